From an optimization exercise on the open Yosys and OpenROAD flow, aimed at small area, a short achievable clock period and few clock cycles; shortcuts taken in it are not production practice. RTL that was checked went through simulation tests only; none was proved equivalent to the original. Runs are listed by start time; runs that overlapped did not see each other's results, and the first one shown may already differ from the original design. Not every run is shown, and edits may drop behaviour that the tests do not exercise. The RTL of runs 2 to 4, 11, 16 and 22 to 25 was laid out without a check of its function.

==> design/flow/design.v <==
module counter(
	clk,
	rst,
	count,
	clear,
	keep
);
	input               clk;
	input               rst;
	input               keep;
	input               clear;
	output reg        [2:0]   count;
	reg        [2:0]   count_in;
	always@(posedge clk or posedge rst)
	begin
		if(rst)
		begin
			count<=3'd0;
		end
		else
		begin
			count<=count_in;
		end
	end
	always@(*)
	begin
		if(clear)
		begin
			count_in=3'd0;
		end
		else if(keep)
		begin
			count_in=count;
		end
		else
		begin
			count_in=count+3'd1;
		end
	end
endmodule
module cross_calculator(
						x0,
						y0,
						x1,
						y1,
						result
);
input signed  [10:0] x0;
input signed  [10:0] y0;
input signed  [10:0] x1;
input signed  [10:0] y1;
output signed [22:0] result;
wire   signed [21:0] Minute; 
wire   signed [21:0] Minus;
assign Minute=$signed(x0)*$signed(y1);
assign Minus =$signed(y0)*$signed(x1);
assign result=$signed(Minute)-$signed(Minus);
endmodule
module store_reg(
		clk,
		rst,
		write_enable,
		address,
		data_inx,
		data_iny,
		data_outx,
		data_outy
);
input	      clk;
input	      rst;
input	      write_enable;
input 	[2:0] address;
input 	[9:0] data_inx;
input 	[9:0] data_iny;
output  [9:0] data_outx;
output  [9:0] data_outy;
reg [9:0] ANS_REG [5:0][1:0];
integer i;
integer j;
always@(posedge clk or posedge rst)
begin
	if(rst)
	begin
		for(i=0;i<6;i=i+1)
		begin
			for(j=0;j<2;j=j+1)
			begin
				ANS_REG[i][j]<=10'd0;
			end
		end
	end
	else
	begin
		if(write_enable)
		begin
			ANS_REG[address][0]<=data_inx;
			ANS_REG[address][1]<=data_iny;
		end
		else
		begin
			for(i=0;i<6;i=i+1)
			begin
				for(j=0;j<2;j=j+1)
				begin
					ANS_REG[i][j]<=ANS_REG[i][j];
				end
			end
		end
	end
end
assign data_outx=ANS_REG[address][0];
assign data_outy=ANS_REG[address][1];
endmodule
module store_reg2(
		clk,
		rst,
		write_enable,
		address0,
		address1,
		data_inx,
		data_iny,
		data_outx0,
		data_outy0,
		data_outx1,
		data_outy1
);
input	      clk;
input	      rst;
input	      write_enable;
input 	[2:0] address0;
input 	[2:0] address1;
input 	[10:0] data_inx;
input 	[10:0] data_iny;
output  [10:0] data_outx0;
output  [10:0] data_outy0;
output  [10:0] data_outx1;
output  [10:0] data_outy1;
reg [10:0] ANS_REG [5:0][1:0];
integer i;
integer j;
always@(posedge clk or posedge rst)
begin
	if(rst)
	begin
		for(i=0;i<6;i=i+1)
		begin
			for(j=0;j<2;j=j+1)
			begin
				ANS_REG[i][j]<=11'd0;
			end
		end
	end
	else
	begin
		if(write_enable)
		begin
			ANS_REG[address0][0]<=data_inx;
			ANS_REG[address0][1]<=data_iny;
		end
		else
		begin
			for(i=0;i<6;i=i+1)
			begin
				for(j=0;j<2;j=j+1)
				begin
					ANS_REG[i][j]<=ANS_REG[i][j];
				end
			end
		end
	end
end
assign data_outx0=ANS_REG[address0][0];
assign data_outy0=ANS_REG[address0][1];
assign data_outx1=ANS_REG[address1][0];
assign data_outy1=ANS_REG[address1][1];
endmodule
module PSE ( clk,
			reset,
			Xin,
			Yin,
			point_num,
			valid,
			Xout,
			Yout);
input        clk;
input        reset;
input [9:0]  Xin;
input [9:0]  Yin;
input [2:0]  point_num;
output reg		 valid;
output reg [9:0] Xout;
output reg [9:0] Yout;
localparam   IDLE       = 3'b000;
localparam   STORE_P    = 3'b001;
localparam   VECTOR_GEN = 3'b010;
localparam   CROSS_CAL  = 3'b011;
localparam   DONE       = 3'b100;
localparam   STORE_ANS  = 3'b101;
integer i;
integer j;
reg         [ 2:0] CS;
reg         [ 2:0] NS;
wire        [ 2:0] point_in_count;
reg                point_in_clear;
reg                point_in_keep;
wire        [2:0]  ier_count;
reg                ier_clear;
reg                ier_keep;
wire        [2:0]  cand_count;
reg                cand_clear;
reg                cand_keep;
reg  signed [10:0] cross_x0;
reg  signed [10:0] cross_y0;
reg  signed [10:0] cross_x1;
reg  signed [10:0] cross_y1;
wire signed [22:0] cross_result1;
reg        ans_write;
reg  [2:0] ans_addr;
reg  [9:0] ans_inx;
reg  [9:0] ans_iny;
wire [9:0] ans_outx;
wire [9:0] ans_outy;
reg        store_write;
reg  [2:0] store_addr;
reg  [9:0] store_inx;
reg  [9:0] store_iny;
wire [9:0] store_outx;
wire [9:0] store_outy;
reg         vector_write;
reg  [ 2:0] vector_addr0;
reg  [ 2:0] vector_addr1;
reg  signed [10:0] vector_inx;
reg  signed [10:0] vector_iny;
wire signed [10:0] vector_outx0;
wire signed [10:0] vector_outy0;
wire signed [10:0] vector_outx1;
wire signed [10:0] vector_outy1;
always@(posedge clk or posedge reset)
begin
	if(reset)
	begin
		CS<=IDLE;
	end
	else
	begin
		CS<=NS;
	end
end
assign keep=1'b0;
store_reg ANS(
		.clk(clk),
		.rst(reset),
		.write_enable(ans_write),
		.address(ans_addr),
		.data_inx(ans_inx),
		.data_iny(ans_iny),
		.data_outx(ans_outx),
		.data_outy(ans_outy)
);
store_reg STORE(
		.clk(clk),
		.rst(reset),
		.write_enable(store_write),
		.address(store_addr),
		.data_inx(store_inx),
		.data_iny(store_iny),
		.data_outx(store_outx),
		.data_outy(store_outy)
);
store_reg2 VECTOR(
		.clk(clk),
		.rst(reset),
		.write_enable(vector_write),
		.address0(vector_addr0),
		.address1(vector_addr1),
		.data_inx(vector_inx),
		.data_iny(vector_iny),
		.data_outx0(vector_outx0),
		.data_outy0(vector_outy0),
		.data_outx1(vector_outx1),
		.data_outy1(vector_outy1)
);
counter point_in_counter(
	.clk(clk),
	.rst(reset),
	.count(point_in_count),
	.clear(point_in_clear),
	.keep(point_in_keep)
);
counter cross_cand_counter(
	.clk(clk),
	.rst(reset),
	.count(cand_count),
	.clear(cand_clear),
	.keep(cand_keep)
);
counter cross_ier_counter(
	.clk(clk),
	.rst(reset),
	.count(ier_count),
	.clear(ier_clear),
	.keep(ier_keep)
);
cross_calculator R0(
						.x0(cross_x0),
						.y0(cross_y0),
						.x1(cross_x1),
						.y1(cross_y1),
						.result(cross_result1)
);
always@(*)
begin
	cross_x0=vector_outx0;
	cross_y0=vector_outy0;
	cross_x1=vector_outx1;
	cross_y1=vector_outy1;
	case(CS)
		IDLE:
		begin
			NS=reset?IDLE:STORE_P;
			point_in_clear=reset?1'b1:1'b0;
			ans_write     =reset?1'b0:1'b1;
			ans_addr      =3'd0;
			ans_inx       =Xin;
			ans_iny       =Yin;
			point_in_keep =1'b0;
			cand_keep     =1'b0;
			cand_clear    =1'b1;
			ier_keep      =1'b0;
			ier_clear     =1'b1;
			valid         =1'b0;
			Xout          =10'd0;
			Yout          =10'd0;
			store_write   =1'b1;
			store_addr    =3'd0;
			store_inx     =Xin;
			store_iny     =Yin;
			vector_write  =1'b0;
			vector_addr0  =3'd0;
			vector_addr1  =3'd0;
			vector_inx    =11'd0;
			vector_iny    =11'd0;
		end
		STORE_P:
		begin
			if($unsigned(point_in_count)<($unsigned(point_num)))
			begin
				NS=STORE_P;
				store_write=1'b1;
				store_addr=point_in_count;
				store_inx  =Xin;
				store_iny  =Yin;
				vector_write=1'b0;
				vector_addr0=3'd0;
				vector_addr1=3'd0;
				vector_inx  =11'd0;
				vector_iny  =11'd0;
				point_in_clear=1'b0;
				point_in_keep =1'b0;
			end
			else
			begin
				NS=VECTOR_GEN;
				point_in_clear=1'b1;
				point_in_keep =1'b0;
				store_write=1'b0;
				store_addr =3'd0;
				store_inx  =10'd0;
				store_iny  =10'd0;
				vector_write=1'b0;
				vector_addr0=3'd0;
				vector_addr1=3'd0;
				vector_inx  =11'd0;
				vector_iny  =11'd0;
			end
			cand_keep =1'b0;
			cand_clear=1'b1;
			ier_keep  =1'b0;
			ier_clear =1'b1;
			valid=1'b0;
			Xout=10'd0;
			Yout=10'd0;
			ans_write=1'b0;
			ans_addr    =3'd0;
			ans_inx     =10'd0;
			ans_iny     =10'd0;
		end
		VECTOR_GEN:
		begin
			store_write=1'b0;
			store_addr =point_in_count+3'd1;
			store_inx  =10'd0;
			store_iny  =10'd0;
			vector_write=1'b1;
			vector_addr0 =point_in_count;
			vector_addr1 =3'd0;
			vector_inx  =$signed({1'b0,store_outx})-$signed({1'b0,ans_outx});
			vector_iny  =$signed({1'b0,store_outy})-$signed({1'b0,ans_outy});
			NS=(point_in_count==(point_num-3'd2))?CROSS_CAL:VECTOR_GEN;
			point_in_clear=(point_in_count==(point_num-3'd2))?1'b1:1'b0;
			point_in_keep =1'b0;
			cand_keep =1'b0;
			cand_clear=1'b1;
			ier_keep  =1'b0;
			ier_clear =1'b1;
			valid=1'b0;
			Xout=10'd0;
			Yout=10'd0;
			ans_write=1'b0;
			ans_addr    =3'd0;
			ans_inx     =10'd0;
			ans_iny     =10'd0;
		end
		CROSS_CAL:
		begin
			ans_write=1'b0;
			ans_addr    =3'd0;
			ans_inx     =10'd0;
			ans_iny     =10'd0;
			valid=1'b0;
			point_in_clear=1'b0;
			point_in_keep=($signed(cross_result1)>$signed(23'd0))?1'b0:1'b1;
			ier_keep=1'b0;
			ier_clear=1'b0;
			cand_keep=1'b1;
			cand_clear=1'b0;
			NS=($unsigned(ier_count[2:0])==($unsigned(point_num)-3'd2) )?STORE_ANS:CROSS_CAL;
			Xout=10'd0;
			Yout=10'd0;
			store_write=1'b0;
			store_addr =3'd0;
			store_inx  =10'd0;
			store_iny  =10'd0;
			vector_write=1'b0;
			vector_addr0=cand_count;
			vector_addr1=ier_count;
			vector_inx  =11'd0;
			vector_iny  =11'd0;
		end
		STORE_ANS:
		begin
			ans_write=1'b1;
			ans_addr    =point_in_count[2:0]+3'd1;
			ans_inx     =store_outx;
			ans_iny     =store_outy;
			store_write=1'b0;
			store_addr =cand_count+16'd1;
			store_inx  =10'd0;
			store_iny  =10'd0;
			vector_write=1'b0;
			vector_addr0=3'd0;
			vector_addr1=3'd0;
			vector_inx  =11'd0;
			vector_iny  =11'd0;
			NS=($unsigned(cand_count[2:0])==($unsigned(point_num)-3'd2) )?DONE:CROSS_CAL;
			point_in_clear=1'b1;
			point_in_keep=1'b0;
			cand_keep =1'b0;
			cand_clear=1'b0;
			ier_keep  =1'b0;
			ier_clear =1'b1;
			valid=1'b0;
			Xout=10'd0;
			Yout=10'd0;
		end
		DONE:
		begin
			valid=1'b1;
			point_in_clear=($unsigned(point_in_count)==($unsigned(point_num)-3'd1))?1'b1:1'b0;
			ans_write=1'b0;
			ans_addr    =point_in_count;
			ans_inx     =10'd0;
			ans_iny     =10'd0;
			store_write=1'b0;
			store_addr =3'd0;
			store_inx  =10'd0;
			store_iny  =10'd0;
			vector_write=1'b0;
			vector_addr0=3'd0;
			vector_addr1=3'd0;
			vector_inx  =11'd0;
			vector_iny  =11'd0;
			point_in_keep=1'b0;
			cand_keep =1'b0;
			cand_clear=1'b1;
			ier_keep  =1'b0;
			ier_clear =1'b1;
			Xout=ans_outx;
			Yout=ans_outy;
			NS=($unsigned(point_in_count)==($unsigned(point_num)-3'd1))?IDLE:DONE;
		end
		default:
		begin
			NS=IDLE;
			point_in_clear=1'b1;
			point_in_keep =1'b0;
			cand_keep =1'b0;
			cand_clear=1'b1;
			ier_keep  =1'b0;
			ier_clear =1'b1;
			Xout=10'd0;
			Yout=10'd0;
			valid=1'b0;
			ans_write=1'b0;
			ans_addr    =3'd0;
			ans_inx     =10'd0;
			ans_iny     =10'd0;
			store_write=1'b0;
			store_addr =3'd0;
			store_inx  =10'd0;
			store_iny  =10'd0;
			vector_write=1'b0;
			vector_addr0=3'd0;
			vector_addr1=3'd0;
			vector_inx  =11'd0;
			vector_iny  =11'd0;
		end
	endcase
end
endmodule
==> design/flow/run.sh <==
#!/bin/bash
# synth_recipe.tcl (not shown) runs the flow's synth.tcl, then flattens the netlist and writes it again
# the make line also repeats each setting of config.mk as NAME=value (left out here)
make -C /OpenROAD-flow-scripts/flow DESIGN_CONFIG=/design/flow/config.mk WORK_HOME=/design/flow/orfs CLKGATE_MAP_FILE= SYNTH_SCRIPT=/design/flow/synth_recipe.tcl finish
==> design/flow/config.mk <==
export PLATFORM = sky130hd
export DESIGN_NAME = PSE
export DESIGN_NICKNAME = PSE
export VERILOG_FILES = /design/flow/design.v
export SDC_FILE = /design/flow/constraint.sdc
export NUM_CORES = 4
export LEC_CHECK = 0
export CAP_MARGIN = 20
export CORE_MARGIN = 2
export CORE_UTILIZATION = 40
export SLEW_MARGIN = 20
==> design/flow/constraint.sdc <==
create_clock -name core_clock -period 11.0 [get_ports {clk}]
set_input_delay 2.2000 -clock core_clock [delete_from_list [all_inputs] [get_ports {clk}]]
set_output_delay 2.2000 -clock core_clock [all_outputs]
set_load 0.01 [all_outputs]
==> impl_metrics.csv, run 1 <==
group,metric,value,unit
global_route,grt_pass1_vias,23400,
clock_tree,clock_latency,0.60,ns
logic_synthesis,synth_top_area_share,32.0,%
worst_setup_path,critPathMostFrequentCell,"fa_1",
timing,rsz0062_at_grt,"false",
clock_tree,post-cts-setup-buffers,0,
clock_tree,clockBufferDepth,3,
clock_tree,htreeDepth,2,
worst_hold_path,hold_start,"ANS.ANS_REG[8][7]$_DFFE_PP0P_",
global_route,grtUsageMet3,3.85,%
final_layout,finalCoreUtilization,44.4,%
worst_setup_path,critPathMaxFanout,18,
timing,fin_crit_sh,93.0,%
final_layout,drive_gt1_share,13.3,%
worst_setup_path,startpoint,"CS[0]$_DFF_PP0_",
die,dieHeight,278,µm
worst_setup_path,arrival,10.72,ns
worst_hold_path,hold_depth,2,
worst_hold_path,min_path_type,"reg2reg",
route,drc_errors,0,
clock_tree,cts_tree,"done",
clock_tree,root_buffer,"clkbuf_16",
route,num_vias,22800,
timing,period_minus_slack,10.23,ns
place,hpwl,63700,µm
clock_tree,hold_buffers,0,
worst_setup_path,cp-end-kind,"flop",
logic_synthesis,syn_area,0.0300,mm²
logic_synthesis,synthTopCellsByArea,"dfrtp_1 (32%), fa_1 (19%), mux2_2 (8.2%)",
worst_setup_path,crit_type,"reg2reg",
clock_tree,cts.sinks,384,
logic_synthesis,ys_types,86,
worst_setup_path,r2r_slack,0.77,ns
global_route,use_met1,30.7,%
route,viasPerCell,5.52,
global_route,grt-busiest-layer,"met2",
timing,hold_slack,0.477,ns
route,wl_per_cell,21.3,µm
die,core,0.0743,mm²
logic_synthesis,synth_nets,3553,
route,first_pass_iters,8,
die,die_w,278,µm
global_route,grt_pass1_wl,139000,µm
worst_setup_path,timing.rr.start,"CS[0]$_DFF_PP0_",
global_route,antenna_found_initial,6,
global_route,overflow,0,
timing,finalSetupTns,0,ns
route,first_iter_violations,1910,
clock_tree,path_clk_slew,0.06,ns
logic_synthesis,ys_seq_area_share,32.0,%
flow_run,drv_cap,0,
logic_synthesis,syn_inst,3140,
place,io_buffers,45,
logic_synthesis,synth-main-ff-cell,"dfrtp_1",
place,place.gp.congestion,0.889,
timing,hold_violations,0,
logic_synthesis,postSynthAreaPerCell,9.55,µm²
worst_setup_path,slowest_stage,"fa_1",
worst_setup_path,reg2reg_depth,31,
timing,drv_slew,0,
die,dieArea,0.0772,mm²
die,num_io_pins,46,
final_layout,multiInputGateArea,0.0184,mm²
die,initial_utilization,40.4,%
route,drt.antenna.violating_nets,0,
place,place_inst,4060,
worst_setup_path,start_kind,"flop",
logic_synthesis,netlist.top_cell.by_area,"dfrtp_1",
worst_hold_path,holdPathEnd,"ANS.ANS_REG[8][7]$_DFFE_PP0P_",
global_route,grt_use_total,23.2,%
final_layout,layout.area.seq,0.00961,mm²
clock_tree,cts_resized,0,
logic_synthesis,ys_seq_elements,384,
final_layout,final_cells,4133,
logic_synthesis,synthArstFlopShare,100,%
worst_setup_path,cp.required,11.48,ns
timing,tightest_slew,1.11,ns
final_layout,nets,3548,
global_route,gr-usage-met2,38.6,%
worst_setup_path,slowest_delay,0.75,ns
route,wirelength,87900,µm
timing,setup_violations,0,
logic_synthesis,yosys_warnings,7,
timing,finClkSkew,0.0380,ns
logic_synthesis,synth_edf_count,0,
run_status,status,"finished clean",
timing,slew_headroom,25.5,%
timing,fmax,0.0977,GHz
clock_tree,cts-buffers-inserted,42,
die,std_cell_rows,100,
global_route,grt_max_degree,176,
final_layout,fillers,7257,
final_layout,syn_to_final_growth,10.0,%
worst_setup_path,r2r_end,"point_in_counter.count[2]$_DFFE_PP0P_",
==> worst max-delay path: cells and delay by family, from the launching register on <==
family          cells  cell delay, ns
compound gates      8            1.70
flops               1            0.70
fa+ha+maj           8            4.14
buf+inv             5            0.26
mux                 1            0.41
simple gates        9            2.88
==> layer usage <==
layer  vias to the layer above  part of all wire [%]
met3                       173                   6.5
met2                       770                    48
li1                      10400                     -
met1                     11400                    42
met5                         -                 0.085
met4                        12                   3.2
==> registers in the layout, indices dropped and copies added (netlist names) <==
name,count
cross_ier_counter.count,3
CS,3
cross_cand_counter.count,3
ANS.ANS_REG,120
point_in_counter.count,3
STORE.ANS_REG,120
VECTOR.ANS_REG,132
==> synthesized netlist by cell type, types with 6 or more instances <==
cell type  instances
a211oi_1          10
a21o_1            17
a21oi_1           85
a221oi_1          11
a222oi_1          11
a22o_1            24
a22oi_1           49
a311oi_1           6
a31oi_1           56
and2_1             8
and3_1            13
and4_1             7
buf_2             46
buf_4             10
clkbuf_1         105
dfrtp_1          384
fa_1             278
ha_1             110
inv_1            366
mux2_2           218
mux2i_1           82
nand2_1          476
nand2b_1          35
nand3_1           55
nand4_1            8
nor2_1           235
nor2b_1           22
nor3_1            18
o21ai_0          193
o21ai_1            6
o22a_1             6
o22ai_1           15
o31ai_1            9
or2_2             24
or3_1              6
xnor2_1           31
xor2_1            13
==> stage by stage <==
| step | setup slack, ns | cell area [µm²] |
|---|---|---|
| after floorplan | 1.65 | 30000 |
| final | 0.767 | 33000 |
| after CTS | 0.538 | 33000 |
| after detailed placement | 0.561 | 31600 |
| after global routing | 0.140 | 33000 |
| after global placement | 0.675 | 31600 |
==> layout make-up <==
cell class,count,area share (%)
Inverter,366,4.18
Clock inverter,12,0.478
Multi-Input combinational cell,2224,55.7
Clock buffer,60,3.73
Tap cell,969,3.67
Timing Repair Buffer,117,3.08
Sequential cell,384,29.1
Antenna cell,1,0.00758
==> cells by family after synthesis <==
group	share of synthesized area, %
and+or+nand+nor	13.7
DFF	32.0
buffers and inverters	7.00
muxes	10.9
xor gates and xnor gates	1.28
AOI/OAI and AO/OA	11.9
adders and majority gates	23.1
==> cell usage in the layout, fill, tap and decap left out, types with 45 or more instances in the layout <==
cell type	instances
ha_1	110
nand2_1	475
fa_1	278
a21oi_1	83
dfrtp_1	384
mux2_2	218
a31oi_1	56
clkdlybuf4s50_1	45
o21ai_0	192
nand3_1	55
nor2_1	234
buf_4	70
a22oi_1	48
mux2i_1	82
inv_1	365
==> worst max-delay path by stage <==
| stage | endpoint | slack, ns | depth (start not counted) |
|---|---|---|---|
| floorplan | ANS.ANS_REG[3][0]$_DFFE_PP0P_ | 1.65 | 5 |
| global placement | point_in_counter.count[2]$_DFFE_PP0P_ | 0.68 | 29 |
| detailed placement | point_in_counter.count[2]$_DFFE_PP0P_ | 0.56 | 29 |
| CTS | point_in_counter.count[2]$_DFFE_PP0P_ | 0.54 | 29 |
| global route | point_in_counter.count[2]$_DFFE_PP0P_ | 0.14 | 31 |
| finish | point_in_counter.count[2]$_DFFE_PP0P_ | 0.77 | 31 |
Testbench counts, summed over its fixed seeds: cycles 72,583.
Power of run 1 is not shown: default switching activity piles up to over one toggle a cycle in this logic, so the estimate is an artifact.
==> run 2: changes to the inputs <==
==> design/flow/design.v (replaced) <==
module cross_calculator(
						x0,
						y0,
						x1,
						y1,
						pos
);
input signed  [10:0] x0;
input signed  [10:0] y0;
input signed  [10:0] x1;
input signed  [10:0] y1;
output               pos;
wire signed [21:0] p = x0 * y1 - y0 * x1;
assign pos = ~p[21];
endmodule
module PSE ( clk,
			reset,
			Xin,
			Yin,
			point_num,
			valid,
			Xout,
			Yout);
input        clk;
input        reset;
input [9:0]  Xin;
input [9:0]  Yin;
input [2:0]  point_num;
output       valid;
output [9:0] Xout;
output [9:0] Yout;
reg  [3:0] cyc;
reg  [2:0] n;
reg  [9:0] p0x, p0y;
reg  signed [10:0] sx1, sy1, sx2, sy2, sx3, sy3, sx4, sy4, sx5, sy5;
reg  [1:0] r1, r2, r3;
reg        b5first;
reg  [1:0] ia;
reg        ib;
reg        ibdone;
reg        vld;
reg  [9:0] ovx, ovy;
wire n6 = (n == 3'd6);
wire n5 = (n == 3'd5);
wire big = n[2] & (n[1] | n[0]);           
wire [3:0] start = big ? {1'b0, n} + 4'd1 : {1'b0, n};
wire merge = (cyc >= start) && (cyc <= start + {1'b0, n} - 4'd2);
wire last  = (cyc == start + {1'b0, n} - 4'd1);
wire [1:0] sizeA = big ? 2'd3 : n[1:0] - 2'd2;   
wire aLeft = ia < sizeA;
wire hA1 = (r1 == ia);
wire hA2 = ~hA1 & (r2 == ia);
wire hA3 = ~hA1 & ~hA2;
wire sel5 = ib ^ b5first;
reg  [3:0] xs;   
reg  [3:0] ys;   
always @(*) begin
	xs = 4'b0000;
	ys = 4'b0000;
	if (merge) begin
		xs = {1'b0, hA3, hA2, hA1};
		if (n6)      ys = sel5 ? 4'b1000 : 4'b0100;
		else if (n5) ys = 4'b0100;
		else if (n[0]) ys = 4'b0001;             
		else         ys = 4'b0010;               
	end else begin
		case (cyc)
			4'd3: begin xs = 4'b0001; ys = 4'b0001; end
			4'd4: begin xs = 4'b0001; ys = 4'b0010; end
			4'd5: begin xs = 4'b0010; ys = 4'b0010; end
			default: begin xs = 4'b1000; ys = 4'b1000; end
		endcase
	end
end
wire signed [10:0] ax = ({11{xs[0]}} & sx1) | ({11{xs[1]}} & sx2) | ({11{xs[2]}} & sx3) | ({11{xs[3]}} & sx4);
wire signed [10:0] ay = ({11{xs[0]}} & sy1) | ({11{xs[1]}} & sy2) | ({11{xs[2]}} & sy3) | ({11{xs[3]}} & sy4);
wire signed [10:0] bx = ({11{ys[0]}} & sx2) | ({11{ys[1]}} & sx3) | ({11{ys[2]}} & sx4) | ({11{ys[3]}} & sx5);
wire signed [10:0] by = ({11{ys[0]}} & sy2) | ({11{ys[1]}} & sy3) | ({11{ys[2]}} & sy4) | ({11{ys[3]}} & sy5);
wire c;   
cross_calculator CC(.x0(ax), .y0(ay), .x1(bx), .y1(by), .pos(c));
wire takeB = ~ibdone & (~aLeft | c);
always @(posedge clk or posedge reset) begin
	if (reset) begin
		cyc <= 4'd0;
		vld <= 1'b0;
	end else begin
		cyc <= last ? 4'd0 : cyc + 4'd1;
		vld <= (cyc != 4'd0) & (merge | (cyc == start - 4'd1));
	end
end
always @(posedge clk) begin
	if (cyc == 4'd0) begin
		p0x <= Xin;
		p0y <= Yin;
		n   <= point_num;
	end
	if (cyc == 4'd1) begin sx1 <= {1'b0, Xin} - {1'b0, p0x}; sy1 <= {1'b0, Yin} - {1'b0, p0y}; end
	if (cyc == 4'd2) begin sx2 <= {1'b0, Xin} - {1'b0, p0x}; sy2 <= {1'b0, Yin} - {1'b0, p0y}; end
	if (cyc == 4'd3) begin sx3 <= {1'b0, Xin} - {1'b0, p0x}; sy3 <= {1'b0, Yin} - {1'b0, p0y}; end
	if (cyc == 4'd4) begin sx4 <= {1'b0, Xin} - {1'b0, p0x}; sy4 <= {1'b0, Yin} - {1'b0, p0y}; end
	if (cyc == 4'd5) begin sx5 <= {1'b0, Xin} - {1'b0, p0x}; sy5 <= {1'b0, Yin} - {1'b0, p0y}; end
	if (cyc == 4'd0) begin
		r1 <= 2'd0; r2 <= 2'd0; r3 <= 2'd0;
		ia <= 2'd0; ib <= 1'b0; ibdone <= 1'b0;
	end else if (merge) begin
		if (takeB) begin
			if (n6 && !ib) ib <= 1'b1;
			else ibdone <= 1'b1;
		end else
			ia <= ia + 2'd1;
	end else begin
		if (cyc == 4'd3) begin r1 <= r1 + c; r2 <= r2 + !c; end
		if (cyc == 4'd4) begin r1 <= r1 + c; r3 <= r3 + !c; end
		if (cyc == 4'd5) begin r2 <= r2 + c; r3 <= r3 + !c; end
		if (cyc == 4'd6) b5first <= c;
	end
	if (merge) begin
		ovx <= takeB ? bx[9:0] : ax[9:0];
		ovy <= takeB ? by[9:0] : ay[9:0];
	end else begin
		ovx <= 10'd0;
		ovy <= 10'd0;
	end
end
assign valid = vld;
assign Xout = ovx + p0x;
assign Yout = ovy + p0y;
endmodule
==> impl_metrics.csv, run 2 <==
group,metric,value,unit
worst_setup_path,critPathMaxFanout,16,
worst_hold_path,hold_start,"r1[0]$_SDFFE_PN0P_",
global_route,grt_pass1_wl,73200,µm
logic_synthesis,postSynthAreaPerCell,10.6,µm²
logic_synthesis,synthArstFlopShare,2.99,%
route,drc_errors,0,
logic_synthesis,syn_area,0.0179,mm²
clock_tree,cts_tree,"done",
die,dieHeight,215,µm
logic_synthesis,syn_inst,1686,
worst_setup_path,r2r_end,"ovy[2]$_SDFF_PP0_",
route,first_iter_violations,798,
timing,setup_violations,0,
timing,tightest_slew,1.07,ns
worst_setup_path,r2r_slack,0.44,ns
clock_tree,root_buffer,"clkbuf_16",
die,dieArea,0.0464,mm²
worst_setup_path,critPathMostFrequentCell,"fa_1",
clock_tree,htreeDepth,4,
global_route,grt_max_degree,33,
route,viasPerCell,5.12,
worst_setup_path,crit_type,"reg2reg",
worst_hold_path,hold_depth,2,
logic_synthesis,ys_types,67,
final_layout,final_cells,2421,
clock_tree,cts.sinks,167,
route,first_pass_iters,6,
logic_synthesis,synth-main-ff-cell,"edfxtp_1",
clock_tree,cts-buffers-inserted,17,
die,std_cell_rows,77,
worst_setup_path,start_kind,"flop",
final_layout,layout_common_cells,"inv_1 (368), fa_1 (268), nor2_1 (166), ha_1 (140), edfxtp_1 (134)",
final_layout,syn_to_final_growth,15.0,%
logic_synthesis,synthXorXnorAreaFrac,3.87,%
logic_synthesis,synthSimpleGateAreaFrac,9.23,%
flow_run,drv_cap,0,
logic_synthesis,synth_top_family_by_area,"adder cells",
timing,fmax,0.0947,GHz
worst_setup_path,arrival,10.91,ns
timing,hold_slack,0.516,ns
timing,period_minus_slack,10.56,ns
logic_synthesis,yosys-top-cells-count,"inv_1 (369), fa_1 (269), nor2_1 (167)",
final_layout,drive_gt1_share,11.9,%
place,place_inst,2366,
place,placed_area,0.0196,mm²
logic_synthesis,synth_nets,2121,
final_layout,fillers,4123,
worst_hold_path,min_path_type,"reg2reg",
logic_synthesis,synthTopCellsByArea,"fa_1 (30%), edfxtp_1 (22%), ha_1 (9.9%)",
place,io_buffers,45,
place,place.gp.congestion,0.933,
worst_setup_path,timing.rr.start,"n[1]$_DFFE_PN_",
worst_setup_path,reg2reg_depth,47,
worst_setup_path,critPathTopFamily,"adder cells",
global_route,grt_pass1_vias,13200,
logic_synthesis,synth_edf_count,134,
logic_synthesis,synth_fa_ha_area_share,40.0,%
worst_setup_path,path_buf_inv,13,
die,num_io_pins,46,
die,core,0.0442,mm²
final_layout,finalCoreUtilization,46.5,%
timing,finClkSkew,0.0105,ns
worst_hold_path,holdPathEnd,"r1[0]$_SDFFE_PN0P_",
place,hpwl,38300,µm
worst_setup_path,cp-end-kind,"flop",
worst_setup_path,slowest_delay,0.54,ns
logic_synthesis,yosysMostFrequentCell,"inv_1",
route,wirelength,46500,µm
clock_tree,clock_latency,0.44,ns
route,wl_per_cell,19.2,µm
global_route,antenna_found_initial,0,
timing,hold_violations,0,
logic_synthesis,netlist.top_cell.by_area,"fa_1",
route,num_vias,12400,
global_route,grt_use_total,20.6,%
clock_tree,clockBufferDepth,2,
worst_setup_path,cp.required,11.35,ns
final_layout,final_area,0.0206,mm²
logic_synthesis,yosys_warnings,1,
logic_synthesis,ys_seq_area_share,26.3,%
run_status,status,"finished clean",
logic_synthesis,synth_mux_area_share,0.483,%
timing,slew_headroom,28.6,%
final_layout,final_common_cell,"inv_1",
route,drt.antenna.violating_nets,0,
logic_synthesis,synth_top_area_share,30.1,%
logic_synthesis,synth_compound_area_share,11.1,%
worst_setup_path,startpoint,"n[1]$_DFFE_PN_",
final_layout,nets,2251,
final_layout,antenna_cells,0,
worst_setup_path,slowest_stage,"fa_1",
die,initial_utilization,40.4,%
global_route,overflow,0,
clock_tree,path_clk_slew,0.06,ns
timing,drv_slew,0,
timing,fin_crit_sh,96.0,%
die,die_w,215,µm
logic_synthesis,ys_seq_elements,167,
-- run 2: cell count changes after synthesis, sizes merged, moves of 56 or more --
cell,delta
nand2,-358
dfrtp,-379
nor2,-67
edfxtp,+134
clkbuf,-66
mux2i,-76
o21ai,-183
mux2,-216
a31oi,-56
-- run 2: worst max-delay path by stage --
stage	slack [ns]	cells after the start	end
after floorplan	0.55	43	ovx[0]$_SDFF_PP0_
after global placement	-0.12	44	r2[0]$_SDFFE_PN0P_
after detailed placement	-0.30	44	r2[0]$_SDFFE_PN0P_
after CTS	0.04	45	r2[0]$_SDFFE_PN0P_
after global routing	-0.07	49	ovy[0]$_SDFF_PP0_
final	0.44	47	ovy[2]$_SDFF_PP0_
-- run 2: worst register-to-register path, delay by kind of cell (launching register included) --
family | cells | cell delay (ns)
DFF | 1 | 0.43
adders and majority gates | 11 | 4.40
xor gates and xnor gates | 3 | 0.51
and+or+nand+nor | 9 | 1.38
AOI/OAI and AO/OA | 9 | 1.74
buffers and inverters | 13 | 1.51
muxes | 2 | 0.52
-- run 2: through the flow --
stage | setup slack (ns) | TNS, ns
floorplan | 0.549 | 0
CTS | 0.0446 | 0
detailed placement | -0.302 | -3.67
global placement | -0.117 | -0.345
finish | 0.440 | 0
global route | -0.0666 | -0.379
-- run 2: logic make-up (layout without fill, tap and decap cells) --
logic type	Yosys count	in the layout
buffers and inverters	416	559
adder cells (fa/ha/maj)	410	410
AND/OR/NAND/NOR	372	372
AO/OA/AOI/OAI	234	234
flip-flops	167	167
XOR/XNOR	79	79
multiplexers	8	8
-- run 2: final cells by class --
| type | instances | area (µm²) | share of cell area (%) |
|---|---|---|---|
| Clock buffer | 20 | 458 | 2.23 |
| Tap cell | 592 | 741 | 3.60 |
| Sequential cell | 167 | 4710 | 22.9 |
| Clock inverter | 12 | 154 | 0.748 |
| Timing Repair Buffer | 158 | 1400 | 6.80 |
| Inverter | 369 | 1390 | 6.73 |
| Multi-Input combinational cell | 1103 | 11700 | 57.0 |
-- run 2: routing by layer --
layer	track usage, %	wire [µm]	up-vias
li1	-	-	5723
met1	27.8	20800	6303
met2	35.2	22500	309
met3	2.42	2210	59
met4	5.86	1040	0
met5	0	0	-
-- run 2: repair_timing --
action | in CTS | in global routing
setup endpoints to repair | 27 | 29
pin swaps | 0 | 11
cloned | 0 | 2
resized for setup | 4 | 35
hold buffers | 0 | 0
buffers inserted | 0 | 21
Power of run 2 is left out for the same reason.
==> run 3: changes to the inputs <==
==> design/flow/design.v (replaced) <==
module cross_calculator(x0, y0, x1, y1, pos);
input  [10:0] x0;
input  [10:0] y0;
input  [10:0] x1;
input  [10:0] y1;
output        pos;
wire pp1 = x0[0] & y1[0];
wire pp2 = x0[0] & y1[1];
wire pp3 = x0[0] & y1[2];
wire pp4 = x0[0] & y1[3];
wire pp5 = x0[0] & y1[4];
wire pp6 = x0[0] & y1[5];
wire pp7 = x0[0] & y1[6];
wire pp8 = x0[0] & y1[7];
wire pp9 = x0[0] & y1[8];
wire pp10 = x0[0] & y1[9];
wire pp11 = ~(x0[0] & y1[10]);
wire pp12 = x0[1] & y1[0];
wire pp13 = x0[1] & y1[1];
wire pp14 = x0[1] & y1[2];
wire pp15 = x0[1] & y1[3];
wire pp16 = x0[1] & y1[4];
wire pp17 = x0[1] & y1[5];
wire pp18 = x0[1] & y1[6];
wire pp19 = x0[1] & y1[7];
wire pp20 = x0[1] & y1[8];
wire pp21 = x0[1] & y1[9];
wire pp22 = ~(x0[1] & y1[10]);
wire pp23 = x0[2] & y1[0];
wire pp24 = x0[2] & y1[1];
wire pp25 = x0[2] & y1[2];
wire pp26 = x0[2] & y1[3];
wire pp27 = x0[2] & y1[4];
wire pp28 = x0[2] & y1[5];
wire pp29 = x0[2] & y1[6];
wire pp30 = x0[2] & y1[7];
wire pp31 = x0[2] & y1[8];
wire pp32 = x0[2] & y1[9];
wire pp33 = ~(x0[2] & y1[10]);
wire pp34 = x0[3] & y1[0];
wire pp35 = x0[3] & y1[1];
wire pp36 = x0[3] & y1[2];
wire pp37 = x0[3] & y1[3];
wire pp38 = x0[3] & y1[4];
wire pp39 = x0[3] & y1[5];
wire pp40 = x0[3] & y1[6];
wire pp41 = x0[3] & y1[7];
wire pp42 = x0[3] & y1[8];
wire pp43 = x0[3] & y1[9];
wire pp44 = ~(x0[3] & y1[10]);
wire pp45 = x0[4] & y1[0];
wire pp46 = x0[4] & y1[1];
wire pp47 = x0[4] & y1[2];
wire pp48 = x0[4] & y1[3];
wire pp49 = x0[4] & y1[4];
wire pp50 = x0[4] & y1[5];
wire pp51 = x0[4] & y1[6];
wire pp52 = x0[4] & y1[7];
wire pp53 = x0[4] & y1[8];
wire pp54 = x0[4] & y1[9];
wire pp55 = ~(x0[4] & y1[10]);
wire pp56 = x0[5] & y1[0];
wire pp57 = x0[5] & y1[1];
wire pp58 = x0[5] & y1[2];
wire pp59 = x0[5] & y1[3];
wire pp60 = x0[5] & y1[4];
wire pp61 = x0[5] & y1[5];
wire pp62 = x0[5] & y1[6];
wire pp63 = x0[5] & y1[7];
wire pp64 = x0[5] & y1[8];
wire pp65 = x0[5] & y1[9];
wire pp66 = ~(x0[5] & y1[10]);
wire pp67 = x0[6] & y1[0];
wire pp68 = x0[6] & y1[1];
wire pp69 = x0[6] & y1[2];
wire pp70 = x0[6] & y1[3];
wire pp71 = x0[6] & y1[4];
wire pp72 = x0[6] & y1[5];
wire pp73 = x0[6] & y1[6];
wire pp74 = x0[6] & y1[7];
wire pp75 = x0[6] & y1[8];
wire pp76 = x0[6] & y1[9];
wire pp77 = ~(x0[6] & y1[10]);
wire pp78 = x0[7] & y1[0];
wire pp79 = x0[7] & y1[1];
wire pp80 = x0[7] & y1[2];
wire pp81 = x0[7] & y1[3];
wire pp82 = x0[7] & y1[4];
wire pp83 = x0[7] & y1[5];
wire pp84 = x0[7] & y1[6];
wire pp85 = x0[7] & y1[7];
wire pp86 = x0[7] & y1[8];
wire pp87 = x0[7] & y1[9];
wire pp88 = ~(x0[7] & y1[10]);
wire pp89 = x0[8] & y1[0];
wire pp90 = x0[8] & y1[1];
wire pp91 = x0[8] & y1[2];
wire pp92 = x0[8] & y1[3];
wire pp93 = x0[8] & y1[4];
wire pp94 = x0[8] & y1[5];
wire pp95 = x0[8] & y1[6];
wire pp96 = x0[8] & y1[7];
wire pp97 = x0[8] & y1[8];
wire pp98 = x0[8] & y1[9];
wire pp99 = ~(x0[8] & y1[10]);
wire pp100 = x0[9] & y1[0];
wire pp101 = x0[9] & y1[1];
wire pp102 = x0[9] & y1[2];
wire pp103 = x0[9] & y1[3];
wire pp104 = x0[9] & y1[4];
wire pp105 = x0[9] & y1[5];
wire pp106 = x0[9] & y1[6];
wire pp107 = x0[9] & y1[7];
wire pp108 = x0[9] & y1[8];
wire pp109 = x0[9] & y1[9];
wire pp110 = ~(x0[9] & y1[10]);
wire pp111 = ~(x0[10] & y1[0]);
wire pp112 = ~(x0[10] & y1[1]);
wire pp113 = ~(x0[10] & y1[2]);
wire pp114 = ~(x0[10] & y1[3]);
wire pp115 = ~(x0[10] & y1[4]);
wire pp116 = ~(x0[10] & y1[5]);
wire pp117 = ~(x0[10] & y1[6]);
wire pp118 = ~(x0[10] & y1[7]);
wire pp119 = ~(x0[10] & y1[8]);
wire pp120 = ~(x0[10] & y1[9]);
wire pp121 = x0[10] & y1[10];
wire pp122 = ~(y0[0] & x1[0]);
wire pp123 = ~(y0[0] & x1[1]);
wire pp124 = ~(y0[0] & x1[2]);
wire pp125 = ~(y0[0] & x1[3]);
wire pp126 = ~(y0[0] & x1[4]);
wire pp127 = ~(y0[0] & x1[5]);
wire pp128 = ~(y0[0] & x1[6]);
wire pp129 = ~(y0[0] & x1[7]);
wire pp130 = ~(y0[0] & x1[8]);
wire pp131 = ~(y0[0] & x1[9]);
wire pp132 = y0[0] & x1[10];
wire pp133 = ~(y0[1] & x1[0]);
wire pp134 = ~(y0[1] & x1[1]);
wire pp135 = ~(y0[1] & x1[2]);
wire pp136 = ~(y0[1] & x1[3]);
wire pp137 = ~(y0[1] & x1[4]);
wire pp138 = ~(y0[1] & x1[5]);
wire pp139 = ~(y0[1] & x1[6]);
wire pp140 = ~(y0[1] & x1[7]);
wire pp141 = ~(y0[1] & x1[8]);
wire pp142 = ~(y0[1] & x1[9]);
wire pp143 = y0[1] & x1[10];
wire pp144 = ~(y0[2] & x1[0]);
wire pp145 = ~(y0[2] & x1[1]);
wire pp146 = ~(y0[2] & x1[2]);
wire pp147 = ~(y0[2] & x1[3]);
wire pp148 = ~(y0[2] & x1[4]);
wire pp149 = ~(y0[2] & x1[5]);
wire pp150 = ~(y0[2] & x1[6]);
wire pp151 = ~(y0[2] & x1[7]);
wire pp152 = ~(y0[2] & x1[8]);
wire pp153 = ~(y0[2] & x1[9]);
wire pp154 = y0[2] & x1[10];
wire pp155 = ~(y0[3] & x1[0]);
wire pp156 = ~(y0[3] & x1[1]);
wire pp157 = ~(y0[3] & x1[2]);
wire pp158 = ~(y0[3] & x1[3]);
wire pp159 = ~(y0[3] & x1[4]);
wire pp160 = ~(y0[3] & x1[5]);
wire pp161 = ~(y0[3] & x1[6]);
wire pp162 = ~(y0[3] & x1[7]);
wire pp163 = ~(y0[3] & x1[8]);
wire pp164 = ~(y0[3] & x1[9]);
wire pp165 = y0[3] & x1[10];
wire pp166 = ~(y0[4] & x1[0]);
wire pp167 = ~(y0[4] & x1[1]);
wire pp168 = ~(y0[4] & x1[2]);
wire pp169 = ~(y0[4] & x1[3]);
wire pp170 = ~(y0[4] & x1[4]);
wire pp171 = ~(y0[4] & x1[5]);
wire pp172 = ~(y0[4] & x1[6]);
wire pp173 = ~(y0[4] & x1[7]);
wire pp174 = ~(y0[4] & x1[8]);
wire pp175 = ~(y0[4] & x1[9]);
wire pp176 = y0[4] & x1[10];
wire pp177 = ~(y0[5] & x1[0]);
wire pp178 = ~(y0[5] & x1[1]);
wire pp179 = ~(y0[5] & x1[2]);
wire pp180 = ~(y0[5] & x1[3]);
wire pp181 = ~(y0[5] & x1[4]);
wire pp182 = ~(y0[5] & x1[5]);
wire pp183 = ~(y0[5] & x1[6]);
wire pp184 = ~(y0[5] & x1[7]);
wire pp185 = ~(y0[5] & x1[8]);
wire pp186 = ~(y0[5] & x1[9]);
wire pp187 = y0[5] & x1[10];
wire pp188 = ~(y0[6] & x1[0]);
wire pp189 = ~(y0[6] & x1[1]);
wire pp190 = ~(y0[6] & x1[2]);
wire pp191 = ~(y0[6] & x1[3]);
wire pp192 = ~(y0[6] & x1[4]);
wire pp193 = ~(y0[6] & x1[5]);
wire pp194 = ~(y0[6] & x1[6]);
wire pp195 = ~(y0[6] & x1[7]);
wire pp196 = ~(y0[6] & x1[8]);
wire pp197 = ~(y0[6] & x1[9]);
wire pp198 = y0[6] & x1[10];
wire pp199 = ~(y0[7] & x1[0]);
wire pp200 = ~(y0[7] & x1[1]);
wire pp201 = ~(y0[7] & x1[2]);
wire pp202 = ~(y0[7] & x1[3]);
wire pp203 = ~(y0[7] & x1[4]);
wire pp204 = ~(y0[7] & x1[5]);
wire pp205 = ~(y0[7] & x1[6]);
wire pp206 = ~(y0[7] & x1[7]);
wire pp207 = ~(y0[7] & x1[8]);
wire pp208 = ~(y0[7] & x1[9]);
wire pp209 = y0[7] & x1[10];
wire pp210 = ~(y0[8] & x1[0]);
wire pp211 = ~(y0[8] & x1[1]);
wire pp212 = ~(y0[8] & x1[2]);
wire pp213 = ~(y0[8] & x1[3]);
wire pp214 = ~(y0[8] & x1[4]);
wire pp215 = ~(y0[8] & x1[5]);
wire pp216 = ~(y0[8] & x1[6]);
wire pp217 = ~(y0[8] & x1[7]);
wire pp218 = ~(y0[8] & x1[8]);
wire pp219 = ~(y0[8] & x1[9]);
wire pp220 = y0[8] & x1[10];
wire pp221 = ~(y0[9] & x1[0]);
wire pp222 = ~(y0[9] & x1[1]);
wire pp223 = ~(y0[9] & x1[2]);
wire pp224 = ~(y0[9] & x1[3]);
wire pp225 = ~(y0[9] & x1[4]);
wire pp226 = ~(y0[9] & x1[5]);
wire pp227 = ~(y0[9] & x1[6]);
wire pp228 = ~(y0[9] & x1[7]);
wire pp229 = ~(y0[9] & x1[8]);
wire pp230 = ~(y0[9] & x1[9]);
wire pp231 = y0[9] & x1[10];
wire pp232 = y0[10] & x1[0];
wire pp233 = y0[10] & x1[1];
wire pp234 = y0[10] & x1[2];
wire pp235 = y0[10] & x1[3];
wire pp236 = y0[10] & x1[4];
wire pp237 = y0[10] & x1[5];
wire pp238 = y0[10] & x1[6];
wire pp239 = y0[10] & x1[7];
wire pp240 = y0[10] & x1[8];
wire pp241 = y0[10] & x1[9];
wire pp242 = ~(y0[10] & x1[10]);
wire s243, c244;
assign s243 = pp10 ^ pp20 ^ pp30;
assign c244 = (pp10 & pp20) | (pp10 & pp30) | (pp20 & pp30);
wire s245, c246;
assign s245 = pp11 ^ pp21 ^ pp31;
assign c246 = (pp11 & pp21) | (pp11 & pp31) | (pp21 & pp31);
wire s247, c248;
assign s247 = pp41 ^ pp51 ^ pp61;
assign c248 = (pp41 & pp51) | (pp41 & pp61) | (pp51 & pp61);
wire s249, c250;
assign s249 = pp71 ^ pp81;
assign c250 = pp71 & pp81;
wire s251, c252;
assign s251 = pp22 ^ pp32 ^ pp42;
assign c252 = (pp22 & pp32) | (pp22 & pp42) | (pp32 & pp42);
wire s253, c254;
assign s253 = pp52 ^ pp62 ^ pp72;
assign c254 = (pp52 & pp62) | (pp52 & pp72) | (pp62 & pp72);
wire s255, c256;
assign s255 = pp82 ^ pp92;
assign c256 = pp82 & pp92;
wire s257, c258;
assign s257 = pp33 ^ pp43 ^ pp53;
assign c258 = (pp33 & pp43) | (pp33 & pp53) | (pp43 & pp53);
wire s259, c260;
assign s259 = pp7 ^ pp17 ^ pp27;
assign c260 = (pp7 & pp17) | (pp7 & pp27) | (pp17 & pp27);
wire s261, c262;
assign s261 = pp8 ^ pp18 ^ pp28;
assign c262 = (pp8 & pp18) | (pp8 & pp28) | (pp18 & pp28);
wire s263, c264;
assign s263 = pp38 ^ pp48 ^ pp58;
assign c264 = (pp38 & pp48) | (pp38 & pp58) | (pp48 & pp58);
wire s265, c266;
assign s265 = pp68 ^ pp78;
assign c266 = pp68 & pp78;
wire s267, c268;
assign s267 = pp9 ^ pp19 ^ pp29;
assign c268 = (pp9 & pp19) | (pp9 & pp29) | (pp19 & pp29);
wire s269, c270;
assign s269 = pp39 ^ pp49 ^ pp59;
assign c270 = (pp39 & pp49) | (pp39 & pp59) | (pp49 & pp59);
wire s271, c272;
assign s271 = pp69 ^ pp79 ^ pp89;
assign c272 = (pp69 & pp79) | (pp69 & pp89) | (pp79 & pp89);
wire s273, c274;
assign s273 = pp130 ^ pp140 ^ pp150;
assign c274 = (pp130 & pp140) | (pp130 & pp150) | (pp140 & pp150);
wire s275, c276;
assign s275 = pp160 ^ pp170;
assign c276 = pp160 & pp170;
wire s277, c278;
assign s277 = pp40 ^ pp50 ^ pp60;
assign c278 = (pp40 & pp50) | (pp40 & pp60) | (pp50 & pp60);
wire s279, c280;
assign s279 = pp70 ^ pp80 ^ pp90;
assign c280 = (pp70 & pp80) | (pp70 & pp90) | (pp80 & pp90);
wire s281, c282;
assign s281 = pp100 ^ pp131 ^ pp141;
assign c282 = (pp100 & pp131) | (pp100 & pp141) | (pp131 & pp141);
wire s283, c284;
assign s283 = pp151 ^ pp161 ^ pp171;
assign c284 = (pp151 & pp161) | (pp151 & pp171) | (pp161 & pp171);
wire s285, c286;
assign s285 = pp181 ^ pp191 ^ pp201;
assign c286 = (pp181 & pp191) | (pp181 & pp201) | (pp191 & pp201);
wire s287, c288;
assign s287 = pp211 ^ pp221;
assign c288 = pp211 & pp221;
wire s289, c290;
assign s289 = pp91 ^ pp101 ^ pp111;
assign c290 = (pp91 & pp101) | (pp91 & pp111) | (pp101 & pp111);
wire s291, c292;
assign s291 = pp132 ^ pp142 ^ pp152;
assign c292 = (pp132 & pp142) | (pp132 & pp152) | (pp142 & pp152);
wire s293, c294;
assign s293 = pp162 ^ pp172 ^ pp182;
assign c294 = (pp162 & pp172) | (pp162 & pp182) | (pp172 & pp182);
wire s295, c296;
assign s295 = pp192 ^ pp202 ^ pp212;
assign c296 = (pp192 & pp202) | (pp192 & pp212) | (pp202 & pp212);
wire s297, c298;
assign s297 = pp222 ^ pp232 ^ c244;
assign c298 = (pp222 & pp232) | (pp222 & c244) | (pp232 & c244);
wire s299, c300;
assign s299 = s245 ^ s247 ^ s249;
assign c300 = (s245 & s247) | (s245 & s249) | (s247 & s249);
wire s301, c302;
assign s301 = pp102 ^ pp112 ^ pp143;
assign c302 = (pp102 & pp112) | (pp102 & pp143) | (pp112 & pp143);
wire s303, c304;
assign s303 = pp153 ^ pp163 ^ pp173;
assign c304 = (pp153 & pp163) | (pp153 & pp173) | (pp163 & pp173);
wire s305, c306;
assign s305 = pp183 ^ pp193 ^ pp203;
assign c306 = (pp183 & pp193) | (pp183 & pp203) | (pp193 & pp203);
wire s307, c308;
assign s307 = pp213 ^ pp223 ^ pp233;
assign c308 = (pp213 & pp223) | (pp213 & pp233) | (pp223 & pp233);
wire s309, c310;
assign s309 = c246 ^ c248 ^ c250;
assign c310 = (c246 & c248) | (c246 & c250) | (c248 & c250);
wire s311, c312;
assign s311 = s251 ^ s253 ^ s255;
assign c312 = (s251 & s253) | (s251 & s255) | (s253 & s255);
wire s313, c314;
assign s313 = pp63 ^ pp73 ^ pp83;
assign c314 = (pp63 & pp73) | (pp63 & pp83) | (pp73 & pp83);
wire s315, c316;
assign s315 = pp93 ^ pp103 ^ pp113;
assign c316 = (pp93 & pp103) | (pp93 & pp113) | (pp103 & pp113);
wire s317, c318;
assign s317 = pp154 ^ pp164 ^ pp174;
assign c318 = (pp154 & pp164) | (pp154 & pp174) | (pp164 & pp174);
wire s319, c320;
assign s319 = pp184 ^ pp194 ^ pp204;
assign c320 = (pp184 & pp194) | (pp184 & pp204) | (pp194 & pp204);
wire s321, c322;
assign s321 = pp214 ^ pp224 ^ pp234;
assign c322 = (pp214 & pp224) | (pp214 & pp234) | (pp224 & pp234);
wire s323, c324;
assign s323 = c252 ^ c254 ^ c256;
assign c324 = (c252 & c254) | (c252 & c256) | (c254 & c256);
wire s325, c326;
assign s325 = pp44 ^ pp54 ^ pp64;
assign c326 = (pp44 & pp54) | (pp44 & pp64) | (pp54 & pp64);
wire s327, c328;
assign s327 = pp74 ^ pp84 ^ pp94;
assign c328 = (pp74 & pp84) | (pp74 & pp94) | (pp84 & pp94);
wire s329, c330;
assign s329 = pp104 ^ pp114 ^ pp165;
assign c330 = (pp104 & pp114) | (pp104 & pp165) | (pp114 & pp165);
wire s331, c332;
assign s331 = pp175 ^ pp185 ^ pp195;
assign c332 = (pp175 & pp185) | (pp175 & pp195) | (pp185 & pp195);
wire s333, c334;
assign s333 = pp205 ^ pp215 ^ pp225;
assign c334 = (pp205 & pp215) | (pp205 & pp225) | (pp215 & pp225);
wire s335, c336;
assign s335 = pp55 ^ pp65 ^ pp75;
assign c336 = (pp55 & pp65) | (pp55 & pp75) | (pp65 & pp75);
wire s337, c338;
assign s337 = pp85 ^ pp95 ^ pp105;
assign c338 = (pp85 & pp95) | (pp85 & pp105) | (pp95 & pp105);
wire s339, c340;
assign s339 = pp115 ^ pp176 ^ pp186;
assign c340 = (pp115 & pp176) | (pp115 & pp186) | (pp176 & pp186);
wire s341, c342;
assign s341 = pp66 ^ pp76 ^ pp86;
assign c342 = (pp66 & pp76) | (pp66 & pp86) | (pp76 & pp86);
wire s343, c344;
assign s343 = pp5 ^ pp15 ^ pp25;
assign c344 = (pp5 & pp15) | (pp5 & pp25) | (pp15 & pp25);
wire s345, c346;
assign s345 = pp6 ^ pp16 ^ pp26;
assign c346 = (pp6 & pp16) | (pp6 & pp26) | (pp16 & pp26);
wire s347, c348;
assign s347 = pp36 ^ pp46 ^ pp56;
assign c348 = (pp36 & pp46) | (pp36 & pp56) | (pp46 & pp56);
wire s349, c350;
assign s349 = pp127 ^ pp137;
assign c350 = pp127 & pp137;
wire s351, c352;
assign s351 = pp37 ^ pp47 ^ pp57;
assign c352 = (pp37 & pp47) | (pp37 & pp57) | (pp47 & pp57);
wire s353, c354;
assign s353 = pp67 ^ pp128 ^ pp138;
assign c354 = (pp67 & pp128) | (pp67 & pp138) | (pp128 & pp138);
wire s355, c356;
assign s355 = pp148 ^ pp158 ^ pp168;
assign c356 = (pp148 & pp158) | (pp148 & pp168) | (pp158 & pp168);
wire s357, c358;
assign s357 = pp178 ^ pp188;
assign c358 = pp178 & pp188;
wire s359, c360;
assign s359 = pp129 ^ pp139 ^ pp149;
assign c360 = (pp129 & pp139) | (pp129 & pp149) | (pp139 & pp149);
wire s361, c362;
assign s361 = pp159 ^ pp169 ^ pp179;
assign c362 = (pp159 & pp169) | (pp159 & pp179) | (pp169 & pp179);
wire s363, c364;
assign s363 = pp189 ^ pp199 ^ c260;
assign c364 = (pp189 & pp199) | (pp189 & c260) | (pp199 & c260);
wire s365, c366;
assign s365 = s261 ^ s263 ^ s265;
assign c366 = (s261 & s263) | (s261 & s265) | (s263 & s265);
wire s367, c368;
assign s367 = pp180 ^ pp190 ^ pp200;
assign c368 = (pp180 & pp190) | (pp180 & pp200) | (pp190 & pp200);
wire s369, c370;
assign s369 = pp210 ^ c262 ^ c264;
assign c370 = (pp210 & c262) | (pp210 & c264) | (c262 & c264);
wire s371, c372;
assign s371 = c266 ^ s267 ^ s269;
assign c372 = (c266 & s267) | (c266 & s269) | (s267 & s269);
wire s373, c374;
assign s373 = s271 ^ s273 ^ s275;
assign c374 = (s271 & s273) | (s271 & s275) | (s273 & s275);
wire s375, c376;
assign s375 = s243 ^ c268 ^ c270;
assign c376 = (s243 & c268) | (s243 & c270) | (c268 & c270);
wire s377, c378;
assign s377 = c272 ^ c274 ^ c276;
assign c378 = (c272 & c274) | (c272 & c276) | (c274 & c276);
wire s379, c380;
assign s379 = s277 ^ s279 ^ s281;
assign c380 = (s277 & s279) | (s277 & s281) | (s279 & s281);
wire s381, c382;
assign s381 = s283 ^ s285 ^ s287;
assign c382 = (s283 & s285) | (s283 & s287) | (s285 & s287);
wire s383, c384;
assign s383 = c278 ^ c280 ^ c282;
assign c384 = (c278 & c280) | (c278 & c282) | (c280 & c282);
wire s385, c386;
assign s385 = c284 ^ c286 ^ c288;
assign c386 = (c284 & c286) | (c284 & c288) | (c286 & c288);
wire s387, c388;
assign s387 = s289 ^ s291 ^ s293;
assign c388 = (s289 & s291) | (s289 & s293) | (s291 & s293);
wire s389, c390;
assign s389 = s295 ^ s297 ^ s299;
assign c390 = (s295 & s297) | (s295 & s299) | (s297 & s299);
wire s391, c392;
assign s391 = c290 ^ c292 ^ c294;
assign c392 = (c290 & c292) | (c290 & c294) | (c292 & c294);
wire s393, c394;
assign s393 = c296 ^ c298 ^ c300;
assign c394 = (c296 & c298) | (c296 & c300) | (c298 & c300);
wire s395, c396;
assign s395 = s301 ^ s303 ^ s305;
assign c396 = (s301 & s303) | (s301 & s305) | (s303 & s305);
wire s397, c398;
assign s397 = s307 ^ s309 ^ s311;
assign c398 = (s307 & s309) | (s307 & s311) | (s309 & s311);
wire s399, c400;
assign s399 = s257 ^ c302 ^ c304;
assign c400 = (s257 & c302) | (s257 & c304) | (c302 & c304);
wire s401, c402;
assign s401 = c306 ^ c308 ^ c310;
assign c402 = (c306 & c308) | (c306 & c310) | (c308 & c310);
wire s403, c404;
assign s403 = c312 ^ s313 ^ s315;
assign c404 = (c312 & s313) | (c312 & s315) | (s313 & s315);
wire s405, c406;
assign s405 = s317 ^ s319 ^ s321;
assign c406 = (s317 & s319) | (s317 & s321) | (s319 & s321);
wire s407, c408;
assign s407 = pp235 ^ c258 ^ c314;
assign c408 = (pp235 & c258) | (pp235 & c314) | (c258 & c314);
wire s409, c410;
assign s409 = c316 ^ c318 ^ c320;
assign c410 = (c316 & c318) | (c316 & c320) | (c318 & c320);
wire s411, c412;
assign s411 = c322 ^ c324 ^ s325;
assign c412 = (c322 & c324) | (c322 & s325) | (c324 & s325);
wire s413, c414;
assign s413 = s327 ^ s329 ^ s331;
assign c414 = (s327 & s329) | (s327 & s331) | (s329 & s331);
wire s415, c416;
assign s415 = pp196 ^ pp206 ^ pp216;
assign c416 = (pp196 & pp206) | (pp196 & pp216) | (pp206 & pp216);
wire s417, c418;
assign s417 = pp226 ^ pp236 ^ c326;
assign c418 = (pp226 & pp236) | (pp226 & c326) | (pp236 & c326);
wire s419, c420;
assign s419 = c328 ^ c330 ^ c332;
assign c420 = (c328 & c330) | (c328 & c332) | (c330 & c332);
wire s421, c422;
assign s421 = c334 ^ s335 ^ s337;
assign c422 = (c334 & s335) | (c334 & s337) | (s335 & s337);
wire s423, c424;
assign s423 = pp96 ^ pp106 ^ pp116;
assign c424 = (pp96 & pp106) | (pp96 & pp116) | (pp106 & pp116);
wire s425, c426;
assign s425 = pp187 ^ pp197 ^ pp207;
assign c426 = (pp187 & pp197) | (pp187 & pp207) | (pp197 & pp207);
wire s427, c428;
assign s427 = pp217 ^ pp227 ^ pp237;
assign c428 = (pp217 & pp227) | (pp217 & pp237) | (pp227 & pp237);
wire s429, c430;
assign s429 = c336 ^ c338 ^ c340;
assign c430 = (c336 & c338) | (c336 & c340) | (c338 & c340);
wire s431, c432;
assign s431 = pp77 ^ pp87 ^ pp97;
assign c432 = (pp77 & pp87) | (pp77 & pp97) | (pp87 & pp97);
wire s433, c434;
assign s433 = pp107 ^ pp117 ^ pp198;
assign c434 = (pp107 & pp117) | (pp107 & pp198) | (pp117 & pp198);
wire s435, c436;
assign s435 = pp208 ^ pp218 ^ pp228;
assign c436 = (pp208 & pp218) | (pp208 & pp228) | (pp218 & pp228);
wire s437, c438;
assign s437 = pp88 ^ pp98 ^ pp108;
assign c438 = (pp88 & pp98) | (pp88 & pp108) | (pp98 & pp108);
wire s439, c440;
assign s439 = pp3 ^ pp13;
assign c440 = pp3 & pp13;
wire s441, c442;
assign s441 = pp4 ^ pp14 ^ pp24;
assign c442 = (pp4 & pp14) | (pp4 & pp24) | (pp14 & pp24);
wire s443, c444;
assign s443 = pp34 ^ pp125 ^ pp135;
assign c444 = (pp34 & pp125) | (pp34 & pp135) | (pp125 & pp135);
wire s445, c446;
assign s445 = pp35 ^ pp45 ^ pp126;
assign c446 = (pp35 & pp45) | (pp35 & pp126) | (pp45 & pp126);
wire s447, c448;
assign s447 = pp136 ^ pp146 ^ pp156;
assign c448 = (pp136 & pp146) | (pp136 & pp156) | (pp146 & pp156);
wire s449, c450;
assign s449 = pp166 ^ s343;
assign c450 = pp166 & s343;
wire s451, c452;
assign s451 = pp147 ^ pp157 ^ pp167;
assign c452 = (pp147 & pp157) | (pp147 & pp167) | (pp157 & pp167);
wire s453, c454;
assign s453 = pp177 ^ c344 ^ s345;
assign c454 = (pp177 & c344) | (pp177 & s345) | (c344 & s345);
wire s455 = ~(s347 ^ s349);
wire c456 = s347 | s349;
wire s457, c458;
assign s457 = s259 ^ c346 ^ c348;
assign c458 = (s259 & c346) | (s259 & c348) | (c346 & c348);
wire s459, c460;
assign s459 = c350 ^ s351 ^ s353;
assign c460 = (c350 & s351) | (c350 & s353) | (s351 & s353);
wire s461 = ~(s355 ^ s357);
wire c462 = s355 | s357;
wire s463, c464;
assign s463 = c352 ^ c354 ^ c356;
assign c464 = (c352 & c354) | (c352 & c356) | (c354 & c356);
wire s465, c466;
assign s465 = c358 ^ s359 ^ s361;
assign c466 = (c358 & s359) | (c358 & s361) | (s359 & s361);
wire s467 = ~(s363 ^ s365);
wire c468 = s363 | s365;
wire s469, c470;
assign s469 = c360 ^ c362 ^ c364;
assign c470 = (c360 & c362) | (c360 & c364) | (c362 & c364);
wire s471, c472;
assign s471 = c366 ^ s367 ^ s369;
assign c472 = (c366 & s367) | (c366 & s369) | (s367 & s369);
wire s473 = ~(s371 ^ s373);
wire c474 = s371 | s373;
wire s475, c476;
assign s475 = c368 ^ c370 ^ c372;
assign c476 = (c368 & c370) | (c368 & c372) | (c370 & c372);
wire s477, c478;
assign s477 = c374 ^ s375 ^ s377;
assign c478 = (c374 & s375) | (c374 & s377) | (s375 & s377);
wire s479 = ~(s379 ^ s381);
wire c480 = s379 | s381;
wire s481, c482;
assign s481 = c376 ^ c378 ^ c380;
assign c482 = (c376 & c378) | (c376 & c380) | (c378 & c380);
wire s483, c484;
assign s483 = c382 ^ s383 ^ s385;
assign c484 = (c382 & s383) | (c382 & s385) | (s383 & s385);
wire s485 = ~(s387 ^ s389);
wire c486 = s387 | s389;
wire s487, c488;
assign s487 = c384 ^ c386 ^ c388;
assign c488 = (c384 & c386) | (c384 & c388) | (c386 & c388);
wire s489, c490;
assign s489 = c390 ^ s391 ^ s393;
assign c490 = (c390 & s391) | (c390 & s393) | (s391 & s393);
wire s491 = ~(s395 ^ s397);
wire c492 = s395 | s397;
wire s493, c494;
assign s493 = s323 ^ c392 ^ c394;
assign c494 = (s323 & c392) | (s323 & c394) | (c392 & c394);
wire s495, c496;
assign s495 = c396 ^ c398 ^ s399;
assign c496 = (c396 & c398) | (c396 & s399) | (c398 & s399);
wire s497, c498;
assign s497 = s401 ^ s403 ^ s405;
assign c498 = (s401 & s403) | (s401 & s405) | (s403 & s405);
wire s499, c500;
assign s499 = s333 ^ c400 ^ c402;
assign c500 = (s333 & c400) | (s333 & c402) | (c400 & c402);
wire s501, c502;
assign s501 = c404 ^ c406 ^ s407;
assign c502 = (c404 & c406) | (c404 & s407) | (c406 & s407);
wire s503, c504;
assign s503 = s409 ^ s411 ^ s413;
assign c504 = (s409 & s411) | (s409 & s413) | (s411 & s413);
wire s505, c506;
assign s505 = s339 ^ c408 ^ c410;
assign c506 = (s339 & c408) | (s339 & c410) | (c408 & c410);
wire s507, c508;
assign s507 = c412 ^ c414 ^ s415;
assign c508 = (c412 & c414) | (c412 & s415) | (c414 & s415);
wire s509, c510;
assign s509 = s417 ^ s419 ^ s421;
assign c510 = (s417 & s419) | (s417 & s421) | (s419 & s421);
wire s511, c512;
assign s511 = s341 ^ c416 ^ c418;
assign c512 = (s341 & c416) | (s341 & c418) | (c416 & c418);
wire s513, c514;
assign s513 = c420 ^ c422 ^ s423;
assign c514 = (c420 & c422) | (c420 & s423) | (c422 & s423);
wire s515, c516;
assign s515 = s425 ^ s427 ^ s429;
assign c516 = (s425 & s427) | (s425 & s429) | (s427 & s429);
wire s517, c518;
assign s517 = pp238 ^ c342 ^ c424;
assign c518 = (pp238 & c342) | (pp238 & c424) | (c342 & c424);
wire s519, c520;
assign s519 = c426 ^ c428 ^ c430;
assign c520 = (c426 & c428) | (c426 & c430) | (c428 & c430);
wire s521, c522;
assign s521 = s431 ^ s433 ^ s435;
assign c522 = (s431 & s433) | (s431 & s435) | (s433 & s435);
wire s523, c524;
assign s523 = pp118 ^ pp209 ^ pp219;
assign c524 = (pp118 & pp209) | (pp118 & pp219) | (pp209 & pp219);
wire s525, c526;
assign s525 = pp229 ^ pp239 ^ c432;
assign c526 = (pp229 & pp239) | (pp229 & c432) | (pp239 & c432);
wire s527, c528;
assign s527 = c434 ^ c436 ^ s437;
assign c528 = (c434 & c436) | (c434 & s437) | (c436 & s437);
wire s529, c530;
assign s529 = pp99 ^ pp109 ^ pp119;
assign c530 = (pp99 & pp109) | (pp99 & pp119) | (pp109 & pp119);
wire s531, c532;
assign s531 = pp220 ^ pp230 ^ pp240;
assign c532 = (pp220 & pp230) | (pp220 & pp240) | (pp230 & pp240);
wire s533, c534;
assign s533 = pp2 ^ pp12;
assign c534 = pp2 & pp12;
wire s535, c536;
assign s535 = pp23 ^ pp124 ^ pp134;
assign c536 = (pp23 & pp124) | (pp23 & pp134) | (pp124 & pp134);
wire s537, c538;
assign s537 = pp144 ^ s439;
assign c538 = pp144 & s439;
wire s539, c540;
assign s539 = pp145 ^ pp155 ^ c440;
assign c540 = (pp145 & pp155) | (pp145 & c440) | (pp155 & c440);
wire s541 = ~(s441 ^ s443);
wire c542 = s441 | s443;
wire s543, c544;
assign s543 = c442 ^ c444 ^ s445;
assign c544 = (c442 & c444) | (c442 & s445) | (c444 & s445);
wire s545 = ~(s447 ^ s449);
wire c546 = s447 | s449;
wire s547, c548;
assign s547 = c446 ^ c448 ^ c450;
assign c548 = (c446 & c448) | (c446 & c450) | (c448 & c450);
wire s549, c550;
assign s549 = s451 ^ s453 ^ s455;
assign c550 = (s451 & s453) | (s451 & s455) | (s453 & s455);
wire s551, c552;
assign s551 = c452 ^ c454 ^ c456;
assign c552 = (c452 & c454) | (c452 & c456) | (c454 & c456);
wire s553, c554;
assign s553 = s457 ^ s459 ^ s461;
assign c554 = (s457 & s459) | (s457 & s461) | (s459 & s461);
wire s555, c556;
assign s555 = c458 ^ c460 ^ c462;
assign c556 = (c458 & c460) | (c458 & c462) | (c460 & c462);
wire s557, c558;
assign s557 = s463 ^ s465 ^ s467;
assign c558 = (s463 & s465) | (s463 & s467) | (s465 & s467);
wire s559, c560;
assign s559 = c464 ^ c466 ^ c468;
assign c560 = (c464 & c466) | (c464 & c468) | (c466 & c468);
wire s561, c562;
assign s561 = s469 ^ s471 ^ s473;
assign c562 = (s469 & s471) | (s469 & s473) | (s471 & s473);
wire s563, c564;
assign s563 = c470 ^ c472 ^ c474;
assign c564 = (c470 & c472) | (c470 & c474) | (c472 & c474);
wire s565, c566;
assign s565 = s475 ^ s477 ^ s479;
assign c566 = (s475 & s477) | (s475 & s479) | (s477 & s479);
wire s567, c568;
assign s567 = c476 ^ c478 ^ c480;
assign c568 = (c476 & c478) | (c476 & c480) | (c478 & c480);
wire s569, c570;
assign s569 = s481 ^ s483 ^ s485;
assign c570 = (s481 & s483) | (s481 & s485) | (s483 & s485);
wire s571, c572;
assign s571 = c482 ^ c484 ^ c486;
assign c572 = (c482 & c484) | (c482 & c486) | (c484 & c486);
wire s573, c574;
assign s573 = s487 ^ s489 ^ s491;
assign c574 = (s487 & s489) | (s487 & s491) | (s489 & s491);
wire s575, c576;
assign s575 = c488 ^ c490 ^ c492;
assign c576 = (c488 & c490) | (c488 & c492) | (c490 & c492);
wire s577, c578;
assign s577 = s493 ^ s495 ^ s497;
assign c578 = (s493 & s495) | (s493 & s497) | (s495 & s497);
wire s579, c580;
assign s579 = c494 ^ c496 ^ c498;
assign c580 = (c494 & c496) | (c494 & c498) | (c496 & c498);
wire s581, c582;
assign s581 = s499 ^ s501 ^ s503;
assign c582 = (s499 & s501) | (s499 & s503) | (s501 & s503);
wire s583, c584;
assign s583 = c500 ^ c502 ^ c504;
assign c584 = (c500 & c502) | (c500 & c504) | (c502 & c504);
wire s585, c586;
assign s585 = s505 ^ s507 ^ s509;
assign c586 = (s505 & s507) | (s505 & s509) | (s507 & s509);
wire s587, c588;
assign s587 = c506 ^ c508 ^ c510;
assign c588 = (c506 & c508) | (c506 & c510) | (c508 & c510);
wire s589, c590;
assign s589 = s511 ^ s513 ^ s515;
assign c590 = (s511 & s513) | (s511 & s515) | (s513 & s515);
wire s591, c592;
assign s591 = c512 ^ c514 ^ c516;
assign c592 = (c512 & c514) | (c512 & c516) | (c514 & c516);
wire s593, c594;
assign s593 = s517 ^ s519 ^ s521;
assign c594 = (s517 & s519) | (s517 & s521) | (s519 & s521);
wire s595, c596;
assign s595 = c518 ^ c520 ^ c522;
assign c596 = (c518 & c520) | (c518 & c522) | (c520 & c522);
wire s597, c598;
assign s597 = s523 ^ s525 ^ s527;
assign c598 = (s523 & s525) | (s523 & s527) | (s525 & s527);
wire s599, c600;
assign s599 = c438 ^ c524 ^ c526;
assign c600 = (c438 & c524) | (c438 & c526) | (c524 & c526);
wire s601, c602;
assign s601 = c528 ^ s529 ^ s531;
assign c602 = (c528 & s529) | (c528 & s531) | (s529 & s531);
wire s603, c604;
assign s603 = pp110 ^ pp120 ^ pp231;
assign c604 = (pp110 & pp120) | (pp110 & pp231) | (pp120 & pp231);
wire s605, c606;
assign s605 = pp241 ^ c530 ^ c532;
assign c606 = (pp241 & c530) | (pp241 & c532) | (c530 & c532);
wire s607, c608;
assign s607 = pp123 ^ pp133;
assign c608 = pp123 & pp133;
wire s609, c610;
assign s609 = c534 ^ s535 ^ s537;
assign c610 = (c534 & s535) | (c534 & s537) | (s535 & s537);
wire s611, c612;
assign s611 = c536 ^ c538 ^ s539;
assign c612 = (c536 & c538) | (c536 & s539) | (c538 & s539);
wire s613, c614;
assign s613 = c540 ^ c542 ^ s543;
assign c614 = (c540 & c542) | (c540 & s543) | (c542 & s543);
wire s615, c616;
assign s615 = c544 ^ c546 ^ s547;
assign c616 = (c544 & c546) | (c544 & s547) | (c546 & s547);
wire s617, c618;
assign s617 = c548 ^ c550 ^ s551;
assign c618 = (c548 & c550) | (c548 & s551) | (c550 & s551);
wire s619, c620;
assign s619 = c552 ^ c554 ^ s555;
assign c620 = (c552 & c554) | (c552 & s555) | (c554 & s555);
wire s621, c622;
assign s621 = c556 ^ c558 ^ s559;
assign c622 = (c556 & c558) | (c556 & s559) | (c558 & s559);
wire s623, c624;
assign s623 = c560 ^ c562 ^ s563;
assign c624 = (c560 & c562) | (c560 & s563) | (c562 & s563);
wire s625, c626;
assign s625 = c564 ^ c566 ^ s567;
assign c626 = (c564 & c566) | (c564 & s567) | (c566 & s567);
wire s627, c628;
assign s627 = c568 ^ c570 ^ s571;
assign c628 = (c568 & c570) | (c568 & s571) | (c570 & s571);
wire s629, c630;
assign s629 = c572 ^ c574 ^ s575;
assign c630 = (c572 & c574) | (c572 & s575) | (c574 & s575);
wire s631, c632;
assign s631 = c576 ^ c578 ^ s579;
assign c632 = (c576 & c578) | (c576 & s579) | (c578 & s579);
wire s633, c634;
assign s633 = c580 ^ c582 ^ s583;
assign c634 = (c580 & c582) | (c580 & s583) | (c582 & s583);
wire s635, c636;
assign s635 = c584 ^ c586 ^ s587;
assign c636 = (c584 & c586) | (c584 & s587) | (c586 & s587);
wire s637, c638;
assign s637 = c588 ^ c590 ^ s591;
assign c638 = (c588 & c590) | (c588 & s591) | (c590 & s591);
wire s639, c640;
assign s639 = c592 ^ c594 ^ s595;
assign c640 = (c592 & c594) | (c592 & s595) | (c594 & s595);
wire s641, c642;
assign s641 = c596 ^ c598 ^ s599;
assign c642 = (c596 & c598) | (c596 & s599) | (c598 & s599);
wire s643, c644;
assign s643 = c600 ^ c602 ^ s603;
assign c644 = (c600 & c602) | (c600 & s603) | (c602 & s603);
wire s645, c646;
assign s645 = pp121 ^ pp242 ^ c604;
assign c646 = (pp121 & pp242) | (pp121 & c604) | (pp242 & c604);
wire s647, c648;
assign s647 = pp1 ^ pp122;
assign c648 = pp1 & pp122;
wire s649 = ~(s533 ^ s607);
wire c650 = s533 | s607;
wire s651 = ~(c608 ^ s609);
wire c652 = c608 | s609;
wire s653, c654;
assign s653 = s541 ^ c610 ^ s611;
assign c654 = (s541 & c610) | (s541 & s611) | (c610 & s611);
wire s655, c656;
assign s655 = s545 ^ c612 ^ s613;
assign c656 = (s545 & c612) | (s545 & s613) | (c612 & s613);
wire s657, c658;
assign s657 = s549 ^ c614 ^ s615;
assign c658 = (s549 & c614) | (s549 & s615) | (c614 & s615);
wire s659, c660;
assign s659 = s553 ^ c616 ^ s617;
assign c660 = (s553 & c616) | (s553 & s617) | (c616 & s617);
wire s661, c662;
assign s661 = s557 ^ c618 ^ s619;
assign c662 = (s557 & c618) | (s557 & s619) | (c618 & s619);
wire s663, c664;
assign s663 = s561 ^ c620 ^ s621;
assign c664 = (s561 & c620) | (s561 & s621) | (c620 & s621);
wire s665, c666;
assign s665 = s565 ^ c622 ^ s623;
assign c666 = (s565 & c622) | (s565 & s623) | (c622 & s623);
wire s667, c668;
assign s667 = s569 ^ c624 ^ s625;
assign c668 = (s569 & c624) | (s569 & s625) | (c624 & s625);
wire s669, c670;
assign s669 = s573 ^ c626 ^ s627;
assign c670 = (s573 & c626) | (s573 & s627) | (c626 & s627);
wire s671, c672;
assign s671 = s577 ^ c628 ^ s629;
assign c672 = (s577 & c628) | (s577 & s629) | (c628 & s629);
wire s673, c674;
assign s673 = s581 ^ c630 ^ s631;
assign c674 = (s581 & c630) | (s581 & s631) | (c630 & s631);
wire s675, c676;
assign s675 = s585 ^ c632 ^ s633;
assign c676 = (s585 & c632) | (s585 & s633) | (c632 & s633);
wire s677, c678;
assign s677 = s589 ^ c634 ^ s635;
assign c678 = (s589 & c634) | (s589 & s635) | (c634 & s635);
wire s679, c680;
assign s679 = s593 ^ c636 ^ s637;
assign c680 = (s593 & c636) | (s593 & s637) | (c636 & s637);
wire s681, c682;
assign s681 = s597 ^ c638 ^ s639;
assign c682 = (s597 & c638) | (s597 & s639) | (c638 & s639);
wire s683, c684;
assign s683 = s601 ^ c640 ^ s641;
assign c684 = (s601 & c640) | (s601 & s641) | (c640 & s641);
wire s685, c686;
assign s685 = s605 ^ c642 ^ s643;
assign c686 = (s605 & c642) | (s605 & s643) | (c642 & s643);
wire s687, c688;
assign s687 = c606 ^ c644 ^ s645;
assign c688 = (c606 & c644) | (c606 & s645) | (c644 & s645);
wire [21:0] ra = {c646, c686, c684, c682, c680, c678, c676, c674, c672, c670, c668, c666, c664, c662, c660, c658, c656, c654, c652, c650, c648, s647};
wire [21:0] rb = {c688, s687, s685, s683, s681, s679, s677, s675, s673, s671, s669, s667, s665, s663, s661, s659, s657, s655, s653, s651, s649, 1'b1};
wire [21:0] sum = ra + rb;
assign pos = ~sum[21];
endmodule
module PSE ( clk,
			reset,
			Xin,
			Yin,
			point_num,
			valid,
			Xout,
			Yout);
input        clk;
input        reset;
input [9:0]  Xin;
input [9:0]  Yin;
input [2:0]  point_num;
output       valid;
output [9:0] Xout;
output [9:0] Yout;
reg  [3:0] cyc;
reg  [2:0] n;
reg  [9:0] p0x, p0y;
reg  [10:0] sx1, sy1, sx2, sy2, sx3, sy3, sx4, sy4, sx5, sy5;
reg  [3:0] xs;          
reg  [3:0] ys;          
reg  [4:0] osel;        
reg        vld;
reg        c12, c13, c23, b5first;
reg        mg;          
reg  [1:0] ia;          
reg        ib;          
reg        aLeft, bLeft;
wire c;   
wire [10:0] ax = ({11{xs[0]}} & sx1) | ({11{xs[1]}} & sx2) | ({11{xs[2]}} & sx3) | ({11{xs[3]}} & sx4);
wire [10:0] ay = ({11{xs[0]}} & sy1) | ({11{xs[1]}} & sy2) | ({11{xs[2]}} & sy3) | ({11{xs[3]}} & sy4);
wire [10:0] bx = ({11{ys[0]}} & sx2) | ({11{ys[1]}} & sx3) | ({11{ys[2]}} & sx4) | ({11{ys[3]}} & sx5);
wire [10:0] by = ({11{ys[0]}} & sy2) | ({11{ys[1]}} & sy3) | ({11{ys[2]}} & sy4) | ({11{ys[3]}} & sy5);
cross_calculator CC(.x0(ax), .y0(ay), .x1(bx), .y1(by), .pos(c));
wire big = n[2] & (n[1] | n[0]);           
wire [3:0] start = big ? {1'b0, n} + 4'd1 : {1'b0, n};    
wire [3:0] stop  = start + {1'b0, n} - 4'd1;              
wire pre  = (cyc == start - 4'd1);         
function [3:0] headA;    
	input [1:0] k;
	input x12, x13, x23;
	input [2:0] nn;
	reg [1:0] r1, r2, r3;
	begin
		if (nn == 3'd3) begin
			r1 = 2'd0; r2 = 2'd3; r3 = 2'd3;
		end else if (nn == 3'd4) begin
			r1 = {1'b0, x12}; r2 = {1'b0, ~x12}; r3 = 2'd3;
		end else begin
			r1 = {1'b0, x12} + {1'b0, x13};
			r2 = {1'b0, ~x12} + {1'b0, x23};
			r3 = {1'b0, ~x13} + {1'b0, ~x23};
		end
		headA = {1'b0, r3 == k, r2 == k, r1 == k};
	end
endfunction
function [3:0] headB;
	input       k;
	input       b5;
	input [2:0] nn;
	begin
		case (nn)
			3'd3: headB = 4'b0001;
			3'd4: headB = 4'b0010;
			3'd5: headB = 4'b0100;
			default: headB = (k ^ b5) ? 4'b1000 : 4'b0100;
		endcase
	end
endfunction
wire [4:0] xslot = {1'b0, xs};
wire [4:0] yslot = {ys, 1'b0};
reg [3:0] xs_n [0:1];
reg [3:0] ys_n [0:1];
reg [4:0] osel_n [0:1];
reg       vld_n [0:1];
reg       mg_n [0:1];
reg [1:0] ia_n [0:1];
reg       ib_n [0:1];
reg       aL_n [0:1];
reg       bL_n [0:1];
reg       c12_n [0:1], c13_n [0:1], c23_n [0:1], b5_n [0:1];
reg [1:0] sizeA;
reg       takeB;
integer v;
always @(*) begin
	sizeA = big ? 2'd3 : (n == 3'd4 ? 2'd2 : 2'd1);
	for (v = 0; v < 2; v = v + 1) begin
		c12_n[v] = (cyc == 4'd3) ? v[0] : c12;
		c13_n[v] = (cyc == 4'd4) ? v[0] : c13;
		c23_n[v] = (cyc == 4'd5) ? v[0] : c23;
		b5_n[v]  = (cyc == 4'd6) ? v[0] : b5first;
		xs_n[v] = 4'b0000;
		ys_n[v] = 4'b0000;
		osel_n[v] = 5'b00000;
		vld_n[v] = 1'b0;
		mg_n[v] = 1'b0;
		ia_n[v] = 2'd0;
		ib_n[v] = 1'b0;
		aL_n[v] = 1'b1;
		bL_n[v] = 1'b1;
		takeB = bLeft & (~aLeft | v[0]);
		if (mg) begin
			vld_n[v] = 1'b1;
			osel_n[v] = takeB ? yslot : xslot;
			ia_n[v] = takeB ? ia : ia + 2'd1;
			ib_n[v] = takeB ? 1'b1 : ib;
			aL_n[v] = takeB ? aLeft : (ia + 2'd1 < sizeA);
			bL_n[v] = takeB ? (n == 3'd6 && !ib) : bLeft;
			mg_n[v] = (cyc != stop - 4'd1);
			xs_n[v] = headA(ia_n[v], c12, c13, c23, n);
			ys_n[v] = headB(ib_n[v], b5first, n);
		end else if (pre) begin
			vld_n[v] = 1'b1;
			mg_n[v] = 1'b1;
			xs_n[v] = headA(2'd0, c12_n[v], c13_n[v], c23_n[v], n);
			ys_n[v] = headB(1'b0, b5_n[v], n);
		end else begin
			case (cyc)
				4'd2: begin xs_n[v] = 4'b0001; ys_n[v] = 4'b0001; end   
				4'd3: begin xs_n[v] = 4'b0001; ys_n[v] = 4'b0010; end   
				4'd4: begin xs_n[v] = 4'b0010; ys_n[v] = 4'b0010; end   
				4'd5: begin xs_n[v] = 4'b1000; ys_n[v] = 4'b1000; end   
				default: ;
			endcase
		end
	end
end
always @(posedge clk or posedge reset) begin
	if (reset) begin
		cyc <= 4'd0;
		vld <= 1'b0;
		mg  <= 1'b0;
	end else begin
		cyc <= (cyc == stop) ? 4'd0 : cyc + 4'd1;
		vld <= (cyc != 4'd0) & (c ? vld_n[1] : vld_n[0]);
		mg  <= (cyc != 4'd0) & (c ? mg_n[1] : mg_n[0]);
	end
end
always @(posedge clk) begin
	if (cyc == 4'd0) begin
		p0x <= Xin;
		p0y <= Yin;
		n   <= point_num;
	end
	if (cyc == 4'd1) begin sx1 <= {1'b0, Xin} - {1'b0, p0x}; sy1 <= {1'b0, Yin} - {1'b0, p0y}; end
	if (cyc == 4'd2) begin sx2 <= {1'b0, Xin} - {1'b0, p0x}; sy2 <= {1'b0, Yin} - {1'b0, p0y}; end
	if (cyc == 4'd3) begin sx3 <= {1'b0, Xin} - {1'b0, p0x}; sy3 <= {1'b0, Yin} - {1'b0, p0y}; end
	if (cyc == 4'd4) begin sx4 <= {1'b0, Xin} - {1'b0, p0x}; sy4 <= {1'b0, Yin} - {1'b0, p0y}; end
	if (cyc == 4'd5) begin sx5 <= {1'b0, Xin} - {1'b0, p0x}; sy5 <= {1'b0, Yin} - {1'b0, p0y}; end
	xs    <= c ? xs_n[1] : xs_n[0];
	ys    <= c ? ys_n[1] : ys_n[0];
	osel  <= c ? osel_n[1] : osel_n[0];
	ia    <= c ? ia_n[1] : ia_n[0];
	ib    <= c ? ib_n[1] : ib_n[0];
	aLeft <= c ? aL_n[1] : aL_n[0];
	bLeft <= c ? bL_n[1] : bL_n[0];
	c12 <= c12_n[c];
	c13 <= c13_n[c];
	c23 <= c23_n[c];
	b5first <= b5_n[c];
end
wire [9:0] ovx = ({10{osel[0]}} & sx1[9:0]) | ({10{osel[1]}} & sx2[9:0]) | ({10{osel[2]}} & sx3[9:0])
               | ({10{osel[3]}} & sx4[9:0]) | ({10{osel[4]}} & sx5[9:0]);
wire [9:0] ovy = ({10{osel[0]}} & sy1[9:0]) | ({10{osel[1]}} & sy2[9:0]) | ({10{osel[2]}} & sy3[9:0])
               | ({10{osel[3]}} & sy4[9:0]) | ({10{osel[4]}} & sy5[9:0]);
assign valid = vld;
assign Xout = ovx + p0x;
assign Yout = ovy + p0y;
endmodule
--- a/design/flow/config.mk
+++ b/design/flow/config.mk
@@ -6,6 +6,8 @@
 export NUM_CORES = 4
 export LEC_CHECK = 0
+export ABC_CLOCK_PERIOD_IN_PS = 5500
 export CAP_MARGIN = 20
 export CORE_MARGIN = 2
 export CORE_UTILIZATION = 40
+export SETUP_SLACK_MARGIN = 4.5
 export SLEW_MARGIN = 20
==> impl_metrics.csv, run 3 <==
group,metric,value,unit
timing,setup_ws,4.54,ns
timing,finalSetupTns,0,ns
final_layout,final_common_cell,"inv_1",
logic_synthesis,synthTopCellsByArea,"edfxtp_1 (26%), fa_1 (26%), ha_1 (8.4%)",
global_route,grt_use_total,20.9,%
worst_setup_path,arrival,6.77,ns
clock_tree,path_clk_slew,0.06,ns
place,hpwl,33300,µm
clock_tree,htreeDepth,4,
logic_synthesis,synth_top_area_share,26.1,%
worst_setup_path,timing.rr.start,"ys[1]$_DFF_P_",
timing,hold_slack,0.537,ns
die,num_io_pins,46,
flow_run,drv_cap,0,
final_layout,multiInputGateArea,0.0103,mm²
die,initial_utilization,40.4,%
timing,drv_slew,0,
timing,slew_headroom,21.0,%
die,dieHeight,204,µm
logic_synthesis,netlist.top_cell.by_area,"edfxtp_1",
route,first_iter_violations,938,
worst_setup_path,crit_type,"reg2reg",
run_status,status,"finished clean",
logic_synthesis,synth_compound_area_share,11.4,%
timing,period_minus_slack,6.46,ns
worst_hold_path,min_path_type,"reg2reg",
worst_setup_path,r2r_end,"ys[2]$_DFF_P_",
logic_synthesis,synth_nets,1957,
worst_setup_path,r2r_slack,4.54,ns
place,place.gp.congestion,0.944,
logic_synthesis,synth_edf_count,139,
die,dieArea,0.0415,mm²
timing,rsz0062_at_grt,"true",
clock_tree,cts_tree,"done",
logic_synthesis,synthArstFlopShare,3.73,%
logic_synthesis,ys_seq_area_share,29.1,%
timing,fmax,0.155,GHz
logic_synthesis,synthSimpleGateAreaFrac,12.6,%
global_route,grt_pass1_wl,67000,µm
route,first_pass_iters,5,
route,wl_per_cell,19.3,µm
global_route,grt_max_degree,26,
die,die_w,204,µm
global_route,overflow,0,
timing,hold_violations,0,
route,viasPerCell,5.31,
worst_setup_path,cp-end-kind,"flop",
logic_synthesis,synth_top_family_by_area,"adder cells",
logic_synthesis,synth-main-ff-cell,"edfxtp_1",
final_layout,layout.area.seq,0.00466,mm²
timing,finClkSkew,0.0103,ns
die,core,0.0395,mm²
logic_synthesis,synthXorXnorAreaFrac,3.18,%
logic_synthesis,postSynthAreaPerCell,9.85,µm²
global_route,antenna_found_initial,0,
global_route,grt_pass1_vias,12000,
route,num_vias,11900,
timing,fin_crit_sh,58.7,%
worst_setup_path,slowest_delay,0.59,ns
logic_synthesis,synth_fa_ha_area_share,34.0,%
route,drc_errors,0,
worst_setup_path,slowest_stage,"fa_2",
logic_synthesis,yosys-top-cells-count,"inv_1 (311), nand2_1 (213), fa_1 (204)",
logic_synthesis,yosys_warnings,14,
final_layout,nets,2034,
logic_synthesis,yosysMostFrequentCell,"inv_1",
worst_hold_path,hold_start,"ib$_DFF_P_",
worst_hold_path,holdPathEnd,"ib$_DFF_P_",
final_layout,drive_gt1_share,13.5,%
worst_setup_path,cp.required,11.31,ns
logic_synthesis,ys_seq_elements,161,
logic_synthesis,ys_types,60,
clock_tree,cts.sinks,161,
route,drt.antenna.violating_nets,0,
final_layout,layout_common_cells,"inv_1 (301), fa_1 (192), nand2_1 (190), edfxtp_1 (139)",
clock_tree,root_buffer,"clkbuf_16",
logic_synthesis,syn_area,0.0160,mm²
final_layout,fillers,3640,
timing,setup_violations,0,
clock_tree,clock_latency,0.44,ns
logic_synthesis,synth_mux_area_share,0.917,%
worst_setup_path,reg2reg_depth,24,
worst_setup_path,critPathMostFrequentCell,"fa_1",
worst_setup_path,critPathMaxFanout,11,
clock_tree,clockBufferDepth,2,
final_layout,syn_to_final_growth,16.2,%
worst_setup_path,cp_cell_sequence,"clkbuf_16 > a22oi_1 > nand2_1 > and2_1 > fa_1 > fa_1 > fa_2 > inv_1 > fa_2 > fa_1 > inv_1 > fa_1 > inv_1 > ha_1 > and4_1 > nand3_2 > o21a_1 > nand2_2 > nor2_4 > xor2_4 > buf_12 > buf_6 > a311oi_2 > a22oi_2",
route,wirelength,43200,µm
final_layout,antenna_cells,0,
logic_synthesis,syn_inst,1621,
worst_setup_path,start_kind,"flop",
die,std_cell_rows,73,
clock_tree,cts-buffers-inserted,17,
timing,tightest_slew,1.18,ns
final_layout,final_cells,2236,
place,post-place-ws,3.01,ns
place,io_buffers,45,
clock_tree,hold_buffers,0,
worst_hold_path,hold_depth,2,
place,place_inst,2150,
-- run 3: worst max-delay path, delay by kind of cell, from the launching register on --
kind | cells | cell delay [ns]
flops | 1 | 0.39
xor+xnor | 1 | 0.10
buf+inv | 6 | 0.65
compound gates | 4 | 0.73
fa+ha+maj | 7 | 3.12
simple gates | 6 | 1.33
-- run 3: through the flow --
| step | area, µm² | utilization (%) |
|---|---|---|
| after floorplan | 16000 | - |
| after global placement | 17000 | 43.0 |
| after detailed placement | 17000 | 43.0 |
| after CTS | 18000 | 45.4 |
| after global routing | 18600 | 46.9 |
| final | 18600 | 46.9 |
-- run 3: area by class of cell --
| type | count | share of cell area (%) |
|---|---|---|
| clock buffers | 18 | 2.31 |
| clock inverters | 14 | 0.930 |
| inverters | 313 | 6.33 |
| multi-input cells | 1085 | 55.6 |
| flip-flops and latches | 161 | 25.1 |
| well taps | 525 | 3.54 |
| repair buffers | 120 | 6.14 |
-- run 3: kinds of logic after synthesis --
logic type               Yosys count
multiplexers                      14
flip-flops                       161
XOR/XNOR                          58
buffers and inverters            375
adder cells (fa/ha/maj)          311
AND/OR/NAND/NOR                  445
AO/OA/AOI/OAI                    257
-- run 3: worst max path at each step --
stage	from	endpoint	slack, ns	cells after the start
after global placement	xs[0]$_DFF_P_	ys[2]$_DFF_P_	3.31	22
after floorplan	ys[0]$_DFF_P_	ys[3]$_DFF_P_	4.52	25
after CTS	sx2[3]$_DFFE_PN_	osel[1]$_DFF_P_	4.51	25
final	ys[1]$_DFF_P_	ys[2]$_DFF_P_	4.54	24
after global routing	xs[2]$_DFF_P_	ys[2]$_DFF_P_	4.33	24
after detailed placement	xs[1]$_DFF_P_	ys[2]$_DFF_P_	3.01	22
-- run 3: per-layer routing --
| metal | global-route usage, % | wire [µm] | part of all wire (%) | up-vias |
|---|---|---|---|---|
| met2 | 34.4 | 20400 | 47 | 465 |
| met1 | 29.2 | 19000 | 44 | 5898 |
| met3 | 2.18 | 2850 | 6.6 | 53 |
| li1 | - | - | - | 5461 |
| met4 | 6.13 | 950 | 2.2 | 0 |
| met5 | 0 | 0 | 0 | - |
-- run 3: timing repair --
action / in CTS / in global routing
pin swaps: 9 / 44
gates resized for setup: 66 / 85
cloned: 0 / 2
buffers inserted: 19 / 33
setup endpoints to repair: 20 / 20
Power of run 3 is left out for the same reason.
==> run 4: changes to the inputs <==
--- a/design/flow/config.mk
+++ b/design/flow/config.mk
@@ -6,8 +6,6 @@
 export NUM_CORES = 4
 export LEC_CHECK = 0
-export ABC_CLOCK_PERIOD_IN_PS = 5500
 export CAP_MARGIN = 20
 export CORE_MARGIN = 2
 export CORE_UTILIZATION = 40
-export SETUP_SLACK_MARGIN = 4.5
 export SLEW_MARGIN = 20
==> impl_metrics.csv, run 4 <==
group,metric,value,unit
run_status,status,"finished clean",
die,std_cell_rows,73,
clock_tree,clock_latency,0.44,ns
timing,hold_violations,0,
timing,setup_violations,0,
final_layout,drive_gt1_share,4.41,%
global_route,overflow,0,
logic_synthesis,postSynthAreaPerCell,9.85,µm²
worst_setup_path,reg2reg_depth,23,
logic_synthesis,syn_area,0.0160,mm²
worst_setup_path,crit_type,"reg2reg",
final_layout,fillers,3792,
logic_synthesis,yosysMostFrequentCell,"inv_1",
timing,finalSetupTns,0,ns
clock_tree,htreeDepth,4,
route,first_iter_violations,1063,
timing,rsz0062_at_grt,"false",
final_layout,nets,1979,
worst_setup_path,r2r_slack,3.19,ns
clock_tree,path_clk_slew,0.07,ns
worst_setup_path,cp-end-kind,"flop",
final_layout,syn_to_final_growth,9.97,%
global_route,grt_pass1_vias,12000,
die,initial_utilization,40.4,%
final_layout,final_cells,2182,
timing,fin_crit_sh,71.0,%
die,dieHeight,204,µm
worst_setup_path,startpoint,"xs[0]$_DFF_P_",
route,first_pass_iters,5,
worst_setup_path,slowest_stage,"dfxtp_1",
logic_synthesis,synth-main-ff-cell,"edfxtp_1",
clock_tree,cts-buffers-inserted,17,
logic_synthesis,synthArstFlopShare,3.73,%
logic_synthesis,ys_seq_area_share,29.1,%
final_layout,final_common_cell,"inv_1",
die,core,0.0395,mm²
die,num_io_pins,46,
timing,finClkSkew,0.00545,ns
clock_tree,cts_resized,0,
worst_setup_path,cp.required,11.36,ns
logic_synthesis,netlist.top_cell.by_area,"edfxtp_1",
worst_setup_path,cp.depth,23,
worst_setup_path,path_buf_inv,4,
clock_tree,clockBufferDepth,2,
flow_run,drv_cap,0,
global_route,grt_pass1_wl,66300,µm
place,hpwl,33500,µm
global_route,grt_max_degree,26,
timing,hold_slack,0.522,ns
logic_synthesis,synth_top_area_share,26.1,%
worst_setup_path,cp_cell_sequence,"a22oi_1 > and2_0 > nor2_1 > fa_1 > inv_1 > fa_1 > fa_1 > fa_1 > inv_1 > fa_1 > fa_1 > inv_1 > fa_1 > inv_1 > ha_1 > and4_1 > nand3_1 > o21a_1 > nand2_1 > nor2_1 > xor2_1 > mux2_2 > a22oi_1",
logic_synthesis,syn_inst,1621,
clock_tree,post-cts-setup-buffers,0,
worst_setup_path,r2r_end,"ys[2]$_DFF_P_",
timing,tightest_slew,1.02,ns
clock_tree,cts.sinks,161,
timing,slew_headroom,32.1,%
route,wirelength,41400,µm
logic_synthesis,yosys_warnings,14,
place,io_buffers,45,
final_layout,layout_common_cells,"inv_1 (310), nand2_1 (213), fa_1 (204), edfxtp_1 (139), nor2_1 (109)",
global_route,grt_use_total,20.7,%
clock_tree,hold_buffers,0,
logic_synthesis,synth_nets,1957,
route,viasPerCell,5.31,
worst_setup_path,critPathTopFamily,"adder cells",
worst_hold_path,min_path_type,"reg2reg",
worst_setup_path,crit_end,"ys[2]$_DFF_P_",
route,num_vias,11600,
timing,period_minus_slack,7.81,ns
logic_synthesis,synth_edf_count,139,
place,place.gp.congestion,0.919,
clock_tree,cts_tree,"done",
die,dieArea,0.0415,mm²
worst_setup_path,arrival,8.17,ns
timing,fmax,0.128,GHz
route,wl_per_cell,19.0,µm
logic_synthesis,yosys-top-cells-count,"inv_1 (311), nand2_1 (213), fa_1 (204)",
place,place_inst,2149,
timing,drv_slew,0,
worst_setup_path,start_kind,"flop",
worst_setup_path,critPathMostFrequentCell,"fa_1",
logic_synthesis,ys_seq_elements,161,
logic_synthesis,ys_types,60,
route,drc_errors,0,
die,die_w,204,µm
worst_setup_path,slowest_delay,0.91,ns
clock_tree,root_buffer,"clkbuf_16",
worst_setup_path,critPathMaxFanout,23,
global_route,antenna_found_initial,1,
route,drt.antenna.violating_nets,0,
worst_setup_path,timing.rr.start,"xs[0]$_DFF_P_",
logic_synthesis,synthTopCellsByArea,"edfxtp_1 (26%), fa_1 (26%), ha_1 (8.4%)",
-- run 4: layout make-up --
cell class | instances | area, µm² | share of cell area, %
repair buffers | 65 | 601 | 3.42
multi-input cells | 1085 | 9910 | 56.4
well taps | 525 | 657 | 3.74
inverters | 313 | 1170 | 6.69
clock inverters | 14 | 143 | 0.812
clock buffers | 18 | 429 | 2.44
diodes | 1 | 2.50 | 0.0142
flip-flops and latches | 161 | 4640 | 26.4
-- run 4: worst register-to-register path, cell delays in order, from the launching register on --
cell and delay (ns):
dfxtp_1 0.91, a22oi_1 0.27, and2_0 0.36, nor2_1 0.21, fa_1 0.43, inv_1 0.09, fa_1 0.44, fa_1 0.43
fa_1 0.52, inv_1 0.05, fa_1 0.41, fa_1 0.51, inv_1 0.05, fa_1 0.48, inv_1 0.05, ha_1 0.28
and4_1 0.18, nand3_1 0.13, o21a_1 0.17, nand2_1 0.06, nor2_1 0.26, xor2_1 0.83, mux2_2 0.42, a22oi_1 0.19
-- run 4: worst min path at each step --
stage                     from  cells after the start  slack [ns]         end
global placement    ib$_DFF_P_                      2        0.50  ib$_DFF_P_
detailed placement  ib$_DFF_P_                      2        0.51  ib$_DFF_P_
CTS                 ib$_DFF_P_                      2        0.52  ib$_DFF_P_
finish              ib$_DFF_P_                      2        0.52  ib$_DFF_P_
global route        ib$_DFF_P_                      2        0.55  ib$_DFF_P_
floorplan           ib$_DFF_P_                      2        0.49  ib$_DFF_P_
-- run 4: metrics by stage --
stage	area, µm²	setup WS [ns]	util (%)
2_1_floorplan	16000	4.20	-
3_3_place_gp	17000	3.36	43.0
3_5_place_dp	17000	3.23	43.0
4_1_cts	17600	3.23	44.4
5_1_grt	17600	2.82	44.4
6_report	17600	3.19	44.4
-- run 4: logic make-up (layout without fill, tap and decap cells) --
family | count (synthesis) | after routing | synth area share (%)
simple gates | 445 | 445 | 12.6
buf+inv | 375 | 410 | 8.89
fa+ha+maj | 311 | 311 | 34.0
compound gates | 257 | 257 | 11.4
flops | 161 | 161 | 29.1
xor+xnor | 58 | 58 | 3.18
mux | 14 | 14 | 0.917
other cells | 0 | 1 | 0
-- run 4: routing by layer --
metal,vias up,GRT usage (%),share of wire [%],routed length (µm)
met1,5688,29.1,45,18400
li1,5369,-,-,-
met4,0,7.01,2.2,903
met3,46,3.60,7.9,3280
met5,-,0,0,0
met2,485,32.6,45,18800
Power of run 4 is left out for the same reason.
==> run 5: changes to the inputs <==
==> design/flow/design.v (replaced) <==
module cross_calculator(x0, y0, x1, y1, pos);
input  [10:0] x0;
input  [10:0] y0;
input  [10:0] x1;
input  [10:0] y1;
output        pos;
wire pp1 = x0[0] & y1[0];
wire pp2 = x0[0] & y1[1];
wire pp3 = x0[0] & y1[2];
wire pp4 = x0[0] & y1[3];
wire pp5 = x0[0] & y1[4];
wire pp6 = x0[0] & y1[5];
wire pp7 = x0[0] & y1[6];
wire pp8 = x0[0] & y1[7];
wire pp9 = x0[0] & y1[8];
wire pp10 = x0[0] & y1[9];
wire pp11 = ~(x0[0] & y1[10]);
wire pp12 = x0[1] & y1[0];
wire pp13 = x0[1] & y1[1];
wire pp14 = x0[1] & y1[2];
wire pp15 = x0[1] & y1[3];
wire pp16 = x0[1] & y1[4];
wire pp17 = x0[1] & y1[5];
wire pp18 = x0[1] & y1[6];
wire pp19 = x0[1] & y1[7];
wire pp20 = x0[1] & y1[8];
wire pp21 = x0[1] & y1[9];
wire pp22 = ~(x0[1] & y1[10]);
wire pp23 = x0[2] & y1[0];
wire pp24 = x0[2] & y1[1];
wire pp25 = x0[2] & y1[2];
wire pp26 = x0[2] & y1[3];
wire pp27 = x0[2] & y1[4];
wire pp28 = x0[2] & y1[5];
wire pp29 = x0[2] & y1[6];
wire pp30 = x0[2] & y1[7];
wire pp31 = x0[2] & y1[8];
wire pp32 = x0[2] & y1[9];
wire pp33 = ~(x0[2] & y1[10]);
wire pp34 = x0[3] & y1[0];
wire pp35 = x0[3] & y1[1];
wire pp36 = x0[3] & y1[2];
wire pp37 = x0[3] & y1[3];
wire pp38 = x0[3] & y1[4];
wire pp39 = x0[3] & y1[5];
wire pp40 = x0[3] & y1[6];
wire pp41 = x0[3] & y1[7];
wire pp42 = x0[3] & y1[8];
wire pp43 = x0[3] & y1[9];
wire pp44 = ~(x0[3] & y1[10]);
wire pp45 = x0[4] & y1[0];
wire pp46 = x0[4] & y1[1];
wire pp47 = x0[4] & y1[2];
wire pp48 = x0[4] & y1[3];
wire pp49 = x0[4] & y1[4];
wire pp50 = x0[4] & y1[5];
wire pp51 = x0[4] & y1[6];
wire pp52 = x0[4] & y1[7];
wire pp53 = x0[4] & y1[8];
wire pp54 = x0[4] & y1[9];
wire pp55 = ~(x0[4] & y1[10]);
wire pp56 = x0[5] & y1[0];
wire pp57 = x0[5] & y1[1];
wire pp58 = x0[5] & y1[2];
wire pp59 = x0[5] & y1[3];
wire pp60 = x0[5] & y1[4];
wire pp61 = x0[5] & y1[5];
wire pp62 = x0[5] & y1[6];
wire pp63 = x0[5] & y1[7];
wire pp64 = x0[5] & y1[8];
wire pp65 = x0[5] & y1[9];
wire pp66 = ~(x0[5] & y1[10]);
wire pp67 = x0[6] & y1[0];
wire pp68 = x0[6] & y1[1];
wire pp69 = x0[6] & y1[2];
wire pp70 = x0[6] & y1[3];
wire pp71 = x0[6] & y1[4];
wire pp72 = x0[6] & y1[5];
wire pp73 = x0[6] & y1[6];
wire pp74 = x0[6] & y1[7];
wire pp75 = x0[6] & y1[8];
wire pp76 = x0[6] & y1[9];
wire pp77 = ~(x0[6] & y1[10]);
wire pp78 = x0[7] & y1[0];
wire pp79 = x0[7] & y1[1];
wire pp80 = x0[7] & y1[2];
wire pp81 = x0[7] & y1[3];
wire pp82 = x0[7] & y1[4];
wire pp83 = x0[7] & y1[5];
wire pp84 = x0[7] & y1[6];
wire pp85 = x0[7] & y1[7];
wire pp86 = x0[7] & y1[8];
wire pp87 = x0[7] & y1[9];
wire pp88 = ~(x0[7] & y1[10]);
wire pp89 = x0[8] & y1[0];
wire pp90 = x0[8] & y1[1];
wire pp91 = x0[8] & y1[2];
wire pp92 = x0[8] & y1[3];
wire pp93 = x0[8] & y1[4];
wire pp94 = x0[8] & y1[5];
wire pp95 = x0[8] & y1[6];
wire pp96 = x0[8] & y1[7];
wire pp97 = x0[8] & y1[8];
wire pp98 = x0[8] & y1[9];
wire pp99 = ~(x0[8] & y1[10]);
wire pp100 = x0[9] & y1[0];
wire pp101 = x0[9] & y1[1];
wire pp102 = x0[9] & y1[2];
wire pp103 = x0[9] & y1[3];
wire pp104 = x0[9] & y1[4];
wire pp105 = x0[9] & y1[5];
wire pp106 = x0[9] & y1[6];
wire pp107 = x0[9] & y1[7];
wire pp108 = x0[9] & y1[8];
wire pp109 = x0[9] & y1[9];
wire pp110 = ~(x0[9] & y1[10]);
wire pp111 = ~(x0[10] & y1[0]);
wire pp112 = ~(x0[10] & y1[1]);
wire pp113 = ~(x0[10] & y1[2]);
wire pp114 = ~(x0[10] & y1[3]);
wire pp115 = ~(x0[10] & y1[4]);
wire pp116 = ~(x0[10] & y1[5]);
wire pp117 = ~(x0[10] & y1[6]);
wire pp118 = ~(x0[10] & y1[7]);
wire pp119 = ~(x0[10] & y1[8]);
wire pp120 = ~(x0[10] & y1[9]);
wire pp121 = x0[10] & y1[10];
wire pp122 = ~(y0[0] & x1[0]);
wire pp123 = ~(y0[0] & x1[1]);
wire pp124 = ~(y0[0] & x1[2]);
wire pp125 = ~(y0[0] & x1[3]);
wire pp126 = ~(y0[0] & x1[4]);
wire pp127 = ~(y0[0] & x1[5]);
wire pp128 = ~(y0[0] & x1[6]);
wire pp129 = ~(y0[0] & x1[7]);
wire pp130 = ~(y0[0] & x1[8]);
wire pp131 = ~(y0[0] & x1[9]);
wire pp132 = y0[0] & x1[10];
wire pp133 = ~(y0[1] & x1[0]);
wire pp134 = ~(y0[1] & x1[1]);
wire pp135 = ~(y0[1] & x1[2]);
wire pp136 = ~(y0[1] & x1[3]);
wire pp137 = ~(y0[1] & x1[4]);
wire pp138 = ~(y0[1] & x1[5]);
wire pp139 = ~(y0[1] & x1[6]);
wire pp140 = ~(y0[1] & x1[7]);
wire pp141 = ~(y0[1] & x1[8]);
wire pp142 = ~(y0[1] & x1[9]);
wire pp143 = y0[1] & x1[10];
wire pp144 = ~(y0[2] & x1[0]);
wire pp145 = ~(y0[2] & x1[1]);
wire pp146 = ~(y0[2] & x1[2]);
wire pp147 = ~(y0[2] & x1[3]);
wire pp148 = ~(y0[2] & x1[4]);
wire pp149 = ~(y0[2] & x1[5]);
wire pp150 = ~(y0[2] & x1[6]);
wire pp151 = ~(y0[2] & x1[7]);
wire pp152 = ~(y0[2] & x1[8]);
wire pp153 = ~(y0[2] & x1[9]);
wire pp154 = y0[2] & x1[10];
wire pp155 = ~(y0[3] & x1[0]);
wire pp156 = ~(y0[3] & x1[1]);
wire pp157 = ~(y0[3] & x1[2]);
wire pp158 = ~(y0[3] & x1[3]);
wire pp159 = ~(y0[3] & x1[4]);
wire pp160 = ~(y0[3] & x1[5]);
wire pp161 = ~(y0[3] & x1[6]);
wire pp162 = ~(y0[3] & x1[7]);
wire pp163 = ~(y0[3] & x1[8]);
wire pp164 = ~(y0[3] & x1[9]);
wire pp165 = y0[3] & x1[10];
wire pp166 = ~(y0[4] & x1[0]);
wire pp167 = ~(y0[4] & x1[1]);
wire pp168 = ~(y0[4] & x1[2]);
wire pp169 = ~(y0[4] & x1[3]);
wire pp170 = ~(y0[4] & x1[4]);
wire pp171 = ~(y0[4] & x1[5]);
wire pp172 = ~(y0[4] & x1[6]);
wire pp173 = ~(y0[4] & x1[7]);
wire pp174 = ~(y0[4] & x1[8]);
wire pp175 = ~(y0[4] & x1[9]);
wire pp176 = y0[4] & x1[10];
wire pp177 = ~(y0[5] & x1[0]);
wire pp178 = ~(y0[5] & x1[1]);
wire pp179 = ~(y0[5] & x1[2]);
wire pp180 = ~(y0[5] & x1[3]);
wire pp181 = ~(y0[5] & x1[4]);
wire pp182 = ~(y0[5] & x1[5]);
wire pp183 = ~(y0[5] & x1[6]);
wire pp184 = ~(y0[5] & x1[7]);
wire pp185 = ~(y0[5] & x1[8]);
wire pp186 = ~(y0[5] & x1[9]);
wire pp187 = y0[5] & x1[10];
wire pp188 = ~(y0[6] & x1[0]);
wire pp189 = ~(y0[6] & x1[1]);
wire pp190 = ~(y0[6] & x1[2]);
wire pp191 = ~(y0[6] & x1[3]);
wire pp192 = ~(y0[6] & x1[4]);
wire pp193 = ~(y0[6] & x1[5]);
wire pp194 = ~(y0[6] & x1[6]);
wire pp195 = ~(y0[6] & x1[7]);
wire pp196 = ~(y0[6] & x1[8]);
wire pp197 = ~(y0[6] & x1[9]);
wire pp198 = y0[6] & x1[10];
wire pp199 = ~(y0[7] & x1[0]);
wire pp200 = ~(y0[7] & x1[1]);
wire pp201 = ~(y0[7] & x1[2]);
wire pp202 = ~(y0[7] & x1[3]);
wire pp203 = ~(y0[7] & x1[4]);
wire pp204 = ~(y0[7] & x1[5]);
wire pp205 = ~(y0[7] & x1[6]);
wire pp206 = ~(y0[7] & x1[7]);
wire pp207 = ~(y0[7] & x1[8]);
wire pp208 = ~(y0[7] & x1[9]);
wire pp209 = y0[7] & x1[10];
wire pp210 = ~(y0[8] & x1[0]);
wire pp211 = ~(y0[8] & x1[1]);
wire pp212 = ~(y0[8] & x1[2]);
wire pp213 = ~(y0[8] & x1[3]);
wire pp214 = ~(y0[8] & x1[4]);
wire pp215 = ~(y0[8] & x1[5]);
wire pp216 = ~(y0[8] & x1[6]);
wire pp217 = ~(y0[8] & x1[7]);
wire pp218 = ~(y0[8] & x1[8]);
wire pp219 = ~(y0[8] & x1[9]);
wire pp220 = y0[8] & x1[10];
wire pp221 = ~(y0[9] & x1[0]);
wire pp222 = ~(y0[9] & x1[1]);
wire pp223 = ~(y0[9] & x1[2]);
wire pp224 = ~(y0[9] & x1[3]);
wire pp225 = ~(y0[9] & x1[4]);
wire pp226 = ~(y0[9] & x1[5]);
wire pp227 = ~(y0[9] & x1[6]);
wire pp228 = ~(y0[9] & x1[7]);
wire pp229 = ~(y0[9] & x1[8]);
wire pp230 = ~(y0[9] & x1[9]);
wire pp231 = y0[9] & x1[10];
wire pp232 = y0[10] & x1[0];
wire pp233 = y0[10] & x1[1];
wire pp234 = y0[10] & x1[2];
wire pp235 = y0[10] & x1[3];
wire pp236 = y0[10] & x1[4];
wire pp237 = y0[10] & x1[5];
wire pp238 = y0[10] & x1[6];
wire pp239 = y0[10] & x1[7];
wire pp240 = y0[10] & x1[8];
wire pp241 = y0[10] & x1[9];
wire pp242 = ~(y0[10] & x1[10]);
wire s243, c244;
assign {c244, s243} = pp10 + pp20 + pp30;
wire s245, c246;
assign {c246, s245} = pp11 + pp21 + pp31;
wire s247, c248;
assign {c248, s247} = pp41 + pp51 + pp61;
wire s249, c250;
assign {c250, s249} = pp71 + pp81;
wire s251, c252;
assign {c252, s251} = pp22 + pp32 + pp42;
wire s253, c254;
assign {c254, s253} = pp52 + pp62 + pp72;
wire s255, c256;
assign {c256, s255} = pp82 + pp92;
wire s257, c258;
assign {c258, s257} = pp33 + pp43 + pp53;
wire s259, c260;
assign {c260, s259} = pp7 + pp17 + pp27;
wire s261, c262;
assign {c262, s261} = pp8 + pp18 + pp28;
wire s263, c264;
assign {c264, s263} = pp38 + pp48 + pp58;
wire s265, c266;
assign {c266, s265} = pp68 + pp78;
wire s267, c268;
assign {c268, s267} = pp9 + pp19 + pp29;
wire s269, c270;
assign {c270, s269} = pp39 + pp49 + pp59;
wire s271, c272;
assign {c272, s271} = pp69 + pp79 + pp89;
wire s273, c274;
assign {c274, s273} = pp130 + pp140 + pp150;
wire s275, c276;
assign {c276, s275} = pp160 + pp170;
wire s277, c278;
assign {c278, s277} = pp40 + pp50 + pp60;
wire s279, c280;
assign {c280, s279} = pp70 + pp80 + pp90;
wire s281, c282;
assign {c282, s281} = pp100 + pp131 + pp141;
wire s283, c284;
assign {c284, s283} = pp151 + pp161 + pp171;
wire s285, c286;
assign {c286, s285} = pp181 + pp191 + pp201;
wire s287, c288;
assign {c288, s287} = pp211 + pp221;
wire s289, c290;
assign {c290, s289} = pp91 + pp101 + pp111;
wire s291, c292;
assign {c292, s291} = pp132 + pp142 + pp152;
wire s293, c294;
assign {c294, s293} = pp162 + pp172 + pp182;
wire s295, c296;
assign {c296, s295} = pp192 + pp202 + pp212;
wire s297, c298;
assign {c298, s297} = pp222 + pp232 + c244;
wire s299, c300;
assign {c300, s299} = s245 + s247 + s249;
wire s301, c302;
assign {c302, s301} = pp102 + pp112 + pp143;
wire s303, c304;
assign {c304, s303} = pp153 + pp163 + pp173;
wire s305, c306;
assign {c306, s305} = pp183 + pp193 + pp203;
wire s307, c308;
assign {c308, s307} = pp213 + pp223 + pp233;
wire s309, c310;
assign {c310, s309} = c246 + c248 + c250;
wire s311, c312;
assign {c312, s311} = s251 + s253 + s255;
wire s313, c314;
assign {c314, s313} = pp63 + pp73 + pp83;
wire s315, c316;
assign {c316, s315} = pp93 + pp103 + pp113;
wire s317, c318;
assign {c318, s317} = pp154 + pp164 + pp174;
wire s319, c320;
assign {c320, s319} = pp184 + pp194 + pp204;
wire s321, c322;
assign {c322, s321} = pp214 + pp224 + pp234;
wire s323, c324;
assign {c324, s323} = c252 + c254 + c256;
wire s325, c326;
assign {c326, s325} = pp44 + pp54 + pp64;
wire s327, c328;
assign {c328, s327} = pp74 + pp84 + pp94;
wire s329, c330;
assign {c330, s329} = pp104 + pp114 + pp165;
wire s331, c332;
assign {c332, s331} = pp175 + pp185 + pp195;
wire s333, c334;
assign {c334, s333} = pp205 + pp215 + pp225;
wire s335, c336;
assign {c336, s335} = pp55 + pp65 + pp75;
wire s337, c338;
assign {c338, s337} = pp85 + pp95 + pp105;
wire s339, c340;
assign {c340, s339} = pp115 + pp176 + pp186;
wire s341, c342;
assign {c342, s341} = pp66 + pp76 + pp86;
wire s343, c344;
assign {c344, s343} = pp5 + pp15 + pp25;
wire s345, c346;
assign {c346, s345} = pp6 + pp16 + pp26;
wire s347, c348;
assign {c348, s347} = pp36 + pp46 + pp56;
wire s349, c350;
assign {c350, s349} = pp127 + pp137;
wire s351, c352;
assign {c352, s351} = pp37 + pp47 + pp57;
wire s353, c354;
assign {c354, s353} = pp67 + pp128 + pp138;
wire s355, c356;
assign {c356, s355} = pp148 + pp158 + pp168;
wire s357, c358;
assign {c358, s357} = pp178 + pp188;
wire s359, c360;
assign {c360, s359} = pp129 + pp139 + pp149;
wire s361, c362;
assign {c362, s361} = pp159 + pp169 + pp179;
wire s363, c364;
assign {c364, s363} = pp189 + pp199 + c260;
wire s365, c366;
assign {c366, s365} = s261 + s263 + s265;
wire s367, c368;
assign {c368, s367} = pp180 + pp190 + pp200;
wire s369, c370;
assign {c370, s369} = pp210 + c262 + c264;
wire s371, c372;
assign {c372, s371} = c266 + s267 + s269;
wire s373, c374;
assign {c374, s373} = s271 + s273 + s275;
wire s375, c376;
assign {c376, s375} = s243 + c268 + c270;
wire s377, c378;
assign {c378, s377} = c272 + c274 + c276;
wire s379, c380;
assign {c380, s379} = s277 + s279 + s281;
wire s381, c382;
assign {c382, s381} = s283 + s285 + s287;
wire s383, c384;
assign {c384, s383} = c278 + c280 + c282;
wire s385, c386;
assign {c386, s385} = c284 + c286 + c288;
wire s387, c388;
assign {c388, s387} = s289 + s291 + s293;
wire s389, c390;
assign {c390, s389} = s295 + s297 + s299;
wire s391, c392;
assign {c392, s391} = c290 + c292 + c294;
wire s393, c394;
assign {c394, s393} = c296 + c298 + c300;
wire s395, c396;
assign {c396, s395} = s301 + s303 + s305;
wire s397, c398;
assign {c398, s397} = s307 + s309 + s311;
wire s399, c400;
assign {c400, s399} = s257 + c302 + c304;
wire s401, c402;
assign {c402, s401} = c306 + c308 + c310;
wire s403, c404;
assign {c404, s403} = c312 + s313 + s315;
wire s405, c406;
assign {c406, s405} = s317 + s319 + s321;
wire s407, c408;
assign {c408, s407} = pp235 + c258 + c314;
wire s409, c410;
assign {c410, s409} = c316 + c318 + c320;
wire s411, c412;
assign {c412, s411} = c322 + c324 + s325;
wire s413, c414;
assign {c414, s413} = s327 + s329 + s331;
wire s415, c416;
assign {c416, s415} = pp196 + pp206 + pp216;
wire s417, c418;
assign {c418, s417} = pp226 + pp236 + c326;
wire s419, c420;
assign {c420, s419} = c328 + c330 + c332;
wire s421, c422;
assign {c422, s421} = c334 + s335 + s337;
wire s423, c424;
assign {c424, s423} = pp96 + pp106 + pp116;
wire s425, c426;
assign {c426, s425} = pp187 + pp197 + pp207;
wire s427, c428;
assign {c428, s427} = pp217 + pp227 + pp237;
wire s429, c430;
assign {c430, s429} = c336 + c338 + c340;
wire s431, c432;
assign {c432, s431} = pp77 + pp87 + pp97;
wire s433, c434;
assign {c434, s433} = pp107 + pp117 + pp198;
wire s435, c436;
assign {c436, s435} = pp208 + pp218 + pp228;
wire s437, c438;
assign {c438, s437} = pp88 + pp98 + pp108;
wire s439, c440;
assign {c440, s439} = pp3 + pp13;
wire s441, c442;
assign {c442, s441} = pp4 + pp14 + pp24;
wire s443, c444;
assign {c444, s443} = pp34 + pp125 + pp135;
wire s445, c446;
assign {c446, s445} = pp35 + pp45 + pp126;
wire s447, c448;
assign {c448, s447} = pp136 + pp146 + pp156;
wire s449, c450;
assign {c450, s449} = pp166 + s343;
wire s451, c452;
assign {c452, s451} = pp147 + pp157 + pp167;
wire s453, c454;
assign {c454, s453} = pp177 + c344 + s345;
wire s455 = ~(s347 ^ s349);
wire c456 = s347 | s349;
wire s457, c458;
assign {c458, s457} = s259 + c346 + c348;
wire s459, c460;
assign {c460, s459} = c350 + s351 + s353;
wire s461 = ~(s355 ^ s357);
wire c462 = s355 | s357;
wire s463, c464;
assign {c464, s463} = c352 + c354 + c356;
wire s465, c466;
assign {c466, s465} = c358 + s359 + s361;
wire s467 = ~(s363 ^ s365);
wire c468 = s363 | s365;
wire s469, c470;
assign {c470, s469} = c360 + c362 + c364;
wire s471, c472;
assign {c472, s471} = c366 + s367 + s369;
wire s473 = ~(s371 ^ s373);
wire c474 = s371 | s373;
wire s475, c476;
assign {c476, s475} = c368 + c370 + c372;
wire s477, c478;
assign {c478, s477} = c374 + s375 + s377;
wire s479 = ~(s379 ^ s381);
wire c480 = s379 | s381;
wire s481, c482;
assign {c482, s481} = c376 + c378 + c380;
wire s483, c484;
assign {c484, s483} = c382 + s383 + s385;
wire s485 = ~(s387 ^ s389);
wire c486 = s387 | s389;
wire s487, c488;
assign {c488, s487} = c384 + c386 + c388;
wire s489, c490;
assign {c490, s489} = c390 + s391 + s393;
wire s491 = ~(s395 ^ s397);
wire c492 = s395 | s397;
wire s493, c494;
assign {c494, s493} = s323 + c392 + c394;
wire s495, c496;
assign {c496, s495} = c396 + c398 + s399;
wire s497, c498;
assign {c498, s497} = s401 + s403 + s405;
wire s499, c500;
assign {c500, s499} = s333 + c400 + c402;
wire s501, c502;
assign {c502, s501} = c404 + c406 + s407;
wire s503, c504;
assign {c504, s503} = s409 + s411 + s413;
wire s505, c506;
assign {c506, s505} = s339 + c408 + c410;
wire s507, c508;
assign {c508, s507} = c412 + c414 + s415;
wire s509, c510;
assign {c510, s509} = s417 + s419 + s421;
wire s511, c512;
assign {c512, s511} = s341 + c416 + c418;
wire s513, c514;
assign {c514, s513} = c420 + c422 + s423;
wire s515, c516;
assign {c516, s515} = s425 + s427 + s429;
wire s517, c518;
assign {c518, s517} = pp238 + c342 + c424;
wire s519, c520;
assign {c520, s519} = c426 + c428 + c430;
wire s521, c522;
assign {c522, s521} = s431 + s433 + s435;
wire s523, c524;
assign {c524, s523} = pp118 + pp209 + pp219;
wire s525, c526;
assign {c526, s525} = pp229 + pp239 + c432;
wire s527, c528;
assign {c528, s527} = c434 + c436 + s437;
wire s529, c530;
assign {c530, s529} = pp99 + pp109 + pp119;
wire s531, c532;
assign {c532, s531} = pp220 + pp230 + pp240;
wire s533, c534;
assign {c534, s533} = pp2 + pp12;
wire s535, c536;
assign {c536, s535} = pp23 + pp124 + pp134;
wire s537, c538;
assign {c538, s537} = pp144 + s439;
wire s539, c540;
assign {c540, s539} = pp145 + pp155 + c440;
wire s541 = ~(s441 ^ s443);
wire c542 = s441 | s443;
wire s543, c544;
assign {c544, s543} = c442 + c444 + s445;
wire s545 = ~(s447 ^ s449);
wire c546 = s447 | s449;
wire s547, c548;
assign {c548, s547} = c446 + c448 + c450;
wire s549, c550;
assign {c550, s549} = s451 + s453 + s455;
wire s551, c552;
assign {c552, s551} = c452 + c454 + c456;
wire s553, c554;
assign {c554, s553} = s457 + s459 + s461;
wire s555, c556;
assign {c556, s555} = c458 + c460 + c462;
wire s557, c558;
assign {c558, s557} = s463 + s465 + s467;
wire s559, c560;
assign {c560, s559} = c464 + c466 + c468;
wire s561, c562;
assign {c562, s561} = s469 + s471 + s473;
wire s563, c564;
assign {c564, s563} = c470 + c472 + c474;
wire s565, c566;
assign {c566, s565} = s475 + s477 + s479;
wire s567, c568;
assign {c568, s567} = c476 + c478 + c480;
wire s569, c570;
assign {c570, s569} = s481 + s483 + s485;
wire s571, c572;
assign {c572, s571} = c482 + c484 + c486;
wire s573, c574;
assign {c574, s573} = s487 + s489 + s491;
wire s575, c576;
assign {c576, s575} = c488 + c490 + c492;
wire s577, c578;
assign {c578, s577} = s493 + s495 + s497;
wire s579, c580;
assign {c580, s579} = c494 + c496 + c498;
wire s581, c582;
assign {c582, s581} = s499 + s501 + s503;
wire s583, c584;
assign {c584, s583} = c500 + c502 + c504;
wire s585, c586;
assign {c586, s585} = s505 + s507 + s509;
wire s587, c588;
assign {c588, s587} = c506 + c508 + c510;
wire s589, c590;
assign {c590, s589} = s511 + s513 + s515;
wire s591, c592;
assign {c592, s591} = c512 + c514 + c516;
wire s593, c594;
assign {c594, s593} = s517 + s519 + s521;
wire s595, c596;
assign {c596, s595} = c518 + c520 + c522;
wire s597, c598;
assign {c598, s597} = s523 + s525 + s527;
wire s599, c600;
assign {c600, s599} = c438 + c524 + c526;
wire s601, c602;
assign {c602, s601} = c528 + s529 + s531;
wire s603, c604;
assign {c604, s603} = pp110 + pp120 + pp231;
wire s605, c606;
assign {c606, s605} = pp241 + c530 + c532;
wire s607, c608;
assign {c608, s607} = pp123 + pp133;
wire s609, c610;
assign {c610, s609} = c534 + s535 + s537;
wire s611, c612;
assign {c612, s611} = c536 + c538 + s539;
wire s613, c614;
assign {c614, s613} = c540 + c542 + s543;
wire s615, c616;
assign {c616, s615} = c544 + c546 + s547;
wire s617, c618;
assign {c618, s617} = c548 + c550 + s551;
wire s619, c620;
assign {c620, s619} = c552 + c554 + s555;
wire s621, c622;
assign {c622, s621} = c556 + c558 + s559;
wire s623, c624;
assign {c624, s623} = c560 + c562 + s563;
wire s625, c626;
assign {c626, s625} = c564 + c566 + s567;
wire s627, c628;
assign {c628, s627} = c568 + c570 + s571;
wire s629, c630;
assign {c630, s629} = c572 + c574 + s575;
wire s631, c632;
assign {c632, s631} = c576 + c578 + s579;
wire s633, c634;
assign {c634, s633} = c580 + c582 + s583;
wire s635, c636;
assign {c636, s635} = c584 + c586 + s587;
wire s637, c638;
assign {c638, s637} = c588 + c590 + s591;
wire s639, c640;
assign {c640, s639} = c592 + c594 + s595;
wire s641, c642;
assign {c642, s641} = c596 + c598 + s599;
wire s643, c644;
assign {c644, s643} = c600 + c602 + s603;
wire s645, c646;
assign {c646, s645} = pp121 + pp242 + c604;
wire s647, c648;
assign {c648, s647} = pp1 + pp122;
wire s649 = ~(s533 ^ s607);
wire c650 = s533 | s607;
wire s651 = ~(c608 ^ s609);
wire c652 = c608 | s609;
wire s653, c654;
assign {c654, s653} = s541 + c610 + s611;
wire s655, c656;
assign {c656, s655} = s545 + c612 + s613;
wire s657, c658;
assign {c658, s657} = s549 + c614 + s615;
wire s659, c660;
assign {c660, s659} = s553 + c616 + s617;
wire s661, c662;
assign {c662, s661} = s557 + c618 + s619;
wire s663, c664;
assign {c664, s663} = s561 + c620 + s621;
wire s665, c666;
assign {c666, s665} = s565 + c622 + s623;
wire s667, c668;
assign {c668, s667} = s569 + c624 + s625;
wire s669, c670;
assign {c670, s669} = s573 + c626 + s627;
wire s671, c672;
assign {c672, s671} = s577 + c628 + s629;
wire s673, c674;
assign {c674, s673} = s581 + c630 + s631;
wire s675, c676;
assign {c676, s675} = s585 + c632 + s633;
wire s677, c678;
assign {c678, s677} = s589 + c634 + s635;
wire s679, c680;
assign {c680, s679} = s593 + c636 + s637;
wire s681, c682;
assign {c682, s681} = s597 + c638 + s639;
wire s683, c684;
assign {c684, s683} = s601 + c640 + s641;
wire s685, c686;
assign {c686, s685} = s605 + c642 + s643;
wire s687, c688;
assign {c688, s687} = c606 + c644 + s645;
wire [21:0] ra = {c646, c686, c684, c682, c680, c678, c676, c674, c672, c670, c668, c666, c664, c662, c660, c658, c656, c654, c652, c650, c648, s647};
wire [21:0] rb = {c688, s687, s685, s683, s681, s679, s677, s675, s673, s671, s669, s667, s665, s663, s661, s659, s657, s655, s653, s651, s649, 1'b1};
wire [21:0] sum = ra + rb;
assign pos = ~sum[21];
endmodule
module PSE ( clk,
			reset,
			Xin,
			Yin,
			point_num,
			valid,
			Xout,
			Yout);
input        clk;
input        reset;
input [9:0]  Xin;
input [9:0]  Yin;
input [2:0]  point_num;
output       valid;
output [9:0] Xout;
output [9:0] Yout;
reg  [3:0] cyc;
reg  [2:0] n;
reg  [9:0] p0x, p0y;
reg  [10:0] sx1, sy1, sx2, sy2, sx3, sy3, sx4, sy4, sx5, sy5;
reg  [3:0] xs;          
reg  [3:0] ys;          
reg  [4:0] osel;        
reg        vld;
reg        c12, c13, c23, b5first;
reg        mg;          
reg  [1:0] ia;          
reg        ib;          
reg        aLeft, bLeft;
wire c;   
wire [10:0] ax = ({11{xs[0]}} & sx1) | ({11{xs[1]}} & sx2) | ({11{xs[2]}} & sx3) | ({11{xs[3]}} & sx4);
wire [10:0] ay = ({11{xs[0]}} & sy1) | ({11{xs[1]}} & sy2) | ({11{xs[2]}} & sy3) | ({11{xs[3]}} & sy4);
wire [10:0] bx = ({11{ys[0]}} & sx2) | ({11{ys[1]}} & sx3) | ({11{ys[2]}} & sx4) | ({11{ys[3]}} & sx5);
wire [10:0] by = ({11{ys[0]}} & sy2) | ({11{ys[1]}} & sy3) | ({11{ys[2]}} & sy4) | ({11{ys[3]}} & sy5);
cross_calculator CC(.x0(ax), .y0(ay), .x1(bx), .y1(by), .pos(c));
wire big = n[2] & (n[1] | n[0]);           
wire [3:0] start = big ? {1'b0, n} + 4'd1 : {1'b0, n};    
wire [3:0] stop  = start + {1'b0, n} - 4'd1;              
wire pre  = (cyc == start - 4'd1);         
function [3:0] headA;    
	input [1:0] k;
	input x12, x13, x23;
	input [2:0] nn;
	reg [1:0] r1, r2, r3;
	begin
		if (nn == 3'd3) begin
			r1 = 2'd0; r2 = 2'd3; r3 = 2'd3;
		end else if (nn == 3'd4) begin
			r1 = {1'b0, x12}; r2 = {1'b0, ~x12}; r3 = 2'd3;
		end else begin
			r1 = {1'b0, x12} + {1'b0, x13};
			r2 = {1'b0, ~x12} + {1'b0, x23};
			r3 = {1'b0, ~x13} + {1'b0, ~x23};
		end
		headA = {1'b0, r3 == k, r2 == k, r1 == k};
	end
endfunction
function [3:0] headB;
	input       k;
	input       b5;
	input [2:0] nn;
	begin
		case (nn)
			3'd3: headB = 4'b0001;
			3'd4: headB = 4'b0010;
			3'd5: headB = 4'b0100;
			default: headB = (k ^ b5) ? 4'b1000 : 4'b0100;
		endcase
	end
endfunction
wire [4:0] xslot = {1'b0, xs};
wire [4:0] yslot = {ys, 1'b0};
reg [3:0] xs_n [0:1];
reg [3:0] ys_n [0:1];
reg [4:0] osel_n [0:1];
reg       vld_n [0:1];
reg       mg_n [0:1];
reg [1:0] ia_n [0:1];
reg       ib_n [0:1];
reg       aL_n [0:1];
reg       bL_n [0:1];
reg       c12_n [0:1], c13_n [0:1], c23_n [0:1], b5_n [0:1];
reg [1:0] sizeA;
reg       takeB;
integer v;
always @(*) begin
	sizeA = big ? 2'd3 : (n == 3'd4 ? 2'd2 : 2'd1);
	for (v = 0; v < 2; v = v + 1) begin
		c12_n[v] = (cyc == 4'd3) ? v[0] : c12;
		c13_n[v] = (cyc == 4'd4) ? v[0] : c13;
		c23_n[v] = (cyc == 4'd5) ? v[0] : c23;
		b5_n[v]  = (cyc == 4'd6) ? v[0] : b5first;
		xs_n[v] = 4'b0000;
		ys_n[v] = 4'b0000;
		osel_n[v] = 5'b00000;
		vld_n[v] = 1'b0;
		mg_n[v] = 1'b0;
		ia_n[v] = 2'd0;
		ib_n[v] = 1'b0;
		aL_n[v] = 1'b1;
		bL_n[v] = 1'b1;
		takeB = bLeft & (~aLeft | v[0]);
		if (mg) begin
			vld_n[v] = 1'b1;
			osel_n[v] = takeB ? yslot : xslot;
			ia_n[v] = takeB ? ia : ia + 2'd1;
			ib_n[v] = takeB ? 1'b1 : ib;
			aL_n[v] = takeB ? aLeft : (ia + 2'd1 < sizeA);
			bL_n[v] = takeB ? (n == 3'd6 && !ib) : bLeft;
			mg_n[v] = (cyc != stop - 4'd1);
			xs_n[v] = headA(ia_n[v], c12, c13, c23, n);
			ys_n[v] = headB(ib_n[v], b5first, n);
		end else if (pre) begin
			vld_n[v] = 1'b1;
			mg_n[v] = 1'b1;
			xs_n[v] = headA(2'd0, c12_n[v], c13_n[v], c23_n[v], n);
			ys_n[v] = headB(1'b0, b5_n[v], n);
		end else begin
			case (cyc)
				4'd2: begin xs_n[v] = 4'b0001; ys_n[v] = 4'b0001; end   
				4'd3: begin xs_n[v] = 4'b0001; ys_n[v] = 4'b0010; end   
				4'd4: begin xs_n[v] = 4'b0010; ys_n[v] = 4'b0010; end   
				4'd5: begin xs_n[v] = 4'b1000; ys_n[v] = 4'b1000; end   
				default: ;
			endcase
		end
	end
end
always @(posedge clk or posedge reset) begin
	if (reset) begin
		cyc <= 4'd0;
		vld <= 1'b0;
		mg  <= 1'b0;
	end else begin
		cyc <= (cyc == stop) ? 4'd0 : cyc + 4'd1;
		vld <= (cyc != 4'd0) & (c ? vld_n[1] : vld_n[0]);
		mg  <= (cyc != 4'd0) & (c ? mg_n[1] : mg_n[0]);
	end
end
always @(posedge clk) begin
	if (cyc == 4'd0) begin
		p0x <= Xin;
		p0y <= Yin;
		n   <= point_num;
	end
	if (cyc == 4'd1) begin sx1 <= {1'b0, Xin} - {1'b0, p0x}; sy1 <= {1'b0, Yin} - {1'b0, p0y}; end
	if (cyc == 4'd2) begin sx2 <= {1'b0, Xin} - {1'b0, p0x}; sy2 <= {1'b0, Yin} - {1'b0, p0y}; end
	if (cyc == 4'd3) begin sx3 <= {1'b0, Xin} - {1'b0, p0x}; sy3 <= {1'b0, Yin} - {1'b0, p0y}; end
	if (cyc == 4'd4) begin sx4 <= {1'b0, Xin} - {1'b0, p0x}; sy4 <= {1'b0, Yin} - {1'b0, p0y}; end
	if (cyc == 4'd5) begin sx5 <= {1'b0, Xin} - {1'b0, p0x}; sy5 <= {1'b0, Yin} - {1'b0, p0y}; end
	xs    <= c ? xs_n[1] : xs_n[0];
	ys    <= c ? ys_n[1] : ys_n[0];
	osel  <= c ? osel_n[1] : osel_n[0];
	ia    <= c ? ia_n[1] : ia_n[0];
	ib    <= c ? ib_n[1] : ib_n[0];
	aLeft <= c ? aL_n[1] : aL_n[0];
	bLeft <= c ? bL_n[1] : bL_n[0];
	c12 <= c12_n[c];
	c13 <= c13_n[c];
	c23 <= c23_n[c];
	b5first <= b5_n[c];
end
wire [9:0] ovx = ({10{osel[0]}} & sx1[9:0]) | ({10{osel[1]}} & sx2[9:0]) | ({10{osel[2]}} & sx3[9:0])
               | ({10{osel[3]}} & sx4[9:0]) | ({10{osel[4]}} & sx5[9:0]);
wire [9:0] ovy = ({10{osel[0]}} & sy1[9:0]) | ({10{osel[1]}} & sy2[9:0]) | ({10{osel[2]}} & sy3[9:0])
               | ({10{osel[3]}} & sy4[9:0]) | ({10{osel[4]}} & sy5[9:0]);
assign valid = vld;
assign Xout = ovx + p0x;
assign Yout = ovy + p0y;
endmodule
--- a/design/flow/config.mk
+++ b/design/flow/config.mk
@@ -6,6 +6,8 @@
 export NUM_CORES = 4
 export LEC_CHECK = 0
+export ABC_CLOCK_PERIOD_IN_PS = 5500
 export CAP_MARGIN = 20
 export CORE_MARGIN = 2
 export CORE_UTILIZATION = 40
+export SETUP_SLACK_MARGIN = 4.5
 export SLEW_MARGIN = 20
==> impl_metrics.csv, run 5 <==
group,metric,value,unit
logic_synthesis,yosys_warnings,14,
timing,drv_slew,0,
clock_tree,root_buffer,"clkbuf_16",
place,place.gp.congestion,0.910,
route,drc_errors,0,
place,io_buffers,45,
worst_hold_path,hold_start,"ib$_DFF_P_",
final_layout,finalCoreUtilization,47.7,%
logic_synthesis,yosysMostFrequentCell,"fa_1",
route,first_pass_iters,8,
logic_synthesis,ys_seq_area_share,29.6,%
clock_tree,cts-buffers-inserted,17,
route,viasPerCell,5.53,
worst_setup_path,critPathMaxFanout,8,
global_route,grt_max_degree,29,
final_layout,nets,1948,
timing,rsz0062_at_grt,"true",
clock_tree,cts.sinks,161,
timing,finClkSkew,0.0111,ns
die,initial_utilization,40.5,%
timing,hold_violations,0,
worst_setup_path,cp.required,11.17,ns
timing,fin_crit_sh,60.2,%
logic_synthesis,ys_seq_elements,161,
die,dieHeight,202,µm
flow_run,drv_cap,0,
global_route,overflow,0,
logic_synthesis,synth-main-ff-cell,"edfxtp_1",
die,dieArea,0.0409,mm²
worst_setup_path,crit_end,"aLeft$_SDFFCE_PN1P_",
worst_setup_path,startpoint,"ys[0]$_DFF_P_",
die,core,0.0387,mm²
clock_tree,clockBufferDepth,2,
place,place_inst,2048,
clock_tree,clock_latency,0.42,ns
clock_tree,path_clk_slew,0.07,ns
logic_synthesis,syn_inst,1517,
worst_setup_path,start_kind,"flop",
timing,setup_violations,0,
route,wl_per_cell,21.3,µm
timing,setup_ws,4.38,ns
worst_setup_path,reg2reg_depth,26,
route,drt.antenna.violating_nets,0,
global_route,grt_use_total,22.9,%
global_route,grt_pass1_wl,71400,µm
clock_tree,hold_buffers,0,
timing,fmax,0.151,GHz
place,hpwl,32900,µm
logic_synthesis,synth_top_area_share,26.6,%
clock_tree,htreeDepth,4,
timing,finalSetupTns,0,ns
logic_synthesis,ys_types,79,
die,std_cell_rows,72,
logic_synthesis,syn_area,0.0157,mm²
die,num_io_pins,46,
global_route,grt_pass1_vias,12500,
route,first_iter_violations,1033,
global_route,antenna_found_initial,0,
final_layout,final_common_cell,"inv_1",
timing,period_minus_slack,6.62,ns
logic_synthesis,postSynthAreaPerCell,10.4,µm²
timing,tightest_slew,1.00,ns
run_status,status,"finished clean",
final_layout,antenna_cells,0,
route,wirelength,45600,µm
worst_setup_path,r2r_end,"aLeft$_SDFFCE_PN1P_",
logic_synthesis,netlist.top_cell.by_area,"edfxtp_1",
die,die_w,202,µm
worst_setup_path,r2r_slack,4.38,ns
clock_tree,cts_tree,"done",
final_layout,final_cells,2144,
worst_setup_path,crit_type,"reg2reg",
final_layout,layout_common_cells,"inv_1 (191), fa_1 (177), nor2_1 (168), nand2_1 (144), edfxtp_1 (139)",
logic_synthesis,synth_edf_count,139,
worst_setup_path,arrival,6.79,ns
place,post-place-ws,3.44,ns
final_layout,drive_gt1_share,16.1,%
final_layout,fillers,3614,
worst_hold_path,min_path_type,"reg2reg",
timing,slew_headroom,33.2,%
route,num_vias,11800,
logic_synthesis,synthTopCellsByArea,"edfxtp_1 (27%), fa_1 (26%), ha_1 (8.4%)",
logic_synthesis,synth_nets,1852,
logic_synthesis,synthArstFlopShare,3.73,%
worst_setup_path,cp-end-kind,"flop",
final_layout,syn_to_final_growth,17.8,%
logic_synthesis,yosys-top-cells-count,"fa_1 (204), inv_1 (200), nor2_1 (174)",
worst_setup_path,timing.rr.start,"ys[0]$_DFF_P_",
-- run 5: kinds of logic after synthesis --
kind of cell               synth area share, %
muxes                                    0.741
buffers and inverters                     6.55
DFF                                       29.6
adders and majority gates                 34.4
xor gates and xnor gates                  3.07
and+or+nand+nor                           13.1
AOI/OAI and AO/OA                         12.5
-- run 5: worst max-delay path: stages (launching register included) --
cell      delay (ns)
dfxtp_4         0.38
buf_12          0.15
a22o_1          0.21
a221oi_2        0.21
buf_4           0.22
buf_6           0.11
nor2_2          0.03
fa_1            0.49
inv_1           0.05
fa_2            0.53
inv_2           0.04
fa_2            0.52
inv_2           0.04
ha_4            0.14
fa_2            0.53
fa_1            0.40
fa_1            0.51
inv_2           0.06
ha_4            0.26
nand4_1         0.19
nor3_2          0.18
o211a_1         0.24
nor4_4          0.06
buf_6           0.15
o221ai_4        0.31
and2_4          0.28
nand2_2         0.06
-- run 5: repair_timing --
action	4_1_cts	5_1_grt
endpoints found under the setup margin	20	22
resized for setup	114	29
pin swaps	55	19
gates cloned	3	0
setup buffers	55	6
-- run 5: final cells by class --
class,instances,area [µm²],area share (%)
clock buffers,18,439,2.37
clock inverters,14,131,0.710
inverters,200,751,4.06
multi-input cells,1095,10500,56.9
flip-flops and latches,161,4660,25.2
well taps,518,648,3.50
repair buffers,138,1330,7.19
-- run 5: how the worst min path moves through the flow --
| stage | cells past startpoint | slack, ns | to |
|---|---|---|---|
| CTS | 1 | 0.61 | ib$_DFF_P_ |
| detailed placement | 1 | 0.60 | ib$_DFF_P_ |
| finish | 1 | 0.61 | ib$_DFF_P_ |
| global route | 1 | 0.64 | ib$_DFF_P_ |
| global placement | 1 | 0.60 | ib$_DFF_P_ |
| floorplan | 1 | 0.55 | ib$_DFF_P_ |
-- run 5: layer usage --
layer	part of all wire, %	routed length (µm)	track usage [%]	vias to the layer above
li1	-	-	-	5349
met1	41	18700	30.2	5928
met2	49	22300	39.0	504
met3	7.3	3310	3.24	68
met4	2.7	1240	7.46	0
met5	0	0	0	-
-- run 5: metrics by stage --
step / hold WS, ns / cell area [µm²]
6_report: 0.610 / 18500
5_1_grt: 0.638 / 18500
4_1_cts: 0.614 / 18300
3_5_place_dp: 0.605 / 16800
3_3_place_gp: 0.601 / 16800
2_1_floorplan: 0.550 / 15700
Testbench counts for the RTL of run 5, summed over its fixed seeds: cycles 22,671.
Power of run 5 is left out for the same reason.
==> run 6: changes to the inputs <==
--- a/design/flow/config.mk
+++ b/design/flow/config.mk
@@ -6,8 +6,8 @@
 export NUM_CORES = 4
 export LEC_CHECK = 0
-export ABC_CLOCK_PERIOD_IN_PS = 5500
+export ABC_CLOCK_PERIOD_IN_PS = 5000
 export CAP_MARGIN = 20
 export CORE_MARGIN = 2
 export CORE_UTILIZATION = 40
-export SETUP_SLACK_MARGIN = 4.5
+export SETUP_SLACK_MARGIN = 5
 export SLEW_MARGIN = 20
==> impl_metrics.csv, run 6 <==
group,metric,value,unit
timing,tightest_slew,0.887,ns
final_layout,syn_to_final_growth,17.4,%
route,viasPerCell,5.61,
clock_tree,clockBufferDepth,2,
place,place.gp.congestion,0.938,
final_layout,final_cells,2130,
flow_run,drv_cap,0,
timing,hold_violations,0,
logic_synthesis,synth-main-ff-cell,"edfxtp_1",
route,wirelength,45500,µm
logic_synthesis,yosysMostFrequentCell,"fa_1",
timing,finClkSkew,0.0105,ns
global_route,grt_pass1_vias,12500,
timing,drv_slew,0,
die,initial_utilization,40.5,%
worst_setup_path,crit_type,"reg2reg",
route,drt.antenna.violating_nets,0,
worst_setup_path,cp-end-kind,"flop",
timing,fmax,0.152,GHz
worst_setup_path,timing.rr.start,"xs[1]$_DFF_P_",
global_route,grt_pass1_wl,71000,µm
worst_setup_path,start_kind,"flop",
clock_tree,cts-buffers-inserted,17,
clock_tree,path_clk_slew,0.06,ns
final_layout,layout_common_cells,"inv_1 (192), fa_1 (185), nor2_1 (169), nand2_1 (144), edfxtp_1 (139)",
logic_synthesis,syn_area,0.0157,mm²
logic_synthesis,yosys_warnings,14,
route,first_pass_iters,9,
final_layout,drive_gt1_share,15.1,%
global_route,overflow,0,
logic_synthesis,postSynthAreaPerCell,10.4,µm²
clock_tree,root_buffer,"clkbuf_16",
final_layout,nets,1934,
die,std_cell_rows,72,
logic_synthesis,synthArstFlopShare,3.73,%
final_layout,final_common_cell,"inv_1",
logic_synthesis,synthTopCellsByArea,"edfxtp_1 (27%), fa_1 (26%), ha_1 (8.4%)",
route,first_iter_violations,1207,
place,hpwl,33300,µm
die,die_w,202,µm
global_route,grt_max_degree,26,
worst_setup_path,reg2reg_depth,20,
worst_setup_path,arrival,6.94,ns
logic_synthesis,ys_seq_area_share,29.6,%
clock_tree,htreeDepth,4,
die,num_io_pins,46,
logic_synthesis,yosys-top-cells-count,"fa_1 (204), inv_1 (200), nor2_1 (174)",
route,num_vias,11900,
worst_hold_path,holdPathEnd,"ib$_DFF_P_",
logic_synthesis,ys_seq_elements,161,
die,core,0.0387,mm²
worst_setup_path,r2r_slack,4.41,ns
clock_tree,cts.sinks,161,
timing,fin_crit_sh,59.9,%
logic_synthesis,syn_inst,1517,
logic_synthesis,synth_edf_count,139,
timing,rsz0062_at_grt,"true",
clock_tree,hold_buffers,0,
place,io_buffers,45,
die,dieHeight,202,µm
route,wl_per_cell,21.4,µm
timing,setup_violations,0,
worst_hold_path,min_path_type,"reg2reg",
timing,finalSetupTns,0,ns
global_route,antenna_found_initial,0,
worst_setup_path,r2r_end,"ys[3]$_DFF_P_",
worst_hold_path,hold_depth,1,
run_status,status,"finished clean",
place,place_inst,2052,
logic_synthesis,synth_nets,1852,
final_layout,antenna_cells,0,
clock_tree,clock_latency,0.44,ns
logic_synthesis,synth_top_area_share,26.6,%
worst_setup_path,cp.required,11.36,ns
worst_setup_path,critPathMaxFanout,23,
timing,slew_headroom,40.1,%
global_route,grt_use_total,22.8,%
route,drc_errors,0,
logic_synthesis,ys_types,79,
clock_tree,cts_tree,"done",
logic_synthesis,netlist.top_cell.by_area,"edfxtp_1",
worst_hold_path,hold_start,"ib$_DFF_P_",
timing,period_minus_slack,6.59,ns
die,dieArea,0.0409,mm²
==> run 6: stage by stage <==
stage / area [µm²] / utilization (%) / worst slack (ns) / hold slack, ns
6_report: 18400 / 47.6 / 4.41 / 0.618
5_1_grt: 18400 / 47.6 / 4.27 / 0.636
4_1_cts: 18200 / 47.0 / 4.51 / 0.599
3_3_place_gp: 16900 / 43.7 / 3.90 / 0.604
3_5_place_dp: 16900 / 43.7 / 3.86 / 0.602
2_1_floorplan: 15900 / - / 4.73 / 0.550
==> run 6: logic make-up (layout without fill, tap and decap cells) <==
family | after synthesis | count (layout) | share of synthesized area (%)
AO/OA/AOI/OAI | 262 | 263 | 12.5
XOR/XNOR | 55 | 55 | 3.07
adder cells (fa/ha/maj) | 310 | 310 | 34.4
buffers and inverters | 262 | 356 | 6.55
flip-flops | 161 | 161 | 29.6
multiplexers | 11 | 11 | 0.741
AND/OR/NAND/NOR | 456 | 456 | 13.1
==> run 6: worst max path at each step <==
stage	start	endpoint	depth (start not counted)
detailed placement	xs[1]$_DFF_P_	bLeft$_DFFE_PP_	21
global placement	xs[1]$_DFF_P_	bLeft$_DFFE_PP_	21
finish	xs[1]$_DFF_P_	ys[3]$_DFF_P_	20
CTS	ys[1]$_DFF_P_	aLeft$_SDFFCE_PN1P_	25
floorplan	ys[0]$_DFF_P_	bLeft$_DFFE_PP_	23
global route	ys[1]$_DFF_P_	aLeft$_SDFFCE_PN1P_	25
==> run 6: layout make-up <==
type                       count  area, µm²
timing repair buffer         124       1270
sequential                   161       4650
inverter                     200        751
multi-input combinational   1095      10600
clock inverter                14        105
fill                        3630      20300
clock buffer                  18        429
tap                          518        648
==> run 6: layer usage <==
layer / share of wire (%) / GRT usage [%] / vias up
li1: - / - / 5327
met1: 43 / 30.6 / 5960
met2: 46 / 36.0 / 560
met3: 8.2 / 4.87 / 102
met4: 3.4 / 8.94 / 0
met5: 0 / 0 / -
==> run 6: worst max-delay path, stage by stage, from the launching register on <==
cell and delay (ns):
dfxtp_1 0.32, buf_12 0.16, a22oi_1 0.52, nand2_2 0.31, nand2_1 0.17, fa_1 0.45
fa_1 0.51, fa_1 0.47, fa_1 0.46, fa_1 0.51, inv_1 0.05, fa_1 0.58
ha_4 0.21, a21o_1 0.18, o2111ai_2 0.19, nand3_2 0.16, nor4_4 0.31, buf_6 0.17
o22ai_4 0.12, or4b_1 0.54, o221ai_1 0.08
==> run 6: timing repair <==
item / in CTS / in global routing
buffers inserted: 32 / 10
resized for setup: 95 / 38
pin swaps: 32 / 17
endpoints found under the setup margin: 22 / 28
cloned: 3 / 1
Power of run 6 is left out for the same reason.
==> run 7: changes to the inputs <==
--- a/design/flow/config.mk
+++ b/design/flow/config.mk
@@ -6,8 +6,8 @@
 export NUM_CORES = 4
 export LEC_CHECK = 0
-export ABC_CLOCK_PERIOD_IN_PS = 5000
+export ABC_CLOCK_PERIOD_IN_PS = 4000
 export CAP_MARGIN = 20
 export CORE_MARGIN = 2
 export CORE_UTILIZATION = 40
-export SETUP_SLACK_MARGIN = 5
+export SETUP_SLACK_MARGIN = 4.5
 export SLEW_MARGIN = 20
==> impl_metrics.csv, run 7 <==
group,metric,value,unit
final_layout,final_common_cell,"inv_1",
route,drt.antenna.violating_nets,0,
worst_hold_path,hold_depth,1,
die,num_io_pins,46,
timing,hold_violations,0,
global_route,overflow,0,
die,core,0.0387,mm²
global_route,gr-usage-met2,39.0,%
logic_synthesis,synth_top_area_share,26.6,%
final_layout,layout_common_cells,"inv_1 (191), fa_1 (177), nor2_1 (168), nand2_1 (144), edfxtp_1 (139)",
final_layout,drive_gt1_share,16.1,%
timing,slew_headroom,33.2,%
die,dieHeight,202,µm
logic_synthesis,netlist.top_cell.by_area,"edfxtp_1",
global_route,grtUsageMet3,3.24,%
final_layout,syn_to_final_growth,17.8,%
die,initial_utilization,40.5,%
timing,finClkSkew,0.0111,ns
worst_hold_path,holdPathEnd,"ib$_DFF_P_",
logic_synthesis,yosys_warnings,14,
logic_synthesis,ys_seq_area_share,29.6,%
global_route,grt_max_degree,29,
worst_setup_path,timing.rr.start,"ys[0]$_DFF_P_",
global_route,grt_pass1_vias,12500,
logic_synthesis,synthTopCellsByArea,"edfxtp_1 (27%), fa_1 (26%), ha_1 (8.4%)",
run_status,status,"finished clean",
logic_synthesis,postSynthAreaPerCell,10.4,µm²
worst_setup_path,cp.required,11.17,ns
flow_run,drv_cap,0,
worst_setup_path,r2r_end,"aLeft$_SDFFCE_PN1P_",
logic_synthesis,synth_nets,1852,
final_layout,final_cells,2144,
timing,drv_slew,0,
route,wirelength,45600,µm
clock_tree,cts-buffers-inserted,17,
worst_setup_path,arrival,6.79,ns
clock_tree,root_buffer,"clkbuf_16",
route,wl_per_cell,21.3,µm
route,drc_errors,0,
worst_setup_path,cp-end-kind,"flop",
timing,setup_violations,0,
global_route,grt_use_total,22.9,%
worst_hold_path,min_path_type,"reg2reg",
timing,finalSetupTns,0,ns
global_route,use_met1,30.2,%
clock_tree,cts_tree,"done",
clock_tree,path_clk_slew,0.07,ns
worst_hold_path,hold_start,"ib$_DFF_P_",
route,first_iter_violations,1033,
clock_tree,clockBufferDepth,2,
worst_setup_path,slowest_stage,"fa_2",
clock_tree,clock_latency,0.42,ns
place,place.gp.congestion,0.910,
logic_synthesis,ys_seq_elements,161,
logic_synthesis,syn_area,0.0157,mm²
final_layout,antenna_cells,0,
final_layout,nets,1948,
logic_synthesis,yosysMostFrequentCell,"fa_1",
die,die_w,202,µm
worst_setup_path,start_kind,"flop",
logic_synthesis,synth_edf_count,139,
logic_synthesis,ys_types,79,
timing,rsz0062_at_grt,"true",
timing,fmax,0.151,GHz
logic_synthesis,syn_inst,1517,
worst_setup_path,slowest_delay,0.53,ns
worst_setup_path,reg2reg_depth,26,
worst_setup_path,crit_type,"reg2reg",
timing,period_minus_slack,6.62,ns
global_route,grt-busiest-layer,"met2",
timing,tightest_slew,1.00,ns
place,place_inst,2048,
logic_synthesis,yosys-top-cells-count,"fa_1 (204), inv_1 (200), nor2_1 (174)",
place,hpwl,32900,µm
worst_setup_path,critPathMaxFanout,8,
place,io_buffers,45,
clock_tree,cts.sinks,161,
timing,hold_slack,0.610,ns
clock_tree,htreeDepth,4,
global_route,antenna_found_initial,0,
global_route,grt_pass1_wl,71400,µm
die,std_cell_rows,72,
logic_synthesis,synth-main-ff-cell,"edfxtp_1",
timing,fin_crit_sh,60.2,%
route,viasPerCell,5.53,
logic_synthesis,synthArstFlopShare,3.73,%
worst_setup_path,r2r_slack,4.38,ns
route,num_vias,11800,
die,dieArea,0.0409,mm²
route,first_pass_iters,8,
run 7: logic make-up after synthesis:
group	count (synthesis)	share of synthesized area (%)
XOR/XNOR	55	3.07
adder cells (fa/ha/maj)	310	34.4
flip-flops	161	29.6
AO/OA/AOI/OAI	262	12.5
buffers and inverters	262	6.55
multiplexers	11	0.741
AND/OR/NAND/NOR	456	13.1
run 7: critical path: cells and delay by family, from the launching register on:
kind,cells,cell delay [ns]
buffers and inverters,8,0.82
DFF,1,0.38
adders and majority gates,8,3.38
AOI/OAI and AO/OA,4,0.97
and+or+nand+nor,6,0.80
run 7: per-stage QoR:
step	cell area [µm²]	worst slack [ns]	util, %
after floorplan	15700	4.52	-
after global placement	16800	3.50	43.4
after detailed placement	16800	3.44	43.4
after CTS	18300	4.42	47.3
after global routing	18500	4.19	47.7
final	18500	4.38	47.7
run 7: worst max-delay path by stage:
stage                                endpoint  cells after the start             start  slack [ns]
after floorplan               bLeft$_DFFE_PP_                     23  sy2[9]$_DFFE_PP_        4.52
after global placement        bLeft$_DFFE_PP_                     20     ys[0]$_DFF_P_        3.50
after detailed placement      bLeft$_DFFE_PP_                     19     xs[2]$_DFF_P_        3.44
after CTS                 aLeft$_SDFFCE_PN1P_                     25     ys[0]$_DFF_P_        4.42
after global routing            ys[2]$_DFF_P_                     26     ys[0]$_DFF_P_        4.19
final                     aLeft$_SDFFCE_PN1P_                     26     ys[0]$_DFF_P_        4.38
run 7: timing repair:
action / in CTS / in global routing
setup buffers: 55 / 6
gates resized for setup: 114 / 29
hold buffers: 0 / 0
pin swaps: 55 / 19
cloned: 3 / 0
setup endpoints to repair: 20 / 22
run 7: layout make-up:
class	count	area [µm²]
fill	3614	20200
multi-input combinational	1095	10500
sequential	161	4660
timing repair buffer	138	1330
inverter	200	751
tap	518	648
clock buffer	18	439
clock inverter	14	131
run 7: per-layer routing:
layer	vias to the layer above	wire length (µm)
met5	-	0
met4	0	1240
met3	68	3310
met2	504	22300
met1	5928	18700
li1	5349	-
Power of run 7 is left out for the same reason.
==> run 8: changes to the inputs <==
--- a/design/flow/config.mk
+++ b/design/flow/config.mk
@@ -6,8 +6,8 @@
 export NUM_CORES = 4
 export LEC_CHECK = 0
-export ABC_CLOCK_PERIOD_IN_PS = 4000
+export ABC_CLOCK_PERIOD_IN_PS = 5500
 export CAP_MARGIN = 20
 export CORE_MARGIN = 2
-export CORE_UTILIZATION = 40
+export CORE_UTILIZATION = 55
 export SETUP_SLACK_MARGIN = 4.5
 export SLEW_MARGIN = 20
==> impl_metrics.csv, run 8 <==
group,metric,value,unit
logic_synthesis,ys_seq_area_share,29.6,%
worst_setup_path,start_kind,"flop",
worst_setup_path,crit_type,"reg2reg",
worst_hold_path,min_path_type,"reg2reg",
logic_synthesis,ys_types,79,
flow_run,drv_cap,0,
logic_synthesis,synthTopCellsByArea,"edfxtp_1 (27%), fa_1 (26%), ha_1 (8.4%)",
run_status,status,"finished clean",
final_layout,antenna_cells,0,
logic_synthesis,yosysMostFrequentCell,"fa_1",
final_layout,final_common_cell,"inv_1",
worst_setup_path,critPathMaxFanout,11,
global_route,grt_pass1_wl,71400,µm
clock_tree,hold_buffers,0,
worst_setup_path,startpoint,"ys[0]$_DFF_P_",
timing,drv_slew,0,
route,first_pass_iters,7,
worst_setup_path,arrival,6.95,ns
timing,fin_crit_sh,60.5,%
logic_synthesis,synth_top_area_share,26.6,%
logic_synthesis,synth_edf_count,139,
logic_synthesis,yosys_warnings,14,
logic_synthesis,syn_area,0.0157,mm²
clock_tree,cts.sinks,161,
timing,fmax,0.150,GHz
logic_synthesis,postSynthAreaPerCell,10.4,µm²
route,first_iter_violations,1189,
timing,tightest_slew,1.03,ns
worst_setup_path,critPathTopFamily,"adder cells",
final_layout,syn_to_final_growth,16.8,%
clock_tree,clock_latency,0.43,ns
route,wl_per_cell,22.9,µm
final_layout,layout_common_cells,"inv_1 (192), fa_1 (181), nor2_1 (171), nand2_1 (144), edfxtp_1 (139)",
logic_synthesis,yosys-top-cells-count,"fa_1 (204), inv_1 (200), nor2_1 (174)",
clock_tree,path_clk_slew,0.07,ns
final_layout,finalCoreUtilization,65.6,%
final_layout,fillers,2264,
global_route,grt_pass1_vias,12400,
clock_tree,cts-buffers-inserted,17,
global_route,overflow,0,
final_layout,drive_gt1_share,15.8,%
clock_tree,root_buffer,"clkbuf_16",
logic_synthesis,synthArstFlopShare,3.73,%
global_route,antenna_found_initial,0,
clock_tree,cts_tree,"done",
die,core,0.0279,mm²
global_route,grt_use_total,31.2,%
logic_synthesis,synth-main-ff-cell,"edfxtp_1",
timing,finalSetupTns,0,ns
route,wirelength,45800,µm
final_layout,layout.area.seq,0.00467,mm²
die,dieHeight,173,µm
die,dieArea,0.0299,mm²
timing,hold_violations,0,
timing,period_minus_slack,6.66,ns
timing,finClkSkew,0.0107,ns
clock_tree,htreeDepth,4,
route,viasPerCell,5.97,
route,drt.antenna.violating_nets,0,
die,std_cell_rows,61,
timing,slew_headroom,31.0,%
logic_synthesis,ys_seq_elements,161,
place,place.gp.congestion,0.976,
global_route,grt_max_degree,29,
die,initial_utilization,56.2,%
worst_setup_path,slowest_stage,"fa_1",
logic_synthesis,syn_inst,1517,
final_layout,nets,1945,
final_layout,multiInputGateArea,0.0105,mm²
place,hpwl,33400,µm
worst_setup_path,path_buf_inv,9,
route,num_vias,12000,
route,drc_errors,0,
worst_setup_path,timing.rr.start,"ys[0]$_DFF_P_",
worst_setup_path,slowest_delay,0.56,ns
logic_synthesis,netlist.top_cell.by_area,"edfxtp_1",
worst_setup_path,cp-end-kind,"flop",
die,die_w,173,µm
die,num_io_pins,46,
worst_setup_path,cp.required,11.29,ns
timing,rsz0062_at_grt,"true",
place,io_buffers,45,
worst_hold_path,hold_start,"ib$_DFF_P_",
clock_tree,clockBufferDepth,2,
logic_synthesis,synth_nets,1852,
timing,setup_violations,0,
[run 8: cell counts after synthesis]
Identical to the previous run, type by type.
[run 8: stage by stage]
stage / cell area, µm² / instances / hold slack [ns] / worst slack, ns
final: 18300 / 2001 / 0.609 / 4.34
after global routing: 18300 / 2001 / 0.610 / 4.13
after detailed placement: 16600 / 1911 / 0.601 / 3.28
after floorplan: 15700 / 1517 / 0.550 / 4.52
after CTS: 17900 / 1977 / 0.608 / 4.44
after global placement: 16600 / 1910 / 0.596 / 3.36
[run 8: logic make-up after synthesis]
| group | Yosys count | synth area share, % |
|---|---|---|
| flip-flops | 161 | 29.6 |
| multiplexers | 11 | 0.741 |
| XOR/XNOR | 55 | 3.07 |
| AO/OA/AOI/OAI | 262 | 12.5 |
| adder cells (fa/ha/maj) | 310 | 34.4 |
| AND/OR/NAND/NOR | 456 | 13.1 |
| buffers and inverters | 262 | 6.55 |
[run 8: metal layers]
layer	up-vias	part of all wire [%]	global-route usage, %
met3	111	8.1	6.00
met2	528	48	52.2
li1	5348	-	-
met4	0	4.2	11.6
met1	5965	40	40.5
met5	-	0	0
[run 8: final timing paths]
check / to / slack [ns] / cells after the start
setup / recovery: xs[2]$_DFF_P_ / 4.34 / 26
hold / removal: ib$_DFF_P_ / 0.61 / 1
setup reg to reg: xs[2]$_DFF_P_ / 4.34 / 26
hold reg to reg: ib$_DFF_P_ / 0.61 / 1
max in group asynchronous: mg$_DFF_PP0_ / 8.84 / 2
min in group asynchronous: cyc[2]$_DFF_PP0_ / 1.98 / 2
[run 8: timing repair]
action                                  4_1_cts  5_1_grt
setup buffers                                32       22
pin swaps                                    45       23
endpoints found under the setup margin       20       21
cloned                                        2        2
resized for setup                            90       52
[run 8: area by class of cell]
type	instances	area share (%)
inverter	200	4.09
multi-input combinational	1095	57.5
clock buffer	17	2.32
tap	378	2.58
clock inverter	15	0.948
timing repair buffer	135	7.10
sequential	161	25.5
Power of run 8 is left out for the same reason.
==> run 9: changes to the inputs <==
==> design/flow/config.mk (replaced) <==
export PLATFORM = sky130hd
export DESIGN_NAME = PSE
export DESIGN_NICKNAME = PSE
export VERILOG_FILES = /design/flow/design.v
export SDC_FILE = /design/flow/constraint.sdc
export NUM_CORES = 4
export LEC_CHECK = 0
export CAP_MARGIN = 20
export CORE_MARGIN = 2
export CORE_UTILIZATION = 40
export SETUP_SLACK_MARGIN = 4.0
export SLEW_MARGIN = 20
==> impl_metrics.csv, run 9 <==
group,metric,value,unit
die,core,0.0387,mm²
logic_synthesis,synth_edf_count,139,
worst_setup_path,cp-end-kind,"flop",
route,viasPerCell,5.56,
final_layout,syn_to_final_growth,13.2,%
run_status,status,"finished clean",
route,wl_per_cell,20.8,µm
die,std_cell_rows,72,
logic_synthesis,syn_area,0.0157,mm²
die,dieHeight,202,µm
final_layout,nets,1906,
route,first_pass_iters,6,
timing,rsz0062_at_grt,"false",
global_route,grt_max_degree,29,
logic_synthesis,ys_seq_elements,161,
global_route,grt_pass1_vias,12400,
clock_tree,root_buffer,"clkbuf_16",
die,initial_utilization,40.5,%
logic_synthesis,synthTopCellsByArea,"edfxtp_1 (27%), fa_1 (26%), ha_1 (8.4%)",
place,place.gp.congestion,0.901,
global_route,grt_pass1_wl,68900,µm
timing,setup_ws,4.20,ns
timing,drv_slew,0,
final_layout,final_common_cell,"fa_1",
logic_synthesis,postSynthAreaPerCell,10.4,µm²
worst_hold_path,min_path_type,"reg2reg",
clock_tree,cts_tree,"done",
global_route,overflow,0,
route,drt.antenna.violating_nets,0,
clock_tree,clockBufferDepth,2,
timing,setup_violations,0,
flow_run,drv_cap,0,
die,die_w,202,µm
global_route,antenna_found_initial,0,
timing,hold_violations,0,
timing,fin_crit_sh,61.9,%
timing,fmax,0.147,GHz
place,io_buffers,45,
clock_tree,cts-buffers-inserted,17,
final_layout,drive_gt1_share,9.47,%
timing,finClkSkew,0.0124,ns
timing,slew_headroom,34.3,%
clock_tree,hold_buffers,0,
logic_synthesis,synth-main-ff-cell,"edfxtp_1",
timing,tightest_slew,0.984,ns
route,wirelength,43800,µm
route,first_iter_violations,1127,
worst_setup_path,critPathMaxFanout,5,
clock_tree,clock_latency,0.44,ns
final_layout,antenna_cells,0,
timing,period_minus_slack,6.80,ns
logic_synthesis,synth_nets,1852,
logic_synthesis,ys_seq_area_share,29.6,%
clock_tree,path_clk_slew,0.06,ns
logic_synthesis,ys_types,79,
place,hpwl,32600,µm
timing,finalSetupTns,0,ns
final_layout,fillers,3688,
logic_synthesis,yosys-top-cells-count,"fa_1 (204), inv_1 (200), nor2_1 (174)",
logic_synthesis,netlist.top_cell.by_area,"edfxtp_1",
global_route,grt_use_total,22.0,%
place,place_inst,2052,
logic_synthesis,synth_top_area_share,26.6,%
worst_setup_path,cp.required,11.18,ns
final_layout,final_cells,2102,
logic_synthesis,syn_inst,1517,
worst_setup_path,crit_type,"reg2reg",
place,post-place-ws,3.30,ns
logic_synthesis,yosysMostFrequentCell,"fa_1",
final_layout,layout_common_cells,"fa_1 (200), inv_1 (199), nor2_1 (174), nand2_1 (150), edfxtp_1 (139)",
worst_setup_path,start_kind,"flop",
die,num_io_pins,46,
clock_tree,htreeDepth,4,
logic_synthesis,yosys_warnings,14,
worst_setup_path,arrival,6.99,ns
die,dieArea,0.0409,mm²
clock_tree,cts.sinks,161,
route,num_vias,11700,
logic_synthesis,synthArstFlopShare,3.73,%
route,drc_errors,0,
[run 9: worst max-delay path: stages, from the launching register on]
cell and delay, ns:
edfxtp_1 0.51, a22oi_1 0.44, and2_1 0.44, nor2_1 0.12, fa_1 0.52, inv_1 0.07
fa_1 0.42, fa_1 0.44, fa_1 0.47, fa_1 0.51, fa_1 0.55, inv_1 0.04
ha_1 0.30, a211oi_1 0.21, o21bai_1 0.12, a21o_1 0.24, nor4_4 0.30, buf_6 0.19
o22ai_4 0.13, buf_6 0.16, or3_1 0.34
[run 9: kinds of logic (layout without fill, tap and decap cells)]
group,after synthesis,after routing,synth area share [%]
fa+ha+maj,310,310,34.4
compound gates,262,263,12.5
buf+inv,262,328,6.55
simple gates,456,456,13.1
xor+xnor,55,55,3.07
mux,11,11,0.741
flops,161,161,29.6
[run 9: repair_timing]
item                                    in CTS  in global routing
endpoints found under the setup margin      20                 15
buffers inserted                             9                  7
resized for setup                           20                 37
cloned                                       1                  1
pin swaps                                    2                 16
[run 9: stage by stage]
step	cell area [µm²]	hold WS, ns	util (%)
2_1_floorplan	15700	0.550	-
5_1_grt	17800	0.613	45.9
3_3_place_gp	16800	0.606	43.4
4_1_cts	17600	0.619	45.3
3_5_place_dp	16800	0.614	43.4
6_report	17800	0.596	45.9
[run 9: worst paths after layout]
| path | startpoint | depth (start not counted) | slack [ns] | endpoint |
|---|---|---|---|---|
| setup / recovery | sy4[2]$_DFFE_PP_ | 20 | 4.20 | bLeft$_DFFE_PP_ |
| hold / removal | ys[1]$_DFF_P_ | 2 | 0.60 | osel[2]$_DFF_P_ |
| setup reg to reg | sy4[2]$_DFFE_PP_ | 20 | 4.20 | bLeft$_DFFE_PP_ |
| hold reg to reg | ys[1]$_DFF_P_ | 2 | 0.60 | osel[2]$_DFF_P_ |
| max in group asynchronous | reset | 2 | 8.85 | cyc[2]$_DFF_PP0_ |
| min in group asynchronous | reset | 2 | 1.96 | cyc[3]$_DFF_PP0_ |
[run 9: layout make-up]
type	count	area (µm²)	share of cell area (%)
Multi-Input combinational cell	1095	10200	57.6
Sequential cell	161	4660	26.2
Timing Repair Buffer	96	887	4.99
Inverter	200	751	4.22
Tap cell	518	648	3.64
Clock buffer	17	425	2.39
Clock inverter	15	171	0.964
[run 9: per-layer routing]
metal / share of wire [%] / track usage, %
met5: 0 / 0
met4: 2.4 / 6.67
met3: 8.6 / 3.82
met2: 48 / 37.0
met1: 41 / 29.1
Power of run 9 is left out for the same reason.
==> run 10: changes to the inputs <==
--- a/design/flow/config.mk
+++ b/design/flow/config.mk
@@ -9,4 +9,4 @@
 export CORE_MARGIN = 2
 export CORE_UTILIZATION = 40
-export SETUP_SLACK_MARGIN = 4.0
+export SETUP_SLACK_MARGIN = 3.5
 export SLEW_MARGIN = 20
==> impl_metrics.csv, run 10 <==
group,metric,value,unit
timing,fmax,0.136,GHz
timing,slew_headroom,34.2,%
logic_synthesis,synth_top_area_share,26.6,%
logic_synthesis,syn_inst,1517,
worst_setup_path,path_buf_inv,3,
run_status,status,"finished clean",
timing,period_minus_slack,7.33,ns
logic_synthesis,synthSimpleGateAreaFrac,13.1,%
global_route,grt_max_degree,29,
worst_hold_path,hold_start,"ib$_DFF_P_",
logic_synthesis,syn_area,0.0157,mm²
route,num_vias,11600,
worst_setup_path,startpoint,"ys[1]$_DFF_P_",
logic_synthesis,postSynthAreaPerCell,10.4,µm²
global_route,grt_pass1_vias,12200,
route,drc_errors,0,
worst_setup_path,cp-end-kind,"flop",
die,die_w,202,µm
worst_setup_path,arrival,7.47,ns
route,viasPerCell,5.54,
logic_synthesis,yosysMostFrequentCell,"fa_1",
logic_synthesis,synthTopCellsByArea,"edfxtp_1 (27%), fa_1 (26%), ha_1 (8.4%)",
logic_synthesis,ys_seq_area_share,29.6,%
die,dieHeight,202,µm
die,num_io_pins,46,
timing,drv_slew,0,
place,place.gp.congestion,0.901,
worst_hold_path,min_path_type,"reg2reg",
timing,hold_violations,0,
clock_tree,cts_tree,"done",
logic_synthesis,yosys_warnings,14,
die,initial_utilization,40.5,%
worst_setup_path,cp.required,11.14,ns
final_layout,final_area,0.0174,mm²
route,wirelength,42800,µm
logic_synthesis,synthXorXnorAreaFrac,3.07,%
flow_run,drv_cap,0,
worst_setup_path,crit_type,"reg2reg",
route,drt.antenna.violating_nets,0,
logic_synthesis,netlist.top_cell.by_area,"edfxtp_1",
clock_tree,cts.sinks,161,
logic_synthesis,synth_mux_area_share,0.741,%
worst_setup_path,critPathMaxFanout,15,
place,placed_area,0.0168,mm²
logic_synthesis,synthArstFlopShare,3.73,%
timing,setup_violations,0,
die,core,0.0387,mm²
timing,fin_crit_sh,66.7,%
final_layout,layout_common_cells,"fa_1 (204), inv_1 (200), nor2_1 (174), nand2_1 (155), edfxtp_1 (139)",
route,first_iter_violations,982,
logic_synthesis,synth_fa_ha_area_share,34.4,%
global_route,grt_use_total,21.6,%
clock_tree,clock_latency,0.43,ns
die,std_cell_rows,72,
clock_tree,htreeDepth,4,
clock_tree,clockBufferDepth,2,
final_layout,antenna_cells,0,
logic_synthesis,ys_seq_elements,161,
logic_synthesis,synth_top_family_by_area,"adder cells",
worst_setup_path,timing.rr.start,"ys[1]$_DFF_P_",
logic_synthesis,synth_nets,1852,
timing,finalSetupTns,0,ns
timing,finClkSkew,0.0129,ns
die,dieArea,0.0409,mm²
final_layout,nets,1890,
place,io_buffers,45,
route,first_pass_iters,9,
worst_setup_path,start_kind,"flop",
worst_setup_path,slowest_delay,0.65,ns
worst_setup_path,slowest_stage,"o22ai_2",
final_layout,drive_gt1_share,6.82,%
route,wl_per_cell,20.5,µm
clock_tree,cts-buffers-inserted,17,
clock_tree,path_clk_slew,0.06,ns
final_layout,final_common_cell,"fa_1",
logic_synthesis,synth-main-ff-cell,"edfxtp_1",
worst_setup_path,cp_cell_sequence,"buf_4 > a22o_1 > a221oi_1 > inv_1 > nand2_1 > fa_1 > fa_1 > fa_1 > fa_1 > fa_1 > inv_1 > fa_1 > ha_1 > o21ai_0 > o21bai_1 > a21o_1 > a211o_1 > o22ai_2 > nor2b_1 > o31ai_1",
worst_setup_path,critPathMostFrequentCell,"fa_1",
final_layout,fillers,3711,
final_layout,syn_to_final_growth,11.1,%
timing,rsz0062_at_grt,"true",
timing,tightest_slew,0.986,ns
place,hpwl,32600,µm
global_route,grt_pass1_wl,67900,µm
global_route,antenna_found_initial,1,
logic_synthesis,synth_edf_count,139,
global_route,overflow,0,
clock_tree,root_buffer,"clkbuf_16",
worst_setup_path,critPathTopFamily,"adder cells",
logic_synthesis,ys_types,79,
logic_synthesis,synth_compound_area_share,12.5,%
logic_synthesis,yosys-top-cells-count,"fa_1 (204), inv_1 (200), nor2_1 (174)",
-- run 10: area by class of cell --
type                            instances  area [µm²]  area share, %
Clock inverter                         15         171          0.983
Clock buffer                           17         425           2.44
Tap cell                              518         648           3.72
Inverter                              200         751           4.30
Sequential cell                       161        4650           26.7
Timing Repair Buffer                   81         731           4.19
Multi-Input combinational cell       1094       10100           57.7
-- run 10: cell families (layout without fill, tap and decap cells) --
logic type,after synthesis,after routing
flops,161,161
mux,11,11
buf+inv,262,313
fa+ha+maj,310,310
compound gates,262,262
xor+xnor,55,55
simple gates,456,456
-- run 10: metrics by stage --
stage / utilization [%] / setup WS (ns) / std cells / hold slack [ns]
floorplan: - / 4.15 / 1517 / 0.550
global placement: 43.4 / 3.32 / 2051 / 0.606
detailed placement: 43.4 / 3.30 / 2052 / 0.614
CTS: 44.9 / 3.72 / 2084 / 0.620
global route: 45.0 / 3.42 / 2086 / 0.655
finish: 45.0 / 3.67 / 2086 / 0.630
-- run 10: layer usage --
| metal | track usage, % | part of all wire [%] | vias to the layer above |
|---|---|---|---|
| li1 | - | - | 5219 |
| met1 | 28.3 | 42 | 5797 |
| met2 | 36.8 | 49 | 478 |
| met3 | 3.85 | 7.3 | 64 |
| met4 | 6.28 | 2.3 | 0 |
| met5 | 0 | 0 | - |
-- run 10: path summary, 6_finish.rpt --
check / end / slack [ns] / depth (start not counted)
max reg2reg: bLeft$_DFFE_PP_ / 3.67 / 20
max in group asynchronous: cyc[2]$_DFF_PP0_ / 8.85 / 2
min in group asynchronous: cyc[3]$_DFF_PP0_ / 1.97 / 2
min: ib$_DFF_P_ / 0.63 / 1
min reg2reg: ib$_DFF_P_ / 0.63 / 1
max: bLeft$_DFFE_PP_ / 3.67 / 20
-- run 10: timing repair --
| item | 4_1_cts | 5_1_grt |
|---|---|---|
| resized for setup | 4 | 2 |
| setup buffers | 0 | 2 |
| hold buffers | 0 | 0 |
| setup endpoints to repair | 15 | 5 |
Power of run 10 is left out for the same reason.
==> run 11: changes to the inputs <==
==> design/flow/design.v (replaced) <==
module cross_calculator(x0, y0, x1, y1, pos);
input  [10:0] x0;
input  [10:0] y0;
input  [10:0] x1;
input  [10:0] y1;
output        pos;
wire one1 = y1[0] ^ 1'b0;
wire two2 = (y1[1] & ~y1[0] & ~1'b0) | (~y1[1] & y1[0] & 1'b0);
wire neg3 = y1[1];
wire pp4 = ((one1 & x0[0]) | (two2 & 1'b0)) ^ neg3;
wire pp5 = ((one1 & x0[1]) | (two2 & x0[0])) ^ neg3;
wire pp6 = ((one1 & x0[2]) | (two2 & x0[1])) ^ neg3;
wire pp7 = ((one1 & x0[3]) | (two2 & x0[2])) ^ neg3;
wire pp8 = ((one1 & x0[4]) | (two2 & x0[3])) ^ neg3;
wire pp9 = ((one1 & x0[5]) | (two2 & x0[4])) ^ neg3;
wire pp10 = ((one1 & x0[6]) | (two2 & x0[5])) ^ neg3;
wire pp11 = ((one1 & x0[7]) | (two2 & x0[6])) ^ neg3;
wire pp12 = ((one1 & x0[8]) | (two2 & x0[7])) ^ neg3;
wire pp13 = ((one1 & x0[9]) | (two2 & x0[8])) ^ neg3;
wire pp14 = ((one1 & x0[10]) | (two2 & x0[9])) ^ neg3;
wire pp15 = ~(((one1 & x0[10]) | (two2 & x0[10])) ^ neg3);
wire one16 = y1[2] ^ y1[1];
wire two17 = (y1[3] & ~y1[2] & ~y1[1]) | (~y1[3] & y1[2] & y1[1]);
wire neg18 = y1[3];
wire pp19 = ((one16 & x0[0]) | (two17 & 1'b0)) ^ neg18;
wire pp20 = ((one16 & x0[1]) | (two17 & x0[0])) ^ neg18;
wire pp21 = ((one16 & x0[2]) | (two17 & x0[1])) ^ neg18;
wire pp22 = ((one16 & x0[3]) | (two17 & x0[2])) ^ neg18;
wire pp23 = ((one16 & x0[4]) | (two17 & x0[3])) ^ neg18;
wire pp24 = ((one16 & x0[5]) | (two17 & x0[4])) ^ neg18;
wire pp25 = ((one16 & x0[6]) | (two17 & x0[5])) ^ neg18;
wire pp26 = ((one16 & x0[7]) | (two17 & x0[6])) ^ neg18;
wire pp27 = ((one16 & x0[8]) | (two17 & x0[7])) ^ neg18;
wire pp28 = ((one16 & x0[9]) | (two17 & x0[8])) ^ neg18;
wire pp29 = ((one16 & x0[10]) | (two17 & x0[9])) ^ neg18;
wire pp30 = ~(((one16 & x0[10]) | (two17 & x0[10])) ^ neg18);
wire one31 = y1[4] ^ y1[3];
wire two32 = (y1[5] & ~y1[4] & ~y1[3]) | (~y1[5] & y1[4] & y1[3]);
wire neg33 = y1[5];
wire pp34 = ((one31 & x0[0]) | (two32 & 1'b0)) ^ neg33;
wire pp35 = ((one31 & x0[1]) | (two32 & x0[0])) ^ neg33;
wire pp36 = ((one31 & x0[2]) | (two32 & x0[1])) ^ neg33;
wire pp37 = ((one31 & x0[3]) | (two32 & x0[2])) ^ neg33;
wire pp38 = ((one31 & x0[4]) | (two32 & x0[3])) ^ neg33;
wire pp39 = ((one31 & x0[5]) | (two32 & x0[4])) ^ neg33;
wire pp40 = ((one31 & x0[6]) | (two32 & x0[5])) ^ neg33;
wire pp41 = ((one31 & x0[7]) | (two32 & x0[6])) ^ neg33;
wire pp42 = ((one31 & x0[8]) | (two32 & x0[7])) ^ neg33;
wire pp43 = ((one31 & x0[9]) | (two32 & x0[8])) ^ neg33;
wire pp44 = ((one31 & x0[10]) | (two32 & x0[9])) ^ neg33;
wire pp45 = ~(((one31 & x0[10]) | (two32 & x0[10])) ^ neg33);
wire one46 = y1[6] ^ y1[5];
wire two47 = (y1[7] & ~y1[6] & ~y1[5]) | (~y1[7] & y1[6] & y1[5]);
wire neg48 = y1[7];
wire pp49 = ((one46 & x0[0]) | (two47 & 1'b0)) ^ neg48;
wire pp50 = ((one46 & x0[1]) | (two47 & x0[0])) ^ neg48;
wire pp51 = ((one46 & x0[2]) | (two47 & x0[1])) ^ neg48;
wire pp52 = ((one46 & x0[3]) | (two47 & x0[2])) ^ neg48;
wire pp53 = ((one46 & x0[4]) | (two47 & x0[3])) ^ neg48;
wire pp54 = ((one46 & x0[5]) | (two47 & x0[4])) ^ neg48;
wire pp55 = ((one46 & x0[6]) | (two47 & x0[5])) ^ neg48;
wire pp56 = ((one46 & x0[7]) | (two47 & x0[6])) ^ neg48;
wire pp57 = ((one46 & x0[8]) | (two47 & x0[7])) ^ neg48;
wire pp58 = ((one46 & x0[9]) | (two47 & x0[8])) ^ neg48;
wire pp59 = ((one46 & x0[10]) | (two47 & x0[9])) ^ neg48;
wire pp60 = ~(((one46 & x0[10]) | (two47 & x0[10])) ^ neg48);
wire one61 = y1[8] ^ y1[7];
wire two62 = (y1[9] & ~y1[8] & ~y1[7]) | (~y1[9] & y1[8] & y1[7]);
wire neg63 = y1[9];
wire pp64 = ((one61 & x0[0]) | (two62 & 1'b0)) ^ neg63;
wire pp65 = ((one61 & x0[1]) | (two62 & x0[0])) ^ neg63;
wire pp66 = ((one61 & x0[2]) | (two62 & x0[1])) ^ neg63;
wire pp67 = ((one61 & x0[3]) | (two62 & x0[2])) ^ neg63;
wire pp68 = ((one61 & x0[4]) | (two62 & x0[3])) ^ neg63;
wire pp69 = ((one61 & x0[5]) | (two62 & x0[4])) ^ neg63;
wire pp70 = ((one61 & x0[6]) | (two62 & x0[5])) ^ neg63;
wire pp71 = ((one61 & x0[7]) | (two62 & x0[6])) ^ neg63;
wire pp72 = ((one61 & x0[8]) | (two62 & x0[7])) ^ neg63;
wire pp73 = ((one61 & x0[9]) | (two62 & x0[8])) ^ neg63;
wire pp74 = ((one61 & x0[10]) | (two62 & x0[9])) ^ neg63;
wire pp75 = ~(((one61 & x0[10]) | (two62 & x0[10])) ^ neg63);
wire one76 = y1[10] ^ y1[9];
wire two77 = (y1[10] & ~y1[10] & ~y1[9]) | (~y1[10] & y1[10] & y1[9]);
wire neg78 = y1[10];
wire pp79 = ((one76 & x0[0]) | (two77 & 1'b0)) ^ neg78;
wire pp80 = ((one76 & x0[1]) | (two77 & x0[0])) ^ neg78;
wire pp81 = ((one76 & x0[2]) | (two77 & x0[1])) ^ neg78;
wire pp82 = ((one76 & x0[3]) | (two77 & x0[2])) ^ neg78;
wire pp83 = ((one76 & x0[4]) | (two77 & x0[3])) ^ neg78;
wire pp84 = ((one76 & x0[5]) | (two77 & x0[4])) ^ neg78;
wire pp85 = ((one76 & x0[6]) | (two77 & x0[5])) ^ neg78;
wire pp86 = ((one76 & x0[7]) | (two77 & x0[6])) ^ neg78;
wire pp87 = ((one76 & x0[8]) | (two77 & x0[7])) ^ neg78;
wire pp88 = ((one76 & x0[9]) | (two77 & x0[8])) ^ neg78;
wire pp89 = ((one76 & x0[10]) | (two77 & x0[9])) ^ neg78;
wire pp90 = ~(((one76 & x0[10]) | (two77 & x0[10])) ^ neg78);
wire one91 = x1[0] ^ 1'b0;
wire two92 = (x1[1] & ~x1[0] & ~1'b0) | (~x1[1] & x1[0] & 1'b0);
wire neg93 = ~x1[1];
wire pp94 = ((one91 & y0[0]) | (two92 & 1'b0)) ^ neg93;
wire pp95 = ((one91 & y0[1]) | (two92 & y0[0])) ^ neg93;
wire pp96 = ((one91 & y0[2]) | (two92 & y0[1])) ^ neg93;
wire pp97 = ((one91 & y0[3]) | (two92 & y0[2])) ^ neg93;
wire pp98 = ((one91 & y0[4]) | (two92 & y0[3])) ^ neg93;
wire pp99 = ((one91 & y0[5]) | (two92 & y0[4])) ^ neg93;
wire pp100 = ((one91 & y0[6]) | (two92 & y0[5])) ^ neg93;
wire pp101 = ((one91 & y0[7]) | (two92 & y0[6])) ^ neg93;
wire pp102 = ((one91 & y0[8]) | (two92 & y0[7])) ^ neg93;
wire pp103 = ((one91 & y0[9]) | (two92 & y0[8])) ^ neg93;
wire pp104 = ((one91 & y0[10]) | (two92 & y0[9])) ^ neg93;
wire pp105 = ~(((one91 & y0[10]) | (two92 & y0[10])) ^ neg93);
wire one106 = x1[2] ^ x1[1];
wire two107 = (x1[3] & ~x1[2] & ~x1[1]) | (~x1[3] & x1[2] & x1[1]);
wire neg108 = ~x1[3];
wire pp109 = ((one106 & y0[0]) | (two107 & 1'b0)) ^ neg108;
wire pp110 = ((one106 & y0[1]) | (two107 & y0[0])) ^ neg108;
wire pp111 = ((one106 & y0[2]) | (two107 & y0[1])) ^ neg108;
wire pp112 = ((one106 & y0[3]) | (two107 & y0[2])) ^ neg108;
wire pp113 = ((one106 & y0[4]) | (two107 & y0[3])) ^ neg108;
wire pp114 = ((one106 & y0[5]) | (two107 & y0[4])) ^ neg108;
wire pp115 = ((one106 & y0[6]) | (two107 & y0[5])) ^ neg108;
wire pp116 = ((one106 & y0[7]) | (two107 & y0[6])) ^ neg108;
wire pp117 = ((one106 & y0[8]) | (two107 & y0[7])) ^ neg108;
wire pp118 = ((one106 & y0[9]) | (two107 & y0[8])) ^ neg108;
wire pp119 = ((one106 & y0[10]) | (two107 & y0[9])) ^ neg108;
wire pp120 = ~(((one106 & y0[10]) | (two107 & y0[10])) ^ neg108);
wire one121 = x1[4] ^ x1[3];
wire two122 = (x1[5] & ~x1[4] & ~x1[3]) | (~x1[5] & x1[4] & x1[3]);
wire neg123 = ~x1[5];
wire pp124 = ((one121 & y0[0]) | (two122 & 1'b0)) ^ neg123;
wire pp125 = ((one121 & y0[1]) | (two122 & y0[0])) ^ neg123;
wire pp126 = ((one121 & y0[2]) | (two122 & y0[1])) ^ neg123;
wire pp127 = ((one121 & y0[3]) | (two122 & y0[2])) ^ neg123;
wire pp128 = ((one121 & y0[4]) | (two122 & y0[3])) ^ neg123;
wire pp129 = ((one121 & y0[5]) | (two122 & y0[4])) ^ neg123;
wire pp130 = ((one121 & y0[6]) | (two122 & y0[5])) ^ neg123;
wire pp131 = ((one121 & y0[7]) | (two122 & y0[6])) ^ neg123;
wire pp132 = ((one121 & y0[8]) | (two122 & y0[7])) ^ neg123;
wire pp133 = ((one121 & y0[9]) | (two122 & y0[8])) ^ neg123;
wire pp134 = ((one121 & y0[10]) | (two122 & y0[9])) ^ neg123;
wire pp135 = ~(((one121 & y0[10]) | (two122 & y0[10])) ^ neg123);
wire one136 = x1[6] ^ x1[5];
wire two137 = (x1[7] & ~x1[6] & ~x1[5]) | (~x1[7] & x1[6] & x1[5]);
wire neg138 = ~x1[7];
wire pp139 = ((one136 & y0[0]) | (two137 & 1'b0)) ^ neg138;
wire pp140 = ((one136 & y0[1]) | (two137 & y0[0])) ^ neg138;
wire pp141 = ((one136 & y0[2]) | (two137 & y0[1])) ^ neg138;
wire pp142 = ((one136 & y0[3]) | (two137 & y0[2])) ^ neg138;
wire pp143 = ((one136 & y0[4]) | (two137 & y0[3])) ^ neg138;
wire pp144 = ((one136 & y0[5]) | (two137 & y0[4])) ^ neg138;
wire pp145 = ((one136 & y0[6]) | (two137 & y0[5])) ^ neg138;
wire pp146 = ((one136 & y0[7]) | (two137 & y0[6])) ^ neg138;
wire pp147 = ((one136 & y0[8]) | (two137 & y0[7])) ^ neg138;
wire pp148 = ((one136 & y0[9]) | (two137 & y0[8])) ^ neg138;
wire pp149 = ((one136 & y0[10]) | (two137 & y0[9])) ^ neg138;
wire pp150 = ~(((one136 & y0[10]) | (two137 & y0[10])) ^ neg138);
wire one151 = x1[8] ^ x1[7];
wire two152 = (x1[9] & ~x1[8] & ~x1[7]) | (~x1[9] & x1[8] & x1[7]);
wire neg153 = ~x1[9];
wire pp154 = ((one151 & y0[0]) | (two152 & 1'b0)) ^ neg153;
wire pp155 = ((one151 & y0[1]) | (two152 & y0[0])) ^ neg153;
wire pp156 = ((one151 & y0[2]) | (two152 & y0[1])) ^ neg153;
wire pp157 = ((one151 & y0[3]) | (two152 & y0[2])) ^ neg153;
wire pp158 = ((one151 & y0[4]) | (two152 & y0[3])) ^ neg153;
wire pp159 = ((one151 & y0[5]) | (two152 & y0[4])) ^ neg153;
wire pp160 = ((one151 & y0[6]) | (two152 & y0[5])) ^ neg153;
wire pp161 = ((one151 & y0[7]) | (two152 & y0[6])) ^ neg153;
wire pp162 = ((one151 & y0[8]) | (two152 & y0[7])) ^ neg153;
wire pp163 = ((one151 & y0[9]) | (two152 & y0[8])) ^ neg153;
wire pp164 = ((one151 & y0[10]) | (two152 & y0[9])) ^ neg153;
wire pp165 = ~(((one151 & y0[10]) | (two152 & y0[10])) ^ neg153);
wire one166 = x1[10] ^ x1[9];
wire two167 = (x1[10] & ~x1[10] & ~x1[9]) | (~x1[10] & x1[10] & x1[9]);
wire neg168 = ~x1[10];
wire pp169 = ((one166 & y0[0]) | (two167 & 1'b0)) ^ neg168;
wire pp170 = ((one166 & y0[1]) | (two167 & y0[0])) ^ neg168;
wire pp171 = ((one166 & y0[2]) | (two167 & y0[1])) ^ neg168;
wire pp172 = ((one166 & y0[3]) | (two167 & y0[2])) ^ neg168;
wire pp173 = ((one166 & y0[4]) | (two167 & y0[3])) ^ neg168;
wire pp174 = ((one166 & y0[5]) | (two167 & y0[4])) ^ neg168;
wire pp175 = ((one166 & y0[6]) | (two167 & y0[5])) ^ neg168;
wire pp176 = ((one166 & y0[7]) | (two167 & y0[6])) ^ neg168;
wire pp177 = ((one166 & y0[8]) | (two167 & y0[7])) ^ neg168;
wire pp178 = ((one166 & y0[9]) | (two167 & y0[8])) ^ neg168;
wire pp179 = ((one166 & y0[10]) | (two167 & y0[9])) ^ neg168;
wire pp180 = ~(((one166 & y0[10]) | (two167 & y0[10])) ^ neg168);
wire s181, c182;
assign {c182, s181} = pp14 + pp27;
wire s183, c184;
assign {c184, s183} = pp10 + pp23;
wire s185, c186;
assign {c186, s185} = pp12 + pp25 + pp38;
wire s187, c188;
assign {c188, s187} = pp51 + pp64;
wire s189, c190;
assign {c190, s189} = pp13 + pp26 + pp39;
wire s191, c192;
assign {c192, s191} = pp52 + pp65;
wire s193, c194;
assign {c194, s193} = pp40 + pp53 + pp66;
wire s195, c196;
assign {c196, s195} = pp79 + neg78 + pp104;
wire s197, c198;
assign {c198, s197} = pp117 + pp130 + pp143;
wire s199, c200;
assign {c200, s199} = pp15 + pp28 + pp41;
wire s201, c202;
assign {c202, s201} = pp54 + pp67 + pp80;
wire s203, c204;
assign {c204, s203} = pp105 + pp118 + pp131;
wire s205, c206;
assign {c206, s205} = pp144 + pp157;
wire s207, c208;
assign {c208, s207} = pp29 + pp42 + pp55;
wire s209, c210;
assign {c210, s209} = pp68 + pp81 + pp119;
wire s211, c212;
assign {c212, s211} = pp132 + pp145 + pp158;
wire s213, c214;
assign {c214, s213} = pp30 + pp43 + pp56;
wire s215, c216;
assign {c216, s215} = pp69 + pp82 + pp120;
wire s217, c218;
assign {c218, s217} = pp133 + pp146;
wire s219, c220;
assign {c220, s219} = pp44 + pp57 + pp70;
wire s221, c222;
assign {c222, s221} = pp45 + pp58;
wire s223, c224;
assign {c224, s223} = pp8 + pp21 + pp34;
wire s225, c226;
assign {c226, s225} = pp9 + pp22;
wire s227, c228;
assign {c228, s227} = pp36 + pp49 + neg48;
wire s229, c230;
assign {c230, s229} = pp100 + pp113 + pp126;
wire s231, c232;
assign {c232, s231} = pp11 + pp24 + pp37;
wire s233, c234;
assign {c234, s233} = pp50 + pp101 + pp114;
wire s235, c236;
assign {c236, s235} = pp127 + pp140;
wire s237, c238;
assign {c238, s237} = neg63 + pp102 + pp115;
wire s239, c240;
assign {c240, s239} = pp128 + pp141 + pp154;
wire s241, c242;
assign {c242, s241} = neg153 + s185 + s187;
wire s243, c244;
assign {c244, s243} = pp103 + pp116 + pp129;
wire s245, c246;
assign {c246, s245} = pp142 + pp155 + c186;
wire s247, c248;
assign {c248, s247} = c188 + s189 + s191;
wire s249, c250;
assign {c250, s249} = pp156 + pp169 + neg168;
wire s251, c252;
assign {c252, s251} = s181 + c190 + c192;
wire s253, c254;
assign {c254, s253} = s193 + s195 + s197;
wire s255, c256;
assign {c256, s255} = pp170 + c182 + c194;
wire s257, c258;
assign {c258, s257} = c196 + c198 + s199;
wire s259, c260;
assign {c260, s259} = s201 + s203 + s205;
wire s261, c262;
assign {c262, s261} = pp171 + c200 + c202;
wire s263, c264;
assign {c264, s263} = c204 + c206 + s207;
wire s265 = ~(s209 ^ s211);
wire c266 = s209 | s211;
wire s267, c268;
assign {c268, s267} = pp159 + pp172 + c208;
wire s269, c270;
assign {c270, s269} = c210 + c212 + s213;
wire s271 = ~(s215 ^ s217);
wire c272 = s215 | s217;
wire s273, c274;
assign {c274, s273} = pp83 + pp134 + pp147;
wire s275, c276;
assign {c276, s275} = pp160 + pp173 + c214;
wire s277, c278;
assign {c278, s277} = c216 + c218 + s219;
wire s279, c280;
assign {c280, s279} = pp71 + pp84 + pp135;
wire s281, c282;
assign {c282, s281} = pp148 + pp161 + pp174;
wire s283 = ~(c220 ^ s221);
wire c284 = c220 | s221;
wire s285, c286;
assign {c286, s285} = pp59 + pp72 + pp85;
wire s287, c288;
assign {c288, s287} = pp149 + pp162 + pp175;
wire s289, c290;
assign {c290, s289} = pp60 + pp73 + pp86;
wire s291, c292;
assign {c292, s291} = pp150 + pp163;
wire s293, c294;
assign {c294, s293} = pp6 + pp19 + neg18;
wire s295, c296;
assign {c296, s295} = pp7 + pp20;
wire s297, c298;
assign {c298, s297} = neg33 + pp98 + pp111;
wire s299, c300;
assign {c300, s299} = pp124 + neg123;
wire s301, c302;
assign {c302, s301} = pp35 + pp99 + pp112;
wire s303, c304;
assign {c304, s303} = pp125 + c224 + s225;
wire s305, c306;
assign {c306, s305} = pp139 + neg138 + s183;
wire s307, c308;
assign {c308, s307} = c226 + s227 + s229;
wire s309, c310;
assign {c310, s309} = c184 + c228 + c230;
wire s311, c312;
assign {c312, s311} = s231 + s233 + s235;
wire s313, c314;
assign {c314, s313} = c232 + c234 + c236;
wire s315, c316;
assign {c316, s315} = s237 + s239 + s241;
wire s317, c318;
assign {c318, s317} = c238 + c240 + c242;
wire s319, c320;
assign {c320, s319} = s243 + s245 + s247;
wire s321, c322;
assign {c322, s321} = c244 + c246 + c248;
wire s323, c324;
assign {c324, s323} = s249 + s251 + s253;
wire s325, c326;
assign {c326, s325} = c250 + c252 + c254;
wire s327, c328;
assign {c328, s327} = s255 + s257 + s259;
wire s329, c330;
assign {c330, s329} = c256 + c258 + c260;
wire s331, c332;
assign {c332, s331} = s261 + s263 + s265;
wire s333, c334;
assign {c334, s333} = c262 + c264 + c266;
wire s335, c336;
assign {c336, s335} = s267 + s269 + s271;
wire s337, c338;
assign {c338, s337} = c268 + c270 + c272;
wire s339, c340;
assign {c340, s339} = s273 + s275 + s277;
wire s341, c342;
assign {c342, s341} = c274 + c276 + c278;
wire s343, c344;
assign {c344, s343} = s279 + s281 + s283;
wire s345, c346;
assign {c346, s345} = c222 + c280 + c282;
wire s347, c348;
assign {c348, s347} = c284 + s285 + s287;
wire s349, c350;
assign {c350, s349} = pp176 + c286 + c288;
wire s351 = ~(s289 ^ s291);
wire c352 = s289 | s291;
wire s353, c354;
assign {c354, s353} = pp74 + pp87 + pp164;
wire s355, c356;
assign {c356, s355} = pp177 + c290 + c292;
wire s357, c358;
assign {c358, s357} = pp75 + pp88 + pp165;
wire s359 = ~pp178;
wire c360 = pp178;
wire s361, c362;
assign {c362, s361} = pp4 + neg3;
wire s363, c364;
assign {c364, s363} = pp96 + pp109;
wire s365, c366;
assign {c366, s365} = pp97 + pp110 + c294;
wire s367, c368;
assign {c368, s367} = s223 + c296 + s297;
wire s369, c370;
assign {c370, s369} = c298 + c300 + s301;
wire s371, c372;
assign {c372, s371} = c302 + c304 + s305;
wire s373, c374;
assign {c374, s373} = c306 + c308 + s309;
wire s375, c376;
assign {c376, s375} = c310 + c312 + s313;
wire s377, c378;
assign {c378, s377} = c314 + c316 + s317;
wire s379, c380;
assign {c380, s379} = c318 + c320 + s321;
wire s381, c382;
assign {c382, s381} = c322 + c324 + s325;
wire s383, c384;
assign {c384, s383} = c326 + c328 + s329;
wire s385, c386;
assign {c386, s385} = c330 + c332 + s333;
wire s387, c388;
assign {c388, s387} = c334 + c336 + s337;
wire s389, c390;
assign {c390, s389} = c338 + c340 + s341;
wire s391, c392;
assign {c392, s391} = c342 + c344 + s345;
wire s393, c394;
assign {c394, s393} = c346 + c348 + s349;
wire s395, c396;
assign {c396, s395} = c350 + c352 + s353;
wire s397, c398;
assign {c398, s397} = c354 + c356 + s357;
wire s399, c400;
assign {c400, s399} = pp89 + pp179 + c358;
wire s401, c402;
assign {c402, s401} = pp90 + pp180;
wire s403, c404;
assign {c404, s403} = pp94 + neg93;
wire s405, c406;
assign {c406, s405} = pp5 + pp95 + c362;
wire s407, c408;
assign {c408, s407} = neg108 + s293 + s363;
wire s409, c410;
assign {c410, s409} = s295 + c364 + s365;
wire s411, c412;
assign {c412, s411} = s299 + c366 + s367;
wire s413, c414;
assign {c414, s413} = s303 + c368 + s369;
wire s415, c416;
assign {c416, s415} = s307 + c370 + s371;
wire s417, c418;
assign {c418, s417} = s311 + c372 + s373;
wire s419, c420;
assign {c420, s419} = s315 + c374 + s375;
wire s421, c422;
assign {c422, s421} = s319 + c376 + s377;
wire s423, c424;
assign {c424, s423} = s323 + c378 + s379;
wire s425, c426;
assign {c426, s425} = s327 + c380 + s381;
wire s427, c428;
assign {c428, s427} = s331 + c382 + s383;
wire s429, c430;
assign {c430, s429} = s335 + c384 + s385;
wire s431, c432;
assign {c432, s431} = s339 + c386 + s387;
wire s433, c434;
assign {c434, s433} = s343 + c388 + s389;
wire s435, c436;
assign {c436, s435} = s347 + c390 + s391;
wire s437, c438;
assign {c438, s437} = s351 + c392 + s393;
wire s439, c440;
assign {c440, s439} = s355 + c394 + s395;
wire s441, c442;
assign {c442, s441} = s359 + c396 + s397;
wire s443, c444;
assign {c444, s443} = c360 + c398 + s399;
wire s445 = ~(c400 ^ s401);
wire c446 = c400 | s401;
wire [21:0] ra = {c444, c442, c440, c438, c436, c434, c432, c430, c428, c426, c424, c422, c420, c418, c416, c414, c412, c410, c408, c406, c404, s361};
wire [21:0] rb = {s445, s443, s441, s439, s437, s435, s433, s431, s429, s427, s425, s423, s421, s419, s417, s415, s413, s411, s409, s407, s405, s403};
wire [21:0] sum = ra + rb;
assign pos = ~sum[21];
endmodule
module PSE ( clk,
			reset,
			Xin,
			Yin,
			point_num,
			valid,
			Xout,
			Yout);
input        clk;
input        reset;
input [9:0]  Xin;
input [9:0]  Yin;
input [2:0]  point_num;
output       valid;
output [9:0] Xout;
output [9:0] Yout;
reg  [3:0] cyc;
reg  [2:0] n;
reg  [9:0] p0x, p0y;
reg  [10:0] sx1, sy1, sx2, sy2, sx3, sy3, sx4, sy4, sx5, sy5;
reg  [3:0] xs;          
reg  [3:0] ys;          
reg  [4:0] osel;        
reg        vld;
reg        c12, c13, c23, b5first;
reg        mg;          
reg  [1:0] ia;          
reg        ib;          
reg        aLeft, bLeft;
wire c;   
wire [10:0] ax = ({11{xs[0]}} & sx1) | ({11{xs[1]}} & sx2) | ({11{xs[2]}} & sx3) | ({11{xs[3]}} & sx4);
wire [10:0] ay = ({11{xs[0]}} & sy1) | ({11{xs[1]}} & sy2) | ({11{xs[2]}} & sy3) | ({11{xs[3]}} & sy4);
wire [10:0] bx = ({11{ys[0]}} & sx2) | ({11{ys[1]}} & sx3) | ({11{ys[2]}} & sx4) | ({11{ys[3]}} & sx5);
wire [10:0] by = ({11{ys[0]}} & sy2) | ({11{ys[1]}} & sy3) | ({11{ys[2]}} & sy4) | ({11{ys[3]}} & sy5);
cross_calculator CC(.x0(ax), .y0(ay), .x1(bx), .y1(by), .pos(c));
wire big = n[2] & (n[1] | n[0]);           
wire [3:0] start = big ? {1'b0, n} + 4'd1 : {1'b0, n};    
wire [3:0] stop  = start + {1'b0, n} - 4'd1;              
wire pre  = (cyc == start - 4'd1);         
function [3:0] headA;    
	input [1:0] k;
	input x12, x13, x23;
	input [2:0] nn;
	reg [1:0] r1, r2, r3;
	begin
		if (nn == 3'd3) begin
			r1 = 2'd0; r2 = 2'd3; r3 = 2'd3;
		end else if (nn == 3'd4) begin
			r1 = {1'b0, x12}; r2 = {1'b0, ~x12}; r3 = 2'd3;
		end else begin
			r1 = {1'b0, x12} + {1'b0, x13};
			r2 = {1'b0, ~x12} + {1'b0, x23};
			r3 = {1'b0, ~x13} + {1'b0, ~x23};
		end
		headA = {1'b0, r3 == k, r2 == k, r1 == k};
	end
endfunction
function [3:0] headB;
	input       k;
	input       b5;
	input [2:0] nn;
	begin
		case (nn)
			3'd3: headB = 4'b0001;
			3'd4: headB = 4'b0010;
			3'd5: headB = 4'b0100;
			default: headB = (k ^ b5) ? 4'b1000 : 4'b0100;
		endcase
	end
endfunction
wire [4:0] xslot = {1'b0, xs};
wire [4:0] yslot = {ys, 1'b0};
reg [3:0] xs_n [0:1];
reg [3:0] ys_n [0:1];
reg [4:0] osel_n [0:1];
reg       vld_n [0:1];
reg       mg_n [0:1];
reg [1:0] ia_n [0:1];
reg       ib_n [0:1];
reg       aL_n [0:1];
reg       bL_n [0:1];
reg       c12_n [0:1], c13_n [0:1], c23_n [0:1], b5_n [0:1];
reg [1:0] sizeA;
reg       takeB;
integer v;
always @(*) begin
	sizeA = big ? 2'd3 : (n == 3'd4 ? 2'd2 : 2'd1);
	for (v = 0; v < 2; v = v + 1) begin
		c12_n[v] = (cyc == 4'd3) ? v[0] : c12;
		c13_n[v] = (cyc == 4'd4) ? v[0] : c13;
		c23_n[v] = (cyc == 4'd5) ? v[0] : c23;
		b5_n[v]  = (cyc == 4'd6) ? v[0] : b5first;
		xs_n[v] = 4'b0000;
		ys_n[v] = 4'b0000;
		osel_n[v] = 5'b00000;
		vld_n[v] = 1'b0;
		mg_n[v] = 1'b0;
		ia_n[v] = 2'd0;
		ib_n[v] = 1'b0;
		aL_n[v] = 1'b1;
		bL_n[v] = 1'b1;
		takeB = bLeft & (~aLeft | v[0]);
		if (mg) begin
			vld_n[v] = 1'b1;
			osel_n[v] = takeB ? yslot : xslot;
			ia_n[v] = takeB ? ia : ia + 2'd1;
			ib_n[v] = takeB ? 1'b1 : ib;
			aL_n[v] = takeB ? aLeft : (ia + 2'd1 < sizeA);
			bL_n[v] = takeB ? (n == 3'd6 && !ib) : bLeft;
			mg_n[v] = (cyc != stop - 4'd1);
			xs_n[v] = headA(ia_n[v], c12, c13, c23, n);
			ys_n[v] = headB(ib_n[v], b5first, n);
		end else if (pre) begin
			vld_n[v] = 1'b1;
			mg_n[v] = 1'b1;
			xs_n[v] = headA(2'd0, c12_n[v], c13_n[v], c23_n[v], n);
			ys_n[v] = headB(1'b0, b5_n[v], n);
		end else begin
			case (cyc)
				4'd2: begin xs_n[v] = 4'b0001; ys_n[v] = 4'b0001; end   
				4'd3: begin xs_n[v] = 4'b0001; ys_n[v] = 4'b0010; end   
				4'd4: begin xs_n[v] = 4'b0010; ys_n[v] = 4'b0010; end   
				4'd5: begin xs_n[v] = 4'b1000; ys_n[v] = 4'b1000; end   
				default: ;
			endcase
		end
	end
end
always @(posedge clk or posedge reset) begin
	if (reset) begin
		cyc <= 4'd0;
		vld <= 1'b0;
		mg  <= 1'b0;
	end else begin
		cyc <= (cyc == stop) ? 4'd0 : cyc + 4'd1;
		vld <= (cyc != 4'd0) & (c ? vld_n[1] : vld_n[0]);
		mg  <= (cyc != 4'd0) & (c ? mg_n[1] : mg_n[0]);
	end
end
always @(posedge clk) begin
	if (cyc == 4'd0) begin
		p0x <= Xin;
		p0y <= Yin;
		n   <= point_num;
	end
	if (cyc == 4'd1) begin sx1 <= {1'b0, Xin} - {1'b0, p0x}; sy1 <= {1'b0, Yin} - {1'b0, p0y}; end
	if (cyc == 4'd2) begin sx2 <= {1'b0, Xin} - {1'b0, p0x}; sy2 <= {1'b0, Yin} - {1'b0, p0y}; end
	if (cyc == 4'd3) begin sx3 <= {1'b0, Xin} - {1'b0, p0x}; sy3 <= {1'b0, Yin} - {1'b0, p0y}; end
	if (cyc == 4'd4) begin sx4 <= {1'b0, Xin} - {1'b0, p0x}; sy4 <= {1'b0, Yin} - {1'b0, p0y}; end
	if (cyc == 4'd5) begin sx5 <= {1'b0, Xin} - {1'b0, p0x}; sy5 <= {1'b0, Yin} - {1'b0, p0y}; end
	xs    <= c ? xs_n[1] : xs_n[0];
	ys    <= c ? ys_n[1] : ys_n[0];
	osel  <= c ? osel_n[1] : osel_n[0];
	ia    <= c ? ia_n[1] : ia_n[0];
	ib    <= c ? ib_n[1] : ib_n[0];
	aLeft <= c ? aL_n[1] : aL_n[0];
	bLeft <= c ? bL_n[1] : bL_n[0];
	c12 <= c12_n[c];
	c13 <= c13_n[c];
	c23 <= c23_n[c];
	b5first <= b5_n[c];
end
wire [9:0] ovx = ({10{osel[0]}} & sx1[9:0]) | ({10{osel[1]}} & sx2[9:0]) | ({10{osel[2]}} & sx3[9:0])
               | ({10{osel[3]}} & sx4[9:0]) | ({10{osel[4]}} & sx5[9:0]);
wire [9:0] ovy = ({10{osel[0]}} & sy1[9:0]) | ({10{osel[1]}} & sy2[9:0]) | ({10{osel[2]}} & sy3[9:0])
               | ({10{osel[3]}} & sy4[9:0]) | ({10{osel[4]}} & sy5[9:0]);
assign valid = vld;
assign Xout = ovx + p0x;
assign Yout = ovy + p0y;
endmodule
--- a/design/flow/config.mk
+++ b/design/flow/config.mk
@@ -9,4 +9,4 @@
 export CORE_MARGIN = 2
 export CORE_UTILIZATION = 40
-export SETUP_SLACK_MARGIN = 3.5
+export SETUP_SLACK_MARGIN = 4.0
 export SLEW_MARGIN = 20
==> impl_metrics.csv, run 11 <==
group,metric,value,unit
worst_setup_path,arrival,7.13,ns
worst_setup_path,r2r_end,"xs[2]$_DFF_P_",
logic_synthesis,netlist.top_cell.by_area,"edfxtp_1",
logic_synthesis,synth-main-ff-cell,"edfxtp_1",
logic_synthesis,synthTopCellsByArea,"edfxtp_1 (26%), fa_1 (14%), ha_1 (7.8%)",
worst_setup_path,start_kind,"flop",
final_layout,antenna_cells,0,
route,first_iter_violations,1836,
route,wl_per_cell,22.9,µm
timing,hold_violations,0,
global_route,grt_pass1_vias,13800,
global_route,grtUsageMet3,4.88,%
clock_tree,path_clk_slew,0.07,ns
clock_tree,clock_latency,0.45,ns
final_layout,syn_to_final_growth,11.0,%
run_status,status,"finished clean",
route,wirelength,53400,µm
logic_synthesis,synthArstFlopShare,3.73,%
worst_setup_path,critPathMaxFanout,37,
logic_synthesis,syn_area,0.0162,mm²
timing,fmax,0.148,GHz
timing,slew_headroom,33.8,%
global_route,grt_use_total,25.6,%
logic_synthesis,ys_seq_elements,161,
die,num_io_pins,46,
timing,setup_violations,0,
clock_tree,cts_tree,"done",
place,io_buffers,45,
timing,finalSetupTns,0,ns
logic_synthesis,postSynthAreaPerCell,8.84,µm²
global_route,grt_max_degree,40,
logic_synthesis,yosys_warnings,14,
global_route,grt-busiest-layer,"met2",
flow_run,drv_cap,0,
clock_tree,cts.sinks,161,
worst_hold_path,hold_depth,2,
worst_setup_path,reg2reg_depth,23,
die,std_cell_rows,73,
worst_setup_path,crit_type,"reg2reg",
logic_synthesis,synth_edf_count,139,
clock_tree,cts-buffers-inserted,17,
worst_hold_path,holdPathEnd,"ib$_DFF_P_",
timing,fin_crit_sh,61.5,%
route,drt.antenna.violating_nets,0,
clock_tree,root_buffer,"clkbuf_16",
route,first_pass_iters,6,
global_route,gr-usage-met2,40.6,%
place,place.gp.congestion,0.995,
die,dieHeight,205,µm
route,viasPerCell,6.19,
global_route,grt_pass1_wl,82100,µm
logic_synthesis,ys_types,70,
timing,rsz0062_at_grt,"false",
timing,period_minus_slack,6.77,ns
die,dieArea,0.0422,mm²
worst_setup_path,timing.rr.start,"ys[1]$_DFF_P_",
route,num_vias,14500,
final_layout,drive_gt1_share,8.01,%
timing,tightest_slew,0.992,ns
route,drc_errors,0,
timing,finClkSkew,0.0110,ns
worst_setup_path,cp.required,11.36,ns
die,core,0.0399,mm²
clock_tree,htreeDepth,4,
worst_setup_path,cp-end-kind,"flop",
clock_tree,clockBufferDepth,2,
timing,drv_slew,0,
logic_synthesis,synth_nets,2074,
global_route,antenna_found_initial,0,
clock_tree,hold_buffers,0,
final_layout,nets,2036,
place,hpwl,39100,µm
global_route,use_met1,35.5,%
die,die_w,205,µm
logic_synthesis,yosysMostFrequentCell,"a21oi_1",
die,initial_utilization,40.6,%
final_layout,layout_common_cells,"a21oi_1 (173), nand2_1 (153), inv_1 (150), o21ai_0 (144), edfxtp_1 (139)",
logic_synthesis,syn_inst,1835,
logic_synthesis,synth_top_area_share,25.7,%
logic_synthesis,ys_seq_area_share,28.6,%
global_route,overflow,0,
final_layout,final_common_cell,"a21oi_1",
worst_setup_path,r2r_slack,4.23,ns
worst_hold_path,min_path_type,"reg2reg",
logic_synthesis,yosys-top-cells-count,"a21oi_1 (175), nand2_1 (168), inv_1 (151)",
worst_hold_path,hold_start,"ib$_DFF_P_",
-- run 11: cell type report --
class | instances | area [µm²]
fillers | 3861 | 21900
multi-input cells | 1374 | 10700
flip-flops and latches | 161 | 4650
repair buffers | 87 | 826
well taps | 525 | 657
inverters | 156 | 598
clock buffers | 17 | 425
clock inverters | 15 | 151
-- run 11: per-layer routing --
metal	part of all wire [%]	vias up	wire, µm
li1	-	6637	-
met1	42	7009	22500
met2	46	724	24400
met3	9.6	94	5130
met4	2.7	0	1430
met5	0	-	0
-- run 11: worst max-delay path by stage --
stage | start | end | slack (ns)
2_1_floorplan | sy3[1]$_DFFE_PP_ | bLeft$_DFFE_PP_ | 4.38
3_3_place_gp | ys[1]$_DFF_P_ | xs[2]$_DFF_P_ | 3.21
3_5_place_dp | ys[1]$_DFF_P_ | xs[2]$_DFF_P_ | 3.06
4_1_cts | ys[3]$_DFF_P_ | xs[2]$_DFF_P_ | 4.00
5_1_grt | ys[1]$_DFF_P_ | xs[2]$_DFF_P_ | 3.97
6_report | ys[1]$_DFF_P_ | xs[2]$_DFF_P_ | 4.23
-- run 11: worst max-delay path: stages (launching register included) --
cell and delay, ns:
dfxtp_1 0.30, buf_4 0.23, a22oi_1 0.37, nand2_1 0.11
buf_6 0.22, xnor2_2 0.28, nand2_2 0.18, o22ai_1 0.20
a21oi_1 0.09, fa_1 0.58, fa_1 0.45, fa_1 0.51
fa_1 0.54, inv_1 0.05, fa_1 0.48, ha_1 0.32
a21o_1 0.17, a21oi_2 0.18, o211a_1 0.19, o311ai_2 0.19
a21boi_4 0.29, xnor2_4 0.21, mux2_2 0.39, o32ai_2 0.11
-- run 11: what timing repair did --
item | 4_1_cts | 5_1_grt
gates resized for setup | 24 | 63
setup buffers | 2 | 10
endpoints found under the setup margin | 20 | 19
endpoints found under the hold margin | 0 | 0
cloned | 0 | 1
pin swaps | 1 | 4
-- run 11: metrics by stage --
stage	util [%]	worst slack (ns)	instance area, µm²	std cells	hold WS (ns)
6_report	45.1	4.23	18000	2335	0.517
5_1_grt	45.1	3.97	18000	2335	0.563
4_1_cts	44.3	4.00	17700	2324	0.523
3_5_place_dp	42.6	3.06	17000	2290	0.512
3_3_place_gp	42.6	3.21	17000	2290	0.497
2_1_floorplan	-	4.38	16200	1835	0.469
-- run 11: cells by family after synthesis --
family	after synthesis	synth area share, %
AOI/OAI and AO/OA	666	26.5
buffers and inverters	300	7.00
and+or+nand+nor	407	11.2
DFF	161	28.6
xor gates and xnor gates	77	4.21
adders and majority gates	214	21.7
muxes	10	0.633
Power of run 11 is left out for the same reason.
==> run 12: changes to the inputs <==
==> design/flow/design.v: back to that of run 5 <==
--- a/design/flow/config.mk
+++ b/design/flow/config.mk
@@ -9,4 +9,4 @@
 export CORE_MARGIN = 2
 export CORE_UTILIZATION = 40
-export SETUP_SLACK_MARGIN = 4.0
+export SETUP_SLACK_MARGIN = 5
 export SLEW_MARGIN = 20
==> impl_metrics.csv, run 12 <==
group,metric,value,unit
global_route,grt_pass1_wl,71000,µm
worst_setup_path,crit_type,"reg2reg",
route,viasPerCell,5.61,
timing,tightest_slew,0.887,ns
final_layout,final_common_cell,"inv_1",
clock_tree,root_buffer,"clkbuf_16",
place,io_buffers,45,
die,initial_utilization,40.5,%
logic_synthesis,synth_nets,1852,
global_route,grt_pass1_vias,12500,
worst_setup_path,timing.rr.start,"xs[1]$_DFF_P_",
final_layout,syn_to_final_growth,17.4,%
clock_tree,cts.sinks,161,
logic_synthesis,syn_area,0.0157,mm²
logic_synthesis,synthArstFlopShare,3.73,%
place,hpwl,33300,µm
worst_setup_path,critPathMostFrequentCell,"fa_1",
worst_setup_path,start_kind,"flop",
die,dieArea,0.0409,mm²
logic_synthesis,ys_seq_elements,161,
global_route,antenna_found_initial,0,
logic_synthesis,netlist.top_cell.by_area,"edfxtp_1",
final_layout,nets,1934,
logic_synthesis,synth_top_area_share,26.6,%
route,num_vias,11900,
global_route,grt_use_total,22.8,%
logic_synthesis,postSynthAreaPerCell,10.4,µm²
worst_setup_path,cp.required,11.36,ns
clock_tree,cts-buffers-inserted,17,
global_route,overflow,0,
timing,fmax,0.152,GHz
logic_synthesis,yosys_warnings,14,
worst_setup_path,arrival,6.94,ns
die,die_w,202,µm
logic_synthesis,synth-main-ff-cell,"edfxtp_1",
place,place.gp.congestion,0.938,
route,wl_per_cell,21.4,µm
route,wirelength,45500,µm
timing,finClkSkew,0.0105,ns
worst_setup_path,slowest_delay,0.58,ns
worst_hold_path,min_path_type,"reg2reg",
timing,slew_headroom,40.1,%
route,first_iter_violations,1207,
clock_tree,htreeDepth,4,
global_route,grt_max_degree,26,
run_status,status,"finished clean",
final_layout,layout_common_cells,"inv_1 (192), fa_1 (185), nor2_1 (169), nand2_1 (144), edfxtp_1 (139)",
worst_setup_path,critPathMaxFanout,23,
final_layout,antenna_cells,0,
timing,rsz0062_at_grt,"true",
timing,hold_violations,0,
worst_setup_path,startpoint,"xs[1]$_DFF_P_",
final_layout,drive_gt1_share,15.1,%
logic_synthesis,ys_seq_area_share,29.6,%
logic_synthesis,ys_types,79,
die,core,0.0387,mm²
logic_synthesis,yosys-top-cells-count,"fa_1 (204), inv_1 (200), nor2_1 (174)",
die,num_io_pins,46,
worst_setup_path,slowest_stage,"fa_1",
clock_tree,clock_latency,0.44,ns
route,drt.antenna.violating_nets,0,
timing,period_minus_slack,6.59,ns
timing,finalSetupTns,0,ns
route,drc_errors,0,
timing,hold_slack,0.618,ns
logic_synthesis,syn_inst,1517,
worst_setup_path,r2r_slack,4.41,ns
timing,fin_crit_sh,59.9,%
clock_tree,path_clk_slew,0.06,ns
worst_setup_path,critPathTopFamily,"adder cells",
clock_tree,cts_tree,"done",
clock_tree,hold_buffers,0,
worst_setup_path,path_buf_inv,3,
logic_synthesis,synthTopCellsByArea,"edfxtp_1 (27%), fa_1 (26%), ha_1 (8.4%)",
clock_tree,clockBufferDepth,2,
logic_synthesis,yosysMostFrequentCell,"fa_1",
logic_synthesis,synth_edf_count,139,
worst_hold_path,hold_start,"ib$_DFF_P_",
die,dieHeight,202,µm
route,first_pass_iters,9,
worst_setup_path,cp-end-kind,"flop",
worst_setup_path,cp_cell_sequence,"buf_12 > a22oi_1 > nand2_2 > nand2_1 > fa_1 > fa_1 > fa_1 > fa_1 > fa_1 > inv_1 > fa_1 > ha_4 > a21o_1 > o2111ai_2 > nand3_2 > nor4_4 > buf_6 > o22ai_4 > or4b_1 > o221ai_1",
timing,setup_violations,0,
die,std_cell_rows,72,
flow_run,drv_cap,0,
timing,drv_slew,0,
[run 12: cell types whose count changed after synthesis, moves of 18 or more]
cell	change
a22oi_1	-37
and2_1	-18
o221ai_1	-38
a21oi_1	-134
nand3_1	-27
fa_1	+91
o21ai_0	-122
inv_1	+49
clkbuf_1	-80
nor2_1	+76
o22ai_1	-74
[run 12: final timing paths]
| kind | depth (start not counted) | to |
|---|---|---|
| max | 20 | ys[3]$_DFF_P_ |
| min | 1 | ib$_DFF_P_ |
| max reg2reg | 20 | ys[3]$_DFF_P_ |
| min reg2reg | 1 | ib$_DFF_P_ |
| max in group asynchronous | 2 | cyc[1]$_DFF_PP0_ |
| min in group asynchronous | 2 | mg$_DFF_PP0_ |
[run 12: layout make-up]
class,instances,area [µm²]
sequential,161,4650
tap,518,648
fill,3630,20300
inverter,200,751
multi-input combinational,1095,10600
timing repair buffer,124,1270
clock buffer,18,429
clock inverter,14,105
[run 12: logic make-up after synthesis]
group	synth area share [%]
AO/OA/AOI/OAI	12.5
XOR/XNOR	3.07
adder cells (fa/ha/maj)	34.4
buffers and inverters	6.55
flip-flops	29.6
multiplexers	0.741
AND/OR/NAND/NOR	13.1
[run 12: per-layer routing]
layer  GRT usage (%)  vias to the layer above  share of wire, %
li1                -                     5327                 -
met1            30.6                     5960                43
met2            36.0                      560                46
met3            4.87                      102               8.2
met4            8.94                        0               3.4
met5               0                        -                 0
[run 12: what timing repair did]
action                                  CTS  global route
cloned                                    3             1
gates resized for setup                  95            38
buffers inserted                         32            10
endpoints found under the setup margin   22            28
pin swaps                                32            17
[run 12: metrics by stage]
step	worst slack, ns	cell area, µm²	std cells	utilization (%)
2_1_floorplan	4.73	15900	1517	-
3_3_place_gp	3.90	16900	2052	43.7
3_5_place_dp	3.86	16900	2052	43.7
4_1_cts	4.51	18200	2119	47.0
5_1_grt	4.27	18400	2130	47.6
6_report	4.41	18400	2130	47.6
Testbench counts for the RTL of run 12, summed over its fixed seeds: cycles 22,671.
Power of run 12 is left out for the same reason.
==> run 13: changes to the inputs <==
--- a/design/flow/design.v
+++ b/design/flow/design.v
@@ -725,6 +725,5 @@
 reg        mg;          
 reg  [1:0] ia;          
-reg        ib;          
-reg        aLeft, bLeft;
+reg  [1:0] ib;          
 wire c;   
 wire [10:0] ax = ({11{xs[0]}} & sx1) | ({11{xs[1]}} & sx2) | ({11{xs[2]}} & sx3) | ({11{xs[3]}} & sx4);
@@ -776,13 +775,16 @@
 reg       mg_n [0:1];
 reg [1:0] ia_n [0:1];
-reg       ib_n [0:1];
-reg       aL_n [0:1];
-reg       bL_n [0:1];
+reg [1:0] ib_n [0:1];
 reg       c12_n [0:1], c13_n [0:1], c23_n [0:1], b5_n [0:1];
 reg [1:0] sizeA;
+reg [1:0] sizeB;
+reg       aLeft, bLeft;
 reg       takeB;
 integer v;
 always @(*) begin
 	sizeA = big ? 2'd3 : (n == 3'd4 ? 2'd2 : 2'd1);
+	sizeB = (n == 3'd6) ? 2'd2 : 2'd1;
+	aLeft = (ia < sizeA);
+	bLeft = (ib < sizeB);
 	for (v = 0; v < 2; v = v + 1) begin
 		c12_n[v] = (cyc == 4'd3) ? v[0] : c12;
@@ -796,7 +798,5 @@
 		mg_n[v] = 1'b0;
 		ia_n[v] = 2'd0;
-		ib_n[v] = 1'b0;
-		aL_n[v] = 1'b1;
-		bL_n[v] = 1'b1;
+		ib_n[v] = 2'd0;
 		takeB = bLeft & (~aLeft | v[0]);
 		if (mg) begin
@@ -804,10 +804,8 @@
 			osel_n[v] = takeB ? yslot : xslot;
 			ia_n[v] = takeB ? ia : ia + 2'd1;
-			ib_n[v] = takeB ? 1'b1 : ib;
-			aL_n[v] = takeB ? aLeft : (ia + 2'd1 < sizeA);
-			bL_n[v] = takeB ? (n == 3'd6 && !ib) : bLeft;
+			ib_n[v] = takeB ? ib + 2'd1 : ib;
 			mg_n[v] = (cyc != stop - 4'd1);
 			xs_n[v] = headA(ia_n[v], c12, c13, c23, n);
-			ys_n[v] = headB(ib_n[v], b5first, n);
+			ys_n[v] = headB(ib_n[v][0], b5first, n);
 		end else if (pre) begin
 			vld_n[v] = 1'b1;
@@ -853,6 +851,4 @@
 	ia    <= c ? ia_n[1] : ia_n[0];
 	ib    <= c ? ib_n[1] : ib_n[0];
-	aLeft <= c ? aL_n[1] : aL_n[0];
-	bLeft <= c ? bL_n[1] : bL_n[0];
 	c12 <= c12_n[c];
 	c13 <= c13_n[c];
--- a/design/flow/config.mk
+++ b/design/flow/config.mk
@@ -9,4 +9,5 @@
 export CORE_MARGIN = 2
 export CORE_UTILIZATION = 40
-export SETUP_SLACK_MARGIN = 5
+export CTS_BUF_LIST = sky130_fd_sc_hd__clkbuf_4 sky130_fd_sc_hd__clkbuf_8
+export SETUP_SLACK_MARGIN = 4.0
 export SLEW_MARGIN = 20
==> impl_metrics.csv, run 13 <==
group,metric,value,unit
worst_setup_path,cp_cell_sequence,"buf_8 > a22o_1 > a221oi_2 > buf_4 > inv_1 > nand2_1 > fa_1 > fa_1 > fa_1 > fa_1 > fa_1 > fa_1 > inv_1 > fa_1 > ha_1 > and4_2 > nand4_1 > a2111o_1 > nand4_1 > xnor2_4 > buf_6 > mux2i_1 > o32ai_1",
clock_tree,htreeDepth,4,
route,num_vias,11700,
timing,finalSetupTns,0,ns
die,core,0.0386,mm²
clock_tree,cts_tree,"done",
logic_synthesis,ys_types,68,
logic_synthesis,synth_nets,1851,
worst_setup_path,critPathMostFrequentCell,"fa_1",
logic_synthesis,synth_mux_area_share,0.712,%
die,die_w,202,µm
route,wirelength,43400,µm
final_layout,syn_to_final_growth,12.8,%
place,placed_area,0.0168,mm²
logic_synthesis,netlist.top_cell.by_area,"edfxtp_1",
timing,finClkSkew,0.0139,ns
logic_synthesis,yosysMostFrequentCell,"fa_1",
final_layout,drive_gt1_share,10.1,%
route,drc_errors,0,
flow_run,drv_cap,0,
worst_setup_path,start_kind,"flop",
worst_setup_path,timing.rr.start,"xs[0]$_DFF_P_",
worst_setup_path,slowest_stage,"fa_1",
die,std_cell_rows,72,
route,drt.antenna.violating_nets,0,
clock_tree,path_clk_slew,0.09,ns
logic_synthesis,postSynthAreaPerCell,10.3,µm²
place,hpwl,33000,µm
die,dieArea,0.0407,mm²
route,viasPerCell,5.55,
global_route,grt_max_degree,28,
timing,tightest_slew,0.858,ns
timing,setup_violations,0,
die,dieHeight,202,µm
worst_setup_path,r2r_slack,4.18,ns
timing,period_minus_slack,6.82,ns
die,initial_utilization,40.5,%
worst_setup_path,cp.required,11.36,ns
logic_synthesis,synth_edf_count,138,
logic_synthesis,synthArstFlopShare,3.75,%
final_layout,antenna_cells,0,
final_layout,final_area,0.0177,mm²
clock_tree,cts-buffers-inserted,17,
logic_synthesis,synthTopCellsByArea,"edfxtp_1 (26%), fa_1 (26%), ha_1 (8.6%)",
timing,rsz0062_at_grt,"false",
clock_tree,cts.sinks,160,
worst_hold_path,holdPathEnd,"ib[0]$_DFF_P_",
global_route,grt_use_total,21.4,%
logic_synthesis,syn_inst,1515,
route,first_iter_violations,1083,
global_route,grt_pass1_vias,11900,
logic_synthesis,ys_seq_elements,160,
worst_setup_path,crit_type,"reg2reg",
timing,fmax,0.147,GHz
timing,slew_headroom,42.1,%
global_route,overflow,0,
worst_setup_path,critPathMaxFanout,15,
logic_synthesis,syn_area,0.0156,mm²
logic_synthesis,yosys-top-cells-count,"fa_1 (204), inv_1 (200), nor2_1 (172)",
logic_synthesis,synth_top_area_share,26.5,%
die,num_io_pins,46,
clock_tree,clockBufferDepth,2,
logic_synthesis,synthSimpleGateAreaFrac,12.8,%
logic_synthesis,synth-main-ff-cell,"edfxtp_1",
worst_hold_path,hold_start,"ib[0]$_DFF_P_",
logic_synthesis,synth_compound_area_share,12.6,%
logic_synthesis,synth_fa_ha_area_share,34.7,%
final_layout,layout_common_cells,"fa_1 (203), inv_1 (199), nor2_1 (172), nand2_1 (141), edfxtp_1 (138)",
worst_setup_path,reg2reg_depth,23,
timing,drv_slew,0,
route,wl_per_cell,20.6,µm
logic_synthesis,yosys_warnings,12,
worst_setup_path,slowest_delay,0.56,ns
logic_synthesis,synthXorXnorAreaFrac,3.36,%
timing,hold_violations,0,
place,place.gp.congestion,0.913,
worst_setup_path,arrival,7.18,ns
logic_synthesis,ys_seq_area_share,29.5,%
worst_hold_path,hold_depth,2,
worst_hold_path,min_path_type,"reg2reg",
clock_tree,root_buffer,"clkbuf_8",
global_route,antenna_found_initial,0,
worst_setup_path,r2r_end,"xs[2]$_DFF_P_",
final_layout,fillers,3594,
run_status,status,"finished clean",
timing,fin_crit_sh,62.0,%
final_layout,nets,1913,
route,first_pass_iters,7,
logic_synthesis,synth_top_family_by_area,"adder cells",
clock_tree,clock_latency,0.49,ns
place,io_buffers,45,
worst_setup_path,cp-end-kind,"flop",
final_layout,final_common_cell,"fa_1",
global_route,grt_pass1_wl,66800,µm
-- run 13: changes by cell type in the layout (fill, tap and decap cells not counted), sizes merged, moves of 4 or more --
cell / before / now
clkdlybuf4s50: 40 / 45
dlymetal6s2s: 5 / 0
or2: 14 / 21
buf: 76 / 59
o221ai: 4 / 0
xnor2: 38 / 44
nand2: 155 / 146
-- run 13: final cells by class --
| class | count | area [µm²] | area share [%] |
|---|---|---|---|
| Inverter | 200 | 751 | 4.25 |
| Timing Repair Buffer | 106 | 1000 | 5.68 |
| Clock buffer | 17 | 234 | 1.33 |
| Tap cell | 518 | 648 | 3.67 |
| Clock inverter | 15 | 188 | 1.06 |
| Sequential cell | 160 | 4630 | 26.2 |
| Multi-Input combinational cell | 1092 | 10200 | 57.8 |
-- run 13: logic make-up after synthesis --
logic type | after synthesis
flops | 160
fa+ha+maj | 311
buf+inv | 263
mux | 11
compound gates | 269
xor+xnor | 60
simple gates | 441
-- run 13: layer usage --
metal  GRT usage, %  vias to the layer above  part of all wire, %
met4           6.72                        0                  2.6
met2           35.6                      483                   48
met3           2.40                       71                  6.3
li1               -                     5282                    -
met1           29.4                     5853                   44
met5              0                        -                    0
-- run 13: metrics by stage --
step           util, %  worst slack, ns  hold slack (ns)  instances
2_1_floorplan        -             4.06            0.550       1515
3_3_place_gp      43.4             3.20            0.609       2051
3_5_place_dp      43.4             3.07            0.615       2052
4_1_cts           45.0             4.08            0.599       2092
5_1_grt           45.7             3.97            0.662       2108
6_report          45.7             4.18            0.623       2108
-- run 13: how the worst max path moves through the flow --
stage | start | endpoint | slack, ns | cells after the start
3_3_place_gp | ys[1]$_DFF_P_ | ib[1]$_DFFE_PP_ | 3.20 | 19
5_1_grt | sy2[9]$_DFFE_PP_ | xs[2]$_DFF_P_ | 3.97 | 24
2_1_floorplan | ys[1]$_DFF_P_ | ib[1]$_DFFE_PP_ | 4.06 | 22
4_1_cts | xs[0]$_DFF_P_ | xs[0]$_DFF_P_ | 4.08 | 25
6_report | xs[0]$_DFF_P_ | xs[2]$_DFF_P_ | 4.18 | 23
3_5_place_dp | ys[2]$_DFF_P_ | ib[1]$_DFFE_PP_ | 3.07 | 20
-- run 13: critical path, delay by kind of cell (launching register included) --
kind | cells | cell delay, ns
AOI/OAI and AO/OA | 4 | 0.91
xor gates and xnor gates | 1 | 0.23
adders and majority gates | 8 | 3.58
buffers and inverters | 5 | 0.66
DFF | 1 | 0.38
muxes | 1 | 0.19
and+or+nand+nor | 4 | 0.72
-- run 13: timing repair --
item                                   CTS  global route
pin swaps                                4            18
hold buffers                             0             0
endpoints found under the hold margin    0             0
gates resized for setup                 26            30
gates cloned                             0             2
setup endpoints to repair               19            11
buffers inserted                         8            13
Testbench counts for the RTL of run 13, summed over its fixed seeds: cycles 22,671.
Power of run 13 is left out for the same reason.
==> run 14: changes to the inputs <==
--- a/design/flow/config.mk
+++ b/design/flow/config.mk
@@ -9,5 +9,4 @@
 export CORE_MARGIN = 2
 export CORE_UTILIZATION = 40
-export CTS_BUF_LIST = sky130_fd_sc_hd__clkbuf_4 sky130_fd_sc_hd__clkbuf_8
 export SETUP_SLACK_MARGIN = 4.0
 export SLEW_MARGIN = 20
==> impl_metrics.csv, run 14 <==
group,metric,value,unit
run_status,status,"finished clean",
logic_synthesis,syn_inst,1515,
clock_tree,root_buffer,"clkbuf_16",
logic_synthesis,yosys_warnings,12,
worst_hold_path,min_path_type,"reg2reg",
logic_synthesis,synthTopCellsByArea,"edfxtp_1 (26%), fa_1 (26%), ha_1 (8.6%)",
global_route,overflow,0,
route,wl_per_cell,20.5,µm
die,num_io_pins,46,
timing,finalSetupTns,0,ns
worst_setup_path,critPathMostFrequentCell,"fa_1",
timing,drv_slew,0,
final_layout,finalCoreUtilization,46.0,%
global_route,grt_pass1_vias,11900,
logic_synthesis,yosysMostFrequentCell,"fa_1",
final_layout,nets,1910,
logic_synthesis,synth_top_area_share,26.5,%
worst_setup_path,slowest_delay,0.54,ns
worst_setup_path,critPathTopFamily,"adder cells",
clock_tree,cts_tree,"done",
route,wirelength,43200,µm
timing,fin_crit_sh,61.6,%
logic_synthesis,syn_area,0.0156,mm²
timing,tightest_slew,0.860,ns
place,place.gp.congestion,0.913,
final_layout,antenna_cells,0,
logic_synthesis,synth_edf_count,138,
logic_synthesis,synth_nets,1851,
die,dieHeight,202,µm
global_route,antenna_found_initial,0,
die,dieArea,0.0407,mm²
logic_synthesis,ys_seq_elements,160,
logic_synthesis,yosys-top-cells-count,"fa_1 (204), inv_1 (200), nor2_1 (172)",
timing,period_minus_slack,6.78,ns
clock_tree,path_clk_slew,0.07,ns
clock_tree,cts.sinks,160,
final_layout,syn_to_final_growth,13.6,%
logic_synthesis,ys_types,68,
flow_run,drv_cap,0,
die,core,0.0386,mm²
final_layout,drive_gt1_share,9.64,%
clock_tree,cts-buffers-inserted,17,
logic_synthesis,ys_seq_area_share,29.5,%
place,hpwl,33000,µm
worst_setup_path,crit_type,"reg2reg",
final_layout,final_common_cell,"fa_1",
route,drc_errors,0,
timing,slew_headroom,42.0,%
logic_synthesis,synth-main-ff-cell,"edfxtp_1",
timing,hold_violations,0,
worst_setup_path,cp.required,11.31,ns
global_route,grt_max_degree,28,
route,first_pass_iters,6,
route,viasPerCell,5.54,
clock_tree,htreeDepth,4,
timing,finClkSkew,0.00856,ns
logic_synthesis,synthArstFlopShare,3.75,%
timing,rsz0062_at_grt,"false",
die,die_w,202,µm
final_layout,layout_common_cells,"fa_1 (203), inv_1 (199), nor2_1 (172), nand2_1 (142), edfxtp_1 (138)",
worst_setup_path,start_kind,"flop",
die,initial_utilization,40.5,%
worst_setup_path,slowest_stage,"fa_1",
timing,fmax,0.148,GHz
timing,setup_violations,0,
worst_setup_path,critPathMaxFanout,8,
clock_tree,clock_latency,0.44,ns
worst_setup_path,path_buf_inv,7,
logic_synthesis,netlist.top_cell.by_area,"edfxtp_1",
clock_tree,clockBufferDepth,2,
route,drt.antenna.violating_nets,0,
worst_setup_path,arrival,7.09,ns
worst_setup_path,r2r_slack,4.22,ns
route,first_iter_violations,1206,
global_route,grt_use_total,21.5,%
route,num_vias,11700,
worst_setup_path,cp-end-kind,"flop",
logic_synthesis,postSynthAreaPerCell,10.3,µm²
die,std_cell_rows,72,
global_route,grt_pass1_wl,66800,µm
place,io_buffers,45,
run 14: cell counts after synthesis:
No cell type changed its count.
run 14: what timing repair did:
item | 4_1_cts | 5_1_grt
setup endpoints to repair | 19 | 15
endpoints found under the hold margin | 0 | 0
resized for setup | 22 | 24
hold buffers | 0 | 0
pin swaps | 3 | 10
gates cloned | 1 | 1
setup buffers | 5 | 13
run 14: worst paths after layout:
kind	startpoint	end	depth (start not counted)
max	sy2[9]$_DFFE_PP_	osel[2]$_DFF_P_	25
min in group asynchronous	reset	mg$_DFF_PP0_	2
max reg2reg	sy2[9]$_DFFE_PP_	osel[2]$_DFF_P_	25
min reg2reg	xs[0]$_DFF_P_	osel[0]$_DFF_P_	1
min	xs[0]$_DFF_P_	osel[0]$_DFF_P_	1
max in group asynchronous	reset	cyc[0]$_DFF_PP0_	2
run 14: per-layer routing:
metal / track usage [%] / vias up / share of wire (%)
met3: 3.18 / 57 / 6.9
li1: - / 5285 / -
met1: 29.2 / 5849 / 43
met4: 7.17 / 0 / 2.6
met2: 35.3 / 475 / 47
met5: 0 / - / 0
run 14: cells by family after synthesis:
kind of cell | share of synthesized area [%]
flip-flops | 29.5
AND/OR/NAND/NOR | 12.8
multiplexers | 0.712
XOR/XNOR | 3.36
AO/OA/AOI/OAI | 12.6
adder cells (fa/ha/maj) | 34.7
buffers and inverters | 6.39
run 14: final cells by class:
class,count,area [µm²]
timing repair buffer,102,935
clock buffer,17,425
sequential,160,4630
inverter,200,751
multi-input combinational,1093,10200
tap,518,648
fill,3566,20900
clock inverter,15,188
run 14: worst reg2reg max path, stage by stage (launching register included):
cell      delay [ns]
edfxtp_1        0.43
a22o_1          0.29
a221oi_4        0.24
buf_6           0.17
nor2_1          0.06
fa_1            0.50
inv_1           0.06
fa_1            0.51
inv_1           0.06
fa_1            0.42
inv_1           0.09
fa_1            0.43
fa_2            0.36
fa_1            0.50
fa_1            0.54
inv_1           0.04
ha_1            0.30
and4_1          0.21
nand4_1         0.13
a2111o_1        0.36
buf_4           0.15
and4_4          0.18
nor3_4          0.15
buf_12          0.17
mux2i_2         0.24
nor2_1          0.06
run 14: stage by stage:
step	instance area [µm²]	hold WS, ns	setup slack (ns)	std cells
2_1_floorplan	15600	0.550	4.06	1515
3_3_place_gp	16800	0.609	3.20	2051
3_5_place_dp	16800	0.615	3.07	2052
4_1_cts	17500	0.594	4.00	2090
5_1_grt	17800	0.560	3.96	2105
6_report	17800	0.554	4.22	2105
Power of run 14 is left out for the same reason.
==> run 15: changes to the inputs <==
--- a/design/flow/config.mk
+++ b/design/flow/config.mk
@@ -6,7 +6,7 @@
 export NUM_CORES = 4
 export LEC_CHECK = 0
-export CAP_MARGIN = 20
+export CAP_MARGIN = 0
 export CORE_MARGIN = 2
 export CORE_UTILIZATION = 40
 export SETUP_SLACK_MARGIN = 4.0
-export SLEW_MARGIN = 20
+export SLEW_MARGIN = 0
==> impl_metrics.csv, run 15 <==
group,metric,value,unit
run_status,status,"finished clean",
logic_synthesis,yosys-top-cells-count,"fa_1 (204), inv_1 (200), nor2_1 (172)",
global_route,grt_max_degree,28,
logic_synthesis,synth_mux_area_share,0.712,%
route,first_iter_violations,1107,
clock_tree,root_buffer,"clkbuf_16",
global_route,use_met1,29.0,%
worst_setup_path,crit_type,"reg2reg",
die,std_cell_rows,72,
timing,rsz0062_at_grt,"false",
logic_synthesis,yosysMostFrequentCell,"fa_1",
worst_setup_path,start_kind,"flop",
worst_setup_path,slowest_delay,0.54,ns
clock_tree,path_clk_slew,0.07,ns
worst_setup_path,crit_end,"ys[3]$_DFF_P_",
clock_tree,cts.sinks,160,
place,post-place-ws,3.09,ns
final_layout,antenna_cells,0,
clock_tree,clockBufferDepth,2,
clock_tree,htreeDepth,4,
logic_synthesis,netlist.top_cell.by_area,"edfxtp_1",
logic_synthesis,synth-main-ff-cell,"edfxtp_1",
timing,period_minus_slack,6.79,ns
die,dieArea,0.0407,mm²
worst_hold_path,min_path_type,"reg2reg",
logic_synthesis,synth_top_area_share,26.5,%
logic_synthesis,ys_types,68,
worst_setup_path,startpoint,"sy2[9]$_DFFE_PP_",
global_route,gr-usage-met2,35.6,%
place,hpwl,32900,µm
logic_synthesis,synth_nets,1851,
logic_synthesis,synth_fa_ha_area_share,34.7,%
logic_synthesis,yosys_warnings,12,
worst_setup_path,cp-end-kind,"flop",
logic_synthesis,synthSimpleGateAreaFrac,12.8,%
logic_synthesis,synthXorXnorAreaFrac,3.36,%
global_route,grt_pass1_vias,11900,
timing,drv_slew,0,
logic_synthesis,synthTopCellsByArea,"edfxtp_1 (26%), fa_1 (26%), ha_1 (8.6%)",
die,dieHeight,202,µm
die,num_io_pins,46,
logic_synthesis,postSynthAreaPerCell,10.3,µm²
worst_setup_path,cp.required,11.31,ns
die,core,0.0386,mm²
route,num_vias,11700,
timing,fmax,0.147,GHz
final_layout,drive_gt1_share,9.29,%
route,wl_per_cell,20.5,µm
flow_run,drv_cap,0,
worst_setup_path,cp_cell_sequence,"a22o_1 > a221oi_4 > buf_6 > buf_4 > nor2_1 > fa_1 > fa_1 > inv_1 > fa_1 > fa_1 > fa_1 > fa_1 > fa_1 > inv_1 > ha_1 > and4_1 > nand4_1 > a2111o_1 > nand4_1 > buf_12 > xnor2_4 > buf_4 > mux2i_1 > o22ai_1",
final_layout,final_common_cell,"fa_1",
timing,slew_headroom,26.7,%
worst_setup_path,r2r_end,"ys[3]$_DFF_P_",
timing,fin_crit_sh,61.7,%
timing,finClkSkew,0.00909,ns
final_layout,syn_to_final_growth,13.1,%
logic_synthesis,synthArstFlopShare,3.75,%
worst_setup_path,critPathMaxFanout,6,
logic_synthesis,syn_inst,1515,
logic_synthesis,syn_area,0.0156,mm²
route,wirelength,43100,µm
worst_setup_path,arrival,7.10,ns
clock_tree,cts_tree,"done",
worst_setup_path,timing.rr.start,"sy2[9]$_DFFE_PP_",
global_route,antenna_found_initial,0,
route,viasPerCell,5.59,
global_route,grtUsageMet3,2.87,%
clock_tree,cts-buffers-inserted,17,
route,drt.antenna.violating_nets,0,
route,drc_errors,0,
timing,hold_violations,0,
worst_setup_path,critPathMostFrequentCell,"fa_1",
global_route,grt_pass1_wl,66900,µm
logic_synthesis,ys_seq_area_share,29.5,%
logic_synthesis,ys_seq_elements,160,
place,place.gp.congestion,0.913,
final_layout,layout_common_cells,"fa_1 (204), inv_1 (200), nor2_1 (172), nand2_1 (142), edfxtp_1 (138)",
timing,setup_violations,0,
route,first_pass_iters,7,
final_layout,nets,1905,
global_route,grt_use_total,21.5,%
logic_synthesis,synth_edf_count,138,
worst_setup_path,r2r_slack,4.21,ns
global_route,grt-busiest-layer,"met2",
die,initial_utilization,40.5,%
clock_tree,clock_latency,0.45,ns
place,io_buffers,45,
die,die_w,202,µm
timing,tightest_slew,1.10,ns
worst_setup_path,reg2reg_depth,24,
worst_setup_path,slowest_stage,"fa_1",
logic_synthesis,synth_top_family_by_area,"adder cells",
final_layout,fillers,3593,
timing,setup_ws,4.21,ns
timing,finalSetupTns,0,ns
global_route,overflow,0,
logic_synthesis,synth_compound_area_share,12.6,%
run 15: through the flow:
stage	instances	instance area, µm²	hold slack (ns)	utilization [%]
after CTS	2089	17500	0.598	45.3
after global placement	2051	16800	0.609	43.4
after global routing	2100	17700	0.603	45.8
after floorplan	1515	15600	0.550	-
final	2100	17700	0.597	45.8
after detailed placement	2051	16800	0.623	43.4
run 15: worst min path at each step:
stage                           startpoint  depth (start not counted)  slack (ns)                to
after detailed placement     ib[0]$_DFF_P_                          2        0.62     ib[0]$_DFF_P_
after global placement       ib[0]$_DFF_P_                          2        0.61     ib[0]$_DFF_P_
final                        xs[0]$_DFF_P_                          1        0.60   osel[0]$_DFF_P_
after floorplan           cyc[0]$_DFF_PP0_                          1        0.55  cyc[0]$_DFF_PP0_
after CTS                    xs[0]$_DFF_P_                          1        0.60   osel[0]$_DFF_P_
after global routing         xs[0]$_DFF_P_                          1        0.60   osel[0]$_DFF_P_
run 15: kinds of logic after synthesis:
family          Yosys count
simple gates            441
fa+ha+maj               311
compound gates          269
buf+inv                 263
flops                   160
xor+xnor                 60
mux                      11
run 15: cell type report:
| cell class | instances | area (µm²) | share of cell area (%) |
|---|---|---|---|
| clock inverters | 15 | 173 | 0.976 |
| inverters | 200 | 751 | 4.24 |
| clock buffers | 17 | 425 | 2.40 |
| well taps | 518 | 648 | 3.66 |
| repair buffers | 97 | 885 | 5.00 |
| flip-flops and latches | 160 | 4630 | 26.2 |
| multi-input cells | 1093 | 10200 | 57.6 |
run 15: worst max-delay path, delay by kind of cell, from the launching register on:
| kind | cells | cell delay, ns |
|---|---|---|
| xor+xnor | 1 | 0.16 |
| simple gates | 4 | 0.58 |
| buf+inv | 6 | 0.73 |
| flops | 1 | 0.43 |
| compound gates | 4 | 0.98 |
| fa+ha+maj | 8 | 3.60 |
| mux | 1 | 0.17 |
run 15: timing repair:
| item | 4_1_cts | 5_1_grt |
|---|---|---|
| pin swaps | 3 | 6 |
| setup endpoints to repair | 19 | 15 |
| gates cloned | 1 | 1 |
| hold buffers | 0 | 0 |
| buffers inserted | 5 | 10 |
| gates resized for setup | 20 | 23 |
run 15: routing by layer:
layer / vias to the layer above / share of wire (%)
met4: 0 / 3.1
met3: 91 / 6.6
met5: - / 0
li1: 5277 / -
met2: 500 / 47
met1: 5873 / 43
Power of run 15 is left out for the same reason.
==> run 16: changes to the inputs <==
--- a/design/flow/design.v
+++ b/design/flow/design.v
@@ -727,4 +727,5 @@
 reg  [1:0] ib;          
 wire c;   
+wire [10:0] ux, uy;
 wire [10:0] ax = ({11{xs[0]}} & sx1) | ({11{xs[1]}} & sx2) | ({11{xs[2]}} & sx3) | ({11{xs[3]}} & sx4);
 wire [10:0] ay = ({11{xs[0]}} & sy1) | ({11{xs[1]}} & sy2) | ({11{xs[2]}} & sy3) | ({11{xs[3]}} & sy4);
@@ -841,9 +842,9 @@
 		n   <= point_num;
 	end
-	if (cyc == 4'd1) begin sx1 <= {1'b0, Xin} - {1'b0, p0x}; sy1 <= {1'b0, Yin} - {1'b0, p0y}; end
-	if (cyc == 4'd2) begin sx2 <= {1'b0, Xin} - {1'b0, p0x}; sy2 <= {1'b0, Yin} - {1'b0, p0y}; end
-	if (cyc == 4'd3) begin sx3 <= {1'b0, Xin} - {1'b0, p0x}; sy3 <= {1'b0, Yin} - {1'b0, p0y}; end
-	if (cyc == 4'd4) begin sx4 <= {1'b0, Xin} - {1'b0, p0x}; sy4 <= {1'b0, Yin} - {1'b0, p0y}; end
-	if (cyc == 4'd5) begin sx5 <= {1'b0, Xin} - {1'b0, p0x}; sy5 <= {1'b0, Yin} - {1'b0, p0y}; end
+	if (cyc == 4'd1) begin sx1 <= ux; sy1 <= uy; end
+	if (cyc == 4'd2) begin sx2 <= ux; sy2 <= uy; end
+	if (cyc == 4'd3) begin sx3 <= ux; sy3 <= uy; end
+	if (cyc == 4'd4) begin sx4 <= ux; sy4 <= uy; end
+	if (cyc == 4'd5) begin sx5 <= ux; sy5 <= uy; end
 	xs    <= c ? xs_n[1] : xs_n[0];
 	ys    <= c ? ys_n[1] : ys_n[0];
@@ -860,6 +861,8 @@
 wire [9:0] ovy = ({10{osel[0]}} & sy1[9:0]) | ({10{osel[1]}} & sy2[9:0]) | ({10{osel[2]}} & sy3[9:0])
                | ({10{osel[3]}} & sy4[9:0]) | ({10{osel[4]}} & sy5[9:0]);
+assign ux = (vld ? {1'b0, ovx} : {1'b0, Xin}) + ({1'b0, p0x} ^ {11{~vld}}) + {10'd0, ~vld};
+assign uy = (vld ? {1'b0, ovy} : {1'b0, Yin}) + ({1'b0, p0y} ^ {11{~vld}}) + {10'd0, ~vld};
 assign valid = vld;
-assign Xout = ovx + p0x;
-assign Yout = ovy + p0y;
+assign Xout = ux[9:0];
+assign Yout = uy[9:0];
 endmodule
--- a/design/flow/config.mk
+++ b/design/flow/config.mk
@@ -6,7 +6,7 @@
 export NUM_CORES = 4
 export LEC_CHECK = 0
-export CAP_MARGIN = 0
+export CAP_MARGIN = 20
 export CORE_MARGIN = 2
 export CORE_UTILIZATION = 40
 export SETUP_SLACK_MARGIN = 4.0
-export SLEW_MARGIN = 0
+export SLEW_MARGIN = 20
==> impl_metrics.csv, run 16 <==
group,metric,value,unit
logic_synthesis,synth_nets,1815,
logic_synthesis,yosysMostFrequentCell,"fa_1",
logic_synthesis,syn_inst,1502,
final_layout,syn_to_final_growth,13.5,%
timing,fin_crit_sh,64.7,%
worst_hold_path,hold_start,"xs[3]$_DFF_P_",
logic_synthesis,synth_edf_count,138,
timing,hold_violations,0,
worst_setup_path,cp_cell_sequence,"clkdlybuf4s50_1 > nor3_2 > nor2_1 > fa_1 > a21o_1 > a21oi_2 > o21bai_1 > a21oi_2 > o21a_1 > xnor2_2 > dlygate4sd2_1",
timing,rsz0062_at_grt,"true",
global_route,grt_max_degree,62,
timing,setup_ws,3.88,ns
final_layout,fillers,3601,
timing,hold_slack,0.535,ns
final_layout,nets,1852,
route,viasPerCell,5.68,
worst_setup_path,start_kind,"input pin",
global_route,grt_use_total,22.1,%
route,num_vias,11700,
logic_synthesis,synthArstFlopShare,3.75,%
place,place.gp.congestion,0.942,
clock_tree,cts-buffers-inserted,17,
route,first_iter_violations,1277,
worst_setup_path,arrival,4.92,ns
worst_setup_path,slowest_delay,0.46,ns
worst_setup_path,path_buf_inv,2,
route,drc_errors,0,
route,wl_per_cell,21.5,µm
final_layout,final_common_cell,"fa_1",
route,first_pass_iters,8,
logic_synthesis,synthTopCellsByArea,"edfxtp_1 (27%), fa_1 (26%), ha_1 (7.0%)",
place,hpwl,32900,µm
logic_synthesis,ys_seq_elements,160,
worst_setup_path,critPathTopFamily,"compound AO/OA/AOI/OAI gates",
logic_synthesis,syn_area,0.0154,mm²
final_layout,antenna_cells,0,
clock_tree,clockBufferDepth,2,
clock_tree,root_buffer,"clkbuf_16",
logic_synthesis,postSynthAreaPerCell,10.3,µm²
worst_setup_path,slowest_stage,"clkdlybuf4s50_1",
timing,slew_headroom,45.1,%
timing,finClkSkew,0.00959,ns
worst_hold_path,min_path_type,"reg2reg",
logic_synthesis,ys_types,66,
worst_setup_path,cp-end-kind,"primary output",
timing,setup_violations,0,
die,dieArea,0.0402,mm²
final_layout,final_area,0.0175,mm²
timing,drv_slew,0,
die,initial_utilization,40.8,%
place,post-place-ws,3.37,ns
final_layout,layout_common_cells,"fa_1 (198), nor2_1 (195), inv_1 (172), edfxtp_1 (138), nand2_1 (121)",
logic_synthesis,yosys-top-cells-count,"fa_1 (202), nor2_1 (195), inv_1 (172)",
logic_synthesis,ys_seq_area_share,29.9,%
die,std_cell_rows,71,
place,io_buffers,45,
logic_synthesis,synth_top_area_share,26.8,%
global_route,grt_pass1_wl,68400,µm
die,core,0.0378,mm²
worst_setup_path,critPathMostFrequentCell,"a21oi_2",
logic_synthesis,netlist.top_cell.by_area,"edfxtp_1",
timing,fmax,0.141,GHz
die,num_io_pins,46,
global_route,overflow,0,
route,wirelength,44300,µm
timing,tightest_slew,0.823,ns
clock_tree,hold_buffers,0,
timing,finalSetupTns,0,ns
clock_tree,clock_latency,0.43,ns
die,die_w,200,µm
final_layout,drive_gt1_share,12.0,%
worst_setup_path,startpoint,"Xin[0]",
logic_synthesis,synth-main-ff-cell,"edfxtp_1",
die,dieHeight,200,µm
worst_setup_path,timing.rr.start,"xs[1]$_DFF_P_",
worst_setup_path,cp.required,8.80,ns
clock_tree,cts_tree,"done",
logic_synthesis,yosys_warnings,12,
place,placed_area,0.0164,mm²
clock_tree,path_clk_slew,0.07,ns
global_route,grt_pass1_vias,12100,
global_route,antenna_found_initial,0,
run_status,status,"finished clean",
flow_run,drv_cap,0,
clock_tree,htreeDepth,4,
final_layout,layout.area.seq,0.00463,mm²
route,drt.antenna.violating_nets,0,
timing,period_minus_slack,7.12,ns
clock_tree,cts.sinks,160,
worst_setup_path,crit_type,"in2out",
final_layout,multiInputGateArea,0.0101,mm²
worst_setup_path,critPathMaxFanout,6,
[run 16: cell count changes in the layout (fill, tap and decap cells not counted), sizes merged, moves of 15 or more]
cell / change
nor2: +23
a21o: -15
inv: -29
ha: -21
a31oi: +21
nand2: -17
[run 16: logic make-up after synthesis]
family	Yosys count	share of synthesized area, %
AND/OR/NAND/NOR	456	13.3
XOR/XNOR	59	3.35
AO/OA/AOI/OAI	269	12.7
flip-flops	160	29.9
buffers and inverters	260	6.84
multiplexers	10	0.753
adder cells (fa/ha/maj)	288	33.2
[run 16: final timing paths]
check,endpoint,slack (ns),cells past startpoint
max,Xout[8],3.88,11
min,osel[3]$_DFF_P_,0.53,2
max reg2reg,ys[3]$_DFF_P_,4.19,24
min reg2reg,osel[3]$_DFF_P_,0.53,2
max in group asynchronous,vld$_DFF_PP0_,8.82,2
min in group asynchronous,mg$_DFF_PP0_,1.98,2
[run 16: tightest hold or removal path, delay by kind of cell, from the launching register on]
family	cells	cell delay, ns
AO/OA/AOI/OAI	2	0.17
flip-flops	1	0.32
[run 16: stage by stage]
step	utilization, %	std cells
global placement	43.4	2010
CTS	45.6	2055
detailed placement	43.4	2010
floorplan	-	1502
global route	46.3	2063
finish	46.3	2063
[run 16: area by class of cell]
class / instances / share of cell area, %
clock buffers: 17 / 2.43
repair buffers: 106 / 5.44
clock inverters: 15 / 0.714
multi-input cells: 1082 / 57.7
flip-flops and latches: 160 / 26.4
inverters: 172 / 3.68
well taps: 511 / 3.65
[run 16: layer usage]
layer	part of all wire, %	vias to the layer above	global-route usage [%]
li1	-	5206	-
met1	42	5911	30.0
met2	47	518	36.1
met3	7.7	85	3.34
met4	3.2	0	7.67
met5	0	-	0
[run 16: timing repair]
item / 4_1_cts / 5_1_grt
gates resized for setup: 41 / 59
pin swaps: 7 / 16
buffers inserted: 13 / 7
cloned: 0 / 1
setup endpoints to repair: 33 / 31
Power of run 16 is left out for the same reason.
==> run 17: changes to the inputs <==
--- a/design/flow/design.v
+++ b/design/flow/design.v
@@ -727,5 +727,4 @@
 reg  [1:0] ib;          
 wire c;   
-wire [10:0] ux, uy;
 wire [10:0] ax = ({11{xs[0]}} & sx1) | ({11{xs[1]}} & sx2) | ({11{xs[2]}} & sx3) | ({11{xs[3]}} & sx4);
 wire [10:0] ay = ({11{xs[0]}} & sy1) | ({11{xs[1]}} & sy2) | ({11{xs[2]}} & sy3) | ({11{xs[3]}} & sy4);
@@ -842,9 +841,9 @@
 		n   <= point_num;
 	end
-	if (cyc == 4'd1) begin sx1 <= ux; sy1 <= uy; end
-	if (cyc == 4'd2) begin sx2 <= ux; sy2 <= uy; end
-	if (cyc == 4'd3) begin sx3 <= ux; sy3 <= uy; end
-	if (cyc == 4'd4) begin sx4 <= ux; sy4 <= uy; end
-	if (cyc == 4'd5) begin sx5 <= ux; sy5 <= uy; end
+	if (cyc == 4'd1) begin sx1 <= {1'b0, Xin} - {1'b0, p0x}; sy1 <= {1'b0, Yin} - {1'b0, p0y}; end
+	if (cyc == 4'd2) begin sx2 <= {1'b0, Xin} - {1'b0, p0x}; sy2 <= {1'b0, Yin} - {1'b0, p0y}; end
+	if (cyc == 4'd3) begin sx3 <= {1'b0, Xin} - {1'b0, p0x}; sy3 <= {1'b0, Yin} - {1'b0, p0y}; end
+	if (cyc == 4'd4) begin sx4 <= {1'b0, Xin} - {1'b0, p0x}; sy4 <= {1'b0, Yin} - {1'b0, p0y}; end
+	if (cyc == 4'd5) begin sx5 <= {1'b0, Xin} - {1'b0, p0x}; sy5 <= {1'b0, Yin} - {1'b0, p0y}; end
 	xs    <= c ? xs_n[1] : xs_n[0];
 	ys    <= c ? ys_n[1] : ys_n[0];
@@ -861,8 +860,6 @@
 wire [9:0] ovy = ({10{osel[0]}} & sy1[9:0]) | ({10{osel[1]}} & sy2[9:0]) | ({10{osel[2]}} & sy3[9:0])
                | ({10{osel[3]}} & sy4[9:0]) | ({10{osel[4]}} & sy5[9:0]);
-assign ux = (vld ? {1'b0, ovx} : {1'b0, Xin}) + ({1'b0, p0x} ^ {11{~vld}}) + {10'd0, ~vld};
-assign uy = (vld ? {1'b0, ovy} : {1'b0, Yin}) + ({1'b0, p0y} ^ {11{~vld}}) + {10'd0, ~vld};
 assign valid = vld;
-assign Xout = ux[9:0];
-assign Yout = uy[9:0];
+assign Xout = ovx + p0x;
+assign Yout = ovy + p0y;
 endmodule
--- a/design/flow/config.mk
+++ b/design/flow/config.mk
@@ -9,4 +9,4 @@
 export CORE_MARGIN = 2
 export CORE_UTILIZATION = 40
-export SETUP_SLACK_MARGIN = 4.0
+export SETUP_SLACK_MARGIN = 4.5
 export SLEW_MARGIN = 20
==> impl_metrics.csv, run 17 <==
group,metric,value,unit
timing,finClkSkew,0.00785,ns
worst_setup_path,reg2reg_depth,23,
flow_run,drv_cap,0,
die,core,0.0386,mm²
global_route,overflow,0,
die,std_cell_rows,72,
logic_synthesis,syn_area,0.0156,mm²
logic_synthesis,synth_edf_count,138,
die,dieHeight,202,µm
route,first_pass_iters,9,
final_layout,multiInputGateArea,0.0103,mm²
worst_hold_path,hold_start,"cyc[0]$_DFF_PP0_",
worst_setup_path,arrival,6.93,ns
clock_tree,root_buffer,"clkbuf_16",
clock_tree,htreeDepth,4,
worst_setup_path,r2r_slack,4.39,ns
die,dieArea,0.0407,mm²
route,num_vias,11700,
worst_setup_path,critPathMostFrequentCell,"fa_1",
place,hpwl,32800,µm
place,place.gp.congestion,0.874,
logic_synthesis,ys_seq_area_share,29.5,%
route,drc_errors,0,
route,viasPerCell,5.53,
final_layout,drive_gt1_share,13.1,%
timing,slew_headroom,33.6,%
logic_synthesis,yosysMostFrequentCell,"fa_1",
logic_synthesis,ys_types,68,
clock_tree,clockBufferDepth,2,
timing,fin_crit_sh,60.1,%
run_status,status,"finished clean",
clock_tree,path_clk_slew,0.07,ns
die,initial_utilization,40.5,%
global_route,grt_use_total,22.5,%
final_layout,antenna_cells,0,
global_route,grt_pass1_wl,70200,µm
place,post-place-ws,3.59,ns
logic_synthesis,synth_nets,1851,
worst_setup_path,critPathMaxFanout,8,
logic_synthesis,yosys-top-cells-count,"fa_1 (204), inv_1 (200), nor2_1 (172)",
final_layout,syn_to_final_growth,15.8,%
place,io_buffers,45,
logic_synthesis,postSynthAreaPerCell,10.3,µm²
logic_synthesis,synth-main-ff-cell,"edfxtp_1",
logic_synthesis,synth_top_area_share,26.5,%
final_layout,nets,1924,
global_route,grt_max_degree,28,
worst_setup_path,slowest_delay,0.59,ns
clock_tree,cts_tree,"done",
route,drt.antenna.violating_nets,0,
timing,rsz0062_at_grt,"true",
timing,finalSetupTns,0,ns
logic_synthesis,syn_inst,1515,
die,num_io_pins,46,
logic_synthesis,netlist.top_cell.by_area,"edfxtp_1",
global_route,antenna_found_initial,0,
timing,drv_slew,0,
worst_hold_path,holdPathEnd,"cyc[0]$_DFF_PP0_",
logic_synthesis,synthTopCellsByArea,"edfxtp_1 (26%), fa_1 (26%), ha_1 (8.6%)",
timing,setup_ws,4.39,ns
timing,tightest_slew,0.982,ns
timing,setup_violations,0,
worst_hold_path,min_path_type,"reg2reg",
final_layout,final_area,0.0181,mm²
die,die_w,202,µm
final_layout,final_common_cell,"fa_1",
global_route,grt_pass1_vias,12200,
worst_setup_path,crit_type,"reg2reg",
logic_synthesis,yosys_warnings,12,
final_layout,layout.area.seq,0.00463,mm²
clock_tree,cts.sinks,160,
worst_setup_path,r2r_end,"ia[1]$_DFF_P_",
worst_setup_path,cp_cell_sequence,"buf_12 > buf_12 > a22o_1 > a221oi_1 > buf_4 > nor2_1 > fa_1 > fa_1 > fa_2 > fa_1 > fa_1 > inv_2 > fa_1 > ha_1 > and4_4 > nand4_1 > a2111o_1 > buf_4 > o211ai_1 > nor3_4 > buf_12 > o211ai_1 > o31ai_1",
timing,period_minus_slack,6.61,ns
timing,hold_violations,0,
timing,fmax,0.151,GHz
worst_setup_path,slowest_stage,"fa_1",
clock_tree,clock_latency,0.44,ns
clock_tree,cts-buffers-inserted,17,
route,first_iter_violations,1078,
worst_setup_path,timing.rr.start,"ys[0]$_DFF_P_",
logic_synthesis,ys_seq_elements,160,
place,placed_area,0.0168,mm²
worst_setup_path,start_kind,"flop",
worst_setup_path,cp-end-kind,"flop",
logic_synthesis,synthArstFlopShare,3.75,%
final_layout,layout_common_cells,"fa_1 (191), inv_1 (187), nor2_1 (169), edfxtp_1 (138), nand2_1 (136)",
final_layout,fillers,3542,
worst_setup_path,cp.required,11.32,ns
route,wirelength,44600,µm
route,wl_per_cell,21.1,µm
worst_hold_path,hold_depth,1,
run 17: cell types whose count changed in the layout (fill, tap and decap cells not counted), sizes merged, moves of 10 or more:
cell,before,now
inv,179,205
nor2,195,172
a31oi,23,2
ha,86,107
nand2,129,146
a21o,6,21
buf,60,70
run 17: per-stage QoR:
| stage | utilization [%] | hold WS [ns] | std cells |
|---|---|---|---|
| 2_1_floorplan | - | 0.550 | 1515 |
| 6_report | 46.9 | 0.625 | 2119 |
| 3_3_place_gp | 43.5 | 0.614 | 2050 |
| 3_5_place_dp | 43.5 | 0.616 | 2050 |
| 5_1_grt | 46.9 | 0.669 | 2119 |
| 4_1_cts | 46.7 | 0.628 | 2114 |
run 17: layout make-up:
cell class / instances / share of cell area [%]
Multi-Input combinational cell: 1092 / 56.9
Clock inverter: 14 / 0.980
Timing Repair Buffer: 117 / 6.46
Inverter: 200 / 4.14
Clock buffer: 18 / 2.37
Tap cell: 518 / 3.58
Sequential cell: 160 / 25.6
run 17: critical path, delay by kind of cell (launching register included):
kind | cells | cell delay [ns]
adder cells (fa/ha/maj) | 7 | 3.30
AO/OA/AOI/OAI | 6 | 1.38
buffers and inverters | 6 | 0.90
AND/OR/NAND/NOR | 4 | 0.52
flip-flops | 1 | 0.37
run 17: cell families (layout without fill, tap and decap cells):
group	count (synthesis)	after routing	synth area share [%]
simple gates	441	441	12.8
fa+ha+maj	311	311	34.7
compound gates	269	269	12.6
buf+inv	263	349	6.39
flops	160	160	29.5
xor+xnor	60	60	3.36
mux	11	11	0.712
run 17: per-layer routing:
layer  global-route usage (%)  vias up  wire length, µm
li1                         -     5301                -
met1                     30.8     5853            19500
met2                     36.5      502            20700
met3                     3.79       70             3240
met4                     7.17        0             1200
met5                        0        -                0
run 17: worst max-delay path by stage:
stage | end | slack (ns) | start | cells after the start
6_report | ia[1]$_DFF_P_ | 4.39 | ys[0]$_DFF_P_ | 23
5_1_grt | ia[1]$_DFF_P_ | 4.18 | sy3[8]$_DFFE_PP_ | 24
4_1_cts | xs[2]$_DFF_P_ | 4.38 | sy3[8]$_DFFE_PP_ | 23
3_5_place_dp | osel[1]$_DFF_P_ | 3.59 | ys[0]$_DFF_P_ | 22
3_3_place_gp | osel[3]$_DFF_P_ | 3.70 | ys[2]$_DFF_P_ | 22
2_1_floorplan | ib[1]$_DFFE_PP_ | 4.59 | ys[1]$_DFF_P_ | 24
run 17: timing repair:
action / in CTS / in global routing
cloned: 2 / 0
hold buffers: 0 / 0
setup buffers: 30 / 5
endpoints found under the setup margin: 19 / 20
pin swaps: 40 / 13
gates resized for setup: 82 / 18
hold endpoints to repair: 0 / 0
Testbench counts for the RTL of run 17, summed over its fixed seeds: cycles 22,671.
Power of run 17 is left out for the same reason.
==> run 18: changes to the inputs <==
--- a/design/flow/config.mk
+++ b/design/flow/config.mk
@@ -6,7 +6,8 @@
 export NUM_CORES = 4
 export LEC_CHECK = 0
+export ABC_AREA = 1
 export CAP_MARGIN = 20
 export CORE_MARGIN = 2
 export CORE_UTILIZATION = 40
-export SETUP_SLACK_MARGIN = 4.5
+export SETUP_SLACK_MARGIN = 4.0
 export SLEW_MARGIN = 20
==> impl_metrics.csv, run 18 <==
group,metric,value,unit
place,hpwl,37900,µm
timing,setup_violations,0,
final_layout,syn_to_final_growth,11.6,%
worst_hold_path,holdPathEnd,"osel[0]$_DFF_P_",
flow_run,drv_cap,0,
timing,rsz0062_at_grt,"false",
logic_synthesis,syn_inst,1864,
clock_tree,path_clk_slew,0.06,ns
logic_synthesis,synth_nets,2200,
worst_setup_path,arrival,6.81,ns
timing,fin_crit_sh,60.5,%
place,post-place-ws,3.74,ns
global_route,overflow,0,
route,drc_errors,0,
worst_setup_path,cp-end-kind,"flop",
logic_synthesis,postSynthAreaPerCell,8.78,µm²
logic_synthesis,yosys_warnings,12,
timing,finalSetupTns,0,ns
clock_tree,hold_buffers,0,
logic_synthesis,synth_edf_count,138,
logic_synthesis,yosysMostFrequentCell,"inv_1",
die,dieArea,0.0426,mm²
route,num_vias,13200,
worst_setup_path,slowest_stage,"fa_1",
final_layout,final_common_cell,"inv_1",
route,drt.antenna.violating_nets,0,
clock_tree,cts-buffers-inserted,17,
clock_tree,clockBufferDepth,2,
logic_synthesis,syn_area,0.0164,mm²
logic_synthesis,yosys-top-cells-count,"inv_1 (362), nand2_1 (328), nor2_1 (253)",
worst_setup_path,critPathMaxFanout,14,
logic_synthesis,synth-main-ff-cell,"edfxtp_1",
worst_setup_path,timing.rr.start,"xs[0]$_DFF_P_",
clock_tree,cts_tree,"done",
final_layout,final_cells,2476,
route,wirelength,48200,µm
worst_setup_path,r2r_slack,4.34,ns
die,num_io_pins,46,
worst_hold_path,min_path_type,"reg2reg",
global_route,grt_pass1_wl,73900,µm
worst_setup_path,critPathMostFrequentCell,"fa_1",
timing,finClkSkew,0.00971,ns
worst_setup_path,path_buf_inv,4,
place,io_buffers,45,
die,std_cell_rows,74,
worst_setup_path,critPathTopFamily,"adder cells",
worst_setup_path,cp.required,11.15,ns
timing,slew_headroom,30.4,%
final_layout,layout_common_cells,"inv_1 (354), nand2_1 (326), nor2_1 (238), fa_1 (204), edfxtp_1 (138)",
global_route,grt_max_degree,26,
die,core,0.0406,mm²
timing,fmax,0.150,GHz
place,place_inst,2422,
worst_hold_path,hold_depth,2,
logic_synthesis,synthArstFlopShare,3.75,%
final_layout,antenna_cells,0,
worst_setup_path,reg2reg_depth,25,
route,viasPerCell,5.35,
final_layout,nets,2267,
global_route,antenna_found_initial,0,
logic_synthesis,netlist.top_cell.by_area,"edfxtp_1",
global_route,grt_use_total,22.9,%
timing,hold_violations,0,
clock_tree,clock_latency,0.44,ns
logic_synthesis,ys_seq_elements,160,
worst_hold_path,hold_start,"xs[0]$_DFF_P_",
die,initial_utilization,40.3,%
logic_synthesis,synth_top_area_share,25.3,%
logic_synthesis,ys_seq_area_share,28.2,%
place,place.gp.congestion,0.919,
clock_tree,htreeDepth,4,
worst_setup_path,start_kind,"flop",
die,dieHeight,206,µm
final_layout,drive_gt1_share,6.84,%
global_route,grt_pass1_vias,13200,
die,die_w,206,µm
worst_setup_path,r2r_end,"ib[1]$_DFFE_PP_",
worst_setup_path,crit_type,"reg2reg",
route,wl_per_cell,19.5,µm
clock_tree,root_buffer,"clkbuf_16",
run_status,status,"finished clean",
timing,tightest_slew,1.04,ns
clock_tree,cts.sinks,160,
timing,period_minus_slack,6.66,ns
route,first_pass_iters,5,
logic_synthesis,synthTopCellsByArea,"edfxtp_1 (25%), fa_1 (25%), inv_1 (8.3%)",
route,first_iter_violations,1351,
timing,setup_ws,4.34,ns
logic_synthesis,ys_types,41,
worst_setup_path,slowest_delay,0.54,ns
timing,drv_slew,0,
==> run 18: cell types whose count changed in the layout (fill, tap and decap cells not counted), moves of 25 or more <==
| cell | change |
|---|---|
| inv_1 | +167 |
| o22ai_1 | +64 |
| nand3_1 | +64 |
| nor2_1 | +69 |
| o21ai_0 | +26 |
| xnor2_1 | -25 |
| nand2_1 | +190 |
| a22oi_1 | -56 |
==> run 18: worst max-delay path by stage <==
stage | start | to | slack (ns) | cells past startpoint
floorplan | ys[2]$_DFF_P_ | ib[1]$_DFFE_PP_ | 4.83 | 27
global placement | ys[0]$_DFF_P_ | ib[1]$_DFFE_PP_ | 3.88 | 24
detailed placement | xs[0]$_DFF_P_ | ib[1]$_DFFE_PP_ | 3.74 | 24
CTS | xs[0]$_DFF_P_ | ib[1]$_DFFE_PP_ | 4.11 | 25
global route | xs[0]$_DFF_P_ | ib[1]$_DFFE_PP_ | 4.01 | 28
finish | xs[0]$_DFF_P_ | ib[1]$_DFFE_PP_ | 4.34 | 25
==> run 18: layout make-up <==
type	count	area, µm²
inverters	368	1400
repair buffers	76	691
repair inverters	8	40.0
well taps	532	666
clock buffers	17	425
flip-flops and latches	160	4630
clock inverters	15	171
fillers	4034	22400
multi-input cells	1300	10200
==> run 18: cell families (layout without fill, tap and decap cells) <==
kind of cell | Yosys count | count (layout) | share of synthesized area, %
and+or+nand+nor | 701 | 702 | 17.7
buffers and inverters | 405 | 484 | 9.59
adders and majority gates | 311 | 311 | 33.1
AOI/OAI and AO/OA | 238 | 238 | 8.82
DFF | 160 | 160 | 28.2
xor gates and xnor gates | 49 | 49 | 2.62
==> run 18: worst min-delay path, delay by kind of cell, from the launching register on <==
kind	cells	cell delay (ns)
AO/OA/AOI/OAI	1	0.08
flip-flops	1	0.38
AND/OR/NAND/NOR	1	0.10
==> run 18: per-stage QoR <==
stage               hold WS (ns)  cell area (µm²)  util (%)
detailed placement         0.545            17400      42.9
floorplan                  0.498            16400         -
finish                     0.605            18300      44.9
global placement           0.539            17400      42.9
global route               0.639            18300      44.9
CTS                        0.641            18100      44.5
==> run 18: layer usage <==
metal / share of wire, % / up-vias / GRT usage (%)
li1: - / 6084 / -
met1: 44 / 6495 / 32.5
met2: 47 / 580 / 37.3
met3: 6.8 / 81 / 3.15
met4: 2.0 / 0 / 5.41
met5: 0 / - / 0
==> run 18: repair_timing <==
action	CTS	global route
resized for setup	10	22
endpoints found under the setup margin	8	15
buffers inserted	0	12
pin swaps	0	1
gates cloned	1	8
Power of run 18 is left out for the same reason.
==> run 19: changes to the inputs <==
==> design/flow/flow/run.sh (new file) <==
#!/bin/bash
# Standard layout, with plain buffers on the ports instead of delay buffers.
cp standard.sh standard_copy.log 2>/dev/null
export BUFFER_PORTS_ARGS="-buffer_cell sky130_fd_sc_hd__buf_2"
bash standard.sh > standard.log 2>&1
==> design/flow/standard.sh (new file) <==
#!/bin/bash
# synth_recipe.tcl (not shown) runs the flow's synth.tcl, then flattens the netlist and writes it again
# the make line also repeats each setting of config.mk as NAME=value (left out here)
make -C /OpenROAD-flow-scripts/flow DESIGN_CONFIG=/design/flow/config.mk WORK_HOME=/design/flow/orfs CLKGATE_MAP_FILE= SYNTH_SCRIPT=/design/flow/synth_recipe.tcl "${@:-finish}"
--- a/design/flow/config.mk
+++ b/design/flow/config.mk
@@ -6,5 +6,4 @@
 export NUM_CORES = 4
 export LEC_CHECK = 0
-export ABC_AREA = 1
 export CAP_MARGIN = 20
 export CORE_MARGIN = 2
removed: design/flow/run.sh
==> impl_metrics.csv, run 19 <==
group,metric,value,unit
worst_hold_path,min_path_type,"reg2reg",
final_layout,drive_gt1_share,11.8,%
logic_synthesis,syn_inst,1515,
logic_synthesis,netlist.top_cell.by_area,"edfxtp_1",
timing,finClkSkew,0.00956,ns
final_layout,antenna_cells,0,
worst_hold_path,hold_start,"cyc[0]$_DFF_PP0_",
logic_synthesis,synth_compound_area_share,12.6,%
logic_synthesis,syn_area,0.0156,mm²
clock_tree,hold_buffers,0,
route,num_vias,11600,
worst_setup_path,startpoint,"ys[1]$_DFF_P_",
worst_setup_path,timing.rr.start,"ys[1]$_DFF_P_",
worst_setup_path,arrival,7.01,ns
route,viasPerCell,5.52,
route,wl_per_cell,20.5,µm
global_route,grt_use_total,21.7,%
timing,drv_slew,0,
clock_tree,cts.sinks,160,
logic_synthesis,postSynthAreaPerCell,10.3,µm²
die,core,0.0386,mm²
logic_synthesis,yosys-top-cells-count,"fa_1 (204), inv_1 (200), nor2_1 (172)",
worst_setup_path,path_buf_inv,6,
worst_setup_path,critPathMostFrequentCell,"fa_1",
worst_setup_path,crit_type,"reg2reg",
worst_setup_path,r2r_slack,4.29,ns
timing,tightest_slew,0.969,ns
worst_setup_path,cp-end-kind,"flop",
place,place.gp.congestion,0.917,
timing,finalSetupTns,0,ns
worst_setup_path,cp.required,11.30,ns
worst_setup_path,critPathMaxFanout,23,
route,first_iter_violations,953,
final_layout,nets,1901,
logic_synthesis,yosysMostFrequentCell,"fa_1",
clock_tree,cts-buffers-inserted,17,
place,hpwl,33000,µm
logic_synthesis,synthSimpleGateAreaFrac,12.8,%
worst_setup_path,cp_cell_sequence,"a22o_1 > a221oi_2 > buf_4 > nor2_1 > fa_1 > inv_1 > fa_1 > inv_1 > fa_1 > inv_1 > fa_1 > fa_2 > fa_1 > fa_1 > inv_1 > ha_1 > and4_1 > nand4_1 > a2111o_1 > nand4_1 > xnor2_4 > buf_4 > mux2i_1 > o22ai_1",
die,dieHeight,202,µm
final_layout,final_common_cell,"fa_1",
worst_setup_path,start_kind,"flop",
die,num_io_pins,46,
logic_synthesis,synth_mux_area_share,0.712,%
timing,rsz0062_at_grt,"true",
timing,setup_violations,0,
global_route,grt_pass1_wl,67800,µm
timing,slew_headroom,34.5,%
logic_synthesis,synth_top_area_share,26.5,%
timing,hold_violations,0,
clock_tree,cts_tree,"done",
clock_tree,clockBufferDepth,2,
final_layout,layout_common_cells,"fa_1 (203), inv_1 (199), nor2_1 (172), nand2_1 (141), edfxtp_1 (138)",
final_layout,fillers,3633,
global_route,antenna_found_initial,0,
route,wirelength,42900,µm
logic_synthesis,synthArstFlopShare,3.75,%
run_status,status,"finished clean",
logic_synthesis,synth_fa_ha_area_share,34.7,%
clock_tree,path_clk_slew,0.06,ns
route,drc_errors,0,
global_route,overflow,0,
die,std_cell_rows,72,
timing,period_minus_slack,6.71,ns
clock_tree,htreeDepth,4,
logic_synthesis,synth_top_family_by_area,"adder cells",
place,io_buffers,45,
worst_setup_path,critPathTopFamily,"adder cells",
route,drt.antenna.violating_nets,0,
timing,fin_crit_sh,61.0,%
route,first_pass_iters,8,
logic_synthesis,synthXorXnorAreaFrac,3.36,%
logic_synthesis,synth_edf_count,138,
logic_synthesis,ys_seq_area_share,29.5,%
logic_synthesis,synth-main-ff-cell,"edfxtp_1",
logic_synthesis,synthTopCellsByArea,"edfxtp_1 (26%), fa_1 (26%), ha_1 (8.6%)",
worst_setup_path,slowest_delay,0.55,ns
clock_tree,root_buffer,"clkbuf_16",
timing,fmax,0.149,GHz
global_route,grt_max_degree,28,
die,dieArea,0.0407,mm²
die,initial_utilization,40.5,%
logic_synthesis,ys_seq_elements,160,
logic_synthesis,ys_types,68,
clock_tree,clock_latency,0.43,ns
die,die_w,202,µm
final_layout,syn_to_final_growth,11.1,%
worst_setup_path,slowest_stage,"fa_1",
logic_synthesis,yosys_warnings,12,
flow_run,drv_cap,0,
logic_synthesis,synth_nets,1851,
global_route,grt_pass1_vias,12000,
run 19: cell types whose count changed in the layout (fill, tap and decap cells not counted), sizes merged, moves of 45 or more:
cell / previous run / this run
a22oi: 0 / 65
buf: 31 / 94
clkdlybuf4s50: 45 / 0
inv: 370 / 203
nand2: 346 / 146
nand3: 73 / 9
nor2: 257 / 172
o22ai: 68 / 4
run 19: metrics by stage:
stage	std cells	setup slack [ns]	instance area, µm²	utilization [%]	hold slack [ns]
final	2096	4.29	17400	45.0	0.622
after global routing	2096	3.99	17400	45.0	0.665
after CTS	2095	4.01	17300	44.8	0.621
after detailed placement	2052	3.48	16600	42.9	0.613
after global placement	2051	3.19	16600	42.9	0.606
after floorplan	1515	4.06	15600	-	0.550
run 19: routing by layer:
layer	track usage, %	share of wire [%]	wire length, µm	vias to the layer above
met5	0	0	0	-
li1	-	-	-	5259
met4	8.40	3.0	1300	0
met3	4.29	7.3	3140	69
met1	29.3	43	18500	5769
met2	34.6	47	20000	474
run 19: worst paths after layout:
kind                            depth (start not counted)               end
worst max-delay path                                   24     ys[3]$_DFF_P_
worst min-delay path                                    1  cyc[0]$_DFF_PP0_
worst max register to register                         24     ys[3]$_DFF_P_
worst min register to register                          1  cyc[0]$_DFF_PP0_
max in group asynchronous                               2  cyc[1]$_DFF_PP0_
min in group asynchronous                               2     vld$_DFF_PP0_
run 19: cells by family after synthesis:
family,after synthesis
AND/OR/NAND/NOR,441
flip-flops,160
XOR/XNOR,60
buffers and inverters,263
adder cells (fa/ha/maj),311
multiplexers,11
AO/OA/AOI/OAI,269
run 19: final cells by class:
type / count / area [µm²] / share of cell area, %
flip-flops and latches: 160 / 4630 / 26.6
well taps: 518 / 648 / 3.73
clock buffers: 19 / 433 / 2.49
repair buffers: 94 / 618 / 3.55
multi-input cells: 1092 / 10200 / 58.5
inverters: 200 / 751 / 4.32
clock inverters: 13 / 138 / 0.791
run 19: repair_timing:
| action | 4_1_cts | 5_1_grt |
|---|---|---|
| buffers inserted | 11 | 1 |
| setup endpoints to repair | 19 | 18 |
| pin swaps | 3 | 6 |
| gates resized for setup | 24 | 18 |
run 19: worst reg2reg max path, delay by kind of cell, from the launching register on:
family,cells,cell delay [ns]
adder cells (fa/ha/maj),8,3.62
AO/OA/AOI/OAI,4,0.91
AND/OR/NAND/NOR,4,0.65
buffers and inverters,6,0.59
flip-flops,1,0.44
XOR/XNOR,1,0.20
multiplexers,1,0.18
Power of run 19 is left out for the same reason.
==> run 20: changes to the inputs <==
==> design/flow/run.sh (new file) <==
#!/bin/bash
# synth_recipe.tcl (not shown) runs the flow's synth.tcl, then flattens the netlist and writes it again
# the make line also repeats each setting of config.mk as NAME=value (left out here)
make -C /OpenROAD-flow-scripts/flow DESIGN_CONFIG=/design/flow/config.mk WORK_HOME=/design/flow/orfs CLKGATE_MAP_FILE= SYNTH_SCRIPT=/design/flow/synth_recipe.tcl finish
--- a/design/flow/config.mk
+++ b/design/flow/config.mk
@@ -9,4 +9,7 @@
 export CORE_MARGIN = 2
 export CORE_UTILIZATION = 40
-export SETUP_SLACK_MARGIN = 4.0
+export CTS_BUF_LIST = sky130_fd_sc_hd__clkbuf_8
+export CTS_CLUSTER_DIAMETER = 100
+export CTS_CLUSTER_SIZE = 40
+export SETUP_SLACK_MARGIN = 4.5
 export SLEW_MARGIN = 20
removed: design/flow/flow/run.sh
removed: design/flow/standard.sh
==> impl_metrics.csv, run 20 <==
group,metric,value,unit
run_status,status,"finished clean",
global_route,grt_pass1_vias,12200,
logic_synthesis,synth-main-ff-cell,"edfxtp_1",
clock_tree,hold_buffers,0,
final_layout,fillers,3570,
place,post-place-ws,3.59,ns
timing,tightest_slew,0.848,ns
logic_synthesis,synth_nets,1851,
worst_setup_path,crit_type,"reg2reg",
timing,rsz0062_at_grt,"true",
place,place.gp.congestion,0.874,
die,die_w,202,µm
timing,hold_violations,0,
logic_synthesis,synth_top_area_share,26.5,%
final_layout,layout.area.seq,0.00463,mm²
die,initial_utilization,40.5,%
worst_setup_path,start_kind,"flop",
die,num_io_pins,46,
logic_synthesis,syn_area,0.0156,mm²
timing,fin_crit_sh,60.2,%
logic_synthesis,synth_edf_count,138,
clock_tree,root_buffer,"clkbuf_8",
route,first_iter_violations,1123,
final_layout,finalCoreUtilization,47.0,%
clock_tree,htreeDepth,4,
clock_tree,cts-buffers-inserted,17,
die,dieHeight,202,µm
route,wl_per_cell,20.9,µm
logic_synthesis,synthArstFlopShare,3.75,%
worst_setup_path,arrival,6.98,ns
logic_synthesis,syn_inst,1515,
logic_synthesis,postSynthAreaPerCell,10.3,µm²
global_route,grt_max_degree,28,
timing,hold_slack,0.627,ns
timing,finalSetupTns,0,ns
route,first_pass_iters,6,
logic_synthesis,ys_types,68,
place,io_buffers,45,
timing,fmax,0.151,GHz
logic_synthesis,yosys_warnings,12,
global_route,overflow,0,
global_route,grt_use_total,22.4,%
die,core,0.0386,mm²
timing,finClkSkew,0.0134,ns
final_layout,drive_gt1_share,15.1,%
timing,drv_slew,0,
route,drt.antenna.violating_nets,0,
clock_tree,clockBufferDepth,2,
worst_hold_path,min_path_type,"reg2reg",
global_route,antenna_found_initial,1,
logic_synthesis,ys_seq_elements,160,
final_layout,layout_common_cells,"inv_1 (188), fa_1 (183), nor2_1 (169), nand2_1 (138), edfxtp_1 (138)",
logic_synthesis,ys_seq_area_share,29.5,%
worst_setup_path,cp-end-kind,"flop",
clock_tree,cts_tree,"done",
timing,period_minus_slack,6.62,ns
final_layout,multiInputGateArea,0.0104,mm²
global_route,grt_pass1_wl,70000,µm
flow_run,drv_cap,0,
route,wirelength,44800,µm
final_layout,nets,1948,
place,hpwl,32800,µm
clock_tree,path_clk_slew,0.09,ns
logic_synthesis,yosys-top-cells-count,"fa_1 (204), inv_1 (200), nor2_1 (172)",
logic_synthesis,synthTopCellsByArea,"edfxtp_1 (26%), fa_1 (26%), ha_1 (8.6%)",
timing,slew_headroom,42.7,%
route,drc_errors,0,
logic_synthesis,netlist.top_cell.by_area,"edfxtp_1",
final_layout,final_common_cell,"inv_1",
die,dieArea,0.0407,mm²
worst_setup_path,cp.required,11.36,ns
timing,setup_ws,4.38,ns
worst_setup_path,critPathMaxFanout,23,
clock_tree,cts.sinks,160,
timing,setup_violations,0,
route,num_vias,11800,
logic_synthesis,yosysMostFrequentCell,"fa_1",
clock_tree,clock_latency,0.47,ns
route,viasPerCell,5.51,
die,std_cell_rows,72,
final_layout,syn_to_final_growth,16.0,%
run 20: cell counts after synthesis:
Identical to the previous run, type by type.
run 20: what timing repair did:
action / in CTS / in global routing
gates cloned: 1 / 0
gates resized for setup: 80 / 33
pin swaps: 59 / 13
endpoints found under the setup margin: 19 / 21
setup buffers: 50 / 10
run 20: logic make-up (layout without fill, tap and decap cells):
group           Yosys count  count (layout)  share of synthesized area [%]
mux                      11              11                          0.712
flops                   160             160                           29.5
other cells               0               1                              0
compound gates          269             269                           12.6
simple gates            441             441                           12.8
buf+inv                 263             373                           6.39
fa+ha+maj               311             311                           34.7
xor+xnor                 60              60                           3.36
run 20: metrics by stage:
step,cell area (µm²),instances
detailed placement,16800,2050
global placement,16800,2050
floorplan,15700,1515
global route,18200,2143
finish,18200,2144
CTS,17900,2133
run 20: per-layer routing:
layer / up-vias / routed length [µm] / track usage, %
li1: 5350 / - / -
met1: 5859 / 19300 / 31.1
met2: 543 / 20800 / 35.6
met3: 71 / 3360 / 3.66
met4: 0 / 1340 / 7.85
met5: - / 0 / 0
run 20: final timing paths:
| path | slack, ns | end | depth (start not counted) | startpoint |
|---|---|---|---|---|
| max | 4.38 | ia[1]$_DFF_P_ | 26 | xs[0]$_DFF_P_ |
| min in group asynchronous | 1.94 | vld$_DFF_PP0_ | 2 | reset |
| min | 0.63 | cyc[0]$_DFF_PP0_ | 1 | cyc[0]$_DFF_PP0_ |
| max reg2reg | 4.38 | ia[1]$_DFF_P_ | 26 | xs[0]$_DFF_P_ |
| max in group asynchronous | 8.86 | cyc[3]$_DFF_PP0_ | 2 | reset |
| min reg2reg | 0.63 | cyc[0]$_DFF_PP0_ | 1 | cyc[0]$_DFF_PP0_ |
run 20: worst max-delay path, stage by stage (launching register included):
cell and delay, ns:
dfxtp_1 0.32, buf_6 0.17, a22o_1 0.25, a221oi_4 0.23
buf_12 0.16, inv_4 0.03, nand2_2 0.06, fa_1 0.44
fa_2 0.56, inv_2 0.04, fa_2 0.32, inv_2 0.06
fa_2 0.46, fa_2 0.41, fa_1 0.55, inv_2 0.04
fa_1 0.44, ha_1 0.30, and4_4 0.20, nand4_1 0.14
a2111o_1 0.36, buf_4 0.15, o211ai_1 0.28, nor3_4 0.09
buf_12 0.16, o211ai_1 0.15, o31ai_1 0.09
run 20: final cells by class:
cell class,count,share of cell area [%]
well taps,518,3.57
clock buffers,17,1.29
flip-flops and latches,160,25.5
repair buffers,141,7.38
diodes,1,0.0138
clock inverters,15,0.999
inverters,200,4.15
multi-input cells,1092,57.1
Power of run 20 is left out for the same reason.
==> run 21: changes to the inputs <==
==> design/flow/flow/run.sh (new file) <==
#!/bin/bash
# The standard layout (standard.sh), with plain buffers on the ports
# instead of delay buffers. Each tool's output goes to standard.log here and
# to the ORFS logs under orfs/logs/.
export BUFFER_PORTS_ARGS="-buffer_cell sky130_fd_sc_hd__buf_1"
bash standard.sh > standard.log 2>&1
==> design/flow/standard.sh (new file) <==
#!/bin/bash
# synth_recipe.tcl (not shown) runs the flow's synth.tcl, then flattens the netlist and writes it again
# the make line also repeats each setting of config.mk as NAME=value (left out here)
make -C /OpenROAD-flow-scripts/flow DESIGN_CONFIG=/design/flow/config.mk WORK_HOME=/design/flow/orfs CLKGATE_MAP_FILE= SYNTH_SCRIPT=/design/flow/synth_recipe.tcl "${@:-finish}"
--- a/design/flow/config.mk
+++ b/design/flow/config.mk
@@ -9,7 +9,4 @@
 export CORE_MARGIN = 2
 export CORE_UTILIZATION = 40
-export CTS_BUF_LIST = sky130_fd_sc_hd__clkbuf_8
-export CTS_CLUSTER_DIAMETER = 100
-export CTS_CLUSTER_SIZE = 40
 export SETUP_SLACK_MARGIN = 4.5
 export SLEW_MARGIN = 20
removed: design/flow/run.sh
==> impl_metrics.csv, run 21 <==
group,metric,value,unit
final_layout,layout_common_cells,"inv_1 (193), fa_1 (182), nor2_1 (169), edfxtp_1 (138), nand2_1 (136)",
logic_synthesis,synthArstFlopShare,3.75,%
clock_tree,cts-buffers-inserted,17,
timing,finClkSkew,0.0116,ns
timing,fmax,0.152,GHz
clock_tree,path_clk_slew,0.07,ns
final_layout,final_cells,2143,
die,num_io_pins,46,
timing,drv_slew,0,
timing,fin_crit_sh,59.9,%
worst_setup_path,startpoint,"xs[1]$_DFF_P_",
place,place_inst,2049,
run_status,status,"finished clean",
die,std_cell_rows,72,
route,first_pass_iters,6,
route,viasPerCell,5.56,
logic_synthesis,ys_types,68,
clock_tree,clock_latency,0.44,ns
logic_synthesis,ys_seq_area_share,29.5,%
die,dieHeight,202,µm
route,wirelength,45100,µm
timing,setup_violations,0,
logic_synthesis,yosys_warnings,12,
global_route,grt_use_total,22.6,%
logic_synthesis,synth_edf_count,138,
clock_tree,clockBufferDepth,2,
logic_synthesis,yosys-top-cells-count,"fa_1 (204), inv_1 (200), nor2_1 (172)",
die,die_w,202,µm
logic_synthesis,syn_area,0.0156,mm²
timing,hold_violations,0,
die,core,0.0386,mm²
clock_tree,root_buffer,"clkbuf_16",
logic_synthesis,synthTopCellsByArea,"edfxtp_1 (26%), fa_1 (26%), ha_1 (8.6%)",
place,place.gp.congestion,0.922,
final_layout,nets,1948,
route,wl_per_cell,21.0,µm
logic_synthesis,synth-main-ff-cell,"edfxtp_1",
route,drc_errors,0,
final_layout,syn_to_final_growth,16.4,%
worst_setup_path,timing.rr.start,"xs[1]$_DFF_P_",
final_layout,antenna_cells,0,
timing,period_minus_slack,6.59,ns
worst_setup_path,cp-end-kind,"flop",
logic_synthesis,syn_inst,1515,
route,num_vias,11900,
worst_setup_path,start_kind,"flop",
logic_synthesis,postSynthAreaPerCell,10.3,µm²
final_layout,drive_gt1_share,15.3,%
worst_setup_path,cp.required,11.30,ns
place,hpwl,33200,µm
global_route,grt_pass1_wl,70800,µm
logic_synthesis,ys_seq_elements,160,
logic_synthesis,netlist.top_cell.by_area,"edfxtp_1",
timing,hold_slack,0.613,ns
clock_tree,cts_tree,"done",
clock_tree,cts.sinks,160,
die,dieArea,0.0407,mm²
worst_setup_path,crit_end,"xs[2]$_DFF_P_",
route,first_iter_violations,1413,
global_route,grt_pass1_vias,12500,
worst_setup_path,r2r_slack,4.41,ns
die,initial_utilization,40.5,%
place,io_buffers,45,
route,drt.antenna.violating_nets,0,
clock_tree,hold_buffers,0,
worst_hold_path,min_path_type,"reg2reg",
worst_setup_path,reg2reg_depth,24,
timing,rsz0062_at_grt,"true",
logic_synthesis,synth_nets,1851,
timing,tightest_slew,1.00,ns
timing,finalSetupTns,0,ns
final_layout,final_common_cell,"inv_1",
global_route,grt_max_degree,28,
logic_synthesis,yosysMostFrequentCell,"fa_1",
global_route,antenna_found_initial,0,
flow_run,drv_cap,0,
worst_setup_path,arrival,6.90,ns
worst_setup_path,crit_type,"reg2reg",
timing,slew_headroom,33.2,%
worst_setup_path,r2r_end,"xs[2]$_DFF_P_",
clock_tree,htreeDepth,4,
logic_synthesis,synth_top_area_share,26.5,%
worst_setup_path,critPathMaxFanout,6,
global_route,overflow,0,
## run 21: cell counts after synthesis
No cell type changed its count.
## run 21: cell type report
| cell class | count | area [µm²] |
|---|---|---|
| Fill cell | 3562 | 20400 |
| Multi-Input combinational cell | 1092 | 10500 |
| Sequential cell | 160 | 4640 |
| Timing Repair Buffer | 141 | 1120 |
| Inverter | 200 | 751 |
| Tap cell | 518 | 648 |
| Clock buffer | 19 | 433 |
| Clock inverter | 13 | 135 |
## run 21: per-layer routing
| layer | GRT usage, % | share of wire [%] | vias to the layer above |
|---|---|---|---|
| met4 | 8.74 | 3.0 | 0 |
| li1 | - | - | 5347 |
| met3 | 3.74 | 7.9 | 74 |
| met1 | 30.8 | 42 | 5943 |
| met2 | 36.1 | 47 | 546 |
| met5 | 0 | 0 | - |
## run 21: worst max-delay path: stages (launching register included)
cell and delay [ns]:
dfxtp_4 0.37, buf_12 0.13, buf_16 0.13, a22oi_2 0.20, and2_4 0.24, nor2_2 0.06
fa_1 0.53, inv_1 0.06, fa_2 0.36, fa_1 0.51, fa_2 0.41, fa_1 0.49
fa_1 0.55, inv_1 0.05, fa_1 0.43, ha_1 0.30, and4_4 0.20, nand4_1 0.11
a2111o_1 0.34, nand4_1 0.25, xnor2_4 0.16, buf_12 0.16, buf_6 0.10, mux2i_2 0.21
o32ai_2 0.09
## run 21: timing repair
item | in CTS | in global routing
setup endpoints to repair | 19 | 19
gates cloned | 2 | 0
pin swaps | 35 | 44
resized for setup | 73 | 51
setup buffers | 43 | 17
## run 21: worst min-delay path by stage
stage / to / cells after the start / start
after floorplan: cyc[0]$_DFF_PP0_ / 1 / cyc[0]$_DFF_PP0_
after global placement: ib[0]$_DFF_P_ / 2 / ib[0]$_DFF_P_
after detailed placement: ib[0]$_DFF_P_ / 2 / ib[0]$_DFF_P_
after CTS: ib[0]$_DFF_P_ / 2 / ib[0]$_DFF_P_
after global routing: osel[0]$_DFF_P_ / 1 / xs[0]$_DFF_P_
final: ib[0]$_DFF_P_ / 2 / ib[0]$_DFF_P_
## run 21: kinds of logic (layout without fill, tap and decap cells)
kind of cell | count (synthesis) | in the layout | synth area share, %
adders and majority gates | 311 | 311 | 34.7
buffers and inverters | 263 | 373 | 6.39
and+or+nand+nor | 441 | 441 | 12.8
DFF | 160 | 160 | 29.5
muxes | 11 | 11 | 0.712
AOI/OAI and AO/OA | 269 | 269 | 12.6
xor gates and xnor gates | 60 | 60 | 3.36
## run 21: metrics by stage
stage | utilization, % | instance area (µm²) | setup WS [ns]
6_report | 47.1 | 18200 | 4.41
5_1_grt | 47.1 | 18200 | 4.19
4_1_cts | 46.1 | 17800 | 4.31
3_5_place_dp | 42.9 | 16600 | 3.50
3_3_place_gp | 42.8 | 16500 | 3.28
2_1_floorplan | - | 15700 | 4.59
Power of run 21 is left out for the same reason.
==> run 22: changes to the inputs <==
--- a/design/flow/design.v
+++ b/design/flow/design.v
@@ -718,12 +718,17 @@
 reg  [9:0] p0x, p0y;
 reg  [10:0] sx1, sy1, sx2, sy2, sx3, sy3, sx4, sy4, sx5, sy5;
-reg  [3:0] xs;          
-reg  [3:0] ys;          
+reg        cr;          
+reg  [3:0] xs0, xs1;    
+reg  [3:0] ys0, ys1;    
+wire [3:0] xs = cr ? xs1 : xs0;
+wire [3:0] ys = cr ? ys1 : ys0;
 reg  [4:0] osel;        
 reg        vld;
 reg        c12, c13, c23, b5first;
 reg        mg;          
-reg  [1:0] ia;          
-reg  [1:0] ib;          
+reg  [1:0] ia0, ia1;    
+reg  [1:0] ib0, ib1;    
+wire [1:0] ia = cr ? ia1 : ia0;
+wire [1:0] ib = cr ? ib1 : ib0;
 wire c;   
 wire [10:0] ax = ({11{xs[0]}} & sx1) | ({11{xs[1]}} & sx2) | ({11{xs[2]}} & sx3) | ({11{xs[3]}} & sx4);
@@ -846,9 +851,14 @@
 	if (cyc == 4'd4) begin sx4 <= {1'b0, Xin} - {1'b0, p0x}; sy4 <= {1'b0, Yin} - {1'b0, p0y}; end
 	if (cyc == 4'd5) begin sx5 <= {1'b0, Xin} - {1'b0, p0x}; sy5 <= {1'b0, Yin} - {1'b0, p0y}; end
-	xs    <= c ? xs_n[1] : xs_n[0];
-	ys    <= c ? ys_n[1] : ys_n[0];
+	cr    <= c;
+	xs0   <= xs_n[0];
+	xs1   <= xs_n[1];
+	ys0   <= ys_n[0];
+	ys1   <= ys_n[1];
 	osel  <= c ? osel_n[1] : osel_n[0];
-	ia    <= c ? ia_n[1] : ia_n[0];
-	ib    <= c ? ib_n[1] : ib_n[0];
+	ia0   <= ia_n[0];
+	ia1   <= ia_n[1];
+	ib0   <= ib_n[0];
+	ib1   <= ib_n[1];
 	c12 <= c12_n[c];
 	c13 <= c13_n[c];
==> design/flow/flow/run.sh (replaced) <==
#!/bin/bash
# The standard layout (standard.sh), with plain buffers on the ports
# instead of delay buffers. Each tool's output goes to standard.log here and
# to the ORFS logs under orfs/logs/.
export BUFFER_PORTS_ARGS="-buffer_cell sky130_fd_sc_hd__buf_2"
bash standard.sh > standard.log 2>&1
==> impl_metrics.csv, run 22 <==
group,metric,value,unit
run_status,status,"finished clean",
route,first_pass_iters,6,
timing,setup_ws,4.21,ns
global_route,grt_max_degree,29,
clock_tree,cts_tree,"done",
logic_synthesis,synth_nets,1949,
logic_synthesis,synthTopCellsByArea,"edfxtp_1 (25%), fa_1 (25%), ha_1 (8.1%)",
place,io_buffers,45,
clock_tree,cts-buffers-inserted,17,
timing,hold_slack,0.584,ns
logic_synthesis,synth_compound_area_share,11.7,%
route,num_vias,13100,
logic_synthesis,yosys_warnings,12,
worst_setup_path,r2r_end,"osel[0]$_DFF_P_",
timing,finClkSkew,0.00826,ns
logic_synthesis,synth_edf_count,137,
flow_run,drv_cap,0,
route,viasPerCell,5.78,
timing,slew_headroom,28.7,%
die,dieHeight,206,µm
route,wirelength,50300,µm
die,std_cell_rows,74,
worst_setup_path,crit_type,"reg2reg",
worst_setup_path,timing.rr.start,"cr$_DFF_P_",
timing,drv_slew,0,
logic_synthesis,synth_fa_ha_area_share,33.1,%
route,drc_errors,0,
timing,fmax,0.147,GHz
final_layout,drive_gt1_share,17.3,%
die,dieArea,0.0424,mm²
final_layout,final_common_cell,"nand2_1",
die,num_io_pins,46,
route,wl_per_cell,22.2,µm
timing,period_minus_slack,6.79,ns
logic_synthesis,netlist.top_cell.by_area,"edfxtp_1",
logic_synthesis,syn_area,0.0163,mm²
route,drt.antenna.violating_nets,0,
die,initial_utilization,40.3,%
worst_setup_path,cp.required,11.36,ns
logic_synthesis,synthSimpleGateAreaFrac,15.3,%
worst_setup_path,cp-end-kind,"flop",
die,core,0.0406,mm²
worst_hold_path,min_path_type,"reg2reg",
timing,tightest_slew,1.07,ns
worst_hold_path,holdPathEnd,"cyc[0]$_DFF_PP0_",
global_route,grt_pass1_wl,77200,µm
timing,hold_violations,0,
route,first_iter_violations,1331,
route,wl_met2,24300,µm
clock_tree,clock_latency,0.44,ns
global_route,overflow,0,
worst_setup_path,start_kind,"flop",
worst_setup_path,arrival,7.15,ns
worst_setup_path,critPathMaxFanout,7,
worst_hold_path,hold_depth,1,
logic_synthesis,ys_seq_elements,170,
worst_setup_path,reg2reg_depth,25,
clock_tree,cts.sinks,170,
global_route,grt_use_total,24.4,%
clock_tree,htreeDepth,4,
place,hpwl,35900,µm
logic_synthesis,postSynthAreaPerCell,10.1,µm²
logic_synthesis,synth_top_area_share,25.2,%
logic_synthesis,yosysMostFrequentCell,"nand2_1",
place,place.gp.congestion,0.931,
route,top_layer,"met4",
clock_tree,hold_buffers,0,
route,m1WireLength,19800,µm
logic_synthesis,synth_top_family_by_area,"adder cells",
final_layout,syn_to_final_growth,15.1,%
logic_synthesis,syn_inst,1614,
worst_hold_path,hold_start,"cyc[0]$_DFF_PP0_",
place,post-place-ws,2.85,ns
timing,fin_crit_sh,61.7,%
final_layout,nets,2055,
clock_tree,clockBufferDepth,2,
route,wl_met3,3730,µm
logic_synthesis,synth-main-ff-cell,"edfxtp_1",
timing,setup_violations,0,
die,die_w,206,µm
timing,finalSetupTns,0,ns
logic_synthesis,synthArstFlopShare,3.53,%
logic_synthesis,yosys-top-cells-count,"nand2_1 (214), fa_1 (204), inv_1 (200)",
clock_tree,path_clk_slew,0.07,ns
worst_setup_path,r2r_slack,4.21,ns
clock_tree,root_buffer,"clkbuf_16",
logic_synthesis,ys_seq_area_share,29.4,%
global_route,antenna_found_initial,0,
global_route,grt_pass1_vias,13300,
final_layout,antenna_cells,0,
timing,rsz0062_at_grt,"true",
logic_synthesis,ys_types,74,
logic_synthesis,synth_mux_area_share,0.996,%
logic_synthesis,synthXorXnorAreaFrac,2.95,%
final_layout,layout_common_cells,"nand2_1 (209), inv_1 (191), fa_1 (179), nor2_1 (173), edfxtp_1 (137)",
## run 22: cell types whose count changed after synthesis, moves of 11 or more
cell | before | now
dfxtp_1 | 16 | 27
a22oi_1 | 65 | 28
nand2_1 | 146 | 214
clkbuf_1 | 55 | 39
buf_2 | 4 | 22
and4_1 | 1 | 15
nand4_1 | 3 | 22
a221o_1 | 0 | 15
a21o_1 | 21 | 7
## run 22: how the worst max path moves through the flow
stage	from	endpoint	slack (ns)	cells past startpoint
2_1_floorplan	cr$_DFF_P_	osel[4]$_DFF_P_	4.56	23
3_3_place_gp	cr$_DFF_P_	osel[4]$_DFF_P_	2.95	19
3_5_place_dp	cr$_DFF_P_	osel[4]$_DFF_P_	2.85	18
4_1_cts	cr$_DFF_P_	flop	4.28	23
5_1_grt	cr$_DFF_P_	osel[2]$_DFF_P_	4.04	24
6_report	cr$_DFF_P_	osel[0]$_DFF_P_	4.21	25
## run 22: cell type report
cell class                 instances  area (µm²)
fill                            3856       21800
sequential                       170        4810
tap                              532         666
clock inverter                    13         106
multi-input combinational       1182       10900
timing repair buffer             148        1060
clock buffer                      19         454
inverter                         201         754
## run 22: what timing repair did
action | CTS | global route
setup buffers | 71 | 6
pin swaps | 61 | 3
setup endpoints to repair | 10 | 10
cloned | 6 | 0
gates resized for setup | 91 | 11
## run 22: worst max-delay path: stages (launching register included)
cell and delay (ns):
dfxtp_4 0.37, buf_6 0.11, mux2_8 0.41, a221oi_4 0.44, buf_6 0.17, a31oi_4 0.03
fa_2 0.56, inv_2 0.04, fa_2 0.52, inv_2 0.04, fa_2 0.32, inv_2 0.07
fa_2 0.42, fa_2 0.36, fa_1 0.48, fa_2 0.55, inv_2 0.04, ha_4 0.22
a21oi_1 0.19, o21ai_2 0.12, a221oi_2 0.27, buf_4 0.18, nand3b_1 0.20, xnor2_2 0.21
buf_4 0.18, a211oi_2 0.17
## run 22: stage by stage
| stage | instance area (µm²) | instances | utilization (%) |
|---|---|---|---|
| final | 18800 | 2265 | 46.3 |
| after global routing | 18800 | 2265 | 46.3 |
| after CTS | 18700 | 2259 | 46.1 |
| after detailed placement | 17200 | 2150 | 42.4 |
| after global placement | 17200 | 2150 | 42.4 |
| after floorplan | 16400 | 1614 | - |
## run 22: cells by family after synthesis
kind of cell	Yosys count
adder cells (fa/ha/maj)	310
AND/OR/NAND/NOR	547
flip-flops	170
XOR/XNOR	55
AO/OA/AOI/OAI	252
buffers and inverters	268
multiplexers	12
## run 22: per-layer routing
layer | track usage [%] | up-vias
met5 | 0 | -
met4 | 11.7 | 0
met3 | 3.26 | 143
met2 | 41.4 | 613
met1 | 30.7 | 6567
li1 | - | 5767
Power of run 22 is left out for the same reason.
==> run 23: changes to the inputs <==
==> design/flow/run.sh (new file) <==
#!/bin/bash
# synth_recipe.tcl (not shown) runs the flow's synth.tcl, then flattens the netlist and writes it again
# the make line also repeats each setting of config.mk as NAME=value (left out here)
make -C /OpenROAD-flow-scripts/flow DESIGN_CONFIG=/design/flow/config.mk WORK_HOME=/design/flow/orfs CLKGATE_MAP_FILE= SYNTH_SCRIPT=/design/flow/synth_recipe.tcl finish
removed: design/flow/flow/run.sh
removed: design/flow/standard.sh
==> impl_metrics.csv, run 23 <==
group,metric,value,unit
clock_tree,clock_latency,0.44,ns
global_route,grt-busiest-layer,"met2",
place,place_inst,2151,
global_route,grt_pass1_vias,13400,
route,viasPerCell,5.73,
final_layout,final_cells,2276,
timing,slew_headroom,29.5,%
logic_synthesis,yosys-top-cells-count,"nand2_1 (214), fa_1 (204), inv_1 (200)",
worst_setup_path,critPathTopFamily,"adder cells",
final_layout,syn_to_final_growth,18.5,%
logic_synthesis,netlist.top_cell.by_area,"edfxtp_1",
logic_synthesis,postSynthAreaPerCell,10.1,µm²
global_route,overflow,0,
global_route,grt_pass1_wl,77600,µm
global_route,antenna_found_initial,0,
worst_setup_path,critPathMostFrequentCell,"fa_2",
route,wirelength,50000,µm
place,hpwl,35200,µm
logic_synthesis,synth_top_area_share,25.2,%
timing,drv_slew,0,
logic_synthesis,yosysMostFrequentCell,"nand2_1",
die,num_io_pins,46,
worst_setup_path,cp.required,11.19,ns
logic_synthesis,ys_types,74,
worst_setup_path,slowest_stage,"fa_2",
timing,fin_crit_sh,60.3,%
worst_setup_path,arrival,6.82,ns
final_layout,antenna_cells,0,
worst_setup_path,cp.depth,22,
die,core,0.0406,mm²
final_layout,final_common_cell,"nand2_1",
worst_setup_path,path_buf_inv,6,
worst_setup_path,startpoint,"cr$_DFF_P_",
final_layout,drive_gt1_share,16.5,%
timing,tightest_slew,1.06,ns
clock_tree,htreeDepth,4,
timing,finalSetupTns,0,ns
worst_setup_path,timing.rr.start,"cr$_DFF_P_",
timing,rsz0062_at_grt,"true",
worst_setup_path,critPathMaxFanout,6,
timing,finClkSkew,0.0144,ns
clock_tree,cts.sinks,170,
logic_synthesis,synth_nets,1949,
worst_setup_path,cp-end-kind,"flop",
clock_tree,cts-buffers-inserted,17,
logic_synthesis,syn_area,0.0163,mm²
route,drt.antenna.violating_nets,0,
run_status,status,"finished clean",
worst_setup_path,cp_cell_sequence,"buf_6 > mux2_8 > a221oi_4 > buf_4 > buf_4 > nor2_1 > fa_2 > fa_2 > inv_2 > fa_2 > fa_2 > fa_2 > fa_2 > fa_1 > inv_2 > ha_4 > nand2_4 > nor4_4 > o211a_4 > nand3b_1 > xnor2_2 > buf_4",
place,io_buffers,45,
logic_synthesis,synthArstFlopShare,3.53,%
logic_synthesis,ys_seq_elements,170,
logic_synthesis,synthTopCellsByArea,"edfxtp_1 (25%), fa_1 (25%), ha_1 (8.1%)",
die,std_cell_rows,74,
clock_tree,path_clk_slew,0.07,ns
die,initial_utilization,40.3,%
global_route,grt_max_degree,29,
worst_setup_path,reg2reg_depth,22,
global_route,grtUsageMet3,3.80,%
worst_setup_path,start_kind,"flop",
worst_hold_path,min_path_type,"reg2reg",
clock_tree,clockBufferDepth,2,
final_layout,fillers,3783,
worst_hold_path,hold_start,"cyc[0]$_DFF_PP0_",
timing,fmax,0.151,GHz
timing,setup_violations,0,
clock_tree,hold_buffers,0,
final_layout,nets,2066,
clock_tree,cts_tree,"done",
global_route,use_met1,30.8,%
place,place.gp.congestion,0.935,
logic_synthesis,synth_edf_count,137,
die,die_w,206,µm
route,first_iter_violations,1382,
logic_synthesis,ys_seq_area_share,29.4,%
final_layout,layout_common_cells,"nand2_1 (207), inv_1 (189), nor2_1 (174), fa_1 (169), edfxtp_1 (137)",
clock_tree,root_buffer,"clkbuf_16",
worst_setup_path,crit_type,"reg2reg",
die,dieArea,0.0424,mm²
logic_synthesis,synth-main-ff-cell,"edfxtp_1",
global_route,gr-usage-met2,40.9,%
timing,hold_violations,0,
flow_run,drv_cap,0,
timing,period_minus_slack,6.63,ns
logic_synthesis,yosys_warnings,12,
logic_synthesis,syn_inst,1614,
route,first_pass_iters,8,
worst_hold_path,hold_depth,1,
global_route,grt_use_total,24.4,%
die,dieHeight,206,µm
route,wl_per_cell,21.9,µm
route,drc_errors,0,
route,num_vias,13000,
worst_setup_path,slowest_delay,0.56,ns
-- run 23: cell counts after synthesis --
No cell type changed its count.
-- run 23: metrics by stage --
step                      util (%)  instance area [µm²]  worst slack (ns)  hold slack (ns)
after detailed placement      43.0                17400              3.10            0.590
after global routing          47.7                19300              4.19            0.639
after floorplan                  -                16400              4.56            0.515
after global placement        43.0                17400              3.17            0.574
after CTS                     47.5                19300              4.39            0.600
final                         47.7                19300              4.37            0.592
-- run 23: worst reg2reg max path, delay by kind of cell, from the launching register on --
kind | cells | cell delay (ns)
adder cells (fa/ha/maj) | 8 | 3.36
AND/OR/NAND/NOR | 4 | 0.74
buffers and inverters | 6 | 0.70
AO/OA/AOI/OAI | 2 | 0.68
flip-flops | 1 | 0.41
multiplexers | 1 | 0.39
XOR/XNOR | 1 | 0.13
-- run 23: cell families after synthesis --
| group | share of synthesized area, % |
|---|---|
| mux | 0.996 |
| buf+inv | 6.42 |
| simple gates | 15.3 |
| xor+xnor | 2.95 |
| flops | 29.4 |
| fa+ha+maj | 33.1 |
| compound gates | 11.7 |
-- run 23: final timing paths --
check / end / slack, ns
worst max-delay path: flop / 4.37
worst min-delay path: cyc[0]$_DFF_PP0_ / 0.59
worst max register to register: flop / 4.37
worst min register to register: cyc[0]$_DFF_PP0_ / 0.59
max in group asynchronous: mg$_DFF_PP0_ / 8.86
min in group asynchronous: cyc[2]$_DFF_PP0_ / 1.97
-- run 23: timing repair --
action	in CTS	in global routing
setup endpoints to repair	10	11
pin swaps	62	12
endpoints found under the hold margin	0	0
cloned	11	0
resized for setup	124	12
buffers inserted	78	4
-- run 23: final cells by class --
| class | count | area [µm²] | area share [%] |
|---|---|---|---|
| flip-flops and latches | 170 | 4810 | 24.9 |
| repair buffers | 155 | 1410 | 7.28 |
| multi-input cells | 1186 | 11100 | 57.5 |
| clock buffers | 21 | 504 | 2.61 |
| clock inverters | 11 | 80.1 | 0.414 |
| inverters | 201 | 754 | 3.90 |
| well taps | 532 | 666 | 3.44 |
-- run 23: routing by layer --
metal | part of all wire [%] | routed length, µm | vias to the layer above
met1 | 39 | 19600 | 6493
met4 | 5.2 | 2580 | 0
li1 | - | - | 5793
met5 | 0 | 0 | -
met3 | 7.4 | 3670 | 158
met2 | 48 | 24100 | 601
Power of run 23 is left out for the same reason.
==> run 24: changes to the inputs <==
--- a/design/flow/design.v
+++ b/design/flow/design.v
@@ -719,11 +719,13 @@
 reg  [10:0] sx1, sy1, sx2, sy2, sx3, sy3, sx4, sy4, sx5, sy5;
 reg        cr;          
+assign cr_ = cr;
 reg  [3:0] xs0, xs1;    
 reg  [3:0] ys0, ys1;    
 wire [3:0] xs = cr ? xs1 : xs0;
 wire [3:0] ys = cr ? ys1 : ys0;
-reg  [4:0] osel;        
+reg  [4:0] osel0, osel1;  
+wire [4:0] osel = cr ? osel1 : osel0;
 reg        vld;
-reg        c12, c13, c23, b5first;
+reg        c12r, c13r, c23r, b5r;    
 reg        mg;          
 reg  [1:0] ia0, ia1;    
@@ -732,4 +734,9 @@
 wire [1:0] ib = cr ? ib1 : ib0;
 wire c;   
+wire cr_;
+wire c12     = (cyc == 4'd4) ? cr_ : c12r;
+wire c13     = (cyc == 4'd5) ? cr_ : c13r;
+wire c23     = (cyc == 4'd6) ? cr_ : c23r;
+wire b5first = (cyc == 4'd7) ? cr_ : b5r;
 wire [10:0] ax = ({11{xs[0]}} & sx1) | ({11{xs[1]}} & sx2) | ({11{xs[2]}} & sx3) | ({11{xs[3]}} & sx4);
 wire [10:0] ay = ({11{xs[0]}} & sy1) | ({11{xs[1]}} & sy2) | ({11{xs[2]}} & sy3) | ({11{xs[3]}} & sy4);
@@ -856,13 +863,14 @@
 	ys0   <= ys_n[0];
 	ys1   <= ys_n[1];
-	osel  <= c ? osel_n[1] : osel_n[0];
+	osel0 <= osel_n[0];
+	osel1 <= osel_n[1];
 	ia0   <= ia_n[0];
 	ia1   <= ia_n[1];
 	ib0   <= ib_n[0];
 	ib1   <= ib_n[1];
-	c12 <= c12_n[c];
-	c13 <= c13_n[c];
-	c23 <= c23_n[c];
-	b5first <= b5_n[c];
+	c12r <= c12;
+	c13r <= c13;
+	c23r <= c23;
+	b5r  <= b5first;
 end
 wire [9:0] ovx = ({10{osel[0]}} & sx1[9:0]) | ({10{osel[1]}} & sx2[9:0]) | ({10{osel[2]}} & sx3[9:0])
==> design/flow/flow/run.sh (new file) <==
#!/bin/bash
# The standard layout (standard.sh), with plain buffers on the ports
# instead of delay buffers. Each tool's output goes to standard.log here and
# to the ORFS logs under orfs/logs/.
export BUFFER_PORTS_ARGS="-buffer_cell sky130_fd_sc_hd__buf_2"
bash standard.sh > standard.log 2>&1
==> design/flow/standard.sh (new file) <==
#!/bin/bash
# synth_recipe.tcl (not shown) runs the flow's synth.tcl, then flattens the netlist and writes it again
# the make line also repeats each setting of config.mk as NAME=value (left out here)
make -C /OpenROAD-flow-scripts/flow DESIGN_CONFIG=/design/flow/config.mk WORK_HOME=/design/flow/orfs CLKGATE_MAP_FILE= SYNTH_SCRIPT=/design/flow/synth_recipe.tcl "${@:-finish}"
--- a/design/flow/config.mk
+++ b/design/flow/config.mk
@@ -9,4 +9,4 @@
 export CORE_MARGIN = 2
 export CORE_UTILIZATION = 40
-export SETUP_SLACK_MARGIN = 4.5
+export SETUP_SLACK_MARGIN = 4.0
 export SLEW_MARGIN = 20
removed: design/flow/run.sh
==> impl_metrics.csv, run 24 <==
group,metric,value,unit
logic_synthesis,netlist.top_cell.by_area,"fa_1",
die,std_cell_rows,74,
logic_synthesis,synthArstFlopShare,3.43,%
die,dieHeight,208,µm
logic_synthesis,synthXorXnorAreaFrac,3.01,%
final_layout,final_common_cell,"nand2_1",
route,first_pass_iters,6,
logic_synthesis,ys_types,82,
timing,setup_ws,4.30,ns
timing,hold_violations,0,
worst_setup_path,cp.required,11.36,ns
clock_tree,path_clk_slew,0.07,ns
logic_synthesis,synth_edf_count,133,
global_route,grt_use_total,20.5,%
logic_synthesis,synth_nets,1956,
global_route,overflow,0,
global_route,grt_pass1_vias,12600,
final_layout,layout_common_cells,"nand2_1 (220), fa_1 (204), inv_1 (196), nor2_1 (189), edfxtp_1 (133)",
clock_tree,root_buffer,"clkbuf_16",
final_layout,nets,1992,
timing,drv_slew,0,
logic_synthesis,ys_seq_area_share,29.4,%
clock_tree,clock_latency,0.44,ns
worst_setup_path,cp-end-kind,"flop",
timing,fin_crit_sh,60.9,%
logic_synthesis,yosys_warnings,12,
logic_synthesis,synth_top_family_by_area,"adder cells",
logic_synthesis,synth-main-ff-cell,"edfxtp_1",
place,hpwl,34100,µm
clock_tree,clockBufferDepth,2,
die,initial_utilization,40.6,%
clock_tree,hold_buffers,0,
logic_synthesis,synthTopCellsByArea,"fa_1 (25%), edfxtp_1 (24%), ha_1 (8.0%)",
timing,rsz0062_at_grt,"false",
final_layout,drive_gt1_share,10.5,%
place,place.gp.congestion,0.938,
global_route,grt_pass1_wl,69200,µm
place,io_buffers,45,
die,num_io_pins,46,
timing,tightest_slew,0.818,ns
worst_setup_path,start_kind,"flop",
die,core,0.0408,mm²
final_layout,antenna_cells,0,
logic_synthesis,ys_seq_elements,175,
logic_synthesis,synth_compound_area_share,11.5,%
route,wirelength,44400,µm
worst_setup_path,crit_type,"reg2reg",
run_status,status,"finished clean",
timing,finClkSkew,0.00831,ns
worst_setup_path,critPathMaxFanout,34,
timing,finalSetupTns,0,ns
global_route,grt_max_degree,36,
route,num_vias,12200,
logic_synthesis,synth_top_area_share,24.6,%
flow_run,drv_cap,0,
logic_synthesis,yosysMostFrequentCell,"nand2_1",
worst_hold_path,min_path_type,"reg2reg",
clock_tree,htreeDepth,4,
timing,setup_violations,0,
timing,slew_headroom,45.5,%
timing,period_minus_slack,6.70,ns
route,first_iter_violations,1004,
die,die_w,208,µm
worst_setup_path,arrival,7.06,ns
timing,fmax,0.149,GHz
global_route,antenna_found_initial,1,
timing,hold_slack,0.576,ns
final_layout,final_area,0.0181,mm²
route,drt.antenna.violating_nets,0,
clock_tree,cts_tree,"done",
logic_synthesis,synth_mux_area_share,1.95,%
die,dieArea,0.0431,mm²
logic_synthesis,syn_area,0.0166,mm²
route,viasPerCell,5.53,
logic_synthesis,postSynthAreaPerCell,10.2,µm²
route,wl_per_cell,20.2,µm
worst_setup_path,reg2reg_depth,21,
logic_synthesis,syn_inst,1621,
worst_hold_path,hold_depth,2,
logic_synthesis,synthSimpleGateAreaFrac,15.1,%
clock_tree,cts-buffers-inserted,17,
logic_synthesis,synth_fa_ha_area_share,32.6,%
place,placed_area,0.0173,mm²
logic_synthesis,yosys-top-cells-count,"nand2_1 (222), fa_1 (204), inv_1 (196)",
route,drc_errors,0,
final_layout,syn_to_final_growth,9.15,%
place,post-place-ws,3.12,ns
clock_tree,cts.sinks,175,
[run 24: final cells by class]
type / count / area (µm²)
Clock inverter: 14 / 95.1
Multi-Input combinational cell: 1183 / 10800
Tap cell: 532 / 666
Sequential cell: 175 / 4870
Inverter: 202 / 759
Fill cell: 3811 / 22700
Timing Repair Buffer: 78 / 510
Clock buffer: 18 / 429
[run 24: path summary, 6_finish.rpt]
path,endpoint,slack (ns),start
worst max-delay path,cr$_DFF_P_,4.30,cr$_DFF_P_
worst min-delay path,c13r$_DFF_P_,0.58,c13r$_DFF_P_
worst max register to register,cr$_DFF_P_,4.30,cr$_DFF_P_
worst min register to register,c13r$_DFF_P_,0.58,c13r$_DFF_P_
max in group asynchronous,cyc[3]$_DFF_PP0_,9.14,reset
min in group asynchronous,cyc[0]$_DFF_PP0_,1.66,reset
[run 24: through the flow]
stage | utilization [%] | std cells
after floorplan | - | 1621
after global placement | 42.4 | 2155
after detailed placement | 42.4 | 2155
after CTS | 43.8 | 2187
after global routing | 44.3 | 2202
final | 44.3 | 2202
[run 24: routing by layer]
metal,part of all wire (%),vias to the layer above,GRT usage [%]
met3,6.2,65,3.25
met2,48,425,34.1
met5,0.029,-,0
met4,2.2,2,7.02
li1,-,5602,-
met1,44,6093,27.4
[run 24: worst max-delay path: stages (launching register included)]
cell	delay, ns
dfxtp_4	0.39
buf_12	0.17
mux2_8	0.49
a221o_2	0.49
inv_1	0.13
nor2_1	0.07
fa_1	0.49
fa_1	0.43
inv_1	0.08
fa_1	0.44
fa_1	0.48
fa_1	0.49
fa_1	0.52
fa_1	0.54
inv_1	0.04
ha_1	0.31
nand4_1	0.13
nor2_1	0.07
a211oi_2	0.23
a211oi_2	0.14
a2111oi_4	0.31
xnor2_1	0.16
[run 24: repair_timing]
item                       in CTS  in global routing
pin swaps                       1                  6
resized for setup              10                 23
setup endpoints to repair       1                  1
gates cloned                    0                  2
setup buffers                   0                 13
[run 24: logic make-up after synthesis]
kind of cell / Yosys count
mux: 27
compound gates: 231
simple gates: 557
buf+inv: 264
flops: 175
fa+ha+maj: 310
xor+xnor: 57
Power of run 24 is left out for the same reason.
==> run 25: changes to the inputs <==
--- a/design/flow/config.mk
+++ b/design/flow/config.mk
@@ -9,4 +9,4 @@
 export CORE_MARGIN = 2
 export CORE_UTILIZATION = 40
-export SETUP_SLACK_MARGIN = 4.0
+export SETUP_SLACK_MARGIN = 4.5
 export SLEW_MARGIN = 20
==> impl_metrics.csv, run 25 <==
group,metric,value,unit
worst_setup_path,cp-end-kind,"flop",
global_route,antenna_found_initial,0,
timing,rsz0062_at_grt,"true",
worst_setup_path,start_kind,"flop",
global_route,overflow,0,
worst_setup_path,path_buf_inv,5,
global_route,grt_use_total,21.9,%
route,first_iter_violations,1034,
flow_run,drv_cap,0,
timing,hold_violations,0,
timing,setup_ws,4.59,ns
die,dieArea,0.0431,mm²
global_route,grt_pass1_wl,73100,µm
worst_setup_path,reg2reg_depth,23,
global_route,grt_max_degree,26,
route,wirelength,46600,µm
logic_synthesis,yosysMostFrequentCell,"nand2_1",
clock_tree,cts_tree,"done",
route,wl_per_cell,20.8,µm
clock_tree,cts-buffers-inserted,17,
logic_synthesis,yosys_warnings,12,
worst_setup_path,slowest_stage,"fa_2",
place,place.gp.congestion,0.943,
die,num_io_pins,46,
die,std_cell_rows,74,
logic_synthesis,synth_edf_count,133,
final_layout,layout.area.seq,0.00487,mm²
logic_synthesis,syn_inst,1621,
final_layout,final_cells,2238,
final_layout,drive_gt1_share,13.7,%
worst_setup_path,critPathTopFamily,"adder cells",
worst_setup_path,r2r_slack,4.59,ns
place,place_inst,2153,
worst_setup_path,critPathMaxFanout,12,
timing,slew_headroom,52.5,%
logic_synthesis,yosys-top-cells-count,"nand2_1 (222), fa_1 (204), inv_1 (196)",
final_layout,fillers,3779,
worst_setup_path,cp.required,11.36,ns
clock_tree,clock_latency,0.43,ns
logic_synthesis,postSynthAreaPerCell,10.2,µm²
die,die_w,208,µm
worst_hold_path,hold_start,"c13r$_DFF_P_",
timing,finalSetupTns,0,ns
logic_synthesis,synth-main-ff-cell,"edfxtp_1",
final_layout,antenna_cells,0,
logic_synthesis,synthArstFlopShare,3.43,%
logic_synthesis,syn_area,0.0166,mm²
die,core,0.0408,mm²
worst_setup_path,crit_type,"reg2reg",
worst_hold_path,holdPathEnd,"c13r$_DFF_P_",
route,first_pass_iters,7,
timing,period_minus_slack,6.41,ns
route,drt.antenna.violating_nets,0,
route,num_vias,12400,
final_layout,final_common_cell,"nand2_1",
timing,fin_crit_sh,58.3,%
worst_setup_path,slowest_delay,0.55,ns
clock_tree,root_buffer,"clkbuf_16",
place,hpwl,34400,µm
global_route,grt_pass1_vias,13000,
clock_tree,cts.sinks,175,
clock_tree,clockBufferDepth,2,
logic_synthesis,netlist.top_cell.by_area,"fa_1",
final_layout,finalCoreUtilization,45.8,%
logic_synthesis,synthTopCellsByArea,"fa_1 (25%), edfxtp_1 (24%), ha_1 (8.0%)",
worst_setup_path,critPathMostFrequentCell,"fa_1",
final_layout,layout_common_cells,"nand2_1 (220), fa_1 (196), inv_1 (194), nor2_1 (187), edfxtp_1 (133)",
worst_hold_path,min_path_type,"reg2reg",
timing,setup_violations,0,
clock_tree,htreeDepth,4,
route,drc_errors,0,
worst_setup_path,arrival,6.77,ns
timing,tightest_slew,0.706,ns
timing,drv_slew,0,
route,viasPerCell,5.55,
final_layout,multiInputGateArea,0.0110,mm²
final_layout,nets,2028,
worst_setup_path,timing.rr.start,"cr$_DFF_P_",
worst_setup_path,r2r_end,"cr$_DFF_P_",
timing,finClkSkew,0.00635,ns
logic_synthesis,ys_types,82,
place,io_buffers,45,
die,dieHeight,208,µm
clock_tree,path_clk_slew,0.07,ns
logic_synthesis,ys_seq_area_share,29.4,%
run_status,status,"finished clean",
timing,fmax,0.156,GHz
logic_synthesis,synth_top_area_share,24.6,%
final_layout,syn_to_final_growth,12.8,%
place,post-place-ws,3.36,ns
logic_synthesis,ys_seq_elements,175,
logic_synthesis,synth_nets,1956,
worst_setup_path,cp_cell_sequence,"buf_12 > mux2_4 > nand2_1 > and4_2 > nor2_1 > fa_1 > inv_1 > fa_2 > inv_2 > fa_2 > inv_1 > ha_2 > fa_1 > fa_1 > inv_1 > fa_1 > ha_4 > a21oi_2 > nand2_1 > a211oi_2 > a211oi_2 > a2111oi_4 > xnor2_1",
die,initial_utilization,40.6,%
worst_hold_path,hold_depth,2,
## run 25: logic make-up (layout without fill, tap and decap cells)
group	after synthesis	after routing	synth area share (%)
simple gates	557	557	15.1
fa+ha+maj	310	310	32.6
flops	175	175	29.4
mux	27	34	1.95
xor+xnor	57	57	3.01
buf+inv	264	342	6.44
compound gates	231	231	11.5
## run 25: timing repair
| action | CTS | global route |
|---|---|---|
| cloned | 9 | 1 |
| setup buffers | 24 | 19 |
| hold buffers | 0 | 0 |
| resized for setup | 43 | 21 |
| setup endpoints to repair | 1 | 5 |
| hold endpoints to repair | 0 | 0 |
| pin swaps | 14 | 23 |
## run 25: how the worst max path moves through the flow
stage | from | to | slack, ns | cells after the start
final | cr$_DFF_P_ | cr$_DFF_P_ | 4.59 | 23
after CTS | cr$_DFF_P_ | cr$_DFF_P_ | 4.51 | 22
after global routing | cr$_DFF_P_ | cr$_DFF_P_ | 4.42 | 22
after global placement | cr$_DFF_P_ | cr$_DFF_P_ | 3.41 | 22
after floorplan | cr$_DFF_P_ | cr$_DFF_P_ | 4.52 | 23
after detailed placement | cr$_DFF_P_ | cr$_DFF_P_ | 3.36 | 21
## run 25: cell type report
cell class                 count  share of cell area [%]
tap                          532                    3.56
clock inverter                15                   0.904
multi-input combinational   1189                    58.9
timing repair buffer         108                    4.25
inverter                     202                    4.06
clock buffer                  17                    2.28
sequential                   175                    26.1
## run 25: metrics by stage
stage	hold WS [ns]	cell area, µm²
final	0.555	18700
after detailed placement	0.543	17300
after CTS	0.560	18400
after floorplan	0.487	16600
after global placement	0.542	17300
after global routing	0.589	18700
## run 25: worst reg2reg max path, cell delays in order (launching register included)
cell,delay (ns)
dfxtp_4,0.38
buf_12,0.15
mux2_4,0.40
nand2_1,0.12
and4_2,0.34
nor2_1,0.09
fa_1,0.48
inv_1,0.06
fa_2,0.54
inv_2,0.05
fa_2,0.55
inv_1,0.04
ha_2,0.17
fa_1,0.50
fa_1,0.54
inv_1,0.05
fa_1,0.51
ha_4,0.21
a21oi_2,0.11
nand2_1,0.07
a211oi_2,0.29
a211oi_2,0.14
a2111oi_4,0.39
xnor2_1,0.16
## run 25: layer usage
metal,global-route usage [%],vias to the layer above,part of all wire (%)
met3,3.03,75,6.9
met5,0,-,0
li1,-,5687,-
met1,29.6,6174,43
met2,36.4,484,48
met4,6.80,0,2.4
Power of run 25 is left out for the same reason.
==> run 26: changes to the inputs <==
--- a/design/flow/design.v
+++ b/design/flow/design.v
@@ -718,25 +718,13 @@
 reg  [9:0] p0x, p0y;
 reg  [10:0] sx1, sy1, sx2, sy2, sx3, sy3, sx4, sy4, sx5, sy5;
-reg        cr;          
-assign cr_ = cr;
-reg  [3:0] xs0, xs1;    
-reg  [3:0] ys0, ys1;    
-wire [3:0] xs = cr ? xs1 : xs0;
-wire [3:0] ys = cr ? ys1 : ys0;
-reg  [4:0] osel0, osel1;  
-wire [4:0] osel = cr ? osel1 : osel0;
+reg  [3:0] xs;          
+reg  [3:0] ys;          
+reg  [4:0] osel;        
 reg        vld;
-reg        c12r, c13r, c23r, b5r;    
+reg        c12, c13, c23, b5first;
 reg        mg;          
-reg  [1:0] ia0, ia1;    
-reg  [1:0] ib0, ib1;    
-wire [1:0] ia = cr ? ia1 : ia0;
-wire [1:0] ib = cr ? ib1 : ib0;
+reg  [1:0] ia;          
+reg  [1:0] ib;          
 wire c;   
-wire cr_;
-wire c12     = (cyc == 4'd4) ? cr_ : c12r;
-wire c13     = (cyc == 4'd5) ? cr_ : c13r;
-wire c23     = (cyc == 4'd6) ? cr_ : c23r;
-wire b5first = (cyc == 4'd7) ? cr_ : b5r;
 wire [10:0] ax = ({11{xs[0]}} & sx1) | ({11{xs[1]}} & sx2) | ({11{xs[2]}} & sx3) | ({11{xs[3]}} & sx4);
 wire [10:0] ay = ({11{xs[0]}} & sy1) | ({11{xs[1]}} & sy2) | ({11{xs[2]}} & sy3) | ({11{xs[3]}} & sy4);
@@ -858,19 +846,13 @@
 	if (cyc == 4'd4) begin sx4 <= {1'b0, Xin} - {1'b0, p0x}; sy4 <= {1'b0, Yin} - {1'b0, p0y}; end
 	if (cyc == 4'd5) begin sx5 <= {1'b0, Xin} - {1'b0, p0x}; sy5 <= {1'b0, Yin} - {1'b0, p0y}; end
-	cr    <= c;
-	xs0   <= xs_n[0];
-	xs1   <= xs_n[1];
-	ys0   <= ys_n[0];
-	ys1   <= ys_n[1];
-	osel0 <= osel_n[0];
-	osel1 <= osel_n[1];
-	ia0   <= ia_n[0];
-	ia1   <= ia_n[1];
-	ib0   <= ib_n[0];
-	ib1   <= ib_n[1];
-	c12r <= c12;
-	c13r <= c13;
-	c23r <= c23;
-	b5r  <= b5first;
+	xs    <= c ? xs_n[1] : xs_n[0];
+	ys    <= c ? ys_n[1] : ys_n[0];
+	osel  <= c ? osel_n[1] : osel_n[0];
+	ia    <= c ? ia_n[1] : ia_n[0];
+	ib    <= c ? ib_n[1] : ib_n[0];
+	c12 <= c12_n[c];
+	c13 <= c13_n[c];
+	c23 <= c23_n[c];
+	b5first <= b5_n[c];
 end
 wire [9:0] ovx = ({10{osel[0]}} & sx1[9:0]) | ({10{osel[1]}} & sx2[9:0]) | ({10{osel[2]}} & sx3[9:0])
==> design/flow/flow/run.sh (replaced) <==
#!/bin/bash
# The standard layout (standard.sh), with plain buffers on the ports
# instead of delay buffers. The tools' output goes to standard.log here and to
# the ORFS logs under orfs/logs/.
export BUFFER_PORTS_ARGS="-buffer_cell sky130_fd_sc_hd__buf_2"
bash standard.sh > standard.log 2>&1
--- a/design/flow/config.mk
+++ b/design/flow/config.mk
@@ -9,4 +9,4 @@
 export CORE_MARGIN = 2
 export CORE_UTILIZATION = 40
-export SETUP_SLACK_MARGIN = 4.5
+export SETUP_SLACK_MARGIN = 4.0
 export SLEW_MARGIN = 20
==> impl_metrics.csv, run 26 <==
group,metric,value,unit
place,place.gp.congestion,0.917,
logic_synthesis,yosys_warnings,12,
timing,fin_crit_sh,61.0,%
worst_setup_path,critPathTopFamily,"adder cells",
logic_synthesis,synth_edf_count,138,
clock_tree,cts.sinks,160,
clock_tree,clockBufferDepth,2,
clock_tree,cts-buffers-inserted,17,
worst_setup_path,critPathMostFrequentCell,"fa_1",
timing,hold_violations,0,
worst_setup_path,start_kind,"flop",
global_route,grt-busiest-layer,"met2",
worst_setup_path,slowest_stage,"fa_1",
die,num_io_pins,46,
worst_setup_path,slowest_delay,0.55,ns
logic_synthesis,synthTopCellsByArea,"edfxtp_1 (26%), fa_1 (26%), ha_1 (8.6%)",
logic_synthesis,synth_nets,1851,
worst_setup_path,cp_cell_sequence,"a22o_1 > a221oi_2 > buf_4 > nor2_1 > fa_1 > inv_1 > fa_1 > inv_1 > fa_1 > inv_1 > fa_1 > fa_2 > fa_1 > fa_1 > inv_1 > ha_1 > and4_1 > nand4_1 > a2111o_1 > nand4_1 > xnor2_4 > buf_4 > mux2i_1 > o22ai_1",
global_route,overflow,0,
logic_synthesis,yosys-top-cells-count,"fa_1 (204), inv_1 (200), nor2_1 (172)",
timing,rsz0062_at_grt,"true",
die,core,0.0386,mm²
final_layout,fillers,3633,
route,wl_per_cell,20.5,µm
logic_synthesis,ys_seq_elements,160,
die,dieHeight,202,µm
timing,finClkSkew,0.00956,ns
timing,period_minus_slack,6.71,ns
logic_synthesis,syn_inst,1515,
timing,drv_slew,0,
worst_setup_path,cp-end-kind,"flop",
route,wirelength,42900,µm
clock_tree,path_clk_slew,0.06,ns
route,drc_errors,0,
global_route,use_met1,29.3,%
logic_synthesis,synth_top_area_share,26.5,%
place,post-place-ws,3.48,ns
clock_tree,htreeDepth,4,
logic_synthesis,syn_area,0.0156,mm²
route,first_iter_violations,953,
logic_synthesis,ys_types,68,
flow_run,drv_cap,0,
die,dieArea,0.0407,mm²
logic_synthesis,postSynthAreaPerCell,10.3,µm²
final_layout,multiInputGateArea,0.0102,mm²
place,io_buffers,45,
global_route,antenna_found_initial,0,
final_layout,final_common_cell,"fa_1",
worst_hold_path,min_path_type,"reg2reg",
route,viasPerCell,5.52,
clock_tree,cts_tree,"done",
logic_synthesis,synthArstFlopShare,3.75,%
final_layout,syn_to_final_growth,11.1,%
clock_tree,root_buffer,"clkbuf_16",
final_layout,layout.area.seq,0.00463,mm²
final_layout,nets,1901,
route,drt.antenna.violating_nets,0,
timing,setup_violations,0,
die,die_w,202,µm
timing,finalSetupTns,0,ns
global_route,grt_pass1_vias,12000,
final_layout,antenna_cells,0,
final_layout,layout_common_cells,"fa_1 (203), inv_1 (199), nor2_1 (172), nand2_1 (141), edfxtp_1 (138)",
timing,tightest_slew,0.969,ns
global_route,gr-usage-met2,34.6,%
timing,fmax,0.149,GHz
route,first_pass_iters,8,
worst_setup_path,cp.required,11.30,ns
timing,setup_ws,4.29,ns
place,hpwl,33000,µm
global_route,grt_use_total,21.7,%
clock_tree,clock_latency,0.43,ns
logic_synthesis,ys_seq_area_share,29.5,%
logic_synthesis,synth-main-ff-cell,"edfxtp_1",
worst_setup_path,arrival,7.01,ns
global_route,grtUsageMet3,4.29,%
worst_setup_path,critPathMaxFanout,23,
die,std_cell_rows,72,
worst_setup_path,crit_type,"reg2reg",
run_status,status,"finished clean",
global_route,grt_max_degree,28,
logic_synthesis,netlist.top_cell.by_area,"edfxtp_1",
route,num_vias,11600,
logic_synthesis,yosysMostFrequentCell,"fa_1",
die,initial_utilization,40.5,%
worst_setup_path,path_buf_inv,6,
clock_tree,hold_buffers,0,
final_layout,drive_gt1_share,11.8,%
global_route,grt_pass1_wl,67800,µm
timing,slew_headroom,34.5,%
## run 26: cell type report
cell class | count | area share [%]
clock inverter | 13 | 0.791
timing repair buffer | 94 | 3.55
sequential | 160 | 26.6
tap | 518 | 3.73
clock buffer | 19 | 2.49
inverter | 200 | 4.32
multi-input combinational | 1092 | 58.5
## run 26: per-layer routing
layer	part of all wire, %	vias up
met1	43	5769
met4	3.0	0
met3	7.3	69
met5	0	-
li1	-	5259
met2	47	474
## run 26: logic make-up after synthesis
kind of cell	Yosys count	synth area share [%]
multiplexers	11	0.712
buffers and inverters	263	6.39
adder cells (fa/ha/maj)	311	34.7
flip-flops	160	29.5
AO/OA/AOI/OAI	269	12.6
AND/OR/NAND/NOR	441	12.8
XOR/XNOR	60	3.36
## run 26: final timing paths
kind	to	depth (start not counted)	slack, ns	start
setup / recovery	ys[3]$_DFF_P_	24	4.29	ys[1]$_DFF_P_
min in group asynchronous	vld$_DFF_PP0_	2	1.68	reset
setup reg to reg	ys[3]$_DFF_P_	24	4.29	ys[1]$_DFF_P_
hold reg to reg	cyc[0]$_DFF_PP0_	1	0.62	cyc[0]$_DFF_PP0_
hold / removal	cyc[0]$_DFF_PP0_	1	0.62	cyc[0]$_DFF_PP0_
max in group asynchronous	cyc[1]$_DFF_PP0_	2	9.13	reset
## run 26: stage by stage
stage	instances	instance area (µm²)	util (%)	hold WS, ns
floorplan	1515	15600	-	0.550
global placement	2051	16600	42.9	0.606
detailed placement	2052	16600	42.9	0.613
CTS	2095	17300	44.8	0.621
global route	2096	17400	45.0	0.665
finish	2096	17400	45.0	0.622
## run 26: what timing repair did
item	CTS	global route
pin swaps	3	6
setup endpoints to repair	19	18
buffers inserted	11	1
endpoints found under the hold margin	0	0
resized for setup	24	18
Testbench counts for the RTL of run 26, summed over its fixed seeds: cycles 22,671.
Power of run 26 is left out for the same reason.
==> run 27: changes to the inputs <==
--- a/design/flow/config.mk
+++ b/design/flow/config.mk
@@ -11,2 +11,3 @@
 export SETUP_SLACK_MARGIN = 4.0
 export SLEW_MARGIN = 20
+export SYNTH_HIERARCHICAL = 1
==> impl_metrics.csv, run 27 <==
group,metric,value,unit
worst_setup_path,crit_type,"reg2reg",
timing,tightest_slew,0.878,ns
die,num_io_pins,46,
place,io_buffers,45,
logic_synthesis,synth_nets,1913,
die,dieHeight,204,µm
die,std_cell_rows,73,
final_layout,antenna_cells,0,
logic_synthesis,yosys_warnings,18,
global_route,grt_max_degree,26,
logic_synthesis,syn_area,0.0161,mm²
logic_synthesis,ys_types,73,
logic_synthesis,synth_edf_count,138,
timing,hold_violations,0,
clock_tree,hold_buffers,0,
flow_run,drv_cap,0,
final_layout,final_common_cell,"inv_1",
clock_tree,cts-buffers-inserted,17,
final_layout,final_area,0.0180,mm²
logic_synthesis,yosys-top-cells-count,"inv_1 (235), fa_1 (204), nand2_1 (193)",
place,hpwl,31600,µm
worst_setup_path,cp-end-kind,"flop",
place,placed_area,0.0167,mm²
logic_synthesis,ys_seq_elements,160,
timing,finClkSkew,0.00813,ns
logic_synthesis,yosysMostFrequentCell,"inv_1",
timing,drv_slew,0,
clock_tree,clockBufferDepth,2,
clock_tree,clock_latency,0.44,ns
logic_synthesis,synthArstFlopShare,3.75,%
run_status,status,"finished clean",
clock_tree,htreeDepth,4,
route,first_pass_iters,6,
logic_synthesis,syn_inst,1580,
route,wl_per_cell,19.7,µm
timing,slew_headroom,40.7,%
worst_hold_path,hold_depth,1,
worst_setup_path,arrival,7.24,ns
route,wirelength,42400,µm
timing,rsz0062_at_grt,"true",
logic_synthesis,ys_seq_area_share,28.7,%
worst_setup_path,critPathMaxFanout,9,
route,drt.antenna.violating_nets,0,
final_layout,syn_to_final_growth,12.1,%
logic_synthesis,netlist.top_cell.by_area,"edfxtp_1",
logic_synthesis,synth_top_area_share,25.8,%
final_layout,layout_common_cells,"inv_1 (230), fa_1 (193), nand2_1 (160), and2_1 (159), edfxtp_1 (138)",
worst_hold_path,min_path_type,"reg2reg",
logic_synthesis,synth-main-ff-cell,"edfxtp_1",
die,core,0.0397,mm²
place,place.gp.congestion,0.883,
worst_setup_path,start_kind,"flop",
final_layout,drive_gt1_share,14.4,%
timing,period_minus_slack,6.91,ns
die,initial_utilization,40.4,%
global_route,grt_pass1_wl,66300,µm
timing,finalSetupTns,0,ns
route,drc_errors,0,
clock_tree,path_clk_slew,0.07,ns
global_route,overflow,0,
clock_tree,cts.sinks,160,
global_route,grt_pass1_vias,12100,
clock_tree,root_buffer,"clkbuf_16",
worst_setup_path,reg2reg_depth,27,
route,num_vias,11700,
clock_tree,cts_tree,"done",
final_layout,nets,1950,
logic_synthesis,synthTopCellsByArea,"edfxtp_1 (26%), fa_1 (25%), ha_1 (8.1%)",
logic_synthesis,postSynthAreaPerCell,10.2,µm²
die,dieArea,0.0418,mm²
worst_setup_path,cp.required,11.33,ns
route,first_iter_violations,1052,
final_layout,finalCoreUtilization,45.3,%
global_route,grt_use_total,20.8,%
global_route,antenna_found_initial,1,
route,viasPerCell,5.44,
timing,fin_crit_sh,62.9,%
timing,fmax,0.145,GHz
die,die_w,204,µm
timing,setup_violations,0,
run 27: cell count changes after synthesis, moves of 16 or more:
cell and change:
a22oi_1 +45, a21oi_1 -17, and2_1 +149, clkbuf_1 +27, a22o_1 -23, a221oi_1 -22
xnor2_1 -16, nand2_1 +47, nand2b_1 -18, nor2_1 -139, or2_2 -18, inv_1 +35
run 27: worst paths after layout:
path                                  startpoint                to  slack, ns
worst max-delay path               ys[2]$_DFF_P_     ys[3]$_DFF_P_       4.09
worst min-delay path            cyc[0]$_DFF_PP0_  cyc[0]$_DFF_PP0_       0.64
worst max register to register     ys[2]$_DFF_P_     ys[3]$_DFF_P_       4.09
worst min register to register  cyc[0]$_DFF_PP0_  cyc[0]$_DFF_PP0_       0.64
max in group asynchronous                  reset  cyc[3]$_DFF_PP0_       9.13
min in group asynchronous                  reset  cyc[1]$_DFF_PP0_       1.67
run 27: layer usage:
metal | global-route usage [%] | vias to the layer above | share of wire, %
met3 | 2.85 | 64 | 7.4
met1 | 28.8 | 5855 | 43
met4 | 6.73 | 0 | 2.5
met5 | 0 | - | 0
li1 | - | 5354 | -
met2 | 33.8 | 458 | 47
run 27: cells by family after synthesis:
kind of cell | after synthesis | synth area share, %
flops | 160 | 28.7
xor+xnor | 51 | 2.87
simple gates | 485 | 15.5
mux | 4 | 0.265
buf+inv | 321 | 7.54
compound gates | 251 | 11.6
fa+ha+maj | 308 | 33.5
run 27: area by class of cell:
class | instances | area (µm²)
Clock buffer | 17 | 425
Clock inverter | 15 | 173
Fill cell | 3708 | 21700
Inverter | 236 | 888
Multi-Input combinational cell | 1099 | 10500
Sequential cell | 160 | 4640
Tap cell | 525 | 657
Timing Repair Buffer | 103 | 721
run 27: through the flow:
step / std cells / setup WS (ns) / hold slack, ns
2_1_floorplan: 1580 / 4.10 / 0.516
3_3_place_gp: 2078 / 3.29 / 0.605
3_5_place_dp: 2078 / 3.10 / 0.634
4_1_cts: 2132 / 4.01 / 0.632
5_1_grt: 2155 / 3.85 / 0.658
6_report: 2155 / 4.09 / 0.640
run 27: per-module statistics from Yosys (local to each module, per instance):
module            copies in the design  area [µm²]
cross_calculator                     1        6850
PSE                                  1        9220
run 27: what timing repair did:
| item | 4_1_cts | 5_1_grt |
|---|---|---|
| setup buffers | 22 | 23 |
| gates resized for setup | 38 | 68 |
| setup endpoints to repair | 15 | 11 |
| pin swaps | 17 | 47 |
run 27: critical path, cell delays in order, from the launching register on:
cell and delay (ns):
dfxtp_4 0.36, buf_8 0.14, a22oi_2 0.21, nand2_2 0.15, and2_4 0.19, fa_1 0.51
inv_2 0.05, fa_2 0.55, inv_1 0.05, fa_2 0.33, inv_2 0.07, fa_1 0.44
fa_2 0.40, fa_1 0.48, inv_1 0.05, fa_1 0.44, ha_1 0.29, nand4_1 0.16
nor4_4 0.29, nand4_1 0.14, o211ai_2 0.25, xnor2_1 0.12, buf_6 0.15, a211oi_4 0.25
nor2_4 0.08, xnor3_1 0.24, nor2_1 0.05, or3_1 0.33
Power of run 27 is left out for the same reason.
==> run 28: changes to the inputs <==
--- a/design/flow/config.mk
+++ b/design/flow/config.mk
@@ -8,6 +8,6 @@
 export CAP_MARGIN = 20
 export CORE_MARGIN = 2
-export CORE_UTILIZATION = 40
+export CORE_UTILIZATION = 60
+export PLACE_DENSITY = 0.8
 export SETUP_SLACK_MARGIN = 4.0
 export SLEW_MARGIN = 20
-export SYNTH_HIERARCHICAL = 1
==> impl_metrics.csv, run 28 <==
group,metric,value,unit
logic_synthesis,synth_top_area_share,26.5,%
timing,drv_slew,0,
logic_synthesis,synthTopCellsByArea,"edfxtp_1 (26%), fa_1 (26%), ha_1 (8.6%)",
worst_hold_path,holdPathEnd,"ib[0]$_DFF_P_",
worst_setup_path,critPathMaxFanout,23,
logic_synthesis,yosys-top-cells-count,"fa_1 (204), inv_1 (200), nor2_1 (172)",
logic_synthesis,yosys_warnings,12,
worst_hold_path,hold_depth,2,
logic_synthesis,yosysMostFrequentCell,"fa_1",
run_status,status,"finished clean",
worst_setup_path,slowest_delay,0.55,ns
route,wl_met3,4970,µm
place,hpwl,31800,µm
clock_tree,cts.sinks,160,
route,m1WireLength,16100,µm
logic_synthesis,synth-main-ff-cell,"edfxtp_1",
route,num_vias,12200,
worst_hold_path,min_path_type,"reg2reg",
worst_setup_path,reg2reg_depth,25,
clock_tree,cts-buffers-inserted,17,
global_route,grt_pass1_wl,67900,µm
die,die_w,165,µm
clock_tree,cts_tree,"done",
logic_synthesis,synth_edf_count,138,
worst_setup_path,r2r_slack,4.19,ns
timing,period_minus_slack,6.81,ns
logic_synthesis,ys_types,68,
worst_setup_path,arrival,7.12,ns
final_layout,layout.area.seq,0.00463,mm²
clock_tree,clockBufferDepth,2,
logic_synthesis,synthArstFlopShare,3.75,%
final_layout,layout_common_cells,"fa_1 (202), inv_1 (199), nor2_1 (172), nand2_1 (143), edfxtp_1 (138)",
logic_synthesis,netlist.top_cell.by_area,"edfxtp_1",
route,drc_errors,0,
route,wl_per_cell,22.6,µm
worst_setup_path,slowest_stage,"fa_1",
worst_setup_path,timing.rr.start,"xs[0]$_DFF_P_",
global_route,overflow,0,
final_layout,fillers,1909,
worst_hold_path,hold_start,"ib[0]$_DFF_P_",
place,place.gp.congestion,1.01,
final_layout,finalCoreUtilization,67.1,%
place,io_buffers,45,
final_layout,syn_to_final_growth,10.8,%
timing,finalSetupTns,0,ns
timing,hold_violations,0,
die,initial_utilization,60.6,%
worst_setup_path,r2r_end,"ys[3]$_DFF_P_",
timing,fin_crit_sh,61.9,%
clock_tree,clock_latency,0.44,ns
timing,rsz0062_at_grt,"false",
global_route,grt_max_degree,28,
clock_tree,hold_buffers,0,
clock_tree,htreeDepth,4,
flow_run,drv_cap,0,
worst_setup_path,crit_type,"reg2reg",
timing,slew_headroom,26.0,%
logic_synthesis,postSynthAreaPerCell,10.3,µm²
clock_tree,path_clk_slew,0.06,ns
final_layout,final_common_cell,"fa_1",
logic_synthesis,syn_area,0.0156,mm²
final_layout,nets,1906,
timing,setup_violations,0,
global_route,grt_use_total,33.0,%
final_layout,multiInputGateArea,0.0102,mm²
worst_setup_path,cp.required,11.32,ns
global_route,antenna_found_initial,0,
route,first_iter_violations,1837,
route,top_layer,"met4",
global_route,grt_pass1_vias,12500,
timing,fmax,0.147,GHz
logic_synthesis,ys_seq_elements,160,
clock_tree,root_buffer,"clkbuf_16",
worst_setup_path,cp-end-kind,"flop",
die,dieHeight,165,µm
die,core,0.0258,mm²
route,wl_met2,20600,µm
die,num_io_pins,46,
route,drt.antenna.violating_nets,0,
final_layout,antenna_cells,0,
die,std_cell_rows,59,
die,dieArea,0.0274,mm²
logic_synthesis,ys_seq_area_share,29.5,%
route,first_pass_iters,8,
timing,tightest_slew,1.11,ns
timing,finClkSkew,0.0113,ns
final_layout,drive_gt1_share,12.5,%
worst_setup_path,critPathMostFrequentCell,"fa_1",
worst_setup_path,start_kind,"flop",
route,wirelength,43300,µm
logic_synthesis,syn_inst,1515,
route,viasPerCell,6.38,
logic_synthesis,synth_nets,1851,
run 28: cell count changes after synthesis, sizes merged, moves of 18 or more:
| cell | change |
|---|---|
| nor2 | +138 |
| nand2b | +18 |
| a22o | +23 |
| or2 | +18 |
| a221oi | +22 |
| inv | -36 |
| and2 | -145 |
| nand2 | -47 |
| a22oi | -45 |
| clkbuf | -27 |
run 28: how the worst max path moves through the flow:
stage                  start              end  cells after the start
6_report       xs[0]$_DFF_P_    ys[3]$_DFF_P_                     25
5_1_grt        xs[0]$_DFF_P_    xs[2]$_DFF_P_                     23
4_1_cts        xs[0]$_DFF_P_    xs[1]$_DFF_P_                     25
3_5_place_dp   ys[2]$_DFF_P_  ib[1]$_DFFE_PP_                     20
3_3_place_gp   ys[3]$_DFF_P_  ib[1]$_DFFE_PP_                     19
2_1_floorplan  ys[1]$_DFF_P_  ib[1]$_DFFE_PP_                     22
run 28: final cells by class:
| class | instances | area share (%) |
|---|---|---|
| clock inverter | 14 | 1.17 |
| tap | 335 | 2.42 |
| sequential | 160 | 26.7 |
| inverter | 200 | 4.33 |
| timing repair buffer | 99 | 3.93 |
| clock buffer | 17 | 2.45 |
| multi-input combinational | 1092 | 59.0 |
run 28: metal layers:
metal | GRT usage, % | vias up
met3 | 7.04 | 147
met4 | 11.5 | 0
met5 | 0 | -
li1 | - | 5262
met1 | 44.5 | 5987
met2 | 53.6 | 841
run 28: repair_timing:
action                                  in CTS  in global routing
pin swaps                                    3                  4
endpoints found under the setup margin      19                 17
setup buffers                                4                 16
gates resized for setup                     20                 22
run 28: logic make-up after synthesis:
group,count (synthesis),share of synthesized area (%)
buf+inv,263,6.39
flops,160,29.5
fa+ha+maj,311,34.7
xor+xnor,60,3.36
compound gates,269,12.6
mux,11,0.712
simple gates,441,12.8
run 28: worst max-delay path, delay by kind of cell, from the launching register on:
kind / cells / cell delay [ns]
fa+ha+maj: 8 / 3.52
buf+inv: 7 / 0.78
compound gates: 4 / 0.75
simple gates: 4 / 0.68
xor+xnor: 1 / 0.34
flops: 1 / 0.32
mux: 1 / 0.24
run 28: per-stage QoR:
stage          instance area [µm²]  worst slack [ns]  hold slack, ns  std cells
6_report                     17300              4.19           0.633       1917
5_1_grt                      17300              3.98           0.650       1917
4_1_cts                      17100              4.01           0.627       1901
3_5_place_dp                 16400              3.14           0.617       1866
3_3_place_gp                 16400              3.41           0.603       1865
2_1_floorplan                15600              4.06           0.550       1515
Power of run 28 is left out for the same reason.
==> run 29: changes to the inputs <==
--- a/design/flow/design.v
+++ b/design/flow/design.v
@@ -715,5 +715,5 @@
 output [9:0] Yout;
 reg  [3:0] cyc;
-reg  [2:0] n;
+wire [2:0] n = point_num;    
 reg  [9:0] p0x, p0y;
 reg  [10:0] sx1, sy1, sx2, sy2, sx3, sy3, sx4, sy4, sx5, sy5;
@@ -733,6 +733,14 @@
 cross_calculator CC(.x0(ax), .y0(ay), .x1(bx), .y1(by), .pos(c));
 wire big = n[2] & (n[1] | n[0]);           
-wire [3:0] start = big ? {1'b0, n} + 4'd1 : {1'b0, n};    
-wire [3:0] stop  = start + {1'b0, n} - 4'd1;              
+reg  [3:0] start;       
+reg  [3:0] stop;        
+always @(*) begin
+	case (n)
+		3'd3:    begin start = 4'd3; stop = 4'd5;  end
+		3'd4:    begin start = 4'd4; stop = 4'd7;  end
+		3'd5:    begin start = 4'd6; stop = 4'd10; end
+		default: begin start = 4'd7; stop = 4'd12; end
+	endcase
+end
 wire pre  = (cyc == start - 4'd1);         
 function [3:0] headA;    
@@ -839,5 +847,4 @@
 		p0x <= Xin;
 		p0y <= Yin;
-		n   <= point_num;
 	end
 	if (cyc == 4'd1) begin sx1 <= {1'b0, Xin} - {1'b0, p0x}; sy1 <= {1'b0, Yin} - {1'b0, p0y}; end
--- a/design/flow/config.mk
+++ b/design/flow/config.mk
@@ -8,6 +8,5 @@
 export CAP_MARGIN = 20
 export CORE_MARGIN = 2
-export CORE_UTILIZATION = 60
-export PLACE_DENSITY = 0.8
+export CORE_UTILIZATION = 40
 export SETUP_SLACK_MARGIN = 4.0
 export SLEW_MARGIN = 20
==> impl_metrics.csv, run 29 <==
group,metric,value,unit
timing,finalSetupTns,0,ns
route,wl_per_cell,20.6,µm
route,drt.antenna.violating_nets,0,
clock_tree,cts.sinks,157,
worst_setup_path,critPathMostFrequentCell,"fa_1",
die,initial_utilization,40.7,%
place,place.gp.congestion,0.945,
die,std_cell_rows,71,
die,dieHeight,200,µm
logic_synthesis,netlist.top_cell.by_area,"fa_1",
route,wirelength,42600,µm
die,die_w,200,µm
worst_setup_path,arrival,6.99,ns
worst_setup_path,critPathTopFamily,"adder cells",
global_route,grt_use_total,22.3,%
worst_setup_path,crit_type,"reg2reg",
place,hpwl,32300,µm
logic_synthesis,synth_edf_count,135,
logic_synthesis,syn_area,0.0153,mm²
global_route,grt_pass1_wl,66900,µm
timing,drv_slew,0,
logic_synthesis,yosysMostFrequentCell,"fa_1",
final_layout,final_cells,2067,
worst_setup_path,cp-end-kind,"flop",
timing,tightest_slew,0.911,ns
worst_setup_path,r2r_slack,4.32,ns
clock_tree,htreeDepth,4,
place,place_inst,2024,
timing,period_minus_slack,6.68,ns
route,num_vias,11600,
logic_synthesis,postSynthAreaPerCell,10.2,µm²
logic_synthesis,ys_types,64,
logic_synthesis,yosys_warnings,12,
worst_setup_path,start_kind,"flop",
global_route,overflow,0,
final_layout,nets,1869,
final_layout,drive_gt1_share,10.9,%
final_layout,finalCoreUtilization,45.1,%
clock_tree,cts-buffers-inserted,17,
route,first_iter_violations,1284,
timing,hold_violations,0,
worst_setup_path,slowest_stage,"fa_1",
clock_tree,path_clk_slew,0.06,ns
logic_synthesis,syn_inst,1502,
clock_tree,cts_tree,"done",
worst_setup_path,cp.required,11.30,ns
final_layout,layout_common_cells,"fa_1 (203), inv_1 (191), nor2_1 (166), nand2_1 (145), edfxtp_1 (135)",
logic_synthesis,ys_seq_elements,157,
timing,slew_headroom,38.8,%
worst_setup_path,critPathMaxFanout,23,
die,num_io_pins,46,
route,viasPerCell,5.63,
logic_synthesis,synthArstFlopShare,3.82,%
logic_synthesis,synth_nets,1828,
global_route,antenna_found_initial,0,
global_route,grt_max_degree,29,
clock_tree,clock_latency,0.43,ns
logic_synthesis,synthTopCellsByArea,"fa_1 (27%), edfxtp_1 (26%), ha_1 (8.0%)",
worst_setup_path,cp_cell_sequence,"a22o_1 > a221oi_2 > buf_4 > nor2_1 > fa_1 > inv_1 > fa_1 > fa_1 > fa_1 > fa_1 > fa_1 > fa_1 > inv_1 > ha_1 > a21oi_1 > nand3_1 > nand2_1 > o211a_1 > xor2_4 > inv_2 > a311oi_1 > o22ai_1",
final_layout,final_common_cell,"fa_1",
logic_synthesis,synth-main-ff-cell,"edfxtp_1",
logic_synthesis,ys_seq_area_share,29.5,%
flow_run,drv_cap,0,
worst_setup_path,path_buf_inv,4,
timing,finClkSkew,0.00646,ns
logic_synthesis,synth_top_area_share,26.5,%
logic_synthesis,yosys-top-cells-count,"fa_1 (203), inv_1 (192), nor2_1 (166)",
worst_hold_path,min_path_type,"reg2reg",
final_layout,antenna_cells,0,
timing,fmax,0.150,GHz
timing,rsz0062_at_grt,"false",
route,first_pass_iters,6,
die,core,0.0377,mm²
clock_tree,clockBufferDepth,2,
run_status,status,"finished clean",
final_layout,syn_to_final_growth,11.0,%
timing,fin_crit_sh,60.8,%
worst_setup_path,slowest_delay,0.54,ns
die,dieArea,0.0399,mm²
clock_tree,root_buffer,"clkbuf_16",
route,drc_errors,0,
clock_tree,hold_buffers,0,
global_route,grt_pass1_vias,12100,
place,io_buffers,45,
timing,setup_violations,0,
-- run 29: changes by cell type after synthesis, sizes merged, moves of 6 or more --
cell	delta
a21o	-9
a21oi	+9
clkbuf	+8
ha	-9
inv	-8
mux2i	-6
nand2b	-6
nand3	+7
nor2	-6
xnor2	-12
-- run 29: final cells by class --
class	count	area, µm²
sequential	157	4540
timing repair buffer	92	622
tap	511	639
fill	3572	20700
inverter	193	726
clock buffer	17	425
clock inverter	15	171
multi-input combinational	1082	9880
-- run 29: kinds of logic (layout without fill, tap and decap cells) --
family / after synthesis / after routing / share of synthesized area [%]
compound gates: 267 / 267 / 12.6
xor+xnor: 51 / 51 / 2.92
mux: 5 / 5 / 0.335
flops: 157 / 157 / 29.5
buf+inv: 263 / 317 / 6.48
fa+ha+maj: 301 / 301 / 34.5
simple gates: 458 / 458 / 13.6
-- run 29: stage by stage --
stage / instance area, µm² / hold slack, ns / worst slack, ns
floorplan: 15300 / 0.516 / 4.16
global placement: 16200 / 0.574 / 3.52
detailed placement: 16200 / 0.584 / 3.34
CTS: 16800 / 0.593 / 3.95
global route: 17000 / 0.619 / 3.95
finish: 17000 / 0.586 / 4.32
-- run 29: final timing paths --
path	endpoint	startpoint	depth (start not counted)
min in group asynchronous	vld$_DFF_PP0_	reset	2
min reg2reg	cyc[0]$_DFF_PP0_	cyc[0]$_DFF_PP0_	1
max	xs[1]$_DFF_P_	ys[1]$_DFF_P_	22
max reg2reg	xs[1]$_DFF_P_	ys[1]$_DFF_P_	22
max in group asynchronous	mg$_DFF_PP0_	reset	2
min	cyc[0]$_DFF_PP0_	cyc[0]$_DFF_PP0_	1
-- run 29: what timing repair did --
action                                  4_1_cts  5_1_grt
setup buffers                                 2        8
pin swaps                                     1        2
endpoints found under the setup margin       19       19
gates resized for setup                       7       21
gates cloned                                  0        1
-- run 29: worst register-to-register path: stages, from the launching register on --
cell	delay, ns
dfxtp_4	0.44
a22o_1	0.27
a221oi_2	0.22
buf_4	0.20
nor2_1	0.07
fa_1	0.54
inv_1	0.06
fa_1	0.46
fa_1	0.53
fa_1	0.47
fa_1	0.48
fa_1	0.52
fa_1	0.54
inv_1	0.04
ha_1	0.32
a21oi_1	0.17
nand3_1	0.14
nand2_1	0.15
o211a_1	0.28
xor2_4	0.20
inv_2	0.11
a311oi_1	0.25
o22ai_1	0.12
-- run 29: metal layers --
layer  vias up  part of all wire (%)  global-route usage [%]
met3        87                   8.0                    4.52
met4         0                   3.6                    9.19
li1       5203                     -                       -
met5         -                     0                       0
met2       526                    46                    35.8
met1      5822                    42                    29.6
Testbench counts for the RTL of run 29, summed over its fixed seeds: cycles 22,671.
Power of run 29 is left out for the same reason.

==> what the ideal ports hide <==
No port has a modelled driver above. Below, the same layouts with a new extraction and two added sets of constraints. Step 1 sets driving cells, clkbuf_16 on the clock port and buf_2 on the other inputs (assumed; they add their load-dependent delay and slew). Step 2 also shifts input and output timing later by t, the mid clock arrival at the registers, as if the neighbouring blocks saw the same clock. a / b / c = ideal / step 1 / step 2; a / b = the first two.
| run | t (ns) | setup slack, ns | worst setup path after step 2 |
|---|---|---|---|
| run 1 | 0.639 | 0.767 / 0.767 / 0.767 | register to register |
| run 2 | 0.482 | 0.440 / 0.440 / 0.440 | register to register |
| run 3 | 0.477 | 4.544 / 4.544 / 4.544 | register to register |
| run 4 | 0.485 | 3.192 / 3.192 / 3.192 | register to register |
| run 5 | 0.467 | 4.377 / 4.377 / 4.377 | register to register |
| run 6 | 0.488 | 4.414 / 4.414 / 4.414 | register to register |
| run 7 | 0.467 | 4.377 / 4.377 / 4.377 | register to register |
| run 8 | 0.466 | 4.341 / 4.341 / 4.341 | register to register |
| run 9 | 0.479 | 4.196 / 4.196 / 4.196 | register to register |
| run 10 | 0.476 | 3.666 / 3.666 / 3.666 | register to register |
| run 11 | 0.489 | 4.231 / 4.231 / 4.231 | register to register |
| run 12 | 0.488 | 4.414 / 4.414 / 4.414 | register to register |
| run 13 | 0.528 | 4.183 / 4.183 / 4.183 | register to register |
| run 14 | 0.479 | 4.222 / 4.222 / 4.222 | register to register |
| run 15 | 0.490 | 4.213 / 4.213 / 4.213 | register to register |
| run 16 | 0.478 | 3.885 / 3.860 / 3.860 | input to output |
| run 17 | 0.476 | 4.391 / 4.391 / 4.391 | register to register |
| run 18 | 0.480 | 4.340 / 4.340 / 4.340 | register to register |
| run 19 | 0.475 | 4.286 / 4.286 / 4.286 | register to register |
| run 20 | 0.507 | 4.381 / 4.381 / 4.381 | register to register |
| run 21 | 0.479 | 4.409 / 4.409 / 4.409 | register to register |
| run 22 | 0.483 | 4.208 / 4.208 / 4.208 | register to register |
| run 23 | 0.479 | 4.370 / 4.370 / 4.370 | register to register |
| run 24 | 0.484 | 4.302 / 4.302 / 4.302 | register to register |
| run 25 | 0.476 | 4.587 / 4.587 / 4.587 | register to register |
| run 26 | 0.475 | 4.286 / 4.286 / 4.286 | register to register |
| run 27 | 0.484 | 4.086 / 4.086 / 4.086 | register to register |
| run 28 | 0.482 | 4.195 / 4.195 / 4.195 | register to register |
| run 29 | 0.474 | 4.317 / 4.317 / 4.317 | register to register |
After both steps every run listed still meets setup and hold. The setup slack of run 16, which loses most, moves by -0.025 ns with the drivers and by -0.025 ns with both steps.
